What follows belongs to an exercise in optimizing a design on an open flow for small area and a short achievable clock period; a production flow would make more cautious choices. Function was checked by simulation only, so behaviour that the tests miss may differ from the original. Order is by start time. A run may have started before the one above it ended, and the first run may already hold edits. Some runs may be left out. An edit can pass the tests and still lose a function that they never use. Power and IR drop assume default switching activity.

==> design.v <==
`timescale 1ns/1ps
module alu_top(
               src1,        
               src2,        
               less,        
               A_invert,    
               B_invert,    
               cin,         
               operation,   
               result,      
               cout        
               );
input         src1;
input         src2;
input         less;
input         A_invert;
input         B_invert;
input         cin;
input [2-1:0] operation;
output       result;
output        cout;
reg result;
reg cout;
reg a,b;
always@(*)begin
		a = src1 ^ A_invert; 
		b = src2 ^ B_invert;
		case (operation)
   		2'b00: begin result = a&b; cout = 1'b0; end
    		2'b01: begin result = a|b; cout = 1'b0; end
      		2'b10: begin result = a^(b^cin); cout = a&b | a&cin | b&cin; end
      		2'b11: begin result = less; cout = a&b | a&cin | b&cin; end
		endcase
end
endmodule
module alu_last(
               src1,        
               src2,        
               less,        
               A_invert,    
               B_invert,    
               cin,         
               operation,   
               result,      
               cout,        
               set
               );
input         src1;
input         src2;
input         less;
input         A_invert;
input         B_invert;
input         cin;
input [2-1:0] operation;
output        result;
output        cout;
output        set;
reg           result;
reg           cout;
reg           set;
reg a,b;
always@(*)begin
		a = src1 ^ A_invert; 
		b = src2 ^ B_invert;
		set = a^(b^cin);
		case (operation)
   		2'b00: begin result = a&b; cout = 1'b0; end
    		2'b01: begin result = a|b; cout = 1'b0; end
      		2'b10: begin result = a^(b^cin); cout = a&b | a&cin | b&cin; end
      		2'b11: begin result = less; cout = 0; set = a^(b^cin); end
		endcase
end
endmodule
`timescale 1ns/1ps
module alu(
           clk,            
           rst_n,          
           src1,           
           src2,           
           ALU_control,    
           result,         
           zero,           
           cout,           
           overflow        
           );
input           clk;
input           rst_n;
input  [32-1:0] src1;
input  [32-1:0] src2;
input   [4-1:0] ALU_control;
output [32-1:0] result;
output          zero;
output          cout;
output          overflow;
reg [32-1:0] result;
reg          overflow;
reg [2-1:0]  top_OP;
reg A_invert,B_invert;
reg zero;
reg cout;
reg next_overflow;
wire [32-1:0] carry;
wire [32-1:0] w_result;
wire the_0;
wire set;
wire the_cout;
assign carry[0]=(ALU_control==4'b0110)? 1: (ALU_control==4'b0111)? 1: 0;
assign the_0=1'b0;
always@(*) 
begin
	A_invert = 0;B_invert = 0;top_OP = 2'b00;
	case(ALU_control)
 		4'b0000: begin A_invert = 0;B_invert = 0;top_OP = 2'b00;end
		4'b0001: begin A_invert = 0;B_invert = 0;top_OP = 2'b01;end
		4'b0010: begin A_invert = 0;B_invert = 0;top_OP = 2'b10;end
		4'b0110: begin A_invert = 0;B_invert = 1;top_OP = 2'b10;end
		4'b1100: begin A_invert = 1;B_invert = 1;top_OP = 2'b00;end
		4'b0111: begin A_invert = 0;B_invert = 1;top_OP = 2'b11;end
		default: begin A_invert = 0;B_invert = 0;top_OP = 2'b00;end
	endcase
end
always@(*)
begin
	case(ALU_control)
		4'b0010: next_overflow = (src1[31] == src2[31]) & (src1[31]^w_result[31]);
		4'b0110: next_overflow = (src1[31] != src2[31]) & (src1[31]^w_result[31]);
		default: next_overflow = 1'b0;
	endcase
end
alu_top r0( .src1(src1[0]), .src2(src2[0]), .less(set), .A_invert(A_invert), .B_invert(B_invert),.cin(carry[0]), .operation(top_OP), .result(w_result[0]), .cout(carry[1]));
alu_top r1( .src1(src1[1]), .src2(src2[1]), .less(the_0), .A_invert(A_invert), .B_invert(B_invert),.cin(carry[1]), .operation(top_OP), .result(w_result[1]), .cout(carry[2]));
alu_top r2( .src1(src1[2]), .src2(src2[2]), .less(the_0), .A_invert(A_invert), .B_invert(B_invert),.cin(carry[2]), .operation(top_OP), .result(w_result[2]), .cout(carry[3]));
alu_top r3( .src1(src1[3]), .src2(src2[3]), .less(the_0), .A_invert(A_invert), .B_invert(B_invert),.cin(carry[3]), .operation(top_OP), .result(w_result[3]), .cout(carry[4]));
alu_top r4( .src1(src1[4]), .src2(src2[4]), .less(the_0), .A_invert(A_invert), .B_invert(B_invert),.cin(carry[4]), .operation(top_OP), .result(w_result[4]), .cout(carry[5]));
alu_top r5( .src1(src1[5]), .src2(src2[5]), .less(the_0), .A_invert(A_invert), .B_invert(B_invert),.cin(carry[5]), .operation(top_OP), .result(w_result[5]), .cout(carry[6]));
alu_top r6( .src1(src1[6]), .src2(src2[6]), .less(the_0), .A_invert(A_invert), .B_invert(B_invert),.cin(carry[6]), .operation(top_OP), .result(w_result[6]), .cout(carry[7]));
alu_top r7( .src1(src1[7]), .src2(src2[7]), .less(the_0), .A_invert(A_invert), .B_invert(B_invert),.cin(carry[7]), .operation(top_OP), .result(w_result[7]), .cout(carry[8]));
alu_top r8( .src1(src1[8]), .src2(src2[8]), .less(the_0), .A_invert(A_invert), .B_invert(B_invert),.cin(carry[8]), .operation(top_OP), .result(w_result[8]), .cout(carry[9]));
alu_top r9( .src1(src1[9]), .src2(src2[9]), .less(the_0), .A_invert(A_invert), .B_invert(B_invert),.cin(carry[9]), .operation(top_OP), .result(w_result[9]), .cout(carry[10]));
alu_top r10( .src1(src1[10]), .src2(src2[10]), .less(the_0), .A_invert(A_invert), .B_invert(B_invert),.cin(carry[10]), .operation(top_OP), .result(w_result[10]), .cout(carry[11]));
alu_top r11( .src1(src1[11]), .src2(src2[11]), .less(the_0), .A_invert(A_invert), .B_invert(B_invert),.cin(carry[11]), .operation(top_OP), .result(w_result[11]), .cout(carry[12]));
alu_top r12( .src1(src1[12]), .src2(src2[12]), .less(the_0), .A_invert(A_invert), .B_invert(B_invert),.cin(carry[12]), .operation(top_OP), .result(w_result[12]), .cout(carry[13]));
alu_top r13( .src1(src1[13]), .src2(src2[13]), .less(the_0), .A_invert(A_invert), .B_invert(B_invert),.cin(carry[13]), .operation(top_OP), .result(w_result[13]), .cout(carry[14]));
alu_top r14( .src1(src1[14]), .src2(src2[14]), .less(the_0), .A_invert(A_invert), .B_invert(B_invert),.cin(carry[14]), .operation(top_OP), .result(w_result[14]), .cout(carry[15]));
alu_top r15( .src1(src1[15]), .src2(src2[15]), .less(the_0), .A_invert(A_invert), .B_invert(B_invert),.cin(carry[15]), .operation(top_OP), .result(w_result[15]), .cout(carry[16]));
alu_top r16( .src1(src1[16]), .src2(src2[16]), .less(the_0), .A_invert(A_invert), .B_invert(B_invert),.cin(carry[16]), .operation(top_OP), .result(w_result[16]), .cout(carry[17]));
alu_top r17( .src1(src1[17]), .src2(src2[17]), .less(the_0), .A_invert(A_invert), .B_invert(B_invert),.cin(carry[17]), .operation(top_OP), .result(w_result[17]), .cout(carry[18]));
alu_top r18( .src1(src1[18]), .src2(src2[18]), .less(the_0), .A_invert(A_invert), .B_invert(B_invert),.cin(carry[18]), .operation(top_OP), .result(w_result[18]), .cout(carry[19]));
alu_top r19( .src1(src1[19]), .src2(src2[19]), .less(the_0), .A_invert(A_invert), .B_invert(B_invert),.cin(carry[19]), .operation(top_OP), .result(w_result[19]), .cout(carry[20]));
alu_top r20( .src1(src1[20]), .src2(src2[20]), .less(the_0), .A_invert(A_invert), .B_invert(B_invert),.cin(carry[20]), .operation(top_OP), .result(w_result[20]), .cout(carry[21]));
alu_top r21( .src1(src1[21]), .src2(src2[21]), .less(the_0), .A_invert(A_invert), .B_invert(B_invert),.cin(carry[21]), .operation(top_OP), .result(w_result[21]), .cout(carry[22]));
alu_top r22( .src1(src1[22]), .src2(src2[22]), .less(the_0), .A_invert(A_invert), .B_invert(B_invert),.cin(carry[22]), .operation(top_OP), .result(w_result[22]), .cout(carry[23]));
alu_top r23( .src1(src1[23]), .src2(src2[23]), .less(the_0), .A_invert(A_invert), .B_invert(B_invert),.cin(carry[23]), .operation(top_OP), .result(w_result[23]), .cout(carry[24]));
alu_top r24( .src1(src1[24]), .src2(src2[24]), .less(the_0), .A_invert(A_invert), .B_invert(B_invert),.cin(carry[24]), .operation(top_OP), .result(w_result[24]), .cout(carry[25]));
alu_top r25( .src1(src1[25]), .src2(src2[25]), .less(the_0), .A_invert(A_invert), .B_invert(B_invert),.cin(carry[25]), .operation(top_OP), .result(w_result[25]), .cout(carry[26]));
alu_top r26( .src1(src1[26]), .src2(src2[26]), .less(the_0), .A_invert(A_invert), .B_invert(B_invert),.cin(carry[26]), .operation(top_OP), .result(w_result[26]), .cout(carry[27]));
alu_top r27( .src1(src1[27]), .src2(src2[27]), .less(the_0), .A_invert(A_invert), .B_invert(B_invert),.cin(carry[27]), .operation(top_OP), .result(w_result[27]), .cout(carry[28]));
alu_top r28( .src1(src1[28]), .src2(src2[28]), .less(the_0), .A_invert(A_invert), .B_invert(B_invert),.cin(carry[28]), .operation(top_OP), .result(w_result[28]), .cout(carry[29]));
alu_top r29( .src1(src1[29]), .src2(src2[29]), .less(the_0), .A_invert(A_invert), .B_invert(B_invert),.cin(carry[29]), .operation(top_OP), .result(w_result[29]), .cout(carry[30]));
alu_top r30( .src1(src1[30]), .src2(src2[30]), .less(the_0), .A_invert(A_invert), .B_invert(B_invert),.cin(carry[30]), .operation(top_OP), .result(w_result[30]), .cout(carry[31]));
alu_last r31( .src1(src1[31]), .src2(src2[31]), .less(the_0), .A_invert(A_invert), .B_invert(B_invert),.cin(carry[31]), .operation(top_OP), .result(w_result[31]), .cout(the_cout),.set(set));
always@( posedge clk or negedge rst_n)
    if(rst_n == 0) begin
	result <= 0;
	zero <= 1'b1;
	cout <= 1'b0;
	overflow <= 1'b0;
    end
    else begin
	cout <= the_cout;
	result <= w_result;
	zero <= (w_result == 0) ? 1 : 0;
	overflow <= next_overflow;
    end
endmodule
==> run.sh <==
#!/bin/bash
# synth_recipe.tcl (not shown) runs the flow's synth.tcl, then flattens the netlist and writes it again
# the make line also repeats each setting of config.mk as NAME=value (left out here)
make -C /OpenROAD-flow-scripts/flow DESIGN_CONFIG=/design/flow/config.mk WORK_HOME=/design/flow/orfs CLKGATE_MAP_FILE= SYNTH_SCRIPT=/design/flow/synth_recipe.tcl finish
==> config.mk <==
export PLATFORM = sky130hd
export DESIGN_NAME = alu
export DESIGN_NICKNAME = alu
export VERILOG_FILES = /design/flow/design.v
export SDC_FILE = /design/flow/constraint.sdc
export NUM_CORES = 8
export LEC_CHECK = 0
export CAP_MARGIN = 20
export CORE_MARGIN = 2
export CORE_UTILIZATION = 40
export SLEW_MARGIN = 20
==> constraint.sdc <==
create_clock -name core_clock -period 25.0 [get_ports {clk}]
set_input_delay 5.0000 -clock core_clock [delete_from_list [all_inputs] [get_ports {clk}]]
set_output_delay 5.0000 -clock core_clock [all_outputs]
set_load 0.01 [all_outputs]
==> results of run 1 <==
[worst max path at each step]
stage,depth (start not counted),slack [ns],to
5_1_grt,73,0.38,zero
3_5_place_dp,73,1.11,zero
4_1_cts,73,1.32,zero
2_1_floorplan,75,2.69,zero
3_3_place_gp,73,1.15,zero
6_report,73,1.25,zero
[metal layers]
layer	routed length, um	part of all wire [%]
met5	0	0
met2	6590	48
met3	1130	8.2
met4	171	1.2
met1	5800	42
[critical path: cells and delay by family]
family | cells | cell delay, ns
fa+ha+maj | 31 | 11.07
simple gates | 37 | 6.42
buf+inv | 3 | 1.07
compound gates | 1 | 0.21
xor+xnor | 1 | 0.18
[cells in the mapped netlist, drive strengths merged, types with 3 or more instances]
cell type | count | area [sq um]
a21o | 7 | 52.6
o2bb2ai | 7 | 61.3
a311o | 3 | 30.0
a221o | 3 | 30.0
dfrtp | 34 | 851
a22oi | 12 | 95.1
nand3b | 3 | 22.5
a21oi | 27 | 135
a31oi | 6 | 37.5
xor2 | 32 | 280
and3b | 3 | 26.3
a2111o | 3 | 33.8
inv | 6 | 22.5
nand2 | 42 | 158
or2 | 4 | 25.0
and2 | 29 | 181
nor2 | 41 | 154
nor3 | 17 | 85.1
a211o | 4 | 35.0
buf | 20 | 123
o211ai | 23 | 173
fa | 32 | 641
nand3 | 18 | 90.1
clkbuf | 16 | 60.1
xnor2 | 33 | 289
nand2b | 6 | 37.5
nor3b | 4 | 41.3
o21ai | 12 | 75.1
nor4 | 5 | 31.3
o2111ai | 4 | 35.0
[per-stage QoR]
step                utilization (%)  hold slack [ns]  cells
finish                         53.1             4.78    715
global route                   53.1             4.85    715
CTS                            53.1             4.81    715
detailed placement             52.2             5.14    707
global placement               52.2             5.13    707
floorplan                         -             4.70    490
[where the power goes]
| part | switching (mW) | internal, mW | total [mW] | leakage (nW) |
|---|---|---|---|---|
| clock | 0.0219 | 0.0223 | 0.0442 | 0.0482 |
| combinational | 0.0515 | 0.0465 | 0.0980 | 1.75 |
| sequential | 0.00162 | 0.0628 | 0.0644 | 0.442 |
[sequential cells by signal, summed over array words and instances, names as in the netlist]
name      count
result       32
overflow      1
zero          1
cout          1
[placed cells by master, fill, tap and decap left out, types with 9 or more instances in the layout]
| master | instances |
|---|---|
| a21oi_1 | 27 |
| a22oi_1 | 11 |
| and2_1 | 29 |
| buf_4 | 13 |
| clkdlybuf4s50_1 | 103 |
| dfrtp_1 | 34 |
| fa_1 | 32 |
| nand2_1 | 42 |
| nand3_1 | 18 |
| nor2_1 | 41 |
| nor3_1 | 17 |
| o211ai_1 | 23 |
| o21ai_0 | 9 |
| xnor2_1 | 33 |
| xor2_1 | 32 |
[kinds of logic (layout without fill, tap and decap cells)]
group	after synthesis	count (layout)	share of synthesized area [%]
adders and majority gates	34	34	15.6
AOI/OAI and AO/OA	128	128	22.6
and+or+nand+nor	186	186	22.8
buffers and inverters	42	131	4.85
xor gates and xnor gates	65	65	13.5
DFF	35	35	20.7
[area by class of cell]
type                       instances  area, sq um  share of cell area, %
timing repair buffer             117         1130                   20.8
sequential                        35          877                   16.1
multi-input combinational        413         3160                   58.0
clock inverter                     1         5.00                 0.0917
tap                              136          170                   3.12
inverter                           6         22.5                  0.413
clock buffer                       7         86.3                   1.58
==> flow_summary.ini, run 1 <==
[timing]
fin_crit_sh_pct = 95.0
final_max_slew_viol_count = 0
final-setup-viol-count = 0
tightest_slew_ns = 0.908
rsz0062_at_grt = false
fin_tns_setup_ns = 0
slew_headroom_pct = 38.7
postLayoutSetupSlackWorst_ns = 1.25
period_needed_ns = 23.75
fmax_mhz = 42.1
hold_viol_final = 0

[die]
die-area_sq_mm = 0.0114
io_pins = 105
start_util_pct = 41.2
rows = 37
dieHeight_um = 107
die_w_um = 107
coreArea_sq_mm = 0.0103

[critical_path]
crit_type = input port to flip-flop
cp_max_fo = 33
slowest_stage = nor4b_1
crit_path_max_incr_delay_ns = 0.53
worstPathRequired_ns = 25.23
crit_start = ALU_control[3]
arrival_ns = 23.98
crit_top_cell = fa_1
cp-start-kind = input port
crit_path_end_kind = flip-flop

[status]
outcome = timing/DRC/antenna clean

[clocking]
postCtsSetupBuffers = 0
numCtsBuffers = 5
clockBufferDepth = 2
clockRootBuffer = clkbuf_8
cts_sinks = 35
htree_num_levels = 2
clk_pin_slew_ns = 0.09
cts_tree = built
hold_buffers = 0
cts_resized = 0

[synthesis]
syn_nets = 592
synth-seq-cells = 35
async_flop_share_pct = 100
synth_edf_count = 0
syn_area_per_cell_sq_um = 8.64
synth_ff_type = dfrtp_1
mappedNetlistArea_sq_mm = 0.00423
syn_inst = 490
yosys_warnings = 3
ys_seq_area_share_pct = 20.7
synth_cell_types = 63

[drt]
ant_nets = 0
routed_wirelength_um = 13700
dr.pass1.iters = 5
via_per_inst = 5.87
drt_iter0_drc = 253
routedWlPerCell_um = 19.1
dr_total_vias = 4195
drc = 0

[global_routing]
gr-total-overflow = 0
grt_pass1_wl_um = 22200
use_met2_pct = 40.7
track_usage_pct = 25.0
busiest_layer = met2
use_met1_pct = 35.3
grt.met3_usage_pct = 3.65
grt_pass1_vias = 4072
antenna_found_initial = 0
grt_max_degree = 42

[flow_run]
maxCapViolCount = 0

[placement]
placed_cell_area_sq_mm = 0.00537
place.gp.congestion = 0.915
io_buffers = 104
hpwl_um = 9790
place_ws_ns = 1.11

[pwr]
ir_worst_vdd_mv = 0.0177
p_total_mw = 0.207
cellPowerDensity_mw_per_mm2 = 37.8
p_leak_nw = 2.24

[layout]
nNetsFinal = 680
final_cell_area_sq_mm = 0.00546
nFillCells = 1010
drive_gt1_share_pct = 6.22
diodes = 0
area_growth_pct = 29.0

[min_path]
hold_path_class = input port to async pin
==> run 2, diff against run 1 <==
==> design.v (replaced) <==
`timescale 1ns/1ps
module alu(clk, rst_n, src1, src2, ALU_control, result, zero, cout, overflow);
input           clk;
input           rst_n;
input  [32-1:0] src1;
input  [32-1:0] src2;
input   [4-1:0] ALU_control;
output [32-1:0] result;
output          zero;
output          cout;
output          overflow;
reg [32-1:0] result;
reg          cout;
reg          overflow;
wire sub    = ALU_control[2] & ALU_control[1];    
wire arith  = ~ALU_control[3] & ALU_control[1];   
wire is_slt = arith & ALU_control[0];
wire is_as  = arith & ~ALU_control[0];            
wire is_nor = ALU_control[3];
wire is_or  = ~ALU_control[3] & ~ALU_control[1] & ALU_control[0];
wire is_and = ~ALU_control[3] & ~ALU_control[1] & ~ALU_control[0];
wire [31:0] a  = src1;
wire [31:0] bx = src2 ^ {32{sub}};
wire [31:0] g  = a & bx;    
wire [31:0] t  = a | bx;    
wire [31:0] p  = a ^ bx;    
wire G_0_0 = g[0] | (t[0] & sub);
wire G_1_1 = g[1] | (t[1] & G_0_0);
wire G_1_3 = g[3] | (t[3] & g[2]);
wire P_1_3 = t[3] & t[2];
wire G_1_5 = g[5] | (t[5] & g[4]);
wire P_1_5 = t[5] & t[4];
wire G_1_7 = g[7] | (t[7] & g[6]);
wire P_1_7 = t[7] & t[6];
wire G_1_9 = g[9] | (t[9] & g[8]);
wire P_1_9 = t[9] & t[8];
wire G_1_11 = g[11] | (t[11] & g[10]);
wire P_1_11 = t[11] & t[10];
wire G_1_13 = g[13] | (t[13] & g[12]);
wire P_1_13 = t[13] & t[12];
wire G_1_15 = g[15] | (t[15] & g[14]);
wire P_1_15 = t[15] & t[14];
wire G_1_17 = g[17] | (t[17] & g[16]);
wire P_1_17 = t[17] & t[16];
wire G_1_19 = g[19] | (t[19] & g[18]);
wire P_1_19 = t[19] & t[18];
wire G_1_21 = g[21] | (t[21] & g[20]);
wire P_1_21 = t[21] & t[20];
wire G_1_23 = g[23] | (t[23] & g[22]);
wire P_1_23 = t[23] & t[22];
wire G_1_25 = g[25] | (t[25] & g[24]);
wire P_1_25 = t[25] & t[24];
wire G_1_27 = g[27] | (t[27] & g[26]);
wire P_1_27 = t[27] & t[26];
wire G_1_29 = g[29] | (t[29] & g[28]);
wire P_1_29 = t[29] & t[28];
wire G_1_31 = g[31] | (t[31] & g[30]);
wire P_1_31 = t[31] & t[30];
wire G_2_2 = g[2] | (t[2] & G_1_1);
wire G_2_3 = G_1_3 | (P_1_3 & G_1_1);
wire G_2_6 = g[6] | (t[6] & G_1_5);
wire P_2_6 = t[6] & P_1_5;
wire G_2_7 = G_1_7 | (P_1_7 & G_1_5);
wire P_2_7 = P_1_7 & P_1_5;
wire G_2_10 = g[10] | (t[10] & G_1_9);
wire P_2_10 = t[10] & P_1_9;
wire G_2_11 = G_1_11 | (P_1_11 & G_1_9);
wire P_2_11 = P_1_11 & P_1_9;
wire G_2_14 = g[14] | (t[14] & G_1_13);
wire P_2_14 = t[14] & P_1_13;
wire G_2_15 = G_1_15 | (P_1_15 & G_1_13);
wire P_2_15 = P_1_15 & P_1_13;
wire G_2_18 = g[18] | (t[18] & G_1_17);
wire P_2_18 = t[18] & P_1_17;
wire G_2_19 = G_1_19 | (P_1_19 & G_1_17);
wire P_2_19 = P_1_19 & P_1_17;
wire G_2_22 = g[22] | (t[22] & G_1_21);
wire P_2_22 = t[22] & P_1_21;
wire G_2_23 = G_1_23 | (P_1_23 & G_1_21);
wire P_2_23 = P_1_23 & P_1_21;
wire G_2_26 = g[26] | (t[26] & G_1_25);
wire P_2_26 = t[26] & P_1_25;
wire G_2_27 = G_1_27 | (P_1_27 & G_1_25);
wire P_2_27 = P_1_27 & P_1_25;
wire G_2_30 = g[30] | (t[30] & G_1_29);
wire P_2_30 = t[30] & P_1_29;
wire G_2_31 = G_1_31 | (P_1_31 & G_1_29);
wire P_2_31 = P_1_31 & P_1_29;
wire G_3_4 = g[4] | (t[4] & G_2_3);
wire G_3_5 = G_1_5 | (P_1_5 & G_2_3);
wire G_3_6 = G_2_6 | (P_2_6 & G_2_3);
wire G_3_7 = G_2_7 | (P_2_7 & G_2_3);
wire G_3_12 = g[12] | (t[12] & G_2_11);
wire P_3_12 = t[12] & P_2_11;
wire G_3_13 = G_1_13 | (P_1_13 & G_2_11);
wire P_3_13 = P_1_13 & P_2_11;
wire G_3_14 = G_2_14 | (P_2_14 & G_2_11);
wire P_3_14 = P_2_14 & P_2_11;
wire G_3_15 = G_2_15 | (P_2_15 & G_2_11);
wire P_3_15 = P_2_15 & P_2_11;
wire G_3_20 = g[20] | (t[20] & G_2_19);
wire P_3_20 = t[20] & P_2_19;
wire G_3_21 = G_1_21 | (P_1_21 & G_2_19);
wire P_3_21 = P_1_21 & P_2_19;
wire G_3_22 = G_2_22 | (P_2_22 & G_2_19);
wire P_3_22 = P_2_22 & P_2_19;
wire G_3_23 = G_2_23 | (P_2_23 & G_2_19);
wire P_3_23 = P_2_23 & P_2_19;
wire G_3_28 = g[28] | (t[28] & G_2_27);
wire P_3_28 = t[28] & P_2_27;
wire G_3_29 = G_1_29 | (P_1_29 & G_2_27);
wire P_3_29 = P_1_29 & P_2_27;
wire G_3_30 = G_2_30 | (P_2_30 & G_2_27);
wire P_3_30 = P_2_30 & P_2_27;
wire G_3_31 = G_2_31 | (P_2_31 & G_2_27);
wire P_3_31 = P_2_31 & P_2_27;
wire G_4_8 = g[8] | (t[8] & G_3_7);
wire G_4_9 = G_1_9 | (P_1_9 & G_3_7);
wire G_4_10 = G_2_10 | (P_2_10 & G_3_7);
wire G_4_11 = G_2_11 | (P_2_11 & G_3_7);
wire G_4_12 = G_3_12 | (P_3_12 & G_3_7);
wire G_4_13 = G_3_13 | (P_3_13 & G_3_7);
wire G_4_14 = G_3_14 | (P_3_14 & G_3_7);
wire G_4_15 = G_3_15 | (P_3_15 & G_3_7);
wire G_4_24 = g[24] | (t[24] & G_3_23);
wire P_4_24 = t[24] & P_3_23;
wire G_4_25 = G_1_25 | (P_1_25 & G_3_23);
wire P_4_25 = P_1_25 & P_3_23;
wire G_4_26 = G_2_26 | (P_2_26 & G_3_23);
wire P_4_26 = P_2_26 & P_3_23;
wire G_4_27 = G_2_27 | (P_2_27 & G_3_23);
wire P_4_27 = P_2_27 & P_3_23;
wire G_4_28 = G_3_28 | (P_3_28 & G_3_23);
wire P_4_28 = P_3_28 & P_3_23;
wire G_4_29 = G_3_29 | (P_3_29 & G_3_23);
wire P_4_29 = P_3_29 & P_3_23;
wire G_4_30 = G_3_30 | (P_3_30 & G_3_23);
wire P_4_30 = P_3_30 & P_3_23;
wire G_4_31 = G_3_31 | (P_3_31 & G_3_23);
wire P_4_31 = P_3_31 & P_3_23;
wire G_5_16 = g[16] | (t[16] & G_4_15);
wire G_5_17 = G_1_17 | (P_1_17 & G_4_15);
wire G_5_18 = G_2_18 | (P_2_18 & G_4_15);
wire G_5_19 = G_2_19 | (P_2_19 & G_4_15);
wire G_5_20 = G_3_20 | (P_3_20 & G_4_15);
wire G_5_21 = G_3_21 | (P_3_21 & G_4_15);
wire G_5_22 = G_3_22 | (P_3_22 & G_4_15);
wire G_5_23 = G_3_23 | (P_3_23 & G_4_15);
wire G_5_24 = G_4_24 | (P_4_24 & G_4_15);
wire G_5_25 = G_4_25 | (P_4_25 & G_4_15);
wire G_5_26 = G_4_26 | (P_4_26 & G_4_15);
wire G_5_27 = G_4_27 | (P_4_27 & G_4_15);
wire G_5_28 = G_4_28 | (P_4_28 & G_4_15);
wire G_5_29 = G_4_29 | (P_4_29 & G_4_15);
wire G_5_30 = G_4_30 | (P_4_30 & G_4_15);
wire G_5_31 = G_4_31 | (P_4_31 & G_4_15);
wire [32:0] c;
assign c[0] = sub;
assign c[1] = G_0_0;
assign c[2] = G_1_1;
assign c[3] = G_2_2;
assign c[4] = G_2_3;
assign c[5] = G_3_4;
assign c[6] = G_3_5;
assign c[7] = G_3_6;
assign c[8] = G_3_7;
assign c[9] = G_4_8;
assign c[10] = G_4_9;
assign c[11] = G_4_10;
assign c[12] = G_4_11;
assign c[13] = G_4_12;
assign c[14] = G_4_13;
assign c[15] = G_4_14;
assign c[16] = G_4_15;
assign c[17] = G_5_16;
assign c[18] = G_5_17;
assign c[19] = G_5_18;
assign c[20] = G_5_19;
assign c[21] = G_5_20;
assign c[22] = G_5_21;
assign c[23] = G_5_22;
assign c[24] = G_5_23;
assign c[25] = G_5_24;
assign c[26] = G_5_25;
assign c[27] = G_5_26;
assign c[28] = G_5_27;
assign c[29] = G_5_28;
assign c[30] = G_5_29;
assign c[31] = G_5_30;
assign c[32] = G_5_31;
wire k0 = ~ALU_control[3] & ~ALU_control[1];         
wire k1 = ALU_control[0] ^ ALU_control[1];           
wire k2 = is_nor;                                    
wire [31:0] y = (g & {32{k0}}) | (p & {32{k1}}) | (~t & {32{k2}});
wire [31:0] cm = c[31:0] & {32{is_as}};
wire [31:0] r = y ^ cm;
wire s31 = p[31] ^ c[31];
wire [31:0] next_result = {r[31:1], is_slt ? s31 : r[0]};
wire next_cout = is_as & c[32];
wire next_overflow = is_as & (c[31] ^ c[32]);
always @(posedge clk or negedge rst_n)
    if (!rst_n) begin
        result   <= 32'b0;
        cout     <= 1'b0;
        overflow <= 1'b0;
    end else begin
        result   <= next_result;
        cout     <= next_cout;
        overflow <= next_overflow;
    end
assign zero = ~|result;
endmodule
==> flow/run.sh (new file) <==
#!/bin/bash
# Layout flow: the standard ORFS flow (standard.sh) with these changes:
#  - synthesis maps with an area-oriented ABC script (flow/area.abc) and leaves
#    full/half adders to ABC instead of fixed adder cells (flow/dont_use.txt);
#  - ports are buffered with sky130_fd_sc_hd__buf_1;
#  - timing repair aims at a setup margin (SETUP_MARGIN below).
# Every tool's output goes to logs under orfs/logs and to flow_*.log here.
set -euo pipefail
HERE=$(pwd)
FLOWDIR=$HERE/flow
SETUP_MARGIN=${SETUP_MARGIN:-17.5}

# ORFS scripts, with synthesis taking its ABC script from ABC_SCRIPT_FILE
rm -rf "$HERE/scripts"
cp -r "$FLOW_HOME/scripts" "$HERE/scripts"
python3 - "$HERE/scripts/synth_preamble.tcl" <<'PY'
import sys
f = sys.argv[1]
s = open(f).read()
old = 'if { $::env(ABC_AREA) } {'
assert old in s
s = s.replace(old, 'if { [info exists ::env(ABC_SCRIPT_FILE)] } {\n  set abc_script $::env(ABC_SCRIPT_FILE)\n} elseif { $::env(ABC_AREA) } {', 1)
open(f, 'w').write(s)
PY

DU="$(tr '\n' ' ' < "$FLOWDIR/dont_use.txt")"
bash standard.sh \
  "SCRIPTS_DIR=$HERE/scripts" \
  "ABC_SCRIPT_FILE=$FLOWDIR/area.abc" \
  "DONT_USE_CELLS=$DU" \
  "BUFFER_PORTS_ARGS=-buffer_cell sky130_fd_sc_hd__buf_1" \
  "SETUP_SLACK_MARGIN=$SETUP_MARGIN" \
  finish > "$HERE/flow_make.log" 2>&1
==> flow/area.abc (new file) <==
strash
dch -f
amap
==> flow/dont_use.txt (new file) <==
sky130_fd_sc_hd__probe_p_8
sky130_fd_sc_hd__probec_p_8
sky130_fd_sc_hd__lpflow_bleeder_1
sky130_fd_sc_hd__lpflow_clkbufkapwr_1
sky130_fd_sc_hd__lpflow_clkbufkapwr_16
sky130_fd_sc_hd__lpflow_clkbufkapwr_2
sky130_fd_sc_hd__lpflow_clkbufkapwr_4
sky130_fd_sc_hd__lpflow_clkbufkapwr_8
sky130_fd_sc_hd__lpflow_clkinvkapwr_1
sky130_fd_sc_hd__lpflow_clkinvkapwr_16
sky130_fd_sc_hd__lpflow_clkinvkapwr_2
sky130_fd_sc_hd__lpflow_clkinvkapwr_4
sky130_fd_sc_hd__lpflow_clkinvkapwr_8
sky130_fd_sc_hd__lpflow_decapkapwr_12
sky130_fd_sc_hd__lpflow_decapkapwr_3
sky130_fd_sc_hd__lpflow_decapkapwr_4
sky130_fd_sc_hd__lpflow_decapkapwr_6
sky130_fd_sc_hd__lpflow_decapkapwr_8
sky130_fd_sc_hd__lpflow_inputiso0n_1
sky130_fd_sc_hd__lpflow_inputiso0p_1
sky130_fd_sc_hd__lpflow_inputiso1n_1
sky130_fd_sc_hd__lpflow_inputiso1p_1
sky130_fd_sc_hd__lpflow_inputisolatch_1
sky130_fd_sc_hd__lpflow_isobufsrc_1
sky130_fd_sc_hd__lpflow_isobufsrc_16
sky130_fd_sc_hd__lpflow_isobufsrc_2
sky130_fd_sc_hd__lpflow_isobufsrc_4
sky130_fd_sc_hd__lpflow_isobufsrc_8
sky130_fd_sc_hd__lpflow_isobufsrckapwr_16
sky130_fd_sc_hd__lpflow_lsbuf_lh_hl_isowell_tap_1
sky130_fd_sc_hd__lpflow_lsbuf_lh_hl_isowell_tap_2
sky130_fd_sc_hd__lpflow_lsbuf_lh_hl_isowell_tap_4
sky130_fd_sc_hd__lpflow_lsbuf_lh_isowell_4
sky130_fd_sc_hd__lpflow_lsbuf_lh_isowell_tap_1
sky130_fd_sc_hd__lpflow_lsbuf_lh_isowell_tap_2
sky130_fd_sc_hd__lpflow_lsbuf_lh_isowell_tap_4
sky130_fd_sc_hd__fa_1
sky130_fd_sc_hd__fa_2
sky130_fd_sc_hd__fa_4
sky130_fd_sc_hd__fah_1
sky130_fd_sc_hd__fahcin_1
sky130_fd_sc_hd__fahcon_1
sky130_fd_sc_hd__ha_1
sky130_fd_sc_hd__ha_2
sky130_fd_sc_hd__ha_4
==> standard.sh (new file) <==
#!/bin/bash
# synth_recipe.tcl (not shown) runs the flow's synth.tcl, then flattens the netlist and writes it again
# the make line also repeats each setting of config.mk as NAME=value (left out here)
make -C /OpenROAD-flow-scripts/flow DESIGN_CONFIG=/design/flow/config.mk WORK_HOME=/design/flow/orfs CLKGATE_MAP_FILE= SYNTH_SCRIPT=/design/flow/synth_recipe.tcl "${@:-finish}"
removed: run.sh
==> flow_summary.ini, run 2 <==
[timing]
slew_headroom_pct = 40.5
fmax_mhz = 136
rsz0062_at_grt = false
hold_viol_final = 0
postLayoutSetupSlackWorst_ns = 17.65
final_max_slew_viol_count = 0
fin_crit_sh_pct = 29.4
whs_ns = 4.82
tightest_slew_ns = 0.892
period_needed_ns = 7.35
fin_tns_setup_ns = 0
final-setup-viol-count = 0

[critical_path]
cp-start-kind = input port
slowest_stage = or4_1
arrival_ns = 7.51
crit_buf_inv = 4
cp_num_cells = 17
path_cells = buf_6 -> nand2_8 -> clkinv_8 -> nor2_1 -> a21oi_2 -> and2_1 -> o22ai_2 -> o221ai_1 -> a31oi_1 -> buf_4 -> clkinv_2 -> a31oi_4 -> nor2_2 -> nor2_4 -> or4_1 -> o21ai_0 -> o21ai_0
cp_max_fo = 19
path_delay_family = simple AND/OR/NAND/NOR gates
crit_top_cell = o21ai_0
crit_path_max_incr_delay_ns = 0.40
crit_path_end_kind = flip-flop
crit_type = input port to flip-flop
worstPathRequired_ns = 25.16

[clocking]
clockBufferDepth = 2
numCtsBuffers = 5
clockRootBuffer = clkbuf_8
cts_sinks = 34
htree_num_levels = 2
cts_tree = built
clk_pin_slew_ns = 0.07

[synthesis]
netlist_top_cells_area = dfrtp_1 28%, nor2_1 17%, nand2_1 9.0%
yosysTopAreaCellShare_pct = 28.4
ys_seq_area_share_pct = 28.4
syn_nets = 547
synth_edf_count = 0
synth.most_common_cell = nor2_1
syn_area_per_cell_sq_um = 6.28
synth_ff_type = dfrtp_1
synthTopCellsByCount = 136 x nor2_1, 72 x nand2_1, 49 x a21oi_1, 45 x clkinv_1, 34 x dfrtp_1
synth_top_area_cell = dfrtp_1
synth_cell_types = 30
mappedNetlistArea_sq_mm = 0.00300
syn_inst = 477
yosys_warnings = 1
async_flop_share_pct = 100
synth-seq-cells = 34

[drt]
drc = 0
routed_wirelength_um = 10300
via_per_inst = 5.48
routedWlPerCell_um = 14.8
drt_iter0_drc = 243
ant_nets = 0
dr_total_vias = 3825
dr.pass1.iters = 8

[layout]
largest_reg_flops = 32
area_growth_pct = 30.9
largest_register = result
reg.largest.list = result: 32 flops, cout: 1 flops, overflow: 1 flops
drive_gt1_share_pct = 8.68
diodes = 0
fin_util_pct = 54.1
final_cell_mix = 127 x nor2_1, 101 x buf_1, 71 x nand2_1
nNetsFinal = 668
layout_commonest_cell = nor2_1
fin_cells = 698

[global_routing]
grt_pass1_wl_um = 16300
track_usage_pct = 24.5
gr-total-overflow = 0
antenna_found_initial = 0
grt_max_degree = 35
grt_pass1_vias = 3511

[placement]
hpwl_um = 7120
place_inst = 683
place.gp.congestion = 0.911
place_ws_ns = 16.72
io_buffers = 104

[min_path]
hold_path_class = input port to async pin

[die]
dieHeight_um = 90.6
die-area_sq_mm = 0.00820
io_pins = 105
start_util_pct = 41.3
rows = 31
coreArea_sq_mm = 0.00725
die_w_um = 90.6

[pwr]
ir_worst_vdd_mv = 0.0218
p_leak_nw = 1.44
cellPowerDensity_mw_per_mm2 = 49.7

[status]
outcome = timing/DRC/antenna clean

[flow_run]
maxCapViolCount = 0
==> run 2: changes by cell type after synthesis, sizes merged, moves of 21 or more <==
cell and delta:
and2 -25, nor2 +95, o21ai +21, clkinv +45
nand2 +30, xor2 -32, xnor2 -33, fa -32
a21oi +22
==> run 2: cells by family after synthesis <==
kind of cell,count (synthesis),share of synthesized area [%]
buffers and inverters,45,5.63
AO/OA/AOI/OAI,151,32.1
AND/OR/NAND/NOR,247,33.8
flip-flops,34,28.4
==> run 2: worst max path at each step <==
stage                        start          to  slack, ns
detailed placement  ALU_control[1]  result[23]      16.72
finish              ALU_control[1]  result[30]      17.65
floorplan           ALU_control[1]  result[25]      17.58
global placement    ALU_control[1]  result[25]      16.87
global route        ALU_control[1]  result[31]      17.47
CTS                 ALU_control[1]  result[30]      17.52
==> run 2: repair_timing <==
item	in CTS	in global routing
buffers inserted	3	1
setup endpoints to repair	29	17
resized for setup	9	34
gates cloned	2	1
hold buffers	0	0
pin swaps	3	7
==> run 2: routing by layer <==
layer  global-route usage [%]  part of all wire (%)
met1                     31.7                    44
met2                     40.7                    46
met3                     4.92                   7.2
met4                     8.72                   2.0
met5                        0                     0
==> run 2: cell type report <==
cell class / instances / area (sq um)
clock buffer: 8 / 110
fill: 739 / 3330
inverter: 45 / 184
multi-input combinational: 401 / 2200
sequential: 34 / 851
tap: 99 / 124
timing repair buffer: 111 / 459
==> run 2: where the power goes <==
part	leakage, nW	switching [mW]	internal [mW]
combinational	0.972	0.0503	0.0274
clock	0.0575	0.0212	0.0278
sequential	0.409	0.00528	0.0629
==> run 2: stage by stage <==
step	area (sq um)	total power, mW
after detailed placement	3590	0.139
final	3930	0.195
after floorplan	3050	0.114
after global routing	3930	0.208
after global placement	3590	0.138
after CTS	3760	0.190
==> run 3, diff against run 2 <==
==> design.v (replaced) <==
`timescale 1ns/1ps
module alu(clk, rst_n, src1, src2, ALU_control, result, zero, cout, overflow);
input           clk;
input           rst_n;
input  [32-1:0] src1;
input  [32-1:0] src2;
input   [4-1:0] ALU_control;
output [32-1:0] result;
output          zero;
output          cout;
output          overflow;
reg [32-1:0] result;
reg          cout;
reg          overflow;
wire i_1 = ~ALU_control[1];
wire i_2 = ~ALU_control[0];
wire subn_3 = ~(ALU_control[2] & ALU_control[1]);
wire subn_4 = ~(ALU_control[2] & ALU_control[1]);
wire subn_5 = ~(ALU_control[2] & ALU_control[1]);
wire subn_6 = ~(ALU_control[2] & ALU_control[1]);
wire m_7 = ~(ALU_control[3] | ALU_control[0] | i_1);
wire i_8 = ~m_7;
wire slt_9 = ~(ALU_control[3] | i_2 | i_1);
wire i_10 = ~ALU_control[3];
wire kgn_11 = ~i_1;
wire x01_12 = (ALU_control[0] ^ ALU_control[1]);
wire kpn_13 = ~(x01_12 | ALU_control[3]);
wire bx_14 = ~(src2[0] ^ subn_3);
wire gn_15 = ~(src1[0] & bx_14);
wire pn_16 = ~(src1[0] ^ bx_14);
wire y_17 = ~((gn_15 | kgn_11) & (pn_16 | kpn_13));
wire bx_18 = ~(src2[1] ^ subn_3);
wire gn_19 = ~(src1[1] & bx_18);
wire pn_20 = ~(src1[1] ^ bx_18);
wire y_21 = ~((gn_19 | kgn_11) & (pn_20 | kpn_13));
wire bx_22 = ~(src2[2] ^ subn_3);
wire gn_23 = ~(src1[2] & bx_22);
wire pn_24 = ~(src1[2] ^ bx_22);
wire y_25 = ~((gn_23 | kgn_11) & (pn_24 | kpn_13));
wire bx_26 = ~(src2[3] ^ subn_3);
wire gn_27 = ~(src1[3] & bx_26);
wire pn_28 = ~(src1[3] ^ bx_26);
wire y_29 = ~((gn_27 | kgn_11) & (pn_28 | kpn_13));
wire bx_30 = ~(src2[4] ^ subn_3);
wire gn_31 = ~(src1[4] & bx_30);
wire pn_32 = ~(src1[4] ^ bx_30);
wire y_33 = ~((gn_31 | kgn_11) & (pn_32 | kpn_13));
wire bx_34 = ~(src2[5] ^ subn_3);
wire gn_35 = ~(src1[5] & bx_34);
wire pn_36 = ~(src1[5] ^ bx_34);
wire y_37 = ~((gn_35 | kgn_11) & (pn_36 | kpn_13));
wire bx_38 = ~(src2[6] ^ subn_3);
wire gn_39 = ~(src1[6] & bx_38);
wire pn_40 = ~(src1[6] ^ bx_38);
wire y_41 = ~((gn_39 | kgn_11) & (pn_40 | kpn_13));
wire bx_42 = ~(src2[7] ^ subn_3);
wire gn_43 = ~(src1[7] & bx_42);
wire pn_44 = ~(src1[7] ^ bx_42);
wire y_45 = ~((gn_43 | kgn_11) & (pn_44 | kpn_13));
wire bx_46 = ~(src2[8] ^ subn_4);
wire gn_47 = ~(src1[8] & bx_46);
wire pn_48 = ~(src1[8] ^ bx_46);
wire y_49 = ~((gn_47 | kgn_11) & (pn_48 | kpn_13));
wire bx_50 = ~(src2[9] ^ subn_4);
wire gn_51 = ~(src1[9] & bx_50);
wire pn_52 = ~(src1[9] ^ bx_50);
wire y_53 = ~((gn_51 | kgn_11) & (pn_52 | kpn_13));
wire bx_54 = ~(src2[10] ^ subn_4);
wire gn_55 = ~(src1[10] & bx_54);
wire pn_56 = ~(src1[10] ^ bx_54);
wire y_57 = ~((gn_55 | kgn_11) & (pn_56 | kpn_13));
wire bx_58 = ~(src2[11] ^ subn_4);
wire gn_59 = ~(src1[11] & bx_58);
wire pn_60 = ~(src1[11] ^ bx_58);
wire y_61 = ~((gn_59 | kgn_11) & (pn_60 | kpn_13));
wire bx_62 = ~(src2[12] ^ subn_4);
wire gn_63 = ~(src1[12] & bx_62);
wire pn_64 = ~(src1[12] ^ bx_62);
wire y_65 = ~((gn_63 | kgn_11) & (pn_64 | kpn_13));
wire bx_66 = ~(src2[13] ^ subn_4);
wire gn_67 = ~(src1[13] & bx_66);
wire pn_68 = ~(src1[13] ^ bx_66);
wire y_69 = ~((gn_67 | kgn_11) & (pn_68 | kpn_13));
wire bx_70 = ~(src2[14] ^ subn_4);
wire gn_71 = ~(src1[14] & bx_70);
wire pn_72 = ~(src1[14] ^ bx_70);
wire y_73 = ~((gn_71 | kgn_11) & (pn_72 | kpn_13));
wire bx_74 = ~(src2[15] ^ subn_4);
wire gn_75 = ~(src1[15] & bx_74);
wire pn_76 = ~(src1[15] ^ bx_74);
wire y_77 = ~((gn_75 | kgn_11) & (pn_76 | kpn_13));
wire bx_78 = ~(src2[16] ^ subn_5);
wire gn_79 = ~(src1[16] & bx_78);
wire pn_80 = ~(src1[16] ^ bx_78);
wire y_81 = ~((gn_79 | kgn_11) & (pn_80 | kpn_13));
wire bx_82 = ~(src2[17] ^ subn_5);
wire gn_83 = ~(src1[17] & bx_82);
wire pn_84 = ~(src1[17] ^ bx_82);
wire y_85 = ~((gn_83 | kgn_11) & (pn_84 | kpn_13));
wire bx_86 = ~(src2[18] ^ subn_5);
wire gn_87 = ~(src1[18] & bx_86);
wire pn_88 = ~(src1[18] ^ bx_86);
wire y_89 = ~((gn_87 | kgn_11) & (pn_88 | kpn_13));
wire bx_90 = ~(src2[19] ^ subn_5);
wire gn_91 = ~(src1[19] & bx_90);
wire pn_92 = ~(src1[19] ^ bx_90);
wire y_93 = ~((gn_91 | kgn_11) & (pn_92 | kpn_13));
wire bx_94 = ~(src2[20] ^ subn_5);
wire gn_95 = ~(src1[20] & bx_94);
wire pn_96 = ~(src1[20] ^ bx_94);
wire y_97 = ~((gn_95 | kgn_11) & (pn_96 | kpn_13));
wire bx_98 = ~(src2[21] ^ subn_5);
wire gn_99 = ~(src1[21] & bx_98);
wire pn_100 = ~(src1[21] ^ bx_98);
wire y_101 = ~((gn_99 | kgn_11) & (pn_100 | kpn_13));
wire bx_102 = ~(src2[22] ^ subn_5);
wire gn_103 = ~(src1[22] & bx_102);
wire pn_104 = ~(src1[22] ^ bx_102);
wire y_105 = ~((gn_103 | kgn_11) & (pn_104 | kpn_13));
wire bx_106 = ~(src2[23] ^ subn_5);
wire gn_107 = ~(src1[23] & bx_106);
wire pn_108 = ~(src1[23] ^ bx_106);
wire y_109 = ~((gn_107 | kgn_11) & (pn_108 | kpn_13));
wire bx_110 = ~(src2[24] ^ subn_6);
wire gn_111 = ~(src1[24] & bx_110);
wire pn_112 = ~(src1[24] ^ bx_110);
wire y_113 = ~((gn_111 | kgn_11) & (pn_112 | kpn_13));
wire bx_114 = ~(src2[25] ^ subn_6);
wire gn_115 = ~(src1[25] & bx_114);
wire pn_116 = ~(src1[25] ^ bx_114);
wire y_117 = ~((gn_115 | kgn_11) & (pn_116 | kpn_13));
wire bx_118 = ~(src2[26] ^ subn_6);
wire gn_119 = ~(src1[26] & bx_118);
wire pn_120 = ~(src1[26] ^ bx_118);
wire y_121 = ~((gn_119 | kgn_11) & (pn_120 | kpn_13));
wire bx_122 = ~(src2[27] ^ subn_6);
wire gn_123 = ~(src1[27] & bx_122);
wire pn_124 = ~(src1[27] ^ bx_122);
wire y_125 = ~((gn_123 | kgn_11) & (pn_124 | kpn_13));
wire bx_126 = ~(src2[28] ^ subn_6);
wire gn_127 = ~(src1[28] & bx_126);
wire pn_128 = ~(src1[28] ^ bx_126);
wire y_129 = ~((gn_127 | kgn_11) & (pn_128 | kpn_13));
wire bx_130 = ~(src2[29] ^ subn_6);
wire gn_131 = ~(src1[29] & bx_130);
wire pn_132 = ~(src1[29] ^ bx_130);
wire y_133 = ~((gn_131 | kgn_11) & (pn_132 | kpn_13));
wire bx_134 = ~(src2[30] ^ subn_6);
wire gn_135 = ~(src1[30] & bx_134);
wire pn_136 = ~(src1[30] ^ bx_134);
wire y_137 = ~((gn_135 | kgn_11) & (pn_136 | kpn_13));
wire bx_138 = ~(src2[31] ^ subn_6);
wire gn_139 = ~(src1[31] & bx_138);
wire pn_140 = ~(src1[31] ^ bx_138);
wire y_141 = ~((gn_139 | kgn_11) & (pn_140 | kpn_13));
wire G_142 = ~((pn_16 | subn_3) & gn_15);
wire i_143 = ~G_142;
wire G_144 = ~((pn_20 | i_143) & gn_19);
wire G_145 = ~((pn_28 | gn_23) & gn_27);
wire P_146 = ~(pn_28 | pn_24);
wire G_147 = ~((pn_36 | gn_31) & gn_35);
wire P_148 = ~(pn_36 | pn_32);
wire G_149 = ~((pn_44 | gn_39) & gn_43);
wire P_150 = ~(pn_44 | pn_40);
wire G_151 = ~((pn_52 | gn_47) & gn_51);
wire P_152 = ~(pn_52 | pn_48);
wire G_153 = ~((pn_60 | gn_55) & gn_59);
wire P_154 = ~(pn_60 | pn_56);
wire G_155 = ~((pn_68 | gn_63) & gn_67);
wire P_156 = ~(pn_68 | pn_64);
wire G_157 = ~((pn_76 | gn_71) & gn_75);
wire P_158 = ~(pn_76 | pn_72);
wire G_159 = ~((pn_84 | gn_79) & gn_83);
wire P_160 = ~(pn_84 | pn_80);
wire G_161 = ~((pn_92 | gn_87) & gn_91);
wire P_162 = ~(pn_92 | pn_88);
wire G_163 = ~((pn_100 | gn_95) & gn_99);
wire P_164 = ~(pn_100 | pn_96);
wire G_165 = ~((pn_108 | gn_103) & gn_107);
wire P_166 = ~(pn_108 | pn_104);
wire G_167 = ~((pn_116 | gn_111) & gn_115);
wire P_168 = ~(pn_116 | pn_112);
wire G_169 = ~((pn_124 | gn_119) & gn_123);
wire P_170 = ~(pn_124 | pn_120);
wire G_171 = ~((pn_132 | gn_127) & gn_131);
wire P_172 = ~(pn_132 | pn_128);
wire G_173 = ~((pn_140 | gn_135) & gn_139);
wire P_174 = ~(pn_140 | pn_136);
wire G_175 = ~((P_146 & G_144) | G_145);
wire G_176 = ~((P_150 & G_147) | G_149);
wire P_177 = ~(P_150 & P_148);
wire G_178 = ~((P_154 & G_151) | G_153);
wire P_179 = ~(P_154 & P_152);
wire G_180 = ~((P_158 & G_155) | G_157);
wire P_181 = ~(P_158 & P_156);
wire G_182 = ~((P_162 & G_159) | G_161);
wire P_183 = ~(P_162 & P_160);
wire G_184 = ~((P_166 & G_163) | G_165);
wire P_185 = ~(P_166 & P_164);
wire G_186 = ~((P_170 & G_167) | G_169);
wire P_187 = ~(P_170 & P_168);
wire G_188 = ~((P_174 & G_171) | G_173);
wire P_189 = ~(P_174 & P_172);
wire i_190 = ~G_175;
wire G_191 = ~((P_148 & i_190) | G_147);
wire G_192 = ~((P_177 | G_175) & G_176);
wire i_193 = ~G_155;
wire i_194 = ~P_156;
wire G_195 = ~((i_194 | G_178) & i_193);
wire P_196 = ~(i_194 | P_179);
wire G_197 = ~((P_181 | G_178) & G_180);
wire P_198 = ~(P_181 | P_179);
wire i_199 = ~G_163;
wire i_200 = ~P_164;
wire G_201 = ~((i_200 | G_182) & i_199);
wire P_202 = ~(i_200 | P_183);
wire G_203 = ~((P_185 | G_182) & G_184);
wire P_204 = ~(P_185 | P_183);
wire i_205 = ~G_171;
wire i_206 = ~P_172;
wire G_207 = ~((i_206 | G_186) & i_205);
wire P_208 = ~(i_206 | P_187);
wire G_209 = ~((P_189 | G_186) & G_188);
wire P_210 = ~(P_189 | P_187);
wire G_211 = ~((P_152 & G_192) | G_151);
wire i_212 = ~G_192;
wire G_213 = ~((P_179 | i_212) & G_178);
wire G_214 = ~((P_196 & G_192) | G_195);
wire G_215 = ~((P_198 & G_192) | G_197);
wire G_216 = ~((P_168 & G_203) | G_167);
wire P_217 = ~(P_168 & P_204);
wire i_218 = ~G_203;
wire i_219 = ~P_204;
wire G_220 = ~((P_187 | i_218) & G_186);
wire P_221 = ~(P_187 | i_219);
wire G_222 = ~((P_208 & G_203) | G_207);
wire P_223 = ~(P_208 & P_204);
wire G_224 = ~((P_210 & G_203) | G_209);
wire P_225 = ~(P_210 & P_204);
wire i_226 = ~G_215;
wire G_227 = ~((P_160 & i_226) | G_159);
wire G_228 = ~((P_183 | G_215) & G_182);
wire G_229 = ~((P_202 & i_226) | G_201);
wire G_230 = ~((P_204 & i_226) | G_203);
wire G_231 = ~((P_217 | G_215) & G_216);
wire G_232 = ~((P_221 & i_226) | G_220);
wire G_233 = ~((P_223 | G_215) & G_222);
wire G_234 = ~((P_225 | G_215) & G_224);
wire i_235 = ~G_144;
wire G_236 = ~((pn_24 | i_235) & gn_23);
wire G_237 = ~((pn_32 | G_175) & gn_31);
wire G_238 = ~((pn_40 | G_191) & gn_39);
wire G_239 = ~((pn_48 | i_212) & gn_47);
wire G_240 = ~((pn_56 | G_211) & gn_55);
wire i_241 = ~G_213;
wire G_242 = ~((pn_64 | i_241) & gn_63);
wire G_243 = ~((pn_72 | G_214) & gn_71);
wire G_244 = ~((pn_80 | G_215) & gn_79);
wire G_245 = ~((pn_88 | G_227) & gn_87);
wire i_246 = ~G_228;
wire G_247 = ~((pn_96 | i_246) & gn_95);
wire G_248 = ~((pn_104 | G_229) & gn_103);
wire G_249 = ~((pn_112 | G_230) & gn_111);
wire i_250 = ~G_231;
wire G_251 = ~((pn_120 | i_250) & gn_119);
wire G_252 = ~((pn_128 | G_232) & gn_127);
wire i_253 = ~G_233;
wire G_254 = ~((pn_136 | i_253) & gn_135);
wire cm_255 = ~((subn_3 | i_8) & i_10);
wire r_256 = (y_17 ^ cm_255);
wire cmn_257 = ~((G_142 & m_7) | ALU_control[3]);
wire r_258 = ~(y_21 ^ cmn_257);
wire cmn_259 = ~((G_144 & m_7) | ALU_control[3]);
wire r_260 = ~(y_25 ^ cmn_259);
wire cmn_261 = ~((G_236 & m_7) | ALU_control[3]);
wire r_262 = ~(y_29 ^ cmn_261);
wire cm_263 = ~((G_175 | i_8) & i_10);
wire r_264 = (y_33 ^ cm_263);
wire cmn_265 = ~((G_237 & m_7) | ALU_control[3]);
wire r_266 = ~(y_37 ^ cmn_265);
wire cm_267 = ~((G_191 | i_8) & i_10);
wire r_268 = (y_41 ^ cm_267);
wire cmn_269 = ~((G_238 & m_7) | ALU_control[3]);
wire r_270 = ~(y_45 ^ cmn_269);
wire cmn_271 = ~((G_192 & m_7) | ALU_control[3]);
wire r_272 = ~(y_49 ^ cmn_271);
wire cmn_273 = ~((G_239 & m_7) | ALU_control[3]);
wire r_274 = ~(y_53 ^ cmn_273);
wire cm_275 = ~((G_211 | i_8) & i_10);
wire r_276 = (y_57 ^ cm_275);
wire cmn_277 = ~((G_240 & m_7) | ALU_control[3]);
wire r_278 = ~(y_61 ^ cmn_277);
wire cmn_279 = ~((G_213 & m_7) | ALU_control[3]);
wire r_280 = ~(y_65 ^ cmn_279);
wire cmn_281 = ~((G_242 & m_7) | ALU_control[3]);
wire r_282 = ~(y_69 ^ cmn_281);
wire cm_283 = ~((G_214 | i_8) & i_10);
wire r_284 = (y_73 ^ cm_283);
wire cmn_285 = ~((G_243 & m_7) | ALU_control[3]);
wire r_286 = ~(y_77 ^ cmn_285);
wire cm_287 = ~((G_215 | i_8) & i_10);
wire r_288 = (y_81 ^ cm_287);
wire cmn_289 = ~((G_244 & m_7) | ALU_control[3]);
wire r_290 = ~(y_85 ^ cmn_289);
wire cm_291 = ~((G_227 | i_8) & i_10);
wire r_292 = (y_89 ^ cm_291);
wire cmn_293 = ~((G_245 & m_7) | ALU_control[3]);
wire r_294 = ~(y_93 ^ cmn_293);
wire cmn_295 = ~((G_228 & m_7) | ALU_control[3]);
wire r_296 = ~(y_97 ^ cmn_295);
wire cmn_297 = ~((G_247 & m_7) | ALU_control[3]);
wire r_298 = ~(y_101 ^ cmn_297);
wire cm_299 = ~((G_229 | i_8) & i_10);
wire r_300 = (y_105 ^ cm_299);
wire cmn_301 = ~((G_248 & m_7) | ALU_control[3]);
wire r_302 = ~(y_109 ^ cmn_301);
wire cm_303 = ~((G_230 | i_8) & i_10);
wire r_304 = (y_113 ^ cm_303);
wire cmn_305 = ~((G_249 & m_7) | ALU_control[3]);
wire r_306 = ~(y_117 ^ cmn_305);
wire cmn_307 = ~((G_231 & m_7) | ALU_control[3]);
wire r_308 = ~(y_121 ^ cmn_307);
wire cmn_309 = ~((G_251 & m_7) | ALU_control[3]);
wire r_310 = ~(y_125 ^ cmn_309);
wire cm_311 = ~((G_232 | i_8) & i_10);
wire r_312 = (y_129 ^ cm_311);
wire cmn_313 = ~((G_252 & m_7) | ALU_control[3]);
wire r_314 = ~(y_133 ^ cmn_313);
wire cmn_315 = ~((G_233 & m_7) | ALU_control[3]);
wire r_316 = ~(y_137 ^ cmn_315);
wire cmn_317 = ~((G_254 & m_7) | ALU_control[3]);
wire r_318 = ~(y_141 ^ cmn_317);
wire s31_319 = ~(pn_140 ^ G_254);
wire r0_320 = ((s31_319 & slt_9) | r_256);
wire co_321 = (m_7 & G_234);
wire ovx_322 = (G_254 ^ G_234);
wire ov_323 = (m_7 & ovx_322);
wire z_324 = ~(result[0] | result[1] | result[2] | result[3]);
wire z_325 = ~(result[4] | result[5] | result[6] | result[7]);
wire z_326 = ~(result[8] | result[9] | result[10] | result[11]);
wire z_327 = ~(result[12] | result[13] | result[14] | result[15]);
wire z_328 = ~(result[16] | result[17] | result[18] | result[19]);
wire z_329 = ~(result[20] | result[21] | result[22] | result[23]);
wire z_330 = ~(result[24] | result[25] | result[26] | result[27]);
wire z_331 = ~(result[28] | result[29] | result[30] | result[31]);
wire zn_332 = ~(z_324 & z_325 & z_326 & z_327);
wire zn_333 = ~(z_328 & z_329 & z_330 & z_331);
wire zero_334 = ~(zn_332 | zn_333);
wire [31:0] next_result = {r_318, r_316, r_314, r_312, r_310, r_308, r_306, r_304, r_302, r_300, r_298, r_296, r_294, r_292, r_290, r_288, r_286, r_284, r_282, r_280, r_278, r_276, r_274, r_272, r_270, r_268, r_266, r_264, r_262, r_260, r_258, r0_320};
always @(posedge clk or negedge rst_n)
    if (!rst_n) begin
        result   <= 32'b0;
        cout     <= 1'b0;
        overflow <= 1'b0;
    end else begin
        result   <= next_result;
        cout     <= co_321;
        overflow <= ov_323;
    end
assign zero = zero_334;
endmodule
==> flow/run.sh (replaced) <==
#!/bin/bash
# Layout flow: the standard ORFS flow (standard.sh), with these changes:
#  - synthesis takes flow/netlist.v, a hand-mapped netlist of the same circuit as rtl/
#    (generated with it by gen/hgen.py; registers named as Yosys names them);
#  - full/half adder cells are not used (flow/dont_use.txt adds them to the don't-use list);
#  - ports are buffered with sky130_fd_sc_hd__buf_1;
#  - timing repair aims at a setup margin.
# make's output goes to flow_make.log here; each ORFS step logs under orfs/logs.
set -euo pipefail
HERE=$(pwd)
DU="$(tr '\n' ' ' < "$HERE/flow/dont_use.txt")"
bash standard.sh \
  "SYNTH_NETLIST_FILES=$HERE/flow/netlist.v" \
  "DONT_USE_CELLS=$DU" \
  "BUFFER_PORTS_ARGS=-buffer_cell sky130_fd_sc_hd__buf_1" \
  "SETUP_SLACK_MARGIN=17.5"  \
  finish > "$HERE/flow_make.log" 2>&1
==> flow/netlist.v (new file) <==
module alu(clk, rst_n, src1, src2, ALU_control, result, zero, cout, overflow);
  input clk;
  input rst_n;
  input [31:0] src1;
  input [31:0] src2;
  input [3:0] ALU_control;
  output [31:0] result;
  output zero;
  output cout;
  output overflow;
  wire i_1;
  wire i_2;
  wire subn_3;
  wire subn_4;
  wire subn_5;
  wire subn_6;
  wire m_7;
  wire i_8;
  wire slt_9;
  wire i_10;
  wire kgn_11;
  wire x01_12;
  wire kpn_13;
  wire bx_14;
  wire gn_15;
  wire pn_16;
  wire y_17;
  wire bx_18;
  wire gn_19;
  wire pn_20;
  wire y_21;
  wire bx_22;
  wire gn_23;
  wire pn_24;
  wire y_25;
  wire bx_26;
  wire gn_27;
  wire pn_28;
  wire y_29;
  wire bx_30;
  wire gn_31;
  wire pn_32;
  wire y_33;
  wire bx_34;
  wire gn_35;
  wire pn_36;
  wire y_37;
  wire bx_38;
  wire gn_39;
  wire pn_40;
  wire y_41;
  wire bx_42;
  wire gn_43;
  wire pn_44;
  wire y_45;
  wire bx_46;
  wire gn_47;
  wire pn_48;
  wire y_49;
  wire bx_50;
  wire gn_51;
  wire pn_52;
  wire y_53;
  wire bx_54;
  wire gn_55;
  wire pn_56;
  wire y_57;
  wire bx_58;
  wire gn_59;
  wire pn_60;
  wire y_61;
  wire bx_62;
  wire gn_63;
  wire pn_64;
  wire y_65;
  wire bx_66;
  wire gn_67;
  wire pn_68;
  wire y_69;
  wire bx_70;
  wire gn_71;
  wire pn_72;
  wire y_73;
  wire bx_74;
  wire gn_75;
  wire pn_76;
  wire y_77;
  wire bx_78;
  wire gn_79;
  wire pn_80;
  wire y_81;
  wire bx_82;
  wire gn_83;
  wire pn_84;
  wire y_85;
  wire bx_86;
  wire gn_87;
  wire pn_88;
  wire y_89;
  wire bx_90;
  wire gn_91;
  wire pn_92;
  wire y_93;
  wire bx_94;
  wire gn_95;
  wire pn_96;
  wire y_97;
  wire bx_98;
  wire gn_99;
  wire pn_100;
  wire y_101;
  wire bx_102;
  wire gn_103;
  wire pn_104;
  wire y_105;
  wire bx_106;
  wire gn_107;
  wire pn_108;
  wire y_109;
  wire bx_110;
  wire gn_111;
  wire pn_112;
  wire y_113;
  wire bx_114;
  wire gn_115;
  wire pn_116;
  wire y_117;
  wire bx_118;
  wire gn_119;
  wire pn_120;
  wire y_121;
  wire bx_122;
  wire gn_123;
  wire pn_124;
  wire y_125;
  wire bx_126;
  wire gn_127;
  wire pn_128;
  wire y_129;
  wire bx_130;
  wire gn_131;
  wire pn_132;
  wire y_133;
  wire bx_134;
  wire gn_135;
  wire pn_136;
  wire y_137;
  wire bx_138;
  wire gn_139;
  wire pn_140;
  wire y_141;
  wire G_142;
  wire i_143;
  wire G_144;
  wire G_145;
  wire P_146;
  wire G_147;
  wire P_148;
  wire G_149;
  wire P_150;
  wire G_151;
  wire P_152;
  wire G_153;
  wire P_154;
  wire G_155;
  wire P_156;
  wire G_157;
  wire P_158;
  wire G_159;
  wire P_160;
  wire G_161;
  wire P_162;
  wire G_163;
  wire P_164;
  wire G_165;
  wire P_166;
  wire G_167;
  wire P_168;
  wire G_169;
  wire P_170;
  wire G_171;
  wire P_172;
  wire G_173;
  wire P_174;
  wire G_175;
  wire G_176;
  wire P_177;
  wire G_178;
  wire P_179;
  wire G_180;
  wire P_181;
  wire G_182;
  wire P_183;
  wire G_184;
  wire P_185;
  wire G_186;
  wire P_187;
  wire G_188;
  wire P_189;
  wire i_190;
  wire G_191;
  wire G_192;
  wire i_193;
  wire i_194;
  wire G_195;
  wire P_196;
  wire G_197;
  wire P_198;
  wire i_199;
  wire i_200;
  wire G_201;
  wire P_202;
  wire G_203;
  wire P_204;
  wire i_205;
  wire i_206;
  wire G_207;
  wire P_208;
  wire G_209;
  wire P_210;
  wire G_211;
  wire i_212;
  wire G_213;
  wire G_214;
  wire G_215;
  wire G_216;
  wire P_217;
  wire i_218;
  wire i_219;
  wire G_220;
  wire P_221;
  wire G_222;
  wire P_223;
  wire G_224;
  wire P_225;
  wire i_226;
  wire G_227;
  wire G_228;
  wire G_229;
  wire G_230;
  wire G_231;
  wire G_232;
  wire G_233;
  wire G_234;
  wire i_235;
  wire G_236;
  wire G_237;
  wire G_238;
  wire G_239;
  wire G_240;
  wire i_241;
  wire G_242;
  wire G_243;
  wire G_244;
  wire G_245;
  wire i_246;
  wire G_247;
  wire G_248;
  wire G_249;
  wire i_250;
  wire G_251;
  wire G_252;
  wire i_253;
  wire G_254;
  wire cm_255;
  wire r_256;
  wire cmn_257;
  wire r_258;
  wire cmn_259;
  wire r_260;
  wire cmn_261;
  wire r_262;
  wire cm_263;
  wire r_264;
  wire cmn_265;
  wire r_266;
  wire cm_267;
  wire r_268;
  wire cmn_269;
  wire r_270;
  wire cmn_271;
  wire r_272;
  wire cmn_273;
  wire r_274;
  wire cm_275;
  wire r_276;
  wire cmn_277;
  wire r_278;
  wire cmn_279;
  wire r_280;
  wire cmn_281;
  wire r_282;
  wire cm_283;
  wire r_284;
  wire cmn_285;
  wire r_286;
  wire cm_287;
  wire r_288;
  wire cmn_289;
  wire r_290;
  wire cm_291;
  wire r_292;
  wire cmn_293;
  wire r_294;
  wire cmn_295;
  wire r_296;
  wire cmn_297;
  wire r_298;
  wire cm_299;
  wire r_300;
  wire cmn_301;
  wire r_302;
  wire cm_303;
  wire r_304;
  wire cmn_305;
  wire r_306;
  wire cmn_307;
  wire r_308;
  wire cmn_309;
  wire r_310;
  wire cm_311;
  wire r_312;
  wire cmn_313;
  wire r_314;
  wire cmn_315;
  wire r_316;
  wire cmn_317;
  wire r_318;
  wire s31_319;
  wire r0_320;
  wire co_321;
  wire ovx_322;
  wire ov_323;
  wire z_324;
  wire z_325;
  wire z_326;
  wire z_327;
  wire z_328;
  wire z_329;
  wire z_330;
  wire z_331;
  wire zn_332;
  wire zn_333;
  sky130_fd_sc_hd__inv_1 u0 (.A(ALU_control[1]), .Y(i_1));
  sky130_fd_sc_hd__inv_1 u1 (.A(ALU_control[0]), .Y(i_2));
  sky130_fd_sc_hd__nand2_1 u2 (.A(ALU_control[2]), .B(ALU_control[1]), .Y(subn_3));
  sky130_fd_sc_hd__nand2_1 u3 (.A(ALU_control[2]), .B(ALU_control[1]), .Y(subn_4));
  sky130_fd_sc_hd__nand2_1 u4 (.A(ALU_control[2]), .B(ALU_control[1]), .Y(subn_5));
  sky130_fd_sc_hd__nand2_1 u5 (.A(ALU_control[2]), .B(ALU_control[1]), .Y(subn_6));
  sky130_fd_sc_hd__nor3_1 u6 (.A(ALU_control[3]), .B(ALU_control[0]), .C(i_1), .Y(m_7));
  sky130_fd_sc_hd__inv_1 u7 (.A(m_7), .Y(i_8));
  sky130_fd_sc_hd__nor3_1 u8 (.A(ALU_control[3]), .B(i_2), .C(i_1), .Y(slt_9));
  sky130_fd_sc_hd__inv_1 u9 (.A(ALU_control[3]), .Y(i_10));
  sky130_fd_sc_hd__inv_1 u10 (.A(i_1), .Y(kgn_11));
  sky130_fd_sc_hd__xor2_1 u11 (.A(ALU_control[0]), .B(ALU_control[1]), .X(x01_12));
  sky130_fd_sc_hd__nor2_1 u12 (.A(x01_12), .B(ALU_control[3]), .Y(kpn_13));
  sky130_fd_sc_hd__xnor2_1 u13 (.A(src2[0]), .B(subn_3), .Y(bx_14));
  sky130_fd_sc_hd__nand2_1 u14 (.A(src1[0]), .B(bx_14), .Y(gn_15));
  sky130_fd_sc_hd__xnor2_1 u15 (.A(src1[0]), .B(bx_14), .Y(pn_16));
  sky130_fd_sc_hd__o22ai_1 u16 (.A1(gn_15), .A2(kgn_11), .B1(pn_16), .B2(kpn_13), .Y(y_17));
  sky130_fd_sc_hd__xnor2_1 u17 (.A(src2[1]), .B(subn_3), .Y(bx_18));
  sky130_fd_sc_hd__nand2_1 u18 (.A(src1[1]), .B(bx_18), .Y(gn_19));
  sky130_fd_sc_hd__xnor2_1 u19 (.A(src1[1]), .B(bx_18), .Y(pn_20));
  sky130_fd_sc_hd__o22ai_1 u20 (.A1(gn_19), .A2(kgn_11), .B1(pn_20), .B2(kpn_13), .Y(y_21));
  sky130_fd_sc_hd__xnor2_1 u21 (.A(src2[2]), .B(subn_3), .Y(bx_22));
  sky130_fd_sc_hd__nand2_1 u22 (.A(src1[2]), .B(bx_22), .Y(gn_23));
  sky130_fd_sc_hd__xnor2_1 u23 (.A(src1[2]), .B(bx_22), .Y(pn_24));
  sky130_fd_sc_hd__o22ai_1 u24 (.A1(gn_23), .A2(kgn_11), .B1(pn_24), .B2(kpn_13), .Y(y_25));
  sky130_fd_sc_hd__xnor2_1 u25 (.A(src2[3]), .B(subn_3), .Y(bx_26));
  sky130_fd_sc_hd__nand2_1 u26 (.A(src1[3]), .B(bx_26), .Y(gn_27));
  sky130_fd_sc_hd__xnor2_1 u27 (.A(src1[3]), .B(bx_26), .Y(pn_28));
  sky130_fd_sc_hd__o22ai_1 u28 (.A1(gn_27), .A2(kgn_11), .B1(pn_28), .B2(kpn_13), .Y(y_29));
  sky130_fd_sc_hd__xnor2_1 u29 (.A(src2[4]), .B(subn_3), .Y(bx_30));
  sky130_fd_sc_hd__nand2_1 u30 (.A(src1[4]), .B(bx_30), .Y(gn_31));
  sky130_fd_sc_hd__xnor2_1 u31 (.A(src1[4]), .B(bx_30), .Y(pn_32));
  sky130_fd_sc_hd__o22ai_1 u32 (.A1(gn_31), .A2(kgn_11), .B1(pn_32), .B2(kpn_13), .Y(y_33));
  sky130_fd_sc_hd__xnor2_1 u33 (.A(src2[5]), .B(subn_3), .Y(bx_34));
  sky130_fd_sc_hd__nand2_1 u34 (.A(src1[5]), .B(bx_34), .Y(gn_35));
  sky130_fd_sc_hd__xnor2_1 u35 (.A(src1[5]), .B(bx_34), .Y(pn_36));
  sky130_fd_sc_hd__o22ai_1 u36 (.A1(gn_35), .A2(kgn_11), .B1(pn_36), .B2(kpn_13), .Y(y_37));
  sky130_fd_sc_hd__xnor2_1 u37 (.A(src2[6]), .B(subn_3), .Y(bx_38));
  sky130_fd_sc_hd__nand2_1 u38 (.A(src1[6]), .B(bx_38), .Y(gn_39));
  sky130_fd_sc_hd__xnor2_1 u39 (.A(src1[6]), .B(bx_38), .Y(pn_40));
  sky130_fd_sc_hd__o22ai_1 u40 (.A1(gn_39), .A2(kgn_11), .B1(pn_40), .B2(kpn_13), .Y(y_41));
  sky130_fd_sc_hd__xnor2_1 u41 (.A(src2[7]), .B(subn_3), .Y(bx_42));
  sky130_fd_sc_hd__nand2_1 u42 (.A(src1[7]), .B(bx_42), .Y(gn_43));
  sky130_fd_sc_hd__xnor2_1 u43 (.A(src1[7]), .B(bx_42), .Y(pn_44));
  sky130_fd_sc_hd__o22ai_1 u44 (.A1(gn_43), .A2(kgn_11), .B1(pn_44), .B2(kpn_13), .Y(y_45));
  sky130_fd_sc_hd__xnor2_1 u45 (.A(src2[8]), .B(subn_4), .Y(bx_46));
  sky130_fd_sc_hd__nand2_1 u46 (.A(src1[8]), .B(bx_46), .Y(gn_47));
  sky130_fd_sc_hd__xnor2_1 u47 (.A(src1[8]), .B(bx_46), .Y(pn_48));
  sky130_fd_sc_hd__o22ai_1 u48 (.A1(gn_47), .A2(kgn_11), .B1(pn_48), .B2(kpn_13), .Y(y_49));
  sky130_fd_sc_hd__xnor2_1 u49 (.A(src2[9]), .B(subn_4), .Y(bx_50));
  sky130_fd_sc_hd__nand2_1 u50 (.A(src1[9]), .B(bx_50), .Y(gn_51));
  sky130_fd_sc_hd__xnor2_1 u51 (.A(src1[9]), .B(bx_50), .Y(pn_52));
  sky130_fd_sc_hd__o22ai_1 u52 (.A1(gn_51), .A2(kgn_11), .B1(pn_52), .B2(kpn_13), .Y(y_53));
  sky130_fd_sc_hd__xnor2_1 u53 (.A(src2[10]), .B(subn_4), .Y(bx_54));
  sky130_fd_sc_hd__nand2_1 u54 (.A(src1[10]), .B(bx_54), .Y(gn_55));
  sky130_fd_sc_hd__xnor2_1 u55 (.A(src1[10]), .B(bx_54), .Y(pn_56));
  sky130_fd_sc_hd__o22ai_1 u56 (.A1(gn_55), .A2(kgn_11), .B1(pn_56), .B2(kpn_13), .Y(y_57));
  sky130_fd_sc_hd__xnor2_1 u57 (.A(src2[11]), .B(subn_4), .Y(bx_58));
  sky130_fd_sc_hd__nand2_1 u58 (.A(src1[11]), .B(bx_58), .Y(gn_59));
  sky130_fd_sc_hd__xnor2_1 u59 (.A(src1[11]), .B(bx_58), .Y(pn_60));
  sky130_fd_sc_hd__o22ai_1 u60 (.A1(gn_59), .A2(kgn_11), .B1(pn_60), .B2(kpn_13), .Y(y_61));
  sky130_fd_sc_hd__xnor2_1 u61 (.A(src2[12]), .B(subn_4), .Y(bx_62));
  sky130_fd_sc_hd__nand2_1 u62 (.A(src1[12]), .B(bx_62), .Y(gn_63));
  sky130_fd_sc_hd__xnor2_1 u63 (.A(src1[12]), .B(bx_62), .Y(pn_64));
  sky130_fd_sc_hd__o22ai_1 u64 (.A1(gn_63), .A2(kgn_11), .B1(pn_64), .B2(kpn_13), .Y(y_65));
  sky130_fd_sc_hd__xnor2_1 u65 (.A(src2[13]), .B(subn_4), .Y(bx_66));
  sky130_fd_sc_hd__nand2_1 u66 (.A(src1[13]), .B(bx_66), .Y(gn_67));
  sky130_fd_sc_hd__xnor2_1 u67 (.A(src1[13]), .B(bx_66), .Y(pn_68));
  sky130_fd_sc_hd__o22ai_1 u68 (.A1(gn_67), .A2(kgn_11), .B1(pn_68), .B2(kpn_13), .Y(y_69));
  sky130_fd_sc_hd__xnor2_1 u69 (.A(src2[14]), .B(subn_4), .Y(bx_70));
  sky130_fd_sc_hd__nand2_1 u70 (.A(src1[14]), .B(bx_70), .Y(gn_71));
  sky130_fd_sc_hd__xnor2_1 u71 (.A(src1[14]), .B(bx_70), .Y(pn_72));
  sky130_fd_sc_hd__o22ai_1 u72 (.A1(gn_71), .A2(kgn_11), .B1(pn_72), .B2(kpn_13), .Y(y_73));
  sky130_fd_sc_hd__xnor2_1 u73 (.A(src2[15]), .B(subn_4), .Y(bx_74));
  sky130_fd_sc_hd__nand2_1 u74 (.A(src1[15]), .B(bx_74), .Y(gn_75));
  sky130_fd_sc_hd__xnor2_1 u75 (.A(src1[15]), .B(bx_74), .Y(pn_76));
  sky130_fd_sc_hd__o22ai_1 u76 (.A1(gn_75), .A2(kgn_11), .B1(pn_76), .B2(kpn_13), .Y(y_77));
  sky130_fd_sc_hd__xnor2_1 u77 (.A(src2[16]), .B(subn_5), .Y(bx_78));
  sky130_fd_sc_hd__nand2_1 u78 (.A(src1[16]), .B(bx_78), .Y(gn_79));
  sky130_fd_sc_hd__xnor2_1 u79 (.A(src1[16]), .B(bx_78), .Y(pn_80));
  sky130_fd_sc_hd__o22ai_1 u80 (.A1(gn_79), .A2(kgn_11), .B1(pn_80), .B2(kpn_13), .Y(y_81));
  sky130_fd_sc_hd__xnor2_1 u81 (.A(src2[17]), .B(subn_5), .Y(bx_82));
  sky130_fd_sc_hd__nand2_1 u82 (.A(src1[17]), .B(bx_82), .Y(gn_83));
  sky130_fd_sc_hd__xnor2_1 u83 (.A(src1[17]), .B(bx_82), .Y(pn_84));
  sky130_fd_sc_hd__o22ai_1 u84 (.A1(gn_83), .A2(kgn_11), .B1(pn_84), .B2(kpn_13), .Y(y_85));
  sky130_fd_sc_hd__xnor2_1 u85 (.A(src2[18]), .B(subn_5), .Y(bx_86));
  sky130_fd_sc_hd__nand2_1 u86 (.A(src1[18]), .B(bx_86), .Y(gn_87));
  sky130_fd_sc_hd__xnor2_1 u87 (.A(src1[18]), .B(bx_86), .Y(pn_88));
  sky130_fd_sc_hd__o22ai_1 u88 (.A1(gn_87), .A2(kgn_11), .B1(pn_88), .B2(kpn_13), .Y(y_89));
  sky130_fd_sc_hd__xnor2_1 u89 (.A(src2[19]), .B(subn_5), .Y(bx_90));
  sky130_fd_sc_hd__nand2_1 u90 (.A(src1[19]), .B(bx_90), .Y(gn_91));
  sky130_fd_sc_hd__xnor2_1 u91 (.A(src1[19]), .B(bx_90), .Y(pn_92));
  sky130_fd_sc_hd__o22ai_1 u92 (.A1(gn_91), .A2(kgn_11), .B1(pn_92), .B2(kpn_13), .Y(y_93));
  sky130_fd_sc_hd__xnor2_1 u93 (.A(src2[20]), .B(subn_5), .Y(bx_94));
  sky130_fd_sc_hd__nand2_1 u94 (.A(src1[20]), .B(bx_94), .Y(gn_95));
  sky130_fd_sc_hd__xnor2_1 u95 (.A(src1[20]), .B(bx_94), .Y(pn_96));
  sky130_fd_sc_hd__o22ai_1 u96 (.A1(gn_95), .A2(kgn_11), .B1(pn_96), .B2(kpn_13), .Y(y_97));
  sky130_fd_sc_hd__xnor2_1 u97 (.A(src2[21]), .B(subn_5), .Y(bx_98));
  sky130_fd_sc_hd__nand2_1 u98 (.A(src1[21]), .B(bx_98), .Y(gn_99));
  sky130_fd_sc_hd__xnor2_1 u99 (.A(src1[21]), .B(bx_98), .Y(pn_100));
  sky130_fd_sc_hd__o22ai_1 u100 (.A1(gn_99), .A2(kgn_11), .B1(pn_100), .B2(kpn_13), .Y(y_101));
  sky130_fd_sc_hd__xnor2_1 u101 (.A(src2[22]), .B(subn_5), .Y(bx_102));
  sky130_fd_sc_hd__nand2_1 u102 (.A(src1[22]), .B(bx_102), .Y(gn_103));
  sky130_fd_sc_hd__xnor2_1 u103 (.A(src1[22]), .B(bx_102), .Y(pn_104));
  sky130_fd_sc_hd__o22ai_1 u104 (.A1(gn_103), .A2(kgn_11), .B1(pn_104), .B2(kpn_13), .Y(y_105));
  sky130_fd_sc_hd__xnor2_1 u105 (.A(src2[23]), .B(subn_5), .Y(bx_106));
  sky130_fd_sc_hd__nand2_1 u106 (.A(src1[23]), .B(bx_106), .Y(gn_107));
  sky130_fd_sc_hd__xnor2_1 u107 (.A(src1[23]), .B(bx_106), .Y(pn_108));
  sky130_fd_sc_hd__o22ai_1 u108 (.A1(gn_107), .A2(kgn_11), .B1(pn_108), .B2(kpn_13), .Y(y_109));
  sky130_fd_sc_hd__xnor2_1 u109 (.A(src2[24]), .B(subn_6), .Y(bx_110));
  sky130_fd_sc_hd__nand2_1 u110 (.A(src1[24]), .B(bx_110), .Y(gn_111));
  sky130_fd_sc_hd__xnor2_1 u111 (.A(src1[24]), .B(bx_110), .Y(pn_112));
  sky130_fd_sc_hd__o22ai_1 u112 (.A1(gn_111), .A2(kgn_11), .B1(pn_112), .B2(kpn_13), .Y(y_113));
  sky130_fd_sc_hd__xnor2_1 u113 (.A(src2[25]), .B(subn_6), .Y(bx_114));
  sky130_fd_sc_hd__nand2_1 u114 (.A(src1[25]), .B(bx_114), .Y(gn_115));
  sky130_fd_sc_hd__xnor2_1 u115 (.A(src1[25]), .B(bx_114), .Y(pn_116));
  sky130_fd_sc_hd__o22ai_1 u116 (.A1(gn_115), .A2(kgn_11), .B1(pn_116), .B2(kpn_13), .Y(y_117));
  sky130_fd_sc_hd__xnor2_1 u117 (.A(src2[26]), .B(subn_6), .Y(bx_118));
  sky130_fd_sc_hd__nand2_1 u118 (.A(src1[26]), .B(bx_118), .Y(gn_119));
  sky130_fd_sc_hd__xnor2_1 u119 (.A(src1[26]), .B(bx_118), .Y(pn_120));
  sky130_fd_sc_hd__o22ai_1 u120 (.A1(gn_119), .A2(kgn_11), .B1(pn_120), .B2(kpn_13), .Y(y_121));
  sky130_fd_sc_hd__xnor2_1 u121 (.A(src2[27]), .B(subn_6), .Y(bx_122));
  sky130_fd_sc_hd__nand2_1 u122 (.A(src1[27]), .B(bx_122), .Y(gn_123));
  sky130_fd_sc_hd__xnor2_1 u123 (.A(src1[27]), .B(bx_122), .Y(pn_124));
  sky130_fd_sc_hd__o22ai_1 u124 (.A1(gn_123), .A2(kgn_11), .B1(pn_124), .B2(kpn_13), .Y(y_125));
  sky130_fd_sc_hd__xnor2_1 u125 (.A(src2[28]), .B(subn_6), .Y(bx_126));
  sky130_fd_sc_hd__nand2_1 u126 (.A(src1[28]), .B(bx_126), .Y(gn_127));
  sky130_fd_sc_hd__xnor2_1 u127 (.A(src1[28]), .B(bx_126), .Y(pn_128));
  sky130_fd_sc_hd__o22ai_1 u128 (.A1(gn_127), .A2(kgn_11), .B1(pn_128), .B2(kpn_13), .Y(y_129));
  sky130_fd_sc_hd__xnor2_1 u129 (.A(src2[29]), .B(subn_6), .Y(bx_130));
  sky130_fd_sc_hd__nand2_1 u130 (.A(src1[29]), .B(bx_130), .Y(gn_131));
  sky130_fd_sc_hd__xnor2_1 u131 (.A(src1[29]), .B(bx_130), .Y(pn_132));
  sky130_fd_sc_hd__o22ai_1 u132 (.A1(gn_131), .A2(kgn_11), .B1(pn_132), .B2(kpn_13), .Y(y_133));
  sky130_fd_sc_hd__xnor2_1 u133 (.A(src2[30]), .B(subn_6), .Y(bx_134));
  sky130_fd_sc_hd__nand2_1 u134 (.A(src1[30]), .B(bx_134), .Y(gn_135));
  sky130_fd_sc_hd__xnor2_1 u135 (.A(src1[30]), .B(bx_134), .Y(pn_136));
  sky130_fd_sc_hd__o22ai_1 u136 (.A1(gn_135), .A2(kgn_11), .B1(pn_136), .B2(kpn_13), .Y(y_137));
  sky130_fd_sc_hd__xnor2_1 u137 (.A(src2[31]), .B(subn_6), .Y(bx_138));
  sky130_fd_sc_hd__nand2_1 u138 (.A(src1[31]), .B(bx_138), .Y(gn_139));
  sky130_fd_sc_hd__xnor2_1 u139 (.A(src1[31]), .B(bx_138), .Y(pn_140));
  sky130_fd_sc_hd__o22ai_1 u140 (.A1(gn_139), .A2(kgn_11), .B1(pn_140), .B2(kpn_13), .Y(y_141));
  sky130_fd_sc_hd__o21ai_1 u141 (.A1(pn_16), .A2(subn_3), .B1(gn_15), .Y(G_142));
  sky130_fd_sc_hd__inv_1 u142 (.A(G_142), .Y(i_143));
  sky130_fd_sc_hd__o21ai_1 u143 (.A1(pn_20), .A2(i_143), .B1(gn_19), .Y(G_144));
  sky130_fd_sc_hd__o21ai_1 u144 (.A1(pn_28), .A2(gn_23), .B1(gn_27), .Y(G_145));
  sky130_fd_sc_hd__nor2_1 u145 (.A(pn_28), .B(pn_24), .Y(P_146));
  sky130_fd_sc_hd__o21ai_1 u146 (.A1(pn_36), .A2(gn_31), .B1(gn_35), .Y(G_147));
  sky130_fd_sc_hd__nor2_1 u147 (.A(pn_36), .B(pn_32), .Y(P_148));
  sky130_fd_sc_hd__o21ai_1 u148 (.A1(pn_44), .A2(gn_39), .B1(gn_43), .Y(G_149));
  sky130_fd_sc_hd__nor2_1 u149 (.A(pn_44), .B(pn_40), .Y(P_150));
  sky130_fd_sc_hd__o21ai_1 u150 (.A1(pn_52), .A2(gn_47), .B1(gn_51), .Y(G_151));
  sky130_fd_sc_hd__nor2_1 u151 (.A(pn_52), .B(pn_48), .Y(P_152));
  sky130_fd_sc_hd__o21ai_1 u152 (.A1(pn_60), .A2(gn_55), .B1(gn_59), .Y(G_153));
  sky130_fd_sc_hd__nor2_1 u153 (.A(pn_60), .B(pn_56), .Y(P_154));
  sky130_fd_sc_hd__o21ai_1 u154 (.A1(pn_68), .A2(gn_63), .B1(gn_67), .Y(G_155));
  sky130_fd_sc_hd__nor2_1 u155 (.A(pn_68), .B(pn_64), .Y(P_156));
  sky130_fd_sc_hd__o21ai_1 u156 (.A1(pn_76), .A2(gn_71), .B1(gn_75), .Y(G_157));
  sky130_fd_sc_hd__nor2_1 u157 (.A(pn_76), .B(pn_72), .Y(P_158));
  sky130_fd_sc_hd__o21ai_1 u158 (.A1(pn_84), .A2(gn_79), .B1(gn_83), .Y(G_159));
  sky130_fd_sc_hd__nor2_1 u159 (.A(pn_84), .B(pn_80), .Y(P_160));
  sky130_fd_sc_hd__o21ai_1 u160 (.A1(pn_92), .A2(gn_87), .B1(gn_91), .Y(G_161));
  sky130_fd_sc_hd__nor2_1 u161 (.A(pn_92), .B(pn_88), .Y(P_162));
  sky130_fd_sc_hd__o21ai_1 u162 (.A1(pn_100), .A2(gn_95), .B1(gn_99), .Y(G_163));
  sky130_fd_sc_hd__nor2_1 u163 (.A(pn_100), .B(pn_96), .Y(P_164));
  sky130_fd_sc_hd__o21ai_1 u164 (.A1(pn_108), .A2(gn_103), .B1(gn_107), .Y(G_165));
  sky130_fd_sc_hd__nor2_1 u165 (.A(pn_108), .B(pn_104), .Y(P_166));
  sky130_fd_sc_hd__o21ai_1 u166 (.A1(pn_116), .A2(gn_111), .B1(gn_115), .Y(G_167));
  sky130_fd_sc_hd__nor2_1 u167 (.A(pn_116), .B(pn_112), .Y(P_168));
  sky130_fd_sc_hd__o21ai_1 u168 (.A1(pn_124), .A2(gn_119), .B1(gn_123), .Y(G_169));
  sky130_fd_sc_hd__nor2_1 u169 (.A(pn_124), .B(pn_120), .Y(P_170));
  sky130_fd_sc_hd__o21ai_1 u170 (.A1(pn_132), .A2(gn_127), .B1(gn_131), .Y(G_171));
  sky130_fd_sc_hd__nor2_1 u171 (.A(pn_132), .B(pn_128), .Y(P_172));
  sky130_fd_sc_hd__o21ai_1 u172 (.A1(pn_140), .A2(gn_135), .B1(gn_139), .Y(G_173));
  sky130_fd_sc_hd__nor2_1 u173 (.A(pn_140), .B(pn_136), .Y(P_174));
  sky130_fd_sc_hd__a21oi_1 u174 (.A1(P_146), .A2(G_144), .B1(G_145), .Y(G_175));
  sky130_fd_sc_hd__a21oi_1 u175 (.A1(P_150), .A2(G_147), .B1(G_149), .Y(G_176));
  sky130_fd_sc_hd__nand2_1 u176 (.A(P_150), .B(P_148), .Y(P_177));
  sky130_fd_sc_hd__a21oi_1 u177 (.A1(P_154), .A2(G_151), .B1(G_153), .Y(G_178));
  sky130_fd_sc_hd__nand2_1 u178 (.A(P_154), .B(P_152), .Y(P_179));
  sky130_fd_sc_hd__a21oi_1 u179 (.A1(P_158), .A2(G_155), .B1(G_157), .Y(G_180));
  sky130_fd_sc_hd__nand2_1 u180 (.A(P_158), .B(P_156), .Y(P_181));
  sky130_fd_sc_hd__a21oi_1 u181 (.A1(P_162), .A2(G_159), .B1(G_161), .Y(G_182));
  sky130_fd_sc_hd__nand2_1 u182 (.A(P_162), .B(P_160), .Y(P_183));
  sky130_fd_sc_hd__a21oi_1 u183 (.A1(P_166), .A2(G_163), .B1(G_165), .Y(G_184));
  sky130_fd_sc_hd__nand2_1 u184 (.A(P_166), .B(P_164), .Y(P_185));
  sky130_fd_sc_hd__a21oi_1 u185 (.A1(P_170), .A2(G_167), .B1(G_169), .Y(G_186));
  sky130_fd_sc_hd__nand2_1 u186 (.A(P_170), .B(P_168), .Y(P_187));
  sky130_fd_sc_hd__a21oi_1 u187 (.A1(P_174), .A2(G_171), .B1(G_173), .Y(G_188));
  sky130_fd_sc_hd__nand2_1 u188 (.A(P_174), .B(P_172), .Y(P_189));
  sky130_fd_sc_hd__inv_1 u189 (.A(G_175), .Y(i_190));
  sky130_fd_sc_hd__a21oi_1 u190 (.A1(P_148), .A2(i_190), .B1(G_147), .Y(G_191));
  sky130_fd_sc_hd__o21ai_1 u191 (.A1(P_177), .A2(G_175), .B1(G_176), .Y(G_192));
  sky130_fd_sc_hd__inv_1 u192 (.A(G_155), .Y(i_193));
  sky130_fd_sc_hd__inv_1 u193 (.A(P_156), .Y(i_194));
  sky130_fd_sc_hd__o21ai_1 u194 (.A1(i_194), .A2(G_178), .B1(i_193), .Y(G_195));
  sky130_fd_sc_hd__nor2_1 u195 (.A(i_194), .B(P_179), .Y(P_196));
  sky130_fd_sc_hd__o21ai_1 u196 (.A1(P_181), .A2(G_178), .B1(G_180), .Y(G_197));
  sky130_fd_sc_hd__nor2_1 u197 (.A(P_181), .B(P_179), .Y(P_198));
  sky130_fd_sc_hd__inv_1 u198 (.A(G_163), .Y(i_199));
  sky130_fd_sc_hd__inv_1 u199 (.A(P_164), .Y(i_200));
  sky130_fd_sc_hd__o21ai_1 u200 (.A1(i_200), .A2(G_182), .B1(i_199), .Y(G_201));
  sky130_fd_sc_hd__nor2_1 u201 (.A(i_200), .B(P_183), .Y(P_202));
  sky130_fd_sc_hd__o21ai_1 u202 (.A1(P_185), .A2(G_182), .B1(G_184), .Y(G_203));
  sky130_fd_sc_hd__nor2_1 u203 (.A(P_185), .B(P_183), .Y(P_204));
  sky130_fd_sc_hd__inv_1 u204 (.A(G_171), .Y(i_205));
  sky130_fd_sc_hd__inv_1 u205 (.A(P_172), .Y(i_206));
  sky130_fd_sc_hd__o21ai_1 u206 (.A1(i_206), .A2(G_186), .B1(i_205), .Y(G_207));
  sky130_fd_sc_hd__nor2_1 u207 (.A(i_206), .B(P_187), .Y(P_208));
  sky130_fd_sc_hd__o21ai_1 u208 (.A1(P_189), .A2(G_186), .B1(G_188), .Y(G_209));
  sky130_fd_sc_hd__nor2_1 u209 (.A(P_189), .B(P_187), .Y(P_210));
  sky130_fd_sc_hd__a21oi_1 u210 (.A1(P_152), .A2(G_192), .B1(G_151), .Y(G_211));
  sky130_fd_sc_hd__inv_1 u211 (.A(G_192), .Y(i_212));
  sky130_fd_sc_hd__o21ai_1 u212 (.A1(P_179), .A2(i_212), .B1(G_178), .Y(G_213));
  sky130_fd_sc_hd__a21oi_1 u213 (.A1(P_196), .A2(G_192), .B1(G_195), .Y(G_214));
  sky130_fd_sc_hd__a21oi_1 u214 (.A1(P_198), .A2(G_192), .B1(G_197), .Y(G_215));
  sky130_fd_sc_hd__a21oi_1 u215 (.A1(P_168), .A2(G_203), .B1(G_167), .Y(G_216));
  sky130_fd_sc_hd__nand2_1 u216 (.A(P_168), .B(P_204), .Y(P_217));
  sky130_fd_sc_hd__inv_1 u217 (.A(G_203), .Y(i_218));
  sky130_fd_sc_hd__inv_1 u218 (.A(P_204), .Y(i_219));
  sky130_fd_sc_hd__o21ai_1 u219 (.A1(P_187), .A2(i_218), .B1(G_186), .Y(G_220));
  sky130_fd_sc_hd__nor2_1 u220 (.A(P_187), .B(i_219), .Y(P_221));
  sky130_fd_sc_hd__a21oi_1 u221 (.A1(P_208), .A2(G_203), .B1(G_207), .Y(G_222));
  sky130_fd_sc_hd__nand2_1 u222 (.A(P_208), .B(P_204), .Y(P_223));
  sky130_fd_sc_hd__a21oi_1 u223 (.A1(P_210), .A2(G_203), .B1(G_209), .Y(G_224));
  sky130_fd_sc_hd__nand2_1 u224 (.A(P_210), .B(P_204), .Y(P_225));
  sky130_fd_sc_hd__inv_1 u225 (.A(G_215), .Y(i_226));
  sky130_fd_sc_hd__a21oi_1 u226 (.A1(P_160), .A2(i_226), .B1(G_159), .Y(G_227));
  sky130_fd_sc_hd__o21ai_1 u227 (.A1(P_183), .A2(G_215), .B1(G_182), .Y(G_228));
  sky130_fd_sc_hd__a21oi_1 u228 (.A1(P_202), .A2(i_226), .B1(G_201), .Y(G_229));
  sky130_fd_sc_hd__a21oi_1 u229 (.A1(P_204), .A2(i_226), .B1(G_203), .Y(G_230));
  sky130_fd_sc_hd__o21ai_1 u230 (.A1(P_217), .A2(G_215), .B1(G_216), .Y(G_231));
  sky130_fd_sc_hd__a21oi_1 u231 (.A1(P_221), .A2(i_226), .B1(G_220), .Y(G_232));
  sky130_fd_sc_hd__o21ai_1 u232 (.A1(P_223), .A2(G_215), .B1(G_222), .Y(G_233));
  sky130_fd_sc_hd__o21ai_1 u233 (.A1(P_225), .A2(G_215), .B1(G_224), .Y(G_234));
  sky130_fd_sc_hd__inv_1 u234 (.A(G_144), .Y(i_235));
  sky130_fd_sc_hd__o21ai_1 u235 (.A1(pn_24), .A2(i_235), .B1(gn_23), .Y(G_236));
  sky130_fd_sc_hd__o21ai_1 u236 (.A1(pn_32), .A2(G_175), .B1(gn_31), .Y(G_237));
  sky130_fd_sc_hd__o21ai_1 u237 (.A1(pn_40), .A2(G_191), .B1(gn_39), .Y(G_238));
  sky130_fd_sc_hd__o21ai_1 u238 (.A1(pn_48), .A2(i_212), .B1(gn_47), .Y(G_239));
  sky130_fd_sc_hd__o21ai_1 u239 (.A1(pn_56), .A2(G_211), .B1(gn_55), .Y(G_240));
  sky130_fd_sc_hd__inv_1 u240 (.A(G_213), .Y(i_241));
  sky130_fd_sc_hd__o21ai_1 u241 (.A1(pn_64), .A2(i_241), .B1(gn_63), .Y(G_242));
  sky130_fd_sc_hd__o21ai_1 u242 (.A1(pn_72), .A2(G_214), .B1(gn_71), .Y(G_243));
  sky130_fd_sc_hd__o21ai_1 u243 (.A1(pn_80), .A2(G_215), .B1(gn_79), .Y(G_244));
  sky130_fd_sc_hd__o21ai_1 u244 (.A1(pn_88), .A2(G_227), .B1(gn_87), .Y(G_245));
  sky130_fd_sc_hd__inv_1 u245 (.A(G_228), .Y(i_246));
  sky130_fd_sc_hd__o21ai_1 u246 (.A1(pn_96), .A2(i_246), .B1(gn_95), .Y(G_247));
  sky130_fd_sc_hd__o21ai_1 u247 (.A1(pn_104), .A2(G_229), .B1(gn_103), .Y(G_248));
  sky130_fd_sc_hd__o21ai_1 u248 (.A1(pn_112), .A2(G_230), .B1(gn_111), .Y(G_249));
  sky130_fd_sc_hd__inv_1 u249 (.A(G_231), .Y(i_250));
  sky130_fd_sc_hd__o21ai_1 u250 (.A1(pn_120), .A2(i_250), .B1(gn_119), .Y(G_251));
  sky130_fd_sc_hd__o21ai_1 u251 (.A1(pn_128), .A2(G_232), .B1(gn_127), .Y(G_252));
  sky130_fd_sc_hd__inv_1 u252 (.A(G_233), .Y(i_253));
  sky130_fd_sc_hd__o21ai_1 u253 (.A1(pn_136), .A2(i_253), .B1(gn_135), .Y(G_254));
  sky130_fd_sc_hd__o21ai_1 u254 (.A1(subn_3), .A2(i_8), .B1(i_10), .Y(cm_255));
  sky130_fd_sc_hd__xor2_1 u255 (.A(y_17), .B(cm_255), .X(r_256));
  sky130_fd_sc_hd__a21oi_1 u256 (.A1(G_142), .A2(m_7), .B1(ALU_control[3]), .Y(cmn_257));
  sky130_fd_sc_hd__xnor2_1 u257 (.A(y_21), .B(cmn_257), .Y(r_258));
  sky130_fd_sc_hd__a21oi_1 u258 (.A1(G_144), .A2(m_7), .B1(ALU_control[3]), .Y(cmn_259));
  sky130_fd_sc_hd__xnor2_1 u259 (.A(y_25), .B(cmn_259), .Y(r_260));
  sky130_fd_sc_hd__a21oi_1 u260 (.A1(G_236), .A2(m_7), .B1(ALU_control[3]), .Y(cmn_261));
  sky130_fd_sc_hd__xnor2_1 u261 (.A(y_29), .B(cmn_261), .Y(r_262));
  sky130_fd_sc_hd__o21ai_1 u262 (.A1(G_175), .A2(i_8), .B1(i_10), .Y(cm_263));
  sky130_fd_sc_hd__xor2_1 u263 (.A(y_33), .B(cm_263), .X(r_264));
  sky130_fd_sc_hd__a21oi_1 u264 (.A1(G_237), .A2(m_7), .B1(ALU_control[3]), .Y(cmn_265));
  sky130_fd_sc_hd__xnor2_1 u265 (.A(y_37), .B(cmn_265), .Y(r_266));
  sky130_fd_sc_hd__o21ai_1 u266 (.A1(G_191), .A2(i_8), .B1(i_10), .Y(cm_267));
  sky130_fd_sc_hd__xor2_1 u267 (.A(y_41), .B(cm_267), .X(r_268));
  sky130_fd_sc_hd__a21oi_1 u268 (.A1(G_238), .A2(m_7), .B1(ALU_control[3]), .Y(cmn_269));
  sky130_fd_sc_hd__xnor2_1 u269 (.A(y_45), .B(cmn_269), .Y(r_270));
  sky130_fd_sc_hd__a21oi_1 u270 (.A1(G_192), .A2(m_7), .B1(ALU_control[3]), .Y(cmn_271));
  sky130_fd_sc_hd__xnor2_1 u271 (.A(y_49), .B(cmn_271), .Y(r_272));
  sky130_fd_sc_hd__a21oi_1 u272 (.A1(G_239), .A2(m_7), .B1(ALU_control[3]), .Y(cmn_273));
  sky130_fd_sc_hd__xnor2_1 u273 (.A(y_53), .B(cmn_273), .Y(r_274));
  sky130_fd_sc_hd__o21ai_1 u274 (.A1(G_211), .A2(i_8), .B1(i_10), .Y(cm_275));
  sky130_fd_sc_hd__xor2_1 u275 (.A(y_57), .B(cm_275), .X(r_276));
  sky130_fd_sc_hd__a21oi_1 u276 (.A1(G_240), .A2(m_7), .B1(ALU_control[3]), .Y(cmn_277));
  sky130_fd_sc_hd__xnor2_1 u277 (.A(y_61), .B(cmn_277), .Y(r_278));
  sky130_fd_sc_hd__a21oi_1 u278 (.A1(G_213), .A2(m_7), .B1(ALU_control[3]), .Y(cmn_279));
  sky130_fd_sc_hd__xnor2_1 u279 (.A(y_65), .B(cmn_279), .Y(r_280));
  sky130_fd_sc_hd__a21oi_1 u280 (.A1(G_242), .A2(m_7), .B1(ALU_control[3]), .Y(cmn_281));
  sky130_fd_sc_hd__xnor2_1 u281 (.A(y_69), .B(cmn_281), .Y(r_282));
  sky130_fd_sc_hd__o21ai_1 u282 (.A1(G_214), .A2(i_8), .B1(i_10), .Y(cm_283));
  sky130_fd_sc_hd__xor2_1 u283 (.A(y_73), .B(cm_283), .X(r_284));
  sky130_fd_sc_hd__a21oi_1 u284 (.A1(G_243), .A2(m_7), .B1(ALU_control[3]), .Y(cmn_285));
  sky130_fd_sc_hd__xnor2_1 u285 (.A(y_77), .B(cmn_285), .Y(r_286));
  sky130_fd_sc_hd__o21ai_1 u286 (.A1(G_215), .A2(i_8), .B1(i_10), .Y(cm_287));
  sky130_fd_sc_hd__xor2_1 u287 (.A(y_81), .B(cm_287), .X(r_288));
  sky130_fd_sc_hd__a21oi_1 u288 (.A1(G_244), .A2(m_7), .B1(ALU_control[3]), .Y(cmn_289));
  sky130_fd_sc_hd__xnor2_1 u289 (.A(y_85), .B(cmn_289), .Y(r_290));
  sky130_fd_sc_hd__o21ai_1 u290 (.A1(G_227), .A2(i_8), .B1(i_10), .Y(cm_291));
  sky130_fd_sc_hd__xor2_1 u291 (.A(y_89), .B(cm_291), .X(r_292));
  sky130_fd_sc_hd__a21oi_1 u292 (.A1(G_245), .A2(m_7), .B1(ALU_control[3]), .Y(cmn_293));
  sky130_fd_sc_hd__xnor2_1 u293 (.A(y_93), .B(cmn_293), .Y(r_294));
  sky130_fd_sc_hd__a21oi_1 u294 (.A1(G_228), .A2(m_7), .B1(ALU_control[3]), .Y(cmn_295));
  sky130_fd_sc_hd__xnor2_1 u295 (.A(y_97), .B(cmn_295), .Y(r_296));
  sky130_fd_sc_hd__a21oi_1 u296 (.A1(G_247), .A2(m_7), .B1(ALU_control[3]), .Y(cmn_297));
  sky130_fd_sc_hd__xnor2_1 u297 (.A(y_101), .B(cmn_297), .Y(r_298));
  sky130_fd_sc_hd__o21ai_1 u298 (.A1(G_229), .A2(i_8), .B1(i_10), .Y(cm_299));
  sky130_fd_sc_hd__xor2_1 u299 (.A(y_105), .B(cm_299), .X(r_300));
  sky130_fd_sc_hd__a21oi_1 u300 (.A1(G_248), .A2(m_7), .B1(ALU_control[3]), .Y(cmn_301));
  sky130_fd_sc_hd__xnor2_1 u301 (.A(y_109), .B(cmn_301), .Y(r_302));
  sky130_fd_sc_hd__o21ai_1 u302 (.A1(G_230), .A2(i_8), .B1(i_10), .Y(cm_303));
  sky130_fd_sc_hd__xor2_1 u303 (.A(y_113), .B(cm_303), .X(r_304));
  sky130_fd_sc_hd__a21oi_1 u304 (.A1(G_249), .A2(m_7), .B1(ALU_control[3]), .Y(cmn_305));
  sky130_fd_sc_hd__xnor2_1 u305 (.A(y_117), .B(cmn_305), .Y(r_306));
  sky130_fd_sc_hd__a21oi_1 u306 (.A1(G_231), .A2(m_7), .B1(ALU_control[3]), .Y(cmn_307));
  sky130_fd_sc_hd__xnor2_1 u307 (.A(y_121), .B(cmn_307), .Y(r_308));
  sky130_fd_sc_hd__a21oi_1 u308 (.A1(G_251), .A2(m_7), .B1(ALU_control[3]), .Y(cmn_309));
  sky130_fd_sc_hd__xnor2_1 u309 (.A(y_125), .B(cmn_309), .Y(r_310));
  sky130_fd_sc_hd__o21ai_1 u310 (.A1(G_232), .A2(i_8), .B1(i_10), .Y(cm_311));
  sky130_fd_sc_hd__xor2_1 u311 (.A(y_129), .B(cm_311), .X(r_312));
  sky130_fd_sc_hd__a21oi_1 u312 (.A1(G_252), .A2(m_7), .B1(ALU_control[3]), .Y(cmn_313));
  sky130_fd_sc_hd__xnor2_1 u313 (.A(y_133), .B(cmn_313), .Y(r_314));
  sky130_fd_sc_hd__a21oi_1 u314 (.A1(G_233), .A2(m_7), .B1(ALU_control[3]), .Y(cmn_315));
  sky130_fd_sc_hd__xnor2_1 u315 (.A(y_137), .B(cmn_315), .Y(r_316));
  sky130_fd_sc_hd__a21oi_1 u316 (.A1(G_254), .A2(m_7), .B1(ALU_control[3]), .Y(cmn_317));
  sky130_fd_sc_hd__xnor2_1 u317 (.A(y_141), .B(cmn_317), .Y(r_318));
  sky130_fd_sc_hd__xnor2_1 u318 (.A(pn_140), .B(G_254), .Y(s31_319));
  sky130_fd_sc_hd__a21o_1 u319 (.A1(s31_319), .A2(slt_9), .B1(r_256), .X(r0_320));
  sky130_fd_sc_hd__and2_1 u320 (.A(m_7), .B(G_234), .X(co_321));
  sky130_fd_sc_hd__xor2_1 u321 (.A(G_254), .B(G_234), .X(ovx_322));
  sky130_fd_sc_hd__and2_1 u322 (.A(m_7), .B(ovx_322), .X(ov_323));
  sky130_fd_sc_hd__nor4_1 u323 (.A(result[0]), .B(result[1]), .C(result[2]), .D(result[3]), .Y(z_324));
  sky130_fd_sc_hd__nor4_1 u324 (.A(result[4]), .B(result[5]), .C(result[6]), .D(result[7]), .Y(z_325));
  sky130_fd_sc_hd__nor4_1 u325 (.A(result[8]), .B(result[9]), .C(result[10]), .D(result[11]), .Y(z_326));
  sky130_fd_sc_hd__nor4_1 u326 (.A(result[12]), .B(result[13]), .C(result[14]), .D(result[15]), .Y(z_327));
  sky130_fd_sc_hd__nor4_1 u327 (.A(result[16]), .B(result[17]), .C(result[18]), .D(result[19]), .Y(z_328));
  sky130_fd_sc_hd__nor4_1 u328 (.A(result[20]), .B(result[21]), .C(result[22]), .D(result[23]), .Y(z_329));
  sky130_fd_sc_hd__nor4_1 u329 (.A(result[24]), .B(result[25]), .C(result[26]), .D(result[27]), .Y(z_330));
  sky130_fd_sc_hd__nor4_1 u330 (.A(result[28]), .B(result[29]), .C(result[30]), .D(result[31]), .Y(z_331));
  sky130_fd_sc_hd__nand4_1 u331 (.A(z_324), .B(z_325), .C(z_326), .D(z_327), .Y(zn_332));
  sky130_fd_sc_hd__nand4_1 u332 (.A(z_328), .B(z_329), .C(z_330), .D(z_331), .Y(zn_333));
  sky130_fd_sc_hd__nor2_1 u333 (.A(zn_332), .B(zn_333), .Y(zero));
  sky130_fd_sc_hd__dfrtp_1 \cout$_DFF_PN0_  (.CLK(clk), .D(co_321), .Q(cout), .RESET_B(rst_n));
  sky130_fd_sc_hd__dfrtp_1 \overflow$_DFF_PN0_  (.CLK(clk), .D(ov_323), .Q(overflow), .RESET_B(rst_n));
  sky130_fd_sc_hd__dfrtp_1 \result[0]$_DFF_PN0_  (.CLK(clk), .D(r0_320), .Q(result[0]), .RESET_B(rst_n));
  sky130_fd_sc_hd__dfrtp_1 \result[1]$_DFF_PN0_  (.CLK(clk), .D(r_258), .Q(result[1]), .RESET_B(rst_n));
  sky130_fd_sc_hd__dfrtp_1 \result[2]$_DFF_PN0_  (.CLK(clk), .D(r_260), .Q(result[2]), .RESET_B(rst_n));
  sky130_fd_sc_hd__dfrtp_1 \result[3]$_DFF_PN0_  (.CLK(clk), .D(r_262), .Q(result[3]), .RESET_B(rst_n));
  sky130_fd_sc_hd__dfrtp_1 \result[4]$_DFF_PN0_  (.CLK(clk), .D(r_264), .Q(result[4]), .RESET_B(rst_n));
  sky130_fd_sc_hd__dfrtp_1 \result[5]$_DFF_PN0_  (.CLK(clk), .D(r_266), .Q(result[5]), .RESET_B(rst_n));
  sky130_fd_sc_hd__dfrtp_1 \result[6]$_DFF_PN0_  (.CLK(clk), .D(r_268), .Q(result[6]), .RESET_B(rst_n));
  sky130_fd_sc_hd__dfrtp_1 \result[7]$_DFF_PN0_  (.CLK(clk), .D(r_270), .Q(result[7]), .RESET_B(rst_n));
  sky130_fd_sc_hd__dfrtp_1 \result[8]$_DFF_PN0_  (.CLK(clk), .D(r_272), .Q(result[8]), .RESET_B(rst_n));
  sky130_fd_sc_hd__dfrtp_1 \result[9]$_DFF_PN0_  (.CLK(clk), .D(r_274), .Q(result[9]), .RESET_B(rst_n));
  sky130_fd_sc_hd__dfrtp_1 \result[10]$_DFF_PN0_  (.CLK(clk), .D(r_276), .Q(result[10]), .RESET_B(rst_n));
  sky130_fd_sc_hd__dfrtp_1 \result[11]$_DFF_PN0_  (.CLK(clk), .D(r_278), .Q(result[11]), .RESET_B(rst_n));
  sky130_fd_sc_hd__dfrtp_1 \result[12]$_DFF_PN0_  (.CLK(clk), .D(r_280), .Q(result[12]), .RESET_B(rst_n));
  sky130_fd_sc_hd__dfrtp_1 \result[13]$_DFF_PN0_  (.CLK(clk), .D(r_282), .Q(result[13]), .RESET_B(rst_n));
  sky130_fd_sc_hd__dfrtp_1 \result[14]$_DFF_PN0_  (.CLK(clk), .D(r_284), .Q(result[14]), .RESET_B(rst_n));
  sky130_fd_sc_hd__dfrtp_1 \result[15]$_DFF_PN0_  (.CLK(clk), .D(r_286), .Q(result[15]), .RESET_B(rst_n));
  sky130_fd_sc_hd__dfrtp_1 \result[16]$_DFF_PN0_  (.CLK(clk), .D(r_288), .Q(result[16]), .RESET_B(rst_n));
  sky130_fd_sc_hd__dfrtp_1 \result[17]$_DFF_PN0_  (.CLK(clk), .D(r_290), .Q(result[17]), .RESET_B(rst_n));
  sky130_fd_sc_hd__dfrtp_1 \result[18]$_DFF_PN0_  (.CLK(clk), .D(r_292), .Q(result[18]), .RESET_B(rst_n));
  sky130_fd_sc_hd__dfrtp_1 \result[19]$_DFF_PN0_  (.CLK(clk), .D(r_294), .Q(result[19]), .RESET_B(rst_n));
  sky130_fd_sc_hd__dfrtp_1 \result[20]$_DFF_PN0_  (.CLK(clk), .D(r_296), .Q(result[20]), .RESET_B(rst_n));
  sky130_fd_sc_hd__dfrtp_1 \result[21]$_DFF_PN0_  (.CLK(clk), .D(r_298), .Q(result[21]), .RESET_B(rst_n));
  sky130_fd_sc_hd__dfrtp_1 \result[22]$_DFF_PN0_  (.CLK(clk), .D(r_300), .Q(result[22]), .RESET_B(rst_n));
  sky130_fd_sc_hd__dfrtp_1 \result[23]$_DFF_PN0_  (.CLK(clk), .D(r_302), .Q(result[23]), .RESET_B(rst_n));
  sky130_fd_sc_hd__dfrtp_1 \result[24]$_DFF_PN0_  (.CLK(clk), .D(r_304), .Q(result[24]), .RESET_B(rst_n));
  sky130_fd_sc_hd__dfrtp_1 \result[25]$_DFF_PN0_  (.CLK(clk), .D(r_306), .Q(result[25]), .RESET_B(rst_n));
  sky130_fd_sc_hd__dfrtp_1 \result[26]$_DFF_PN0_  (.CLK(clk), .D(r_308), .Q(result[26]), .RESET_B(rst_n));
  sky130_fd_sc_hd__dfrtp_1 \result[27]$_DFF_PN0_  (.CLK(clk), .D(r_310), .Q(result[27]), .RESET_B(rst_n));
  sky130_fd_sc_hd__dfrtp_1 \result[28]$_DFF_PN0_  (.CLK(clk), .D(r_312), .Q(result[28]), .RESET_B(rst_n));
  sky130_fd_sc_hd__dfrtp_1 \result[29]$_DFF_PN0_  (.CLK(clk), .D(r_314), .Q(result[29]), .RESET_B(rst_n));
  sky130_fd_sc_hd__dfrtp_1 \result[30]$_DFF_PN0_  (.CLK(clk), .D(r_316), .Q(result[30]), .RESET_B(rst_n));
  sky130_fd_sc_hd__dfrtp_1 \result[31]$_DFF_PN0_  (.CLK(clk), .D(r_318), .Q(result[31]), .RESET_B(rst_n));
endmodule
removed: flow/area.abc
==> flow_summary.ini, run 3 <==
[synthesis]
mappedNetlistArea_sq_mm = 0.00284
yosys_warnings = 0
syn_nets = 438
syn_area_per_cell_sq_um = 7.71
syn_inst = 368

[critical_path]
cp-start-kind = input port
crit_buf_inv = 3
worstPathRequired_ns = 25.17
crit_type = input port to flip-flop
crit_path_max_incr_delay_ns = 0.27
path_delay_family = compound AO/OA/AOI/OAI gates
crit_top_cell = o21ai_2
cp_max_fo = 10
slowest_stage = o21ai_2
arrival_ns = 7.46
path_cells = buf_2 -> nand2_4 -> xnor2_2 -> xnor2_1 -> o21ai_1 -> inv_1 -> o21ai_2 -> a21oi_2 -> o21ai_2 -> a21oi_4 -> o21ai_1 -> inv_1 -> o21ai_2 -> xnor2_1 -> a21o_1
crit_path_end_kind = flip-flop

[layout]
final_cell_area_sq_mm = 0.00352
final_cell_mix = 101 x buf_1, 86 x xnor2_1, 52 x o21ai_1
fin_cells = 578
nNetsFinal = 553
area_growth_pct = 24.3
layout_commonest_cell = buf_1
drive_gt1_share_pct = 5.19
largest_reg_flops = 32
diodes = 0
reg.largest.list = result: 32 flops, cout: 1 flops, overflow: 1 flops
largest_register = result
fin_util_pct = 51.6

[clocking]
htree_num_levels = 2
clockRootBuffer = clkbuf_8
clockBufferDepth = 2
numCtsBuffers = 5
cts_sinks = 34
cts_tree = built
hold_buffers = 0
clk_pin_slew_ns = 0.07

[timing]
rsz0062_at_grt = false
slew_headroom_pct = 26.5
postLayoutSetupSlackWorst_ns = 17.71
final-setup-viol-count = 0
fin_tns_setup_ns = 0
final_max_slew_viol_count = 0
hold_viol_final = 0
period_needed_ns = 7.29
fin_crit_sh_pct = 29.2
whs_ns = 4.81
fmax_mhz = 137
tightest_slew_ns = 1.10

[pwr]
ir_worst_vdd_mv = 0.0216
p_seq_share_pct = 36.1
p_switching_mw = 0.0812
cellPowerDensity_mw_per_mm2 = 58.6
p_total_mw = 0.207
p_comb_share_pct = 44.7
p_sw_share_pct = 39.3
power.internal_mw = 0.125
p_leak_nw = 1.27
p_clk_share_pct = 19.2

[global_routing]
antenna_found_initial = 0
grt_max_degree = 35
grt_pass1_wl_um = 11700
gr-total-overflow = 0
grt_pass1_vias = 2615
track_usage_pct = 19.2

[drt]
drc = 0
ant_nets = 0
drt_iter0_drc = 112
dr.pass1.iters = 4
via_per_inst = 5.04
dr_total_vias = 2914
routedWlPerCell_um = 13.1
routed_wirelength_um = 7550

[die]
die-area_sq_mm = 0.00778
dieHeight_um = 88.2
coreArea_sq_mm = 0.00683
rows = 30
die_w_um = 88.2
start_util_pct = 41.5
io_pins = 105

[placement]
placed_cell_area_sq_mm = 0.00338
hpwl_um = 5730
io_buffers = 104
place_inst = 571
place_ws_ns = 16.60
place.gp.congestion = 0.839

[flow_run]
maxCapViolCount = 0

[status]
outcome = timing/DRC/antenna clean

[min_path]
hold_path_class = input port to async pin
[run 3: cell count changes in the layout (fill, tap and decap cells not counted), moves of 8 or more]
| cell | previous run | this run |
|---|---|---|
| xor2_1 | 0 | 12 |
| a31oi_1 | 8 | 0 |
| o21ai_1 | 3 | 52 |
| nor2_1 | 127 | 23 |
| nand2_1 | 71 | 42 |
| xnor2_1 | 0 | 86 |
| clkinv_1 | 42 | 0 |
| o22ai_1 | 7 | 32 |
| o21ai_0 | 28 | 0 |
| a222oi_1 | 11 | 0 |
| inv_1 | 0 | 22 |
[run 3: cell type report]
type	instances	area [sq um]
Fill cell	713	3310
Sequential cell	34	851
Multi-Input combinational cell	312	1960
Tap cell	96	120
Inverter	22	82.6
Clock buffer	6	82.6
Timing Repair Buffer	108	424
[run 3: what timing repair did]
| action | in CTS | in global routing |
|---|---|---|
| gates resized for setup | 6 | 9 |
| endpoints found under the setup margin | 20 | 13 |
| pin swaps | 0 | 1 |
| setup buffers | 0 | 1 |
[run 3: path summary, 6_finish.rpt]
kind                       cells past startpoint           start    endpoint
worst min-delay path                           1           rst_n  result[29]
min in group core_clock                        4         src1[7]   result[7]
max in group asynchronous                      1           rst_n   result[8]
worst max-delay path                          15  ALU_control[1]   result[0]
[run 3: power by group through the flow]
stage                     registers [mW]  clock network [mW]  logic [mW]
after global placement            0.0755                   0      0.0890
final                             0.0746              0.0396      0.0923
after detailed placement          0.0758                   0      0.0898
after CTS                         0.0748              0.0407      0.0910
after floorplan                   0.0805                   0      0.0564
after global routing              0.0761              0.0424       0.103
[run 3: per-layer routing]
metal / up-vias / part of all wire (%) / track usage [%]
met5: - / 0 / 0
met4: 0 / 2.1 / 6.61
met3: 12 / 3.9 / 2.24
met2: 74 / 50 / 33.9
met1: 1324 / 44 / 24.2
li1: 1504 / - / -
==> run 4, diff against run 3 <==
--- a/design.v
+++ b/design.v
@@ -332,19 +332,21 @@
 wire r_318 = ~(y_141 ^ cmn_317);
-wire s31_319 = ~(pn_140 ^ G_254);
-wire r0_320 = ((s31_319 & slt_9) | r_256);
-wire co_321 = (m_7 & G_234);
-wire ovx_322 = (G_254 ^ G_234);
-wire ov_323 = (m_7 & ovx_322);
-wire z_324 = ~(result[0] | result[1] | result[2] | result[3]);
-wire z_325 = ~(result[4] | result[5] | result[6] | result[7]);
-wire z_326 = ~(result[8] | result[9] | result[10] | result[11]);
-wire z_327 = ~(result[12] | result[13] | result[14] | result[15]);
-wire z_328 = ~(result[16] | result[17] | result[18] | result[19]);
-wire z_329 = ~(result[20] | result[21] | result[22] | result[23]);
-wire z_330 = ~(result[24] | result[25] | result[26] | result[27]);
-wire z_331 = ~(result[28] | result[29] | result[30] | result[31]);
-wire zn_332 = ~(z_324 & z_325 & z_326 & z_327);
-wire zn_333 = ~(z_328 & z_329 & z_330 & z_331);
-wire zero_334 = ~(zn_332 | zn_333);
-wire [31:0] next_result = {r_318, r_316, r_314, r_312, r_310, r_308, r_306, r_304, r_302, r_300, r_298, r_296, r_294, r_292, r_290, r_288, r_286, r_284, r_282, r_280, r_278, r_276, r_274, r_272, r_270, r_268, r_266, r_264, r_262, r_260, r_258, r0_320};
+wire i_319 = ~pn_140;
+wire e0_320 = ~((slt_9 & i_319) | r_256);
+wire e1_321 = ~((slt_9 & pn_140) | r_256);
+wire r0_322 = ~(G_254 ? e1_321 : e0_320);
+wire co_323 = (m_7 & G_234);
+wire ovx_324 = (G_254 ^ G_234);
+wire ov_325 = (m_7 & ovx_324);
+wire z_326 = ~(result[0] | result[1] | result[2] | result[3]);
+wire z_327 = ~(result[4] | result[5] | result[6] | result[7]);
+wire z_328 = ~(result[8] | result[9] | result[10] | result[11]);
+wire z_329 = ~(result[12] | result[13] | result[14] | result[15]);
+wire z_330 = ~(result[16] | result[17] | result[18] | result[19]);
+wire z_331 = ~(result[20] | result[21] | result[22] | result[23]);
+wire z_332 = ~(result[24] | result[25] | result[26] | result[27]);
+wire z_333 = ~(result[28] | result[29] | result[30] | result[31]);
+wire zn_334 = ~(z_326 & z_327 & z_328 & z_329);
+wire zn_335 = ~(z_330 & z_331 & z_332 & z_333);
+wire zero_336 = ~(zn_334 | zn_335);
+wire [31:0] next_result = {r_318, r_316, r_314, r_312, r_310, r_308, r_306, r_304, r_302, r_300, r_298, r_296, r_294, r_292, r_290, r_288, r_286, r_284, r_282, r_280, r_278, r_276, r_274, r_272, r_270, r_268, r_266, r_264, r_262, r_260, r_258, r0_322};
 always @(posedge clk or negedge rst_n)
@@ -356,6 +358,6 @@
         result   <= next_result;
-        cout     <= co_321;
-        overflow <= ov_323;
+        cout     <= co_323;
+        overflow <= ov_325;
     end
-assign zero = zero_334;
+assign zero = zero_336;
 endmodule
--- a/flow/netlist.v
+++ b/flow/netlist.v
@@ -328,9 +328,9 @@
   wire r_318;
-  wire s31_319;
-  wire r0_320;
-  wire co_321;
-  wire ovx_322;
-  wire ov_323;
-  wire z_324;
-  wire z_325;
+  wire i_319;
+  wire e0_320;
+  wire e1_321;
+  wire r0_322;
+  wire co_323;
+  wire ovx_324;
+  wire ov_325;
   wire z_326;
@@ -341,4 +341,6 @@
   wire z_331;
-  wire zn_332;
-  wire zn_333;
+  wire z_332;
+  wire z_333;
+  wire zn_334;
+  wire zn_335;
   sky130_fd_sc_hd__inv_1 u0 (.A(ALU_control[1]), .Y(i_1));
@@ -661,21 +663,23 @@
   sky130_fd_sc_hd__xnor2_1 u317 (.A(y_141), .B(cmn_317), .Y(r_318));
-  sky130_fd_sc_hd__xnor2_1 u318 (.A(pn_140), .B(G_254), .Y(s31_319));
-  sky130_fd_sc_hd__a21o_1 u319 (.A1(s31_319), .A2(slt_9), .B1(r_256), .X(r0_320));
-  sky130_fd_sc_hd__and2_1 u320 (.A(m_7), .B(G_234), .X(co_321));
-  sky130_fd_sc_hd__xor2_1 u321 (.A(G_254), .B(G_234), .X(ovx_322));
-  sky130_fd_sc_hd__and2_1 u322 (.A(m_7), .B(ovx_322), .X(ov_323));
-  sky130_fd_sc_hd__nor4_1 u323 (.A(result[0]), .B(result[1]), .C(result[2]), .D(result[3]), .Y(z_324));
-  sky130_fd_sc_hd__nor4_1 u324 (.A(result[4]), .B(result[5]), .C(result[6]), .D(result[7]), .Y(z_325));
-  sky130_fd_sc_hd__nor4_1 u325 (.A(result[8]), .B(result[9]), .C(result[10]), .D(result[11]), .Y(z_326));
-  sky130_fd_sc_hd__nor4_1 u326 (.A(result[12]), .B(result[13]), .C(result[14]), .D(result[15]), .Y(z_327));
-  sky130_fd_sc_hd__nor4_1 u327 (.A(result[16]), .B(result[17]), .C(result[18]), .D(result[19]), .Y(z_328));
-  sky130_fd_sc_hd__nor4_1 u328 (.A(result[20]), .B(result[21]), .C(result[22]), .D(result[23]), .Y(z_329));
-  sky130_fd_sc_hd__nor4_1 u329 (.A(result[24]), .B(result[25]), .C(result[26]), .D(result[27]), .Y(z_330));
-  sky130_fd_sc_hd__nor4_1 u330 (.A(result[28]), .B(result[29]), .C(result[30]), .D(result[31]), .Y(z_331));
-  sky130_fd_sc_hd__nand4_1 u331 (.A(z_324), .B(z_325), .C(z_326), .D(z_327), .Y(zn_332));
-  sky130_fd_sc_hd__nand4_1 u332 (.A(z_328), .B(z_329), .C(z_330), .D(z_331), .Y(zn_333));
-  sky130_fd_sc_hd__nor2_1 u333 (.A(zn_332), .B(zn_333), .Y(zero));
-  sky130_fd_sc_hd__dfrtp_1 \cout$_DFF_PN0_  (.CLK(clk), .D(co_321), .Q(cout), .RESET_B(rst_n));
-  sky130_fd_sc_hd__dfrtp_1 \overflow$_DFF_PN0_  (.CLK(clk), .D(ov_323), .Q(overflow), .RESET_B(rst_n));
-  sky130_fd_sc_hd__dfrtp_1 \result[0]$_DFF_PN0_  (.CLK(clk), .D(r0_320), .Q(result[0]), .RESET_B(rst_n));
+  sky130_fd_sc_hd__inv_1 u318 (.A(pn_140), .Y(i_319));
+  sky130_fd_sc_hd__a21oi_1 u319 (.A1(slt_9), .A2(i_319), .B1(r_256), .Y(e0_320));
+  sky130_fd_sc_hd__a21oi_1 u320 (.A1(slt_9), .A2(pn_140), .B1(r_256), .Y(e1_321));
+  sky130_fd_sc_hd__mux2i_1 u321 (.A0(e0_320), .A1(e1_321), .S(G_254), .Y(r0_322));
+  sky130_fd_sc_hd__and2_1 u322 (.A(m_7), .B(G_234), .X(co_323));
+  sky130_fd_sc_hd__xor2_1 u323 (.A(G_254), .B(G_234), .X(ovx_324));
+  sky130_fd_sc_hd__and2_1 u324 (.A(m_7), .B(ovx_324), .X(ov_325));
+  sky130_fd_sc_hd__nor4_1 u325 (.A(result[0]), .B(result[1]), .C(result[2]), .D(result[3]), .Y(z_326));
+  sky130_fd_sc_hd__nor4_1 u326 (.A(result[4]), .B(result[5]), .C(result[6]), .D(result[7]), .Y(z_327));
+  sky130_fd_sc_hd__nor4_1 u327 (.A(result[8]), .B(result[9]), .C(result[10]), .D(result[11]), .Y(z_328));
+  sky130_fd_sc_hd__nor4_1 u328 (.A(result[12]), .B(result[13]), .C(result[14]), .D(result[15]), .Y(z_329));
+  sky130_fd_sc_hd__nor4_1 u329 (.A(result[16]), .B(result[17]), .C(result[18]), .D(result[19]), .Y(z_330));
+  sky130_fd_sc_hd__nor4_1 u330 (.A(result[20]), .B(result[21]), .C(result[22]), .D(result[23]), .Y(z_331));
+  sky130_fd_sc_hd__nor4_1 u331 (.A(result[24]), .B(result[25]), .C(result[26]), .D(result[27]), .Y(z_332));
+  sky130_fd_sc_hd__nor4_1 u332 (.A(result[28]), .B(result[29]), .C(result[30]), .D(result[31]), .Y(z_333));
+  sky130_fd_sc_hd__nand4_1 u333 (.A(z_326), .B(z_327), .C(z_328), .D(z_329), .Y(zn_334));
+  sky130_fd_sc_hd__nand4_1 u334 (.A(z_330), .B(z_331), .C(z_332), .D(z_333), .Y(zn_335));
+  sky130_fd_sc_hd__nor2_1 u335 (.A(zn_334), .B(zn_335), .Y(zero));
+  sky130_fd_sc_hd__dfrtp_1 \cout$_DFF_PN0_  (.CLK(clk), .D(co_323), .Q(cout), .RESET_B(rst_n));
+  sky130_fd_sc_hd__dfrtp_1 \overflow$_DFF_PN0_  (.CLK(clk), .D(ov_325), .Q(overflow), .RESET_B(rst_n));
+  sky130_fd_sc_hd__dfrtp_1 \result[0]$_DFF_PN0_  (.CLK(clk), .D(r0_322), .Q(result[0]), .RESET_B(rst_n));
   sky130_fd_sc_hd__dfrtp_1 \result[1]$_DFF_PN0_  (.CLK(clk), .D(r_258), .Q(result[1]), .RESET_B(rst_n));
==> flow_summary.ini, run 4 <==
[drt]
dr.pass1.iters = 4
routedWlPerCell_um = 13.3
drc = 0
via_per_inst = 5.19
drt_iter0_drc = 144
routed_wirelength_um = 7730
ant_nets = 0
dr_total_vias = 3017

[pwr]
p_leak_nw = 1.27
ir_worst_vdd_mv = 0.0209
cellPowerDensity_mw_per_mm2 = 58.3
p_total_mw = 0.205

[layout]
largest_register = result
area_growth_pct = 23.7
fin_cells = 581
diodes = 0
largest_reg_flops = 32
reg.largest.list = result: 32 flops, cout: 1 flops, overflow: 1 flops
drive_gt1_share_pct = 4.74
final_cell_mix = 101 x buf_1, 85 x xnor2_1, 53 x o21ai_1
layout_commonest_cell = buf_1
nNetsFinal = 555
nFillCells = 713

[critical_path]
arrival_ns = 7.36
crit_type = input port to flip-flop
crit_path_end_kind = flip-flop
cp-start-kind = input port
cp_max_fo = 10
worstPathRequired_ns = 25.17

[die]
start_util_pct = 41.6
die_w_um = 88.3
coreArea_sq_mm = 0.00683
die-area_sq_mm = 0.00780
dieHeight_um = 88.3
io_pins = 105
rows = 30

[clocking]
numCtsBuffers = 5
cts_sinks = 34
cts_tree = built
clockRootBuffer = clkbuf_8
clk_pin_slew_ns = 0.06
htree_num_levels = 2
hold_buffers = 0
clockBufferDepth = 2

[timing]
final_max_slew_viol_count = 0
period_needed_ns = 7.19
fin_tns_setup_ns = 0
tightest_slew_ns = 1.10
rsz0062_at_grt = false
slew_headroom_pct = 26.7
hold_viol_final = 0
fmax_mhz = 139
final-setup-viol-count = 0
fin_crit_sh_pct = 28.8

[synthesis]
syn_area_per_cell_sq_um = 7.69
syn_inst = 370
mappedNetlistArea_sq_mm = 0.00284
yosys_warnings = 0
syn_nets = 440

[global_routing]
gr-total-overflow = 0
track_usage_pct = 20.1
grt_max_degree = 35
grt_pass1_vias = 2799
grt_pass1_wl_um = 12300
antenna_found_initial = 0

[flow_run]
maxCapViolCount = 0

[status]
outcome = timing/DRC/antenna clean

[min_path]
hold_path_class = input port to async pin

[placement]
place_inst = 573
hpwl_um = 5910
io_buffers = 104
place.gp.congestion = 0.856
## run 4: changes by cell type in the layout (fill, tap and decap cells not counted), sizes merged
cell	change
buf	-1
xnor2	-1
a21oi	+2
a21o	-1
clkbuf	+2
inv	+1
mux2i	+1
## run 4: worst max-delay path, cell delays in order
cell and delay, ns:
clkbuf_2 0.19, nand2_4 0.16, xnor2_2 0.18, xnor2_1 0.14, o21ai_1 0.18, inv_1 0.06, o21ai_1 0.25, a21oi_2 0.13
o21ai_2 0.24, a21oi_4 0.12, o21ai_1 0.19, inv_1 0.07, o21ai_2 0.20, a21oi_1 0.11, xnor2_1 0.13
## run 4: per-stage QoR
stage / hold WS [ns] / setup WS (ns) / util [%] / cell area, sq um
floorplan: 4.70 / 17.55 / - / 2840
global placement: 5.14 / 16.79 / 49.6 / 3390
detailed placement: 5.15 / 16.66 / 49.6 / 3390
CTS: 4.83 / 17.53 / 51.1 / 3490
global route: 4.88 / 17.56 / 51.5 / 3520
finish: 4.81 / 17.81 / 51.5 / 3520
## run 4: power by group
| part | leakage (nW) | switching, mW | internal (mW) |
|---|---|---|---|
| logic | 0.827 | 0.0560 | 0.0367 |
| registers | 0.400 | 0.00721 | 0.0674 |
| clock network | 0.0383 | 0.0186 | 0.0191 |
## run 4: final cells by class
cell class	instances	area (sq um)	share of cell area (%)
Clock buffer	7	76.3	2.17
Inverter	23	86.3	2.45
Tap cell	96	120	3.42
Sequential cell	34	851	24.2
Timing Repair Buffer	108	424	12.1
Multi-Input combinational cell	313	1960	55.7
## run 4: final timing paths
path | slack (ns) | depth (start not counted) | start | to
max | 17.81 | 15 | ALU_control[1] | result[31]
min | 4.81 | 1 | rst_n | result[21]
max in group asynchronous | 19.66 | 1 | rst_n | cout
min in group core_clock | 5.14 | 4 | src1[3] | result[3]
## run 4: what timing repair did
item                                    in CTS  in global routing
endpoints found under the hold margin        0                  0
endpoints found under the setup margin      19                 14
pin swaps                                    1                  0
buffers inserted                             1                  0
gates resized for setup                      5                  8
## run 4: layer usage
metal / global-route usage (%) / wire, um / vias up
li1: - / - / 1521
met2: 36.0 / 3900 / 100
met3: 3.82 / 477 / 4
met5: 0 / 0 / -
met1: 24.7 / 3320 / 1392
met4: 5.37 / 37 / 0
==> run 5, diff against run 4 <==
--- a/design.v
+++ b/design.v
@@ -203,150 +203,130 @@
 wire P_189 = ~(P_174 & P_172);
-wire i_190 = ~G_175;
-wire G_191 = ~((P_148 & i_190) | G_147);
-wire G_192 = ~((P_177 | G_175) & G_176);
-wire i_193 = ~G_155;
-wire i_194 = ~P_156;
-wire G_195 = ~((i_194 | G_178) & i_193);
-wire P_196 = ~(i_194 | P_179);
-wire G_197 = ~((P_181 | G_178) & G_180);
-wire P_198 = ~(P_181 | P_179);
-wire i_199 = ~G_163;
-wire i_200 = ~P_164;
-wire G_201 = ~((i_200 | G_182) & i_199);
-wire P_202 = ~(i_200 | P_183);
-wire G_203 = ~((P_185 | G_182) & G_184);
-wire P_204 = ~(P_185 | P_183);
-wire i_205 = ~G_171;
-wire i_206 = ~P_172;
-wire G_207 = ~((i_206 | G_186) & i_205);
-wire P_208 = ~(i_206 | P_187);
-wire G_209 = ~((P_189 | G_186) & G_188);
-wire P_210 = ~(P_189 | P_187);
-wire G_211 = ~((P_152 & G_192) | G_151);
-wire i_212 = ~G_192;
-wire G_213 = ~((P_179 | i_212) & G_178);
-wire G_214 = ~((P_196 & G_192) | G_195);
-wire G_215 = ~((P_198 & G_192) | G_197);
-wire G_216 = ~((P_168 & G_203) | G_167);
-wire P_217 = ~(P_168 & P_204);
-wire i_218 = ~G_203;
-wire i_219 = ~P_204;
-wire G_220 = ~((P_187 | i_218) & G_186);
-wire P_221 = ~(P_187 | i_219);
-wire G_222 = ~((P_208 & G_203) | G_207);
-wire P_223 = ~(P_208 & P_204);
-wire G_224 = ~((P_210 & G_203) | G_209);
-wire P_225 = ~(P_210 & P_204);
-wire i_226 = ~G_215;
-wire G_227 = ~((P_160 & i_226) | G_159);
-wire G_228 = ~((P_183 | G_215) & G_182);
-wire G_229 = ~((P_202 & i_226) | G_201);
-wire G_230 = ~((P_204 & i_226) | G_203);
-wire G_231 = ~((P_217 | G_215) & G_216);
-wire G_232 = ~((P_221 & i_226) | G_220);
-wire G_233 = ~((P_223 | G_215) & G_222);
-wire G_234 = ~((P_225 | G_215) & G_224);
-wire i_235 = ~G_144;
-wire G_236 = ~((pn_24 | i_235) & gn_23);
-wire G_237 = ~((pn_32 | G_175) & gn_31);
-wire G_238 = ~((pn_40 | G_191) & gn_39);
-wire G_239 = ~((pn_48 | i_212) & gn_47);
-wire G_240 = ~((pn_56 | G_211) & gn_55);
-wire i_241 = ~G_213;
-wire G_242 = ~((pn_64 | i_241) & gn_63);
-wire G_243 = ~((pn_72 | G_214) & gn_71);
-wire G_244 = ~((pn_80 | G_215) & gn_79);
-wire G_245 = ~((pn_88 | G_227) & gn_87);
-wire i_246 = ~G_228;
-wire G_247 = ~((pn_96 | i_246) & gn_95);
-wire G_248 = ~((pn_104 | G_229) & gn_103);
-wire G_249 = ~((pn_112 | G_230) & gn_111);
-wire i_250 = ~G_231;
-wire G_251 = ~((pn_120 | i_250) & gn_119);
-wire G_252 = ~((pn_128 | G_232) & gn_127);
-wire i_253 = ~G_233;
-wire G_254 = ~((pn_136 | i_253) & gn_135);
-wire cm_255 = ~((subn_3 | i_8) & i_10);
-wire r_256 = (y_17 ^ cm_255);
-wire cmn_257 = ~((G_142 & m_7) | ALU_control[3]);
-wire r_258 = ~(y_21 ^ cmn_257);
-wire cmn_259 = ~((G_144 & m_7) | ALU_control[3]);
-wire r_260 = ~(y_25 ^ cmn_259);
-wire cmn_261 = ~((G_236 & m_7) | ALU_control[3]);
-wire r_262 = ~(y_29 ^ cmn_261);
-wire cm_263 = ~((G_175 | i_8) & i_10);
-wire r_264 = (y_33 ^ cm_263);
-wire cmn_265 = ~((G_237 & m_7) | ALU_control[3]);
-wire r_266 = ~(y_37 ^ cmn_265);
-wire cm_267 = ~((G_191 | i_8) & i_10);
-wire r_268 = (y_41 ^ cm_267);
-wire cmn_269 = ~((G_238 & m_7) | ALU_control[3]);
-wire r_270 = ~(y_45 ^ cmn_269);
-wire cmn_271 = ~((G_192 & m_7) | ALU_control[3]);
-wire r_272 = ~(y_49 ^ cmn_271);
-wire cmn_273 = ~((G_239 & m_7) | ALU_control[3]);
-wire r_274 = ~(y_53 ^ cmn_273);
-wire cm_275 = ~((G_211 | i_8) & i_10);
-wire r_276 = (y_57 ^ cm_275);
-wire cmn_277 = ~((G_240 & m_7) | ALU_control[3]);
-wire r_278 = ~(y_61 ^ cmn_277);
-wire cmn_279 = ~((G_213 & m_7) | ALU_control[3]);
-wire r_280 = ~(y_65 ^ cmn_279);
-wire cmn_281 = ~((G_242 & m_7) | ALU_control[3]);
-wire r_282 = ~(y_69 ^ cmn_281);
-wire cm_283 = ~((G_214 | i_8) & i_10);
-wire r_284 = (y_73 ^ cm_283);
-wire cmn_285 = ~((G_243 & m_7) | ALU_control[3]);
-wire r_286 = ~(y_77 ^ cmn_285);
-wire cm_287 = ~((G_215 | i_8) & i_10);
-wire r_288 = (y_81 ^ cm_287);
-wire cmn_289 = ~((G_244 & m_7) | ALU_control[3]);
-wire r_290 = ~(y_85 ^ cmn_289);
-wire cm_291 = ~((G_227 | i_8) & i_10);
-wire r_292 = (y_89 ^ cm_291);
-wire cmn_293 = ~((G_245 & m_7) | ALU_control[3]);
-wire r_294 = ~(y_93 ^ cmn_293);
-wire cmn_295 = ~((G_228 & m_7) | ALU_control[3]);
-wire r_296 = ~(y_97 ^ cmn_295);
-wire cmn_297 = ~((G_247 & m_7) | ALU_control[3]);
-wire r_298 = ~(y_101 ^ cmn_297);
-wire cm_299 = ~((G_229 | i_8) & i_10);
-wire r_300 = (y_105 ^ cm_299);
-wire cmn_301 = ~((G_248 & m_7) | ALU_control[3]);
-wire r_302 = ~(y_109 ^ cmn_301);
-wire cm_303 = ~((G_230 | i_8) & i_10);
-wire r_304 = (y_113 ^ cm_303);
-wire cmn_305 = ~((G_249 & m_7) | ALU_control[3]);
-wire r_306 = ~(y_117 ^ cmn_305);
-wire cmn_307 = ~((G_231 & m_7) | ALU_control[3]);
-wire r_308 = ~(y_121 ^ cmn_307);
-wire cmn_309 = ~((G_251 & m_7) | ALU_control[3]);
-wire r_310 = ~(y_125 ^ cmn_309);
-wire cm_311 = ~((G_232 | i_8) & i_10);
-wire r_312 = (y_129 ^ cm_311);
-wire cmn_313 = ~((G_252 & m_7) | ALU_control[3]);
-wire r_314 = ~(y_133 ^ cmn_313);
-wire cmn_315 = ~((G_233 & m_7) | ALU_control[3]);
-wire r_316 = ~(y_137 ^ cmn_315);
-wire cmn_317 = ~((G_254 & m_7) | ALU_control[3]);
-wire r_318 = ~(y_141 ^ cmn_317);
-wire i_319 = ~pn_140;
-wire e0_320 = ~((slt_9 & i_319) | r_256);
-wire e1_321 = ~((slt_9 & pn_140) | r_256);
-wire r0_322 = ~(G_254 ? e1_321 : e0_320);
-wire co_323 = (m_7 & G_234);
-wire ovx_324 = (G_254 ^ G_234);
-wire ov_325 = (m_7 & ovx_324);
-wire z_326 = ~(result[0] | result[1] | result[2] | result[3]);
-wire z_327 = ~(result[4] | result[5] | result[6] | result[7]);
-wire z_328 = ~(result[8] | result[9] | result[10] | result[11]);
-wire z_329 = ~(result[12] | result[13] | result[14] | result[15]);
-wire z_330 = ~(result[16] | result[17] | result[18] | result[19]);
-wire z_331 = ~(result[20] | result[21] | result[22] | result[23]);
-wire z_332 = ~(result[24] | result[25] | result[26] | result[27]);
-wire z_333 = ~(result[28] | result[29] | result[30] | result[31]);
-wire zn_334 = ~(z_326 & z_327 & z_328 & z_329);
-wire zn_335 = ~(z_330 & z_331 & z_332 & z_333);
-wire zero_336 = ~(zn_334 | zn_335);
-wire [31:0] next_result = {r_318, r_316, r_314, r_312, r_310, r_308, r_306, r_304, r_302, r_300, r_298, r_296, r_294, r_292, r_290, r_288, r_286, r_284, r_282, r_280, r_278, r_276, r_274, r_272, r_270, r_268, r_266, r_264, r_262, r_260, r_258, r0_322};
+wire G_190 = ~((P_177 | G_175) & G_176);
+wire G_191 = ~((P_181 | G_178) & G_180);
+wire P_192 = ~(P_181 | P_179);
+wire G_193 = ~((P_185 | G_182) & G_184);
+wire P_194 = ~(P_185 | P_183);
+wire G_195 = ~((P_189 | G_186) & G_188);
+wire P_196 = ~(P_189 | P_187);
+wire G_197 = ~((P_192 & G_190) | G_191);
+wire G_198 = ~((P_196 & G_193) | G_195);
+wire P_199 = ~(P_196 & P_194);
+wire G_200 = ~((P_199 | G_197) & G_198);
+wire i_201 = ~G_197;
+wire G_202 = ~((P_194 & i_201) | G_193);
+wire i_203 = ~G_190;
+wire G_204 = ~((P_179 | i_203) & G_178);
+wire G_205 = ~((P_183 | G_197) & G_182);
+wire G_206 = ~((P_187 | G_202) & G_186);
+wire i_207 = ~G_175;
+wire G_208 = ~((P_148 & i_207) | G_147);
+wire G_209 = ~((P_152 & G_190) | G_151);
+wire G_210 = ~((P_156 & G_204) | G_155);
+wire G_211 = ~((P_160 & i_201) | G_159);
+wire G_212 = ~((P_164 & G_205) | G_163);
+wire i_213 = ~G_202;
+wire G_214 = ~((P_168 & i_213) | G_167);
+wire G_215 = ~((P_172 & G_206) | G_171);
+wire i_216 = ~G_144;
+wire G_217 = ~((pn_24 | i_216) & gn_23);
+wire G_218 = ~((pn_32 | G_175) & gn_31);
+wire G_219 = ~((pn_40 | G_208) & gn_39);
+wire G_220 = ~((pn_48 | i_203) & gn_47);
+wire G_221 = ~((pn_56 | G_209) & gn_55);
+wire i_222 = ~G_204;
+wire G_223 = ~((pn_64 | i_222) & gn_63);
+wire G_224 = ~((pn_72 | G_210) & gn_71);
+wire G_225 = ~((pn_80 | G_197) & gn_79);
+wire G_226 = ~((pn_88 | G_211) & gn_87);
+wire i_227 = ~G_205;
+wire G_228 = ~((pn_96 | i_227) & gn_95);
+wire G_229 = ~((pn_104 | G_212) & gn_103);
+wire G_230 = ~((pn_112 | G_202) & gn_111);
+wire G_231 = ~((pn_120 | G_214) & gn_119);
+wire i_232 = ~G_206;
+wire G_233 = ~((pn_128 | i_232) & gn_127);
+wire G_234 = ~((pn_136 | G_215) & gn_135);
+wire cm_235 = ~((subn_3 | i_8) & i_10);
+wire r_236 = (y_17 ^ cm_235);
+wire cmn_237 = ~((G_142 & m_7) | ALU_control[3]);
+wire r_238 = ~(y_21 ^ cmn_237);
+wire cmn_239 = ~((G_144 & m_7) | ALU_control[3]);
+wire r_240 = ~(y_25 ^ cmn_239);
+wire cmn_241 = ~((G_217 & m_7) | ALU_control[3]);
+wire r_242 = ~(y_29 ^ cmn_241);
+wire cm_243 = ~((G_175 | i_8) & i_10);
+wire r_244 = (y_33 ^ cm_243);
+wire cmn_245 = ~((G_218 & m_7) | ALU_control[3]);
+wire r_246 = ~(y_37 ^ cmn_245);
+wire cm_247 = ~((G_208 | i_8) & i_10);
+wire r_248 = (y_41 ^ cm_247);
+wire cmn_249 = ~((G_219 & m_7) | ALU_control[3]);
+wire r_250 = ~(y_45 ^ cmn_249);
+wire cmn_251 = ~((G_190 & m_7) | ALU_control[3]);
+wire r_252 = ~(y_49 ^ cmn_251);
+wire cmn_253 = ~((G_220 & m_7) | ALU_control[3]);
+wire r_254 = ~(y_53 ^ cmn_253);
+wire cm_255 = ~((G_209 | i_8) & i_10);
+wire r_256 = (y_57 ^ cm_255);
+wire cmn_257 = ~((G_221 & m_7) | ALU_control[3]);
+wire r_258 = ~(y_61 ^ cmn_257);
+wire cmn_259 = ~((G_204 & m_7) | ALU_control[3]);
+wire r_260 = ~(y_65 ^ cmn_259);
+wire cmn_261 = ~((G_223 & m_7) | ALU_control[3]);
+wire r_262 = ~(y_69 ^ cmn_261);
+wire cm_263 = ~((G_210 | i_8) & i_10);
+wire r_264 = (y_73 ^ cm_263);
+wire cmn_265 = ~((G_224 & m_7) | ALU_control[3]);
+wire r_266 = ~(y_77 ^ cmn_265);
+wire cm_267 = ~((G_197 | i_8) & i_10);
+wire r_268 = (y_81 ^ cm_267);
+wire cmn_269 = ~((G_225 & m_7) | ALU_control[3]);
+wire r_270 = ~(y_85 ^ cmn_269);
+wire cm_271 = ~((G_211 | i_8) & i_10);
+wire r_272 = (y_89 ^ cm_271);
+wire cmn_273 = ~((G_226 & m_7) | ALU_control[3]);
+wire r_274 = ~(y_93 ^ cmn_273);
+wire cmn_275 = ~((G_205 & m_7) | ALU_control[3]);
+wire r_276 = ~(y_97 ^ cmn_275);
+wire cmn_277 = ~((G_228 & m_7) | ALU_control[3]);
+wire r_278 = ~(y_101 ^ cmn_277);
+wire cm_279 = ~((G_212 | i_8) & i_10);
+wire r_280 = (y_105 ^ cm_279);
+wire cmn_281 = ~((G_229 & m_7) | ALU_control[3]);
+wire r_282 = ~(y_109 ^ cmn_281);
+wire cm_283 = ~((G_202 | i_8) & i_10);
+wire r_284 = (y_113 ^ cm_283);
+wire cmn_285 = ~((G_230 & m_7) | ALU_control[3]);
+wire r_286 = ~(y_117 ^ cmn_285);
+wire cm_287 = ~((G_214 | i_8) & i_10);
+wire r_288 = (y_121 ^ cm_287);
+wire cmn_289 = ~((G_231 & m_7) | ALU_control[3]);
+wire r_290 = ~(y_125 ^ cmn_289);
+wire cmn_291 = ~((G_206 & m_7) | ALU_control[3]);
+wire r_292 = ~(y_129 ^ cmn_291);
+wire cmn_293 = ~((G_233 & m_7) | ALU_control[3]);
+wire r_294 = ~(y_133 ^ cmn_293);
+wire cm_295 = ~((G_215 | i_8) & i_10);
+wire r_296 = (y_137 ^ cm_295);
+wire cmn_297 = ~((G_234 & m_7) | ALU_control[3]);
+wire r_298 = ~(y_141 ^ cmn_297);
+wire i_299 = ~pn_140;
+wire e0_300 = ~((slt_9 & i_299) | r_236);
+wire e1_301 = ~((slt_9 & pn_140) | r_236);
+wire r0_302 = ~(G_234 ? e1_301 : e0_300);
+wire co_303 = (m_7 & G_200);
+wire ovx_304 = (G_234 ^ G_200);
+wire ov_305 = (m_7 & ovx_304);
+wire z_306 = ~(result[0] | result[1] | result[2] | result[3]);
+wire z_307 = ~(result[4] | result[5] | result[6] | result[7]);
+wire z_308 = ~(result[8] | result[9] | result[10] | result[11]);
+wire z_309 = ~(result[12] | result[13] | result[14] | result[15]);
+wire z_310 = ~(result[16] | result[17] | result[18] | result[19]);
+wire z_311 = ~(result[20] | result[21] | result[22] | result[23]);
+wire z_312 = ~(result[24] | result[25] | result[26] | result[27]);
+wire z_313 = ~(result[28] | result[29] | result[30] | result[31]);
+wire zn_314 = ~(z_306 & z_307 & z_308 & z_309);
+wire zn_315 = ~(z_310 & z_311 & z_312 & z_313);
+wire zero_316 = ~(zn_314 | zn_315);
+wire [31:0] next_result = {r_298, r_296, r_294, r_292, r_290, r_288, r_286, r_284, r_282, r_280, r_278, r_276, r_274, r_272, r_270, r_268, r_266, r_264, r_262, r_260, r_258, r_256, r_254, r_252, r_250, r_248, r_246, r_244, r_242, r_240, r_238, r0_302};
 always @(posedge clk or negedge rst_n)
@@ -358,6 +338,6 @@
         result   <= next_result;
-        cout     <= co_323;
-        overflow <= ov_325;
+        cout     <= co_303;
+        overflow <= ov_305;
     end
-assign zero = zero_336;
+assign zero = zero_316;
 endmodule
--- a/flow/netlist.v
+++ b/flow/netlist.v
@@ -199,7 +199,7 @@
   wire P_189;
-  wire i_190;
+  wire G_190;
   wire G_191;
-  wire G_192;
-  wire i_193;
-  wire i_194;
+  wire P_192;
+  wire G_193;
+  wire P_194;
   wire G_195;
@@ -207,32 +207,32 @@
   wire G_197;
-  wire P_198;
-  wire i_199;
-  wire i_200;
-  wire G_201;
-  wire P_202;
-  wire G_203;
-  wire P_204;
-  wire i_205;
-  wire i_206;
-  wire G_207;
-  wire P_208;
+  wire G_198;
+  wire P_199;
+  wire G_200;
+  wire i_201;
+  wire G_202;
+  wire i_203;
+  wire G_204;
+  wire G_205;
+  wire G_206;
+  wire i_207;
+  wire G_208;
   wire G_209;
-  wire P_210;
+  wire G_210;
   wire G_211;
-  wire i_212;
-  wire G_213;
+  wire G_212;
+  wire i_213;
   wire G_214;
   wire G_215;
-  wire G_216;
-  wire P_217;
-  wire i_218;
-  wire i_219;
+  wire i_216;
+  wire G_217;
+  wire G_218;
+  wire G_219;
   wire G_220;
-  wire P_221;
-  wire G_222;
-  wire P_223;
+  wire G_221;
+  wire i_222;
+  wire G_223;
   wire G_224;
-  wire P_225;
-  wire i_226;
-  wire G_227;
+  wire G_225;
+  wire G_226;
+  wire i_227;
   wire G_228;
@@ -241,25 +241,25 @@
   wire G_231;
-  wire G_232;
+  wire i_232;
   wire G_233;
   wire G_234;
-  wire i_235;
-  wire G_236;
-  wire G_237;
-  wire G_238;
-  wire G_239;
-  wire G_240;
-  wire i_241;
-  wire G_242;
-  wire G_243;
-  wire G_244;
-  wire G_245;
-  wire i_246;
-  wire G_247;
-  wire G_248;
-  wire G_249;
-  wire i_250;
-  wire G_251;
-  wire G_252;
-  wire i_253;
-  wire G_254;
+  wire cm_235;
+  wire r_236;
+  wire cmn_237;
+  wire r_238;
+  wire cmn_239;
+  wire r_240;
+  wire cmn_241;
+  wire r_242;
+  wire cm_243;
+  wire r_244;
+  wire cmn_245;
+  wire r_246;
+  wire cm_247;
+  wire r_248;
+  wire cmn_249;
+  wire r_250;
+  wire cmn_251;
+  wire r_252;
+  wire cmn_253;
+  wire r_254;
   wire cm_255;
@@ -280,3 +280,3 @@
   wire r_270;
-  wire cmn_271;
+  wire cm_271;
   wire r_272;
@@ -284,3 +284,3 @@
   wire r_274;
-  wire cm_275;
+  wire cmn_275;
   wire r_276;
@@ -288,3 +288,3 @@
   wire r_278;
-  wire cmn_279;
+  wire cm_279;
   wire r_280;
@@ -300,3 +300,3 @@
   wire r_290;
-  wire cm_291;
+  wire cmn_291;
   wire r_292;
@@ -304,3 +304,3 @@
   wire r_294;
-  wire cmn_295;
+  wire cm_295;
   wire r_296;
@@ -308,39 +308,19 @@
   wire r_298;
-  wire cm_299;
-  wire r_300;
-  wire cmn_301;
-  wire r_302;
-  wire cm_303;
-  wire r_304;
-  wire cmn_305;
-  wire r_306;
-  wire cmn_307;
-  wire r_308;
-  wire cmn_309;
-  wire r_310;
-  wire cm_311;
-  wire r_312;
-  wire cmn_313;
-  wire r_314;
-  wire cmn_315;
-  wire r_316;
-  wire cmn_317;
-  wire r_318;
-  wire i_319;
-  wire e0_320;
-  wire e1_321;
-  wire r0_322;
-  wire co_323;
-  wire ovx_324;
-  wire ov_325;
-  wire z_326;
-  wire z_327;
-  wire z_328;
-  wire z_329;
-  wire z_330;
-  wire z_331;
-  wire z_332;
-  wire z_333;
-  wire zn_334;
-  wire zn_335;
+  wire i_299;
+  wire e0_300;
+  wire e1_301;
+  wire r0_302;
+  wire co_303;
+  wire ovx_304;
+  wire ov_305;
+  wire z_306;
+  wire z_307;
+  wire z_308;
+  wire z_309;
+  wire z_310;
+  wire z_311;
+  wire z_312;
+  wire z_313;
+  wire zn_314;
+  wire zn_315;
   sky130_fd_sc_hd__inv_1 u0 (.A(ALU_control[1]), .Y(i_1));
@@ -534,183 +514,163 @@
   sky130_fd_sc_hd__nand2_1 u188 (.A(P_174), .B(P_172), .Y(P_189));
-  sky130_fd_sc_hd__inv_1 u189 (.A(G_175), .Y(i_190));
-  sky130_fd_sc_hd__a21oi_1 u190 (.A1(P_148), .A2(i_190), .B1(G_147), .Y(G_191));
-  sky130_fd_sc_hd__o21ai_1 u191 (.A1(P_177), .A2(G_175), .B1(G_176), .Y(G_192));
-  sky130_fd_sc_hd__inv_1 u192 (.A(G_155), .Y(i_193));
-  sky130_fd_sc_hd__inv_1 u193 (.A(P_156), .Y(i_194));
-  sky130_fd_sc_hd__o21ai_1 u194 (.A1(i_194), .A2(G_178), .B1(i_193), .Y(G_195));
-  sky130_fd_sc_hd__nor2_1 u195 (.A(i_194), .B(P_179), .Y(P_196));
-  sky130_fd_sc_hd__o21ai_1 u196 (.A1(P_181), .A2(G_178), .B1(G_180), .Y(G_197));
-  sky130_fd_sc_hd__nor2_1 u197 (.A(P_181), .B(P_179), .Y(P_198));
-  sky130_fd_sc_hd__inv_1 u198 (.A(G_163), .Y(i_199));
-  sky130_fd_sc_hd__inv_1 u199 (.A(P_164), .Y(i_200));
-  sky130_fd_sc_hd__o21ai_1 u200 (.A1(i_200), .A2(G_182), .B1(i_199), .Y(G_201));
-  sky130_fd_sc_hd__nor2_1 u201 (.A(i_200), .B(P_183), .Y(P_202));
-  sky130_fd_sc_hd__o21ai_1 u202 (.A1(P_185), .A2(G_182), .B1(G_184), .Y(G_203));
-  sky130_fd_sc_hd__nor2_1 u203 (.A(P_185), .B(P_183), .Y(P_204));
-  sky130_fd_sc_hd__inv_1 u204 (.A(G_171), .Y(i_205));
-  sky130_fd_sc_hd__inv_1 u205 (.A(P_172), .Y(i_206));
-  sky130_fd_sc_hd__o21ai_1 u206 (.A1(i_206), .A2(G_186), .B1(i_205), .Y(G_207));
-  sky130_fd_sc_hd__nor2_1 u207 (.A(i_206), .B(P_187), .Y(P_208));
-  sky130_fd_sc_hd__o21ai_1 u208 (.A1(P_189), .A2(G_186), .B1(G_188), .Y(G_209));
-  sky130_fd_sc_hd__nor2_1 u209 (.A(P_189), .B(P_187), .Y(P_210));
-  sky130_fd_sc_hd__a21oi_1 u210 (.A1(P_152), .A2(G_192), .B1(G_151), .Y(G_211));
-  sky130_fd_sc_hd__inv_1 u211 (.A(G_192), .Y(i_212));
-  sky130_fd_sc_hd__o21ai_1 u212 (.A1(P_179), .A2(i_212), .B1(G_178), .Y(G_213));
-  sky130_fd_sc_hd__a21oi_1 u213 (.A1(P_196), .A2(G_192), .B1(G_195), .Y(G_214));
-  sky130_fd_sc_hd__a21oi_1 u214 (.A1(P_198), .A2(G_192), .B1(G_197), .Y(G_215));
-  sky130_fd_sc_hd__a21oi_1 u215 (.A1(P_168), .A2(G_203), .B1(G_167), .Y(G_216));
-  sky130_fd_sc_hd__nand2_1 u216 (.A(P_168), .B(P_204), .Y(P_217));
-  sky130_fd_sc_hd__inv_1 u217 (.A(G_203), .Y(i_218));
-  sky130_fd_sc_hd__inv_1 u218 (.A(P_204), .Y(i_219));
-  sky130_fd_sc_hd__o21ai_1 u219 (.A1(P_187), .A2(i_218), .B1(G_186), .Y(G_220));
-  sky130_fd_sc_hd__nor2_1 u220 (.A(P_187), .B(i_219), .Y(P_221));
-  sky130_fd_sc_hd__a21oi_1 u221 (.A1(P_208), .A2(G_203), .B1(G_207), .Y(G_222));
-  sky130_fd_sc_hd__nand2_1 u222 (.A(P_208), .B(P_204), .Y(P_223));
-  sky130_fd_sc_hd__a21oi_1 u223 (.A1(P_210), .A2(G_203), .B1(G_209), .Y(G_224));
-  sky130_fd_sc_hd__nand2_1 u224 (.A(P_210), .B(P_204), .Y(P_225));
-  sky130_fd_sc_hd__inv_1 u225 (.A(G_215), .Y(i_226));
-  sky130_fd_sc_hd__a21oi_1 u226 (.A1(P_160), .A2(i_226), .B1(G_159), .Y(G_227));
-  sky130_fd_sc_hd__o21ai_1 u227 (.A1(P_183), .A2(G_215), .B1(G_182), .Y(G_228));
-  sky130_fd_sc_hd__a21oi_1 u228 (.A1(P_202), .A2(i_226), .B1(G_201), .Y(G_229));
-  sky130_fd_sc_hd__a21oi_1 u229 (.A1(P_204), .A2(i_226), .B1(G_203), .Y(G_230));
-  sky130_fd_sc_hd__o21ai_1 u230 (.A1(P_217), .A2(G_215), .B1(G_216), .Y(G_231));
-  sky130_fd_sc_hd__a21oi_1 u231 (.A1(P_221), .A2(i_226), .B1(G_220), .Y(G_232));
-  sky130_fd_sc_hd__o21ai_1 u232 (.A1(P_223), .A2(G_215), .B1(G_222), .Y(G_233));
-  sky130_fd_sc_hd__o21ai_1 u233 (.A1(P_225), .A2(G_215), .B1(G_224), .Y(G_234));
-  sky130_fd_sc_hd__inv_1 u234 (.A(G_144), .Y(i_235));
-  sky130_fd_sc_hd__o21ai_1 u235 (.A1(pn_24), .A2(i_235), .B1(gn_23), .Y(G_236));
-  sky130_fd_sc_hd__o21ai_1 u236 (.A1(pn_32), .A2(G_175), .B1(gn_31), .Y(G_237));
-  sky130_fd_sc_hd__o21ai_1 u237 (.A1(pn_40), .A2(G_191), .B1(gn_39), .Y(G_238));
-  sky130_fd_sc_hd__o21ai_1 u238 (.A1(pn_48), .A2(i_212), .B1(gn_47), .Y(G_239));
-  sky130_fd_sc_hd__o21ai_1 u239 (.A1(pn_56), .A2(G_211), .B1(gn_55), .Y(G_240));
-  sky130_fd_sc_hd__inv_1 u240 (.A(G_213), .Y(i_241));
-  sky130_fd_sc_hd__o21ai_1 u241 (.A1(pn_64), .A2(i_241), .B1(gn_63), .Y(G_242));
-  sky130_fd_sc_hd__o21ai_1 u242 (.A1(pn_72), .A2(G_214), .B1(gn_71), .Y(G_243));
-  sky130_fd_sc_hd__o21ai_1 u243 (.A1(pn_80), .A2(G_215), .B1(gn_79), .Y(G_244));
-  sky130_fd_sc_hd__o21ai_1 u244 (.A1(pn_88), .A2(G_227), .B1(gn_87), .Y(G_245));
-  sky130_fd_sc_hd__inv_1 u245 (.A(G_228), .Y(i_246));
-  sky130_fd_sc_hd__o21ai_1 u246 (.A1(pn_96), .A2(i_246), .B1(gn_95), .Y(G_247));
-  sky130_fd_sc_hd__o21ai_1 u247 (.A1(pn_104), .A2(G_229), .B1(gn_103), .Y(G_248));
-  sky130_fd_sc_hd__o21ai_1 u248 (.A1(pn_112), .A2(G_230), .B1(gn_111), .Y(G_249));
-  sky130_fd_sc_hd__inv_1 u249 (.A(G_231), .Y(i_250));
-  sky130_fd_sc_hd__o21ai_1 u250 (.A1(pn_120), .A2(i_250), .B1(gn_119), .Y(G_251));
-  sky130_fd_sc_hd__o21ai_1 u251 (.A1(pn_128), .A2(G_232), .B1(gn_127), .Y(G_252));
-  sky130_fd_sc_hd__inv_1 u252 (.A(G_233), .Y(i_253));
-  sky130_fd_sc_hd__o21ai_1 u253 (.A1(pn_136), .A2(i_253), .B1(gn_135), .Y(G_254));
-  sky130_fd_sc_hd__o21ai_1 u254 (.A1(subn_3), .A2(i_8), .B1(i_10), .Y(cm_255));
-  sky130_fd_sc_hd__xor2_1 u255 (.A(y_17), .B(cm_255), .X(r_256));
-  sky130_fd_sc_hd__a21oi_1 u256 (.A1(G_142), .A2(m_7), .B1(ALU_control[3]), .Y(cmn_257));
-  sky130_fd_sc_hd__xnor2_1 u257 (.A(y_21), .B(cmn_257), .Y(r_258));
-  sky130_fd_sc_hd__a21oi_1 u258 (.A1(G_144), .A2(m_7), .B1(ALU_control[3]), .Y(cmn_259));
-  sky130_fd_sc_hd__xnor2_1 u259 (.A(y_25), .B(cmn_259), .Y(r_260));
-  sky130_fd_sc_hd__a21oi_1 u260 (.A1(G_236), .A2(m_7), .B1(ALU_control[3]), .Y(cmn_261));
-  sky130_fd_sc_hd__xnor2_1 u261 (.A(y_29), .B(cmn_261), .Y(r_262));
-  sky130_fd_sc_hd__o21ai_1 u262 (.A1(G_175), .A2(i_8), .B1(i_10), .Y(cm_263));
-  sky130_fd_sc_hd__xor2_1 u263 (.A(y_33), .B(cm_263), .X(r_264));
-  sky130_fd_sc_hd__a21oi_1 u264 (.A1(G_237), .A2(m_7), .B1(ALU_control[3]), .Y(cmn_265));
-  sky130_fd_sc_hd__xnor2_1 u265 (.A(y_37), .B(cmn_265), .Y(r_266));
-  sky130_fd_sc_hd__o21ai_1 u266 (.A1(G_191), .A2(i_8), .B1(i_10), .Y(cm_267));
-  sky130_fd_sc_hd__xor2_1 u267 (.A(y_41), .B(cm_267), .X(r_268));
-  sky130_fd_sc_hd__a21oi_1 u268 (.A1(G_238), .A2(m_7), .B1(ALU_control[3]), .Y(cmn_269));
-  sky130_fd_sc_hd__xnor2_1 u269 (.A(y_45), .B(cmn_269), .Y(r_270));
-  sky130_fd_sc_hd__a21oi_1 u270 (.A1(G_192), .A2(m_7), .B1(ALU_control[3]), .Y(cmn_271));
-  sky130_fd_sc_hd__xnor2_1 u271 (.A(y_49), .B(cmn_271), .Y(r_272));
-  sky130_fd_sc_hd__a21oi_1 u272 (.A1(G_239), .A2(m_7), .B1(ALU_control[3]), .Y(cmn_273));
-  sky130_fd_sc_hd__xnor2_1 u273 (.A(y_53), .B(cmn_273), .Y(r_274));
-  sky130_fd_sc_hd__o21ai_1 u274 (.A1(G_211), .A2(i_8), .B1(i_10), .Y(cm_275));
-  sky130_fd_sc_hd__xor2_1 u275 (.A(y_57), .B(cm_275), .X(r_276));
-  sky130_fd_sc_hd__a21oi_1 u276 (.A1(G_240), .A2(m_7), .B1(ALU_control[3]), .Y(cmn_277));
-  sky130_fd_sc_hd__xnor2_1 u277 (.A(y_61), .B(cmn_277), .Y(r_278));
-  sky130_fd_sc_hd__a21oi_1 u278 (.A1(G_213), .A2(m_7), .B1(ALU_control[3]), .Y(cmn_279));
-  sky130_fd_sc_hd__xnor2_1 u279 (.A(y_65), .B(cmn_279), .Y(r_280));
-  sky130_fd_sc_hd__a21oi_1 u280 (.A1(G_242), .A2(m_7), .B1(ALU_control[3]), .Y(cmn_281));
-  sky130_fd_sc_hd__xnor2_1 u281 (.A(y_69), .B(cmn_281), .Y(r_282));
-  sky130_fd_sc_hd__o21ai_1 u282 (.A1(G_214), .A2(i_8), .B1(i_10), .Y(cm_283));
-  sky130_fd_sc_hd__xor2_1 u283 (.A(y_73), .B(cm_283), .X(r_284));
-  sky130_fd_sc_hd__a21oi_1 u284 (.A1(G_243), .A2(m_7), .B1(ALU_control[3]), .Y(cmn_285));
-  sky130_fd_sc_hd__xnor2_1 u285 (.A(y_77), .B(cmn_285), .Y(r_286));
-  sky130_fd_sc_hd__o21ai_1 u286 (.A1(G_215), .A2(i_8), .B1(i_10), .Y(cm_287));
-  sky130_fd_sc_hd__xor2_1 u287 (.A(y_81), .B(cm_287), .X(r_288));
-  sky130_fd_sc_hd__a21oi_1 u288 (.A1(G_244), .A2(m_7), .B1(ALU_control[3]), .Y(cmn_289));
-  sky130_fd_sc_hd__xnor2_1 u289 (.A(y_85), .B(cmn_289), .Y(r_290));
-  sky130_fd_sc_hd__o21ai_1 u290 (.A1(G_227), .A2(i_8), .B1(i_10), .Y(cm_291));
-  sky130_fd_sc_hd__xor2_1 u291 (.A(y_89), .B(cm_291), .X(r_292));
-  sky130_fd_sc_hd__a21oi_1 u292 (.A1(G_245), .A2(m_7), .B1(ALU_control[3]), .Y(cmn_293));
-  sky130_fd_sc_hd__xnor2_1 u293 (.A(y_93), .B(cmn_293), .Y(r_294));
-  sky130_fd_sc_hd__a21oi_1 u294 (.A1(G_228), .A2(m_7), .B1(ALU_control[3]), .Y(cmn_295));
-  sky130_fd_sc_hd__xnor2_1 u295 (.A(y_97), .B(cmn_295), .Y(r_296));
-  sky130_fd_sc_hd__a21oi_1 u296 (.A1(G_247), .A2(m_7), .B1(ALU_control[3]), .Y(cmn_297));
-  sky130_fd_sc_hd__xnor2_1 u297 (.A(y_101), .B(cmn_297), .Y(r_298));
-  sky130_fd_sc_hd__o21ai_1 u298 (.A1(G_229), .A2(i_8), .B1(i_10), .Y(cm_299));
-  sky130_fd_sc_hd__xor2_1 u299 (.A(y_105), .B(cm_299), .X(r_300));
-  sky130_fd_sc_hd__a21oi_1 u300 (.A1(G_248), .A2(m_7), .B1(ALU_control[3]), .Y(cmn_301));
-  sky130_fd_sc_hd__xnor2_1 u301 (.A(y_109), .B(cmn_301), .Y(r_302));
-  sky130_fd_sc_hd__o21ai_1 u302 (.A1(G_230), .A2(i_8), .B1(i_10), .Y(cm_303));
-  sky130_fd_sc_hd__xor2_1 u303 (.A(y_113), .B(cm_303), .X(r_304));
-  sky130_fd_sc_hd__a21oi_1 u304 (.A1(G_249), .A2(m_7), .B1(ALU_control[3]), .Y(cmn_305));
-  sky130_fd_sc_hd__xnor2_1 u305 (.A(y_117), .B(cmn_305), .Y(r_306));
-  sky130_fd_sc_hd__a21oi_1 u306 (.A1(G_231), .A2(m_7), .B1(ALU_control[3]), .Y(cmn_307));
-  sky130_fd_sc_hd__xnor2_1 u307 (.A(y_121), .B(cmn_307), .Y(r_308));
-  sky130_fd_sc_hd__a21oi_1 u308 (.A1(G_251), .A2(m_7), .B1(ALU_control[3]), .Y(cmn_309));
-  sky130_fd_sc_hd__xnor2_1 u309 (.A(y_125), .B(cmn_309), .Y(r_310));
-  sky130_fd_sc_hd__o21ai_1 u310 (.A1(G_232), .A2(i_8), .B1(i_10), .Y(cm_311));
-  sky130_fd_sc_hd__xor2_1 u311 (.A(y_129), .B(cm_311), .X(r_312));
-  sky130_fd_sc_hd__a21oi_1 u312 (.A1(G_252), .A2(m_7), .B1(ALU_control[3]), .Y(cmn_313));
-  sky130_fd_sc_hd__xnor2_1 u313 (.A(y_133), .B(cmn_313), .Y(r_314));
-  sky130_fd_sc_hd__a21oi_1 u314 (.A1(G_233), .A2(m_7), .B1(ALU_control[3]), .Y(cmn_315));
-  sky130_fd_sc_hd__xnor2_1 u315 (.A(y_137), .B(cmn_315), .Y(r_316));
-  sky130_fd_sc_hd__a21oi_1 u316 (.A1(G_254), .A2(m_7), .B1(ALU_control[3]), .Y(cmn_317));
-  sky130_fd_sc_hd__xnor2_1 u317 (.A(y_141), .B(cmn_317), .Y(r_318));
-  sky130_fd_sc_hd__inv_1 u318 (.A(pn_140), .Y(i_319));
-  sky130_fd_sc_hd__a21oi_1 u319 (.A1(slt_9), .A2(i_319), .B1(r_256), .Y(e0_320));
-  sky130_fd_sc_hd__a21oi_1 u320 (.A1(slt_9), .A2(pn_140), .B1(r_256), .Y(e1_321));
-  sky130_fd_sc_hd__mux2i_1 u321 (.A0(e0_320), .A1(e1_321), .S(G_254), .Y(r0_322));
-  sky130_fd_sc_hd__and2_1 u322 (.A(m_7), .B(G_234), .X(co_323));
-  sky130_fd_sc_hd__xor2_1 u323 (.A(G_254), .B(G_234), .X(ovx_324));
-  sky130_fd_sc_hd__and2_1 u324 (.A(m_7), .B(ovx_324), .X(ov_325));
-  sky130_fd_sc_hd__nor4_1 u325 (.A(result[0]), .B(result[1]), .C(result[2]), .D(result[3]), .Y(z_326));
-  sky130_fd_sc_hd__nor4_1 u326 (.A(result[4]), .B(result[5]), .C(result[6]), .D(result[7]), .Y(z_327));
-  sky130_fd_sc_hd__nor4_1 u327 (.A(result[8]), .B(result[9]), .C(result[10]), .D(result[11]), .Y(z_328));
-  sky130_fd_sc_hd__nor4_1 u328 (.A(result[12]), .B(result[13]), .C(result[14]), .D(result[15]), .Y(z_329));
-  sky130_fd_sc_hd__nor4_1 u329 (.A(result[16]), .B(result[17]), .C(result[18]), .D(result[19]), .Y(z_330));
-  sky130_fd_sc_hd__nor4_1 u330 (.A(result[20]), .B(result[21]), .C(result[22]), .D(result[23]), .Y(z_331));
-  sky130_fd_sc_hd__nor4_1 u331 (.A(result[24]), .B(result[25]), .C(result[26]), .D(result[27]), .Y(z_332));
-  sky130_fd_sc_hd__nor4_1 u332 (.A(result[28]), .B(result[29]), .C(result[30]), .D(result[31]), .Y(z_333));
-  sky130_fd_sc_hd__nand4_1 u333 (.A(z_326), .B(z_327), .C(z_328), .D(z_329), .Y(zn_334));
-  sky130_fd_sc_hd__nand4_1 u334 (.A(z_330), .B(z_331), .C(z_332), .D(z_333), .Y(zn_335));
-  sky130_fd_sc_hd__nor2_1 u335 (.A(zn_334), .B(zn_335), .Y(zero));
-  sky130_fd_sc_hd__dfrtp_1 \cout$_DFF_PN0_  (.CLK(clk), .D(co_323), .Q(cout), .RESET_B(rst_n));
-  sky130_fd_sc_hd__dfrtp_1 \overflow$_DFF_PN0_  (.CLK(clk), .D(ov_325), .Q(overflow), .RESET_B(rst_n));
-  sky130_fd_sc_hd__dfrtp_1 \result[0]$_DFF_PN0_  (.CLK(clk), .D(r0_322), .Q(result[0]), .RESET_B(rst_n));
-  sky130_fd_sc_hd__dfrtp_1 \result[1]$_DFF_PN0_  (.CLK(clk), .D(r_258), .Q(result[1]), .RESET_B(rst_n));
-  sky130_fd_sc_hd__dfrtp_1 \result[2]$_DFF_PN0_  (.CLK(clk), .D(r_260), .Q(result[2]), .RESET_B(rst_n));
-  sky130_fd_sc_hd__dfrtp_1 \result[3]$_DFF_PN0_  (.CLK(clk), .D(r_262), .Q(result[3]), .RESET_B(rst_n));
-  sky130_fd_sc_hd__dfrtp_1 \result[4]$_DFF_PN0_  (.CLK(clk), .D(r_264), .Q(result[4]), .RESET_B(rst_n));
-  sky130_fd_sc_hd__dfrtp_1 \result[5]$_DFF_PN0_  (.CLK(clk), .D(r_266), .Q(result[5]), .RESET_B(rst_n));
-  sky130_fd_sc_hd__dfrtp_1 \result[6]$_DFF_PN0_  (.CLK(clk), .D(r_268), .Q(result[6]), .RESET_B(rst_n));
-  sky130_fd_sc_hd__dfrtp_1 \result[7]$_DFF_PN0_  (.CLK(clk), .D(r_270), .Q(result[7]), .RESET_B(rst_n));
-  sky130_fd_sc_hd__dfrtp_1 \result[8]$_DFF_PN0_  (.CLK(clk), .D(r_272), .Q(result[8]), .RESET_B(rst_n));
-  sky130_fd_sc_hd__dfrtp_1 \result[9]$_DFF_PN0_  (.CLK(clk), .D(r_274), .Q(result[9]), .RESET_B(rst_n));
-  sky130_fd_sc_hd__dfrtp_1 \result[10]$_DFF_PN0_  (.CLK(clk), .D(r_276), .Q(result[10]), .RESET_B(rst_n));
-  sky130_fd_sc_hd__dfrtp_1 \result[11]$_DFF_PN0_  (.CLK(clk), .D(r_278), .Q(result[11]), .RESET_B(rst_n));
-  sky130_fd_sc_hd__dfrtp_1 \result[12]$_DFF_PN0_  (.CLK(clk), .D(r_280), .Q(result[12]), .RESET_B(rst_n));
-  sky130_fd_sc_hd__dfrtp_1 \result[13]$_DFF_PN0_  (.CLK(clk), .D(r_282), .Q(result[13]), .RESET_B(rst_n));
-  sky130_fd_sc_hd__dfrtp_1 \result[14]$_DFF_PN0_  (.CLK(clk), .D(r_284), .Q(result[14]), .RESET_B(rst_n));
-  sky130_fd_sc_hd__dfrtp_1 \result[15]$_DFF_PN0_  (.CLK(clk), .D(r_286), .Q(result[15]), .RESET_B(rst_n));
-  sky130_fd_sc_hd__dfrtp_1 \result[16]$_DFF_PN0_  (.CLK(clk), .D(r_288), .Q(result[16]), .RESET_B(rst_n));
-  sky130_fd_sc_hd__dfrtp_1 \result[17]$_DFF_PN0_  (.CLK(clk), .D(r_290), .Q(result[17]), .RESET_B(rst_n));
-  sky130_fd_sc_hd__dfrtp_1 \result[18]$_DFF_PN0_  (.CLK(clk), .D(r_292), .Q(result[18]), .RESET_B(rst_n));
-  sky130_fd_sc_hd__dfrtp_1 \result[19]$_DFF_PN0_  (.CLK(clk), .D(r_294), .Q(result[19]), .RESET_B(rst_n));
-  sky130_fd_sc_hd__dfrtp_1 \result[20]$_DFF_PN0_  (.CLK(clk), .D(r_296), .Q(result[20]), .RESET_B(rst_n));
-  sky130_fd_sc_hd__dfrtp_1 \result[21]$_DFF_PN0_  (.CLK(clk), .D(r_298), .Q(result[21]), .RESET_B(rst_n));
-  sky130_fd_sc_hd__dfrtp_1 \result[22]$_DFF_PN0_  (.CLK(clk), .D(r_300), .Q(result[22]), .RESET_B(rst_n));
-  sky130_fd_sc_hd__dfrtp_1 \result[23]$_DFF_PN0_  (.CLK(clk), .D(r_302), .Q(result[23]), .RESET_B(rst_n));
-  sky130_fd_sc_hd__dfrtp_1 \result[24]$_DFF_PN0_  (.CLK(clk), .D(r_304), .Q(result[24]), .RESET_B(rst_n));
-  sky130_fd_sc_hd__dfrtp_1 \result[25]$_DFF_PN0_  (.CLK(clk), .D(r_306), .Q(result[25]), .RESET_B(rst_n));
-  sky130_fd_sc_hd__dfrtp_1 \result[26]$_DFF_PN0_  (.CLK(clk), .D(r_308), .Q(result[26]), .RESET_B(rst_n));
-  sky130_fd_sc_hd__dfrtp_1 \result[27]$_DFF_PN0_  (.CLK(clk), .D(r_310), .Q(result[27]), .RESET_B(rst_n));
-  sky130_fd_sc_hd__dfrtp_1 \result[28]$_DFF_PN0_  (.CLK(clk), .D(r_312), .Q(result[28]), .RESET_B(rst_n));
-  sky130_fd_sc_hd__dfrtp_1 \result[29]$_DFF_PN0_  (.CLK(clk), .D(r_314), .Q(result[29]), .RESET_B(rst_n));
-  sky130_fd_sc_hd__dfrtp_1 \result[30]$_DFF_PN0_  (.CLK(clk), .D(r_316), .Q(result[30]), .RESET_B(rst_n));
-  sky130_fd_sc_hd__dfrtp_1 \result[31]$_DFF_PN0_  (.CLK(clk), .D(r_318), .Q(result[31]), .RESET_B(rst_n));
+  sky130_fd_sc_hd__o21ai_1 u189 (.A1(P_177), .A2(G_175), .B1(G_176), .Y(G_190));
+  sky130_fd_sc_hd__o21ai_1 u190 (.A1(P_181), .A2(G_178), .B1(G_180), .Y(G_191));
+  sky130_fd_sc_hd__nor2_1 u191 (.A(P_181), .B(P_179), .Y(P_192));
+  sky130_fd_sc_hd__o21ai_1 u192 (.A1(P_185), .A2(G_182), .B1(G_184), .Y(G_193));
+  sky130_fd_sc_hd__nor2_1 u193 (.A(P_185), .B(P_183), .Y(P_194));
+  sky130_fd_sc_hd__o21ai_1 u194 (.A1(P_189), .A2(G_186), .B1(G_188), .Y(G_195));
+  sky130_fd_sc_hd__nor2_1 u195 (.A(P_189), .B(P_187), .Y(P_196));
+  sky130_fd_sc_hd__a21oi_1 u196 (.A1(P_192), .A2(G_190), .B1(G_191), .Y(G_197));
+  sky130_fd_sc_hd__a21oi_1 u197 (.A1(P_196), .A2(G_193), .B1(G_195), .Y(G_198));
+  sky130_fd_sc_hd__nand2_1 u198 (.A(P_196), .B(P_194), .Y(P_199));
+  sky130_fd_sc_hd__o21ai_1 u199 (.A1(P_199), .A2(G_197), .B1(G_198), .Y(G_200));
+  sky130_fd_sc_hd__inv_1 u200 (.A(G_197), .Y(i_201));
+  sky130_fd_sc_hd__a21oi_1 u201 (.A1(P_194), .A2(i_201), .B1(G_193), .Y(G_202));
+  sky130_fd_sc_hd__inv_1 u202 (.A(G_190), .Y(i_203));
+  sky130_fd_sc_hd__o21ai_1 u203 (.A1(P_179), .A2(i_203), .B1(G_178), .Y(G_204));
+  sky130_fd_sc_hd__o21ai_1 u204 (.A1(P_183), .A2(G_197), .B1(G_182), .Y(G_205));
+  sky130_fd_sc_hd__o21ai_1 u205 (.A1(P_187), .A2(G_202), .B1(G_186), .Y(G_206));
+  sky130_fd_sc_hd__inv_1 u206 (.A(G_175), .Y(i_207));
+  sky130_fd_sc_hd__a21oi_1 u207 (.A1(P_148), .A2(i_207), .B1(G_147), .Y(G_208));
+  sky130_fd_sc_hd__a21oi_1 u208 (.A1(P_152), .A2(G_190), .B1(G_151), .Y(G_209));
+  sky130_fd_sc_hd__a21oi_1 u209 (.A1(P_156), .A2(G_204), .B1(G_155), .Y(G_210));
+  sky130_fd_sc_hd__a21oi_1 u210 (.A1(P_160), .A2(i_201), .B1(G_159), .Y(G_211));
+  sky130_fd_sc_hd__a21oi_1 u211 (.A1(P_164), .A2(G_205), .B1(G_163), .Y(G_212));
+  sky130_fd_sc_hd__inv_1 u212 (.A(G_202), .Y(i_213));
+  sky130_fd_sc_hd__a21oi_1 u213 (.A1(P_168), .A2(i_213), .B1(G_167), .Y(G_214));
+  sky130_fd_sc_hd__a21oi_1 u214 (.A1(P_172), .A2(G_206), .B1(G_171), .Y(G_215));
+  sky130_fd_sc_hd__inv_1 u215 (.A(G_144), .Y(i_216));
+  sky130_fd_sc_hd__o21ai_1 u216 (.A1(pn_24), .A2(i_216), .B1(gn_23), .Y(G_217));
+  sky130_fd_sc_hd__o21ai_1 u217 (.A1(pn_32), .A2(G_175), .B1(gn_31), .Y(G_218));
+  sky130_fd_sc_hd__o21ai_1 u218 (.A1(pn_40), .A2(G_208), .B1(gn_39), .Y(G_219));
+  sky130_fd_sc_hd__o21ai_1 u219 (.A1(pn_48), .A2(i_203), .B1(gn_47), .Y(G_220));
+  sky130_fd_sc_hd__o21ai_1 u220 (.A1(pn_56), .A2(G_209), .B1(gn_55), .Y(G_221));
+  sky130_fd_sc_hd__inv_1 u221 (.A(G_204), .Y(i_222));
+  sky130_fd_sc_hd__o21ai_1 u222 (.A1(pn_64), .A2(i_222), .B1(gn_63), .Y(G_223));
+  sky130_fd_sc_hd__o21ai_1 u223 (.A1(pn_72), .A2(G_210), .B1(gn_71), .Y(G_224));
+  sky130_fd_sc_hd__o21ai_1 u224 (.A1(pn_80), .A2(G_197), .B1(gn_79), .Y(G_225));
+  sky130_fd_sc_hd__o21ai_1 u225 (.A1(pn_88), .A2(G_211), .B1(gn_87), .Y(G_226));
+  sky130_fd_sc_hd__inv_1 u226 (.A(G_205), .Y(i_227));
+  sky130_fd_sc_hd__o21ai_1 u227 (.A1(pn_96), .A2(i_227), .B1(gn_95), .Y(G_228));
+  sky130_fd_sc_hd__o21ai_1 u228 (.A1(pn_104), .A2(G_212), .B1(gn_103), .Y(G_229));
+  sky130_fd_sc_hd__o21ai_1 u229 (.A1(pn_112), .A2(G_202), .B1(gn_111), .Y(G_230));
+  sky130_fd_sc_hd__o21ai_1 u230 (.A1(pn_120), .A2(G_214), .B1(gn_119), .Y(G_231));
+  sky130_fd_sc_hd__inv_1 u231 (.A(G_206), .Y(i_232));
+  sky130_fd_sc_hd__o21ai_1 u232 (.A1(pn_128), .A2(i_232), .B1(gn_127), .Y(G_233));
+  sky130_fd_sc_hd__o21ai_1 u233 (.A1(pn_136), .A2(G_215), .B1(gn_135), .Y(G_234));
+  sky130_fd_sc_hd__o21ai_1 u234 (.A1(subn_3), .A2(i_8), .B1(i_10), .Y(cm_235));
+  sky130_fd_sc_hd__xor2_1 u235 (.A(y_17), .B(cm_235), .X(r_236));
+  sky130_fd_sc_hd__a21oi_1 u236 (.A1(G_142), .A2(m_7), .B1(ALU_control[3]), .Y(cmn_237));
+  sky130_fd_sc_hd__xnor2_1 u237 (.A(y_21), .B(cmn_237), .Y(r_238));
+  sky130_fd_sc_hd__a21oi_1 u238 (.A1(G_144), .A2(m_7), .B1(ALU_control[3]), .Y(cmn_239));
+  sky130_fd_sc_hd__xnor2_1 u239 (.A(y_25), .B(cmn_239), .Y(r_240));
+  sky130_fd_sc_hd__a21oi_1 u240 (.A1(G_217), .A2(m_7), .B1(ALU_control[3]), .Y(cmn_241));
+  sky130_fd_sc_hd__xnor2_1 u241 (.A(y_29), .B(cmn_241), .Y(r_242));
+  sky130_fd_sc_hd__o21ai_1 u242 (.A1(G_175), .A2(i_8), .B1(i_10), .Y(cm_243));
+  sky130_fd_sc_hd__xor2_1 u243 (.A(y_33), .B(cm_243), .X(r_244));
+  sky130_fd_sc_hd__a21oi_1 u244 (.A1(G_218), .A2(m_7), .B1(ALU_control[3]), .Y(cmn_245));
+  sky130_fd_sc_hd__xnor2_1 u245 (.A(y_37), .B(cmn_245), .Y(r_246));
+  sky130_fd_sc_hd__o21ai_1 u246 (.A1(G_208), .A2(i_8), .B1(i_10), .Y(cm_247));
+  sky130_fd_sc_hd__xor2_1 u247 (.A(y_41), .B(cm_247), .X(r_248));
+  sky130_fd_sc_hd__a21oi_1 u248 (.A1(G_219), .A2(m_7), .B1(ALU_control[3]), .Y(cmn_249));
+  sky130_fd_sc_hd__xnor2_1 u249 (.A(y_45), .B(cmn_249), .Y(r_250));
+  sky130_fd_sc_hd__a21oi_1 u250 (.A1(G_190), .A2(m_7), .B1(ALU_control[3]), .Y(cmn_251));
+  sky130_fd_sc_hd__xnor2_1 u251 (.A(y_49), .B(cmn_251), .Y(r_252));
+  sky130_fd_sc_hd__a21oi_1 u252 (.A1(G_220), .A2(m_7), .B1(ALU_control[3]), .Y(cmn_253));
+  sky130_fd_sc_hd__xnor2_1 u253 (.A(y_53), .B(cmn_253), .Y(r_254));
+  sky130_fd_sc_hd__o21ai_1 u254 (.A1(G_209), .A2(i_8), .B1(i_10), .Y(cm_255));
+  sky130_fd_sc_hd__xor2_1 u255 (.A(y_57), .B(cm_255), .X(r_256));
+  sky130_fd_sc_hd__a21oi_1 u256 (.A1(G_221), .A2(m_7), .B1(ALU_control[3]), .Y(cmn_257));
+  sky130_fd_sc_hd__xnor2_1 u257 (.A(y_61), .B(cmn_257), .Y(r_258));
+  sky130_fd_sc_hd__a21oi_1 u258 (.A1(G_204), .A2(m_7), .B1(ALU_control[3]), .Y(cmn_259));
+  sky130_fd_sc_hd__xnor2_1 u259 (.A(y_65), .B(cmn_259), .Y(r_260));
+  sky130_fd_sc_hd__a21oi_1 u260 (.A1(G_223), .A2(m_7), .B1(ALU_control[3]), .Y(cmn_261));
+  sky130_fd_sc_hd__xnor2_1 u261 (.A(y_69), .B(cmn_261), .Y(r_262));
+  sky130_fd_sc_hd__o21ai_1 u262 (.A1(G_210), .A2(i_8), .B1(i_10), .Y(cm_263));
+  sky130_fd_sc_hd__xor2_1 u263 (.A(y_73), .B(cm_263), .X(r_264));
+  sky130_fd_sc_hd__a21oi_1 u264 (.A1(G_224), .A2(m_7), .B1(ALU_control[3]), .Y(cmn_265));
+  sky130_fd_sc_hd__xnor2_1 u265 (.A(y_77), .B(cmn_265), .Y(r_266));
+  sky130_fd_sc_hd__o21ai_1 u266 (.A1(G_197), .A2(i_8), .B1(i_10), .Y(cm_267));
+  sky130_fd_sc_hd__xor2_1 u267 (.A(y_81), .B(cm_267), .X(r_268));
+  sky130_fd_sc_hd__a21oi_1 u268 (.A1(G_225), .A2(m_7), .B1(ALU_control[3]), .Y(cmn_269));
+  sky130_fd_sc_hd__xnor2_1 u269 (.A(y_85), .B(cmn_269), .Y(r_270));
+  sky130_fd_sc_hd__o21ai_1 u270 (.A1(G_211), .A2(i_8), .B1(i_10), .Y(cm_271));
+  sky130_fd_sc_hd__xor2_1 u271 (.A(y_89), .B(cm_271), .X(r_272));
+  sky130_fd_sc_hd__a21oi_1 u272 (.A1(G_226), .A2(m_7), .B1(ALU_control[3]), .Y(cmn_273));
+  sky130_fd_sc_hd__xnor2_1 u273 (.A(y_93), .B(cmn_273), .Y(r_274));
+  sky130_fd_sc_hd__a21oi_1 u274 (.A1(G_205), .A2(m_7), .B1(ALU_control[3]), .Y(cmn_275));
+  sky130_fd_sc_hd__xnor2_1 u275 (.A(y_97), .B(cmn_275), .Y(r_276));
+  sky130_fd_sc_hd__a21oi_1 u276 (.A1(G_228), .A2(m_7), .B1(ALU_control[3]), .Y(cmn_277));
+  sky130_fd_sc_hd__xnor2_1 u277 (.A(y_101), .B(cmn_277), .Y(r_278));
+  sky130_fd_sc_hd__o21ai_1 u278 (.A1(G_212), .A2(i_8), .B1(i_10), .Y(cm_279));
+  sky130_fd_sc_hd__xor2_1 u279 (.A(y_105), .B(cm_279), .X(r_280));
+  sky130_fd_sc_hd__a21oi_1 u280 (.A1(G_229), .A2(m_7), .B1(ALU_control[3]), .Y(cmn_281));
+  sky130_fd_sc_hd__xnor2_1 u281 (.A(y_109), .B(cmn_281), .Y(r_282));
+  sky130_fd_sc_hd__o21ai_1 u282 (.A1(G_202), .A2(i_8), .B1(i_10), .Y(cm_283));
+  sky130_fd_sc_hd__xor2_1 u283 (.A(y_113), .B(cm_283), .X(r_284));
+  sky130_fd_sc_hd__a21oi_1 u284 (.A1(G_230), .A2(m_7), .B1(ALU_control[3]), .Y(cmn_285));
+  sky130_fd_sc_hd__xnor2_1 u285 (.A(y_117), .B(cmn_285), .Y(r_286));
+  sky130_fd_sc_hd__o21ai_1 u286 (.A1(G_214), .A2(i_8), .B1(i_10), .Y(cm_287));
+  sky130_fd_sc_hd__xor2_1 u287 (.A(y_121), .B(cm_287), .X(r_288));
+  sky130_fd_sc_hd__a21oi_1 u288 (.A1(G_231), .A2(m_7), .B1(ALU_control[3]), .Y(cmn_289));
+  sky130_fd_sc_hd__xnor2_1 u289 (.A(y_125), .B(cmn_289), .Y(r_290));
+  sky130_fd_sc_hd__a21oi_1 u290 (.A1(G_206), .A2(m_7), .B1(ALU_control[3]), .Y(cmn_291));
+  sky130_fd_sc_hd__xnor2_1 u291 (.A(y_129), .B(cmn_291), .Y(r_292));
+  sky130_fd_sc_hd__a21oi_1 u292 (.A1(G_233), .A2(m_7), .B1(ALU_control[3]), .Y(cmn_293));
+  sky130_fd_sc_hd__xnor2_1 u293 (.A(y_133), .B(cmn_293), .Y(r_294));
+  sky130_fd_sc_hd__o21ai_1 u294 (.A1(G_215), .A2(i_8), .B1(i_10), .Y(cm_295));
+  sky130_fd_sc_hd__xor2_1 u295 (.A(y_137), .B(cm_295), .X(r_296));
+  sky130_fd_sc_hd__a21oi_1 u296 (.A1(G_234), .A2(m_7), .B1(ALU_control[3]), .Y(cmn_297));
+  sky130_fd_sc_hd__xnor2_1 u297 (.A(y_141), .B(cmn_297), .Y(r_298));
+  sky130_fd_sc_hd__inv_1 u298 (.A(pn_140), .Y(i_299));
+  sky130_fd_sc_hd__a21oi_1 u299 (.A1(slt_9), .A2(i_299), .B1(r_236), .Y(e0_300));
+  sky130_fd_sc_hd__a21oi_1 u300 (.A1(slt_9), .A2(pn_140), .B1(r_236), .Y(e1_301));
+  sky130_fd_sc_hd__mux2i_1 u301 (.A0(e0_300), .A1(e1_301), .S(G_234), .Y(r0_302));
+  sky130_fd_sc_hd__and2_1 u302 (.A(m_7), .B(G_200), .X(co_303));
+  sky130_fd_sc_hd__xor2_1 u303 (.A(G_234), .B(G_200), .X(ovx_304));
+  sky130_fd_sc_hd__and2_1 u304 (.A(m_7), .B(ovx_304), .X(ov_305));
+  sky130_fd_sc_hd__nor4_1 u305 (.A(result[0]), .B(result[1]), .C(result[2]), .D(result[3]), .Y(z_306));
+  sky130_fd_sc_hd__nor4_1 u306 (.A(result[4]), .B(result[5]), .C(result[6]), .D(result[7]), .Y(z_307));
+  sky130_fd_sc_hd__nor4_1 u307 (.A(result[8]), .B(result[9]), .C(result[10]), .D(result[11]), .Y(z_308));
+  sky130_fd_sc_hd__nor4_1 u308 (.A(result[12]), .B(result[13]), .C(result[14]), .D(result[15]), .Y(z_309));
+  sky130_fd_sc_hd__nor4_1 u309 (.A(result[16]), .B(result[17]), .C(result[18]), .D(result[19]), .Y(z_310));
+  sky130_fd_sc_hd__nor4_1 u310 (.A(result[20]), .B(result[21]), .C(result[22]), .D(result[23]), .Y(z_311));
+  sky130_fd_sc_hd__nor4_1 u311 (.A(result[24]), .B(result[25]), .C(result[26]), .D(result[27]), .Y(z_312));
+  sky130_fd_sc_hd__nor4_1 u312 (.A(result[28]), .B(result[29]), .C(result[30]), .D(result[31]), .Y(z_313));
+  sky130_fd_sc_hd__nand4_1 u313 (.A(z_306), .B(z_307), .C(z_308), .D(z_309), .Y(zn_314));
+  sky130_fd_sc_hd__nand4_1 u314 (.A(z_310), .B(z_311), .C(z_312), .D(z_313), .Y(zn_315));
+  sky130_fd_sc_hd__nor2_1 u315 (.A(zn_314), .B(zn_315), .Y(zero));
+  sky130_fd_sc_hd__dfrtp_1 \cout$_DFF_PN0_  (.CLK(clk), .D(co_303), .Q(cout), .RESET_B(rst_n));
+  sky130_fd_sc_hd__dfrtp_1 \overflow$_DFF_PN0_  (.CLK(clk), .D(ov_305), .Q(overflow), .RESET_B(rst_n));
+  sky130_fd_sc_hd__dfrtp_1 \result[0]$_DFF_PN0_  (.CLK(clk), .D(r0_302), .Q(result[0]), .RESET_B(rst_n));
+  sky130_fd_sc_hd__dfrtp_1 \result[1]$_DFF_PN0_  (.CLK(clk), .D(r_238), .Q(result[1]), .RESET_B(rst_n));
+  sky130_fd_sc_hd__dfrtp_1 \result[2]$_DFF_PN0_  (.CLK(clk), .D(r_240), .Q(result[2]), .RESET_B(rst_n));
+  sky130_fd_sc_hd__dfrtp_1 \result[3]$_DFF_PN0_  (.CLK(clk), .D(r_242), .Q(result[3]), .RESET_B(rst_n));
+  sky130_fd_sc_hd__dfrtp_1 \result[4]$_DFF_PN0_  (.CLK(clk), .D(r_244), .Q(result[4]), .RESET_B(rst_n));
+  sky130_fd_sc_hd__dfrtp_1 \result[5]$_DFF_PN0_  (.CLK(clk), .D(r_246), .Q(result[5]), .RESET_B(rst_n));
+  sky130_fd_sc_hd__dfrtp_1 \result[6]$_DFF_PN0_  (.CLK(clk), .D(r_248), .Q(result[6]), .RESET_B(rst_n));
+  sky130_fd_sc_hd__dfrtp_1 \result[7]$_DFF_PN0_  (.CLK(clk), .D(r_250), .Q(result[7]), .RESET_B(rst_n));
+  sky130_fd_sc_hd__dfrtp_1 \result[8]$_DFF_PN0_  (.CLK(clk), .D(r_252), .Q(result[8]), .RESET_B(rst_n));
+  sky130_fd_sc_hd__dfrtp_1 \result[9]$_DFF_PN0_  (.CLK(clk), .D(r_254), .Q(result[9]), .RESET_B(rst_n));
+  sky130_fd_sc_hd__dfrtp_1 \result[10]$_DFF_PN0_  (.CLK(clk), .D(r_256), .Q(result[10]), .RESET_B(rst_n));
+  sky130_fd_sc_hd__dfrtp_1 \result[11]$_DFF_PN0_  (.CLK(clk), .D(r_258), .Q(result[11]), .RESET_B(rst_n));
+  sky130_fd_sc_hd__dfrtp_1 \result[12]$_DFF_PN0_  (.CLK(clk), .D(r_260), .Q(result[12]), .RESET_B(rst_n));
+  sky130_fd_sc_hd__dfrtp_1 \result[13]$_DFF_PN0_  (.CLK(clk), .D(r_262), .Q(result[13]), .RESET_B(rst_n));
+  sky130_fd_sc_hd__dfrtp_1 \result[14]$_DFF_PN0_  (.CLK(clk), .D(r_264), .Q(result[14]), .RESET_B(rst_n));
+  sky130_fd_sc_hd__dfrtp_1 \result[15]$_DFF_PN0_  (.CLK(clk), .D(r_266), .Q(result[15]), .RESET_B(rst_n));
+  sky130_fd_sc_hd__dfrtp_1 \result[16]$_DFF_PN0_  (.CLK(clk), .D(r_268), .Q(result[16]), .RESET_B(rst_n));
+  sky130_fd_sc_hd__dfrtp_1 \result[17]$_DFF_PN0_  (.CLK(clk), .D(r_270), .Q(result[17]), .RESET_B(rst_n));
+  sky130_fd_sc_hd__dfrtp_1 \result[18]$_DFF_PN0_  (.CLK(clk), .D(r_272), .Q(result[18]), .RESET_B(rst_n));
+  sky130_fd_sc_hd__dfrtp_1 \result[19]$_DFF_PN0_  (.CLK(clk), .D(r_274), .Q(result[19]), .RESET_B(rst_n));
+  sky130_fd_sc_hd__dfrtp_1 \result[20]$_DFF_PN0_  (.CLK(clk), .D(r_276), .Q(result[20]), .RESET_B(rst_n));
+  sky130_fd_sc_hd__dfrtp_1 \result[21]$_DFF_PN0_  (.CLK(clk), .D(r_278), .Q(result[21]), .RESET_B(rst_n));
+  sky130_fd_sc_hd__dfrtp_1 \result[22]$_DFF_PN0_  (.CLK(clk), .D(r_280), .Q(result[22]), .RESET_B(rst_n));
+  sky130_fd_sc_hd__dfrtp_1 \result[23]$_DFF_PN0_  (.CLK(clk), .D(r_282), .Q(result[23]), .RESET_B(rst_n));
+  sky130_fd_sc_hd__dfrtp_1 \result[24]$_DFF_PN0_  (.CLK(clk), .D(r_284), .Q(result[24]), .RESET_B(rst_n));
+  sky130_fd_sc_hd__dfrtp_1 \result[25]$_DFF_PN0_  (.CLK(clk), .D(r_286), .Q(result[25]), .RESET_B(rst_n));
+  sky130_fd_sc_hd__dfrtp_1 \result[26]$_DFF_PN0_  (.CLK(clk), .D(r_288), .Q(result[26]), .RESET_B(rst_n));
+  sky130_fd_sc_hd__dfrtp_1 \result[27]$_DFF_PN0_  (.CLK(clk), .D(r_290), .Q(result[27]), .RESET_B(rst_n));
+  sky130_fd_sc_hd__dfrtp_1 \result[28]$_DFF_PN0_  (.CLK(clk), .D(r_292), .Q(result[28]), .RESET_B(rst_n));
+  sky130_fd_sc_hd__dfrtp_1 \result[29]$_DFF_PN0_  (.CLK(clk), .D(r_294), .Q(result[29]), .RESET_B(rst_n));
+  sky130_fd_sc_hd__dfrtp_1 \result[30]$_DFF_PN0_  (.CLK(clk), .D(r_296), .Q(result[30]), .RESET_B(rst_n));
+  sky130_fd_sc_hd__dfrtp_1 \result[31]$_DFF_PN0_  (.CLK(clk), .D(r_298), .Q(result[31]), .RESET_B(rst_n));
 endmodule
==> flow_summary.ini, run 5 <==
[status]
outcome = timing/DRC/antenna clean

[critical_path]
worstPathRequired_ns = 25.17
crit_path_end_kind = flip-flop
cp_max_fo = 10
cp-start-kind = input port
arrival_ns = 7.45
crit_type = input port to flip-flop

[placement]
hpwl_um = 5620
placed_cell_area_sq_mm = 0.00330
place.gp.congestion = 0.768
io_buffers = 104
place_ws_ns = 16.82
place_inst = 537

[clocking]
clk_pin_slew_ns = 0.06
cts_sinks = 34
numCtsBuffers = 5
cts_tree = built
clockBufferDepth = 2
htree_num_levels = 2
clockRootBuffer = clkbuf_8

[layout]
nFillCells = 688
area_growth_pct = 25.1
final_cell_area_sq_mm = 0.00345
fin_cells = 546
largest_reg_flops = 32
diodes = 0
reg.largest.list = result: 32 flops, cout: 1 flops, overflow: 1 flops
drive_gt1_share_pct = 6.01
nNetsFinal = 536
largest_register = result
final_cell_mix = 101 x buf_1, 83 x xnor2_1, 47 x o21ai_1
layout_commonest_cell = buf_1

[synthesis]
syn_nets = 420
syn_inst = 350
mappedNetlistArea_sq_mm = 0.00276
yosys_warnings = 0
syn_area_per_cell_sq_um = 7.89

[global_routing]
track_usage_pct = 19.0
grt_pass1_vias = 2521
grt_max_degree = 35
antenna_found_initial = 0
gr-total-overflow = 0
grt_pass1_wl_um = 11300

[timing]
fmax_mhz = 137
slew_headroom_pct = 31.0
final-setup-viol-count = 0
hold_viol_final = 0
fin_tns_setup_ns = 0
fin_crit_sh_pct = 29.1
final_max_slew_viol_count = 0
rsz0062_at_grt = false
period_needed_ns = 7.28
postLayoutSetupSlackWorst_ns = 17.72
tightest_slew_ns = 1.03

[drt]
routed_wirelength_um = 7310
routedWlPerCell_um = 13.4
ant_nets = 0
dr_total_vias = 2861
drt_iter0_drc = 56
via_per_inst = 5.24
dr.pass1.iters = 4
drc = 0

[pwr]
p_total_mw = 0.203
cellPowerDensity_mw_per_mm2 = 58.9
ir_worst_vdd_mv = 0.0207
p_leak_nw = 1.25

[flow_run]
maxCapViolCount = 0

[die]
dieHeight_um = 87.1
coreArea_sq_mm = 0.00672
start_util_pct = 41.1
rows = 30
die_w_um = 87.1
die-area_sq_mm = 0.00758
io_pins = 105

[min_path]
hold_path_class = input port to async pin
[run 5: per-layer routing]
layer | global-route usage (%) | share of wire, % | vias up
met1 | 22.9 | 43 | 1305
met2 | 33.9 | 50 | 83
li1 | - | - | 1465
met4 | 5.97 | 1.4 | 0
met3 | 3.51 | 5.2 | 8
met5 | 0 | 0 | -
[run 5: worst paths after layout]
kind / end / depth (start not counted) / slack (ns) / start
hold / removal: result[26] / 1 / 4.82 / rst_n
setup / recovery: overflow / 17 / 17.72 / ALU_control[1]
max in group asynchronous: result[3] / 1 / 19.66 / rst_n
min in group core_clock: result[29] / 4 / 5.14 / src1[29]
[run 5: cell type report]
class | instances | area, sq um | area share (%)
Clock buffer | 7 | 76.3 | 2.21
Inverter | 15 | 56.3 | 1.63
Multi-Input combinational cell | 301 | 1940 | 56.1
Sequential cell | 34 | 851 | 24.6
Tap cell | 80 | 100 | 2.90
Timing Repair Buffer | 109 | 432 | 12.5
[run 5: report_power, final]
group	switching (mW)	internal, mW
clock	0.0181	0.0191
combinational	0.0545	0.0368
sequential	0.00738	0.0674
[run 5: critical path, stage by stage]
cell and delay, ns:
buf_2 0.19, nand2_4 0.15, xnor2_2 0.17, xnor2_1 0.19, o21ai_1 0.12, inv_1 0.08
o21ai_2 0.07, a21oi_2 0.18, o21ai_2 0.10, a21oi_2 0.17, inv_1 0.10, a21oi_4 0.22
o21ai_4 0.08, a21oi_2 0.18, o21ai_2 0.09, xor2_1 0.17, and2_1 0.16
[run 5: stage by stage]
step           hold slack (ns)  util (%)
2_1_floorplan             4.70         -
3_3_place_gp              5.14      49.1
3_5_place_dp              5.15      49.1
4_1_cts                   4.84      50.7
5_1_grt                   4.89      51.4
6_report                  4.82      51.4
[run 5: repair_timing]
item                                    4_1_cts  5_1_grt
pin swaps                                     1        1
gates resized for setup                       6        9
endpoints found under the setup margin        8       10
hold buffers                                  0        0
setup buffers                                 1        1
==> run 6, diff against run 5 <==
==> design.v: back to that of run 4 <==
--- a/flow/run.sh
+++ b/flow/run.sh
@@ -15,3 +15,3 @@
   "BUFFER_PORTS_ARGS=-buffer_cell sky130_fd_sc_hd__buf_1" \
-  "SETUP_SLACK_MARGIN=17.5"  \
+  "SETUP_SLACK_MARGIN=17.7"  \
   finish > "$HERE/flow_make.log" 2>&1
==> flow/netlist.v: back to that of run 4 <==
==> flow_summary.ini, run 6 <==
[layout]
diodes = 0
layout_commonest_cell = buf_1
reg.largest.list = result: 32 flops, cout: 1 flops, overflow: 1 flops
nNetsFinal = 555
drive_gt1_share_pct = 5.76
fin_util_pct = 52.0
area_growth_pct = 25.0
fin_cells = 582
largest_reg_flops = 32
final_cell_mix = 101 x buf_1, 85 x xnor2_1, 51 x o21ai_1
largest_register = result

[pwr]
p_leak_nw = 1.28
p_total_mw = 0.210
cellPowerDensity_mw_per_mm2 = 59.1
p_sw_share_pct = 39.8
p_seq_share_pct = 35.6
p_switching_mw = 0.0836
p_comb_share_pct = 44.4
p_clk_share_pct = 20.0
ir_worst_vdd_mv = 0.0205
power.internal_mw = 0.127

[global_routing]
grt_max_degree = 35
gr-total-overflow = 0
grt_pass1_vias = 2760
grt_pass1_wl_um = 12100
track_usage_pct = 19.8
antenna_found_initial = 0

[clocking]
clockBufferDepth = 2
cts_tree = built
numCtsBuffers = 5
hold_buffers = 0
htree_num_levels = 2
cts_sinks = 34
clockRootBuffer = clkbuf_8
clk_pin_slew_ns = 0.07

[die]
dieHeight_um = 88.3
die-area_sq_mm = 0.00780
io_pins = 105
start_util_pct = 41.6
rows = 30
die_w_um = 88.3
coreArea_sq_mm = 0.00683

[critical_path]
crit_path_max_incr_delay_ns = 0.27
crit_path_end_kind = flip-flop
cp_max_fo = 10
crit_type = input port to flip-flop
path_cells = buf_2 -> nand2_4 -> xnor2_1 -> xnor2_1 -> o21ai_1 -> a21oi_1 -> o21ai_4 -> a21oi_4 -> inv_1 -> a21oi_1 -> o21ai_1 -> a21oi_1 -> xnor2_1
worstPathRequired_ns = 25.21
slowest_stage = a21oi_1
arrival_ns = 7.31
cp-start-kind = input port

[synthesis]
yosys_warnings = 0
syn_nets = 440
mappedNetlistArea_sq_mm = 0.00284
syn_area_per_cell_sq_um = 7.69
syn_inst = 370

[timing]
final-setup-viol-count = 0
final_max_slew_viol_count = 0
hold_viol_final = 0
postLayoutSetupSlackWorst_ns = 17.90
fmax_mhz = 141
rsz0062_at_grt = true
fin_crit_sh_pct = 28.4
tightest_slew_ns = 1.11
slew_headroom_pct = 25.6
fin_tns_setup_ns = 0
period_needed_ns = 7.10

[placement]
io_buffers = 104
place_ws_ns = 16.89
place_inst = 573
hpwl_um = 5850
place.gp.congestion = 0.851

[min_path]
hold_path_class = input port to async pin

[drt]
routed_wirelength_um = 7660
drc = 0
via_per_inst = 5.12
drt_iter0_drc = 100
routedWlPerCell_um = 13.2
dr.pass1.iters = 4
ant_nets = 0
dr_total_vias = 2981

[status]
outcome = timing/DRC/antenna clean

[flow_run]
maxCapViolCount = 0
run 6: final timing paths:
path                                start  depth (start not counted)    endpoint
min in group core_clock           src1[3]                          4   result[3]
max in group asynchronous           rst_n                          1  result[13]
max                        ALU_control[1]                         13  result[25]
min                                 rst_n                          1  result[21]
run 6: power groups by stage:
stage / combinational [mW] / sequential, mW / clock [mW]
6_report: 0.0934 / 0.0748 / 0.0420
5_1_grt: 0.104 / 0.0761 / 0.0447
4_1_cts: 0.0927 / 0.0748 / 0.0437
3_5_place_dp: 0.0907 / 0.0759 / 0
3_3_place_gp: 0.0893 / 0.0761 / 0
2_1_floorplan: 0.0567 / 0.0807 / 0
run 6: cell type report:
class	instances	area, sq um
fill	736	3280
inverter	23	86.3
clock inverter	1	5.00
clock buffer	7	86.3
tap	96	120
sequential	34	851
timing repair buffer	108	424
multi-input combinational	313	1980
run 6: metal layers:
layer	routed length, um	GRT usage (%)	vias up
met4	57	5.37	0
met2	3670	34.2	93
li1	-	-	1518
met1	3480	25.0	1364
met3	449	4.20	6
met5	0	0	-
run 6: what timing repair did:
| action | 4_1_cts | 5_1_grt |
|---|---|---|
| setup buffers | 0 | 1 |
| gates resized for setup | 10 | 6 |
| pin swaps | 0 | 2 |
| setup endpoints to repair | 19 | 13 |
run 6: critical path: cells and delay by family:
kind | cells | cell delay [ns]
buffers and inverters | 2 | 0.34
and+or+nand+nor | 1 | 0.15
xor gates and xnor gates | 3 | 0.57
AOI/OAI and AO/OA | 7 | 1.23
run 6: through the flow:
step | area, sq um | hold slack, ns
floorplan | 2860 | 4.70
global placement | 3400 | 5.15
detailed placement | 3400 | 5.14
CTS | 3530 | 4.83
global route | 3550 | 4.87
finish | 3550 | 4.81
==> run 7, diff against run 6 <==
==> design.v (replaced) <==
`timescale 1ns/1ps
module alu(clk, rst_n, src1, src2, ALU_control, result, zero, cout, overflow);
input           clk;
input           rst_n;
input  [32-1:0] src1;
input  [32-1:0] src2;
input   [4-1:0] ALU_control;
output [32-1:0] result;
output          zero;
output          cout;
output          overflow;
reg [32-1:0] result;
reg          cout;
reg          overflow;
wire i_1 = ~ALU_control[1];
wire i_2 = ~ALU_control[0];
wire subn_3 = ~(ALU_control[2] & ALU_control[1]);
wire subn_4 = ~(ALU_control[2] & ALU_control[1]);
wire subn_5 = ~(ALU_control[2] & ALU_control[1]);
wire subn_6 = ~(ALU_control[2] & ALU_control[1]);
wire m_7 = ~(ALU_control[3] | ALU_control[0] | i_1);
wire i_8 = ~m_7;
wire slt_9 = ~(ALU_control[3] | i_2 | i_1);
wire i_10 = ~ALU_control[3];
wire kgn_11 = ~i_1;
wire x01_12 = (ALU_control[0] ^ ALU_control[1]);
wire kpn_13 = ~(x01_12 | ALU_control[3]);
wire xab_14 = ~(src1[0] ^ src2[0]);
wire pn_15 = ~(xab_14 ^ subn_3);
wire gn_16 = ~(src1[0] & pn_15);
wire y_17 = ~((gn_16 | kgn_11) & (pn_15 | kpn_13));
wire xab_18 = ~(src1[1] ^ src2[1]);
wire pn_19 = ~(xab_18 ^ subn_3);
wire gn_20 = ~(src1[1] & pn_19);
wire y_21 = ~((gn_20 | kgn_11) & (pn_19 | kpn_13));
wire xab_22 = ~(src1[2] ^ src2[2]);
wire pn_23 = ~(xab_22 ^ subn_3);
wire gn_24 = ~(src1[2] & pn_23);
wire y_25 = ~((gn_24 | kgn_11) & (pn_23 | kpn_13));
wire xab_26 = ~(src1[3] ^ src2[3]);
wire pn_27 = ~(xab_26 ^ subn_3);
wire gn_28 = ~(src1[3] & pn_27);
wire y_29 = ~((gn_28 | kgn_11) & (pn_27 | kpn_13));
wire xab_30 = ~(src1[4] ^ src2[4]);
wire pn_31 = ~(xab_30 ^ subn_3);
wire gn_32 = ~(src1[4] & pn_31);
wire y_33 = ~((gn_32 | kgn_11) & (pn_31 | kpn_13));
wire xab_34 = ~(src1[5] ^ src2[5]);
wire pn_35 = ~(xab_34 ^ subn_3);
wire gn_36 = ~(src1[5] & pn_35);
wire y_37 = ~((gn_36 | kgn_11) & (pn_35 | kpn_13));
wire xab_38 = ~(src1[6] ^ src2[6]);
wire pn_39 = ~(xab_38 ^ subn_3);
wire gn_40 = ~(src1[6] & pn_39);
wire y_41 = ~((gn_40 | kgn_11) & (pn_39 | kpn_13));
wire xab_42 = ~(src1[7] ^ src2[7]);
wire pn_43 = ~(xab_42 ^ subn_3);
wire gn_44 = ~(src1[7] & pn_43);
wire y_45 = ~((gn_44 | kgn_11) & (pn_43 | kpn_13));
wire xab_46 = ~(src1[8] ^ src2[8]);
wire pn_47 = ~(xab_46 ^ subn_4);
wire gn_48 = ~(src1[8] & pn_47);
wire y_49 = ~((gn_48 | kgn_11) & (pn_47 | kpn_13));
wire xab_50 = ~(src1[9] ^ src2[9]);
wire pn_51 = ~(xab_50 ^ subn_4);
wire gn_52 = ~(src1[9] & pn_51);
wire y_53 = ~((gn_52 | kgn_11) & (pn_51 | kpn_13));
wire xab_54 = ~(src1[10] ^ src2[10]);
wire pn_55 = ~(xab_54 ^ subn_4);
wire gn_56 = ~(src1[10] & pn_55);
wire y_57 = ~((gn_56 | kgn_11) & (pn_55 | kpn_13));
wire xab_58 = ~(src1[11] ^ src2[11]);
wire pn_59 = ~(xab_58 ^ subn_4);
wire gn_60 = ~(src1[11] & pn_59);
wire y_61 = ~((gn_60 | kgn_11) & (pn_59 | kpn_13));
wire xab_62 = ~(src1[12] ^ src2[12]);
wire pn_63 = ~(xab_62 ^ subn_4);
wire gn_64 = ~(src1[12] & pn_63);
wire y_65 = ~((gn_64 | kgn_11) & (pn_63 | kpn_13));
wire xab_66 = ~(src1[13] ^ src2[13]);
wire pn_67 = ~(xab_66 ^ subn_4);
wire gn_68 = ~(src1[13] & pn_67);
wire y_69 = ~((gn_68 | kgn_11) & (pn_67 | kpn_13));
wire xab_70 = ~(src1[14] ^ src2[14]);
wire pn_71 = ~(xab_70 ^ subn_4);
wire gn_72 = ~(src1[14] & pn_71);
wire y_73 = ~((gn_72 | kgn_11) & (pn_71 | kpn_13));
wire xab_74 = ~(src1[15] ^ src2[15]);
wire pn_75 = ~(xab_74 ^ subn_4);
wire gn_76 = ~(src1[15] & pn_75);
wire y_77 = ~((gn_76 | kgn_11) & (pn_75 | kpn_13));
wire xab_78 = ~(src1[16] ^ src2[16]);
wire pn_79 = ~(xab_78 ^ subn_5);
wire gn_80 = ~(src1[16] & pn_79);
wire y_81 = ~((gn_80 | kgn_11) & (pn_79 | kpn_13));
wire xab_82 = ~(src1[17] ^ src2[17]);
wire pn_83 = ~(xab_82 ^ subn_5);
wire gn_84 = ~(src1[17] & pn_83);
wire y_85 = ~((gn_84 | kgn_11) & (pn_83 | kpn_13));
wire xab_86 = ~(src1[18] ^ src2[18]);
wire pn_87 = ~(xab_86 ^ subn_5);
wire gn_88 = ~(src1[18] & pn_87);
wire y_89 = ~((gn_88 | kgn_11) & (pn_87 | kpn_13));
wire xab_90 = ~(src1[19] ^ src2[19]);
wire pn_91 = ~(xab_90 ^ subn_5);
wire gn_92 = ~(src1[19] & pn_91);
wire y_93 = ~((gn_92 | kgn_11) & (pn_91 | kpn_13));
wire xab_94 = ~(src1[20] ^ src2[20]);
wire pn_95 = ~(xab_94 ^ subn_5);
wire gn_96 = ~(src1[20] & pn_95);
wire y_97 = ~((gn_96 | kgn_11) & (pn_95 | kpn_13));
wire xab_98 = ~(src1[21] ^ src2[21]);
wire pn_99 = ~(xab_98 ^ subn_5);
wire gn_100 = ~(src1[21] & pn_99);
wire y_101 = ~((gn_100 | kgn_11) & (pn_99 | kpn_13));
wire xab_102 = ~(src1[22] ^ src2[22]);
wire pn_103 = ~(xab_102 ^ subn_5);
wire gn_104 = ~(src1[22] & pn_103);
wire y_105 = ~((gn_104 | kgn_11) & (pn_103 | kpn_13));
wire xab_106 = ~(src1[23] ^ src2[23]);
wire pn_107 = ~(xab_106 ^ subn_5);
wire gn_108 = ~(src1[23] & pn_107);
wire y_109 = ~((gn_108 | kgn_11) & (pn_107 | kpn_13));
wire xab_110 = ~(src1[24] ^ src2[24]);
wire pn_111 = ~(xab_110 ^ subn_6);
wire gn_112 = ~(src1[24] & pn_111);
wire y_113 = ~((gn_112 | kgn_11) & (pn_111 | kpn_13));
wire xab_114 = ~(src1[25] ^ src2[25]);
wire pn_115 = ~(xab_114 ^ subn_6);
wire gn_116 = ~(src1[25] & pn_115);
wire y_117 = ~((gn_116 | kgn_11) & (pn_115 | kpn_13));
wire xab_118 = ~(src1[26] ^ src2[26]);
wire pn_119 = ~(xab_118 ^ subn_6);
wire gn_120 = ~(src1[26] & pn_119);
wire y_121 = ~((gn_120 | kgn_11) & (pn_119 | kpn_13));
wire xab_122 = ~(src1[27] ^ src2[27]);
wire pn_123 = ~(xab_122 ^ subn_6);
wire gn_124 = ~(src1[27] & pn_123);
wire y_125 = ~((gn_124 | kgn_11) & (pn_123 | kpn_13));
wire xab_126 = ~(src1[28] ^ src2[28]);
wire pn_127 = ~(xab_126 ^ subn_6);
wire gn_128 = ~(src1[28] & pn_127);
wire y_129 = ~((gn_128 | kgn_11) & (pn_127 | kpn_13));
wire xab_130 = ~(src1[29] ^ src2[29]);
wire pn_131 = ~(xab_130 ^ subn_6);
wire gn_132 = ~(src1[29] & pn_131);
wire y_133 = ~((gn_132 | kgn_11) & (pn_131 | kpn_13));
wire xab_134 = ~(src1[30] ^ src2[30]);
wire pn_135 = ~(xab_134 ^ subn_6);
wire gn_136 = ~(src1[30] & pn_135);
wire y_137 = ~((gn_136 | kgn_11) & (pn_135 | kpn_13));
wire xab_138 = ~(src1[31] ^ src2[31]);
wire pn_139 = ~(xab_138 ^ subn_6);
wire gn_140 = ~(src1[31] & pn_139);
wire y_141 = ~((gn_140 | kgn_11) & (pn_139 | kpn_13));
wire G_142 = ~((pn_15 | subn_3) & gn_16);
wire i_143 = ~G_142;
wire G_144 = ~((pn_19 | i_143) & gn_20);
wire G_145 = ~((pn_27 | gn_24) & gn_28);
wire P_146 = ~(pn_27 | pn_23);
wire G_147 = ~((pn_35 | gn_32) & gn_36);
wire P_148 = ~(pn_35 | pn_31);
wire G_149 = ~((pn_43 | gn_40) & gn_44);
wire P_150 = ~(pn_43 | pn_39);
wire G_151 = ~((pn_51 | gn_48) & gn_52);
wire P_152 = ~(pn_51 | pn_47);
wire G_153 = ~((pn_59 | gn_56) & gn_60);
wire P_154 = ~(pn_59 | pn_55);
wire G_155 = ~((pn_67 | gn_64) & gn_68);
wire P_156 = ~(pn_67 | pn_63);
wire G_157 = ~((pn_75 | gn_72) & gn_76);
wire P_158 = ~(pn_75 | pn_71);
wire G_159 = ~((pn_83 | gn_80) & gn_84);
wire P_160 = ~(pn_83 | pn_79);
wire G_161 = ~((pn_91 | gn_88) & gn_92);
wire P_162 = ~(pn_91 | pn_87);
wire G_163 = ~((pn_99 | gn_96) & gn_100);
wire P_164 = ~(pn_99 | pn_95);
wire G_165 = ~((pn_107 | gn_104) & gn_108);
wire P_166 = ~(pn_107 | pn_103);
wire G_167 = ~((pn_115 | gn_112) & gn_116);
wire P_168 = ~(pn_115 | pn_111);
wire G_169 = ~((pn_123 | gn_120) & gn_124);
wire P_170 = ~(pn_123 | pn_119);
wire G_171 = ~((pn_131 | gn_128) & gn_132);
wire P_172 = ~(pn_131 | pn_127);
wire G_173 = ~((pn_139 | gn_136) & gn_140);
wire P_174 = ~(pn_139 | pn_135);
wire G_175 = ~((P_146 & G_144) | G_145);
wire G_176 = ~((P_150 & G_147) | G_149);
wire P_177 = ~(P_150 & P_148);
wire G_178 = ~((P_154 & G_151) | G_153);
wire P_179 = ~(P_154 & P_152);
wire G_180 = ~((P_158 & G_155) | G_157);
wire P_181 = ~(P_158 & P_156);
wire G_182 = ~((P_162 & G_159) | G_161);
wire P_183 = ~(P_162 & P_160);
wire G_184 = ~((P_166 & G_163) | G_165);
wire P_185 = ~(P_166 & P_164);
wire G_186 = ~((P_170 & G_167) | G_169);
wire P_187 = ~(P_170 & P_168);
wire G_188 = ~((P_174 & G_171) | G_173);
wire P_189 = ~(P_174 & P_172);
wire G_190 = ~((P_177 | G_175) & G_176);
wire G_191 = ~((P_181 | G_178) & G_180);
wire P_192 = ~(P_181 | P_179);
wire G_193 = ~((P_185 | G_182) & G_184);
wire P_194 = ~(P_185 | P_183);
wire G_195 = ~((P_189 | G_186) & G_188);
wire P_196 = ~(P_189 | P_187);
wire G_197 = ~((P_192 & G_190) | G_191);
wire G_198 = ~((P_196 & G_193) | G_195);
wire P_199 = ~(P_196 & P_194);
wire G_200 = ~((P_199 | G_197) & G_198);
wire i_201 = ~G_197;
wire G_202 = ~((P_194 & i_201) | G_193);
wire i_203 = ~G_190;
wire G_204 = ~((P_179 | i_203) & G_178);
wire G_205 = ~((P_183 | G_197) & G_182);
wire G_206 = ~((P_187 | G_202) & G_186);
wire i_207 = ~G_175;
wire G_208 = ~((P_148 & i_207) | G_147);
wire G_209 = ~((P_152 & G_190) | G_151);
wire G_210 = ~((P_156 & G_204) | G_155);
wire G_211 = ~((P_160 & i_201) | G_159);
wire G_212 = ~((P_164 & G_205) | G_163);
wire i_213 = ~G_202;
wire G_214 = ~((P_168 & i_213) | G_167);
wire G_215 = ~((P_172 & G_206) | G_171);
wire i_216 = ~G_144;
wire G_217 = ~((pn_23 | i_216) & gn_24);
wire G_218 = ~((pn_31 | G_175) & gn_32);
wire G_219 = ~((pn_39 | G_208) & gn_40);
wire G_220 = ~((pn_47 | i_203) & gn_48);
wire G_221 = ~((pn_55 | G_209) & gn_56);
wire i_222 = ~G_204;
wire G_223 = ~((pn_63 | i_222) & gn_64);
wire G_224 = ~((pn_71 | G_210) & gn_72);
wire G_225 = ~((pn_79 | G_197) & gn_80);
wire G_226 = ~((pn_87 | G_211) & gn_88);
wire i_227 = ~G_205;
wire G_228 = ~((pn_95 | i_227) & gn_96);
wire G_229 = ~((pn_103 | G_212) & gn_104);
wire G_230 = ~((pn_111 | G_202) & gn_112);
wire G_231 = ~((pn_119 | G_214) & gn_120);
wire i_232 = ~G_206;
wire G_233 = ~((pn_127 | i_232) & gn_128);
wire G_234 = ~((pn_135 | G_215) & gn_136);
wire cm_235 = ~((subn_3 | i_8) & i_10);
wire r_236 = (y_17 ^ cm_235);
wire cmn_237 = ~((G_142 & m_7) | ALU_control[3]);
wire r_238 = ~(y_21 ^ cmn_237);
wire cmn_239 = ~((G_144 & m_7) | ALU_control[3]);
wire r_240 = ~(y_25 ^ cmn_239);
wire cmn_241 = ~((G_217 & m_7) | ALU_control[3]);
wire r_242 = ~(y_29 ^ cmn_241);
wire cm_243 = ~((G_175 | i_8) & i_10);
wire r_244 = (y_33 ^ cm_243);
wire cmn_245 = ~((G_218 & m_7) | ALU_control[3]);
wire r_246 = ~(y_37 ^ cmn_245);
wire cm_247 = ~((G_208 | i_8) & i_10);
wire r_248 = (y_41 ^ cm_247);
wire cmn_249 = ~((G_219 & m_7) | ALU_control[3]);
wire r_250 = ~(y_45 ^ cmn_249);
wire cmn_251 = ~((G_190 & m_7) | ALU_control[3]);
wire r_252 = ~(y_49 ^ cmn_251);
wire cmn_253 = ~((G_220 & m_7) | ALU_control[3]);
wire r_254 = ~(y_53 ^ cmn_253);
wire cm_255 = ~((G_209 | i_8) & i_10);
wire r_256 = (y_57 ^ cm_255);
wire cmn_257 = ~((G_221 & m_7) | ALU_control[3]);
wire r_258 = ~(y_61 ^ cmn_257);
wire cmn_259 = ~((G_204 & m_7) | ALU_control[3]);
wire r_260 = ~(y_65 ^ cmn_259);
wire cmn_261 = ~((G_223 & m_7) | ALU_control[3]);
wire r_262 = ~(y_69 ^ cmn_261);
wire cm_263 = ~((G_210 | i_8) & i_10);
wire r_264 = (y_73 ^ cm_263);
wire cmn_265 = ~((G_224 & m_7) | ALU_control[3]);
wire r_266 = ~(y_77 ^ cmn_265);
wire cm_267 = ~((G_197 | i_8) & i_10);
wire r_268 = (y_81 ^ cm_267);
wire cmn_269 = ~((G_225 & m_7) | ALU_control[3]);
wire r_270 = ~(y_85 ^ cmn_269);
wire cm_271 = ~((G_211 | i_8) & i_10);
wire r_272 = (y_89 ^ cm_271);
wire cmn_273 = ~((G_226 & m_7) | ALU_control[3]);
wire r_274 = ~(y_93 ^ cmn_273);
wire cmn_275 = ~((G_205 & m_7) | ALU_control[3]);
wire r_276 = ~(y_97 ^ cmn_275);
wire cmn_277 = ~((G_228 & m_7) | ALU_control[3]);
wire r_278 = ~(y_101 ^ cmn_277);
wire cm_279 = ~((G_212 | i_8) & i_10);
wire r_280 = (y_105 ^ cm_279);
wire cmn_281 = ~((G_229 & m_7) | ALU_control[3]);
wire r_282 = ~(y_109 ^ cmn_281);
wire cm_283 = ~((G_202 | i_8) & i_10);
wire r_284 = (y_113 ^ cm_283);
wire cmn_285 = ~((G_230 & m_7) | ALU_control[3]);
wire r_286 = ~(y_117 ^ cmn_285);
wire cm_287 = ~((G_214 | i_8) & i_10);
wire r_288 = (y_121 ^ cm_287);
wire cmn_289 = ~((G_231 & m_7) | ALU_control[3]);
wire r_290 = ~(y_125 ^ cmn_289);
wire cmn_291 = ~((G_206 & m_7) | ALU_control[3]);
wire r_292 = ~(y_129 ^ cmn_291);
wire cmn_293 = ~((G_233 & m_7) | ALU_control[3]);
wire r_294 = ~(y_133 ^ cmn_293);
wire cm_295 = ~((G_215 | i_8) & i_10);
wire r_296 = (y_137 ^ cm_295);
wire cmn_297 = ~((G_234 & m_7) | ALU_control[3]);
wire r_298 = ~(y_141 ^ cmn_297);
wire i_299 = ~pn_139;
wire e0_300 = ~((slt_9 & i_299) | r_236);
wire e1_301 = ~((slt_9 & pn_139) | r_236);
wire r0_302 = ~(G_234 ? e1_301 : e0_300);
wire co_303 = (m_7 & G_200);
wire ovx_304 = (G_234 ^ G_200);
wire ov_305 = (m_7 & ovx_304);
wire z_306 = ~(result[0] | result[1] | result[2] | result[3]);
wire z_307 = ~(result[4] | result[5] | result[6] | result[7]);
wire z_308 = ~(result[8] | result[9] | result[10] | result[11]);
wire z_309 = ~(result[12] | result[13] | result[14] | result[15]);
wire z_310 = ~(result[16] | result[17] | result[18] | result[19]);
wire z_311 = ~(result[20] | result[21] | result[22] | result[23]);
wire z_312 = ~(result[24] | result[25] | result[26] | result[27]);
wire z_313 = ~(result[28] | result[29] | result[30] | result[31]);
wire zn_314 = ~(z_306 & z_307 & z_308 & z_309);
wire zn_315 = ~(z_310 & z_311 & z_312 & z_313);
wire zero_316 = ~(zn_314 | zn_315);
wire [31:0] next_result = {r_298, r_296, r_294, r_292, r_290, r_288, r_286, r_284, r_282, r_280, r_278, r_276, r_274, r_272, r_270, r_268, r_266, r_264, r_262, r_260, r_258, r_256, r_254, r_252, r_250, r_248, r_246, r_244, r_242, r_240, r_238, r0_302};
always @(posedge clk or negedge rst_n)
    if (!rst_n) begin
        result   <= 32'b0;
        cout     <= 1'b0;
        overflow <= 1'b0;
    end else begin
        result   <= next_result;
        cout     <= co_303;
        overflow <= ov_305;
    end
assign zero = zero_316;
endmodule
--- a/flow/run.sh
+++ b/flow/run.sh
@@ -15,3 +15,3 @@
   "BUFFER_PORTS_ARGS=-buffer_cell sky130_fd_sc_hd__buf_1" \
-  "SETUP_SLACK_MARGIN=17.7"  \
+  "SETUP_SLACK_MARGIN=17.5"  \
   finish > "$HERE/flow_make.log" 2>&1
==> flow/netlist.v (replaced) <==
module alu(clk, rst_n, src1, src2, ALU_control, result, zero, cout, overflow);
  input clk;
  input rst_n;
  input [31:0] src1;
  input [31:0] src2;
  input [3:0] ALU_control;
  output [31:0] result;
  output zero;
  output cout;
  output overflow;
  wire i_1;
  wire i_2;
  wire subn_3;
  wire subn_4;
  wire subn_5;
  wire subn_6;
  wire m_7;
  wire i_8;
  wire slt_9;
  wire i_10;
  wire kgn_11;
  wire x01_12;
  wire kpn_13;
  wire xab_14;
  wire pn_15;
  wire gn_16;
  wire y_17;
  wire xab_18;
  wire pn_19;
  wire gn_20;
  wire y_21;
  wire xab_22;
  wire pn_23;
  wire gn_24;
  wire y_25;
  wire xab_26;
  wire pn_27;
  wire gn_28;
  wire y_29;
  wire xab_30;
  wire pn_31;
  wire gn_32;
  wire y_33;
  wire xab_34;
  wire pn_35;
  wire gn_36;
  wire y_37;
  wire xab_38;
  wire pn_39;
  wire gn_40;
  wire y_41;
  wire xab_42;
  wire pn_43;
  wire gn_44;
  wire y_45;
  wire xab_46;
  wire pn_47;
  wire gn_48;
  wire y_49;
  wire xab_50;
  wire pn_51;
  wire gn_52;
  wire y_53;
  wire xab_54;
  wire pn_55;
  wire gn_56;
  wire y_57;
  wire xab_58;
  wire pn_59;
  wire gn_60;
  wire y_61;
  wire xab_62;
  wire pn_63;
  wire gn_64;
  wire y_65;
  wire xab_66;
  wire pn_67;
  wire gn_68;
  wire y_69;
  wire xab_70;
  wire pn_71;
  wire gn_72;
  wire y_73;
  wire xab_74;
  wire pn_75;
  wire gn_76;
  wire y_77;
  wire xab_78;
  wire pn_79;
  wire gn_80;
  wire y_81;
  wire xab_82;
  wire pn_83;
  wire gn_84;
  wire y_85;
  wire xab_86;
  wire pn_87;
  wire gn_88;
  wire y_89;
  wire xab_90;
  wire pn_91;
  wire gn_92;
  wire y_93;
  wire xab_94;
  wire pn_95;
  wire gn_96;
  wire y_97;
  wire xab_98;
  wire pn_99;
  wire gn_100;
  wire y_101;
  wire xab_102;
  wire pn_103;
  wire gn_104;
  wire y_105;
  wire xab_106;
  wire pn_107;
  wire gn_108;
  wire y_109;
  wire xab_110;
  wire pn_111;
  wire gn_112;
  wire y_113;
  wire xab_114;
  wire pn_115;
  wire gn_116;
  wire y_117;
  wire xab_118;
  wire pn_119;
  wire gn_120;
  wire y_121;
  wire xab_122;
  wire pn_123;
  wire gn_124;
  wire y_125;
  wire xab_126;
  wire pn_127;
  wire gn_128;
  wire y_129;
  wire xab_130;
  wire pn_131;
  wire gn_132;
  wire y_133;
  wire xab_134;
  wire pn_135;
  wire gn_136;
  wire y_137;
  wire xab_138;
  wire pn_139;
  wire gn_140;
  wire y_141;
  wire G_142;
  wire i_143;
  wire G_144;
  wire G_145;
  wire P_146;
  wire G_147;
  wire P_148;
  wire G_149;
  wire P_150;
  wire G_151;
  wire P_152;
  wire G_153;
  wire P_154;
  wire G_155;
  wire P_156;
  wire G_157;
  wire P_158;
  wire G_159;
  wire P_160;
  wire G_161;
  wire P_162;
  wire G_163;
  wire P_164;
  wire G_165;
  wire P_166;
  wire G_167;
  wire P_168;
  wire G_169;
  wire P_170;
  wire G_171;
  wire P_172;
  wire G_173;
  wire P_174;
  wire G_175;
  wire G_176;
  wire P_177;
  wire G_178;
  wire P_179;
  wire G_180;
  wire P_181;
  wire G_182;
  wire P_183;
  wire G_184;
  wire P_185;
  wire G_186;
  wire P_187;
  wire G_188;
  wire P_189;
  wire G_190;
  wire G_191;
  wire P_192;
  wire G_193;
  wire P_194;
  wire G_195;
  wire P_196;
  wire G_197;
  wire G_198;
  wire P_199;
  wire G_200;
  wire i_201;
  wire G_202;
  wire i_203;
  wire G_204;
  wire G_205;
  wire G_206;
  wire i_207;
  wire G_208;
  wire G_209;
  wire G_210;
  wire G_211;
  wire G_212;
  wire i_213;
  wire G_214;
  wire G_215;
  wire i_216;
  wire G_217;
  wire G_218;
  wire G_219;
  wire G_220;
  wire G_221;
  wire i_222;
  wire G_223;
  wire G_224;
  wire G_225;
  wire G_226;
  wire i_227;
  wire G_228;
  wire G_229;
  wire G_230;
  wire G_231;
  wire i_232;
  wire G_233;
  wire G_234;
  wire cm_235;
  wire r_236;
  wire cmn_237;
  wire r_238;
  wire cmn_239;
  wire r_240;
  wire cmn_241;
  wire r_242;
  wire cm_243;
  wire r_244;
  wire cmn_245;
  wire r_246;
  wire cm_247;
  wire r_248;
  wire cmn_249;
  wire r_250;
  wire cmn_251;
  wire r_252;
  wire cmn_253;
  wire r_254;
  wire cm_255;
  wire r_256;
  wire cmn_257;
  wire r_258;
  wire cmn_259;
  wire r_260;
  wire cmn_261;
  wire r_262;
  wire cm_263;
  wire r_264;
  wire cmn_265;
  wire r_266;
  wire cm_267;
  wire r_268;
  wire cmn_269;
  wire r_270;
  wire cm_271;
  wire r_272;
  wire cmn_273;
  wire r_274;
  wire cmn_275;
  wire r_276;
  wire cmn_277;
  wire r_278;
  wire cm_279;
  wire r_280;
  wire cmn_281;
  wire r_282;
  wire cm_283;
  wire r_284;
  wire cmn_285;
  wire r_286;
  wire cm_287;
  wire r_288;
  wire cmn_289;
  wire r_290;
  wire cmn_291;
  wire r_292;
  wire cmn_293;
  wire r_294;
  wire cm_295;
  wire r_296;
  wire cmn_297;
  wire r_298;
  wire i_299;
  wire e0_300;
  wire e1_301;
  wire r0_302;
  wire co_303;
  wire ovx_304;
  wire ov_305;
  wire z_306;
  wire z_307;
  wire z_308;
  wire z_309;
  wire z_310;
  wire z_311;
  wire z_312;
  wire z_313;
  wire zn_314;
  wire zn_315;
  sky130_fd_sc_hd__inv_1 u0 (.A(ALU_control[1]), .Y(i_1));
  sky130_fd_sc_hd__inv_1 u1 (.A(ALU_control[0]), .Y(i_2));
  sky130_fd_sc_hd__nand2_1 u2 (.A(ALU_control[2]), .B(ALU_control[1]), .Y(subn_3));
  sky130_fd_sc_hd__nand2_1 u3 (.A(ALU_control[2]), .B(ALU_control[1]), .Y(subn_4));
  sky130_fd_sc_hd__nand2_1 u4 (.A(ALU_control[2]), .B(ALU_control[1]), .Y(subn_5));
  sky130_fd_sc_hd__nand2_1 u5 (.A(ALU_control[2]), .B(ALU_control[1]), .Y(subn_6));
  sky130_fd_sc_hd__nor3_1 u6 (.A(ALU_control[3]), .B(ALU_control[0]), .C(i_1), .Y(m_7));
  sky130_fd_sc_hd__inv_1 u7 (.A(m_7), .Y(i_8));
  sky130_fd_sc_hd__nor3_1 u8 (.A(ALU_control[3]), .B(i_2), .C(i_1), .Y(slt_9));
  sky130_fd_sc_hd__inv_1 u9 (.A(ALU_control[3]), .Y(i_10));
  sky130_fd_sc_hd__inv_1 u10 (.A(i_1), .Y(kgn_11));
  sky130_fd_sc_hd__xor2_1 u11 (.A(ALU_control[0]), .B(ALU_control[1]), .X(x01_12));
  sky130_fd_sc_hd__nor2_1 u12 (.A(x01_12), .B(ALU_control[3]), .Y(kpn_13));
  sky130_fd_sc_hd__xnor2_1 u13 (.A(src1[0]), .B(src2[0]), .Y(xab_14));
  sky130_fd_sc_hd__xnor2_1 u14 (.A(xab_14), .B(subn_3), .Y(pn_15));
  sky130_fd_sc_hd__nand2_1 u15 (.A(src1[0]), .B(pn_15), .Y(gn_16));
  sky130_fd_sc_hd__o22ai_1 u16 (.A1(gn_16), .A2(kgn_11), .B1(pn_15), .B2(kpn_13), .Y(y_17));
  sky130_fd_sc_hd__xnor2_1 u17 (.A(src1[1]), .B(src2[1]), .Y(xab_18));
  sky130_fd_sc_hd__xnor2_1 u18 (.A(xab_18), .B(subn_3), .Y(pn_19));
  sky130_fd_sc_hd__nand2_1 u19 (.A(src1[1]), .B(pn_19), .Y(gn_20));
  sky130_fd_sc_hd__o22ai_1 u20 (.A1(gn_20), .A2(kgn_11), .B1(pn_19), .B2(kpn_13), .Y(y_21));
  sky130_fd_sc_hd__xnor2_1 u21 (.A(src1[2]), .B(src2[2]), .Y(xab_22));
  sky130_fd_sc_hd__xnor2_1 u22 (.A(xab_22), .B(subn_3), .Y(pn_23));
  sky130_fd_sc_hd__nand2_1 u23 (.A(src1[2]), .B(pn_23), .Y(gn_24));
  sky130_fd_sc_hd__o22ai_1 u24 (.A1(gn_24), .A2(kgn_11), .B1(pn_23), .B2(kpn_13), .Y(y_25));
  sky130_fd_sc_hd__xnor2_1 u25 (.A(src1[3]), .B(src2[3]), .Y(xab_26));
  sky130_fd_sc_hd__xnor2_1 u26 (.A(xab_26), .B(subn_3), .Y(pn_27));
  sky130_fd_sc_hd__nand2_1 u27 (.A(src1[3]), .B(pn_27), .Y(gn_28));
  sky130_fd_sc_hd__o22ai_1 u28 (.A1(gn_28), .A2(kgn_11), .B1(pn_27), .B2(kpn_13), .Y(y_29));
  sky130_fd_sc_hd__xnor2_1 u29 (.A(src1[4]), .B(src2[4]), .Y(xab_30));
  sky130_fd_sc_hd__xnor2_1 u30 (.A(xab_30), .B(subn_3), .Y(pn_31));
  sky130_fd_sc_hd__nand2_1 u31 (.A(src1[4]), .B(pn_31), .Y(gn_32));
  sky130_fd_sc_hd__o22ai_1 u32 (.A1(gn_32), .A2(kgn_11), .B1(pn_31), .B2(kpn_13), .Y(y_33));
  sky130_fd_sc_hd__xnor2_1 u33 (.A(src1[5]), .B(src2[5]), .Y(xab_34));
  sky130_fd_sc_hd__xnor2_1 u34 (.A(xab_34), .B(subn_3), .Y(pn_35));
  sky130_fd_sc_hd__nand2_1 u35 (.A(src1[5]), .B(pn_35), .Y(gn_36));
  sky130_fd_sc_hd__o22ai_1 u36 (.A1(gn_36), .A2(kgn_11), .B1(pn_35), .B2(kpn_13), .Y(y_37));
  sky130_fd_sc_hd__xnor2_1 u37 (.A(src1[6]), .B(src2[6]), .Y(xab_38));
  sky130_fd_sc_hd__xnor2_1 u38 (.A(xab_38), .B(subn_3), .Y(pn_39));
  sky130_fd_sc_hd__nand2_1 u39 (.A(src1[6]), .B(pn_39), .Y(gn_40));
  sky130_fd_sc_hd__o22ai_1 u40 (.A1(gn_40), .A2(kgn_11), .B1(pn_39), .B2(kpn_13), .Y(y_41));
  sky130_fd_sc_hd__xnor2_1 u41 (.A(src1[7]), .B(src2[7]), .Y(xab_42));
  sky130_fd_sc_hd__xnor2_1 u42 (.A(xab_42), .B(subn_3), .Y(pn_43));
  sky130_fd_sc_hd__nand2_1 u43 (.A(src1[7]), .B(pn_43), .Y(gn_44));
  sky130_fd_sc_hd__o22ai_1 u44 (.A1(gn_44), .A2(kgn_11), .B1(pn_43), .B2(kpn_13), .Y(y_45));
  sky130_fd_sc_hd__xnor2_1 u45 (.A(src1[8]), .B(src2[8]), .Y(xab_46));
  sky130_fd_sc_hd__xnor2_1 u46 (.A(xab_46), .B(subn_4), .Y(pn_47));
  sky130_fd_sc_hd__nand2_1 u47 (.A(src1[8]), .B(pn_47), .Y(gn_48));
  sky130_fd_sc_hd__o22ai_1 u48 (.A1(gn_48), .A2(kgn_11), .B1(pn_47), .B2(kpn_13), .Y(y_49));
  sky130_fd_sc_hd__xnor2_1 u49 (.A(src1[9]), .B(src2[9]), .Y(xab_50));
  sky130_fd_sc_hd__xnor2_1 u50 (.A(xab_50), .B(subn_4), .Y(pn_51));
  sky130_fd_sc_hd__nand2_1 u51 (.A(src1[9]), .B(pn_51), .Y(gn_52));
  sky130_fd_sc_hd__o22ai_1 u52 (.A1(gn_52), .A2(kgn_11), .B1(pn_51), .B2(kpn_13), .Y(y_53));
  sky130_fd_sc_hd__xnor2_1 u53 (.A(src1[10]), .B(src2[10]), .Y(xab_54));
  sky130_fd_sc_hd__xnor2_1 u54 (.A(xab_54), .B(subn_4), .Y(pn_55));
  sky130_fd_sc_hd__nand2_1 u55 (.A(src1[10]), .B(pn_55), .Y(gn_56));
  sky130_fd_sc_hd__o22ai_1 u56 (.A1(gn_56), .A2(kgn_11), .B1(pn_55), .B2(kpn_13), .Y(y_57));
  sky130_fd_sc_hd__xnor2_1 u57 (.A(src1[11]), .B(src2[11]), .Y(xab_58));
  sky130_fd_sc_hd__xnor2_1 u58 (.A(xab_58), .B(subn_4), .Y(pn_59));
  sky130_fd_sc_hd__nand2_1 u59 (.A(src1[11]), .B(pn_59), .Y(gn_60));
  sky130_fd_sc_hd__o22ai_1 u60 (.A1(gn_60), .A2(kgn_11), .B1(pn_59), .B2(kpn_13), .Y(y_61));
  sky130_fd_sc_hd__xnor2_1 u61 (.A(src1[12]), .B(src2[12]), .Y(xab_62));
  sky130_fd_sc_hd__xnor2_1 u62 (.A(xab_62), .B(subn_4), .Y(pn_63));
  sky130_fd_sc_hd__nand2_1 u63 (.A(src1[12]), .B(pn_63), .Y(gn_64));
  sky130_fd_sc_hd__o22ai_1 u64 (.A1(gn_64), .A2(kgn_11), .B1(pn_63), .B2(kpn_13), .Y(y_65));
  sky130_fd_sc_hd__xnor2_1 u65 (.A(src1[13]), .B(src2[13]), .Y(xab_66));
  sky130_fd_sc_hd__xnor2_1 u66 (.A(xab_66), .B(subn_4), .Y(pn_67));
  sky130_fd_sc_hd__nand2_1 u67 (.A(src1[13]), .B(pn_67), .Y(gn_68));
  sky130_fd_sc_hd__o22ai_1 u68 (.A1(gn_68), .A2(kgn_11), .B1(pn_67), .B2(kpn_13), .Y(y_69));
  sky130_fd_sc_hd__xnor2_1 u69 (.A(src1[14]), .B(src2[14]), .Y(xab_70));
  sky130_fd_sc_hd__xnor2_1 u70 (.A(xab_70), .B(subn_4), .Y(pn_71));
  sky130_fd_sc_hd__nand2_1 u71 (.A(src1[14]), .B(pn_71), .Y(gn_72));
  sky130_fd_sc_hd__o22ai_1 u72 (.A1(gn_72), .A2(kgn_11), .B1(pn_71), .B2(kpn_13), .Y(y_73));
  sky130_fd_sc_hd__xnor2_1 u73 (.A(src1[15]), .B(src2[15]), .Y(xab_74));
  sky130_fd_sc_hd__xnor2_1 u74 (.A(xab_74), .B(subn_4), .Y(pn_75));
  sky130_fd_sc_hd__nand2_1 u75 (.A(src1[15]), .B(pn_75), .Y(gn_76));
  sky130_fd_sc_hd__o22ai_1 u76 (.A1(gn_76), .A2(kgn_11), .B1(pn_75), .B2(kpn_13), .Y(y_77));
  sky130_fd_sc_hd__xnor2_1 u77 (.A(src1[16]), .B(src2[16]), .Y(xab_78));
  sky130_fd_sc_hd__xnor2_1 u78 (.A(xab_78), .B(subn_5), .Y(pn_79));
  sky130_fd_sc_hd__nand2_1 u79 (.A(src1[16]), .B(pn_79), .Y(gn_80));
  sky130_fd_sc_hd__o22ai_1 u80 (.A1(gn_80), .A2(kgn_11), .B1(pn_79), .B2(kpn_13), .Y(y_81));
  sky130_fd_sc_hd__xnor2_1 u81 (.A(src1[17]), .B(src2[17]), .Y(xab_82));
  sky130_fd_sc_hd__xnor2_1 u82 (.A(xab_82), .B(subn_5), .Y(pn_83));
  sky130_fd_sc_hd__nand2_1 u83 (.A(src1[17]), .B(pn_83), .Y(gn_84));
  sky130_fd_sc_hd__o22ai_1 u84 (.A1(gn_84), .A2(kgn_11), .B1(pn_83), .B2(kpn_13), .Y(y_85));
  sky130_fd_sc_hd__xnor2_1 u85 (.A(src1[18]), .B(src2[18]), .Y(xab_86));
  sky130_fd_sc_hd__xnor2_1 u86 (.A(xab_86), .B(subn_5), .Y(pn_87));
  sky130_fd_sc_hd__nand2_1 u87 (.A(src1[18]), .B(pn_87), .Y(gn_88));
  sky130_fd_sc_hd__o22ai_1 u88 (.A1(gn_88), .A2(kgn_11), .B1(pn_87), .B2(kpn_13), .Y(y_89));
  sky130_fd_sc_hd__xnor2_1 u89 (.A(src1[19]), .B(src2[19]), .Y(xab_90));
  sky130_fd_sc_hd__xnor2_1 u90 (.A(xab_90), .B(subn_5), .Y(pn_91));
  sky130_fd_sc_hd__nand2_1 u91 (.A(src1[19]), .B(pn_91), .Y(gn_92));
  sky130_fd_sc_hd__o22ai_1 u92 (.A1(gn_92), .A2(kgn_11), .B1(pn_91), .B2(kpn_13), .Y(y_93));
  sky130_fd_sc_hd__xnor2_1 u93 (.A(src1[20]), .B(src2[20]), .Y(xab_94));
  sky130_fd_sc_hd__xnor2_1 u94 (.A(xab_94), .B(subn_5), .Y(pn_95));
  sky130_fd_sc_hd__nand2_1 u95 (.A(src1[20]), .B(pn_95), .Y(gn_96));
  sky130_fd_sc_hd__o22ai_1 u96 (.A1(gn_96), .A2(kgn_11), .B1(pn_95), .B2(kpn_13), .Y(y_97));
  sky130_fd_sc_hd__xnor2_1 u97 (.A(src1[21]), .B(src2[21]), .Y(xab_98));
  sky130_fd_sc_hd__xnor2_1 u98 (.A(xab_98), .B(subn_5), .Y(pn_99));
  sky130_fd_sc_hd__nand2_1 u99 (.A(src1[21]), .B(pn_99), .Y(gn_100));
  sky130_fd_sc_hd__o22ai_1 u100 (.A1(gn_100), .A2(kgn_11), .B1(pn_99), .B2(kpn_13), .Y(y_101));
  sky130_fd_sc_hd__xnor2_1 u101 (.A(src1[22]), .B(src2[22]), .Y(xab_102));
  sky130_fd_sc_hd__xnor2_1 u102 (.A(xab_102), .B(subn_5), .Y(pn_103));
  sky130_fd_sc_hd__nand2_1 u103 (.A(src1[22]), .B(pn_103), .Y(gn_104));
  sky130_fd_sc_hd__o22ai_1 u104 (.A1(gn_104), .A2(kgn_11), .B1(pn_103), .B2(kpn_13), .Y(y_105));
  sky130_fd_sc_hd__xnor2_1 u105 (.A(src1[23]), .B(src2[23]), .Y(xab_106));
  sky130_fd_sc_hd__xnor2_1 u106 (.A(xab_106), .B(subn_5), .Y(pn_107));
  sky130_fd_sc_hd__nand2_1 u107 (.A(src1[23]), .B(pn_107), .Y(gn_108));
  sky130_fd_sc_hd__o22ai_1 u108 (.A1(gn_108), .A2(kgn_11), .B1(pn_107), .B2(kpn_13), .Y(y_109));
  sky130_fd_sc_hd__xnor2_1 u109 (.A(src1[24]), .B(src2[24]), .Y(xab_110));
  sky130_fd_sc_hd__xnor2_1 u110 (.A(xab_110), .B(subn_6), .Y(pn_111));
  sky130_fd_sc_hd__nand2_1 u111 (.A(src1[24]), .B(pn_111), .Y(gn_112));
  sky130_fd_sc_hd__o22ai_1 u112 (.A1(gn_112), .A2(kgn_11), .B1(pn_111), .B2(kpn_13), .Y(y_113));
  sky130_fd_sc_hd__xnor2_1 u113 (.A(src1[25]), .B(src2[25]), .Y(xab_114));
  sky130_fd_sc_hd__xnor2_1 u114 (.A(xab_114), .B(subn_6), .Y(pn_115));
  sky130_fd_sc_hd__nand2_1 u115 (.A(src1[25]), .B(pn_115), .Y(gn_116));
  sky130_fd_sc_hd__o22ai_1 u116 (.A1(gn_116), .A2(kgn_11), .B1(pn_115), .B2(kpn_13), .Y(y_117));
  sky130_fd_sc_hd__xnor2_1 u117 (.A(src1[26]), .B(src2[26]), .Y(xab_118));
  sky130_fd_sc_hd__xnor2_1 u118 (.A(xab_118), .B(subn_6), .Y(pn_119));
  sky130_fd_sc_hd__nand2_1 u119 (.A(src1[26]), .B(pn_119), .Y(gn_120));
  sky130_fd_sc_hd__o22ai_1 u120 (.A1(gn_120), .A2(kgn_11), .B1(pn_119), .B2(kpn_13), .Y(y_121));
  sky130_fd_sc_hd__xnor2_1 u121 (.A(src1[27]), .B(src2[27]), .Y(xab_122));
  sky130_fd_sc_hd__xnor2_1 u122 (.A(xab_122), .B(subn_6), .Y(pn_123));
  sky130_fd_sc_hd__nand2_1 u123 (.A(src1[27]), .B(pn_123), .Y(gn_124));
  sky130_fd_sc_hd__o22ai_1 u124 (.A1(gn_124), .A2(kgn_11), .B1(pn_123), .B2(kpn_13), .Y(y_125));
  sky130_fd_sc_hd__xnor2_1 u125 (.A(src1[28]), .B(src2[28]), .Y(xab_126));
  sky130_fd_sc_hd__xnor2_1 u126 (.A(xab_126), .B(subn_6), .Y(pn_127));
  sky130_fd_sc_hd__nand2_1 u127 (.A(src1[28]), .B(pn_127), .Y(gn_128));
  sky130_fd_sc_hd__o22ai_1 u128 (.A1(gn_128), .A2(kgn_11), .B1(pn_127), .B2(kpn_13), .Y(y_129));
  sky130_fd_sc_hd__xnor2_1 u129 (.A(src1[29]), .B(src2[29]), .Y(xab_130));
  sky130_fd_sc_hd__xnor2_1 u130 (.A(xab_130), .B(subn_6), .Y(pn_131));
  sky130_fd_sc_hd__nand2_1 u131 (.A(src1[29]), .B(pn_131), .Y(gn_132));
  sky130_fd_sc_hd__o22ai_1 u132 (.A1(gn_132), .A2(kgn_11), .B1(pn_131), .B2(kpn_13), .Y(y_133));
  sky130_fd_sc_hd__xnor2_1 u133 (.A(src1[30]), .B(src2[30]), .Y(xab_134));
  sky130_fd_sc_hd__xnor2_1 u134 (.A(xab_134), .B(subn_6), .Y(pn_135));
  sky130_fd_sc_hd__nand2_1 u135 (.A(src1[30]), .B(pn_135), .Y(gn_136));
  sky130_fd_sc_hd__o22ai_1 u136 (.A1(gn_136), .A2(kgn_11), .B1(pn_135), .B2(kpn_13), .Y(y_137));
  sky130_fd_sc_hd__xnor2_1 u137 (.A(src1[31]), .B(src2[31]), .Y(xab_138));
  sky130_fd_sc_hd__xnor2_1 u138 (.A(xab_138), .B(subn_6), .Y(pn_139));
  sky130_fd_sc_hd__nand2_1 u139 (.A(src1[31]), .B(pn_139), .Y(gn_140));
  sky130_fd_sc_hd__o22ai_1 u140 (.A1(gn_140), .A2(kgn_11), .B1(pn_139), .B2(kpn_13), .Y(y_141));
  sky130_fd_sc_hd__o21ai_1 u141 (.A1(pn_15), .A2(subn_3), .B1(gn_16), .Y(G_142));
  sky130_fd_sc_hd__inv_1 u142 (.A(G_142), .Y(i_143));
  sky130_fd_sc_hd__o21ai_1 u143 (.A1(pn_19), .A2(i_143), .B1(gn_20), .Y(G_144));
  sky130_fd_sc_hd__o21ai_1 u144 (.A1(pn_27), .A2(gn_24), .B1(gn_28), .Y(G_145));
  sky130_fd_sc_hd__nor2_1 u145 (.A(pn_27), .B(pn_23), .Y(P_146));
  sky130_fd_sc_hd__o21ai_1 u146 (.A1(pn_35), .A2(gn_32), .B1(gn_36), .Y(G_147));
  sky130_fd_sc_hd__nor2_1 u147 (.A(pn_35), .B(pn_31), .Y(P_148));
  sky130_fd_sc_hd__o21ai_1 u148 (.A1(pn_43), .A2(gn_40), .B1(gn_44), .Y(G_149));
  sky130_fd_sc_hd__nor2_1 u149 (.A(pn_43), .B(pn_39), .Y(P_150));
  sky130_fd_sc_hd__o21ai_1 u150 (.A1(pn_51), .A2(gn_48), .B1(gn_52), .Y(G_151));
  sky130_fd_sc_hd__nor2_1 u151 (.A(pn_51), .B(pn_47), .Y(P_152));
  sky130_fd_sc_hd__o21ai_1 u152 (.A1(pn_59), .A2(gn_56), .B1(gn_60), .Y(G_153));
  sky130_fd_sc_hd__nor2_1 u153 (.A(pn_59), .B(pn_55), .Y(P_154));
  sky130_fd_sc_hd__o21ai_1 u154 (.A1(pn_67), .A2(gn_64), .B1(gn_68), .Y(G_155));
  sky130_fd_sc_hd__nor2_1 u155 (.A(pn_67), .B(pn_63), .Y(P_156));
  sky130_fd_sc_hd__o21ai_1 u156 (.A1(pn_75), .A2(gn_72), .B1(gn_76), .Y(G_157));
  sky130_fd_sc_hd__nor2_1 u157 (.A(pn_75), .B(pn_71), .Y(P_158));
  sky130_fd_sc_hd__o21ai_1 u158 (.A1(pn_83), .A2(gn_80), .B1(gn_84), .Y(G_159));
  sky130_fd_sc_hd__nor2_1 u159 (.A(pn_83), .B(pn_79), .Y(P_160));
  sky130_fd_sc_hd__o21ai_1 u160 (.A1(pn_91), .A2(gn_88), .B1(gn_92), .Y(G_161));
  sky130_fd_sc_hd__nor2_1 u161 (.A(pn_91), .B(pn_87), .Y(P_162));
  sky130_fd_sc_hd__o21ai_1 u162 (.A1(pn_99), .A2(gn_96), .B1(gn_100), .Y(G_163));
  sky130_fd_sc_hd__nor2_1 u163 (.A(pn_99), .B(pn_95), .Y(P_164));
  sky130_fd_sc_hd__o21ai_1 u164 (.A1(pn_107), .A2(gn_104), .B1(gn_108), .Y(G_165));
  sky130_fd_sc_hd__nor2_1 u165 (.A(pn_107), .B(pn_103), .Y(P_166));
  sky130_fd_sc_hd__o21ai_1 u166 (.A1(pn_115), .A2(gn_112), .B1(gn_116), .Y(G_167));
  sky130_fd_sc_hd__nor2_1 u167 (.A(pn_115), .B(pn_111), .Y(P_168));
  sky130_fd_sc_hd__o21ai_1 u168 (.A1(pn_123), .A2(gn_120), .B1(gn_124), .Y(G_169));
  sky130_fd_sc_hd__nor2_1 u169 (.A(pn_123), .B(pn_119), .Y(P_170));
  sky130_fd_sc_hd__o21ai_1 u170 (.A1(pn_131), .A2(gn_128), .B1(gn_132), .Y(G_171));
  sky130_fd_sc_hd__nor2_1 u171 (.A(pn_131), .B(pn_127), .Y(P_172));
  sky130_fd_sc_hd__o21ai_1 u172 (.A1(pn_139), .A2(gn_136), .B1(gn_140), .Y(G_173));
  sky130_fd_sc_hd__nor2_1 u173 (.A(pn_139), .B(pn_135), .Y(P_174));
  sky130_fd_sc_hd__a21oi_1 u174 (.A1(P_146), .A2(G_144), .B1(G_145), .Y(G_175));
  sky130_fd_sc_hd__a21oi_1 u175 (.A1(P_150), .A2(G_147), .B1(G_149), .Y(G_176));
  sky130_fd_sc_hd__nand2_1 u176 (.A(P_150), .B(P_148), .Y(P_177));
  sky130_fd_sc_hd__a21oi_1 u177 (.A1(P_154), .A2(G_151), .B1(G_153), .Y(G_178));
  sky130_fd_sc_hd__nand2_1 u178 (.A(P_154), .B(P_152), .Y(P_179));
  sky130_fd_sc_hd__a21oi_1 u179 (.A1(P_158), .A2(G_155), .B1(G_157), .Y(G_180));
  sky130_fd_sc_hd__nand2_1 u180 (.A(P_158), .B(P_156), .Y(P_181));
  sky130_fd_sc_hd__a21oi_1 u181 (.A1(P_162), .A2(G_159), .B1(G_161), .Y(G_182));
  sky130_fd_sc_hd__nand2_1 u182 (.A(P_162), .B(P_160), .Y(P_183));
  sky130_fd_sc_hd__a21oi_1 u183 (.A1(P_166), .A2(G_163), .B1(G_165), .Y(G_184));
  sky130_fd_sc_hd__nand2_1 u184 (.A(P_166), .B(P_164), .Y(P_185));
  sky130_fd_sc_hd__a21oi_1 u185 (.A1(P_170), .A2(G_167), .B1(G_169), .Y(G_186));
  sky130_fd_sc_hd__nand2_1 u186 (.A(P_170), .B(P_168), .Y(P_187));
  sky130_fd_sc_hd__a21oi_1 u187 (.A1(P_174), .A2(G_171), .B1(G_173), .Y(G_188));
  sky130_fd_sc_hd__nand2_1 u188 (.A(P_174), .B(P_172), .Y(P_189));
  sky130_fd_sc_hd__o21ai_1 u189 (.A1(P_177), .A2(G_175), .B1(G_176), .Y(G_190));
  sky130_fd_sc_hd__o21ai_1 u190 (.A1(P_181), .A2(G_178), .B1(G_180), .Y(G_191));
  sky130_fd_sc_hd__nor2_1 u191 (.A(P_181), .B(P_179), .Y(P_192));
  sky130_fd_sc_hd__o21ai_1 u192 (.A1(P_185), .A2(G_182), .B1(G_184), .Y(G_193));
  sky130_fd_sc_hd__nor2_1 u193 (.A(P_185), .B(P_183), .Y(P_194));
  sky130_fd_sc_hd__o21ai_1 u194 (.A1(P_189), .A2(G_186), .B1(G_188), .Y(G_195));
  sky130_fd_sc_hd__nor2_1 u195 (.A(P_189), .B(P_187), .Y(P_196));
  sky130_fd_sc_hd__a21oi_1 u196 (.A1(P_192), .A2(G_190), .B1(G_191), .Y(G_197));
  sky130_fd_sc_hd__a21oi_1 u197 (.A1(P_196), .A2(G_193), .B1(G_195), .Y(G_198));
  sky130_fd_sc_hd__nand2_1 u198 (.A(P_196), .B(P_194), .Y(P_199));
  sky130_fd_sc_hd__o21ai_1 u199 (.A1(P_199), .A2(G_197), .B1(G_198), .Y(G_200));
  sky130_fd_sc_hd__inv_1 u200 (.A(G_197), .Y(i_201));
  sky130_fd_sc_hd__a21oi_1 u201 (.A1(P_194), .A2(i_201), .B1(G_193), .Y(G_202));
  sky130_fd_sc_hd__inv_1 u202 (.A(G_190), .Y(i_203));
  sky130_fd_sc_hd__o21ai_1 u203 (.A1(P_179), .A2(i_203), .B1(G_178), .Y(G_204));
  sky130_fd_sc_hd__o21ai_1 u204 (.A1(P_183), .A2(G_197), .B1(G_182), .Y(G_205));
  sky130_fd_sc_hd__o21ai_1 u205 (.A1(P_187), .A2(G_202), .B1(G_186), .Y(G_206));
  sky130_fd_sc_hd__inv_1 u206 (.A(G_175), .Y(i_207));
  sky130_fd_sc_hd__a21oi_1 u207 (.A1(P_148), .A2(i_207), .B1(G_147), .Y(G_208));
  sky130_fd_sc_hd__a21oi_1 u208 (.A1(P_152), .A2(G_190), .B1(G_151), .Y(G_209));
  sky130_fd_sc_hd__a21oi_1 u209 (.A1(P_156), .A2(G_204), .B1(G_155), .Y(G_210));
  sky130_fd_sc_hd__a21oi_1 u210 (.A1(P_160), .A2(i_201), .B1(G_159), .Y(G_211));
  sky130_fd_sc_hd__a21oi_1 u211 (.A1(P_164), .A2(G_205), .B1(G_163), .Y(G_212));
  sky130_fd_sc_hd__inv_1 u212 (.A(G_202), .Y(i_213));
  sky130_fd_sc_hd__a21oi_1 u213 (.A1(P_168), .A2(i_213), .B1(G_167), .Y(G_214));
  sky130_fd_sc_hd__a21oi_1 u214 (.A1(P_172), .A2(G_206), .B1(G_171), .Y(G_215));
  sky130_fd_sc_hd__inv_1 u215 (.A(G_144), .Y(i_216));
  sky130_fd_sc_hd__o21ai_1 u216 (.A1(pn_23), .A2(i_216), .B1(gn_24), .Y(G_217));
  sky130_fd_sc_hd__o21ai_1 u217 (.A1(pn_31), .A2(G_175), .B1(gn_32), .Y(G_218));
  sky130_fd_sc_hd__o21ai_1 u218 (.A1(pn_39), .A2(G_208), .B1(gn_40), .Y(G_219));
  sky130_fd_sc_hd__o21ai_1 u219 (.A1(pn_47), .A2(i_203), .B1(gn_48), .Y(G_220));
  sky130_fd_sc_hd__o21ai_1 u220 (.A1(pn_55), .A2(G_209), .B1(gn_56), .Y(G_221));
  sky130_fd_sc_hd__inv_1 u221 (.A(G_204), .Y(i_222));
  sky130_fd_sc_hd__o21ai_1 u222 (.A1(pn_63), .A2(i_222), .B1(gn_64), .Y(G_223));
  sky130_fd_sc_hd__o21ai_1 u223 (.A1(pn_71), .A2(G_210), .B1(gn_72), .Y(G_224));
  sky130_fd_sc_hd__o21ai_1 u224 (.A1(pn_79), .A2(G_197), .B1(gn_80), .Y(G_225));
  sky130_fd_sc_hd__o21ai_1 u225 (.A1(pn_87), .A2(G_211), .B1(gn_88), .Y(G_226));
  sky130_fd_sc_hd__inv_1 u226 (.A(G_205), .Y(i_227));
  sky130_fd_sc_hd__o21ai_1 u227 (.A1(pn_95), .A2(i_227), .B1(gn_96), .Y(G_228));
  sky130_fd_sc_hd__o21ai_1 u228 (.A1(pn_103), .A2(G_212), .B1(gn_104), .Y(G_229));
  sky130_fd_sc_hd__o21ai_1 u229 (.A1(pn_111), .A2(G_202), .B1(gn_112), .Y(G_230));
  sky130_fd_sc_hd__o21ai_1 u230 (.A1(pn_119), .A2(G_214), .B1(gn_120), .Y(G_231));
  sky130_fd_sc_hd__inv_1 u231 (.A(G_206), .Y(i_232));
  sky130_fd_sc_hd__o21ai_1 u232 (.A1(pn_127), .A2(i_232), .B1(gn_128), .Y(G_233));
  sky130_fd_sc_hd__o21ai_1 u233 (.A1(pn_135), .A2(G_215), .B1(gn_136), .Y(G_234));
  sky130_fd_sc_hd__o21ai_1 u234 (.A1(subn_3), .A2(i_8), .B1(i_10), .Y(cm_235));
  sky130_fd_sc_hd__xor2_1 u235 (.A(y_17), .B(cm_235), .X(r_236));
  sky130_fd_sc_hd__a21oi_1 u236 (.A1(G_142), .A2(m_7), .B1(ALU_control[3]), .Y(cmn_237));
  sky130_fd_sc_hd__xnor2_1 u237 (.A(y_21), .B(cmn_237), .Y(r_238));
  sky130_fd_sc_hd__a21oi_1 u238 (.A1(G_144), .A2(m_7), .B1(ALU_control[3]), .Y(cmn_239));
  sky130_fd_sc_hd__xnor2_1 u239 (.A(y_25), .B(cmn_239), .Y(r_240));
  sky130_fd_sc_hd__a21oi_1 u240 (.A1(G_217), .A2(m_7), .B1(ALU_control[3]), .Y(cmn_241));
  sky130_fd_sc_hd__xnor2_1 u241 (.A(y_29), .B(cmn_241), .Y(r_242));
  sky130_fd_sc_hd__o21ai_1 u242 (.A1(G_175), .A2(i_8), .B1(i_10), .Y(cm_243));
  sky130_fd_sc_hd__xor2_1 u243 (.A(y_33), .B(cm_243), .X(r_244));
  sky130_fd_sc_hd__a21oi_1 u244 (.A1(G_218), .A2(m_7), .B1(ALU_control[3]), .Y(cmn_245));
  sky130_fd_sc_hd__xnor2_1 u245 (.A(y_37), .B(cmn_245), .Y(r_246));
  sky130_fd_sc_hd__o21ai_1 u246 (.A1(G_208), .A2(i_8), .B1(i_10), .Y(cm_247));
  sky130_fd_sc_hd__xor2_1 u247 (.A(y_41), .B(cm_247), .X(r_248));
  sky130_fd_sc_hd__a21oi_1 u248 (.A1(G_219), .A2(m_7), .B1(ALU_control[3]), .Y(cmn_249));
  sky130_fd_sc_hd__xnor2_1 u249 (.A(y_45), .B(cmn_249), .Y(r_250));
  sky130_fd_sc_hd__a21oi_1 u250 (.A1(G_190), .A2(m_7), .B1(ALU_control[3]), .Y(cmn_251));
  sky130_fd_sc_hd__xnor2_1 u251 (.A(y_49), .B(cmn_251), .Y(r_252));
  sky130_fd_sc_hd__a21oi_1 u252 (.A1(G_220), .A2(m_7), .B1(ALU_control[3]), .Y(cmn_253));
  sky130_fd_sc_hd__xnor2_1 u253 (.A(y_53), .B(cmn_253), .Y(r_254));
  sky130_fd_sc_hd__o21ai_1 u254 (.A1(G_209), .A2(i_8), .B1(i_10), .Y(cm_255));
  sky130_fd_sc_hd__xor2_1 u255 (.A(y_57), .B(cm_255), .X(r_256));
  sky130_fd_sc_hd__a21oi_1 u256 (.A1(G_221), .A2(m_7), .B1(ALU_control[3]), .Y(cmn_257));
  sky130_fd_sc_hd__xnor2_1 u257 (.A(y_61), .B(cmn_257), .Y(r_258));
  sky130_fd_sc_hd__a21oi_1 u258 (.A1(G_204), .A2(m_7), .B1(ALU_control[3]), .Y(cmn_259));
  sky130_fd_sc_hd__xnor2_1 u259 (.A(y_65), .B(cmn_259), .Y(r_260));
  sky130_fd_sc_hd__a21oi_1 u260 (.A1(G_223), .A2(m_7), .B1(ALU_control[3]), .Y(cmn_261));
  sky130_fd_sc_hd__xnor2_1 u261 (.A(y_69), .B(cmn_261), .Y(r_262));
  sky130_fd_sc_hd__o21ai_1 u262 (.A1(G_210), .A2(i_8), .B1(i_10), .Y(cm_263));
  sky130_fd_sc_hd__xor2_1 u263 (.A(y_73), .B(cm_263), .X(r_264));
  sky130_fd_sc_hd__a21oi_1 u264 (.A1(G_224), .A2(m_7), .B1(ALU_control[3]), .Y(cmn_265));
  sky130_fd_sc_hd__xnor2_1 u265 (.A(y_77), .B(cmn_265), .Y(r_266));
  sky130_fd_sc_hd__o21ai_1 u266 (.A1(G_197), .A2(i_8), .B1(i_10), .Y(cm_267));
  sky130_fd_sc_hd__xor2_1 u267 (.A(y_81), .B(cm_267), .X(r_268));
  sky130_fd_sc_hd__a21oi_1 u268 (.A1(G_225), .A2(m_7), .B1(ALU_control[3]), .Y(cmn_269));
  sky130_fd_sc_hd__xnor2_1 u269 (.A(y_85), .B(cmn_269), .Y(r_270));
  sky130_fd_sc_hd__o21ai_1 u270 (.A1(G_211), .A2(i_8), .B1(i_10), .Y(cm_271));
  sky130_fd_sc_hd__xor2_1 u271 (.A(y_89), .B(cm_271), .X(r_272));
  sky130_fd_sc_hd__a21oi_1 u272 (.A1(G_226), .A2(m_7), .B1(ALU_control[3]), .Y(cmn_273));
  sky130_fd_sc_hd__xnor2_1 u273 (.A(y_93), .B(cmn_273), .Y(r_274));
  sky130_fd_sc_hd__a21oi_1 u274 (.A1(G_205), .A2(m_7), .B1(ALU_control[3]), .Y(cmn_275));
  sky130_fd_sc_hd__xnor2_1 u275 (.A(y_97), .B(cmn_275), .Y(r_276));
  sky130_fd_sc_hd__a21oi_1 u276 (.A1(G_228), .A2(m_7), .B1(ALU_control[3]), .Y(cmn_277));
  sky130_fd_sc_hd__xnor2_1 u277 (.A(y_101), .B(cmn_277), .Y(r_278));
  sky130_fd_sc_hd__o21ai_1 u278 (.A1(G_212), .A2(i_8), .B1(i_10), .Y(cm_279));
  sky130_fd_sc_hd__xor2_1 u279 (.A(y_105), .B(cm_279), .X(r_280));
  sky130_fd_sc_hd__a21oi_1 u280 (.A1(G_229), .A2(m_7), .B1(ALU_control[3]), .Y(cmn_281));
  sky130_fd_sc_hd__xnor2_1 u281 (.A(y_109), .B(cmn_281), .Y(r_282));
  sky130_fd_sc_hd__o21ai_1 u282 (.A1(G_202), .A2(i_8), .B1(i_10), .Y(cm_283));
  sky130_fd_sc_hd__xor2_1 u283 (.A(y_113), .B(cm_283), .X(r_284));
  sky130_fd_sc_hd__a21oi_1 u284 (.A1(G_230), .A2(m_7), .B1(ALU_control[3]), .Y(cmn_285));
  sky130_fd_sc_hd__xnor2_1 u285 (.A(y_117), .B(cmn_285), .Y(r_286));
  sky130_fd_sc_hd__o21ai_1 u286 (.A1(G_214), .A2(i_8), .B1(i_10), .Y(cm_287));
  sky130_fd_sc_hd__xor2_1 u287 (.A(y_121), .B(cm_287), .X(r_288));
  sky130_fd_sc_hd__a21oi_1 u288 (.A1(G_231), .A2(m_7), .B1(ALU_control[3]), .Y(cmn_289));
  sky130_fd_sc_hd__xnor2_1 u289 (.A(y_125), .B(cmn_289), .Y(r_290));
  sky130_fd_sc_hd__a21oi_1 u290 (.A1(G_206), .A2(m_7), .B1(ALU_control[3]), .Y(cmn_291));
  sky130_fd_sc_hd__xnor2_1 u291 (.A(y_129), .B(cmn_291), .Y(r_292));
  sky130_fd_sc_hd__a21oi_1 u292 (.A1(G_233), .A2(m_7), .B1(ALU_control[3]), .Y(cmn_293));
  sky130_fd_sc_hd__xnor2_1 u293 (.A(y_133), .B(cmn_293), .Y(r_294));
  sky130_fd_sc_hd__o21ai_1 u294 (.A1(G_215), .A2(i_8), .B1(i_10), .Y(cm_295));
  sky130_fd_sc_hd__xor2_1 u295 (.A(y_137), .B(cm_295), .X(r_296));
  sky130_fd_sc_hd__a21oi_1 u296 (.A1(G_234), .A2(m_7), .B1(ALU_control[3]), .Y(cmn_297));
  sky130_fd_sc_hd__xnor2_1 u297 (.A(y_141), .B(cmn_297), .Y(r_298));
  sky130_fd_sc_hd__inv_1 u298 (.A(pn_139), .Y(i_299));
  sky130_fd_sc_hd__a21oi_1 u299 (.A1(slt_9), .A2(i_299), .B1(r_236), .Y(e0_300));
  sky130_fd_sc_hd__a21oi_1 u300 (.A1(slt_9), .A2(pn_139), .B1(r_236), .Y(e1_301));
  sky130_fd_sc_hd__mux2i_1 u301 (.A0(e0_300), .A1(e1_301), .S(G_234), .Y(r0_302));
  sky130_fd_sc_hd__and2_1 u302 (.A(m_7), .B(G_200), .X(co_303));
  sky130_fd_sc_hd__xor2_1 u303 (.A(G_234), .B(G_200), .X(ovx_304));
  sky130_fd_sc_hd__and2_1 u304 (.A(m_7), .B(ovx_304), .X(ov_305));
  sky130_fd_sc_hd__nor4_1 u305 (.A(result[0]), .B(result[1]), .C(result[2]), .D(result[3]), .Y(z_306));
  sky130_fd_sc_hd__nor4_1 u306 (.A(result[4]), .B(result[5]), .C(result[6]), .D(result[7]), .Y(z_307));
  sky130_fd_sc_hd__nor4_1 u307 (.A(result[8]), .B(result[9]), .C(result[10]), .D(result[11]), .Y(z_308));
  sky130_fd_sc_hd__nor4_1 u308 (.A(result[12]), .B(result[13]), .C(result[14]), .D(result[15]), .Y(z_309));
  sky130_fd_sc_hd__nor4_1 u309 (.A(result[16]), .B(result[17]), .C(result[18]), .D(result[19]), .Y(z_310));
  sky130_fd_sc_hd__nor4_1 u310 (.A(result[20]), .B(result[21]), .C(result[22]), .D(result[23]), .Y(z_311));
  sky130_fd_sc_hd__nor4_1 u311 (.A(result[24]), .B(result[25]), .C(result[26]), .D(result[27]), .Y(z_312));
  sky130_fd_sc_hd__nor4_1 u312 (.A(result[28]), .B(result[29]), .C(result[30]), .D(result[31]), .Y(z_313));
  sky130_fd_sc_hd__nand4_1 u313 (.A(z_306), .B(z_307), .C(z_308), .D(z_309), .Y(zn_314));
  sky130_fd_sc_hd__nand4_1 u314 (.A(z_310), .B(z_311), .C(z_312), .D(z_313), .Y(zn_315));
  sky130_fd_sc_hd__nor2_1 u315 (.A(zn_314), .B(zn_315), .Y(zero));
  sky130_fd_sc_hd__dfrtp_1 \cout$_DFF_PN0_  (.CLK(clk), .D(co_303), .Q(cout), .RESET_B(rst_n));
  sky130_fd_sc_hd__dfrtp_1 \overflow$_DFF_PN0_  (.CLK(clk), .D(ov_305), .Q(overflow), .RESET_B(rst_n));
  sky130_fd_sc_hd__dfrtp_1 \result[0]$_DFF_PN0_  (.CLK(clk), .D(r0_302), .Q(result[0]), .RESET_B(rst_n));
  sky130_fd_sc_hd__dfrtp_1 \result[1]$_DFF_PN0_  (.CLK(clk), .D(r_238), .Q(result[1]), .RESET_B(rst_n));
  sky130_fd_sc_hd__dfrtp_1 \result[2]$_DFF_PN0_  (.CLK(clk), .D(r_240), .Q(result[2]), .RESET_B(rst_n));
  sky130_fd_sc_hd__dfrtp_1 \result[3]$_DFF_PN0_  (.CLK(clk), .D(r_242), .Q(result[3]), .RESET_B(rst_n));
  sky130_fd_sc_hd__dfrtp_1 \result[4]$_DFF_PN0_  (.CLK(clk), .D(r_244), .Q(result[4]), .RESET_B(rst_n));
  sky130_fd_sc_hd__dfrtp_1 \result[5]$_DFF_PN0_  (.CLK(clk), .D(r_246), .Q(result[5]), .RESET_B(rst_n));
  sky130_fd_sc_hd__dfrtp_1 \result[6]$_DFF_PN0_  (.CLK(clk), .D(r_248), .Q(result[6]), .RESET_B(rst_n));
  sky130_fd_sc_hd__dfrtp_1 \result[7]$_DFF_PN0_  (.CLK(clk), .D(r_250), .Q(result[7]), .RESET_B(rst_n));
  sky130_fd_sc_hd__dfrtp_1 \result[8]$_DFF_PN0_  (.CLK(clk), .D(r_252), .Q(result[8]), .RESET_B(rst_n));
  sky130_fd_sc_hd__dfrtp_1 \result[9]$_DFF_PN0_  (.CLK(clk), .D(r_254), .Q(result[9]), .RESET_B(rst_n));
  sky130_fd_sc_hd__dfrtp_1 \result[10]$_DFF_PN0_  (.CLK(clk), .D(r_256), .Q(result[10]), .RESET_B(rst_n));
  sky130_fd_sc_hd__dfrtp_1 \result[11]$_DFF_PN0_  (.CLK(clk), .D(r_258), .Q(result[11]), .RESET_B(rst_n));
  sky130_fd_sc_hd__dfrtp_1 \result[12]$_DFF_PN0_  (.CLK(clk), .D(r_260), .Q(result[12]), .RESET_B(rst_n));
  sky130_fd_sc_hd__dfrtp_1 \result[13]$_DFF_PN0_  (.CLK(clk), .D(r_262), .Q(result[13]), .RESET_B(rst_n));
  sky130_fd_sc_hd__dfrtp_1 \result[14]$_DFF_PN0_  (.CLK(clk), .D(r_264), .Q(result[14]), .RESET_B(rst_n));
  sky130_fd_sc_hd__dfrtp_1 \result[15]$_DFF_PN0_  (.CLK(clk), .D(r_266), .Q(result[15]), .RESET_B(rst_n));
  sky130_fd_sc_hd__dfrtp_1 \result[16]$_DFF_PN0_  (.CLK(clk), .D(r_268), .Q(result[16]), .RESET_B(rst_n));
  sky130_fd_sc_hd__dfrtp_1 \result[17]$_DFF_PN0_  (.CLK(clk), .D(r_270), .Q(result[17]), .RESET_B(rst_n));
  sky130_fd_sc_hd__dfrtp_1 \result[18]$_DFF_PN0_  (.CLK(clk), .D(r_272), .Q(result[18]), .RESET_B(rst_n));
  sky130_fd_sc_hd__dfrtp_1 \result[19]$_DFF_PN0_  (.CLK(clk), .D(r_274), .Q(result[19]), .RESET_B(rst_n));
  sky130_fd_sc_hd__dfrtp_1 \result[20]$_DFF_PN0_  (.CLK(clk), .D(r_276), .Q(result[20]), .RESET_B(rst_n));
  sky130_fd_sc_hd__dfrtp_1 \result[21]$_DFF_PN0_  (.CLK(clk), .D(r_278), .Q(result[21]), .RESET_B(rst_n));
  sky130_fd_sc_hd__dfrtp_1 \result[22]$_DFF_PN0_  (.CLK(clk), .D(r_280), .Q(result[22]), .RESET_B(rst_n));
  sky130_fd_sc_hd__dfrtp_1 \result[23]$_DFF_PN0_  (.CLK(clk), .D(r_282), .Q(result[23]), .RESET_B(rst_n));
  sky130_fd_sc_hd__dfrtp_1 \result[24]$_DFF_PN0_  (.CLK(clk), .D(r_284), .Q(result[24]), .RESET_B(rst_n));
  sky130_fd_sc_hd__dfrtp_1 \result[25]$_DFF_PN0_  (.CLK(clk), .D(r_286), .Q(result[25]), .RESET_B(rst_n));
  sky130_fd_sc_hd__dfrtp_1 \result[26]$_DFF_PN0_  (.CLK(clk), .D(r_288), .Q(result[26]), .RESET_B(rst_n));
  sky130_fd_sc_hd__dfrtp_1 \result[27]$_DFF_PN0_  (.CLK(clk), .D(r_290), .Q(result[27]), .RESET_B(rst_n));
  sky130_fd_sc_hd__dfrtp_1 \result[28]$_DFF_PN0_  (.CLK(clk), .D(r_292), .Q(result[28]), .RESET_B(rst_n));
  sky130_fd_sc_hd__dfrtp_1 \result[29]$_DFF_PN0_  (.CLK(clk), .D(r_294), .Q(result[29]), .RESET_B(rst_n));
  sky130_fd_sc_hd__dfrtp_1 \result[30]$_DFF_PN0_  (.CLK(clk), .D(r_296), .Q(result[30]), .RESET_B(rst_n));
  sky130_fd_sc_hd__dfrtp_1 \result[31]$_DFF_PN0_  (.CLK(clk), .D(r_298), .Q(result[31]), .RESET_B(rst_n));
endmodule
==> flow_summary.ini, run 7 <==
[status]
outcome = timing/DRC/antenna clean

[synthesis]
syn_nets = 420
syn_inst = 350
mappedNetlistArea_sq_mm = 0.00276
syn_area_per_cell_sq_um = 7.89
yosys_warnings = 0

[pwr]
ir_worst_vdd_mv = 0.0202
p_comb_share_pct = 45.1
p_clk_share_pct = 19.7
power.internal_mw = 0.129
cellPowerDensity_mw_per_mm2 = 62.4
p_leak_nw = 1.25
p_switching_mw = 0.0863
p_total_mw = 0.215
p_sw_share_pct = 40.1
p_seq_share_pct = 35.3

[drt]
dr.pass1.iters = 5
dr_total_vias = 2785
routedWlPerCell_um = 13.6
via_per_inst = 5.10
ant_nets = 0
routed_wirelength_um = 7410
drc = 0
drt_iter0_drc = 86

[global_routing]
antenna_found_initial = 0
grt_pass1_wl_um = 11600
use_met1_pct = 23.8
gr-total-overflow = 0
grt_pass1_vias = 2575
grt_max_degree = 35
busiest_layer = met2
track_usage_pct = 19.4
use_met2_pct = 35.7
grt.met3_usage_pct = 2.37

[timing]
slew_headroom_pct = 30.5
tightest_slew_ns = 1.04
final_max_slew_viol_count = 0
fmax_mhz = 138
rsz0062_at_grt = false
fin_tns_setup_ns = 0
hold_viol_final = 0
period_needed_ns = 7.26
postLayoutSetupSlackWorst_ns = 17.74
fin_crit_sh_pct = 29.0
final-setup-viol-count = 0

[clocking]
numCtsBuffers = 5
clockRootBuffer = clkbuf_8
clockBufferDepth = 2
clk_pin_slew_ns = 0.07
htree_num_levels = 2
cts_sinks = 34
cts_tree = built

[placement]
place.gp.congestion = 0.805
place_ws_ns = 16.84
placed_cell_area_sq_mm = 0.00330
io_buffers = 104
hpwl_um = 5570

[die]
dieHeight_um = 87.1
die_w_um = 87.1
coreArea_sq_mm = 0.00672
rows = 30
die-area_sq_mm = 0.00758
start_util_pct = 41.1
io_pins = 105

[min_path]
hold_path_class = input port to async pin

[critical_path]
path_cells = buf_2 -> nand2_4 -> xnor2_2 -> nand2_1 -> o21ai_1 -> inv_1 -> o21ai_2 -> a21oi_2 -> o21ai_2 -> a21oi_2 -> inv_1 -> a21oi_2 -> o21ai_2 -> a21oi_2 -> o21ai_2 -> xor2_1 -> and2_1
crit_buf_inv = 3
crit_path_max_incr_delay_ns = 0.24
arrival_ns = 7.43
cp_max_fo = 10
crit_path_end_kind = flip-flop
worstPathRequired_ns = 25.18
path_delay_family = compound AO/OA/AOI/OAI gates
crit_type = input port to flip-flop
cp-start-kind = input port
slowest_stage = a21oi_2

[layout]
final_cell_mix = 101 x buf_1, 82 x xnor2_1, 47 x o21ai_1
final_cell_area_sq_mm = 0.00345
drive_gt1_share_pct = 6.22
layout_commonest_cell = buf_1
largest_reg_flops = 32
area_growth_pct = 24.8
largest_register = result
diodes = 0
nFillCells = 689
reg.largest.list = result: 32 flops, cout: 1 flops, overflow: 1 flops
nNetsFinal = 535

[flow_run]
maxCapViolCount = 0
run 7: cell types whose count changed in the layout (fill, tap and decap cells not counted), moves of 2 or more:
cell | previous run | this run
a21oi_1 | 41 | 37
xnor2_1 | 85 | 82
nor2_1 | 22 | 19
o21ai_1 | 51 | 47
xnor2_2 | 1 | 3
inv_1 | 23 | 15
a21oi_2 | 1 | 4
run 7: area by class of cell:
type	count	area [sq um]	area share [%]
Clock buffer	7	86.3	2.50
Clock inverter	1	5.00	0.145
Tap cell	80	100	2.90
Inverter	15	56.3	1.63
Multi-Input combinational cell	301	1920	55.8
Sequential cell	34	851	24.7
Timing Repair Buffer	108	424	12.3
run 7: layer usage:
| layer | part of all wire (%) | vias to the layer above | routed length, um |
|---|---|---|---|
| met5 | 0 | - | 0 |
| met4 | 0.42 | 0 | 31 |
| met3 | 4.9 | 5 | 364 |
| met2 | 52 | 75 | 3850 |
| met1 | 43 | 1241 | 3160 |
| li1 | - | 1464 | - |
run 7: through the flow:
stage	hold slack [ns]	utilization [%]	instances
finish	4.82	51.3	546
floorplan	4.70	-	350
global placement	5.14	49.1	537
global route	4.89	51.3	546
CTS	4.85	50.8	546
detailed placement	5.16	49.1	537
run 7: repair_timing:
action                     CTS  global route
resized for setup            5             8
setup endpoints to repair    7            10
hold buffers                 0             0
setup buffers                1             0
pin swaps                    1             0
run 7: how the worst max path moves through the flow:
| stage | startpoint | end | slack [ns] | cells after the start |
|---|---|---|---|---|
| finish | ALU_control[1] | overflow | 17.74 | 17 |
| floorplan | src1[0] | overflow | 17.57 | 16 |
| global route | ALU_control[1] | overflow | 17.52 | 17 |
| detailed placement | ALU_control[1] | overflow | 16.84 | 17 |
| global placement | ALU_control[1] | overflow | 16.97 | 17 |
| CTS | ALU_control[2] | result[31] | 17.51 | 17 |
run 7: power by group through the flow:
stage	registers (mW)	logic (mW)	clock network, mW
2_1_floorplan	0.0818	0.0594	0
3_5_place_dp	0.0771	0.0942	0
6_report	0.0758	0.0969	0.0423
4_1_cts	0.0761	0.0958	0.0435
5_1_grt	0.0770	0.109	0.0460
3_3_place_gp	0.0767	0.0932	0
==> run 8, diff against run 7 <==
--- a/design.v
+++ b/design.v
@@ -316,16 +316,19 @@
 wire r0_302 = ~(G_234 ? e1_301 : e0_300);
-wire co_303 = (m_7 & G_200);
-wire ovx_304 = (G_234 ^ G_200);
-wire ov_305 = (m_7 & ovx_304);
-wire z_306 = ~(result[0] | result[1] | result[2] | result[3]);
-wire z_307 = ~(result[4] | result[5] | result[6] | result[7]);
-wire z_308 = ~(result[8] | result[9] | result[10] | result[11]);
-wire z_309 = ~(result[12] | result[13] | result[14] | result[15]);
-wire z_310 = ~(result[16] | result[17] | result[18] | result[19]);
-wire z_311 = ~(result[20] | result[21] | result[22] | result[23]);
-wire z_312 = ~(result[24] | result[25] | result[26] | result[27]);
-wire z_313 = ~(result[28] | result[29] | result[30] | result[31]);
-wire zn_314 = ~(z_306 & z_307 & z_308 & z_309);
-wire zn_315 = ~(z_310 & z_311 & z_312 & z_313);
-wire zero_316 = ~(zn_314 | zn_315);
+wire coa0_303 = (gn_140 | ~m_7);
+wire ova1_304 = ~(m_7 & gn_140 & pn_139);
+wire t31_305 = ~(gn_140 & pn_139);
+wire coa1_306 = ~(m_7 & t31_305);
+wire co_307 = ~(G_234 ? coa1_306 : coa0_303);
+wire ov_308 = ~(G_234 ? ova1_304 : coa0_303);
+wire z_309 = ~(result[0] | result[1] | result[2] | result[3]);
+wire z_310 = ~(result[4] | result[5] | result[6] | result[7]);
+wire z_311 = ~(result[8] | result[9] | result[10] | result[11]);
+wire z_312 = ~(result[12] | result[13] | result[14] | result[15]);
+wire z_313 = ~(result[16] | result[17] | result[18] | result[19]);
+wire z_314 = ~(result[20] | result[21] | result[22] | result[23]);
+wire z_315 = ~(result[24] | result[25] | result[26] | result[27]);
+wire z_316 = ~(result[28] | result[29] | result[30] | result[31]);
+wire zn_317 = ~(z_309 & z_310 & z_311 & z_312);
+wire zn_318 = ~(z_313 & z_314 & z_315 & z_316);
+wire zero_319 = ~(zn_317 | zn_318);
 wire [31:0] next_result = {r_298, r_296, r_294, r_292, r_290, r_288, r_286, r_284, r_282, r_280, r_278, r_276, r_274, r_272, r_270, r_268, r_266, r_264, r_262, r_260, r_258, r_256, r_254, r_252, r_250, r_248, r_246, r_244, r_242, r_240, r_238, r0_302};
@@ -338,6 +341,6 @@
         result   <= next_result;
-        cout     <= co_303;
-        overflow <= ov_305;
+        cout     <= co_307;
+        overflow <= ov_308;
     end
-assign zero = zero_316;
+assign zero = zero_319;
 endmodule
--- a/flow/netlist.v
+++ b/flow/netlist.v
@@ -312,8 +312,8 @@
   wire r0_302;
-  wire co_303;
-  wire ovx_304;
-  wire ov_305;
-  wire z_306;
-  wire z_307;
-  wire z_308;
+  wire coa0_303;
+  wire ova1_304;
+  wire t31_305;
+  wire coa1_306;
+  wire co_307;
+  wire ov_308;
   wire z_309;
@@ -323,4 +323,7 @@
   wire z_313;
-  wire zn_314;
-  wire zn_315;
+  wire z_314;
+  wire z_315;
+  wire z_316;
+  wire zn_317;
+  wire zn_318;
   sky130_fd_sc_hd__inv_1 u0 (.A(ALU_control[1]), .Y(i_1));
@@ -627,18 +630,21 @@
   sky130_fd_sc_hd__mux2i_1 u301 (.A0(e0_300), .A1(e1_301), .S(G_234), .Y(r0_302));
-  sky130_fd_sc_hd__and2_1 u302 (.A(m_7), .B(G_200), .X(co_303));
-  sky130_fd_sc_hd__xor2_1 u303 (.A(G_234), .B(G_200), .X(ovx_304));
-  sky130_fd_sc_hd__and2_1 u304 (.A(m_7), .B(ovx_304), .X(ov_305));
-  sky130_fd_sc_hd__nor4_1 u305 (.A(result[0]), .B(result[1]), .C(result[2]), .D(result[3]), .Y(z_306));
-  sky130_fd_sc_hd__nor4_1 u306 (.A(result[4]), .B(result[5]), .C(result[6]), .D(result[7]), .Y(z_307));
-  sky130_fd_sc_hd__nor4_1 u307 (.A(result[8]), .B(result[9]), .C(result[10]), .D(result[11]), .Y(z_308));
-  sky130_fd_sc_hd__nor4_1 u308 (.A(result[12]), .B(result[13]), .C(result[14]), .D(result[15]), .Y(z_309));
-  sky130_fd_sc_hd__nor4_1 u309 (.A(result[16]), .B(result[17]), .C(result[18]), .D(result[19]), .Y(z_310));
-  sky130_fd_sc_hd__nor4_1 u310 (.A(result[20]), .B(result[21]), .C(result[22]), .D(result[23]), .Y(z_311));
-  sky130_fd_sc_hd__nor4_1 u311 (.A(result[24]), .B(result[25]), .C(result[26]), .D(result[27]), .Y(z_312));
-  sky130_fd_sc_hd__nor4_1 u312 (.A(result[28]), .B(result[29]), .C(result[30]), .D(result[31]), .Y(z_313));
-  sky130_fd_sc_hd__nand4_1 u313 (.A(z_306), .B(z_307), .C(z_308), .D(z_309), .Y(zn_314));
-  sky130_fd_sc_hd__nand4_1 u314 (.A(z_310), .B(z_311), .C(z_312), .D(z_313), .Y(zn_315));
-  sky130_fd_sc_hd__nor2_1 u315 (.A(zn_314), .B(zn_315), .Y(zero));
-  sky130_fd_sc_hd__dfrtp_1 \cout$_DFF_PN0_  (.CLK(clk), .D(co_303), .Q(cout), .RESET_B(rst_n));
-  sky130_fd_sc_hd__dfrtp_1 \overflow$_DFF_PN0_  (.CLK(clk), .D(ov_305), .Q(overflow), .RESET_B(rst_n));
+  sky130_fd_sc_hd__nand2b_1 u302 (.A_N(gn_140), .B(m_7), .Y(coa0_303));
+  sky130_fd_sc_hd__nand3_1 u303 (.A(m_7), .B(gn_140), .C(pn_139), .Y(ova1_304));
+  sky130_fd_sc_hd__nand2_1 u304 (.A(gn_140), .B(pn_139), .Y(t31_305));
+  sky130_fd_sc_hd__nand2_1 u305 (.A(m_7), .B(t31_305), .Y(coa1_306));
+  sky130_fd_sc_hd__mux2i_1 u306 (.A0(coa0_303), .A1(coa1_306), .S(G_234), .Y(co_307));
+  sky130_fd_sc_hd__mux2i_1 u307 (.A0(coa0_303), .A1(ova1_304), .S(G_234), .Y(ov_308));
+  sky130_fd_sc_hd__nor4_1 u308 (.A(result[0]), .B(result[1]), .C(result[2]), .D(result[3]), .Y(z_309));
+  sky130_fd_sc_hd__nor4_1 u309 (.A(result[4]), .B(result[5]), .C(result[6]), .D(result[7]), .Y(z_310));
+  sky130_fd_sc_hd__nor4_1 u310 (.A(result[8]), .B(result[9]), .C(result[10]), .D(result[11]), .Y(z_311));
+  sky130_fd_sc_hd__nor4_1 u311 (.A(result[12]), .B(result[13]), .C(result[14]), .D(result[15]), .Y(z_312));
+  sky130_fd_sc_hd__nor4_1 u312 (.A(result[16]), .B(result[17]), .C(result[18]), .D(result[19]), .Y(z_313));
+  sky130_fd_sc_hd__nor4_1 u313 (.A(result[20]), .B(result[21]), .C(result[22]), .D(result[23]), .Y(z_314));
+  sky130_fd_sc_hd__nor4_1 u314 (.A(result[24]), .B(result[25]), .C(result[26]), .D(result[27]), .Y(z_315));
+  sky130_fd_sc_hd__nor4_1 u315 (.A(result[28]), .B(result[29]), .C(result[30]), .D(result[31]), .Y(z_316));
+  sky130_fd_sc_hd__nand4_1 u316 (.A(z_309), .B(z_310), .C(z_311), .D(z_312), .Y(zn_317));
+  sky130_fd_sc_hd__nand4_1 u317 (.A(z_313), .B(z_314), .C(z_315), .D(z_316), .Y(zn_318));
+  sky130_fd_sc_hd__nor2_1 u318 (.A(zn_317), .B(zn_318), .Y(zero));
+  sky130_fd_sc_hd__dfrtp_1 \cout$_DFF_PN0_  (.CLK(clk), .D(co_307), .Q(cout), .RESET_B(rst_n));
+  sky130_fd_sc_hd__dfrtp_1 \overflow$_DFF_PN0_  (.CLK(clk), .D(ov_308), .Q(overflow), .RESET_B(rst_n));
   sky130_fd_sc_hd__dfrtp_1 \result[0]$_DFF_PN0_  (.CLK(clk), .D(r0_302), .Q(result[0]), .RESET_B(rst_n));
==> flow_summary.ini, run 8 <==
[synthesis]
syn_nets = 414
syn_inst = 344
mappedNetlistArea_sq_mm = 0.00274
yosys_warnings = 0
syn_area_per_cell_sq_um = 7.96

[clocking]
cts_sinks = 34
numCtsBuffers = 5
cts_tree = built
hold_buffers = 0
htree_num_levels = 2
clockBufferDepth = 2
clk_pin_slew_ns = 0.07
clockRootBuffer = clkbuf_8

[layout]
nFillCells = 706
largest_reg_flops = 32
drive_gt1_share_pct = 5.45
fin_util_pct = 50.7
reg.largest.list = result: 32 flops, cout: 1 flops, overflow: 1 flops
final_cell_mix = 101 x buf_1, 83 x xnor2_1, 45 x o21ai_1
diodes = 0
area_growth_pct = 24.3
largest_register = result
nNetsFinal = 529
layout_commonest_cell = buf_1

[timing]
slew_headroom_pct = 27.7
postLayoutSetupSlackWorst_ns = 17.77
rsz0062_at_grt = false
final_max_slew_viol_count = 0
period_needed_ns = 7.23
fmax_mhz = 138
tightest_slew_ns = 1.08
hold_viol_final = 0
fin_tns_setup_ns = 0
fin_crit_sh_pct = 28.9
final-setup-viol-count = 0

[pwr]
p_clk_share_pct = 17.8
power.internal_mw = 0.125
p_seq_share_pct = 36.6
p_leak_nw = 1.23
p_comb_share_pct = 45.6
ir_worst_vdd_mv = 0.0209
cellPowerDensity_mw_per_mm2 = 60.9
p_sw_share_pct = 39.7
p_switching_mw = 0.0823

[critical_path]
crit_path_max_incr_delay_ns = 0.24
crit_type = input port to flip-flop
cp_num_cells = 17
crit_path_end_kind = flip-flop
path_cells = buf_2 -> nand2_4 -> xnor2_2 -> nand2_1 -> o21ai_1 -> inv_1 -> o21ai_1 -> a21oi_2 -> o21ai_2 -> a21oi_2 -> inv_1 -> a21oi_2 -> o21ai_2 -> a21oi_2 -> o21ai_4 -> a21oi_1 -> xnor2_1
worstPathRequired_ns = 25.21
cp_max_fo = 10
crit_buf_inv = 3
cp-start-kind = input port
slowest_stage = a21oi_2
crit_top_cell = a21oi_2
path_delay_family = compound AO/OA/AOI/OAI gates
arrival_ns = 7.44

[global_routing]
track_usage_pct = 19.1
grt_pass1_wl_um = 11500
gr-total-overflow = 0
grt_max_degree = 35
antenna_found_initial = 0
grt_pass1_vias = 2542

[die]
die_w_um = 86.7
coreArea_sq_mm = 0.00672
rows = 30
io_pins = 105
dieHeight_um = 86.7
start_util_pct = 40.8
die-area_sq_mm = 0.00752

[drt]
drt_iter0_drc = 103
drc = 0
via_per_inst = 5.23
ant_nets = 0
routedWlPerCell_um = 13.2
dr.pass1.iters = 4
dr_total_vias = 2818
routed_wirelength_um = 7110

[min_path]
hold_path_class = input port to async pin

[status]
outcome = timing/DRC/antenna clean

[placement]
place_ws_ns = 16.81
hpwl_um = 5350
io_buffers = 104
place.gp.congestion = 0.778

[flow_run]
maxCapViolCount = 0
==> run 8: how the worst max path moves through the flow <==
stage	start	to	slack, ns
2_1_floorplan	ALU_control[3]	result[0]	17.54
5_1_grt	ALU_control[1]	result[31]	17.50
4_1_cts	ALU_control[2]	result[31]	17.57
3_5_place_dp	ALU_control[1]	result[31]	16.81
6_report	ALU_control[1]	result[31]	17.77
3_3_place_gp	ALU_control[1]	result[31]	16.94
==> run 8: final cells by class <==
cell class / count / area, sq um / area share, %
Multi-Input combinational cell: 295 / 1900 / 55.7
Sequential cell: 34 / 851 / 25.0
Timing Repair Buffer: 108 / 424 / 12.5
Tap cell: 80 / 100 / 2.94
Clock buffer: 7 / 76.3 / 2.24
Inverter: 15 / 56.3 / 1.65
==> run 8: per-layer routing <==
layer  wire (um)  part of all wire (%)  global-route usage (%)
met4         144                   2.0                    6.96
met3         297                   4.2                    2.57
met1        3100                    44                    22.7
met2        3570                    50                    34.8
met5           0                     0                       0
==> run 8: power groups by stage <==
stage	Combinational (mW)	Clock (mW)	Sequential [mW]
6_report	0.0947	0.0368	0.0759
5_1_grt	0.106	0.0404	0.0772
4_1_cts	0.0935	0.0386	0.0760
3_5_place_dp	0.0921	0	0.0770
3_3_place_gp	0.0911	0	0.0769
2_1_floorplan	0.0582	0	0.0818
==> run 8: repair_timing <==
item,in CTS,in global routing
pin swaps,0,2
hold endpoints to repair,0,0
resized for setup,7,5
setup endpoints to repair,9,7
setup buffers,0,1
==> run 8: stage by stage <==
stage / cells / hold slack (ns) / cell area (sq um) / total power [mW]
CTS: 538 / 4.84 / 3370 / 0.208
finish: 539 / 4.81 / 3410 / 0.207
detailed placement: 531 / 5.15 / 3270 / 0.169
global placement: 531 / 5.13 / 3270 / 0.168
floorplan: 344 / 4.70 / 2750 / 0.140
global route: 539 / 4.88 / 3410 / 0.223

-- separate check: timing with driven ports --
The flow's constraints put no driver on any port. The routed layouts listed below were extracted and timed again, unchanged, in two steps. Step 1: set_driving_cell puts a clkbuf_16 on clk and a buf_2 on each other input, an assumption about the parent block. Step 2 adds t to the input delays and takes it off the output delays; t is the mean of the earliest and latest rising clock arrival at the registers after step 1. Input paths then give back, and output paths get back, about the clock's delay inside the block. Three values: ideal, step 1, step 2; two values: the first two.
| run | t, ns | setup slack, ns | worst setup path after step 2 | worst register clock-pin slew, ns | worst slew at a driven data input, ns |
|---|---|---|---|---|---|
| run 1 | 0.326 | 1.252 / 1.259 / 0.933 | input to register | 0.09 / 0.09 | 0.04 |
| run 2 | 0.312 | 17.647 / 17.628 / 17.316 | input to register | 0.08 / 0.08 | 0.04 |
| run 3 | 0.304 | 17.707 / 17.713 / 17.409 | input to register | 0.07 / 0.07 | 0.05 |
| run 4 | 0.315 | 17.810 / 17.797 / 17.483 | input to register | 0.06 / 0.06 | 0.05 |
| run 5 | 0.306 | 17.721 / 17.724 / 17.418 | input to register | 0.07 / 0.07 | 0.04 |
| run 6 | 0.312 | 17.904 / 17.895 / 17.582 | input to register | 0.07 / 0.07 | 0.05 |
| run 7 | 0.310 | 17.744 / 17.749 / 17.438 | input to register | 0.07 / 0.07 | 0.03 |
| run 8 | 0.308 | 17.768 / 17.777 / 17.468 | input to register | 0.07 / 0.07 | 0.03 |
After both steps every run listed still meets setup and hold. For run 2, which loses most, drivers alone change the setup slack by -0.019 ns; drivers and shift together by -0.331 ns.
